This is an optimization exercise on Yosys and OpenROAD, whose aim is small area, not a production implementation. At most, simulation tests tie the RTL to the original design; equivalence was not proved. The runs stand in the order in which they began. Some may have run side by side, so a run need not build on the results above it, and the first need not be the original design. The series may have gaps, and a smaller design here may also do less where the tests do not look. No functional check of the RTL was part of runs 4, 9, 11 to 14 and 16 to 23. Power is estimated from default activity; no workload was simulated.

### flow/design.v
module alu (
    input wire clk,
    input wire reset,
    input wire [3:0] opcode,
    input wire [15:0] operand_a,
    input wire [15:0] operand_b,
    output reg [15:0] result,
    output wire overflow_flag
);
    wire [15:0] add_result, sub_result, and_result, or_result, xor_result;
    wire [15:0] shift_left, shift_right;
    wire [15:0] mult_result;
    wire carry_out, borrow;
    wire overflow_add, overflow_sub, overflow_mult;
    assign add_result = operand_a + operand_b;
    assign sub_result = operand_a - operand_b;
    assign and_result = operand_a & operand_b;
    assign or_result = operand_a | operand_b;
    assign xor_result = operand_a ^ operand_b;
    assign shift_left = operand_a << operand_b[3:0];
    assign shift_right = operand_a >> operand_b[3:0];
    assign mult_result = operand_a * operand_b;
    assign carry_out = (operand_a + operand_b) > 16'hFFFF;
    assign borrow = operand_a < operand_b;
    assign overflow_add = (operand_a[15] == operand_b[15]) && (add_result[15] != operand_a[15]);
    assign overflow_sub = (operand_a[15] != operand_b[15]) && (sub_result[15] != operand_a[15]);
    assign overflow_mult = (mult_result[15:0] != mult_result);
    assign overflow_flag = (opcode == 4'b0000) ? overflow_add :
                          (opcode == 4'b0001) ? overflow_sub :
                          (opcode == 4'b0010) ? overflow_mult :
                          (opcode == 4'b0011) ? carry_out :
                          (opcode == 4'b0100) ? borrow : 1'b0;
    always @(posedge clk or posedge reset) begin
        if (reset) begin
            result <= 16'h0000;
        end else begin
            case (opcode)
                4'b0000: result <= add_result;
                4'b0001: result <= sub_result;
                4'b0010: result <= mult_result[15:0];
                4'b0011: result <= and_result;
                4'b0100: result <= or_result;
                4'b0101: result <= xor_result;
                4'b0110: result <= shift_left;
                4'b0111: result <= shift_right;
                default: result <= 16'h0000;
            endcase
        end
    end
endmodule 
### flow/run.sh
#!/bin/bash
# synth_recipe.tcl (not shown) runs the flow's synth.tcl, then flattens the netlist and writes it again
# the make line also repeats each setting of config.mk as NAME=value (left out here)
make -C /OpenROAD-flow-scripts/flow DESIGN_CONFIG=/design/flow/config.mk WORK_HOME=/design/flow/orfs CLKGATE_MAP_FILE= SYNTH_SCRIPT=/design/flow/synth_recipe.tcl finish
### flow/config.mk
export PLATFORM = sky130hd
export DESIGN_NAME = alu
export DESIGN_NICKNAME = alu
export VERILOG_FILES = /design/flow/design.v
export SDC_FILE = /design/flow/constraint.sdc
export NUM_CORES = 4
export LEC_CHECK = 0
export CAP_MARGIN = 20
export CORE_MARGIN = 2
export CORE_UTILIZATION = 40
export SLEW_MARGIN = 20
### flow/constraint.sdc
create_clock -name core_clock -period 6.5 [get_ports {clk}]
set_input_delay 1.3000 -clock core_clock [delete_from_list [all_inputs] [get_ports {clk}]]
set_output_delay 1.3000 -clock core_clock [all_outputs]
set_load 0.01 [all_outputs]
==> results.sh, run 1 <==
export IMPL_holdWs_ps=1460
export IMPL_die_x_um=142
export IMPL_dr_pass1_iters=5
export IMPL_worst_slew_pin_transition_ps=999
export IMPL_antenna_found_initial=0
export IMPL_final_layout_size_suffix_gt1_share_pct=18.3
export IMPL_placed_area_sq_um=9240
export IMPL_dp_cells=1383
export IMPL_final_cells=1403
export IMPL_grt_pass1_vias=7749
export IMPL_grt_pass1_wl_mm=44.7
export IMPL_leakage_nw=4.74
export IMPL_syn_to_final_growth_pct=25.4
export IMPL_syn_avg_cell_area_sq_um=7.53
export IMPL_largest_reg_flops=16
export IMPL_syn_nets=1235
export IMPL_reg_top3="result (16)"
export IMPL_start_util_pct=40.9
export IMPL_fp_dieH_um=142
export IMPL_path_class="input port to flip-flop"
export IMPL_wl_per_cell_um=21.3
export IMPL_max_freq_mhz=157
export IMPL_drc=0
export IMPL_antenna_cells=0
export IMPL_met1_length_mm=13.0
export IMPL_path_clk_slew_ps=50
export IMPL_critical_path_required_ps=6610
export IMPL_io_buffers=54
export IMPL_setup_viol=0
export IMPL_final_hold_viol_count=0
export IMPL_drt_antenna_violating_nets=0
export IMPL_period_share_pct=98.1
export IMPL_endpoint_kind="flip-flop"
export IMPL_hold_buffers=0
export IMPL_slew_limit_headroom_pct=33.4
export IMPL_cts_buffers=3
export IMPL_ys_warn_count=1
export IMPL_status="finished clean"
export IMPL_synth_area_sq_um=7650
export IMPL_finalCriticalPeriod_ps=6380
export IMPL_cts_tree="built"
export IMPL_root_buffer="clkbuf_16"
export IMPL_crit_path_start="operand_a[0]"
export IMPL_overflow=0
export IMPL_synth_edff_count=0
export IMPL_rows=50
export IMPL_dp_hpwl_mm=24.9
export IMPL_grt_start_max_net_pins=47
export IMPL_dr_wl_met3_mm=2.40
export IMPL_cap_viol_max_count=0
export IMPL_layout_setup_ws_ps=121
export IMPL_async_reset_ff_share_pct=100
export IMPL_syn_inst=1016
export IMPL_cp_start_kind="input port"
export IMPL_synth_seq_area_share_pct=5.24
export IMPL_yosys_area_top_type="fa_1"
export IMPL_hold_class="input port to asynchronous set/reset pin"
export IMPL_drtIter0Drc=921
export IMPL_h_tree_depth=1
export IMPL_die_area_sq_um=20200
export IMPL_vias_per_cell=5.69
export IMPL_arrival_ps=6490
export IMPL_place_gp_congestion=1.00
export IMPL_pre_cts_slack_ps=-507
export IMPL_final_cell_area_sq_um=9590
export IMPL_regMostFlops="result"
export IMPL_routed_wirelength_mm=29.9
export IMPL_synth_top_area_share_pct=21.2
export IMPL_synth_area_leaders="fa_1 (21%), ha_1 (16%), inv_1 (7.6%)"
export IMPL_final_max_slew_violation_count=0
export IMPL_cts_buffer_depth=2
export IMPL_io_pins=55
export IMPL_rsz0062_at_grt="true"
export IMPL_synth_seq_cells=16
export IMPL_synth_ff_type="dfrtp_1"
export IMPL_vias=7984
export IMPL_synth_cell_types=71
export IMPL_top_layer="met4"
export IMPL_clock_sinks=16
export IMPL_fin_nets=1390
export IMPL_grt_use_total_pct=29.4
export IMPL_wl_met2_mm=13.3
export IMPL_total_power_mw=3.10
export IMPL_crit_fanout=4
export IMPL_worst_ir_drop_vdd_v=0.000375
export IMPL_power_density_nw_per_um2=323
export IMPL_core_sq_um=18700
==> placed cells by master, fill, tap and decap left out, types with 8 or more instances in the layout <==
| master | n |
|---|---|
| nor2_1 | 124 |
| clkdlybuf4s50_1 | 32 |
| a221oi_1 | 11 |
| inv_1 | 146 |
| xor2_1 | 12 |
| nand2_1 | 106 |
| dlygate4sd2_1 | 10 |
| a21o_1 | 10 |
| a211oi_1 | 13 |
| dlymetal6s2s_1 | 8 |
| xnor2_1 | 39 |
| dfrtp_1 | 16 |
| o21ai_0 | 60 |
| a22oi_1 | 8 |
| o22ai_1 | 9 |
| mux2i_1 | 12 |
| nand2b_1 | 10 |
| nor3_1 | 15 |
| inv_2 | 9 |
| a21oi_1 | 45 |
| buf_4 | 142 |
| o31ai_1 | 8 |
| ha_1 | 97 |
| fa_1 | 80 |
| mux2_2 | 8 |
==> area by class of cell <==
type                    instances  area, sq um
fillers                      1895         9120
multi-input cells             785         6520
repair buffers                203         1690
inverters                     162          614
flip-flops and latches         16          400
well taps                     234          293
clock buffers                   3         75.1
==> power by group <==
group          internal (mW)  switching (mW)  leakage (nW)
Clock                 0.0807          0.0375        0.0370
Sequential             0.123         0.00707         0.209
Combinational           1.37            1.49          4.50
Total                   1.57            1.53          4.74
==> through the flow <==
| stage | util (%) | TNS [ps] |
|---|---|---|
| 2_1_floorplan | - | 0 |
| 3_3_place_gp | 49.4 | -1820 |
| 3_5_place_dp | 49.4 | -1960 |
| 4_1_cts | 50.5 | 0 |
| 5_1_grt | 51.3 | -87.7 |
| 6_report | 51.3 | 0 |
==> cells in the mapped netlist (all sizes together), types with 8 or more instances <==
library cell and n:
dfrtp 16, buf 21, o21ai 63, clkbuf 32, mux2 8, nor2 130, xor2 12, a211oi 15
nor3 15, o31ai 9, a21oi 48, a21o 10, ha 100, mux2i 12, nand2b 10, nand2 107
inv 155, a22oi 8, a221oi 12, fa 81, xnor2 39, a31oi 9, o22ai 9
==> per-layer routing <==
layer / global-route usage (%) / vias up
met1: 41.0 / 3826
met3: 4.17 / 72
met5: 0 / -
met2: 46.2 / 415
li1: - / 3671
met4: 11.0 / 0
==> worst max-delay path, cell delays in order <==
cell             delay, ps
clkdlybuf4s50_1        460
buf_4                  170
inv_1                  140
buf_4                  170
buf_4                  130
nor2_1                 110
ha_1                   250
ha_1                   300
fa_1                   510
fa_1                   550
inv_1                   50
fa_1                   450
fa_1                   490
inv_1                   40
ha_1                   200
or4_4                  540
o21ai_2                 80
a31oi_2                 60
xnor2_1                170
a211oi_2               220
o211ai_1               110
==> what timing repair did <==
item	CTS	global route
pin swaps	6	21
cloned	0	0
gates resized for setup	36	31
hold endpoints to repair	0	0
endpoints found under the setup margin	3	6
buffers inserted	11	6
==> worst paths after layout <==
path,end,depth (start not counted)
min in group core_clock,result[0],5
worst min-delay path,result[11],2
worst max-delay path,result[15],21
max in group asynchronous,result[5],2
==> logic make-up (layout without fill, tap and decap cells) <==
family          count (synthesis)  in the layout  synth area share [%]
xor+xnor                       52             52                  6.14
buf+inv                       215            368                  10.9
simple gates                  303            303                  17.0
fa+ha+maj                     181            181                  37.6
mux                            22             22                  3.34
flops                          16             16                  5.24
compound gates                227            227                  19.8
==> inputs of run 2 (changes only) <==
==> flow/design.v (replaced) <==
module alu (
    input wire clk,
    input wire reset,
    input wire [3:0] opcode,
    input wire [15:0] operand_a,
    input wire [15:0] operand_b,
    output reg [15:0] result,
    output wire overflow_flag
);
  wire        sub = opcode[0] | opcode[2];
  wire [15:0] bx = operand_b ^ {16{sub}};
  wire [16:0] sum = {1'b0, operand_a} + {1'b0, bx} + {16'd0, sub};
  wire        ovf = (operand_a[15] == bx[15]) & (sum[15] != operand_a[15]);
  wire        lt = ~sum[16];
  assign overflow_flag = (opcode[3:1] == 3'b000) ? ovf :
                         (opcode == 4'b0100) ? lt : 1'b0;
  wire [15:0] mul;
  wire        is_sh = opcode[2] & opcode[1];
  wire        is_shr = is_sh & opcode[0];
  wire [15:0] onehot = 16'd1 << operand_b[3:0];
  wire [15:0] arev;
  genvar gi;
  generate for (gi = 0; gi < 16; gi = gi + 1) begin : g_rev
    assign arev[gi] = operand_a[15 - gi];
  end endgenerate
  wire [15:0] ma = is_shr ? arev : operand_a;
  wire [15:0] mb = is_sh ? onehot : operand_b;
  wire [15:0] mrev;
  generate for (gi = 0; gi < 16; gi = gi + 1) begin : g_mrev
    assign mrev[gi] = mul[15 - gi];
  end endgenerate
  wire pp0_0 = ma[0] & mb[0];
  wire pp0_1 = ma[0] & mb[1];
  wire pp0_2 = ma[0] & mb[2];
  wire pp0_3 = ma[0] & mb[3];
  wire pp0_4 = ma[0] & mb[4];
  wire pp0_5 = ma[0] & mb[5];
  wire pp0_6 = ma[0] & mb[6];
  wire pp0_7 = ma[0] & mb[7];
  wire pp0_8 = ma[0] & mb[8];
  wire pp0_9 = ma[0] & mb[9];
  wire pp0_10 = ma[0] & mb[10];
  wire pp0_11 = ma[0] & mb[11];
  wire pp0_12 = ma[0] & mb[12];
  wire pp0_13 = ma[0] & mb[13];
  wire pp0_14 = ma[0] & mb[14];
  wire pp0_15 = ma[0] & mb[15];
  wire pp1_0 = ma[1] & mb[0];
  wire pp1_1 = ma[1] & mb[1];
  wire pp1_2 = ma[1] & mb[2];
  wire pp1_3 = ma[1] & mb[3];
  wire pp1_4 = ma[1] & mb[4];
  wire pp1_5 = ma[1] & mb[5];
  wire pp1_6 = ma[1] & mb[6];
  wire pp1_7 = ma[1] & mb[7];
  wire pp1_8 = ma[1] & mb[8];
  wire pp1_9 = ma[1] & mb[9];
  wire pp1_10 = ma[1] & mb[10];
  wire pp1_11 = ma[1] & mb[11];
  wire pp1_12 = ma[1] & mb[12];
  wire pp1_13 = ma[1] & mb[13];
  wire pp1_14 = ma[1] & mb[14];
  wire pp2_0 = ma[2] & mb[0];
  wire pp2_1 = ma[2] & mb[1];
  wire pp2_2 = ma[2] & mb[2];
  wire pp2_3 = ma[2] & mb[3];
  wire pp2_4 = ma[2] & mb[4];
  wire pp2_5 = ma[2] & mb[5];
  wire pp2_6 = ma[2] & mb[6];
  wire pp2_7 = ma[2] & mb[7];
  wire pp2_8 = ma[2] & mb[8];
  wire pp2_9 = ma[2] & mb[9];
  wire pp2_10 = ma[2] & mb[10];
  wire pp2_11 = ma[2] & mb[11];
  wire pp2_12 = ma[2] & mb[12];
  wire pp2_13 = ma[2] & mb[13];
  wire pp3_0 = ma[3] & mb[0];
  wire pp3_1 = ma[3] & mb[1];
  wire pp3_2 = ma[3] & mb[2];
  wire pp3_3 = ma[3] & mb[3];
  wire pp3_4 = ma[3] & mb[4];
  wire pp3_5 = ma[3] & mb[5];
  wire pp3_6 = ma[3] & mb[6];
  wire pp3_7 = ma[3] & mb[7];
  wire pp3_8 = ma[3] & mb[8];
  wire pp3_9 = ma[3] & mb[9];
  wire pp3_10 = ma[3] & mb[10];
  wire pp3_11 = ma[3] & mb[11];
  wire pp3_12 = ma[3] & mb[12];
  wire pp4_0 = ma[4] & mb[0];
  wire pp4_1 = ma[4] & mb[1];
  wire pp4_2 = ma[4] & mb[2];
  wire pp4_3 = ma[4] & mb[3];
  wire pp4_4 = ma[4] & mb[4];
  wire pp4_5 = ma[4] & mb[5];
  wire pp4_6 = ma[4] & mb[6];
  wire pp4_7 = ma[4] & mb[7];
  wire pp4_8 = ma[4] & mb[8];
  wire pp4_9 = ma[4] & mb[9];
  wire pp4_10 = ma[4] & mb[10];
  wire pp4_11 = ma[4] & mb[11];
  wire pp5_0 = ma[5] & mb[0];
  wire pp5_1 = ma[5] & mb[1];
  wire pp5_2 = ma[5] & mb[2];
  wire pp5_3 = ma[5] & mb[3];
  wire pp5_4 = ma[5] & mb[4];
  wire pp5_5 = ma[5] & mb[5];
  wire pp5_6 = ma[5] & mb[6];
  wire pp5_7 = ma[5] & mb[7];
  wire pp5_8 = ma[5] & mb[8];
  wire pp5_9 = ma[5] & mb[9];
  wire pp5_10 = ma[5] & mb[10];
  wire pp6_0 = ma[6] & mb[0];
  wire pp6_1 = ma[6] & mb[1];
  wire pp6_2 = ma[6] & mb[2];
  wire pp6_3 = ma[6] & mb[3];
  wire pp6_4 = ma[6] & mb[4];
  wire pp6_5 = ma[6] & mb[5];
  wire pp6_6 = ma[6] & mb[6];
  wire pp6_7 = ma[6] & mb[7];
  wire pp6_8 = ma[6] & mb[8];
  wire pp6_9 = ma[6] & mb[9];
  wire pp7_0 = ma[7] & mb[0];
  wire pp7_1 = ma[7] & mb[1];
  wire pp7_2 = ma[7] & mb[2];
  wire pp7_3 = ma[7] & mb[3];
  wire pp7_4 = ma[7] & mb[4];
  wire pp7_5 = ma[7] & mb[5];
  wire pp7_6 = ma[7] & mb[6];
  wire pp7_7 = ma[7] & mb[7];
  wire pp7_8 = ma[7] & mb[8];
  wire pp8_0 = ma[8] & mb[0];
  wire pp8_1 = ma[8] & mb[1];
  wire pp8_2 = ma[8] & mb[2];
  wire pp8_3 = ma[8] & mb[3];
  wire pp8_4 = ma[8] & mb[4];
  wire pp8_5 = ma[8] & mb[5];
  wire pp8_6 = ma[8] & mb[6];
  wire pp8_7 = ma[8] & mb[7];
  wire pp9_0 = ma[9] & mb[0];
  wire pp9_1 = ma[9] & mb[1];
  wire pp9_2 = ma[9] & mb[2];
  wire pp9_3 = ma[9] & mb[3];
  wire pp9_4 = ma[9] & mb[4];
  wire pp9_5 = ma[9] & mb[5];
  wire pp9_6 = ma[9] & mb[6];
  wire pp10_0 = ma[10] & mb[0];
  wire pp10_1 = ma[10] & mb[1];
  wire pp10_2 = ma[10] & mb[2];
  wire pp10_3 = ma[10] & mb[3];
  wire pp10_4 = ma[10] & mb[4];
  wire pp10_5 = ma[10] & mb[5];
  wire pp11_0 = ma[11] & mb[0];
  wire pp11_1 = ma[11] & mb[1];
  wire pp11_2 = ma[11] & mb[2];
  wire pp11_3 = ma[11] & mb[3];
  wire pp11_4 = ma[11] & mb[4];
  wire pp12_0 = ma[12] & mb[0];
  wire pp12_1 = ma[12] & mb[1];
  wire pp12_2 = ma[12] & mb[2];
  wire pp12_3 = ma[12] & mb[3];
  wire pp13_0 = ma[13] & mb[0];
  wire pp13_1 = ma[13] & mb[1];
  wire pp13_2 = ma[13] & mb[2];
  wire pp14_0 = ma[14] & mb[0];
  wire pp14_1 = ma[14] & mb[1];
  wire pp15_0 = ma[15] & mb[0];
  wire s1, c2;
  assign {c2, s1} = pp0_13 + pp10_3;
  wire s3, c4;
  assign {c4, s3} = pp0_14 + pp10_4 + pp11_3;
  wire s5, c6;
  assign {c6, s5} = pp12_2 + pp13_1;
  wire s7 = pp0_15 ^ pp10_5 ^ pp11_4;
  wire s8 = pp12_3 ^ pp13_2 ^ pp14_1;
  wire s9 = pp15_0 ^ pp1_14;
  wire s10, c11;
  assign {c11, s10} = pp0_9 + pp1_8;
  wire s12, c13;
  assign {c13, s12} = pp0_10 + pp10_0 + pp1_9;
  wire s14, c15;
  assign {c15, s14} = pp2_8 + pp3_7;
  wire s16, c17;
  assign {c17, s16} = pp0_11 + pp10_1 + pp11_0;
  wire s18, c19;
  assign {c19, s18} = pp1_10 + pp2_9 + pp3_8;
  wire s20, c21;
  assign {c21, s20} = pp4_7 + pp5_6;
  wire s22, c23;
  assign {c23, s22} = pp0_12 + pp10_2 + pp11_1;
  wire s24, c25;
  assign {c25, s24} = pp12_0 + pp1_11 + pp2_10;
  wire s26, c27;
  assign {c27, s26} = pp3_9 + pp4_8 + pp5_7;
  wire s28, c29;
  assign {c29, s28} = pp6_6 + pp7_5;
  wire s30, c31;
  assign {c31, s30} = pp11_2 + pp12_1 + pp13_0;
  wire s32, c33;
  assign {c33, s32} = pp1_12 + pp2_11 + pp3_10;
  wire s34, c35;
  assign {c35, s34} = pp4_9 + pp5_8 + pp6_7;
  wire s36, c37;
  assign {c37, s36} = pp7_6 + pp8_5 + pp9_4;
  wire s38, c39;
  assign {c39, s38} = pp14_0 + pp1_13 + pp2_12;
  wire s40, c41;
  assign {c41, s40} = pp3_11 + pp4_10 + pp5_9;
  wire s42, c43;
  assign {c43, s42} = pp6_8 + pp7_7 + pp8_6;
  wire s44, c45;
  assign {c45, s44} = pp9_5 + c2 + s5;
  wire s46 = pp2_13 ^ pp3_12 ^ pp4_11;
  wire s47 = pp5_10 ^ pp6_9 ^ pp7_8;
  wire s48 = pp8_7 ^ pp9_6 ^ c6;
  wire s49 = s9 ^ c4 ^ s7;
  wire s50, c51;
  assign {c51, s50} = pp0_6 + pp1_5;
  wire s52, c53;
  assign {c53, s52} = pp0_7 + pp1_6 + pp2_5;
  wire s54, c55;
  assign {c55, s54} = pp3_4 + pp4_3;
  wire s56, c57;
  assign {c57, s56} = pp0_8 + pp1_7 + pp2_6;
  wire s58, c59;
  assign {c59, s58} = pp3_5 + pp4_4 + pp5_3;
  wire s60, c61;
  assign {c61, s60} = pp6_2 + pp7_1;
  wire s62, c63;
  assign {c63, s62} = pp2_7 + pp3_6 + pp4_5;
  wire s64, c65;
  assign {c65, s64} = pp5_4 + pp6_3 + pp7_2;
  wire s66, c67;
  assign {c67, s66} = pp8_1 + pp9_0 + s10;
  wire s68, c69;
  assign {c69, s68} = pp4_6 + pp5_5 + pp6_4;
  wire s70, c71;
  assign {c71, s70} = pp7_3 + pp8_2 + pp9_1;
  wire s72, c73;
  assign {c73, s72} = c11 + s14 + s12;
  wire s74, c75;
  assign {c75, s74} = pp6_5 + pp7_4 + pp8_3;
  wire s76, c77;
  assign {c77, s76} = pp9_2 + c15 + s20;
  wire s78, c79;
  assign {c79, s78} = c13 + s16 + s18;
  wire s80, c81;
  assign {c81, s80} = pp8_4 + pp9_3 + c21;
  wire s82, c83;
  assign {c83, s82} = s28 + c17 + c19;
  wire s84, c85;
  assign {c85, s84} = s22 + s24 + s26;
  wire s86, c87;
  assign {c87, s86} = c29 + s1 + c23;
  wire s88, c89;
  assign {c89, s88} = c25 + c27 + s30;
  wire s90, c91;
  assign {c91, s90} = s32 + s34 + s36;
  wire s92, c93;
  assign {c93, s92} = c31 + c33 + c35;
  wire s94, c95;
  assign {c95, s94} = c37 + s3 + s38;
  wire s96, c97;
  assign {c97, s96} = s40 + s42 + s44;
  wire s98 = c39 ^ c41 ^ c43;
  wire s99 = s46 ^ s47 ^ s8;
  wire s100 = c45 ^ s48 ^ s49;
  wire s101, c102;
  assign {c102, s101} = pp0_4 + pp1_3;
  wire s103, c104;
  assign {c104, s103} = pp0_5 + pp1_4 + pp2_3;
  wire s105, c106;
  assign {c106, s105} = pp3_2 + pp4_1;
  wire s107, c108;
  assign {c108, s107} = pp2_4 + pp3_3 + pp4_2;
  wire s109, c110;
  assign {c110, s109} = pp5_1 + pp6_0 + s50;
  wire s111, c112;
  assign {c112, s111} = pp5_2 + pp6_1 + pp7_0;
  wire s113, c114;
  assign {c114, s113} = c51 + s54 + s52;
  wire s115, c116;
  assign {c116, s115} = pp8_0 + c55 + s60;
  wire s117, c118;
  assign {c118, s117} = c53 + s56 + s58;
  wire s119, c120;
  assign {c120, s119} = c61 + c57 + c59;
  wire s121, c122;
  assign {c122, s121} = s62 + s64 + s66;
  wire s123, c124;
  assign {c124, s123} = c63 + c65 + s68;
  wire s125, c126;
  assign {c126, s125} = s70 + c67 + s72;
  wire s127, c128;
  assign {c128, s127} = c69 + c71 + s74;
  wire s129, c130;
  assign {c130, s129} = s76 + c73 + s78;
  wire s131, c132;
  assign {c132, s131} = c75 + c77 + s80;
  wire s133, c134;
  assign {c134, s133} = c79 + s82 + s84;
  wire s135, c136;
  assign {c136, s135} = c81 + c83 + c85;
  wire s137, c138;
  assign {c138, s137} = s86 + s88 + s90;
  wire s139, c140;
  assign {c140, s139} = c87 + c89 + c91;
  wire s141, c142;
  assign {c142, s141} = s92 + s94 + s96;
  wire s143 = c93 ^ c95 ^ s98;
  wire s144 = s99 ^ c97 ^ s100;
  wire s145, c146;
  assign {c146, s145} = pp0_3 + pp1_2;
  wire s147, c148;
  assign {c148, s147} = pp2_2 + pp3_1 + pp4_0;
  wire s149, c150;
  assign {c150, s149} = pp5_0 + c102 + s105;
  wire s151, c152;
  assign {c152, s151} = c106 + c104 + s107;
  wire s153, c154;
  assign {c154, s153} = c108 + s111 + c110;
  wire s155, c156;
  assign {c156, s155} = c112 + s115 + c114;
  wire s157, c158;
  assign {c158, s157} = c116 + c118 + s119;
  wire s159, c160;
  assign {c160, s159} = c120 + s123 + c122;
  wire s161, c162;
  assign {c162, s161} = c124 + s127 + c126;
  wire s163, c164;
  assign {c164, s163} = c128 + s131 + c130;
  wire s165, c166;
  assign {c166, s165} = c132 + c134 + s135;
  wire s167, c168;
  assign {c168, s167} = c136 + c138 + s139;
  wire s169 = c140 ^ s143 ^ c142;
  wire s170, c171;
  assign {c171, s170} = pp0_2 + pp1_1;
  wire s172, c173;
  assign {c173, s172} = pp2_1 + pp3_0 + s145;
  wire s174, c175;
  assign {c175, s174} = c146 + s101 + s147;
  wire s176, c177;
  assign {c177, s176} = c148 + s103 + s149;
  wire s178, c179;
  assign {c179, s178} = c150 + s109 + s151;
  wire s180, c181;
  assign {c181, s180} = c152 + s113 + s153;
  wire s182, c183;
  assign {c183, s182} = s117 + c154 + s155;
  wire s184, c185;
  assign {c185, s184} = s121 + c156 + s157;
  wire s186, c187;
  assign {c187, s186} = c158 + s125 + s159;
  wire s188, c189;
  assign {c189, s188} = s129 + c160 + s161;
  wire s190, c191;
  assign {c191, s190} = s133 + c162 + s163;
  wire s192, c193;
  assign {c193, s192} = s137 + c164 + s165;
  wire s194, c195;
  assign {c195, s194} = s141 + c166 + s167;
  wire s196 = c168 ^ s144 ^ s169;
  assign mul = {c195, c193, c191, c189, c187, c185, c183, c181, c179, c177, c175, c173, c171, s170, pp0_1, pp0_0} + {s196, s194, s192, s190, s188, s186, s184, s182, s180, s178, s176, s174, s172, pp2_0, pp1_0, 1'b0};
  always @(posedge clk or posedge reset) begin
    if (reset) begin
      result <= 16'h0000;
    end else begin
      case (opcode)
        4'b0000: result <= sum[15:0];
        4'b0001: result <= sum[15:0];
        4'b0010: result <= mul;
        4'b0011: result <= operand_a & operand_b;
        4'b0100: result <= operand_a | operand_b;
        4'b0101: result <= operand_a ^ operand_b;
        4'b0110: result <= mul;
        4'b0111: result <= mrev;
        default: result <= 16'h0000;
      endcase
    end
  end
endmodule
==> results.sh, run 2 <==
export IMPL_status="finished clean"
export IMPL_max_freq_mhz=160
export IMPL_synth_area_sq_um=6430
export IMPL_synth_top_family_by_area="adder cells"
export IMPL_die_x_um=131
export IMPL_dp_hpwl_mm=17.5
export IMPL_hold_buffers=0
export IMPL_synth_most_common_cell="nor2_1"
export IMPL_arrival_ps=6370
export IMPL_routed_wirelength_mm=20.8
export IMPL_final_layout_size_suffix_gt1_share_pct=29.3
export IMPL_synthMuxAreaShare_pct=2.96
export IMPL_crit_fanout=4
export IMPL_path_class="input port to flip-flop"
export IMPL_cp_start_kind="input port"
export IMPL_synthXorXnorAreaFrac_pct=9.60
export IMPL_final_common_cell="buf_4"
export IMPL_io_pins=55
export IMPL_synth_compound_area_share_pct=16.4
export IMPL_worst_slew_pin_transition_ps=970
export IMPL_clock_sinks=16
export IMPL_antenna_found_initial=0
export IMPL_rsz0062_at_grt="false"
export IMPL_core_sq_um=15800
export IMPL_synth_ff_type="dfrtp_1"
export IMPL_wl_per_cell_um=17.5
export IMPL_regMostFlops="result"
export IMPL_drt_antenna_violating_nets=0
export IMPL_period_share_pct=96.1
export IMPL_synth_seq_cells=16
export IMPL_drc=0
export IMPL_leakage_nw=4.16
export IMPL_syn_inst=755
export IMPL_finalCriticalPeriod_ps=6240
export IMPL_largest_reg_flops=16
export IMPL_post_synth_most_frequent_cells="nor2_1 (110), inv_1 (106), fa_1 (80)"
export IMPL_cts_buffers=3
export IMPL_setup_viol=0
export IMPL_synth_area_leaders="fa_1 (25%), ha_1 (14%), xnor2_1 (6.8%)"
export IMPL_io_buffers=54
export IMPL_async_reset_ff_share_pct=100
export IMPL_cts_tree="built"
export IMPL_vias_per_cell=5.11
export IMPL_slew_limit_headroom_pct=35.1
export IMPL_synth_cell_types=67
export IMPL_h_tree_depth=1
export IMPL_syn_to_final_growth_pct=38.4
export IMPL_grt_pass1_wl_mm=32.7
export IMPL_rows=46
export IMPL_antenna_cells=0
export IMPL_root_buffer="clkbuf_16"
export IMPL_dr_pass1_iters=4
export IMPL_path_clk_slew_ps=50
export IMPL_ys_warn_count=1
export IMPL_grt_use_total_pct=25.1
export IMPL_cts_buffer_depth=2
export IMPL_grt_start_max_net_pins=18
export IMPL_synth_adder_area_share_pct=39.3
export IMPL_synth_simple_gate_area_share_pct=16.4
export IMPL_syn_nets=947
export IMPL_holdWs_ps=1440
export IMPL_fp_dieH_um=131
export IMPL_cap_viol_max_count=0
export IMPL_synth_edff_count=0
export IMPL_worst_ir_drop_vdd_v=0.000336
export IMPL_synth_top_area_share_pct=24.9
export IMPL_final_max_slew_violation_count=0
export IMPL_reg_top3="result (16)"
export IMPL_fin_nets=1166
export IMPL_final_hold_viol_count=0
export IMPL_post_route_util_pct=56.4
export IMPL_critical_path_required_ps=6620
export IMPL_grt_pass1_vias=6219
export IMPL_most_common_layout_cells="buf_4 (181), nor2_1 (107), inv_1 (106)"
export IMPL_overflow=0
export IMPL_hold_class="input port to asynchronous set/reset pin"
export IMPL_drtIter0Drc=302
export IMPL_endpoint_kind="flip-flop"
export IMPL_power_density_nw_per_um2=320
export IMPL_vias=6079
export IMPL_yosys_area_top_type="fa_1"
export IMPL_start_util_pct=40.8
export IMPL_syn_avg_cell_area_sq_um=8.51
export IMPL_synth_seq_area_share_pct=6.23
export IMPL_place_gp_congestion=0.918
export IMPL_die_area_sq_um=17100
==> run 2: cell count changes after synthesis, sizes merged, moves of 14 or more <==
cell,delta
a21oi,-23
clkbuf,-14
nor2,-19
inv,-49
or2,+26
nand2,-61
ha,-26
o21ai,-31
==> run 2: stage by stage <==
step	setup WS, ps	setup TNS (ps)	std cells	cell area (sq um)	power, mW
global route	70.2	0	1189	8900	3.08
global placement	-533	-3240	1175	8430	2.55
finish	257	0	1189	8900	2.84
floorplan	3.63	0	755	6440	1.46
detailed placement	-609	-3540	1175	8430	2.56
CTS	-9.79	-9.79	1184	8750	2.81
==> run 2: worst max-delay path by stage <==
stage / start / endpoint / slack, ps
floorplan: opcode[0] / result[15] / 4
global placement: opcode[2] / result[15] / -530
detailed placement: opcode[2] / result[15] / -610
CTS: opcode[1] / result[15] / -10
global route: operand_b[3] / result[13] / 70
finish: operand_b[3] / result[3] / 260
==> run 2: where the power goes <==
part	total, mW	switching (mW)	internal [mW]
Sequential	0.147	0.00967	0.138
Clock	0.136	0.0423	0.0937
Combinational	2.56	1.28	1.28
Total	2.84	1.33	1.52
==> run 2: logic make-up after synthesis <==
kind of cell / Yosys count
flops: 16
compound gates: 141
simple gates: 224
buf+inv: 138
fa+ha+maj: 154
mux: 14
xor+xnor: 68
==> run 2: per-layer routing <==
| layer | GRT usage (%) | wire length [um] |
|---|---|---|
| met1 | 33.6 | 9140 |
| met2 | 42.9 | 10000 |
| met3 | 4.15 | 1180 |
| met4 | 5.07 | 423 |
| met5 | 0 | 0 |
==> run 2: area by class of cell <==
type / count / area (sq um)
Sequential cell: 16 / 400
Inverter: 106 / 398
Tap cell: 216 / 270
Fill cell: 1460 / 6870
Timing Repair Buffer: 246 / 2110
Multi-Input combinational cell: 601 / 5630
Clock buffer: 4 / 88.8
==> run 2: worst max-delay path, stage by stage <==
cell           delay [ps]
dlygate4sd2_1         340
and4bb_2              310
buf_4                 160
a22oi_2               240
nor2_2                 80
fa_1                  480
inv_1                  50
fa_1                  490
fa_2                  380
fa_1                  470
fa_1                  500
inv_1                  50
ha_2                  180
or3_4                 330
a211oi_2              200
buf_4                 150
nor2_1                 60
xor2_2                180
a221o_1               400
==> run 2: timing repair <==
action | 4_1_cts | 5_1_grt
cloned | 3 | 0
gates resized for setup | 44 | 25
pin swaps | 28 | 23
setup buffers | 3 | 5
endpoints found under the setup margin | 9 | 11
==> inputs of run 3 (changes only) <==
--- a/flow/config.mk
+++ b/flow/config.mk
@@ -10,2 +10,3 @@
 export CORE_UTILIZATION = 40
+export GPL_TIMING_DRIVEN = 0
 export SLEW_MARGIN = 20
==> results.sh, run 3 <==
export IMPL_drtIter0Drc=434
export IMPL_syn_nets=947
export IMPL_yosys_area_top_type="fa_1"
export IMPL_most_common_layout_cells="nor2_1 (106), inv_1 (106), ha_1 (74)"
export IMPL_setup_viol=0
export IMPL_grt_pass1_wl_mm=31.1
export IMPL_reg_top3="result (16)"
export IMPL_drt_antenna_violating_nets=0
export IMPL_root_buffer="clkbuf_16"
export IMPL_leakage_nw=3.45
export IMPL_grt_start_max_net_pins=17
export IMPL_worst_slew_pin_transition_ps=970
export IMPL_sw_frac_of_total_pct=53.2
export IMPL_io_buffers=50
export IMPL_h_tree_depth=1
export IMPL_worst_ir_drop_vdd_v=0.000375
export IMPL_clockPowerShare_pct=5.1
export IMPL_vias=5625
export IMPL_path_clk_slew_ps=50
export IMPL_overflow=0
export IMPL_critPathTopFamily="adder cells"
export IMPL_post_synth_most_frequent_cells="nor2_1 (110), inv_1 (106), fa_1 (80)"
export IMPL_hold_class="input port to asynchronous set/reset pin"
export IMPL_final_max_slew_violation_count=0
export IMPL_holdWs_ps=1430
export IMPL_antenna_cells=0
export IMPL_routed_wirelength_mm=19.6
export IMPL_cp_cell_sequence="clkdlybuf4s50_1 > mux2i_4 > or2_2 > fa_1 > fa_2 > fa_2 > fa_1 > fa_2 > xnor2_2 > xnor2_2 > xnor2_2 > xnor2_2 > xnor2_2 > xnor2_1 > xnor3_1 > xor2_2 > o221ai_2"
export IMPL_drc=0
export IMPL_cap_viol_max_count=0
export IMPL_dp_hpwl_mm=15.9
export IMPL_path_buf_inv=1
export IMPL_grt_use_total_pct=24.1
export IMPL_rsz0062_at_grt="true"
export IMPL_synth_area_sq_um=6430
export IMPL_die_x_um=131
export IMPL_wl_per_cell_um=18.8
export IMPL_core_sq_um=15800
export IMPL_syn_avg_cell_area_sq_um=8.51
export IMPL_synth_ff_type="dfrtp_1"
export IMPL_combPwrFrac_pct=88.7
export IMPL_fillers=1587
export IMPL_crit_fanout=7
export IMPL_path_class="input port to flip-flop"
export IMPL_critPathSlowestCell="clkdlybuf4s50_1"
export IMPL_critical_path_required_ps=6610
export IMPL_synth_cell_types=67
export IMPL_endpoint_kind="flip-flop"
export IMPL_fp_dieH_um=131
export IMPL_pre_cts_slack_ps=-1460
export IMPL_status="finished clean"
export IMPL_final_layout_size_suffix_gt1_share_pct=16.7
export IMPL_pwr_share_seq_pct=6.2
export IMPL_cts_buffer_depth=2
export IMPL_period_share_pct=97.7
export IMPL_seqCellArea_sq_um=400
export IMPL_tns_ps=0
export IMPL_die_area_sq_um=17100
export IMPL_rows=46
export IMPL_grt_pass1_vias=5642
export IMPL_cts_tree="built"
export IMPL_cp_common_cell="xnor2_2"
export IMPL_start_util_pct=40.8
export IMPL_syn_to_final_growth_pct=20.0
export IMPL_p_int_mw=1.11
export IMPL_multi_input_area_sq_um=5650
export IMPL_arrival_ps=6460
export IMPL_vias_per_cell=5.41
export IMPL_antenna_found_initial=0
export IMPL_place_gp_congestion=0.888
export IMPL_largest_reg_flops=16
export IMPL_io_pins=55
export IMPL_cp_start_kind="input port"
export IMPL_p_sw_mw=1.26
export IMPL_synth_most_common_cell="nor2_1"
export IMPL_slew_limit_headroom_pct=34.9
export IMPL_synth_area_leaders="fa_1 (25%), ha_1 (14%), xnor2_1 (6.8%)"
export IMPL_syn_inst=755
export IMPL_clock_sinks=16
export IMPL_finalCriticalPeriod_ps=6350
export IMPL_synth_top_area_share_pct=24.9
export IMPL_crit_path_max_incr_delay_ps=720
export IMPL_dr_pass1_iters=5
export IMPL_regMostFlops="result"
export IMPL_power_density_nw_per_um2=307
export IMPL_synth_seq_area_share_pct=6.23
export IMPL_cts_buffers=3
export IMPL_layout_setup_ws_ps=149
export IMPL_synth_edff_count=0
export IMPL_max_freq_mhz=157
export IMPL_fin_nets=1018
export IMPL_ys_warn_count=1
export IMPL_async_reset_ff_share_pct=100
export IMPL_final_hold_viol_count=0
export IMPL_synth_seq_cells=16
run 3: cell types whose count changed in the layout (fill, tap and decap cells not counted), moves of 4 or more:
| cell | before | now |
|---|---|---|
| buf_4 | 181 | 19 |
| fa_2 | 15 | 9 |
| clkdlybuf4s50_1 | 46 | 32 |
| xnor2_1 | 49 | 45 |
| or2_4 | 4 | 0 |
| clkbuf_1 | 0 | 7 |
| o21ai_2 | 1 | 5 |
| dlygate4sd2_1 | 2 | 6 |
| clkbuf_8 | 1 | 5 |
| xnor2_2 | 2 | 6 |
| or2_2 | 22 | 26 |
| buf_6 | 5 | 11 |
| fa_1 | 65 | 71 |
run 3: cell families after synthesis:
family,count (synthesis),synth area share (%)
AND/OR/NAND/NOR,224,16.4
adder cells (fa/ha/maj),154,39.3
AO/OA/AOI/OAI,141,16.4
buffers and inverters,138,9.11
XOR/XNOR,68,9.60
flip-flops,16,6.23
multiplexers,14,2.96
run 3: final cells by class:
| type | count | area share (%) |
|---|---|---|
| multi-input cells | 601 | 73.2 |
| plain buffers | 32 | 3.81 |
| well taps | 216 | 3.50 |
| clock buffers | 3 | 0.973 |
| flip-flops and latches | 16 | 5.19 |
| inverters | 106 | 5.16 |
| repair buffers | 66 | 8.18 |
run 3: through the flow:
| stage | power (mW) | instance area [sq um] | instances | util (%) |
|---|---|---|---|---|
| 3_3_place_gp | 2.04 | 7210 | 1021 | 45.7 |
| 2_1_floorplan | 1.46 | 6440 | 755 | - |
| 4_1_cts | 2.34 | 7640 | 1039 | 48.4 |
| 5_1_grt | 2.56 | 7710 | 1040 | 48.9 |
| 3_5_place_dp | 2.05 | 7210 | 1021 | 45.7 |
| 6_report | 2.36 | 7710 | 1040 | 48.9 |
run 3: worst paths after layout:
path | cells past startpoint | endpoint | slack [ps] | from
max | 17 | result[15] | 150 | operand_a[9]
max in group asynchronous | 2 | result[4] | 4680 | reset
min in group core_clock | 4 | result[2] | 1520 | operand_b[2]
min | 2 | result[7] | 1430 | reset
run 3: repair_timing:
item | in CTS | in global routing
pin swaps | 22 | 10
resized for setup | 76 | 37
hold buffers | 0 | 0
setup buffers | 15 | 1
endpoints found under the setup margin | 13 | 9
hold endpoints to repair | 0 | 0
run 3: layer usage:
metal	vias up	routed length [um]	GRT usage, %
met5	-	0	0
met4	0	255	2.44
met3	23	1550	5.25
met2	216	9030	40.1
met1	2753	8730	33.6
li1	2633	-	-
run 3: power groups by stage:
stage	Combinational, mW	Clock, mW	Sequential (mW)
4_1_cts	2.07	0.121	0.147
5_1_grt	2.28	0.127	0.150
2_1_floorplan	1.29	0	0.170
3_3_place_gp	1.89	0	0.148
6_report	2.10	0.120	0.146
3_5_place_dp	1.90	0	0.149
==> inputs of run 4 (changes only) <==
==> flow/design.v (replaced) <==
module alu (
    input wire clk,
    input wire reset,
    input wire [3:0] opcode,
    input wire [15:0] operand_a,
    input wire [15:0] operand_b,
    output reg [15:0] result,
    output wire overflow_flag
);
  wire        sub = ~opcode[1] & (opcode[0] ^ opcode[2]);
  wire [15:0] bx = operand_b ^ {16{sub}};
  wire ap0 = operand_a[0] ^ bx[0];
  wire ac1;
  wire as0 = ap0 ^ sub;
  carry_p uac0 (.x(operand_a[0]), .y(bx[0]), .p(ap0), .ci(sub), .con(ac1));
  wire ap1 = operand_a[1] ^ bx[1];
  wire ac2;
  wire as1 = ~(ap1 ^ ac1);
  carry_n uac1 (.x(operand_a[1]), .y(bx[1]), .cin(ac1), .co(ac2));
  wire ap2 = operand_a[2] ^ bx[2];
  wire ac3;
  wire as2 = ap2 ^ ac2;
  carry_p uac2 (.x(operand_a[2]), .y(bx[2]), .p(ap2), .ci(ac2), .con(ac3));
  wire ap3 = operand_a[3] ^ bx[3];
  wire ac4;
  wire as3 = ~(ap3 ^ ac3);
  carry_n uac3 (.x(operand_a[3]), .y(bx[3]), .cin(ac3), .co(ac4));
  wire ap4 = operand_a[4] ^ bx[4];
  wire ac5;
  wire as4 = ap4 ^ ac4;
  carry_p uac4 (.x(operand_a[4]), .y(bx[4]), .p(ap4), .ci(ac4), .con(ac5));
  wire ap5 = operand_a[5] ^ bx[5];
  wire ac6;
  wire as5 = ~(ap5 ^ ac5);
  carry_n uac5 (.x(operand_a[5]), .y(bx[5]), .cin(ac5), .co(ac6));
  wire ap6 = operand_a[6] ^ bx[6];
  wire ac7;
  wire as6 = ap6 ^ ac6;
  carry_p uac6 (.x(operand_a[6]), .y(bx[6]), .p(ap6), .ci(ac6), .con(ac7));
  wire ap7 = operand_a[7] ^ bx[7];
  wire ac8;
  wire as7 = ~(ap7 ^ ac7);
  carry_n uac7 (.x(operand_a[7]), .y(bx[7]), .cin(ac7), .co(ac8));
  wire ap8 = operand_a[8] ^ bx[8];
  wire ac9;
  wire as8 = ap8 ^ ac8;
  carry_p uac8 (.x(operand_a[8]), .y(bx[8]), .p(ap8), .ci(ac8), .con(ac9));
  wire ap9 = operand_a[9] ^ bx[9];
  wire ac10;
  wire as9 = ~(ap9 ^ ac9);
  carry_n uac9 (.x(operand_a[9]), .y(bx[9]), .cin(ac9), .co(ac10));
  wire ap10 = operand_a[10] ^ bx[10];
  wire ac11;
  wire as10 = ap10 ^ ac10;
  carry_p uac10 (.x(operand_a[10]), .y(bx[10]), .p(ap10), .ci(ac10), .con(ac11));
  wire ap11 = operand_a[11] ^ bx[11];
  wire ac12;
  wire as11 = ~(ap11 ^ ac11);
  carry_n uac11 (.x(operand_a[11]), .y(bx[11]), .cin(ac11), .co(ac12));
  wire ap12 = operand_a[12] ^ bx[12];
  wire ac13;
  wire as12 = ap12 ^ ac12;
  carry_p uac12 (.x(operand_a[12]), .y(bx[12]), .p(ap12), .ci(ac12), .con(ac13));
  wire ap13 = operand_a[13] ^ bx[13];
  wire ac14;
  wire as13 = ~(ap13 ^ ac13);
  carry_n uac13 (.x(operand_a[13]), .y(bx[13]), .cin(ac13), .co(ac14));
  wire ap14 = operand_a[14] ^ bx[14];
  wire ac15;
  wire as14 = ap14 ^ ac14;
  carry_p uac14 (.x(operand_a[14]), .y(bx[14]), .p(ap14), .ci(ac14), .con(ac15));
  wire ap15 = operand_a[15] ^ bx[15];
  wire ac16;
  wire as15 = ~(ap15 ^ ac15);
  carry_n uac15 (.x(operand_a[15]), .y(bx[15]), .cin(ac15), .co(ac16));
  wire [16:0] sum = {ac16, as15, as14, as13, as12, as11, as10, as9, as8, as7, as6, as5, as4, as3, as2, as1, as0};
  wire        ovf = (operand_a[15] == bx[15]) & (sum[15] != operand_a[15]);
  wire        lt = ~sum[16];
  assign overflow_flag = (opcode[3:1] == 3'b000) ? ovf :
                         (opcode == 4'b0100) ? lt : 1'b0;
  wire [15:0] mul;
  wire        is_sh = opcode[2] & opcode[1];
  wire        is_shr = is_sh & opcode[0];
  wire [15:0] onehot = 16'd1 << operand_b[3:0];
  wire [15:0] arev, mrev;
  genvar gi;
  generate for (gi = 0; gi < 16; gi = gi + 1) begin : g_rev
    assign arev[gi] = operand_a[15 - gi];
    assign mrev[gi] = mul[15 - gi];
  end endgenerate
  wire [15:0] ma = is_shr ? arev : operand_a;
  wire [15:0] mb = is_sh ? onehot : operand_b;
  wire one0 = mb[0] ^ 1'b0;
  wire two0 = (mb[1] & ~mb[0] & ~1'b0) | (~mb[1] & mb[0] & 1'b0);
  wire neg0 = mb[1];
  wire pp0_0 = ((one0 & ma[0]) | (two0 & 1'b0)) ^ neg0;
  wire pp0_1 = ((one0 & ma[1]) | (two0 & ma[0])) ^ neg0;
  wire pp0_2 = ((one0 & ma[2]) | (two0 & ma[1])) ^ neg0;
  wire pp0_3 = ((one0 & ma[3]) | (two0 & ma[2])) ^ neg0;
  wire pp0_4 = ((one0 & ma[4]) | (two0 & ma[3])) ^ neg0;
  wire pp0_5 = ((one0 & ma[5]) | (two0 & ma[4])) ^ neg0;
  wire pp0_6 = ((one0 & ma[6]) | (two0 & ma[5])) ^ neg0;
  wire pp0_7 = ((one0 & ma[7]) | (two0 & ma[6])) ^ neg0;
  wire pp0_8 = ((one0 & ma[8]) | (two0 & ma[7])) ^ neg0;
  wire pp0_9 = ((one0 & ma[9]) | (two0 & ma[8])) ^ neg0;
  wire pp0_10 = ((one0 & ma[10]) | (two0 & ma[9])) ^ neg0;
  wire pp0_11 = ((one0 & ma[11]) | (two0 & ma[10])) ^ neg0;
  wire pp0_12 = ((one0 & ma[12]) | (two0 & ma[11])) ^ neg0;
  wire pp0_13 = ((one0 & ma[13]) | (two0 & ma[12])) ^ neg0;
  wire pp0_14 = ((one0 & ma[14]) | (two0 & ma[13])) ^ neg0;
  wire pp0_15 = ((one0 & ma[15]) | (two0 & ma[14])) ^ neg0;
  wire one1 = mb[2] ^ mb[1];
  wire two1 = (mb[3] & ~mb[2] & ~mb[1]) | (~mb[3] & mb[2] & mb[1]);
  wire neg1 = mb[3];
  wire pp1_0 = ((one1 & ma[0]) | (two1 & 1'b0)) ^ neg1;
  wire pp1_1 = ((one1 & ma[1]) | (two1 & ma[0])) ^ neg1;
  wire pp1_2 = ((one1 & ma[2]) | (two1 & ma[1])) ^ neg1;
  wire pp1_3 = ((one1 & ma[3]) | (two1 & ma[2])) ^ neg1;
  wire pp1_4 = ((one1 & ma[4]) | (two1 & ma[3])) ^ neg1;
  wire pp1_5 = ((one1 & ma[5]) | (two1 & ma[4])) ^ neg1;
  wire pp1_6 = ((one1 & ma[6]) | (two1 & ma[5])) ^ neg1;
  wire pp1_7 = ((one1 & ma[7]) | (two1 & ma[6])) ^ neg1;
  wire pp1_8 = ((one1 & ma[8]) | (two1 & ma[7])) ^ neg1;
  wire pp1_9 = ((one1 & ma[9]) | (two1 & ma[8])) ^ neg1;
  wire pp1_10 = ((one1 & ma[10]) | (two1 & ma[9])) ^ neg1;
  wire pp1_11 = ((one1 & ma[11]) | (two1 & ma[10])) ^ neg1;
  wire pp1_12 = ((one1 & ma[12]) | (two1 & ma[11])) ^ neg1;
  wire pp1_13 = ((one1 & ma[13]) | (two1 & ma[12])) ^ neg1;
  wire one2 = mb[4] ^ mb[3];
  wire two2 = (mb[5] & ~mb[4] & ~mb[3]) | (~mb[5] & mb[4] & mb[3]);
  wire neg2 = mb[5];
  wire pp2_0 = ((one2 & ma[0]) | (two2 & 1'b0)) ^ neg2;
  wire pp2_1 = ((one2 & ma[1]) | (two2 & ma[0])) ^ neg2;
  wire pp2_2 = ((one2 & ma[2]) | (two2 & ma[1])) ^ neg2;
  wire pp2_3 = ((one2 & ma[3]) | (two2 & ma[2])) ^ neg2;
  wire pp2_4 = ((one2 & ma[4]) | (two2 & ma[3])) ^ neg2;
  wire pp2_5 = ((one2 & ma[5]) | (two2 & ma[4])) ^ neg2;
  wire pp2_6 = ((one2 & ma[6]) | (two2 & ma[5])) ^ neg2;
  wire pp2_7 = ((one2 & ma[7]) | (two2 & ma[6])) ^ neg2;
  wire pp2_8 = ((one2 & ma[8]) | (two2 & ma[7])) ^ neg2;
  wire pp2_9 = ((one2 & ma[9]) | (two2 & ma[8])) ^ neg2;
  wire pp2_10 = ((one2 & ma[10]) | (two2 & ma[9])) ^ neg2;
  wire pp2_11 = ((one2 & ma[11]) | (two2 & ma[10])) ^ neg2;
  wire one3 = mb[6] ^ mb[5];
  wire two3 = (mb[7] & ~mb[6] & ~mb[5]) | (~mb[7] & mb[6] & mb[5]);
  wire neg3 = mb[7];
  wire pp3_0 = ((one3 & ma[0]) | (two3 & 1'b0)) ^ neg3;
  wire pp3_1 = ((one3 & ma[1]) | (two3 & ma[0])) ^ neg3;
  wire pp3_2 = ((one3 & ma[2]) | (two3 & ma[1])) ^ neg3;
  wire pp3_3 = ((one3 & ma[3]) | (two3 & ma[2])) ^ neg3;
  wire pp3_4 = ((one3 & ma[4]) | (two3 & ma[3])) ^ neg3;
  wire pp3_5 = ((one3 & ma[5]) | (two3 & ma[4])) ^ neg3;
  wire pp3_6 = ((one3 & ma[6]) | (two3 & ma[5])) ^ neg3;
  wire pp3_7 = ((one3 & ma[7]) | (two3 & ma[6])) ^ neg3;
  wire pp3_8 = ((one3 & ma[8]) | (two3 & ma[7])) ^ neg3;
  wire pp3_9 = ((one3 & ma[9]) | (two3 & ma[8])) ^ neg3;
  wire one4 = mb[8] ^ mb[7];
  wire two4 = (mb[9] & ~mb[8] & ~mb[7]) | (~mb[9] & mb[8] & mb[7]);
  wire neg4 = mb[9];
  wire pp4_0 = ((one4 & ma[0]) | (two4 & 1'b0)) ^ neg4;
  wire pp4_1 = ((one4 & ma[1]) | (two4 & ma[0])) ^ neg4;
  wire pp4_2 = ((one4 & ma[2]) | (two4 & ma[1])) ^ neg4;
  wire pp4_3 = ((one4 & ma[3]) | (two4 & ma[2])) ^ neg4;
  wire pp4_4 = ((one4 & ma[4]) | (two4 & ma[3])) ^ neg4;
  wire pp4_5 = ((one4 & ma[5]) | (two4 & ma[4])) ^ neg4;
  wire pp4_6 = ((one4 & ma[6]) | (two4 & ma[5])) ^ neg4;
  wire pp4_7 = ((one4 & ma[7]) | (two4 & ma[6])) ^ neg4;
  wire one5 = mb[10] ^ mb[9];
  wire two5 = (mb[11] & ~mb[10] & ~mb[9]) | (~mb[11] & mb[10] & mb[9]);
  wire neg5 = mb[11];
  wire pp5_0 = ((one5 & ma[0]) | (two5 & 1'b0)) ^ neg5;
  wire pp5_1 = ((one5 & ma[1]) | (two5 & ma[0])) ^ neg5;
  wire pp5_2 = ((one5 & ma[2]) | (two5 & ma[1])) ^ neg5;
  wire pp5_3 = ((one5 & ma[3]) | (two5 & ma[2])) ^ neg5;
  wire pp5_4 = ((one5 & ma[4]) | (two5 & ma[3])) ^ neg5;
  wire pp5_5 = ((one5 & ma[5]) | (two5 & ma[4])) ^ neg5;
  wire one6 = mb[12] ^ mb[11];
  wire two6 = (mb[13] & ~mb[12] & ~mb[11]) | (~mb[13] & mb[12] & mb[11]);
  wire neg6 = mb[13];
  wire pp6_0 = ((one6 & ma[0]) | (two6 & 1'b0)) ^ neg6;
  wire pp6_1 = ((one6 & ma[1]) | (two6 & ma[0])) ^ neg6;
  wire pp6_2 = ((one6 & ma[2]) | (two6 & ma[1])) ^ neg6;
  wire pp6_3 = ((one6 & ma[3]) | (two6 & ma[2])) ^ neg6;
  wire one7 = mb[14] ^ mb[13];
  wire two7 = (mb[15] & ~mb[14] & ~mb[13]) | (~mb[15] & mb[14] & mb[13]);
  wire neg7 = mb[15];
  wire pp7_0 = ((one7 & ma[0]) | (two7 & 1'b0)) ^ neg7;
  wire pp7_1 = ((one7 & ma[1]) | (two7 & ma[0])) ^ neg7;
  wire s1, c2;
  ha_cell us1 (.a(neg5), .b(pp0_10), .s(s1), .co(c2));
  wire s3, c4;
  ha_cell us3 (.a(pp0_11), .b(pp1_9), .s(s3), .co(c4));
  wire s5, c6;
  fa_cell us5 (.a(neg6), .b(pp0_12), .c(pp1_10), .s(s5), .co(c6));
  wire s7, c8;
  ha_cell us7 (.a(pp2_8), .b(pp3_6), .s(s7), .co(c8));
  wire s9, c10;
  fa_cell us9 (.a(pp0_13), .b(pp1_11), .c(pp2_9), .s(s9), .co(c10));
  wire s11, c12;
  ha_cell us11 (.a(pp3_7), .b(pp4_5), .s(s11), .co(c12));
  wire s13, c14;
  fa_cell us13 (.a(neg7), .b(pp0_14), .c(pp1_12), .s(s13), .co(c14));
  wire s15, c16;
  fa_cell us15 (.a(pp2_10), .b(pp3_8), .c(pp4_6), .s(s15), .co(c16));
  wire s17, c18;
  ha_cell us17 (.a(pp5_4), .b(pp6_2), .s(s17), .co(c18));
  wire s19, c20;
  ha_cell us19 (.a(neg3), .b(pp0_6), .s(s19), .co(c20));
  wire s21, c22;
  ha_cell us21 (.a(pp0_7), .b(pp1_5), .s(s21), .co(c22));
  wire s23, c24;
  fa_cell us23 (.a(neg4), .b(pp0_8), .c(pp1_6), .s(s23), .co(c24));
  wire s25, c26;
  ha_cell us25 (.a(pp2_4), .b(pp3_2), .s(s25), .co(c26));
  wire s27, c28;
  fa_cell us27 (.a(pp0_9), .b(pp1_7), .c(pp2_5), .s(s27), .co(c28));
  wire s29, c30;
  ha_cell us29 (.a(pp3_3), .b(pp4_1), .s(s29), .co(c30));
  wire s31, c32;
  fa_cell us31 (.a(pp1_8), .b(pp2_6), .c(pp3_4), .s(s31), .co(c32));
  wire s33, c34;
  fa_cell us33 (.a(pp4_2), .b(pp5_0), .c(s1), .s(s33), .co(c34));
  wire s35, c36;
  fa_cell us35 (.a(pp2_7), .b(pp3_5), .c(pp4_3), .s(s35), .co(c36));
  wire s37, c38;
  fa_cell us37 (.a(pp5_1), .b(c2), .c(s3), .s(s37), .co(c38));
  wire s39, c40;
  fa_cell us39 (.a(pp4_4), .b(pp5_2), .c(pp6_0), .s(s39), .co(c40));
  wire s41, c42;
  fa_cell us41 (.a(c4), .b(s7), .c(s5), .s(s41), .co(c42));
  wire s43, c44;
  fa_cell us43 (.a(pp5_3), .b(pp6_1), .c(c8), .s(s43), .co(c44));
  wire s45, c46;
  fa_cell us45 (.a(s11), .b(c6), .c(s9), .s(s45), .co(c46));
  wire s47, c48;
  fa_cell us47 (.a(pp7_0), .b(c12), .c(s17), .s(s47), .co(c48));
  wire s49, c50;
  fa_cell us49 (.a(c10), .b(s13), .c(s15), .s(s49), .co(c50));
  wire s51, c52;
  ha_cell us51 (.a(neg2), .b(pp0_4), .s(s51), .co(c52));
  wire s53, c54;
  ha_cell us53 (.a(pp0_5), .b(pp1_3), .s(s53), .co(c54));
  wire s55, c56;
  fa_cell us55 (.a(pp1_4), .b(pp2_2), .c(pp3_0), .s(s55), .co(c56));
  wire s57, c58;
  fa_cell us57 (.a(pp2_3), .b(pp3_1), .c(c20), .s(s57), .co(c58));
  wire s59, c60;
  fa_cell us59 (.a(pp4_0), .b(c22), .c(s25), .s(s59), .co(c60));
  wire s61, c62;
  fa_cell us61 (.a(c26), .b(s29), .c(c24), .s(s61), .co(c62));
  wire s63, c64;
  fa_cell us63 (.a(c30), .b(c28), .c(s31), .s(s63), .co(c64));
  wire s65, c66;
  fa_cell us65 (.a(c32), .b(s35), .c(c34), .s(s65), .co(c66));
  wire s67, c68;
  fa_cell us67 (.a(c36), .b(s39), .c(c38), .s(s67), .co(c68));
  wire s69, c70;
  fa_cell us69 (.a(c40), .b(s43), .c(c42), .s(s69), .co(c70));
  wire s71, c72;
  fa_cell us71 (.a(c44), .b(s47), .c(c46), .s(s71), .co(c72));
  wire s73, c74;
  ha_cell us73 (.a(neg1), .b(pp0_2), .s(s73), .co(c74));
  wire s75, c76;
  ha_cell us75 (.a(pp0_3), .b(pp1_1), .s(s75), .co(c76));
  wire s77, c78;
  fa_cell us77 (.a(pp1_2), .b(pp2_0), .c(s51), .s(s77), .co(c78));
  wire s79, c80;
  fa_cell us79 (.a(pp2_1), .b(c52), .c(s53), .s(s79), .co(c80));
  wire s81, c82;
  fa_cell us81 (.a(c54), .b(s19), .c(s55), .s(s81), .co(c82));
  wire s83, c84;
  fa_cell us83 (.a(s21), .b(c56), .c(s57), .s(s83), .co(c84));
  wire s85, c86;
  fa_cell us85 (.a(s23), .b(c58), .c(s59), .s(s85), .co(c86));
  wire s87, c88;
  fa_cell us87 (.a(s27), .b(c60), .c(s61), .s(s87), .co(c88));
  wire s89, c90;
  fa_cell us89 (.a(s33), .b(c62), .c(s63), .s(s89), .co(c90));
  wire s91, c92;
  fa_cell us91 (.a(s37), .b(c64), .c(s65), .s(s91), .co(c92));
  wire s93, c94;
  fa_cell us93 (.a(s41), .b(c66), .c(s67), .s(s93), .co(c94));
  wire s95, c96;
  fa_cell us95 (.a(s45), .b(c68), .c(s69), .s(s95), .co(c96));
  wire s97, c98;
  fa_cell us97 (.a(s49), .b(c70), .c(s71), .s(s97), .co(c98));
  wire x99 = pp0_15 ^ pp1_13;
  wire x100 = pp2_11 ^ pp3_9;
  wire x101 = pp4_7 ^ pp5_5;
  wire x102 = pp6_3 ^ pp7_1;
  wire x103 = x100 ^ x101;
  wire x104 = x102 ^ x99;
  wire x105 = c18 ^ x103;
  wire x106 = x104 ^ c14;
  wire x107 = c16 ^ x105;
  wire x108 = x106 ^ c48;
  wire x109 = x107 ^ x108;
  wire x110 = c50 ^ x109;
  wire x111 = x110 ^ c72;
  wire s112, c113;
  ha_cell us112 (.a(neg0), .b(pp0_0), .s(s112), .co(c113));
  wire fp0 = pp0_1 ^ 1'b0;
  wire fc1;
  wire fs0 = fp0 ^ c113;
  carry_p ufc0 (.x(pp0_1), .y(1'b0), .p(fp0), .ci(c113), .con(fc1));
  wire fp1 = pp1_0 ^ s73;
  wire fc2;
  wire fs1 = ~(fp1 ^ fc1);
  carry_n ufc1 (.x(pp1_0), .y(s73), .cin(fc1), .co(fc2));
  wire fp2 = c74 ^ s75;
  wire fc3;
  wire fs2 = fp2 ^ fc2;
  carry_p ufc2 (.x(c74), .y(s75), .p(fp2), .ci(fc2), .con(fc3));
  wire fp3 = c76 ^ s77;
  wire fc4;
  wire fs3 = ~(fp3 ^ fc3);
  carry_n ufc3 (.x(c76), .y(s77), .cin(fc3), .co(fc4));
  wire fp4 = c78 ^ s79;
  wire fc5;
  wire fs4 = fp4 ^ fc4;
  carry_p ufc4 (.x(c78), .y(s79), .p(fp4), .ci(fc4), .con(fc5));
  wire fp5 = c80 ^ s81;
  wire fc6;
  wire fs5 = ~(fp5 ^ fc5);
  carry_n ufc5 (.x(c80), .y(s81), .cin(fc5), .co(fc6));
  wire fp6 = c82 ^ s83;
  wire fc7;
  wire fs6 = fp6 ^ fc6;
  carry_p ufc6 (.x(c82), .y(s83), .p(fp6), .ci(fc6), .con(fc7));
  wire fp7 = c84 ^ s85;
  wire fc8;
  wire fs7 = ~(fp7 ^ fc7);
  carry_n ufc7 (.x(c84), .y(s85), .cin(fc7), .co(fc8));
  wire fp8 = c86 ^ s87;
  wire fc9;
  wire fs8 = fp8 ^ fc8;
  carry_p ufc8 (.x(c86), .y(s87), .p(fp8), .ci(fc8), .con(fc9));
  wire fp9 = c88 ^ s89;
  wire fc10;
  wire fs9 = ~(fp9 ^ fc9);
  carry_n ufc9 (.x(c88), .y(s89), .cin(fc9), .co(fc10));
  wire fp10 = c90 ^ s91;
  wire fc11;
  wire fs10 = fp10 ^ fc10;
  carry_p ufc10 (.x(c90), .y(s91), .p(fp10), .ci(fc10), .con(fc11));
  wire fp11 = c92 ^ s93;
  wire fc12;
  wire fs11 = ~(fp11 ^ fc11);
  carry_n ufc11 (.x(c92), .y(s93), .cin(fc11), .co(fc12));
  wire fp12 = c94 ^ s95;
  wire fc13;
  wire fs12 = fp12 ^ fc12;
  carry_p ufc12 (.x(c94), .y(s95), .p(fp12), .ci(fc12), .con(fc13));
  wire fp13 = c96 ^ s97;
  wire fc14;
  wire fs13 = ~(fp13 ^ fc13);
  carry_n ufc13 (.x(c96), .y(s97), .cin(fc13), .co(fc14));
  wire s114 = c98 ^ x111 ^ fc14;
  assign mul = {s114, fs13, fs12, fs11, fs10, fs9, fs8, fs7, fs6, fs5, fs4, fs3, fs2, fs1, fs0, s112};
  always @(posedge clk or posedge reset) begin
    if (reset) begin
      result <= 16'h0000;
    end else begin
      case (opcode)
        4'b0000: result <= sum[15:0];
        4'b0001: result <= sum[15:0];
        4'b0010: result <= mul;
        4'b0011: result <= operand_a & operand_b;
        4'b0100: result <= operand_a | operand_b;
        4'b0101: result <= operand_a ^ operand_b;
        4'b0110: result <= mul;
        4'b0111: result <= mrev;
        default: result <= 16'h0000;
      endcase
    end
  end
endmodule
module fa_cell (input wire a, input wire b, input wire c, output wire s, output wire co);
  assign s = a ^ b ^ c;
  assign co = (a & b) | (a & c) | (b & c);
endmodule
module ha_cell (input wire a, input wire b, output wire s, output wire co);
  assign s = a ^ b;
  assign co = a & b;
endmodule
module carry_p (input wire x, input wire y, input wire p, input wire ci, output wire con);
  assign con = ~((x & y) | (p & ci));
endmodule
module carry_n (input wire x, input wire y, input wire cin, output wire co);
  assign co = ~(~(x & y) & (~(x | y) | cin));
endmodule
==> flow/flow/run.sh (new file) <==
#!/bin/bash
# Layout flow: the standard flow (standard.sh), with two changes:
#  - synthesis is the standard synthesis script, except that the final ABC
#    mapping uses an area-oriented script (flow/abc_area.script) instead of
#    ORFS's delay-oriented one; timing is then repaired by OpenROAD as usual.
#  - port buffers are sky130_fd_sc_hd__buf_1 instead of the default choice.
# Each tool's output goes to a log file in this folder.
set -euo pipefail
W=$(pwd)
ABC=$W/flow/abc_area.script
# synthesis script: ORFS synth.tcl with the abc script swapped
sed "s#^  log_cmd abc {\*}\$abc_args#  lset abc_args 1 $ABC\n  log_cmd abc {*}\$abc_args#" \
  "$FLOW_HOME/scripts/synth.tcl" > "$W/synth_area.tcl"
grep -q "lset abc_args 1" "$W/synth_area.tcl"
sed "s#^source .*synth.tcl\$#source $W/synth_area.tcl#" "$W/synth_recipe.tcl" > "$W/synth_recipe_area.tcl"
grep -q "synth_area.tcl" "$W/synth_recipe_area.tcl"
bash standard.sh SYNTH_SCRIPT="$W/synth_recipe_area.tcl" \
  BUFFER_PORTS_ARGS="-buffer_cell sky130_fd_sc_hd__buf_1" finish > "$W/standard.log" 2>&1
==> flow/flow/abc_area.script (new file) <==
&get -n
&st
&dch
&nf -R 1000
&put
topo
stime -c
==> flow/standard.sh (new file) <==
#!/bin/bash
# synth_recipe.tcl (not shown) runs the flow's synth.tcl, then flattens the netlist and writes it again
# the make line also repeats each setting of config.mk as NAME=value (left out here)
make -C /OpenROAD-flow-scripts/flow DESIGN_CONFIG=/design/flow/config.mk WORK_HOME=/design/flow/orfs CLKGATE_MAP_FILE= SYNTH_SCRIPT=/design/flow/synth_recipe.tcl "${@:-finish}"
--- a/flow/config.mk
+++ b/flow/config.mk
@@ -12 +12,3 @@
 export SLEW_MARGIN = 20
+export SYNTH_HIERARCHICAL = 1
+export SYNTH_MINIMUM_KEEP_SIZE = 0
removed: flow/run.sh
==> results.sh, run 4 <==
export IMPL_place_gp_congestion=0.901
export IMPL_path_buf_inv=2
export IMPL_regMostFlops="result"
export IMPL_status="finished clean"
export IMPL_slew_limit_headroom_pct=32.1
export IMPL_synth_top_area_share_pct=23.6
export IMPL_yosys_area_top_type="xnor2_1"
export IMPL_cp_cell_sequence="buf_16 > xnor2_4 > nor2_4 > xnor2_2 > xnor2_1 > a22oi_2 > o21ai_2 > a22oi_2 > o21ai_2 > a22oi_2 > o21ai_2 > a22oi_2 > o21ai_2 > a22oi_2 > o21ai_2 > a22oi_2 > o21ai_2 > a22oi_2 > o21ai_2 > a22oi_2 > xor2_1 > or3_1 > o21ai_2 > buf_2"
export IMPL_critPathTopFamily="compound AO/OA/AOI/OAI gates"
export IMPL_path_class="input port to primary output"
export IMPL_io_pins=55
export IMPL_max_freq_mhz=157
export IMPL_worst_ir_drop_vdd_v=0.000976
export IMPL_clock_sinks=16
export IMPL_cap_viol_max_count=0
export IMPL_synth_seq_area_share_pct=8.00
export IMPL_grt_pass1_wl_mm=25.8
export IMPL_power_density_nw_per_um2=504
export IMPL_multi_input_area_sq_um=5130
export IMPL_synth_cell_types=32
export IMPL_wl_per_cell_um=18.1
export IMPL_arrival_ps=5080
export IMPL_synth_area_leaders="xnor2_1 (24%), fa_1 (14%), ha_1 (12%)"
export IMPL_dp_hpwl_mm=11.8
export IMPL_grt_pass1_vias=5048
export IMPL_critical_path_required_ps=5200
export IMPL_crit_fanout=5
export IMPL_syn_nets=732
export IMPL_grt_start_max_net_pins=20
export IMPL_syn_to_final_growth_pct=35.7
export IMPL_final_hold_viol_count=0
export IMPL_reg_top3="result (16)"
export IMPL_grt_use_total_pct=24.2
export IMPL_die_area_sq_um=13400
export IMPL_setup_viol=0
export IMPL_endpoint_kind="primary output"
export IMPL_final_common_cell="xnor2_1"
export IMPL_core_sq_um=12100
export IMPL_post_route_util_pct=56.0
export IMPL_worst_slew_pin_transition_ps=1010
export IMPL_holdWs_ps=1010
export IMPL_path_clk_slew_ps=50
export IMPL_total_power_mw=3.42
export IMPL_antenna_cells=0
export IMPL_tns_ps=0
export IMPL_final_max_slew_violation_count=0
export IMPL_synth_most_common_cell="xnor2_1"
export IMPL_vias_per_cell=5.79
export IMPL_syn_inst=612
export IMPL_final_layout_size_suffix_gt1_share_pct=24.1
export IMPL_most_common_layout_cells="xnor2_1 (121), o22ai_1 (62), buf_4 (56)"
export IMPL_cts_tree="built"
export IMPL_crit_path_max_incr_delay_ps=370
export IMPL_antenna_found_initial=0
export IMPL_h_tree_depth=1
export IMPL_root_buffer="clkbuf_16"
export IMPL_io_buffers=54
export IMPL_period_share_pct=98.2
export IMPL_drtIter0Drc=485
export IMPL_synth_ff_type="dfrtp_1"
export IMPL_critPathSlowestCell="or3_1"
export IMPL_vias=5231
export IMPL_fp_dieH_um=116
export IMPL_hold_class="input port to asynchronous set/reset pin"
export IMPL_rsz0062_at_grt="true"
export IMPL_cts_buffer_depth=2
export IMPL_finalCriticalPeriod_ps=6380
export IMPL_dr_pass1_iters=8
export IMPL_drt_antenna_violating_nets=0
export IMPL_synth_edff_count=0
export IMPL_fin_nets=857
export IMPL_async_reset_ff_share_pct=100
export IMPL_hold_buffers=0
export IMPL_die_x_um=116
export IMPL_overflow=0
export IMPL_post_synth_most_frequent_cells="xnor2_1 (135), o22ai_1 (65), nor2_1 (51)"
export IMPL_leakage_nw=2.54
export IMPL_fillers=1111
export IMPL_cts_buffers=3
export IMPL_cp_start_kind="input port"
export IMPL_synth_seq_cells=16
export IMPL_syn_avg_cell_area_sq_um=8.17
export IMPL_seqCellArea_sq_um=400
export IMPL_drc=0
export IMPL_rows=40
export IMPL_ys_warn_count=7
export IMPL_synth_area_sq_um=5000
export IMPL_routed_wirelength_mm=16.4
export IMPL_start_util_pct=41.3
export IMPL_largest_reg_flops=16
## run 4: per-module statistics from Yosys, one instance, submodules excluded
| module | flip-flops and latches | copies in the design | cell area [sq um] |
|---|---|---|---|
| alu | 16 | 1 | 3810 |
| carry_n | 0 | 15 | 12.5 |
| carry_p | 0 | 15 | 7.51 |
| ha_cell | 0 | 14 | 12.5 |
| fa_cell | 0 | 36 | 20.0 |
## run 4: cell type report
cell class              count  area share [%]
flip-flops and latches     16            5.90
inverters                  41            2.43
well taps                 168            3.10
clock buffers               3            1.11
multi-input cells         557            75.6
repair buffers            118            11.9
## run 4: metrics by stage
| step | std cells | area [sq um] | setup WS (ps) |
|---|---|---|---|
| 2_1_floorplan | 612 | 5150 | -180 |
| 3_3_place_gp | 834 | 5560 | -1850 |
| 3_5_place_dp | 840 | 5670 | -1850 |
| 4_1_cts | 870 | 6270 | -1.39 |
| 5_1_grt | 903 | 6790 | -125 |
| 6_report | 903 | 6790 | 119 |
## run 4: report_power, final
| group | internal, mW | leakage, nW | switching [mW] |
|---|---|---|---|
| sequential | 0.140 | 0.208 | 0.00731 |
| clock | 0.0804 | 0.0370 | 0.0340 |
| combinational | 1.35 | 2.29 | 1.81 |
## run 4: routing by layer
layer,global-route usage (%),wire length (um),vias up
met1,33.6,7370,2551
met5,0,0,-
met4,5.87,293,0
met2,41.3,7950,187
met3,1.52,768,25
li1,-,-,2468
## run 4: kinds of logic (layout without fill, tap and decap cells)
| kind of cell | count (synthesis) | count (layout) | share of synthesized area, % |
|---|---|---|---|
| adders and majority gates | 82 | 82 | 25.9 |
| buffers and inverters | 41 | 162 | 3.08 |
| xor gates and xnor gates | 162 | 162 | 28.4 |
| and+or+nand+nor | 118 | 120 | 10.0 |
| AOI/OAI and AO/OA | 191 | 191 | 24.4 |
| DFF | 16 | 16 | 8.00 |
| muxes | 1 | 1 | 0.200 |
| other | 1 | 1 | 0.0750 |
## run 4: worst paths after layout
path,end,depth (start not counted),start
max in group asynchronous,result[8],2,reset
min in group core_clock,result[11],4,opcode[2]
max,overflow_flag,24,opcode[2]
min,result[15],2,reset
## run 4: what timing repair did
action,CTS,global route
setup endpoints to repair,13,4
pin swaps,19,45
resized for setup,67,51
gates cloned,1,2
buffers inserted,26,31
==> inputs of run 5 (changes only) <==
==> flow/design.v (replaced) <==
module alu (
    input wire clk,
    input wire reset,
    input wire [3:0] opcode,
    input wire [15:0] operand_a,
    input wire [15:0] operand_b,
    output reg [15:0] result,
    output wire overflow_flag
);
  wire        sub = opcode[0] | opcode[2];
  wire [15:0] bx = operand_b ^ {16{sub}};
  wire [16:0] sum = {1'b0, operand_a} + {1'b0, bx} + {16'd0, sub};
  wire        ovf = (operand_a[15] == bx[15]) & (sum[15] != operand_a[15]);
  wire        lt = ~sum[16];
  assign overflow_flag = (opcode[3:1] == 3'b000) ? ovf :
                         (opcode == 4'b0100) ? lt : 1'b0;
  wire [15:0] mul;
  wire        is_sh = opcode[2] & opcode[1];
  wire        is_shr = is_sh & opcode[0];
  wire [15:0] onehot = 16'd1 << operand_b[3:0];
  wire [15:0] arev;
  genvar gi;
  generate for (gi = 0; gi < 16; gi = gi + 1) begin : g_rev
    assign arev[gi] = operand_a[15 - gi];
  end endgenerate
  wire [15:0] ma = is_shr ? arev : operand_a;
  wire [15:0] mb = is_sh ? onehot : operand_b;
  wire [15:0] mrev;
  generate for (gi = 0; gi < 16; gi = gi + 1) begin : g_mrev
    assign mrev[gi] = mul[15 - gi];
  end endgenerate
  wire pp0_0 = ma[0] & mb[0];
  wire pp0_1 = ma[0] & mb[1];
  wire pp0_2 = ma[0] & mb[2];
  wire pp0_3 = ma[0] & mb[3];
  wire pp0_4 = ma[0] & mb[4];
  wire pp0_5 = ma[0] & mb[5];
  wire pp0_6 = ma[0] & mb[6];
  wire pp0_7 = ma[0] & mb[7];
  wire pp0_8 = ma[0] & mb[8];
  wire pp0_9 = ma[0] & mb[9];
  wire pp0_10 = ma[0] & mb[10];
  wire pp0_11 = ma[0] & mb[11];
  wire pp0_12 = ma[0] & mb[12];
  wire pp0_13 = ma[0] & mb[13];
  wire pp0_14 = ma[0] & mb[14];
  wire pp0_15 = ma[0] & mb[15];
  wire pp1_0 = ma[1] & mb[0];
  wire pp1_1 = ma[1] & mb[1];
  wire pp1_2 = ma[1] & mb[2];
  wire pp1_3 = ma[1] & mb[3];
  wire pp1_4 = ma[1] & mb[4];
  wire pp1_5 = ma[1] & mb[5];
  wire pp1_6 = ma[1] & mb[6];
  wire pp1_7 = ma[1] & mb[7];
  wire pp1_8 = ma[1] & mb[8];
  wire pp1_9 = ma[1] & mb[9];
  wire pp1_10 = ma[1] & mb[10];
  wire pp1_11 = ma[1] & mb[11];
  wire pp1_12 = ma[1] & mb[12];
  wire pp1_13 = ma[1] & mb[13];
  wire pp1_14 = ma[1] & mb[14];
  wire pp2_0 = ma[2] & mb[0];
  wire pp2_1 = ma[2] & mb[1];
  wire pp2_2 = ma[2] & mb[2];
  wire pp2_3 = ma[2] & mb[3];
  wire pp2_4 = ma[2] & mb[4];
  wire pp2_5 = ma[2] & mb[5];
  wire pp2_6 = ma[2] & mb[6];
  wire pp2_7 = ma[2] & mb[7];
  wire pp2_8 = ma[2] & mb[8];
  wire pp2_9 = ma[2] & mb[9];
  wire pp2_10 = ma[2] & mb[10];
  wire pp2_11 = ma[2] & mb[11];
  wire pp2_12 = ma[2] & mb[12];
  wire pp2_13 = ma[2] & mb[13];
  wire pp3_0 = ma[3] & mb[0];
  wire pp3_1 = ma[3] & mb[1];
  wire pp3_2 = ma[3] & mb[2];
  wire pp3_3 = ma[3] & mb[3];
  wire pp3_4 = ma[3] & mb[4];
  wire pp3_5 = ma[3] & mb[5];
  wire pp3_6 = ma[3] & mb[6];
  wire pp3_7 = ma[3] & mb[7];
  wire pp3_8 = ma[3] & mb[8];
  wire pp3_9 = ma[3] & mb[9];
  wire pp3_10 = ma[3] & mb[10];
  wire pp3_11 = ma[3] & mb[11];
  wire pp3_12 = ma[3] & mb[12];
  wire pp4_0 = ma[4] & mb[0];
  wire pp4_1 = ma[4] & mb[1];
  wire pp4_2 = ma[4] & mb[2];
  wire pp4_3 = ma[4] & mb[3];
  wire pp4_4 = ma[4] & mb[4];
  wire pp4_5 = ma[4] & mb[5];
  wire pp4_6 = ma[4] & mb[6];
  wire pp4_7 = ma[4] & mb[7];
  wire pp4_8 = ma[4] & mb[8];
  wire pp4_9 = ma[4] & mb[9];
  wire pp4_10 = ma[4] & mb[10];
  wire pp4_11 = ma[4] & mb[11];
  wire pp5_0 = ma[5] & mb[0];
  wire pp5_1 = ma[5] & mb[1];
  wire pp5_2 = ma[5] & mb[2];
  wire pp5_3 = ma[5] & mb[3];
  wire pp5_4 = ma[5] & mb[4];
  wire pp5_5 = ma[5] & mb[5];
  wire pp5_6 = ma[5] & mb[6];
  wire pp5_7 = ma[5] & mb[7];
  wire pp5_8 = ma[5] & mb[8];
  wire pp5_9 = ma[5] & mb[9];
  wire pp5_10 = ma[5] & mb[10];
  wire pp6_0 = ma[6] & mb[0];
  wire pp6_1 = ma[6] & mb[1];
  wire pp6_2 = ma[6] & mb[2];
  wire pp6_3 = ma[6] & mb[3];
  wire pp6_4 = ma[6] & mb[4];
  wire pp6_5 = ma[6] & mb[5];
  wire pp6_6 = ma[6] & mb[6];
  wire pp6_7 = ma[6] & mb[7];
  wire pp6_8 = ma[6] & mb[8];
  wire pp6_9 = ma[6] & mb[9];
  wire pp7_0 = ma[7] & mb[0];
  wire pp7_1 = ma[7] & mb[1];
  wire pp7_2 = ma[7] & mb[2];
  wire pp7_3 = ma[7] & mb[3];
  wire pp7_4 = ma[7] & mb[4];
  wire pp7_5 = ma[7] & mb[5];
  wire pp7_6 = ma[7] & mb[6];
  wire pp7_7 = ma[7] & mb[7];
  wire pp7_8 = ma[7] & mb[8];
  wire pp8_0 = ma[8] & mb[0];
  wire pp8_1 = ma[8] & mb[1];
  wire pp8_2 = ma[8] & mb[2];
  wire pp8_3 = ma[8] & mb[3];
  wire pp8_4 = ma[8] & mb[4];
  wire pp8_5 = ma[8] & mb[5];
  wire pp8_6 = ma[8] & mb[6];
  wire pp8_7 = ma[8] & mb[7];
  wire pp9_0 = ma[9] & mb[0];
  wire pp9_1 = ma[9] & mb[1];
  wire pp9_2 = ma[9] & mb[2];
  wire pp9_3 = ma[9] & mb[3];
  wire pp9_4 = ma[9] & mb[4];
  wire pp9_5 = ma[9] & mb[5];
  wire pp9_6 = ma[9] & mb[6];
  wire pp10_0 = ma[10] & mb[0];
  wire pp10_1 = ma[10] & mb[1];
  wire pp10_2 = ma[10] & mb[2];
  wire pp10_3 = ma[10] & mb[3];
  wire pp10_4 = ma[10] & mb[4];
  wire pp10_5 = ma[10] & mb[5];
  wire pp11_0 = ma[11] & mb[0];
  wire pp11_1 = ma[11] & mb[1];
  wire pp11_2 = ma[11] & mb[2];
  wire pp11_3 = ma[11] & mb[3];
  wire pp11_4 = ma[11] & mb[4];
  wire pp12_0 = ma[12] & mb[0];
  wire pp12_1 = ma[12] & mb[1];
  wire pp12_2 = ma[12] & mb[2];
  wire pp12_3 = ma[12] & mb[3];
  wire pp13_0 = ma[13] & mb[0];
  wire pp13_1 = ma[13] & mb[1];
  wire pp13_2 = ma[13] & mb[2];
  wire pp14_0 = ma[14] & mb[0];
  wire pp14_1 = ma[14] & mb[1];
  wire pp15_0 = ma[15] & mb[0];
  wire s1, c2;
  ha_cell us1 (.a(pp0_13), .b(pp10_3), .s(s1), .co(c2));
  wire s3, c4;
  fa_cell us3 (.a(pp0_14), .b(pp10_4), .c(pp11_3), .s(s3), .co(c4));
  wire s5, c6;
  ha_cell us5 (.a(pp12_2), .b(pp13_1), .s(s5), .co(c6));
  wire s7 = pp0_15 ^ pp10_5 ^ pp11_4;
  wire s8 = pp12_3 ^ pp13_2 ^ pp14_1;
  wire s9 = pp15_0 ^ pp1_14;
  wire s10, c11;
  ha_cell us10 (.a(pp0_9), .b(pp1_8), .s(s10), .co(c11));
  wire s12, c13;
  fa_cell us12 (.a(pp0_10), .b(pp10_0), .c(pp1_9), .s(s12), .co(c13));
  wire s14, c15;
  ha_cell us14 (.a(pp2_8), .b(pp3_7), .s(s14), .co(c15));
  wire s16, c17;
  fa_cell us16 (.a(pp0_11), .b(pp10_1), .c(pp11_0), .s(s16), .co(c17));
  wire s18, c19;
  fa_cell us18 (.a(pp1_10), .b(pp2_9), .c(pp3_8), .s(s18), .co(c19));
  wire s20, c21;
  ha_cell us20 (.a(pp4_7), .b(pp5_6), .s(s20), .co(c21));
  wire s22, c23;
  fa_cell us22 (.a(pp0_12), .b(pp10_2), .c(pp11_1), .s(s22), .co(c23));
  wire s24, c25;
  fa_cell us24 (.a(pp12_0), .b(pp1_11), .c(pp2_10), .s(s24), .co(c25));
  wire s26, c27;
  fa_cell us26 (.a(pp3_9), .b(pp4_8), .c(pp5_7), .s(s26), .co(c27));
  wire s28, c29;
  ha_cell us28 (.a(pp6_6), .b(pp7_5), .s(s28), .co(c29));
  wire s30, c31;
  fa_cell us30 (.a(pp11_2), .b(pp12_1), .c(pp13_0), .s(s30), .co(c31));
  wire s32, c33;
  fa_cell us32 (.a(pp1_12), .b(pp2_11), .c(pp3_10), .s(s32), .co(c33));
  wire s34, c35;
  fa_cell us34 (.a(pp4_9), .b(pp5_8), .c(pp6_7), .s(s34), .co(c35));
  wire s36, c37;
  fa_cell us36 (.a(pp7_6), .b(pp8_5), .c(pp9_4), .s(s36), .co(c37));
  wire s38, c39;
  fa_cell us38 (.a(pp14_0), .b(pp1_13), .c(pp2_12), .s(s38), .co(c39));
  wire s40, c41;
  fa_cell us40 (.a(pp3_11), .b(pp4_10), .c(pp5_9), .s(s40), .co(c41));
  wire s42, c43;
  fa_cell us42 (.a(pp6_8), .b(pp7_7), .c(pp8_6), .s(s42), .co(c43));
  wire s44, c45;
  fa_cell us44 (.a(pp9_5), .b(c2), .c(s5), .s(s44), .co(c45));
  wire s46 = pp2_13 ^ pp3_12 ^ pp4_11;
  wire s47 = pp5_10 ^ pp6_9 ^ pp7_8;
  wire s48 = pp8_7 ^ pp9_6 ^ c6;
  wire s49 = s9 ^ c4 ^ s7;
  wire s50, c51;
  ha_cell us50 (.a(pp0_6), .b(pp1_5), .s(s50), .co(c51));
  wire s52, c53;
  fa_cell us52 (.a(pp0_7), .b(pp1_6), .c(pp2_5), .s(s52), .co(c53));
  wire s54, c55;
  ha_cell us54 (.a(pp3_4), .b(pp4_3), .s(s54), .co(c55));
  wire s56, c57;
  fa_cell us56 (.a(pp0_8), .b(pp1_7), .c(pp2_6), .s(s56), .co(c57));
  wire s58, c59;
  fa_cell us58 (.a(pp3_5), .b(pp4_4), .c(pp5_3), .s(s58), .co(c59));
  wire s60, c61;
  ha_cell us60 (.a(pp6_2), .b(pp7_1), .s(s60), .co(c61));
  wire s62, c63;
  fa_cell us62 (.a(pp2_7), .b(pp3_6), .c(pp4_5), .s(s62), .co(c63));
  wire s64, c65;
  fa_cell us64 (.a(pp5_4), .b(pp6_3), .c(pp7_2), .s(s64), .co(c65));
  wire s66, c67;
  fa_cell us66 (.a(pp8_1), .b(pp9_0), .c(s10), .s(s66), .co(c67));
  wire s68, c69;
  fa_cell us68 (.a(pp4_6), .b(pp5_5), .c(pp6_4), .s(s68), .co(c69));
  wire s70, c71;
  fa_cell us70 (.a(pp7_3), .b(pp8_2), .c(pp9_1), .s(s70), .co(c71));
  wire s72, c73;
  fa_cell us72 (.a(c11), .b(s14), .c(s12), .s(s72), .co(c73));
  wire s74, c75;
  fa_cell us74 (.a(pp6_5), .b(pp7_4), .c(pp8_3), .s(s74), .co(c75));
  wire s76, c77;
  fa_cell us76 (.a(pp9_2), .b(c15), .c(s20), .s(s76), .co(c77));
  wire s78, c79;
  fa_cell us78 (.a(c13), .b(s16), .c(s18), .s(s78), .co(c79));
  wire s80, c81;
  fa_cell us80 (.a(pp8_4), .b(pp9_3), .c(c21), .s(s80), .co(c81));
  wire s82, c83;
  fa_cell us82 (.a(s28), .b(c17), .c(c19), .s(s82), .co(c83));
  wire s84, c85;
  fa_cell us84 (.a(s22), .b(s24), .c(s26), .s(s84), .co(c85));
  wire s86, c87;
  fa_cell us86 (.a(c29), .b(s1), .c(c23), .s(s86), .co(c87));
  wire s88, c89;
  fa_cell us88 (.a(c25), .b(c27), .c(s30), .s(s88), .co(c89));
  wire s90, c91;
  fa_cell us90 (.a(s32), .b(s34), .c(s36), .s(s90), .co(c91));
  wire s92, c93;
  fa_cell us92 (.a(c31), .b(c33), .c(c35), .s(s92), .co(c93));
  wire s94, c95;
  fa_cell us94 (.a(c37), .b(s3), .c(s38), .s(s94), .co(c95));
  wire s96, c97;
  fa_cell us96 (.a(s40), .b(s42), .c(s44), .s(s96), .co(c97));
  wire s98 = c39 ^ c41 ^ c43;
  wire s99 = s46 ^ s47 ^ s8;
  wire s100 = c45 ^ s48 ^ s49;
  wire s101, c102;
  ha_cell us101 (.a(pp0_4), .b(pp1_3), .s(s101), .co(c102));
  wire s103, c104;
  fa_cell us103 (.a(pp0_5), .b(pp1_4), .c(pp2_3), .s(s103), .co(c104));
  wire s105, c106;
  ha_cell us105 (.a(pp3_2), .b(pp4_1), .s(s105), .co(c106));
  wire s107, c108;
  fa_cell us107 (.a(pp2_4), .b(pp3_3), .c(pp4_2), .s(s107), .co(c108));
  wire s109, c110;
  fa_cell us109 (.a(pp5_1), .b(pp6_0), .c(s50), .s(s109), .co(c110));
  wire s111, c112;
  fa_cell us111 (.a(pp5_2), .b(pp6_1), .c(pp7_0), .s(s111), .co(c112));
  wire s113, c114;
  fa_cell us113 (.a(c51), .b(s54), .c(s52), .s(s113), .co(c114));
  wire s115, c116;
  fa_cell us115 (.a(pp8_0), .b(c55), .c(s60), .s(s115), .co(c116));
  wire s117, c118;
  fa_cell us117 (.a(c53), .b(s56), .c(s58), .s(s117), .co(c118));
  wire s119, c120;
  fa_cell us119 (.a(c61), .b(c57), .c(c59), .s(s119), .co(c120));
  wire s121, c122;
  fa_cell us121 (.a(s62), .b(s64), .c(s66), .s(s121), .co(c122));
  wire s123, c124;
  fa_cell us123 (.a(c63), .b(c65), .c(s68), .s(s123), .co(c124));
  wire s125, c126;
  fa_cell us125 (.a(s70), .b(c67), .c(s72), .s(s125), .co(c126));
  wire s127, c128;
  fa_cell us127 (.a(c69), .b(c71), .c(s74), .s(s127), .co(c128));
  wire s129, c130;
  fa_cell us129 (.a(s76), .b(c73), .c(s78), .s(s129), .co(c130));
  wire s131, c132;
  fa_cell us131 (.a(c75), .b(c77), .c(s80), .s(s131), .co(c132));
  wire s133, c134;
  fa_cell us133 (.a(c79), .b(s82), .c(s84), .s(s133), .co(c134));
  wire s135, c136;
  fa_cell us135 (.a(c81), .b(c83), .c(c85), .s(s135), .co(c136));
  wire s137, c138;
  fa_cell us137 (.a(s86), .b(s88), .c(s90), .s(s137), .co(c138));
  wire s139, c140;
  fa_cell us139 (.a(c87), .b(c89), .c(c91), .s(s139), .co(c140));
  wire s141, c142;
  fa_cell us141 (.a(s92), .b(s94), .c(s96), .s(s141), .co(c142));
  wire s143 = c93 ^ c95 ^ s98;
  wire s144 = s99 ^ c97 ^ s100;
  wire s145, c146;
  ha_cell us145 (.a(pp0_3), .b(pp1_2), .s(s145), .co(c146));
  wire s147, c148;
  fa_cell us147 (.a(pp2_2), .b(pp3_1), .c(pp4_0), .s(s147), .co(c148));
  wire s149, c150;
  fa_cell us149 (.a(pp5_0), .b(c102), .c(s105), .s(s149), .co(c150));
  wire s151, c152;
  fa_cell us151 (.a(c106), .b(c104), .c(s107), .s(s151), .co(c152));
  wire s153, c154;
  fa_cell us153 (.a(c108), .b(s111), .c(c110), .s(s153), .co(c154));
  wire s155, c156;
  fa_cell us155 (.a(c112), .b(s115), .c(c114), .s(s155), .co(c156));
  wire s157, c158;
  fa_cell us157 (.a(c116), .b(c118), .c(s119), .s(s157), .co(c158));
  wire s159, c160;
  fa_cell us159 (.a(c120), .b(s123), .c(c122), .s(s159), .co(c160));
  wire s161, c162;
  fa_cell us161 (.a(c124), .b(s127), .c(c126), .s(s161), .co(c162));
  wire s163, c164;
  fa_cell us163 (.a(c128), .b(s131), .c(c130), .s(s163), .co(c164));
  wire s165, c166;
  fa_cell us165 (.a(c132), .b(c134), .c(s135), .s(s165), .co(c166));
  wire s167, c168;
  fa_cell us167 (.a(c136), .b(c138), .c(s139), .s(s167), .co(c168));
  wire s169 = c140 ^ s143 ^ c142;
  wire s170, c171;
  ha_cell us170 (.a(pp0_2), .b(pp1_1), .s(s170), .co(c171));
  wire s172, c173;
  fa_cell us172 (.a(pp2_1), .b(pp3_0), .c(s145), .s(s172), .co(c173));
  wire s174, c175;
  fa_cell us174 (.a(c146), .b(s101), .c(s147), .s(s174), .co(c175));
  wire s176, c177;
  fa_cell us176 (.a(c148), .b(s103), .c(s149), .s(s176), .co(c177));
  wire s178, c179;
  fa_cell us178 (.a(c150), .b(s109), .c(s151), .s(s178), .co(c179));
  wire s180, c181;
  fa_cell us180 (.a(c152), .b(s113), .c(s153), .s(s180), .co(c181));
  wire s182, c183;
  fa_cell us182 (.a(s117), .b(c154), .c(s155), .s(s182), .co(c183));
  wire s184, c185;
  fa_cell us184 (.a(s121), .b(c156), .c(s157), .s(s184), .co(c185));
  wire s186, c187;
  fa_cell us186 (.a(c158), .b(s125), .c(s159), .s(s186), .co(c187));
  wire s188, c189;
  fa_cell us188 (.a(s129), .b(c160), .c(s161), .s(s188), .co(c189));
  wire s190, c191;
  fa_cell us190 (.a(s133), .b(c162), .c(s163), .s(s190), .co(c191));
  wire s192, c193;
  fa_cell us192 (.a(s137), .b(c164), .c(s165), .s(s192), .co(c193));
  wire s194, c195;
  fa_cell us194 (.a(s141), .b(c166), .c(s167), .s(s194), .co(c195));
  wire s196 = c168 ^ s144 ^ s169;
  assign mul = {c195, c193, c191, c189, c187, c185, c183, c181, c179, c177, c175, c173, c171, s170, pp0_1, pp0_0} + {s196, s194, s192, s190, s188, s186, s184, s182, s180, s178, s176, s174, s172, pp2_0, pp1_0, 1'b0};
  always @(posedge clk or posedge reset) begin
    if (reset) begin
      result <= 16'h0000;
    end else begin
      case (opcode)
        4'b0000: result <= sum[15:0];
        4'b0001: result <= sum[15:0];
        4'b0010: result <= mul;
        4'b0011: result <= operand_a & operand_b;
        4'b0100: result <= operand_a | operand_b;
        4'b0101: result <= operand_a ^ operand_b;
        4'b0110: result <= mul;
        4'b0111: result <= mrev;
        default: result <= 16'h0000;
      endcase
    end
  end
endmodule
module fa_cell (input wire a, input wire b, input wire c, output wire s, output wire co);
  assign s = a ^ b ^ c;
  assign co = (a & b) | (a & c) | (b & c);
endmodule
module ha_cell (input wire a, input wire b, output wire s, output wire co);
  assign s = a ^ b;
  assign co = a & b;
endmodule
==> results.sh, run 5 <==
export IMPL_dp_cells=884
export IMPL_drtIter0Drc=381
export IMPL_syn_nets=838
export IMPL_fin_nets=929
export IMPL_slew_limit_headroom_pct=27.3
export IMPL_setup_viol=0
export IMPL_cts_buffers=3
export IMPL_final_hold_viol_count=0
export IMPL_grt_use_total_pct=24.4
export IMPL_period_share_pct=95.9
export IMPL_hold_class="input port to asynchronous set/reset pin"
export IMPL_synth_edff_count=0
export IMPL_antenna_found_initial=0
export IMPL_synth_ff_type="dfrtp_1"
export IMPL_post_synth_most_frequent_cells="nor2_1 (165), fa_1 (80), ha_1 (74)"
export IMPL_wl_per_cell_um=19.2
export IMPL_fp_dieH_um=121
export IMPL_grt_pass1_wl_mm=27.7
export IMPL_syn_inst=646
export IMPL_largest_reg_flops=16
export IMPL_drt_antenna_violating_nets=0
export IMPL_pre_cts_slack_ps=-888
export IMPL_vias=5168
export IMPL_endpoint_kind="flip-flop"
export IMPL_tns_ps=0
export IMPL_rows=42
export IMPL_grt_start_max_net_pins=20
export IMPL_worst_slew_pin_transition_ps=1090
export IMPL_final_max_slew_violation_count=0
export IMPL_yosys_area_top_type="fa_1"
export IMPL_syn_to_final_growth_pct=20.5
export IMPL_synth_cell_types=35
export IMPL_async_reset_ff_share_pct=100
export IMPL_start_util_pct=41.1
export IMPL_ys_warn_count=7
export IMPL_arrival_ps=6400
export IMPL_status="finished clean"
export IMPL_combPwrFrac_pct=85.0
export IMPL_antenna_cells=0
export IMPL_overflow=0
export IMPL_final_common_cell="nor2_1"
export IMPL_synth_seq_cells=16
export IMPL_synth_most_common_cell="nor2_1"
export IMPL_cts_tree="built"
export IMPL_layout_setup_ws_ps=265
export IMPL_leakage_nw=2.93
export IMPL_power_density_nw_per_um2=281
export IMPL_synth_area_sq_um=5460
export IMPL_die_area_sq_um=14600
export IMPL_clock_sinks=16
export IMPL_drc=0
export IMPL_final_layout_size_suffix_gt1_share_pct=11.0
export IMPL_grt_pass1_vias=5247
export IMPL_syn_avg_cell_area_sq_um=8.45
export IMPL_reg_top3="result (16)"
export IMPL_core_sq_um=13300
export IMPL_regMostFlops="result"
export IMPL_final_cells=912
export IMPL_synth_top_area_share_pct=29.3
export IMPL_die_x_um=121
export IMPL_path_clk_slew_ps=50
export IMPL_multi_input_area_sq_um=5200
export IMPL_crit_fanout=17
export IMPL_place_gp_congestion=0.903
export IMPL_most_common_layout_cells="nor2_1 (162), fa_1 (80), ha_1 (74)"
export IMPL_io_buffers=54
export IMPL_synth_seq_area_share_pct=7.33
export IMPL_pwr_share_seq_pct=7.9
export IMPL_root_buffer="clkbuf_16"
export IMPL_cp_start_kind="input port"
export IMPL_seqCellArea_sq_um=400
export IMPL_path_class="input port to flip-flop"
export IMPL_cts_buffer_depth=2
export IMPL_routed_wirelength_mm=17.5
export IMPL_cap_viol_max_count=0
export IMPL_finalCriticalPeriod_ps=6240
export IMPL_clockPowerShare_pct=7.1
export IMPL_sw_frac_of_total_pct=52.8
export IMPL_p_sw_mw=0.976
export IMPL_vias_per_cell=5.67
export IMPL_h_tree_depth=1
export IMPL_io_pins=55
export IMPL_max_freq_mhz=160
export IMPL_fillers=1286
export IMPL_dr_pass1_iters=5
export IMPL_p_int_mw=0.874
export IMPL_worst_ir_drop_vdd_v=0.000192
export IMPL_dp_hpwl_mm=13.3
export IMPL_critical_path_required_ps=6670
export IMPL_synth_area_leaders="fa_1 (29%), ha_1 (17%), nor2_1 (11%)"
run 5: cell count changes after synthesis, moves of 13 or more:
cell,before,now
nor2_1,51,165
xnor2_1,135,55
o22ai_1,65,3
fa_1,36,80
ha_1,46,74
a21oi_1,30,50
a22oi_1,37,20
xor2_1,27,14
run 5: repair_timing:
action,4_1_cts,5_1_grt
cloned,1,0
buffers inserted,17,6
hold buffers,0,0
resized for setup,29,19
hold endpoints to repair,0,0
setup endpoints to repair,13,8
pin swaps,8,5
run 5: layout make-up:
cell class              count  area share [%]
multi-input cells         591            79.1
repair buffers             85            7.74
flip-flops and latches     16            6.09
clock buffers               4            1.35
inverters                  40            2.34
well taps                 176            3.35
run 5: power groups by stage:
stage | sequential, mW | combinational [mW] | clock (mW)
after floorplan | 0.169 | 1.06 | 0
after global placement | 0.147 | 1.45 | 0
after detailed placement | 0.148 | 1.49 | 0
after CTS | 0.147 | 1.53 | 0.135
after global routing | 0.149 | 1.71 | 0.139
final | 0.146 | 1.57 | 0.132
run 5: modules after synthesis (local to each module, per instance):
module | flip-flops and latches | cells | area, sq um | times used
alu | 16 | 555 | 3740 | 1
ha_cell | 0 | 1 | 12.5 | 13
fa_cell | 0 | 1 | 20.0 | 78
run 5: layer usage:
metal / global-route usage, % / vias up / routed length, um
li1: - / 2381 / -
met1: 32.8 / 2526 / 7380
met2: 39.9 / 224 / 8230
met3: 4.39 / 37 / 1290
met4: 7.49 / 0 / 612
met5: 0 / - / 0
run 5: kinds of logic after synthesis:
group / share of synthesized area [%]
compound gates: 15.0
buf+inv: 2.75
flops: 7.33
fa+ha+maj: 46.3
xor+xnor: 11.1
simple gates: 17.6
run 5: final timing paths:
path	cells after the start	slack (ps)	end	from
min	2	1030	result[4]	reset
min in group core_clock	5	1550	result[12]	operand_b[12]
max in group asynchronous	2	5170	result[3]	reset
max	18	260	result[15]	opcode[0]
run 5: per-stage QoR:
stage	utilization (%)	hold slack, ps	cell area, sq um	power [mW]
4_1_cts	48.5	1030	6450	1.81
3_3_place_gp	44.3	1260	5880	1.59
2_1_floorplan	-	1150	5460	1.23
5_1_grt	49.5	1060	6580	1.99
6_report	49.5	1030	6580	1.85
3_5_place_dp	45.5	1280	6050	1.64
run 5: critical path, cell delays in order:
cell and delay (ps):
buf_2 230, nand3_4 350, a21oi_4 440, nor2_1 130
fa_1 600, fa_1 450, fa_1 400, fa_1 520
fa_1 420, ha_1 340, clkinv_1 70, o21bai_1 180
a21oi_2 100, o21bai_1 170, a21oi_1 120, xnor2_1 340
nand2_1 90, nand3_1 120
==> inputs of run 6 (changes only) <==
--- a/flow/config.mk
+++ b/flow/config.mk
@@ -9,3 +9,4 @@
 export CORE_MARGIN = 2
-export CORE_UTILIZATION = 40
+export CORE_UTILIZATION = 65
+export CTS_BUF_LIST = sky130_fd_sc_hd__clkbuf_4
 export GPL_TIMING_DRIVEN = 0
==> results.sh, run 6 <==
export IMPL_cts_buffer_depth=2
export IMPL_grt_start_max_net_pins=20
export IMPL_critical_path_required_ps=6740
export IMPL_leakage_nw=2.87
export IMPL_fillers=609
export IMPL_crit_path_start="operand_b[1]"
export IMPL_seqCellArea_sq_um=400
export IMPL_endpoint_kind="flip-flop"
export IMPL_path_class="input port to flip-flop"
export IMPL_drtIter0Drc=463
export IMPL_regMostFlops="result"
export IMPL_final_layout_size_suffix_gt1_share_pct=9.43
export IMPL_sw_frac_of_total_pct=54.5
export IMPL_worst_ir_drop_vdd_v=0.000267
export IMPL_fp_dieH_um=95.7
export IMPL_final_max_slew_violation_count=0
export IMPL_slew_limit_headroom_pct=32.2
export IMPL_endpoint="result[15]"
export IMPL_pwr_share_seq_pct=8.2
export IMPL_wl_per_cell_um=20.2
export IMPL_antenna_found_initial=0
export IMPL_h_tree_depth=1
export IMPL_arrival_ps=6510
export IMPL_post_synth_most_frequent_cells="nor2_1 (165), fa_1 (80), ha_1 (74)"
export IMPL_vias_per_cell=6.37
export IMPL_drt_antenna_violating_nets=0
export IMPL_async_reset_ff_share_pct=100
export IMPL_overflow=0
export IMPL_io_pins=55
export IMPL_post_route_util_pct=77.4
export IMPL_yosys_area_top_type="fa_1"
export IMPL_vias=5328
export IMPL_rows=33
export IMPL_fin_nets=926
export IMPL_power_density_nw_per_um2=276
export IMPL_synth_seq_area_share_pct=7.33
export IMPL_clock_sinks=16
export IMPL_crit_fanout=9
export IMPL_p_int_mw=0.794
export IMPL_synth_area_leaders="fa_1 (29%), ha_1 (17%), nor2_1 (11%)"
export IMPL_grt_pass1_vias=5239
export IMPL_syn_nets=838
export IMPL_max_freq_mhz=160
export IMPL_multi_input_area_sq_um=5150
export IMPL_synth_top_area_share_pct=29.3
export IMPL_dp_hpwl_mm=12.6
export IMPL_synth_ff_type="dfrtp_1"
export IMPL_final_hold_viol_count=0
export IMPL_place_gp_congestion=0.937
export IMPL_grt_pass1_wl_mm=25.8
export IMPL_p_sw_mw=0.951
export IMPL_synth_most_common_cell="nor2_1"
export IMPL_period_share_pct=96.4
export IMPL_setup_viol=0
export IMPL_syn_avg_cell_area_sq_um=8.45
export IMPL_clockPowerShare_pct=3.1
export IMPL_synth_edff_count=0
export IMPL_syn_to_final_growth_pct=15.9
export IMPL_synth_seq_cells=16
export IMPL_most_common_layout_cells="nor2_1 (161), fa_1 (80), ha_1 (74)"
export IMPL_cts_tree="built"
export IMPL_finalCriticalPeriod_ps=6260
export IMPL_largest_reg_flops=16
export IMPL_die_area_sq_um=9150
export IMPL_start_util_pct=66.8
export IMPL_antenna_cells=0
export IMPL_dr_pass1_iters=7
export IMPL_reg_top3="result (16)"
export IMPL_die_x_um=95.7
export IMPL_root_buffer="clkbuf_4"
export IMPL_hold_class="input port to asynchronous set/reset pin"
export IMPL_status="finished clean"
export IMPL_grt_use_total_pct=37.0
export IMPL_tns_ps=0
export IMPL_cts_buffers=3
export IMPL_holdWs_ps=937
export IMPL_path_clk_slew_ps=100
export IMPL_ys_warn_count=7
export IMPL_cap_viol_max_count=0
export IMPL_synth_cell_types=35
export IMPL_routed_wirelength_mm=16.9
export IMPL_io_buffers=54
export IMPL_combPwrFrac_pct=88.6
export IMPL_core_sq_um=8180
export IMPL_final_common_cell="nor2_1"
export IMPL_worst_slew_pin_transition_ps=1010
export IMPL_cp_start_kind="input port"
export IMPL_synth_area_sq_um=5460
export IMPL_syn_inst=646
export IMPL_drc=0
-- run 6: cell types whose count changed in the layout (fill, tap and decap cells not counted), moves of 2 or more --
cell,delta
a22oi_2,-3
clkbuf_4,+4
a21oi_4,-2
nor2_2,+2
a21oi_1,+3
clkbuf_16,-3
buf_4,-4
a22oi_1,+3
-- run 6: routing by layer --
layer	part of all wire, %	track usage [%]
met4	3.7	15.0
met2	47	60.3
met3	9.1	4.98
met1	40	49.7
met5	0	0
-- run 6: through the flow --
step	cell area [sq um]	instances	worst slack, ps	power (mW)
finish	6330	837	235	1.74
global route	6330	837	-18.4	1.89
global placement	5790	805	-1490	1.56
detailed placement	5970	815	-876	1.61
CTS	6110	819	127	1.69
floorplan	5460	646	18.0	1.23
-- run 6: cell type report --
class | instances | share of cell area (%)
repair buffers | 81 | 7.49
flip-flops and latches | 16 | 6.33
clock buffers | 3 | 0.356
inverters | 40 | 2.37
multi-input cells | 592 | 81.4
well taps | 105 | 2.08
-- run 6: Yosys stat by module, one instance, submodules excluded --
module / cells / area, sq um / flops+latches / copies in the design
fa_cell: 1 / 20.0 / 0 / 78
alu: 555 / 3740 / 16 / 1
ha_cell: 1 / 12.5 / 0 / 13
-- run 6: timing repair --
action                     CTS  global route
pin swaps                    1             7
hold buffers                 0             0
buffers inserted             0            17
cloned                       1             1
setup endpoints to repair   11             7
resized for setup           24            11
-- run 6: critical path, cell delays in order --
cell and delay [ps]:
clkbuf_2 220, clkinv_1 160, nor3_1 320, a22oi_2 180, buf_4 200, buf_4 160
nor2_1 140, fa_1 430, fa_1 480, ha_1 360, a21oi_1 180, o21ai_0 190
a21o_1 230, a21o_1 200, a21oi_1 140, nor2b_1 70, o21ai_0 170, nand2b_1 120
a21oi_2 200, o21bai_1 80, a21oi_1 240, o21bai_1 100, a21oi_1 190, xnor2_1 230
nand2_1 110, nand3_1 110
-- run 6: cell families after synthesis --
family / share of synthesized area, %
AO/OA/AOI/OAI: 15.0
XOR/XNOR: 11.1
adder cells (fa/ha/maj): 46.3
buffers and inverters: 2.75
flip-flops: 7.33
AND/OR/NAND/NOR: 17.6
-- run 6: how the worst min path moves through the flow --
stage / start / end / slack, ps / cells after the start
6_report: reset / result[12] / 940 / 2
5_1_grt: reset / result[12] / 980 / 2
4_1_cts: reset / result[3] / 960 / 2
3_5_place_dp: reset / result[8] / 1280 / 2
3_3_place_gp: reset / result[8] / 1260 / 2
2_1_floorplan: reset / result[0] / 1150 / 1
-- run 6: power groups by stage --
stage / combinational, mW / sequential [mW] / clock [mW]
2_1_floorplan: 1.06 / 0.169 / 0
4_1_cts: 1.49 / 0.144 / 0.0544
3_3_place_gp: 1.42 / 0.146 / 0
5_1_grt: 1.68 / 0.148 / 0.0595
3_5_place_dp: 1.46 / 0.146 / 0
6_report: 1.55 / 0.144 / 0.0549
==> inputs of run 7 (changes only) <==
--- a/flow/config.mk
+++ b/flow/config.mk
@@ -7,8 +7,8 @@
 export LEC_CHECK = 0
-export CAP_MARGIN = 20
+export CAP_MARGIN = 0
 export CORE_MARGIN = 2
-export CORE_UTILIZATION = 65
+export CORE_UTILIZATION = 80
 export CTS_BUF_LIST = sky130_fd_sc_hd__clkbuf_4
 export GPL_TIMING_DRIVEN = 0
-export SLEW_MARGIN = 20
+export SLEW_MARGIN = 0
 export SYNTH_HIERARCHICAL = 1
==> results.sh, run 7 <==
export IMPL_synth_simple_gate_area_share_pct=17.6
export IMPL_yosys_area_top_type="fa_1"
export IMPL_clock_sinks=16
export IMPL_syn_inst=646
export IMPL_io_buffers=54
export IMPL_synth_top_family_by_area="adder cells"
export IMPL_ys_warn_count=7
export IMPL_synth_cell_types=35
export IMPL_overflow=644
export IMPL_place_gp_congestion=0.915
export IMPL_io_pins=55
export IMPL_firstError="[ERROR GRT-0232] Routing congestion too high. Check the congestion heatmap in the GUI."
export IMPL_h_tree_depth=1
export IMPL_synthMuxAreaShare_pct=0
export IMPL_synth_area_leaders="fa_1 (29%), ha_1 (17%), nor2_1 (11%)"
export IMPL_grt_use_total_pct=101
export IMPL_root_buffer="clkbuf_4"
export IMPL_synth_most_common_cell="nor2_1"
export IMPL_grt_start_max_net_pins=20
export IMPL_cts_buffers=3
export IMPL_start_util_pct=81.7
export IMPL_lastStage="5_1_grt"
export IMPL_status="aborted with a tool error"
export IMPL_synth_ff_type="dfrtp_1"
export IMPL_synth_seq_cells=16
export IMPL_synth_edff_count=0
export IMPL_post_synth_most_frequent_cells="nor2_1 (165), fa_1 (80), ha_1 (74)"
export IMPL_fp_dieH_um=86.6
export IMPL_syn_nets=838
export IMPL_die_x_um=86.6
export IMPL_synth_seq_area_share_pct=7.33
export IMPL_syn_avg_cell_area_sq_um=8.45
export IMPL_async_reset_ff_share_pct=100
export IMPL_synthXorXnorAreaFrac_pct=11.1
export IMPL_cts_buffer_depth=2
export IMPL_placed_area_sq_um=5820
export IMPL_rows=30
export IMPL_synth_area_sq_um=5460
export IMPL_dp_hpwl_mm=13.2
export IMPL_synth_top_area_share_pct=29.3
export IMPL_pre_cts_slack_ps=-1780
export IMPL_synth_compound_area_share_pct=15.0
export IMPL_synth_adder_area_share_pct=46.3
export IMPL_dp_cells=782
==> run 7: cell counts after synthesis <==
No cell type changed its count.
==> run 7: worst min path at each step <==
| stage | from | end | slack, ps | cells past startpoint |
|---|---|---|---|---|
| after floorplan | reset | result[0] | 1150 | 1 |
| after detailed placement | reset | result[8] | 1290 | 2 |
| after CTS | reset | result[13] | 970 | 2 |
| after global placement | reset | result[6] | 1260 | 2 |
==> run 7: timing repair <==
| action | in CTS |
|---|---|
| hold endpoints to repair | 0 |
| gates cloned | 1 |
| pin swaps | 13 |
| hold buffers | 0 |
| buffers inserted | 34 |
| resized for setup | 39 |
| setup endpoints to repair | 17 |
==> run 7: modules after synthesis, one instance, submodules excluded <==
module / copies in the design / area [sq um]
ha_cell: 13 / 12.5
alu: 1 / 3740
fa_cell: 78 / 20.0
==> run 7: routing by layer <==
layer | GRT overflow | GRT usage [%]
met1 | 14 | 88.9
met5 | 3 | 44.8
met3 | 14 | 76.8
met4 | 188 | 121
met2 | 425 | 128
==> run 7: power groups by stage <==
| stage | sequential (mW) | clock (mW) | combinational (mW) |
|---|---|---|---|
| 2_1_floorplan | 0.169 | 0 | 1.06 |
| 3_3_place_gp | 0.146 | 0 | 1.38 |
| 3_5_place_dp | 0.149 | 0 | 1.49 |
| 4_1_cts | 0.146 | 0.0579 | 1.54 |
==> run 7: metrics by stage <==
step	setup TNS, ps	hold slack [ps]	power [mW]
2_1_floorplan	0	1150	1.23
3_3_place_gp	-13780	1260	1.53
3_5_place_dp	-19040	1290	1.64
4_1_cts	0	968	1.74
==> run 7: cell families after synthesis <==
logic type | count (synthesis)
buf+inv | 40
xor+xnor | 69
flops | 16
compound gates | 132
simple gates | 235
fa+ha+maj | 154
==> inputs of run 8 (changes only) <==
--- a/flow/config.mk
+++ b/flow/config.mk
@@ -9,3 +9,3 @@
 export CORE_MARGIN = 2
-export CORE_UTILIZATION = 80
+export CORE_UTILIZATION = 65
 export CTS_BUF_LIST = sky130_fd_sc_hd__clkbuf_4
==> results.sh, run 8 <==
export IMPL_routed_wirelength_mm=17.0
export IMPL_root_buffer="clkbuf_4"
export IMPL_vias_per_cell=6.37
export IMPL_final_layout_size_suffix_gt1_share_pct=10.8
export IMPL_grt_pass1_wl_mm=25.8
export IMPL_cp_start_kind="input port"
export IMPL_power_density_nw_per_um2=269
export IMPL_reg_top3="result (16)"
export IMPL_clock_sinks=16
export IMPL_fin_nets=935
export IMPL_final_cell_area_sq_um=6410
export IMPL_most_common_layout_cells="nor2_1 (161), fa_1 (80), ha_1 (74)"
export IMPL_max_freq_mhz=159
export IMPL_final_hold_viol_count=0
export IMPL_critical_path_required_ps=6720
export IMPL_fp_dieH_um=95.7
export IMPL_path_clk_slew_ps=90
export IMPL_path_class="input port to flip-flop"
export IMPL_arrival_ps=6500
export IMPL_core_sq_um=8180
export IMPL_crit_fanout=19
export IMPL_place_gp_congestion=0.937
export IMPL_synth_ff_type="dfrtp_1"
export IMPL_so_violations="max-capacitance violations, max-slew violations"
export IMPL_cp_cell_sequence="clkbuf_2 > nand2_4 > nor2_2 > a22oi_1 > nor2_1 > fa_1 > fa_1 > fa_1 > fa_1 > fa_1 > ha_1 > clkinv_1 > o21bai_1 > a21oi_1 > o21bai_1 > a21oi_1 > xnor2_1 > nand2_1 > nand3_1"
export IMPL_regMostFlops="result"
export IMPL_io_pins=55
export IMPL_grt_pass1_vias=5185
export IMPL_hold_buffers=0
export IMPL_yosys_area_top_type="fa_1"
export IMPL_synth_most_common_cell="nor2_1"
export IMPL_synth_area_leaders="fa_1 (29%), ha_1 (17%), nor2_1 (11%)"
export IMPL_setup_viol=0
export IMPL_drc=0
export IMPL_grt_start_max_net_pins=35
export IMPL_path_buf_inv=2
export IMPL_cts_buffers=3
export IMPL_h_tree_depth=1
export IMPL_fillers=608
export IMPL_dr_pass1_iters=5
export IMPL_grt_use_total_pct=37.0
export IMPL_syn_avg_cell_area_sq_um=8.45
export IMPL_vias=5390
export IMPL_period_share_pct=96.7
export IMPL_synth_cell_types=35
export IMPL_synth_top_area_share_pct=29.3
export IMPL_dp_hpwl_mm=12.2
export IMPL_drt_antenna_violating_nets=0
export IMPL_synth_edff_count=0
export IMPL_status="failed layout checks"
export IMPL_placed_area_sq_um=5860
export IMPL_cts_tree="built"
export IMPL_multi_input_area_sq_um=5160
export IMPL_leakage_nw=2.92
export IMPL_overflow=0
export IMPL_slew_limit_headroom_pct=-4.03
export IMPL_drtIter0Drc=488
export IMPL_async_reset_ff_share_pct=100
export IMPL_worst_slew_pin_transition_ps=1550
export IMPL_synth_area_sq_um=5460
export IMPL_post_synth_most_frequent_cells="nor2_1 (165), fa_1 (80), ha_1 (74)"
export IMPL_critPathSlowestCell="a22oi_1"
export IMPL_syn_to_final_growth_pct=17.4
export IMPL_io_buffers=54
export IMPL_final_max_slew_violation_count=10
export IMPL_final_common_cell="nor2_1"
export IMPL_antenna_cells=0
export IMPL_hold_class="input port to asynchronous set/reset pin"
export IMPL_crit_path_max_incr_delay_ps=590
export IMPL_seqCellArea_sq_um=400
export IMPL_worst_ir_drop_vdd_v=0.000229
export IMPL_synth_seq_area_share_pct=7.33
export IMPL_start_util_pct=66.8
export IMPL_cts_buffer_depth=2
export IMPL_die_area_sq_um=9150
export IMPL_rows=33
export IMPL_cap_viol_max_count=1
export IMPL_total_power_mw=1.72
export IMPL_synth_seq_cells=16
export IMPL_largest_reg_flops=16
export IMPL_die_x_um=95.7
export IMPL_finalCriticalPeriod_ps=6280
export IMPL_syn_inst=646
export IMPL_antenna_found_initial=0
export IMPL_wl_per_cell_um=20.1
export IMPL_endpoint_kind="flip-flop"
export IMPL_ys_warn_count=7
export IMPL_critPathTopFamily="adder cells"
export IMPL_cp_common_cell="fa_1"
export IMPL_syn_nets=838
## run 8: cell counts after synthesis
No cell type changed its count.
## run 8: report_power, final
part | internal (mW) | switching (mW) | total, mW | leakage (nW)
registers | 0.136 | 0.00790 | 0.144 | 0.208
clock network | 0.0215 | 0.0294 | 0.0509 | 0.0138
logic | 0.635 | 0.893 | 1.53 | 2.70
## run 8: area by class of cell
type / count / share of cell area, %
Multi-Input combinational cell: 592 / 80.5
Timing Repair Buffer: 90 / 8.47
Sequential cell: 16 / 6.25
Inverter: 40 / 2.34
Tap cell: 105 / 2.05
Clock buffer: 3 / 0.351
## run 8: final timing paths
| check | startpoint | end | cells past startpoint |
|---|---|---|---|
| setup / recovery | opcode[1] | result[15] | 19 |
| hold / removal | reset | result[12] | 2 |
| max in group asynchronous | reset | result[11] | 2 |
| min in group core_clock | operand_b[15] | result[15] | 5 |
## run 8: logic make-up (layout without fill, tap and decap cells)
logic type                 Yosys count  in the layout  share of synthesized area (%)
AOI/OAI and AO/OA                  132            133                           15.0
xor gates and xnor gates            69             69                           11.1
buffers and inverters               40            133                           2.75
and+or+nand+nor                    235            236                           17.6
adders and majority gates          154            154                           46.3
DFF                                 16             16                           7.33
## run 8: modules after synthesis (local to each module, per instance)
module / flops+latches / area (sq um) / copies in the design
alu: 16 / 3740 / 1
fa_cell: 0 / 20.0 / 78
ha_cell: 0 / 12.5 / 13
## run 8: what timing repair did
item | 4_1_cts | 5_1_grt
buffers inserted | 14 | 18
endpoints found under the setup margin | 17 | 10
gates resized for setup | 36 | 13
pin swaps | 7 | 8
cloned | 0 | 2
## run 8: metrics by stage
stage	TNS [ps]	std cells	hold WS [ps]	setup WS, ps	utilization (%)
after global routing	-40.9	846	987	-21.6	78.4
final	0	846	957	216	78.4
after CTS	-18.9	826	970	-18.9	75.6
after floorplan	0	646	1150	18.0	-
after detailed placement	-19170	809	1280	-1690	71.7
after global placement	-16180	805	1260	-1490	70.9
## run 8: per-layer routing
metal | up-vias | share of wire, % | routed length (um) | track usage [%]
met5 | - | 0 | 0 | 0
met4 | 0 | 4.0 | 683 | 12.7
met3 | 63 | 11 | 1800 | 6.80
met2 | 359 | 47 | 7930 | 59.8
met1 | 2580 | 39 | 6610 | 50.1
li1 | 2388 | - | - | -
==> inputs of run 9 (changes only) <==
==> flow/design.v (replaced) <==
module alu (
    input wire clk,
    input wire reset,
    input wire [3:0] opcode,
    input wire [15:0] operand_a,
    input wire [15:0] operand_b,
    output reg [15:0] result,
    output wire overflow_flag
);
  wire        sub = ~opcode[1] & (opcode[0] ^ opcode[2]);
  wire [15:0] bx = operand_b ^ {16{sub}};
  wire ap0 = operand_a[0] ^ bx[0];
  wire ag0 = operand_a[0] & bx[0];
  wire ap1 = operand_a[1] ^ bx[1];
  wire ag1 = operand_a[1] & bx[1];
  wire ap2 = operand_a[2] ^ bx[2];
  wire ag2 = operand_a[2] & bx[2];
  wire ap3 = operand_a[3] ^ bx[3];
  wire ag3 = operand_a[3] & bx[3];
  wire ap4 = operand_a[4] ^ bx[4];
  wire ag4 = operand_a[4] & bx[4];
  wire ap5 = operand_a[5] ^ bx[5];
  wire ag5 = operand_a[5] & bx[5];
  wire ap6 = operand_a[6] ^ bx[6];
  wire ag6 = operand_a[6] & bx[6];
  wire ap7 = operand_a[7] ^ bx[7];
  wire ag7 = operand_a[7] & bx[7];
  wire ap8 = operand_a[8] ^ bx[8];
  wire ag8 = operand_a[8] & bx[8];
  wire ap9 = operand_a[9] ^ bx[9];
  wire ag9 = operand_a[9] & bx[9];
  wire ap10 = operand_a[10] ^ bx[10];
  wire ag10 = operand_a[10] & bx[10];
  wire ap11 = operand_a[11] ^ bx[11];
  wire ag11 = operand_a[11] & bx[11];
  wire ap12 = operand_a[12] ^ bx[12];
  wire ag12 = operand_a[12] & bx[12];
  wire ap13 = operand_a[13] ^ bx[13];
  wire ag13 = operand_a[13] & bx[13];
  wire ap14 = operand_a[14] ^ bx[14];
  wire ag14 = operand_a[14] & bx[14];
  wire ap15 = operand_a[15] ^ bx[15];
  wire ag15 = operand_a[15] & bx[15];
  wire agc0 = ag0 | (ap0 & sub);
  wire aG1_1 = ag1 | (ap1 & agc0);
  wire aG1_2 = ag2 | (ap2 & ag1);
  wire aP1_2 = ap2 & ap1;
  wire aG1_3 = ag3 | (ap3 & ag2);
  wire aP1_3 = ap3 & ap2;
  wire aG1_4 = ag4 | (ap4 & ag3);
  wire aP1_4 = ap4 & ap3;
  wire aG1_5 = ag5 | (ap5 & ag4);
  wire aP1_5 = ap5 & ap4;
  wire aG1_6 = ag6 | (ap6 & ag5);
  wire aP1_6 = ap6 & ap5;
  wire aG1_7 = ag7 | (ap7 & ag6);
  wire aP1_7 = ap7 & ap6;
  wire aG1_8 = ag8 | (ap8 & ag7);
  wire aP1_8 = ap8 & ap7;
  wire aG1_9 = ag9 | (ap9 & ag8);
  wire aP1_9 = ap9 & ap8;
  wire aG1_10 = ag10 | (ap10 & ag9);
  wire aP1_10 = ap10 & ap9;
  wire aG1_11 = ag11 | (ap11 & ag10);
  wire aP1_11 = ap11 & ap10;
  wire aG1_12 = ag12 | (ap12 & ag11);
  wire aP1_12 = ap12 & ap11;
  wire aG1_13 = ag13 | (ap13 & ag12);
  wire aP1_13 = ap13 & ap12;
  wire aG1_14 = ag14 | (ap14 & ag13);
  wire aP1_14 = ap14 & ap13;
  wire aG1_15 = ag15 | (ap15 & ag14);
  wire aP1_15 = ap15 & ap14;
  wire aG2_2 = aG1_2 | (aP1_2 & agc0);
  wire aG2_3 = aG1_3 | (aP1_3 & aG1_1);
  wire aG2_4 = aG1_4 | (aP1_4 & aG1_2);
  wire aP2_4 = aP1_4 & aP1_2;
  wire aG2_5 = aG1_5 | (aP1_5 & aG1_3);
  wire aP2_5 = aP1_5 & aP1_3;
  wire aG2_6 = aG1_6 | (aP1_6 & aG1_4);
  wire aP2_6 = aP1_6 & aP1_4;
  wire aG2_7 = aG1_7 | (aP1_7 & aG1_5);
  wire aP2_7 = aP1_7 & aP1_5;
  wire aG2_8 = aG1_8 | (aP1_8 & aG1_6);
  wire aP2_8 = aP1_8 & aP1_6;
  wire aG2_9 = aG1_9 | (aP1_9 & aG1_7);
  wire aP2_9 = aP1_9 & aP1_7;
  wire aG2_10 = aG1_10 | (aP1_10 & aG1_8);
  wire aP2_10 = aP1_10 & aP1_8;
  wire aG2_11 = aG1_11 | (aP1_11 & aG1_9);
  wire aP2_11 = aP1_11 & aP1_9;
  wire aG2_12 = aG1_12 | (aP1_12 & aG1_10);
  wire aP2_12 = aP1_12 & aP1_10;
  wire aG2_13 = aG1_13 | (aP1_13 & aG1_11);
  wire aP2_13 = aP1_13 & aP1_11;
  wire aG2_14 = aG1_14 | (aP1_14 & aG1_12);
  wire aP2_14 = aP1_14 & aP1_12;
  wire aG2_15 = aG1_15 | (aP1_15 & aG1_13);
  wire aP2_15 = aP1_15 & aP1_13;
  wire aG3_4 = aG2_4 | (aP2_4 & agc0);
  wire aG3_5 = aG2_5 | (aP2_5 & aG1_1);
  wire aG3_6 = aG2_6 | (aP2_6 & aG2_2);
  wire aG3_7 = aG2_7 | (aP2_7 & aG2_3);
  wire aG3_8 = aG2_8 | (aP2_8 & aG2_4);
  wire aP3_8 = aP2_8 & aP2_4;
  wire aG3_9 = aG2_9 | (aP2_9 & aG2_5);
  wire aP3_9 = aP2_9 & aP2_5;
  wire aG3_10 = aG2_10 | (aP2_10 & aG2_6);
  wire aP3_10 = aP2_10 & aP2_6;
  wire aG3_11 = aG2_11 | (aP2_11 & aG2_7);
  wire aP3_11 = aP2_11 & aP2_7;
  wire aG3_12 = aG2_12 | (aP2_12 & aG2_8);
  wire aP3_12 = aP2_12 & aP2_8;
  wire aG3_13 = aG2_13 | (aP2_13 & aG2_9);
  wire aP3_13 = aP2_13 & aP2_9;
  wire aG3_14 = aG2_14 | (aP2_14 & aG2_10);
  wire aP3_14 = aP2_14 & aP2_10;
  wire aG3_15 = aG2_15 | (aP2_15 & aG2_11);
  wire aP3_15 = aP2_15 & aP2_11;
  wire aG4_8 = aG3_8 | (aP3_8 & agc0);
  wire aG4_9 = aG3_9 | (aP3_9 & aG1_1);
  wire aG4_10 = aG3_10 | (aP3_10 & aG2_2);
  wire aG4_11 = aG3_11 | (aP3_11 & aG2_3);
  wire aG4_12 = aG3_12 | (aP3_12 & aG3_4);
  wire aG4_13 = aG3_13 | (aP3_13 & aG3_5);
  wire aG4_14 = aG3_14 | (aP3_14 & aG3_6);
  wire aG4_15 = aG3_15 | (aP3_15 & aG3_7);
  wire as0 = ap0 ^ sub;
  wire as1 = ap1 ^ agc0;
  wire as2 = ap2 ^ aG1_1;
  wire as3 = ap3 ^ aG2_2;
  wire as4 = ap4 ^ aG2_3;
  wire as5 = ap5 ^ aG3_4;
  wire as6 = ap6 ^ aG3_5;
  wire as7 = ap7 ^ aG3_6;
  wire as8 = ap8 ^ aG3_7;
  wire as9 = ap9 ^ aG4_8;
  wire as10 = ap10 ^ aG4_9;
  wire as11 = ap11 ^ aG4_10;
  wire as12 = ap12 ^ aG4_11;
  wire as13 = ap13 ^ aG4_12;
  wire as14 = ap14 ^ aG4_13;
  wire as15 = ap15 ^ aG4_14;
  wire [16:0] sum = {aG4_15, as15, as14, as13, as12, as11, as10, as9, as8, as7, as6, as5, as4, as3, as2, as1, as0};
  wire [15:0] ap = {ap15, ap14, ap13, ap12, ap11, ap10, ap9, ap8, ap7, ap6, ap5, ap4, ap3, ap2, ap1, ap0};
  wire [15:0] ag = {ag15, ag14, ag13, ag12, ag11, ag10, ag9, ag8, ag7, ag6, ag5, ag4, ag3, ag2, ag1, ag0};
  wire        ovf = (operand_a[15] == bx[15]) & (sum[15] != operand_a[15]);
  wire        lt = ~sum[16];
  assign overflow_flag = (opcode[3:1] == 3'b000) ? ovf :
                         (opcode == 4'b0100) ? lt : 1'b0;
  wire [15:0] mul;
  wire        is_sh = opcode[2] & opcode[1];
  wire        is_shr = is_sh & opcode[0];
  wire [15:0] onehot = 16'd1 << operand_b[3:0];
  wire [15:0] arev, mrev;
  genvar gi;
  generate for (gi = 0; gi < 16; gi = gi + 1) begin : g_rev
    assign arev[gi] = operand_a[15 - gi];
    assign mrev[gi] = mul[15 - gi];
  end endgenerate
  wire [15:0] ma = is_shr ? arev : operand_a;
  wire [15:0] mb = is_sh ? onehot : operand_b;
  wire pp0_0 = ma[0] & mb[0];
  wire pp0_1 = ma[0] & mb[1];
  wire pp0_2 = ma[0] & mb[2];
  wire pp0_3 = ma[0] & mb[3];
  wire pp0_4 = ma[0] & mb[4];
  wire pp0_5 = ma[0] & mb[5];
  wire pp0_6 = ma[0] & mb[6];
  wire pp0_7 = ma[0] & mb[7];
  wire pp0_8 = ma[0] & mb[8];
  wire pp0_9 = ma[0] & mb[9];
  wire pp0_10 = ma[0] & mb[10];
  wire pp0_11 = ma[0] & mb[11];
  wire pp0_12 = ma[0] & mb[12];
  wire pp0_13 = ma[0] & mb[13];
  wire pp0_14 = ma[0] & mb[14];
  wire pp0_15 = ma[0] & mb[15];
  wire pp1_0 = ma[1] & mb[0];
  wire pp1_1 = ma[1] & mb[1];
  wire pp1_2 = ma[1] & mb[2];
  wire pp1_3 = ma[1] & mb[3];
  wire pp1_4 = ma[1] & mb[4];
  wire pp1_5 = ma[1] & mb[5];
  wire pp1_6 = ma[1] & mb[6];
  wire pp1_7 = ma[1] & mb[7];
  wire pp1_8 = ma[1] & mb[8];
  wire pp1_9 = ma[1] & mb[9];
  wire pp1_10 = ma[1] & mb[10];
  wire pp1_11 = ma[1] & mb[11];
  wire pp1_12 = ma[1] & mb[12];
  wire pp1_13 = ma[1] & mb[13];
  wire pp1_14 = ma[1] & mb[14];
  wire pp2_0 = ma[2] & mb[0];
  wire pp2_1 = ma[2] & mb[1];
  wire pp2_2 = ma[2] & mb[2];
  wire pp2_3 = ma[2] & mb[3];
  wire pp2_4 = ma[2] & mb[4];
  wire pp2_5 = ma[2] & mb[5];
  wire pp2_6 = ma[2] & mb[6];
  wire pp2_7 = ma[2] & mb[7];
  wire pp2_8 = ma[2] & mb[8];
  wire pp2_9 = ma[2] & mb[9];
  wire pp2_10 = ma[2] & mb[10];
  wire pp2_11 = ma[2] & mb[11];
  wire pp2_12 = ma[2] & mb[12];
  wire pp2_13 = ma[2] & mb[13];
  wire pp3_0 = ma[3] & mb[0];
  wire pp3_1 = ma[3] & mb[1];
  wire pp3_2 = ma[3] & mb[2];
  wire pp3_3 = ma[3] & mb[3];
  wire pp3_4 = ma[3] & mb[4];
  wire pp3_5 = ma[3] & mb[5];
  wire pp3_6 = ma[3] & mb[6];
  wire pp3_7 = ma[3] & mb[7];
  wire pp3_8 = ma[3] & mb[8];
  wire pp3_9 = ma[3] & mb[9];
  wire pp3_10 = ma[3] & mb[10];
  wire pp3_11 = ma[3] & mb[11];
  wire pp3_12 = ma[3] & mb[12];
  wire pp4_0 = ma[4] & mb[0];
  wire pp4_1 = ma[4] & mb[1];
  wire pp4_2 = ma[4] & mb[2];
  wire pp4_3 = ma[4] & mb[3];
  wire pp4_4 = ma[4] & mb[4];
  wire pp4_5 = ma[4] & mb[5];
  wire pp4_6 = ma[4] & mb[6];
  wire pp4_7 = ma[4] & mb[7];
  wire pp4_8 = ma[4] & mb[8];
  wire pp4_9 = ma[4] & mb[9];
  wire pp4_10 = ma[4] & mb[10];
  wire pp4_11 = ma[4] & mb[11];
  wire pp5_0 = ma[5] & mb[0];
  wire pp5_1 = ma[5] & mb[1];
  wire pp5_2 = ma[5] & mb[2];
  wire pp5_3 = ma[5] & mb[3];
  wire pp5_4 = ma[5] & mb[4];
  wire pp5_5 = ma[5] & mb[5];
  wire pp5_6 = ma[5] & mb[6];
  wire pp5_7 = ma[5] & mb[7];
  wire pp5_8 = ma[5] & mb[8];
  wire pp5_9 = ma[5] & mb[9];
  wire pp5_10 = ma[5] & mb[10];
  wire pp6_0 = ma[6] & mb[0];
  wire pp6_1 = ma[6] & mb[1];
  wire pp6_2 = ma[6] & mb[2];
  wire pp6_3 = ma[6] & mb[3];
  wire pp6_4 = ma[6] & mb[4];
  wire pp6_5 = ma[6] & mb[5];
  wire pp6_6 = ma[6] & mb[6];
  wire pp6_7 = ma[6] & mb[7];
  wire pp6_8 = ma[6] & mb[8];
  wire pp6_9 = ma[6] & mb[9];
  wire pp7_0 = ma[7] & mb[0];
  wire pp7_1 = ma[7] & mb[1];
  wire pp7_2 = ma[7] & mb[2];
  wire pp7_3 = ma[7] & mb[3];
  wire pp7_4 = ma[7] & mb[4];
  wire pp7_5 = ma[7] & mb[5];
  wire pp7_6 = ma[7] & mb[6];
  wire pp7_7 = ma[7] & mb[7];
  wire pp7_8 = ma[7] & mb[8];
  wire pp8_0 = ma[8] & mb[0];
  wire pp8_1 = ma[8] & mb[1];
  wire pp8_2 = ma[8] & mb[2];
  wire pp8_3 = ma[8] & mb[3];
  wire pp8_4 = ma[8] & mb[4];
  wire pp8_5 = ma[8] & mb[5];
  wire pp8_6 = ma[8] & mb[6];
  wire pp8_7 = ma[8] & mb[7];
  wire pp9_0 = ma[9] & mb[0];
  wire pp9_1 = ma[9] & mb[1];
  wire pp9_2 = ma[9] & mb[2];
  wire pp9_3 = ma[9] & mb[3];
  wire pp9_4 = ma[9] & mb[4];
  wire pp9_5 = ma[9] & mb[5];
  wire pp9_6 = ma[9] & mb[6];
  wire pp10_0 = ma[10] & mb[0];
  wire pp10_1 = ma[10] & mb[1];
  wire pp10_2 = ma[10] & mb[2];
  wire pp10_3 = ma[10] & mb[3];
  wire pp10_4 = ma[10] & mb[4];
  wire pp10_5 = ma[10] & mb[5];
  wire pp11_0 = ma[11] & mb[0];
  wire pp11_1 = ma[11] & mb[1];
  wire pp11_2 = ma[11] & mb[2];
  wire pp11_3 = ma[11] & mb[3];
  wire pp11_4 = ma[11] & mb[4];
  wire pp12_0 = ma[12] & mb[0];
  wire pp12_1 = ma[12] & mb[1];
  wire pp12_2 = ma[12] & mb[2];
  wire pp12_3 = ma[12] & mb[3];
  wire pp13_0 = ma[13] & mb[0];
  wire pp13_1 = ma[13] & mb[1];
  wire pp13_2 = ma[13] & mb[2];
  wire pp14_0 = ma[14] & mb[0];
  wire pp14_1 = ma[14] & mb[1];
  wire pp15_0 = ma[15] & mb[0];
  wire s1, c2;
  ha_cell us1 (.a(pp0_13), .b(pp10_3), .s(s1), .co(c2));
  wire s3, c4;
  fa_cell us3 (.a(pp0_14), .b(pp10_4), .c(pp11_3), .s(s3), .co(c4));
  wire s5, c6;
  ha_cell us5 (.a(pp12_2), .b(pp13_1), .s(s5), .co(c6));
  wire s7, c8;
  ha_cell us7 (.a(pp0_9), .b(pp1_8), .s(s7), .co(c8));
  wire s9, c10;
  fa_cell us9 (.a(pp0_10), .b(pp10_0), .c(pp1_9), .s(s9), .co(c10));
  wire s11, c12;
  ha_cell us11 (.a(pp2_8), .b(pp3_7), .s(s11), .co(c12));
  wire s13, c14;
  fa_cell us13 (.a(pp0_11), .b(pp10_1), .c(pp11_0), .s(s13), .co(c14));
  wire s15, c16;
  fa_cell us15 (.a(pp1_10), .b(pp2_9), .c(pp3_8), .s(s15), .co(c16));
  wire s17, c18;
  ha_cell us17 (.a(pp4_7), .b(pp5_6), .s(s17), .co(c18));
  wire s19, c20;
  fa_cell us19 (.a(pp0_12), .b(pp10_2), .c(pp11_1), .s(s19), .co(c20));
  wire s21, c22;
  fa_cell us21 (.a(pp12_0), .b(pp1_11), .c(pp2_10), .s(s21), .co(c22));
  wire s23, c24;
  fa_cell us23 (.a(pp3_9), .b(pp4_8), .c(pp5_7), .s(s23), .co(c24));
  wire s25, c26;
  ha_cell us25 (.a(pp6_6), .b(pp7_5), .s(s25), .co(c26));
  wire s27, c28;
  fa_cell us27 (.a(pp11_2), .b(pp12_1), .c(pp13_0), .s(s27), .co(c28));
  wire s29, c30;
  fa_cell us29 (.a(pp1_12), .b(pp2_11), .c(pp3_10), .s(s29), .co(c30));
  wire s31, c32;
  fa_cell us31 (.a(pp4_9), .b(pp5_8), .c(pp6_7), .s(s31), .co(c32));
  wire s33, c34;
  fa_cell us33 (.a(pp7_6), .b(pp8_5), .c(pp9_4), .s(s33), .co(c34));
  wire s35, c36;
  fa_cell us35 (.a(pp14_0), .b(pp1_13), .c(pp2_12), .s(s35), .co(c36));
  wire s37, c38;
  fa_cell us37 (.a(pp3_11), .b(pp4_10), .c(pp5_9), .s(s37), .co(c38));
  wire s39, c40;
  fa_cell us39 (.a(pp6_8), .b(pp7_7), .c(pp8_6), .s(s39), .co(c40));
  wire s41, c42;
  fa_cell us41 (.a(pp9_5), .b(c2), .c(s5), .s(s41), .co(c42));
  wire s43, c44;
  ha_cell us43 (.a(pp0_6), .b(pp1_5), .s(s43), .co(c44));
  wire s45, c46;
  fa_cell us45 (.a(pp0_7), .b(pp1_6), .c(pp2_5), .s(s45), .co(c46));
  wire s47, c48;
  ha_cell us47 (.a(pp3_4), .b(pp4_3), .s(s47), .co(c48));
  wire s49, c50;
  fa_cell us49 (.a(pp0_8), .b(pp1_7), .c(pp2_6), .s(s49), .co(c50));
  wire s51, c52;
  fa_cell us51 (.a(pp3_5), .b(pp4_4), .c(pp5_3), .s(s51), .co(c52));
  wire s53, c54;
  ha_cell us53 (.a(pp6_2), .b(pp7_1), .s(s53), .co(c54));
  wire s55, c56;
  fa_cell us55 (.a(pp2_7), .b(pp3_6), .c(pp4_5), .s(s55), .co(c56));
  wire s57, c58;
  fa_cell us57 (.a(pp5_4), .b(pp6_3), .c(pp7_2), .s(s57), .co(c58));
  wire s59, c60;
  fa_cell us59 (.a(pp8_1), .b(pp9_0), .c(s7), .s(s59), .co(c60));
  wire s61, c62;
  fa_cell us61 (.a(pp4_6), .b(pp5_5), .c(pp6_4), .s(s61), .co(c62));
  wire s63, c64;
  fa_cell us63 (.a(pp7_3), .b(pp8_2), .c(pp9_1), .s(s63), .co(c64));
  wire s65, c66;
  fa_cell us65 (.a(c8), .b(s11), .c(s9), .s(s65), .co(c66));
  wire s67, c68;
  fa_cell us67 (.a(pp6_5), .b(pp7_4), .c(pp8_3), .s(s67), .co(c68));
  wire s69, c70;
  fa_cell us69 (.a(pp9_2), .b(c12), .c(s17), .s(s69), .co(c70));
  wire s71, c72;
  fa_cell us71 (.a(c10), .b(s13), .c(s15), .s(s71), .co(c72));
  wire s73, c74;
  fa_cell us73 (.a(pp8_4), .b(pp9_3), .c(c18), .s(s73), .co(c74));
  wire s75, c76;
  fa_cell us75 (.a(s25), .b(c14), .c(c16), .s(s75), .co(c76));
  wire s77, c78;
  fa_cell us77 (.a(s19), .b(s21), .c(s23), .s(s77), .co(c78));
  wire s79, c80;
  fa_cell us79 (.a(c26), .b(s1), .c(c20), .s(s79), .co(c80));
  wire s81, c82;
  fa_cell us81 (.a(c22), .b(c24), .c(s27), .s(s81), .co(c82));
  wire s83, c84;
  fa_cell us83 (.a(s29), .b(s31), .c(s33), .s(s83), .co(c84));
  wire s85, c86;
  fa_cell us85 (.a(c28), .b(c30), .c(c32), .s(s85), .co(c86));
  wire s87, c88;
  fa_cell us87 (.a(c34), .b(s3), .c(s35), .s(s87), .co(c88));
  wire s89, c90;
  fa_cell us89 (.a(s37), .b(s39), .c(s41), .s(s89), .co(c90));
  wire s91, c92;
  ha_cell us91 (.a(pp0_4), .b(pp1_3), .s(s91), .co(c92));
  wire s93, c94;
  fa_cell us93 (.a(pp0_5), .b(pp1_4), .c(pp2_3), .s(s93), .co(c94));
  wire s95, c96;
  ha_cell us95 (.a(pp3_2), .b(pp4_1), .s(s95), .co(c96));
  wire s97, c98;
  fa_cell us97 (.a(pp2_4), .b(pp3_3), .c(pp4_2), .s(s97), .co(c98));
  wire s99, c100;
  fa_cell us99 (.a(pp5_1), .b(pp6_0), .c(s43), .s(s99), .co(c100));
  wire s101, c102;
  fa_cell us101 (.a(pp5_2), .b(pp6_1), .c(pp7_0), .s(s101), .co(c102));
  wire s103, c104;
  fa_cell us103 (.a(c44), .b(s47), .c(s45), .s(s103), .co(c104));
  wire s105, c106;
  fa_cell us105 (.a(pp8_0), .b(c48), .c(s53), .s(s105), .co(c106));
  wire s107, c108;
  fa_cell us107 (.a(c46), .b(s49), .c(s51), .s(s107), .co(c108));
  wire s109, c110;
  fa_cell us109 (.a(c54), .b(c50), .c(c52), .s(s109), .co(c110));
  wire s111, c112;
  fa_cell us111 (.a(s55), .b(s57), .c(s59), .s(s111), .co(c112));
  wire s113, c114;
  fa_cell us113 (.a(c56), .b(c58), .c(s61), .s(s113), .co(c114));
  wire s115, c116;
  fa_cell us115 (.a(s63), .b(c60), .c(s65), .s(s115), .co(c116));
  wire s117, c118;
  fa_cell us117 (.a(c62), .b(c64), .c(s67), .s(s117), .co(c118));
  wire s119, c120;
  fa_cell us119 (.a(s69), .b(c66), .c(s71), .s(s119), .co(c120));
  wire s121, c122;
  fa_cell us121 (.a(c68), .b(c70), .c(s73), .s(s121), .co(c122));
  wire s123, c124;
  fa_cell us123 (.a(c72), .b(s75), .c(s77), .s(s123), .co(c124));
  wire s125, c126;
  fa_cell us125 (.a(c74), .b(c76), .c(c78), .s(s125), .co(c126));
  wire s127, c128;
  fa_cell us127 (.a(s79), .b(s81), .c(s83), .s(s127), .co(c128));
  wire s129, c130;
  fa_cell us129 (.a(c80), .b(c82), .c(c84), .s(s129), .co(c130));
  wire s131, c132;
  fa_cell us131 (.a(s85), .b(s87), .c(s89), .s(s131), .co(c132));
  wire s133, c134;
  ha_cell us133 (.a(pp0_3), .b(pp1_2), .s(s133), .co(c134));
  wire s135, c136;
  fa_cell us135 (.a(pp2_2), .b(pp3_1), .c(pp4_0), .s(s135), .co(c136));
  wire s137, c138;
  fa_cell us137 (.a(pp5_0), .b(c92), .c(s95), .s(s137), .co(c138));
  wire s139, c140;
  fa_cell us139 (.a(c96), .b(c94), .c(s97), .s(s139), .co(c140));
  wire s141, c142;
  fa_cell us141 (.a(c98), .b(s101), .c(c100), .s(s141), .co(c142));
  wire s143, c144;
  fa_cell us143 (.a(c102), .b(s105), .c(c104), .s(s143), .co(c144));
  wire s145, c146;
  fa_cell us145 (.a(c106), .b(c108), .c(s109), .s(s145), .co(c146));
  wire s147, c148;
  fa_cell us147 (.a(c110), .b(s113), .c(c112), .s(s147), .co(c148));
  wire s149, c150;
  fa_cell us149 (.a(c114), .b(s117), .c(c116), .s(s149), .co(c150));
  wire s151, c152;
  fa_cell us151 (.a(c118), .b(s121), .c(c120), .s(s151), .co(c152));
  wire s153, c154;
  fa_cell us153 (.a(c122), .b(c124), .c(s125), .s(s153), .co(c154));
  wire s155, c156;
  fa_cell us155 (.a(c126), .b(c128), .c(s129), .s(s155), .co(c156));
  wire s157, c158;
  ha_cell us157 (.a(pp0_2), .b(pp1_1), .s(s157), .co(c158));
  wire s159, c160;
  fa_cell us159 (.a(pp2_1), .b(pp3_0), .c(s133), .s(s159), .co(c160));
  wire s161, c162;
  fa_cell us161 (.a(c134), .b(s91), .c(s135), .s(s161), .co(c162));
  wire s163, c164;
  fa_cell us163 (.a(c136), .b(s93), .c(s137), .s(s163), .co(c164));
  wire s165, c166;
  fa_cell us165 (.a(c138), .b(s99), .c(s139), .s(s165), .co(c166));
  wire s167, c168;
  fa_cell us167 (.a(c140), .b(s103), .c(s141), .s(s167), .co(c168));
  wire s169, c170;
  fa_cell us169 (.a(s107), .b(c142), .c(s143), .s(s169), .co(c170));
  wire s171, c172;
  fa_cell us171 (.a(s111), .b(c144), .c(s145), .s(s171), .co(c172));
  wire s173, c174;
  fa_cell us173 (.a(c146), .b(s115), .c(s147), .s(s173), .co(c174));
  wire s175, c176;
  fa_cell us175 (.a(s119), .b(c148), .c(s149), .s(s175), .co(c176));
  wire s177, c178;
  fa_cell us177 (.a(s123), .b(c150), .c(s151), .s(s177), .co(c178));
  wire s179, c180;
  fa_cell us179 (.a(s127), .b(c152), .c(s153), .s(s179), .co(c180));
  wire s181, c182;
  fa_cell us181 (.a(s131), .b(c154), .c(s155), .s(s181), .co(c182));
  wire x183 = pp0_15 ^ pp10_5;
  wire x184 = pp11_4 ^ pp12_3;
  wire x185 = pp13_2 ^ pp14_1;
  wire x186 = pp15_0 ^ pp1_14;
  wire x187 = pp2_13 ^ pp3_12;
  wire x188 = pp4_11 ^ pp5_10;
  wire x189 = pp6_9 ^ pp7_8;
  wire x190 = pp8_7 ^ pp9_6;
  wire x191 = x183 ^ x184;
  wire x192 = x185 ^ x186;
  wire x193 = x187 ^ x188;
  wire x194 = x189 ^ x190;
  wire x195 = c6 ^ x191;
  wire x196 = x192 ^ x193;
  wire x197 = x194 ^ c36;
  wire x198 = c38 ^ c4;
  wire x199 = c40 ^ x195;
  wire x200 = x196 ^ x197;
  wire x201 = x198 ^ c42;
  wire x202 = x199 ^ x200;
  wire x203 = c86 ^ x201;
  wire x204 = c88 ^ x202;
  wire x205 = x203 ^ x204;
  wire x206 = c90 ^ x205;
  wire x207 = c130 ^ x206;
  wire x208 = x207 ^ c132;
  wire x209 = c156 ^ x208;
  wire [14:0] fsum = {c182, c180, c178, c176, c174, c172, c170, c168, c166, c164, c162, c160, c158, pp2_0, pp0_1} + {x209, s181, s179, s177, s175, s173, s171, s169, s167, s165, s163, s161, s159, s157, pp1_0};
  assign mul = {fsum[14], fsum[13], fsum[12], fsum[11], fsum[10], fsum[9], fsum[8], fsum[7], fsum[6], fsum[5], fsum[4], fsum[3], fsum[2], fsum[1], fsum[0], pp0_0};
  always @(posedge clk or posedge reset) begin
    if (reset) begin
      result <= 16'h0000;
    end else begin
      case (opcode)
        4'b0000: result <= sum[15:0];
        4'b0001: result <= sum[15:0];
        4'b0010: result <= mul;
        4'b0011: result <= ag;
        4'b0100: result <= ~ap | operand_a;
        4'b0101: result <= ap;
        4'b0110: result <= mul;
        4'b0111: result <= mrev;
        default: result <= 16'h0000;
      endcase
    end
  end
endmodule
module fa_cell (input wire a, input wire b, input wire c, output wire s, output wire co);
  assign s = a ^ b ^ c;
  assign co = (a & b) | (a & c) | (b & c);
endmodule
module ha_cell (input wire a, input wire b, output wire s, output wire co);
  assign s = a ^ b;
  assign co = a & b;
endmodule
module carry_p (input wire x, input wire y, input wire p, input wire ci, output wire con);
  assign con = ~((x & y) | (p & ci));
endmodule
module carry_n (input wire x, input wire y, input wire cin, output wire co);
  assign co = ~(~(x & y) & (~(x | y) | cin));
endmodule
--- a/flow/config.mk
+++ b/flow/config.mk
@@ -7,3 +7,3 @@
 export LEC_CHECK = 0
-export CAP_MARGIN = 0
+export CAP_MARGIN = 20
 export CORE_MARGIN = 2
@@ -12,3 +12,3 @@
 export GPL_TIMING_DRIVEN = 0
-export SLEW_MARGIN = 0
+export SLEW_MARGIN = 20
 export SYNTH_HIERARCHICAL = 1
==> results.sh, run 9 <==
export IMPL_status="failed layout checks"
export IMPL_so_violations="negative setup slack"
export IMPL_critPathSlowestCell="fa_1"
export IMPL_setup_viol=1
export IMPL_io_buffers=54
export IMPL_critical_path_required_ps=6650
export IMPL_rsz0062_at_grt="true"
export IMPL_final_hold_viol_count=0
export IMPL_final_common_cell="nor2_1"
export IMPL_hold_buffers=0
export IMPL_synth_seq_cells=16
export IMPL_leakage_nw=2.99
export IMPL_path_buf_inv=2
export IMPL_path_clk_slew_ps=100
export IMPL_layout_setup_ws_ps=-11.1
export IMPL_regMostFlops="result"
export IMPL_io_pins=55
export IMPL_antenna_found_initial=0
export IMPL_fp_dieH_um=94.3
export IMPL_final_layout_size_suffix_gt1_share_pct=16.6
export IMPL_power_density_nw_per_um2=364
export IMPL_drtIter0Drc=565
export IMPL_root_buffer="clkbuf_4"
export IMPL_synth_area_sq_um=5300
export IMPL_arrival_ps=6660
export IMPL_overflow=0
export IMPL_synth_most_common_cell="nor2_1"
export IMPL_tns_ps=-11.1
export IMPL_place_gp_congestion=0.949
export IMPL_syn_nets=802
export IMPL_grt_pass1_wl_mm=26.8
export IMPL_final_cell_area_sq_um=6630
export IMPL_hold_class="input port to asynchronous set/reset pin"
export IMPL_routed_wirelength_mm=18.2
export IMPL_wl_per_cell_um=21.5
export IMPL_rows=32
export IMPL_grt_pass1_vias=5361
export IMPL_vias_per_cell=6.55
export IMPL_dr_pass1_iters=6
export IMPL_syn_inst=625
export IMPL_finalCriticalPeriod_ps=6510
export IMPL_synth_top_area_share_pct=30.2
export IMPL_syn_avg_cell_area_sq_um=8.48
export IMPL_crit_fanout=8
export IMPL_cts_buffers=3
export IMPL_cap_viol_max_count=0
export IMPL_async_reset_ff_share_pct=100
export IMPL_clock_sinks=16
export IMPL_cts_buffer_depth=2
export IMPL_crit_path_start="operand_b[1]"
export IMPL_fin_nets=923
export IMPL_period_share_pct=100
export IMPL_placed_area_sq_um=5750
export IMPL_largest_reg_flops=16
export IMPL_slew_limit_headroom_pct=14.5
export IMPL_fillers=447
export IMPL_syn_to_final_growth_pct=25.2
export IMPL_max_freq_mhz=154
export IMPL_synth_area_leaders="fa_1 (30%), ha_1 (14%), nor2_1 (14%)"
export IMPL_most_common_layout_cells="nor2_1 (186), fa_1 (79), ha_1 (59)"
export IMPL_drt_antenna_violating_nets=0
export IMPL_drc=0
export IMPL_cp_cell_sequence="clkbuf_2 > nand2b_1 > or2_0 > o21ai_0 > o21ai_2 > buf_4 > nor2_1 > ha_1 > fa_1 > fa_1 > fa_1 > ha_1 > o21ai_0 > nand2b_1 > a21o_1 > a21oi_2 > o31ai_2 > a21o_1 > a21o_1 > xnor2_2 > o221ai_1 > a21oi_1 > o21ai_0"
export IMPL_synth_cell_types=36
export IMPL_path_class="input port to flip-flop"
export IMPL_dp_hpwl_mm=12.0
export IMPL_start_util_pct=67.9
export IMPL_grt_use_total_pct=39.4
export IMPL_final_max_slew_violation_count=0
export IMPL_synth_edff_count=0
export IMPL_yosys_area_top_type="fa_1"
export IMPL_synth_seq_area_share_pct=7.56
export IMPL_core_sq_um=7810
export IMPL_synth_ff_type="dfrtp_1"
export IMPL_die_area_sq_um=8890
export IMPL_die_x_um=94.3
export IMPL_critPathTopFamily="compound AO/OA/AOI/OAI gates"
export IMPL_worst_ir_drop_vdd_v=0.000343
export IMPL_crit_path_max_incr_delay_ps=520
export IMPL_h_tree_depth=1
export IMPL_ys_warn_count=7
export IMPL_cts_tree="built"
export IMPL_reg_top3="result (16)"
export IMPL_post_synth_most_frequent_cells="nor2_1 (191), fa_1 (80), ha_1 (59)"
export IMPL_antenna_cells=0
export IMPL_endpoint_kind="flip-flop"
export IMPL_cp_start_kind="input port"
export IMPL_vias=5545
export IMPL_grt_start_max_net_pins=20
export IMPL_worst_slew_pin_transition_ps=1280
-- run 9: timing repair --
| item | in CTS | in global routing |
|---|---|---|
| gates resized for setup | 32 | 46 |
| pin swaps | 4 | 16 |
| setup endpoints to repair | 15 | 9 |
| cloned | 1 | 4 |
| buffers inserted | 31 | 21 |
-- run 9: worst max path at each step --
stage / endpoint / slack, ps / cells past startpoint
after floorplan: result[14] / -10 / 18
after global placement: result[15] / -1420 / 20
after detailed placement: result[15] / -1560 / 20
after CTS: result[14] / 2 / 23
after global routing: overflow_flag / -90 / 28
final: result[14] / -10 / 23
-- run 9: layer usage --
metal	wire [um]	global-route usage [%]	vias to the layer above
met5	0	0	-
met4	772	10.3	0
met3	2170	8.75	102
met2	8590	65.8	413
met1	6690	52.0	2665
li1	-	-	2365
-- run 9: cells by family (layout without fill, tap and decap cells) --
kind of cell	after synthesis	count (layout)	synth area share [%]
AO/OA/AOI/OAI	107	107	13.1
XOR/XNOR	68	68	11.2
adder cells (fa/ha/maj)	139	139	44.2
buffers and inverters	28	143	1.98
flip-flops	16	16	7.56
multiplexers	15	16	2.83
AND/OR/NAND/NOR	252	256	19.1
-- run 9: per-module statistics from Yosys, one instance, submodules excluded --
module / times used / cells / flops+latches
ha_cell: 13 / 1 / 0
fa_cell: 78 / 1 / 0
alu: 1 / 534 / 16
-- run 9: final cells by class --
cell class | count | area (sq um) | share of cell area (%)
Clock inverter | 1 | 3.75 | 0.0566
Multi-Input combinational cell | 586 | 5250 | 79.2
Clock buffer | 3 | 22.5 | 0.340
Sequential cell | 16 | 400 | 6.04
Inverter | 28 | 105 | 1.59
Timing Repair Buffer | 111 | 718 | 10.8
Tap cell | 102 | 128 | 1.92
-- run 9: stage by stage --
step	setup WS, ps	hold WS [ps]	utilization, %	power [mW]	cells
floorplan	-14.6	1150	-	1.52	625
global placement	-1420	1260	72.9	1.93	781
detailed placement	-1560	1290	73.6	1.98	786
CTS	1.80	965	79.6	2.09	822
global route	-86.4	984	84.9	2.57	847
finish	-11.1	948	84.9	2.42	847
-- run 9: power by group --
part	leakage [nW]	internal (mW)	switching, mW	total (mW)
Sequential	0.208	0.139	0.00900	0.148
Clock	0.0154	0.0224	0.0340	0.0564
Combinational	2.76	0.949	1.26	2.21
Total	2.99	1.11	1.31	2.42
==> inputs of run 10 (changes only) <==
--- a/flow/design.v
+++ b/flow/design.v
@@ -151,4 +151,2 @@
   wire [15:0] mul;
-  wire        is_sh = opcode[2] & opcode[1];
-  wire        is_shr = is_sh & opcode[0];
   wire [15:0] onehot = 16'd1 << operand_b[3:0];
@@ -160,140 +158,278 @@
   end endgenerate
-  wire [15:0] ma = is_shr ? arev : operand_a;
-  wire [15:0] mb = is_sh ? onehot : operand_b;
-  wire pp0_0 = ma[0] & mb[0];
-  wire pp0_1 = ma[0] & mb[1];
-  wire pp0_2 = ma[0] & mb[2];
-  wire pp0_3 = ma[0] & mb[3];
-  wire pp0_4 = ma[0] & mb[4];
-  wire pp0_5 = ma[0] & mb[5];
-  wire pp0_6 = ma[0] & mb[6];
-  wire pp0_7 = ma[0] & mb[7];
-  wire pp0_8 = ma[0] & mb[8];
-  wire pp0_9 = ma[0] & mb[9];
-  wire pp0_10 = ma[0] & mb[10];
-  wire pp0_11 = ma[0] & mb[11];
-  wire pp0_12 = ma[0] & mb[12];
-  wire pp0_13 = ma[0] & mb[13];
-  wire pp0_14 = ma[0] & mb[14];
-  wire pp0_15 = ma[0] & mb[15];
-  wire pp1_0 = ma[1] & mb[0];
-  wire pp1_1 = ma[1] & mb[1];
-  wire pp1_2 = ma[1] & mb[2];
-  wire pp1_3 = ma[1] & mb[3];
-  wire pp1_4 = ma[1] & mb[4];
-  wire pp1_5 = ma[1] & mb[5];
-  wire pp1_6 = ma[1] & mb[6];
-  wire pp1_7 = ma[1] & mb[7];
-  wire pp1_8 = ma[1] & mb[8];
-  wire pp1_9 = ma[1] & mb[9];
-  wire pp1_10 = ma[1] & mb[10];
-  wire pp1_11 = ma[1] & mb[11];
-  wire pp1_12 = ma[1] & mb[12];
-  wire pp1_13 = ma[1] & mb[13];
-  wire pp1_14 = ma[1] & mb[14];
-  wire pp2_0 = ma[2] & mb[0];
-  wire pp2_1 = ma[2] & mb[1];
-  wire pp2_2 = ma[2] & mb[2];
-  wire pp2_3 = ma[2] & mb[3];
-  wire pp2_4 = ma[2] & mb[4];
-  wire pp2_5 = ma[2] & mb[5];
-  wire pp2_6 = ma[2] & mb[6];
-  wire pp2_7 = ma[2] & mb[7];
-  wire pp2_8 = ma[2] & mb[8];
-  wire pp2_9 = ma[2] & mb[9];
-  wire pp2_10 = ma[2] & mb[10];
-  wire pp2_11 = ma[2] & mb[11];
-  wire pp2_12 = ma[2] & mb[12];
-  wire pp2_13 = ma[2] & mb[13];
-  wire pp3_0 = ma[3] & mb[0];
-  wire pp3_1 = ma[3] & mb[1];
-  wire pp3_2 = ma[3] & mb[2];
-  wire pp3_3 = ma[3] & mb[3];
-  wire pp3_4 = ma[3] & mb[4];
-  wire pp3_5 = ma[3] & mb[5];
-  wire pp3_6 = ma[3] & mb[6];
-  wire pp3_7 = ma[3] & mb[7];
-  wire pp3_8 = ma[3] & mb[8];
-  wire pp3_9 = ma[3] & mb[9];
-  wire pp3_10 = ma[3] & mb[10];
-  wire pp3_11 = ma[3] & mb[11];
-  wire pp3_12 = ma[3] & mb[12];
-  wire pp4_0 = ma[4] & mb[0];
-  wire pp4_1 = ma[4] & mb[1];
-  wire pp4_2 = ma[4] & mb[2];
-  wire pp4_3 = ma[4] & mb[3];
-  wire pp4_4 = ma[4] & mb[4];
-  wire pp4_5 = ma[4] & mb[5];
-  wire pp4_6 = ma[4] & mb[6];
-  wire pp4_7 = ma[4] & mb[7];
-  wire pp4_8 = ma[4] & mb[8];
-  wire pp4_9 = ma[4] & mb[9];
-  wire pp4_10 = ma[4] & mb[10];
-  wire pp4_11 = ma[4] & mb[11];
-  wire pp5_0 = ma[5] & mb[0];
-  wire pp5_1 = ma[5] & mb[1];
-  wire pp5_2 = ma[5] & mb[2];
-  wire pp5_3 = ma[5] & mb[3];
-  wire pp5_4 = ma[5] & mb[4];
-  wire pp5_5 = ma[5] & mb[5];
-  wire pp5_6 = ma[5] & mb[6];
-  wire pp5_7 = ma[5] & mb[7];
-  wire pp5_8 = ma[5] & mb[8];
-  wire pp5_9 = ma[5] & mb[9];
-  wire pp5_10 = ma[5] & mb[10];
-  wire pp6_0 = ma[6] & mb[0];
-  wire pp6_1 = ma[6] & mb[1];
-  wire pp6_2 = ma[6] & mb[2];
-  wire pp6_3 = ma[6] & mb[3];
-  wire pp6_4 = ma[6] & mb[4];
-  wire pp6_5 = ma[6] & mb[5];
-  wire pp6_6 = ma[6] & mb[6];
-  wire pp6_7 = ma[6] & mb[7];
-  wire pp6_8 = ma[6] & mb[8];
-  wire pp6_9 = ma[6] & mb[9];
-  wire pp7_0 = ma[7] & mb[0];
-  wire pp7_1 = ma[7] & mb[1];
-  wire pp7_2 = ma[7] & mb[2];
-  wire pp7_3 = ma[7] & mb[3];
-  wire pp7_4 = ma[7] & mb[4];
-  wire pp7_5 = ma[7] & mb[5];
-  wire pp7_6 = ma[7] & mb[6];
-  wire pp7_7 = ma[7] & mb[7];
-  wire pp7_8 = ma[7] & mb[8];
-  wire pp8_0 = ma[8] & mb[0];
-  wire pp8_1 = ma[8] & mb[1];
-  wire pp8_2 = ma[8] & mb[2];
-  wire pp8_3 = ma[8] & mb[3];
-  wire pp8_4 = ma[8] & mb[4];
-  wire pp8_5 = ma[8] & mb[5];
-  wire pp8_6 = ma[8] & mb[6];
-  wire pp8_7 = ma[8] & mb[7];
-  wire pp9_0 = ma[9] & mb[0];
-  wire pp9_1 = ma[9] & mb[1];
-  wire pp9_2 = ma[9] & mb[2];
-  wire pp9_3 = ma[9] & mb[3];
-  wire pp9_4 = ma[9] & mb[4];
-  wire pp9_5 = ma[9] & mb[5];
-  wire pp9_6 = ma[9] & mb[6];
-  wire pp10_0 = ma[10] & mb[0];
-  wire pp10_1 = ma[10] & mb[1];
-  wire pp10_2 = ma[10] & mb[2];
-  wire pp10_3 = ma[10] & mb[3];
-  wire pp10_4 = ma[10] & mb[4];
-  wire pp10_5 = ma[10] & mb[5];
-  wire pp11_0 = ma[11] & mb[0];
-  wire pp11_1 = ma[11] & mb[1];
-  wire pp11_2 = ma[11] & mb[2];
-  wire pp11_3 = ma[11] & mb[3];
-  wire pp11_4 = ma[11] & mb[4];
-  wire pp12_0 = ma[12] & mb[0];
-  wire pp12_1 = ma[12] & mb[1];
-  wire pp12_2 = ma[12] & mb[2];
-  wire pp12_3 = ma[12] & mb[3];
-  wire pp13_0 = ma[13] & mb[0];
-  wire pp13_1 = ma[13] & mb[1];
-  wire pp13_2 = ma[13] & mb[2];
-  wire pp14_0 = ma[14] & mb[0];
-  wire pp14_1 = ma[14] & mb[1];
-  wire pp15_0 = ma[15] & mb[0];
+  wire [15:0] ma = opcode[0] ? arev : operand_a;
+  wire [15:0] mb = opcode[2] ? onehot : operand_b;
+  wire [15:0] man = ~ma;
+  wire [15:0] mbn = ~mb;
+  wire pp0_0;
+  pp_nor upp0_0 (.an(man[0]), .bn(mbn[0]), .y(pp0_0));
+  wire pp0_1;
+  pp_nor upp0_1 (.an(man[0]), .bn(mbn[1]), .y(pp0_1));
+  wire pp0_2;
+  pp_nor upp0_2 (.an(man[0]), .bn(mbn[2]), .y(pp0_2));
+  wire pp0_3;
+  pp_nor upp0_3 (.an(man[0]), .bn(mbn[3]), .y(pp0_3));
+  wire pp0_4;
+  pp_nor upp0_4 (.an(man[0]), .bn(mbn[4]), .y(pp0_4));
+  wire pp0_5;
+  pp_nor upp0_5 (.an(man[0]), .bn(mbn[5]), .y(pp0_5));
+  wire pp0_6;
+  pp_nor upp0_6 (.an(man[0]), .bn(mbn[6]), .y(pp0_6));
+  wire pp0_7;
+  pp_nor upp0_7 (.an(man[0]), .bn(mbn[7]), .y(pp0_7));
+  wire pp0_8;
+  pp_nor upp0_8 (.an(man[0]), .bn(mbn[8]), .y(pp0_8));
+  wire pp0_9;
+  pp_nor upp0_9 (.an(man[0]), .bn(mbn[9]), .y(pp0_9));
+  wire pp0_10;
+  pp_nor upp0_10 (.an(man[0]), .bn(mbn[10]), .y(pp0_10));
+  wire pp0_11;
+  pp_nor upp0_11 (.an(man[0]), .bn(mbn[11]), .y(pp0_11));
+  wire pp0_12;
+  pp_nor upp0_12 (.an(man[0]), .bn(mbn[12]), .y(pp0_12));
+  wire pp0_13;
+  pp_nor upp0_13 (.an(man[0]), .bn(mbn[13]), .y(pp0_13));
+  wire pp0_14;
+  pp_nor upp0_14 (.an(man[0]), .bn(mbn[14]), .y(pp0_14));
+  wire pp0_15;
+  pp_nor upp0_15 (.an(man[0]), .bn(mbn[15]), .y(pp0_15));
+  wire pp1_0;
+  pp_nor upp1_0 (.an(man[1]), .bn(mbn[0]), .y(pp1_0));
+  wire pp1_1;
+  pp_nor upp1_1 (.an(man[1]), .bn(mbn[1]), .y(pp1_1));
+  wire pp1_2;
+  pp_nor upp1_2 (.an(man[1]), .bn(mbn[2]), .y(pp1_2));
+  wire pp1_3;
+  pp_nor upp1_3 (.an(man[1]), .bn(mbn[3]), .y(pp1_3));
+  wire pp1_4;
+  pp_nor upp1_4 (.an(man[1]), .bn(mbn[4]), .y(pp1_4));
+  wire pp1_5;
+  pp_nor upp1_5 (.an(man[1]), .bn(mbn[5]), .y(pp1_5));
+  wire pp1_6;
+  pp_nor upp1_6 (.an(man[1]), .bn(mbn[6]), .y(pp1_6));
+  wire pp1_7;
+  pp_nor upp1_7 (.an(man[1]), .bn(mbn[7]), .y(pp1_7));
+  wire pp1_8;
+  pp_nor upp1_8 (.an(man[1]), .bn(mbn[8]), .y(pp1_8));
+  wire pp1_9;
+  pp_nor upp1_9 (.an(man[1]), .bn(mbn[9]), .y(pp1_9));
+  wire pp1_10;
+  pp_nor upp1_10 (.an(man[1]), .bn(mbn[10]), .y(pp1_10));
+  wire pp1_11;
+  pp_nor upp1_11 (.an(man[1]), .bn(mbn[11]), .y(pp1_11));
+  wire pp1_12;
+  pp_nor upp1_12 (.an(man[1]), .bn(mbn[12]), .y(pp1_12));
+  wire pp1_13;
+  pp_nor upp1_13 (.an(man[1]), .bn(mbn[13]), .y(pp1_13));
+  wire pp1_14;
+  pp_nor upp1_14 (.an(man[1]), .bn(mbn[14]), .y(pp1_14));
+  wire pp2_0;
+  pp_nor upp2_0 (.an(man[2]), .bn(mbn[0]), .y(pp2_0));
+  wire pp2_1;
+  pp_nor upp2_1 (.an(man[2]), .bn(mbn[1]), .y(pp2_1));
+  wire pp2_2;
+  pp_nor upp2_2 (.an(man[2]), .bn(mbn[2]), .y(pp2_2));
+  wire pp2_3;
+  pp_nor upp2_3 (.an(man[2]), .bn(mbn[3]), .y(pp2_3));
+  wire pp2_4;
+  pp_nor upp2_4 (.an(man[2]), .bn(mbn[4]), .y(pp2_4));
+  wire pp2_5;
+  pp_nor upp2_5 (.an(man[2]), .bn(mbn[5]), .y(pp2_5));
+  wire pp2_6;
+  pp_nor upp2_6 (.an(man[2]), .bn(mbn[6]), .y(pp2_6));
+  wire pp2_7;
+  pp_nor upp2_7 (.an(man[2]), .bn(mbn[7]), .y(pp2_7));
+  wire pp2_8;
+  pp_nor upp2_8 (.an(man[2]), .bn(mbn[8]), .y(pp2_8));
+  wire pp2_9;
+  pp_nor upp2_9 (.an(man[2]), .bn(mbn[9]), .y(pp2_9));
+  wire pp2_10;
+  pp_nor upp2_10 (.an(man[2]), .bn(mbn[10]), .y(pp2_10));
+  wire pp2_11;
+  pp_nor upp2_11 (.an(man[2]), .bn(mbn[11]), .y(pp2_11));
+  wire pp2_12;
+  pp_nor upp2_12 (.an(man[2]), .bn(mbn[12]), .y(pp2_12));
+  wire pp2_13;
+  pp_nor upp2_13 (.an(man[2]), .bn(mbn[13]), .y(pp2_13));
+  wire pp3_0;
+  pp_nor upp3_0 (.an(man[3]), .bn(mbn[0]), .y(pp3_0));
+  wire pp3_1;
+  pp_nor upp3_1 (.an(man[3]), .bn(mbn[1]), .y(pp3_1));
+  wire pp3_2;
+  pp_nor upp3_2 (.an(man[3]), .bn(mbn[2]), .y(pp3_2));
+  wire pp3_3;
+  pp_nor upp3_3 (.an(man[3]), .bn(mbn[3]), .y(pp3_3));
+  wire pp3_4;
+  pp_nor upp3_4 (.an(man[3]), .bn(mbn[4]), .y(pp3_4));
+  wire pp3_5;
+  pp_nor upp3_5 (.an(man[3]), .bn(mbn[5]), .y(pp3_5));
+  wire pp3_6;
+  pp_nor upp3_6 (.an(man[3]), .bn(mbn[6]), .y(pp3_6));
+  wire pp3_7;
+  pp_nor upp3_7 (.an(man[3]), .bn(mbn[7]), .y(pp3_7));
+  wire pp3_8;
+  pp_nor upp3_8 (.an(man[3]), .bn(mbn[8]), .y(pp3_8));
+  wire pp3_9;
+  pp_nor upp3_9 (.an(man[3]), .bn(mbn[9]), .y(pp3_9));
+  wire pp3_10;
+  pp_nor upp3_10 (.an(man[3]), .bn(mbn[10]), .y(pp3_10));
+  wire pp3_11;
+  pp_nor upp3_11 (.an(man[3]), .bn(mbn[11]), .y(pp3_11));
+  wire pp3_12;
+  pp_nor upp3_12 (.an(man[3]), .bn(mbn[12]), .y(pp3_12));
+  wire pp4_0;
+  pp_nor upp4_0 (.an(man[4]), .bn(mbn[0]), .y(pp4_0));
+  wire pp4_1;
+  pp_nor upp4_1 (.an(man[4]), .bn(mbn[1]), .y(pp4_1));
+  wire pp4_2;
+  pp_nor upp4_2 (.an(man[4]), .bn(mbn[2]), .y(pp4_2));
+  wire pp4_3;
+  pp_nor upp4_3 (.an(man[4]), .bn(mbn[3]), .y(pp4_3));
+  wire pp4_4;
+  pp_nor upp4_4 (.an(man[4]), .bn(mbn[4]), .y(pp4_4));
+  wire pp4_5;
+  pp_nor upp4_5 (.an(man[4]), .bn(mbn[5]), .y(pp4_5));
+  wire pp4_6;
+  pp_nor upp4_6 (.an(man[4]), .bn(mbn[6]), .y(pp4_6));
+  wire pp4_7;
+  pp_nor upp4_7 (.an(man[4]), .bn(mbn[7]), .y(pp4_7));
+  wire pp4_8;
+  pp_nor upp4_8 (.an(man[4]), .bn(mbn[8]), .y(pp4_8));
+  wire pp4_9;
+  pp_nor upp4_9 (.an(man[4]), .bn(mbn[9]), .y(pp4_9));
+  wire pp4_10;
+  pp_nor upp4_10 (.an(man[4]), .bn(mbn[10]), .y(pp4_10));
+  wire pp4_11;
+  pp_nor upp4_11 (.an(man[4]), .bn(mbn[11]), .y(pp4_11));
+  wire pp5_0;
+  pp_nor upp5_0 (.an(man[5]), .bn(mbn[0]), .y(pp5_0));
+  wire pp5_1;
+  pp_nor upp5_1 (.an(man[5]), .bn(mbn[1]), .y(pp5_1));
+  wire pp5_2;
+  pp_nor upp5_2 (.an(man[5]), .bn(mbn[2]), .y(pp5_2));
+  wire pp5_3;
+  pp_nor upp5_3 (.an(man[5]), .bn(mbn[3]), .y(pp5_3));
+  wire pp5_4;
+  pp_nor upp5_4 (.an(man[5]), .bn(mbn[4]), .y(pp5_4));
+  wire pp5_5;
+  pp_nor upp5_5 (.an(man[5]), .bn(mbn[5]), .y(pp5_5));
+  wire pp5_6;
+  pp_nor upp5_6 (.an(man[5]), .bn(mbn[6]), .y(pp5_6));
+  wire pp5_7;
+  pp_nor upp5_7 (.an(man[5]), .bn(mbn[7]), .y(pp5_7));
+  wire pp5_8;
+  pp_nor upp5_8 (.an(man[5]), .bn(mbn[8]), .y(pp5_8));
+  wire pp5_9;
+  pp_nor upp5_9 (.an(man[5]), .bn(mbn[9]), .y(pp5_9));
+  wire pp5_10;
+  pp_nor upp5_10 (.an(man[5]), .bn(mbn[10]), .y(pp5_10));
+  wire pp6_0;
+  pp_nor upp6_0 (.an(man[6]), .bn(mbn[0]), .y(pp6_0));
+  wire pp6_1;
+  pp_nor upp6_1 (.an(man[6]), .bn(mbn[1]), .y(pp6_1));
+  wire pp6_2;
+  pp_nor upp6_2 (.an(man[6]), .bn(mbn[2]), .y(pp6_2));
+  wire pp6_3;
+  pp_nor upp6_3 (.an(man[6]), .bn(mbn[3]), .y(pp6_3));
+  wire pp6_4;
+  pp_nor upp6_4 (.an(man[6]), .bn(mbn[4]), .y(pp6_4));
+  wire pp6_5;
+  pp_nor upp6_5 (.an(man[6]), .bn(mbn[5]), .y(pp6_5));
+  wire pp6_6;
+  pp_nor upp6_6 (.an(man[6]), .bn(mbn[6]), .y(pp6_6));
+  wire pp6_7;
+  pp_nor upp6_7 (.an(man[6]), .bn(mbn[7]), .y(pp6_7));
+  wire pp6_8;
+  pp_nor upp6_8 (.an(man[6]), .bn(mbn[8]), .y(pp6_8));
+  wire pp6_9;
+  pp_nor upp6_9 (.an(man[6]), .bn(mbn[9]), .y(pp6_9));
+  wire pp7_0;
+  pp_nor upp7_0 (.an(man[7]), .bn(mbn[0]), .y(pp7_0));
+  wire pp7_1;
+  pp_nor upp7_1 (.an(man[7]), .bn(mbn[1]), .y(pp7_1));
+  wire pp7_2;
+  pp_nor upp7_2 (.an(man[7]), .bn(mbn[2]), .y(pp7_2));
+  wire pp7_3;
+  pp_nor upp7_3 (.an(man[7]), .bn(mbn[3]), .y(pp7_3));
+  wire pp7_4;
+  pp_nor upp7_4 (.an(man[7]), .bn(mbn[4]), .y(pp7_4));
+  wire pp7_5;
+  pp_nor upp7_5 (.an(man[7]), .bn(mbn[5]), .y(pp7_5));
+  wire pp7_6;
+  pp_nor upp7_6 (.an(man[7]), .bn(mbn[6]), .y(pp7_6));
+  wire pp7_7;
+  pp_nor upp7_7 (.an(man[7]), .bn(mbn[7]), .y(pp7_7));
+  wire pp7_8;
+  pp_nor upp7_8 (.an(man[7]), .bn(mbn[8]), .y(pp7_8));
+  wire pp8_0;
+  pp_nor upp8_0 (.an(man[8]), .bn(mbn[0]), .y(pp8_0));
+  wire pp8_1;
+  pp_nor upp8_1 (.an(man[8]), .bn(mbn[1]), .y(pp8_1));
+  wire pp8_2;
+  pp_nor upp8_2 (.an(man[8]), .bn(mbn[2]), .y(pp8_2));
+  wire pp8_3;
+  pp_nor upp8_3 (.an(man[8]), .bn(mbn[3]), .y(pp8_3));
+  wire pp8_4;
+  pp_nor upp8_4 (.an(man[8]), .bn(mbn[4]), .y(pp8_4));
+  wire pp8_5;
+  pp_nor upp8_5 (.an(man[8]), .bn(mbn[5]), .y(pp8_5));
+  wire pp8_6;
+  pp_nor upp8_6 (.an(man[8]), .bn(mbn[6]), .y(pp8_6));
+  wire pp8_7;
+  pp_nor upp8_7 (.an(man[8]), .bn(mbn[7]), .y(pp8_7));
+  wire pp9_0;
+  pp_nor upp9_0 (.an(man[9]), .bn(mbn[0]), .y(pp9_0));
+  wire pp9_1;
+  pp_nor upp9_1 (.an(man[9]), .bn(mbn[1]), .y(pp9_1));
+  wire pp9_2;
+  pp_nor upp9_2 (.an(man[9]), .bn(mbn[2]), .y(pp9_2));
+  wire pp9_3;
+  pp_nor upp9_3 (.an(man[9]), .bn(mbn[3]), .y(pp9_3));
+  wire pp9_4;
+  pp_nor upp9_4 (.an(man[9]), .bn(mbn[4]), .y(pp9_4));
+  wire pp9_5;
+  pp_nor upp9_5 (.an(man[9]), .bn(mbn[5]), .y(pp9_5));
+  wire pp9_6;
+  pp_nor upp9_6 (.an(man[9]), .bn(mbn[6]), .y(pp9_6));
+  wire pp10_0;
+  pp_nor upp10_0 (.an(man[10]), .bn(mbn[0]), .y(pp10_0));
+  wire pp10_1;
+  pp_nor upp10_1 (.an(man[10]), .bn(mbn[1]), .y(pp10_1));
+  wire pp10_2;
+  pp_nor upp10_2 (.an(man[10]), .bn(mbn[2]), .y(pp10_2));
+  wire pp10_3;
+  pp_nor upp10_3 (.an(man[10]), .bn(mbn[3]), .y(pp10_3));
+  wire pp10_4;
+  pp_nor upp10_4 (.an(man[10]), .bn(mbn[4]), .y(pp10_4));
+  wire pp10_5;
+  pp_nor upp10_5 (.an(man[10]), .bn(mbn[5]), .y(pp10_5));
+  wire pp11_0;
+  pp_nor upp11_0 (.an(man[11]), .bn(mbn[0]), .y(pp11_0));
+  wire pp11_1;
+  pp_nor upp11_1 (.an(man[11]), .bn(mbn[1]), .y(pp11_1));
+  wire pp11_2;
+  pp_nor upp11_2 (.an(man[11]), .bn(mbn[2]), .y(pp11_2));
+  wire pp11_3;
+  pp_nor upp11_3 (.an(man[11]), .bn(mbn[3]), .y(pp11_3));
+  wire pp11_4;
+  pp_nor upp11_4 (.an(man[11]), .bn(mbn[4]), .y(pp11_4));
+  wire pp12_0;
+  pp_nor upp12_0 (.an(man[12]), .bn(mbn[0]), .y(pp12_0));
+  wire pp12_1;
+  pp_nor upp12_1 (.an(man[12]), .bn(mbn[1]), .y(pp12_1));
+  wire pp12_2;
+  pp_nor upp12_2 (.an(man[12]), .bn(mbn[2]), .y(pp12_2));
+  wire pp12_3;
+  pp_nor upp12_3 (.an(man[12]), .bn(mbn[3]), .y(pp12_3));
+  wire pp13_0;
+  pp_nor upp13_0 (.an(man[13]), .bn(mbn[0]), .y(pp13_0));
+  wire pp13_1;
+  pp_nor upp13_1 (.an(man[13]), .bn(mbn[1]), .y(pp13_1));
+  wire pp13_2;
+  pp_nor upp13_2 (.an(man[13]), .bn(mbn[2]), .y(pp13_2));
+  wire pp14_0;
+  pp_nor upp14_0 (.an(man[14]), .bn(mbn[0]), .y(pp14_0));
+  wire pp14_1;
+  pp_nor upp14_1 (.an(man[14]), .bn(mbn[1]), .y(pp14_1));
+  wire pp15_0;
+  pp_nor upp15_0 (.an(man[15]), .bn(mbn[0]), .y(pp15_0));
   wire s1, c2;
@@ -541 +677,4 @@
 endmodule
+module pp_nor (input wire an, input wire bn, output wire y);
+  assign y = ~(an | bn);
+endmodule
==> flow/flow/abc_area.script (replaced) <==
&get -n
&st
&dc2
&dch -f
&nf -R 1000
&put
topo
stime -c
==> results.sh, run 10 <==
export IMPL_endpoint_kind="flip-flop"
export IMPL_tns_ps=0
export IMPL_reg_top3="result (16)"
export IMPL_ys_warn_count=7
export IMPL_path_class="input port to flip-flop"
export IMPL_final_common_cell="nor2_1"
export IMPL_slew_limit_headroom_pct=27.9
export IMPL_arrival_ps=6560
export IMPL_grt_pass1_vias=4990
export IMPL_rsz0062_at_grt="true"
export IMPL_max_freq_mhz=157
export IMPL_worst_ir_drop_vdd_v=0.000326
export IMPL_cp_common_cell="fa_1"
export IMPL_root_buffer="clkbuf_4"
export IMPL_overflow=0
export IMPL_cp_cell_sequence="buf_2 > nor2b_1 > nor2b_1 > a22oi_1 > nor2_1 > ha_1 > fa_1 > fa_1 > fa_1 > fa_1 > ha_1 > a21oi_1 > o21bai_1 > a21oi_1 > o21bai_1 > a21oi_2 > xnor2_1 > a221o_1"
export IMPL_post_synth_most_frequent_cells="nor2_1 (187), fa_1 (80), ha_1 (59)"
export IMPL_final_hold_viol_count=0
export IMPL_final_max_slew_violation_count=0
export IMPL_finalCriticalPeriod_ps=6370
export IMPL_antenna_found_initial=0
export IMPL_clock_sinks=16
export IMPL_routed_wirelength_mm=15.4
export IMPL_syn_inst=618
export IMPL_cts_buffers=3
export IMPL_largest_reg_flops=16
export IMPL_antenna_cells=0
export IMPL_synth_seq_cells=16
export IMPL_die_x_um=94.0
export IMPL_grt_use_total_pct=35.9
export IMPL_regMostFlops="result"
export IMPL_final_layout_size_suffix_gt1_share_pct=8.79
export IMPL_endpoint="result[0]"
export IMPL_place_gp_congestion=0.953
export IMPL_synth_ff_type="dfrtp_1"
export IMPL_synth_edff_count=0
export IMPL_synth_seq_area_share_pct=7.60
export IMPL_critPathSlowestCell="a22oi_1"
export IMPL_syn_to_final_growth_pct=13.9
export IMPL_crit_path_start="operand_b[0]"
export IMPL_total_power_mw=1.44
export IMPL_critPathTopFamily="adder cells"
export IMPL_rows=32
export IMPL_h_tree_depth=1
export IMPL_synth_area_leaders="fa_1 (30%), ha_1 (14%), nor2_1 (13%)"
export IMPL_cp_start_kind="input port"
export IMPL_drt_antenna_violating_nets=0
export IMPL_crit_fanout=11
export IMPL_io_pins=55
export IMPL_synth_area_sq_um=5270
export IMPL_dr_pass1_iters=5
export IMPL_grt_start_max_net_pins=24
export IMPL_setup_viol=0
export IMPL_drc=0
export IMPL_vias_per_cell=6.31
export IMPL_die_area_sq_um=8840
export IMPL_path_buf_inv=1
export IMPL_hold_buffers=0
export IMPL_cts_buffer_depth=2
export IMPL_synth_top_area_share_pct=30.4
export IMPL_fin_nets=872
export IMPL_fp_dieH_um=94.0
export IMPL_synth_most_common_cell="nor2_1"
export IMPL_syn_nets=795
export IMPL_critical_path_required_ps=6680
export IMPL_syn_avg_cell_area_sq_um=8.53
export IMPL_async_reset_ff_share_pct=100
export IMPL_vias=5020
export IMPL_dp_hpwl_mm=12.0
export IMPL_most_common_layout_cells="nor2_1 (183), fa_1 (79), ha_1 (59)"
export IMPL_leakage_nw=2.74
export IMPL_wl_per_cell_um=19.3
export IMPL_crit_path_max_incr_delay_ps=650
export IMPL_path_clk_slew_ps=100
export IMPL_cts_tree="built"
export IMPL_drtIter0Drc=309
export IMPL_fillers=599
export IMPL_status="finished clean"
export IMPL_grt_pass1_wl_mm=24.5
export IMPL_worst_slew_pin_transition_ps=1050
export IMPL_io_buffers=54
export IMPL_cap_viol_max_count=0
export IMPL_hold_class="input port to asynchronous set/reset pin"
export IMPL_cp_depth=18
export IMPL_power_density_nw_per_um2=240
export IMPL_synth_cell_types=34
export IMPL_period_share_pct=98.1
export IMPL_start_util_pct=67.5
export IMPL_core_sq_um=7810
export IMPL_yosys_area_top_type="fa_1"
[run 10: cell types whose count changed after synthesis, moves of 5 or more]
cell | before | now
a21oi_1 | 27 | 34
o21bai_1 | 2 | 9
a32oi_1 | 0 | 6
nand3_1 | 3 | 9
nor3_1 | 9 | 3
o211ai_1 | 7 | 1
o21ai_0 | 22 | 16
o221ai_1 | 11 | 5
a21o_1 | 7 | 2
a221o_1 | 0 | 5
nand2_1 | 30 | 25
o22ai_1 | 8 | 13
[run 10: final cells by class]
type | instances | area (sq um) | area share, %
timing repair buffer | 72 | 374 | 6.23
tap | 102 | 128 | 2.13
sequential | 16 | 400 | 6.67
clock buffer | 3 | 22.5 | 0.375
clock inverter | 1 | 3.75 | 0.0625
multi-input combinational | 570 | 4950 | 82.5
inverter | 32 | 123 | 2.04
[run 10: logic make-up (layout without fill, tap and decap cells)]
family	after synthesis	after routing	synth area share, %
AO/OA/AOI/OAI	106	106	13.0
XOR/XNOR	68	68	11.3
AND/OR/NAND/NOR	241	241	18.3
buffers and inverters	32	108	2.28
flip-flops	16	16	7.60
adder cells (fa/ha/maj)	139	139	44.4
multiplexers	16	16	3.04
[run 10: modules after synthesis (local to each module, per instance)]
module,cells,cell area (sq um),flip-flops and latches
alu,391,3030,16
fa_cell,1,20.0,0
ha_cell,1,12.5,0
pp_nor,1,3.75,0
[run 10: how the worst min path moves through the flow]
stage                 to  slack [ps]
6_report       result[3]         950
5_1_grt        result[6]        1000
4_1_cts        result[6]         960
3_5_place_dp   result[6]        1280
3_3_place_gp   result[9]        1260
2_1_floorplan  result[0]        1150
[run 10: timing repair]
item,4_1_cts,5_1_grt
endpoints found under the setup margin,10,3
setup buffers,3,5
pin swaps,1,9
gates resized for setup,13,31
[run 10: stage by stage]
step / area [sq um] / util [%] / setup WS, ps / instances / hold WS (ps)
after floorplan: 5270 / - / 316 / 618 / 1150
final: 6000 / 76.9 / 127 / 796 / 954
after global routing: 6000 / 76.9 / -105 / 796 / 999
after detailed placement: 5730 / 73.4 / -1100 / 784 / 1280
after CTS: 5830 / 74.7 / 17.7 / 791 / 963
after global placement: 5600 / 71.7 / -1430 / 774 / 1260
[run 10: layer usage]
metal,up-vias,global-route usage [%],share of wire (%)
met3,45,5.30,9.7
met4,0,9.30,2.8
met2,315,58.6,48
met5,-,0,0
li1,2232,-,-
met1,2428,50.3,40
[run 10: power by group]
| part | internal, mW | switching (mW) |
|---|---|---|
| registers | 0.133 | 0.00778 |
| logic | 0.511 | 0.736 |
| clock network | 0.0223 | 0.0333 |
==> inputs of run 11 (changes only) <==
--- a/flow/design.v
+++ b/flow/design.v
@@ -127,17 +127,33 @@
   wire aG4_15 = aG3_15 | (aP3_15 & aG3_7);
+  wire ac0 = sub;
   wire as0 = ap0 ^ sub;
+  wire ac1 = agc0;
   wire as1 = ap1 ^ agc0;
+  wire ac2 = aG1_1;
   wire as2 = ap2 ^ aG1_1;
+  wire ac3 = aG2_2;
   wire as3 = ap3 ^ aG2_2;
+  wire ac4 = aG2_3;
   wire as4 = ap4 ^ aG2_3;
+  wire ac5 = aG3_4;
   wire as5 = ap5 ^ aG3_4;
+  wire ac6 = aG3_5;
   wire as6 = ap6 ^ aG3_5;
+  wire ac7 = aG3_6;
   wire as7 = ap7 ^ aG3_6;
+  wire ac8 = aG3_7;
   wire as8 = ap8 ^ aG3_7;
+  wire ac9 = aG4_8;
   wire as9 = ap9 ^ aG4_8;
+  wire ac10 = aG4_9;
   wire as10 = ap10 ^ aG4_9;
+  wire ac11 = aG4_10;
   wire as11 = ap11 ^ aG4_10;
+  wire ac12 = aG4_11;
   wire as12 = ap12 ^ aG4_11;
+  wire ac13 = aG4_12;
   wire as13 = ap13 ^ aG4_12;
+  wire ac14 = aG4_13;
   wire as14 = ap14 ^ aG4_13;
+  wire ac15 = aG4_14;
   wire as15 = ap15 ^ aG4_14;
@@ -146,2 +162,3 @@
   wire [15:0] ag = {ag15, ag14, ag13, ag12, ag11, ag10, ag9, ag8, ag7, ag6, ag5, ag4, ag3, ag2, ag1, ag0};
+  wire [15:0] ac = {ac15, ac14, ac13, ac12, ac11, ac10, ac9, ac8, ac7, ac6, ac5, ac4, ac3, ac2, ac1, ac0};
   wire        ovf = (operand_a[15] == bx[15]) & (sum[15] != operand_a[15]);
@@ -645,2 +662,11 @@
   assign mul = {fsum[14], fsum[13], fsum[12], fsum[11], fsum[10], fsum[9], fsum[8], fsum[7], fsum[6], fsum[5], fsum[4], fsum[3], fsum[2], fsum[1], fsum[0], pp0_0};
+  wire        op_arith = ~opcode[3] & ~opcode[2] & ~opcode[1];
+  wire        sel_x = op_arith | (opcode == 4'b0101);
+  wire        sel_mul = ~opcode[3] & opcode[1] & ~opcode[0];
+  wire        sel_rev = (opcode == 4'b0111);
+  wire        sel_and = (opcode == 4'b0011);
+  wire        sel_or = (opcode == 4'b0100);
+  wire [15:0] xs = ap ^ (ac & {16{op_arith}});
+  wire [15:0] next = ({16{sel_x}} & xs) | ({16{sel_mul}} & mul) | ({16{sel_rev}} & mrev) |
+                     ({16{sel_and}} & ag) | ({16{sel_or}} & (operand_a | ~ap));
   always @(posedge clk or posedge reset) begin
@@ -649,13 +675,3 @@
     end else begin
-      case (opcode)
-        4'b0000: result <= sum[15:0];
-        4'b0001: result <= sum[15:0];
-        4'b0010: result <= mul;
-        4'b0011: result <= ag;
-        4'b0100: result <= ~ap | operand_a;
-        4'b0101: result <= ap;
-        4'b0110: result <= mul;
-        4'b0111: result <= mrev;
-        default: result <= 16'h0000;
-      endcase
+      result <= next;
     end
--- a/flow/config.mk
+++ b/flow/config.mk
@@ -9,3 +9,3 @@
 export CORE_MARGIN = 2
-export CORE_UTILIZATION = 65
+export CORE_UTILIZATION = 72
 export CTS_BUF_LIST = sky130_fd_sc_hd__clkbuf_4
==> results.sh, run 11 <==
export IMPL_final_max_slew_violation_count=0
export IMPL_vias=5162
export IMPL_critPathTopFamily="compound AO/OA/AOI/OAI gates"
export IMPL_post_synth_most_frequent_cells="nor2_1 (164), fa_1 (79), ha_1 (61)"
export IMPL_vias_per_cell=6.61
export IMPL_most_common_layout_cells="nor2_1 (163), fa_1 (79), ha_1 (61)"
export IMPL_crit_path_max_incr_delay_ps=540
export IMPL_final_cells=781
export IMPL_leakage_nw=2.68
export IMPL_routed_wirelength_mm=15.8
export IMPL_clockPowerShare_pct=3.8
export IMPL_path_clk_slew_ps=100
export IMPL_cap_viol_max_count=0
export IMPL_async_reset_ff_share_pct=100
export IMPL_die_area_sq_um=8010
export IMPL_drtIter0Drc=406
export IMPL_max_freq_mhz=159
export IMPL_arrival_ps=6450
export IMPL_endpoint_kind="flip-flop"
export IMPL_reg_top3="result (16)"
export IMPL_syn_nets=786
export IMPL_p_sw_mw=0.788
export IMPL_rows=31
export IMPL_slew_limit_headroom_pct=24.8
export IMPL_ys_warn_count=7
export IMPL_grt_use_total_pct=40.9
export IMPL_synth_area_leaders="fa_1 (30%), ha_1 (15%), nor2_1 (12%)"
export IMPL_crit_fanout=17
export IMPL_largest_reg_flops=16
export IMPL_path_class="input port to flip-flop"
export IMPL_period_share_pct=96.9
export IMPL_synth_seq_area_share_pct=7.61
export IMPL_place_gp_congestion=0.942
export IMPL_rsz0062_at_grt="true"
export IMPL_hold_class="input port to asynchronous set/reset pin"
export IMPL_synth_area_sq_um=5260
export IMPL_dp_cells=769
export IMPL_grt_start_max_net_pins=22
export IMPL_synth_ff_type="dfrtp_1"
export IMPL_dr_pass1_iters=5
export IMPL_core_sq_um=7180
export IMPL_cts_buffers=3
export IMPL_final_hold_viol_count=0
export IMPL_grt_pass1_wl_mm=24.9
export IMPL_worst_ir_drop_vdd_v=0.000590
export IMPL_synth_edff_count=0
export IMPL_die_x_um=89.5
export IMPL_root_buffer="clkbuf_4"
export IMPL_final_layout_size_suffix_gt1_share_pct=7.62
export IMPL_sw_frac_of_total_pct=53.5
export IMPL_synth_top_area_share_pct=30.1
export IMPL_antenna_found_initial=0
export IMPL_placed_area_sq_um=5710
export IMPL_power_density_nw_per_um2=248
export IMPL_fin_nets=861
export IMPL_regMostFlops="result"
export IMPL_syn_inst=608
export IMPL_antenna_cells=0
export IMPL_worst_slew_pin_transition_ps=1130
export IMPL_cts_buffer_depth=2
export IMPL_combPwrFrac_pct=86.6
export IMPL_wl_per_cell_um=20.2
export IMPL_yosys_area_top_type="fa_1"
export IMPL_cp_common_cell="a21oi_1"
export IMPL_dp_hpwl_mm=12.3
export IMPL_total_power_mw=1.47
export IMPL_cp_cell_sequence="buf_2 > clkinv_4 > nor2_4 > a21oi_1 > buf_4 > nor2_1 > fa_1 > fa_1 > fa_1 > ha_1 > a21oi_1 > o21bai_1 > a21oi_1 > o21bai_1 > a21oi_1 > o21bai_1 > a21oi_1 > o21ai_0 > xnor2_1 > buf_4 > a21oi_1 > o21ai_0"
export IMPL_clock_sinks=16
export IMPL_critical_path_required_ps=6650
export IMPL_critPathSlowestCell="a21oi_1"
export IMPL_status="finished clean"
export IMPL_drt_antenna_violating_nets=0
export IMPL_hold_buffers=0
export IMPL_drc=0
export IMPL_cp_start_kind="input port"
export IMPL_setup_viol=0
export IMPL_h_tree_depth=1
export IMPL_pwr_share_seq_pct=9.5
export IMPL_fp_dieH_um=89.5
export IMPL_path_buf_inv=4
export IMPL_post_route_util_pct=82.7
export IMPL_syn_avg_cell_area_sq_um=8.66
export IMPL_start_util_pct=73.3
export IMPL_io_pins=55
export IMPL_finalCriticalPeriod_ps=6300
export IMPL_overflow=0
export IMPL_cts_tree="built"
export IMPL_synth_seq_cells=16
export IMPL_syn_to_final_growth_pct=12.8
export IMPL_p_int_mw=0.685
export IMPL_synth_most_common_cell="nor2_1"
export IMPL_final_cell_area_sq_um=5940
export IMPL_final_common_cell="nor2_1"
export IMPL_grt_pass1_vias=5075
export IMPL_io_buffers=54
export IMPL_synth_cell_types=39
==> run 11: power groups by stage <==
stage / combinational, mW / clock (mW) / sequential [mW]
global placement: 1.12 / 0 / 0.140
CTS: 1.19 / 0.0579 / 0.141
global route: 1.40 / 0.0619 / 0.144
detailed placement: 1.18 / 0 / 0.143
finish: 1.28 / 0.0560 / 0.141
floorplan: 0.833 / 0 / 0.161
==> run 11: path summary, 6_finish.rpt <==
path,start,endpoint,cells after the start
max in group asynchronous,reset,result[0],2
worst max-delay path,opcode[2],result[0],22
min in group core_clock,opcode[1],result[6],4
worst min-delay path,reset,result[9],2
==> run 11: modules after synthesis (local to each module, per instance) <==
module	copies in the design	cells	flip-flops and latches	cell area, sq um
alu	1	381	16	3030
ha_cell	13	1	0	12.5
pp_nor	136	1	0	3.75
fa_cell	78	1	0	20.0
==> run 11: through the flow <==
stage          hold WS (ps)  setup slack [ps]  TNS, ps
4_1_cts                 975               119        0
5_1_grt                1010             -36.3    -64.3
6_report                967               200        0
3_3_place_gp           1260             -1730   -11560
2_1_floorplan          1150               146        0
3_5_place_dp           1300              -871    -6440
==> run 11: kinds of logic (layout without fill, tap and decap cells) <==
group / count (synthesis) / count (layout) / synth area share [%]
AOI/OAI and AO/OA: 114 / 114 / 14.8
xor gates and xnor gates: 60 / 60 / 9.99
adders and majority gates: 140 / 140 / 44.6
buffers and inverters: 36 / 110 / 2.57
DFF: 16 / 16 / 7.61
muxes: 17 / 17 / 3.26
and+or+nand+nor: 225 / 225 / 17.3
==> run 11: routing by layer <==
metal / share of wire (%) / wire length (um) / vias to the layer above / GRT usage (%)
li1: - / - / 2239 / -
met1: 38 / 5930 / 2472 / 53.8
met2: 48 / 7640 / 372 / 67.1
met3: 11 / 1670 / 79 / 9.42
met4: 3.6 / 568 / 0 / 13.6
met5: 0 / 0 / - / 0
==> run 11: repair_timing <==
item | in CTS | in global routing
resized for setup | 10 | 20
pin swaps | 0 | 3
endpoints found under the setup margin | 11 | 3
cloned | 0 | 0
setup buffers | 0 | 8
==> run 11: cell type report <==
cell class / instances / area [sq um]
tap: 99 / 124
inverter: 36 / 140
fill: 470 / 1240
clock inverter: 1 / 3.75
timing repair buffer: 70 / 355
clock buffer: 3 / 22.5
multi-input combinational: 556 / 4890
sequential: 16 / 400
==> inputs of run 12 (changes only) <==
--- a/flow/config.mk
+++ b/flow/config.mk
@@ -9,3 +9,3 @@
 export CORE_MARGIN = 2
-export CORE_UTILIZATION = 72
+export CORE_UTILIZATION = 65
 export CTS_BUF_LIST = sky130_fd_sc_hd__clkbuf_4
==> results.sh, run 12 <==
export IMPL_dp_hpwl_mm=11.9
export IMPL_critPathSlowestCell="fa_1"
export IMPL_arrival_ps=6530
export IMPL_fp_dieH_um=94.0
export IMPL_cts_buffers=3
export IMPL_synth_most_common_cell="nor2_1"
export IMPL_dr_pass1_iters=5
export IMPL_ys_warn_count=7
export IMPL_p_int_mw=0.652
export IMPL_grt_pass1_wl_mm=24.1
export IMPL_syn_nets=786
export IMPL_tns_ps=0
export IMPL_placed_area_sq_um=5710
export IMPL_path_clk_slew_ps=90
export IMPL_grt_pass1_vias=5055
export IMPL_crit_path_max_incr_delay_ps=540
export IMPL_antenna_found_initial=0
export IMPL_drtIter0Drc=327
export IMPL_h_tree_depth=1
export IMPL_drt_antenna_violating_nets=0
export IMPL_post_synth_most_frequent_cells="nor2_1 (164), fa_1 (79), ha_1 (61)"
export IMPL_finalCriticalPeriod_ps=6340
export IMPL_wl_per_cell_um=19.5
export IMPL_io_pins=55
export IMPL_clockPowerShare_pct=3.7
export IMPL_setup_viol=0
export IMPL_regMostFlops="result"
export IMPL_leakage_nw=2.68
export IMPL_final_cell_area_sq_um=6020
export IMPL_io_buffers=54
export IMPL_cp_common_cell="a21oi_1"
export IMPL_die_area_sq_um=8830
export IMPL_period_share_pct=97.6
export IMPL_synth_seq_area_share_pct=7.61
export IMPL_pwr_share_seq_pct=9.7
export IMPL_antenna_cells=0
export IMPL_dp_cells=771
export IMPL_synth_top_family_by_area="adder cells"
export IMPL_place_gp_congestion=0.951
export IMPL_syn_inst=608
export IMPL_cp_cell_sequence="clkbuf_2 > nor2b_1 > nor2b_1 > a22oi_2 > buf_4 > buf_4 > nor2_1 > fa_1 > fa_1 > fa_1 > ha_1 > clkinv_1 > o21bai_1 > a21oi_1 > o21bai_1 > a21oi_1 > o21bai_1 > a21oi_1 > o21ai_0 > xnor2_1 > a21oi_1 > o21ai_0"
export IMPL_synth_simple_gate_area_share_pct=17.3
export IMPL_slew_limit_headroom_pct=30.1
export IMPL_syn_to_final_growth_pct=14.3
export IMPL_status="finished clean"
export IMPL_synthMuxAreaShare_pct=3.26
export IMPL_cts_tree="built"
export IMPL_vias_per_cell=6.38
export IMPL_crit_fanout=8
export IMPL_synth_adder_area_share_pct=44.6
export IMPL_cap_viol_max_count=0
export IMPL_grt_start_max_net_pins=22
export IMPL_critical_path_required_ps=6690
export IMPL_final_layout_size_suffix_gt1_share_pct=7.77
export IMPL_combPwrFrac_pct=86.6
export IMPL_endpoint_kind="flip-flop"
export IMPL_overflow=0
export IMPL_die_x_um=94.0
export IMPL_root_buffer="clkbuf_4"
export IMPL_synth_area_leaders="fa_1 (30%), ha_1 (15%), nor2_1 (12%)"
export IMPL_final_hold_viol_count=0
export IMPL_synth_edff_count=0
export IMPL_synth_cell_types=39
export IMPL_rows=32
export IMPL_worst_slew_pin_transition_ps=1020
export IMPL_reg_top3="result (16)"
export IMPL_core_sq_um=7770
export IMPL_yosys_area_top_type="fa_1"
export IMPL_max_freq_mhz=158
export IMPL_async_reset_ff_share_pct=100
export IMPL_synth_area_sq_um=5260
export IMPL_p_sw_mw=0.788
export IMPL_cts_buffer_depth=2
export IMPL_final_max_slew_violation_count=0
export IMPL_most_common_layout_cells="nor2_1 (163), fa_1 (79), ha_1 (61)"
export IMPL_sw_frac_of_total_pct=54.7
export IMPL_start_util_pct=67.8
export IMPL_path_class="input port to flip-flop"
export IMPL_power_density_nw_per_um2=239
export IMPL_clock_sinks=16
export IMPL_worst_ir_drop_vdd_v=0.000367
export IMPL_final_cells=784
export IMPL_drc=0
export IMPL_synth_seq_cells=16
export IMPL_routed_wirelength_mm=15.3
export IMPL_grt_use_total_pct=35.2
export IMPL_synth_compound_area_share_pct=14.8
export IMPL_fin_nets=861
export IMPL_synthXorXnorAreaFrac_pct=9.99
export IMPL_hold_buffers=0
export IMPL_synth_top_area_share_pct=30.1
export IMPL_largest_reg_flops=16
export IMPL_hold_class="input port to asynchronous set/reset pin"
export IMPL_final_common_cell="nor2_1"
export IMPL_cp_start_kind="input port"
export IMPL_vias=5005
export IMPL_synth_ff_type="dfrtp_1"
export IMPL_syn_avg_cell_area_sq_um=8.66
run 12: power by group through the flow:
stage / clock [mW] / combinational [mW] / sequential [mW]
after floorplan: 0 / 0.833 / 0.161
after global placement: 0 / 1.14 / 0.140
after detailed placement: 0 / 1.17 / 0.141
after CTS: 0.0548 / 1.18 / 0.139
after global routing: 0.0603 / 1.37 / 0.143
final: 0.0534 / 1.25 / 0.139
run 12: timing repair:
action                     CTS  global route
pin swaps                    0             3
gates cloned                 0             0
setup buffers                0             9
resized for setup            6            30
setup endpoints to repair   14             6
run 12: metal layers:
metal	routed length [um]	vias up	part of all wire, %	track usage, %
li1	-	2242	-	-
met1	5930	2418	39	47.0
met2	7380	291	48	57.4
met3	1460	54	9.6	7.62
met4	515	0	3.4	11.1
met5	0	-	0	0
run 12: worst max-delay path, delay by kind of cell:
kind,cells,cell delay (ps)
xor gates and xnor gates,1,340
buffers and inverters,4,630
AOI/OAI and AO/OA,10,1650
adders and majority gates,4,1770
and+or+nand+nor,3,830
run 12: logic make-up after synthesis:
| logic type | after synthesis |
|---|---|
| simple gates | 225 |
| fa+ha+maj | 140 |
| compound gates | 114 |
| xor+xnor | 60 |
| buf+inv | 36 |
| mux | 17 |
| flops | 16 |
run 12: Yosys stat by module, one instance, submodules excluded:
module	flops+latches	area, sq um	times used
alu	16	3030	1
ha_cell	0	12.5	13
fa_cell	0	20.0	78
pp_nor	0	3.75	136
run 12: worst max path at each step:
stage                             from  cells past startpoint  slack, ps       endpoint
final                     operand_b[1]                     22        160      result[0]
after global routing      operand_b[1]                     22       -130      result[0]
after CTS                    opcode[2]                     18         10     result[15]
after detailed placement     opcode[2]                     20      -1100     result[15]
after global placement       opcode[0]                     21      -1600  overflow_flag
after floorplan              opcode[1]                     19        150  overflow_flag
run 12: cell type report:
type | instances | area (sq um)
flip-flops and latches | 16 | 400
well taps | 102 | 128
clock inverters | 1 | 3.75
repair buffers | 70 | 360
clock buffers | 3 | 22.5
multi-input cells | 556 | 4960
fillers | 582 | 1750
inverters | 36 | 140
run 12: through the flow:
stage	hold WS, ps	total power [mW]	utilization, %	setup slack (ps)
global placement	1260	1.28	72.0	-1600
global route	979	1.57	77.4	-130
CTS	973	1.38	74.1	13.1
detailed placement	1290	1.31	73.5	-1100
finish	961	1.44	77.4	159
floorplan	1150	0.994	-	146
==> inputs of run 13 (changes only) <==
--- a/flow/design.v
+++ b/flow/design.v
@@ -45,84 +45,65 @@
   wire aG1_1 = ag1 | (ap1 & agc0);
-  wire aG1_2 = ag2 | (ap2 & ag1);
-  wire aP1_2 = ap2 & ap1;
+  wire aP1_1 = ap1 & ap0;
   wire aG1_3 = ag3 | (ap3 & ag2);
   wire aP1_3 = ap3 & ap2;
-  wire aG1_4 = ag4 | (ap4 & ag3);
-  wire aP1_4 = ap4 & ap3;
   wire aG1_5 = ag5 | (ap5 & ag4);
   wire aP1_5 = ap5 & ap4;
-  wire aG1_6 = ag6 | (ap6 & ag5);
-  wire aP1_6 = ap6 & ap5;
   wire aG1_7 = ag7 | (ap7 & ag6);
   wire aP1_7 = ap7 & ap6;
-  wire aG1_8 = ag8 | (ap8 & ag7);
-  wire aP1_8 = ap8 & ap7;
   wire aG1_9 = ag9 | (ap9 & ag8);
   wire aP1_9 = ap9 & ap8;
-  wire aG1_10 = ag10 | (ap10 & ag9);
-  wire aP1_10 = ap10 & ap9;
   wire aG1_11 = ag11 | (ap11 & ag10);
   wire aP1_11 = ap11 & ap10;
-  wire aG1_12 = ag12 | (ap12 & ag11);
-  wire aP1_12 = ap12 & ap11;
   wire aG1_13 = ag13 | (ap13 & ag12);
   wire aP1_13 = ap13 & ap12;
-  wire aG1_14 = ag14 | (ap14 & ag13);
-  wire aP1_14 = ap14 & ap13;
   wire aG1_15 = ag15 | (ap15 & ag14);
   wire aP1_15 = ap15 & ap14;
-  wire aG2_2 = aG1_2 | (aP1_2 & agc0);
+  wire aG2_2 = ag2 | (ap2 & aG1_1);
+  wire aP2_2 = ap2 & aP1_1;
   wire aG2_3 = aG1_3 | (aP1_3 & aG1_1);
-  wire aG2_4 = aG1_4 | (aP1_4 & aG1_2);
-  wire aP2_4 = aP1_4 & aP1_2;
-  wire aG2_5 = aG1_5 | (aP1_5 & aG1_3);
-  wire aP2_5 = aP1_5 & aP1_3;
-  wire aG2_6 = aG1_6 | (aP1_6 & aG1_4);
-  wire aP2_6 = aP1_6 & aP1_4;
+  wire aP2_3 = aP1_3 & aP1_1;
+  wire aG2_6 = ag6 | (ap6 & aG1_5);
+  wire aP2_6 = ap6 & aP1_5;
   wire aG2_7 = aG1_7 | (aP1_7 & aG1_5);
   wire aP2_7 = aP1_7 & aP1_5;
-  wire aG2_8 = aG1_8 | (aP1_8 & aG1_6);
-  wire aP2_8 = aP1_8 & aP1_6;
-  wire aG2_9 = aG1_9 | (aP1_9 & aG1_7);
-  wire aP2_9 = aP1_9 & aP1_7;
-  wire aG2_10 = aG1_10 | (aP1_10 & aG1_8);
-  wire aP2_10 = aP1_10 & aP1_8;
+  wire aG2_10 = ag10 | (ap10 & aG1_9);
+  wire aP2_10 = ap10 & aP1_9;
   wire aG2_11 = aG1_11 | (aP1_11 & aG1_9);
   wire aP2_11 = aP1_11 & aP1_9;
-  wire aG2_12 = aG1_12 | (aP1_12 & aG1_10);
-  wire aP2_12 = aP1_12 & aP1_10;
-  wire aG2_13 = aG1_13 | (aP1_13 & aG1_11);
-  wire aP2_13 = aP1_13 & aP1_11;
-  wire aG2_14 = aG1_14 | (aP1_14 & aG1_12);
-  wire aP2_14 = aP1_14 & aP1_12;
+  wire aG2_14 = ag14 | (ap14 & aG1_13);
+  wire aP2_14 = ap14 & aP1_13;
   wire aG2_15 = aG1_15 | (aP1_15 & aG1_13);
   wire aP2_15 = aP1_15 & aP1_13;
-  wire aG3_4 = aG2_4 | (aP2_4 & agc0);
-  wire aG3_5 = aG2_5 | (aP2_5 & aG1_1);
-  wire aG3_6 = aG2_6 | (aP2_6 & aG2_2);
+  wire aG3_4 = ag4 | (ap4 & aG2_3);
+  wire aP3_4 = ap4 & aP2_3;
+  wire aG3_5 = aG1_5 | (aP1_5 & aG2_3);
+  wire aP3_5 = aP1_5 & aP2_3;
+  wire aG3_6 = aG2_6 | (aP2_6 & aG2_3);
+  wire aP3_6 = aP2_6 & aP2_3;
   wire aG3_7 = aG2_7 | (aP2_7 & aG2_3);
-  wire aG3_8 = aG2_8 | (aP2_8 & aG2_4);
-  wire aP3_8 = aP2_8 & aP2_4;
-  wire aG3_9 = aG2_9 | (aP2_9 & aG2_5);
-  wire aP3_9 = aP2_9 & aP2_5;
-  wire aG3_10 = aG2_10 | (aP2_10 & aG2_6);
-  wire aP3_10 = aP2_10 & aP2_6;
-  wire aG3_11 = aG2_11 | (aP2_11 & aG2_7);
-  wire aP3_11 = aP2_11 & aP2_7;
-  wire aG3_12 = aG2_12 | (aP2_12 & aG2_8);
-  wire aP3_12 = aP2_12 & aP2_8;
-  wire aG3_13 = aG2_13 | (aP2_13 & aG2_9);
-  wire aP3_13 = aP2_13 & aP2_9;
-  wire aG3_14 = aG2_14 | (aP2_14 & aG2_10);
-  wire aP3_14 = aP2_14 & aP2_10;
+  wire aP3_7 = aP2_7 & aP2_3;
+  wire aG3_12 = ag12 | (ap12 & aG2_11);
+  wire aP3_12 = ap12 & aP2_11;
+  wire aG3_13 = aG1_13 | (aP1_13 & aG2_11);
+  wire aP3_13 = aP1_13 & aP2_11;
+  wire aG3_14 = aG2_14 | (aP2_14 & aG2_11);
+  wire aP3_14 = aP2_14 & aP2_11;
   wire aG3_15 = aG2_15 | (aP2_15 & aG2_11);
   wire aP3_15 = aP2_15 & aP2_11;
-  wire aG4_8 = aG3_8 | (aP3_8 & agc0);
-  wire aG4_9 = aG3_9 | (aP3_9 & aG1_1);
-  wire aG4_10 = aG3_10 | (aP3_10 & aG2_2);
-  wire aG4_11 = aG3_11 | (aP3_11 & aG2_3);
-  wire aG4_12 = aG3_12 | (aP3_12 & aG3_4);
-  wire aG4_13 = aG3_13 | (aP3_13 & aG3_5);
-  wire aG4_14 = aG3_14 | (aP3_14 & aG3_6);
+  wire aG4_8 = ag8 | (ap8 & aG3_7);
+  wire aP4_8 = ap8 & aP3_7;
+  wire aG4_9 = aG1_9 | (aP1_9 & aG3_7);
+  wire aP4_9 = aP1_9 & aP3_7;
+  wire aG4_10 = aG2_10 | (aP2_10 & aG3_7);
+  wire aP4_10 = aP2_10 & aP3_7;
+  wire aG4_11 = aG2_11 | (aP2_11 & aG3_7);
+  wire aP4_11 = aP2_11 & aP3_7;
+  wire aG4_12 = aG3_12 | (aP3_12 & aG3_7);
+  wire aP4_12 = aP3_12 & aP3_7;
+  wire aG4_13 = aG3_13 | (aP3_13 & aG3_7);
+  wire aP4_13 = aP3_13 & aP3_7;
+  wire aG4_14 = aG3_14 | (aP3_14 & aG3_7);
+  wire aP4_14 = aP3_14 & aP3_7;
   wire aG4_15 = aG3_15 | (aP3_15 & aG3_7);
+  wire aP4_15 = aP3_15 & aP3_7;
   wire ac0 = sub;
@@ -660,4 +641,109 @@
   wire x209 = c156 ^ x208;
-  wire [14:0] fsum = {c182, c180, c178, c176, c174, c172, c170, c168, c166, c164, c162, c160, c158, pp2_0, pp0_1} + {x209, s181, s179, s177, s175, s173, s171, s169, s167, s165, s163, s161, s159, s157, pp1_0};
-  assign mul = {fsum[14], fsum[13], fsum[12], fsum[11], fsum[10], fsum[9], fsum[8], fsum[7], fsum[6], fsum[5], fsum[4], fsum[3], fsum[2], fsum[1], fsum[0], pp0_0};
+  wire fp0 = pp0_1 ^ pp1_0;
+  wire fg0 = pp0_1 & pp1_0;
+  wire fp1 = pp2_0 ^ s157;
+  wire fg1 = pp2_0 & s157;
+  wire fp2 = c158 ^ s159;
+  wire fg2 = c158 & s159;
+  wire fp3 = c160 ^ s161;
+  wire fg3 = c160 & s161;
+  wire fp4 = c162 ^ s163;
+  wire fg4 = c162 & s163;
+  wire fp5 = c164 ^ s165;
+  wire fg5 = c164 & s165;
+  wire fp6 = c166 ^ s167;
+  wire fg6 = c166 & s167;
+  wire fp7 = c168 ^ s169;
+  wire fg7 = c168 & s169;
+  wire fp8 = c170 ^ s171;
+  wire fg8 = c170 & s171;
+  wire fp9 = c172 ^ s173;
+  wire fg9 = c172 & s173;
+  wire fp10 = c174 ^ s175;
+  wire fg10 = c174 & s175;
+  wire fp11 = c176 ^ s177;
+  wire fg11 = c176 & s177;
+  wire fp12 = c178 ^ s179;
+  wire fg12 = c178 & s179;
+  wire fp13 = c180 ^ s181;
+  wire fg13 = c180 & s181;
+  wire fG1_1 = fg1 | (fp1 & fg0);
+  wire fP1_1 = fp1 & fp0;
+  wire fG1_3 = fg3 | (fp3 & fg2);
+  wire fP1_3 = fp3 & fp2;
+  wire fG1_5 = fg5 | (fp5 & fg4);
+  wire fP1_5 = fp5 & fp4;
+  wire fG1_7 = fg7 | (fp7 & fg6);
+  wire fP1_7 = fp7 & fp6;
+  wire fG1_9 = fg9 | (fp9 & fg8);
+  wire fP1_9 = fp9 & fp8;
+  wire fG1_11 = fg11 | (fp11 & fg10);
+  wire fP1_11 = fp11 & fp10;
+  wire fG1_13 = fg13 | (fp13 & fg12);
+  wire fP1_13 = fp13 & fp12;
+  wire fG2_2 = fg2 | (fp2 & fG1_1);
+  wire fP2_2 = fp2 & fP1_1;
+  wire fG2_3 = fG1_3 | (fP1_3 & fG1_1);
+  wire fP2_3 = fP1_3 & fP1_1;
+  wire fG2_6 = fg6 | (fp6 & fG1_5);
+  wire fP2_6 = fp6 & fP1_5;
+  wire fG2_7 = fG1_7 | (fP1_7 & fG1_5);
+  wire fP2_7 = fP1_7 & fP1_5;
+  wire fG2_10 = fg10 | (fp10 & fG1_9);
+  wire fP2_10 = fp10 & fP1_9;
+  wire fG2_11 = fG1_11 | (fP1_11 & fG1_9);
+  wire fP2_11 = fP1_11 & fP1_9;
+  wire fG3_4 = fg4 | (fp4 & fG2_3);
+  wire fP3_4 = fp4 & fP2_3;
+  wire fG3_5 = fG1_5 | (fP1_5 & fG2_3);
+  wire fP3_5 = fP1_5 & fP2_3;
+  wire fG3_6 = fG2_6 | (fP2_6 & fG2_3);
+  wire fP3_6 = fP2_6 & fP2_3;
+  wire fG3_7 = fG2_7 | (fP2_7 & fG2_3);
+  wire fP3_7 = fP2_7 & fP2_3;
+  wire fG3_12 = fg12 | (fp12 & fG2_11);
+  wire fP3_12 = fp12 & fP2_11;
+  wire fG3_13 = fG1_13 | (fP1_13 & fG2_11);
+  wire fP3_13 = fP1_13 & fP2_11;
+  wire fG4_8 = fg8 | (fp8 & fG3_7);
+  wire fP4_8 = fp8 & fP3_7;
+  wire fG4_9 = fG1_9 | (fP1_9 & fG3_7);
+  wire fP4_9 = fP1_9 & fP3_7;
+  wire fG4_10 = fG2_10 | (fP2_10 & fG3_7);
+  wire fP4_10 = fP2_10 & fP3_7;
+  wire fG4_11 = fG2_11 | (fP2_11 & fG3_7);
+  wire fP4_11 = fP2_11 & fP3_7;
+  wire fG4_12 = fG3_12 | (fP3_12 & fG3_7);
+  wire fP4_12 = fP3_12 & fP3_7;
+  wire fG4_13 = fG3_13 | (fP3_13 & fG3_7);
+  wire fP4_13 = fP3_13 & fP3_7;
+  wire fs0 = fp0;
+  wire fc1 = fg0;
+  wire fs1 = fp1 ^ fg0;
+  wire fc2 = fG1_1;
+  wire fs2 = fp2 ^ fG1_1;
+  wire fc3 = fG2_2;
+  wire fs3 = fp3 ^ fG2_2;
+  wire fc4 = fG2_3;
+  wire fs4 = fp4 ^ fG2_3;
+  wire fc5 = fG3_4;
+  wire fs5 = fp5 ^ fG3_4;
+  wire fc6 = fG3_5;
+  wire fs6 = fp6 ^ fG3_5;
+  wire fc7 = fG3_6;
+  wire fs7 = fp7 ^ fG3_6;
+  wire fc8 = fG3_7;
+  wire fs8 = fp8 ^ fG3_7;
+  wire fc9 = fG4_8;
+  wire fs9 = fp9 ^ fG4_8;
+  wire fc10 = fG4_9;
+  wire fs10 = fp10 ^ fG4_9;
+  wire fc11 = fG4_10;
+  wire fs11 = fp11 ^ fG4_10;
+  wire fc12 = fG4_11;
+  wire fs12 = fp12 ^ fG4_11;
+  wire fc13 = fG4_12;
+  wire fs13 = fp13 ^ fG4_12;
+  wire s210 = c182 ^ x209 ^ fG4_13;
+  assign mul = {s210, fs13, fs12, fs11, fs10, fs9, fs8, fs7, fs6, fs5, fs4, fs3, fs2, fs1, fs0, pp0_0};
   wire        op_arith = ~opcode[3] & ~opcode[2] & ~opcode[1];
--- a/flow/config.mk
+++ b/flow/config.mk
@@ -9,3 +9,3 @@
 export CORE_MARGIN = 2
-export CORE_UTILIZATION = 65
+export CORE_UTILIZATION = 72
 export CTS_BUF_LIST = sky130_fd_sc_hd__clkbuf_4
==> results.sh, run 13 <==
export IMPL_syn_nets=757
export IMPL_final_layout_size_suffix_gt1_share_pct=12.9
export IMPL_clockPowerShare_pct=3.5
export IMPL_rows=30
export IMPL_path_clk_slew_ps=100
export IMPL_die_x_um=88.3
export IMPL_endpoint="overflow_flag"
export IMPL_met1_length_mm=6.02
export IMPL_largest_reg_flops=16
export IMPL_io_pins=55
export IMPL_dr_wl_met3_mm=2.89
export IMPL_p_sw_mw=0.899
export IMPL_holdWs_ps=952
export IMPL_syn_to_final_growth_pct=19.4
export IMPL_vias=5583
export IMPL_vias_per_cell=7.34
export IMPL_worst_slew_pin_transition_ps=1050
export IMPL_antenna_found_initial=0
export IMPL_grt_pass1_vias=5610
export IMPL_crit_path_start="opcode[2]"
export IMPL_grt_use_total_pct=47.2
export IMPL_final_common_cell="nor2_1"
export IMPL_cts_tree="built"
export IMPL_final_max_slew_violation_count=0
export IMPL_so_violations="negative setup slack"
export IMPL_cts_buffer_depth=2
export IMPL_arrival_ps=5330
export IMPL_cts_buffers=3
export IMPL_critical_path_required_ps=5200
export IMPL_drc=0
export IMPL_synth_most_common_cell="nor2_1"
export IMPL_period_share_pct=102
export IMPL_wl_per_cell_um=26.0
export IMPL_reg_top3="result (16)"
export IMPL_cap_viol_max_count=0
export IMPL_async_reset_ff_share_pct=100
export IMPL_hold_class="input port to asynchronous set/reset pin"
export IMPL_clock_sinks=16
export IMPL_most_common_layout_cells="nor2_1 (158), fa_1 (82), ha_1 (57)"
export IMPL_synth_top_area_share_pct=32.1
export IMPL_crit_fanout=10
export IMPL_synth_area_sq_um=5120
export IMPL_place_gp_congestion=0.905
export IMPL_core_sq_um=6830
export IMPL_slew_limit_headroom_pct=29.9
export IMPL_fp_dieH_um=88.3
export IMPL_power_density_nw_per_um2=259
export IMPL_grt_start_max_net_pins=24
export IMPL_syn_inst=579
export IMPL_p_int_mw=0.687
export IMPL_setup_viol=2
export IMPL_pwr_share_seq_pct=8.8
export IMPL_ys_warn_count=7
export IMPL_sw_frac_of_total_pct=56.7
export IMPL_tns_ps=-150
export IMPL_h_tree_depth=1
export IMPL_start_util_pct=74.9
export IMPL_dp_hpwl_mm=12.1
export IMPL_total_power_mw=1.59
export IMPL_yosys_area_top_type="fa_1"
export IMPL_cp_start_kind="input port"
export IMPL_synth_ff_type="dfrtp_1"
export IMPL_placed_area_sq_um=5530
export IMPL_synth_seq_area_share_pct=7.82
export IMPL_hold_buffers=0
export IMPL_wl_met2_mm=8.58
export IMPL_synth_cell_types=36
export IMPL_finalCriticalPeriod_ps=6630
export IMPL_combPwrFrac_pct=87.7
export IMPL_dr_pass1_iters=7
export IMPL_leakage_nw=2.75
export IMPL_pre_cts_slack_ps=-1440
export IMPL_post_synth_most_frequent_cells="nor2_1 (165), fa_1 (82), ha_1 (58)"
export IMPL_path_class="input port to primary output"
export IMPL_layout_setup_ws_ps=-134
export IMPL_synth_edff_count=0
export IMPL_synth_seq_cells=16
export IMPL_routed_wirelength_mm=19.8
export IMPL_regMostFlops="result"
export IMPL_drt_antenna_violating_nets=0
export IMPL_die_area_sq_um=7800
export IMPL_overflow=0
export IMPL_antenna_cells=0
export IMPL_final_hold_viol_count=0
export IMPL_top_layer="met4"
export IMPL_worst_ir_drop_vdd_v=0.000361
export IMPL_endpoint_kind="primary output"
export IMPL_grt_pass1_wl_mm=27.5
export IMPL_fillers=302
export IMPL_status="failed layout checks"
export IMPL_io_buffers=54
export IMPL_synth_area_leaders="fa_1 (32%), ha_1 (14%), nor2_1 (12%)"
export IMPL_max_freq_mhz=151
export IMPL_root_buffer="clkbuf_4"
export IMPL_fin_nets=844
export IMPL_final_cell_area_sq_um=6110
export IMPL_drtIter0Drc=719
export IMPL_syn_avg_cell_area_sq_um=8.84
[run 13: changes by cell type in the layout (fill, tap and decap cells not counted), moves of 4 or more]
cell,before,now
nor2b_4,0,5
o21a_1,0,4
ha_1,61,57
xnor2_1,36,32
buf_4,10,24
a21oi_1,22,17
nor2_1,163,158
buf_6,5,1
nand2_1,28,17
o21bai_1,8,1
clkinv_1,36,30
[run 13: per-module statistics from Yosys, one instance, submodules excluded]
module,copies in the design,flops+latches,cells inside
ha_cell,13,0,1
alu,1,16,352
fa_cell,78,0,1
pp_nor,136,0,1
[run 13: timing repair]
item                                    4_1_cts  5_1_grt
gates resized for setup                      45       35
buffers inserted                             10       10
endpoints found under the setup margin       15        7
pin swaps                                     6        9
[run 13: layout make-up]
class / instances / area [sq um] / share of cell area, %
clock buffers: 3 / 22.5 / 0.368
clock inverters: 1 / 3.75 / 0.0614
inverters: 30 / 125 / 2.05
multi-input cells: 533 / 4960 / 81.2
flip-flops and latches: 16 / 400 / 6.55
well taps: 96 / 120 / 1.97
repair buffers: 82 / 479 / 7.84
[run 13: worst min path at each step]
stage	startpoint	to	cells after the start
final	reset	result[8]	2
after global routing	reset	result[9]	2
after CTS	reset	result[7]	2
after detailed placement	reset	result[7]	2
after global placement	reset	result[9]	2
after floorplan	reset	result[0]	1
[run 13: cell families after synthesis]
logic type               count (synthesis)  share of synthesized area, %
buffers and inverters                   30                          2.20
XOR/XNOR                                58                          9.92
adder cells (fa/ha/maj)                140                          46.2
multiplexers                            18                          3.54
AND/OR/NAND/NOR                        220                          17.6
flip-flops                              16                          7.82
AO/OA/AOI/OAI                           97                          12.6
[run 13: critical path: stages]
cell and delay [ps]:
buf_4 200, clkinv_8 110, nor2_4 160, nor2_4 50
nor2_4 180, xor2_4 230, ha_4 250, nor2_1 200
nor2_1 110, nor2_1 120, nor2_2 60, nor2_1 120
nor2_2 70, o31ai_2 260, a221oi_2 130, o31ai_2 320
a221oi_2 160, nor3_1 230, nor3_2 120, buf_4 150
buf_4 140, o31ai_1 320, o21ai_0 140, buf_2 180
[run 13: power groups by stage]
stage	clock network, mW	logic, mW	registers, mW
floorplan	0	0.737	0.159
global placement	0	1.02	0.139
detailed placement	0	1.09	0.142
CTS	0.0554	1.14	0.140
global route	0.0606	1.47	0.143
finish	0.0555	1.39	0.140
[run 13: stage by stage]
| step | utilization, % | std cells |
|---|---|---|
| floorplan | - | 579 |
| global placement | 79.8 | 729 |
| detailed placement | 81.0 | 737 |
| CTS | 86.2 | 751 |
| global route | 89.5 | 761 |
| finish | 89.5 | 761 |
[run 13: metal layers]
metal | vias up | global-route usage, %
li1 | 2141 | -
met1 | 2545 | 53.6
met2 | 623 | 74.6
met3 | 274 | 16.3
met4 | 0 | 33.2
met5 | - | 0
==> inputs of run 14 (changes only) <==
--- a/flow/design.v
+++ b/flow/design.v
@@ -641,109 +641,4 @@
   wire x209 = c156 ^ x208;
-  wire fp0 = pp0_1 ^ pp1_0;
-  wire fg0 = pp0_1 & pp1_0;
-  wire fp1 = pp2_0 ^ s157;
-  wire fg1 = pp2_0 & s157;
-  wire fp2 = c158 ^ s159;
-  wire fg2 = c158 & s159;
-  wire fp3 = c160 ^ s161;
-  wire fg3 = c160 & s161;
-  wire fp4 = c162 ^ s163;
-  wire fg4 = c162 & s163;
-  wire fp5 = c164 ^ s165;
-  wire fg5 = c164 & s165;
-  wire fp6 = c166 ^ s167;
-  wire fg6 = c166 & s167;
-  wire fp7 = c168 ^ s169;
-  wire fg7 = c168 & s169;
-  wire fp8 = c170 ^ s171;
-  wire fg8 = c170 & s171;
-  wire fp9 = c172 ^ s173;
-  wire fg9 = c172 & s173;
-  wire fp10 = c174 ^ s175;
-  wire fg10 = c174 & s175;
-  wire fp11 = c176 ^ s177;
-  wire fg11 = c176 & s177;
-  wire fp12 = c178 ^ s179;
-  wire fg12 = c178 & s179;
-  wire fp13 = c180 ^ s181;
-  wire fg13 = c180 & s181;
-  wire fG1_1 = fg1 | (fp1 & fg0);
-  wire fP1_1 = fp1 & fp0;
-  wire fG1_3 = fg3 | (fp3 & fg2);
-  wire fP1_3 = fp3 & fp2;
-  wire fG1_5 = fg5 | (fp5 & fg4);
-  wire fP1_5 = fp5 & fp4;
-  wire fG1_7 = fg7 | (fp7 & fg6);
-  wire fP1_7 = fp7 & fp6;
-  wire fG1_9 = fg9 | (fp9 & fg8);
-  wire fP1_9 = fp9 & fp8;
-  wire fG1_11 = fg11 | (fp11 & fg10);
-  wire fP1_11 = fp11 & fp10;
-  wire fG1_13 = fg13 | (fp13 & fg12);
-  wire fP1_13 = fp13 & fp12;
-  wire fG2_2 = fg2 | (fp2 & fG1_1);
-  wire fP2_2 = fp2 & fP1_1;
-  wire fG2_3 = fG1_3 | (fP1_3 & fG1_1);
-  wire fP2_3 = fP1_3 & fP1_1;
-  wire fG2_6 = fg6 | (fp6 & fG1_5);
-  wire fP2_6 = fp6 & fP1_5;
-  wire fG2_7 = fG1_7 | (fP1_7 & fG1_5);
-  wire fP2_7 = fP1_7 & fP1_5;
-  wire fG2_10 = fg10 | (fp10 & fG1_9);
-  wire fP2_10 = fp10 & fP1_9;
-  wire fG2_11 = fG1_11 | (fP1_11 & fG1_9);
-  wire fP2_11 = fP1_11 & fP1_9;
-  wire fG3_4 = fg4 | (fp4 & fG2_3);
-  wire fP3_4 = fp4 & fP2_3;
-  wire fG3_5 = fG1_5 | (fP1_5 & fG2_3);
-  wire fP3_5 = fP1_5 & fP2_3;
-  wire fG3_6 = fG2_6 | (fP2_6 & fG2_3);
-  wire fP3_6 = fP2_6 & fP2_3;
-  wire fG3_7 = fG2_7 | (fP2_7 & fG2_3);
-  wire fP3_7 = fP2_7 & fP2_3;
-  wire fG3_12 = fg12 | (fp12 & fG2_11);
-  wire fP3_12 = fp12 & fP2_11;
-  wire fG3_13 = fG1_13 | (fP1_13 & fG2_11);
-  wire fP3_13 = fP1_13 & fP2_11;
-  wire fG4_8 = fg8 | (fp8 & fG3_7);
-  wire fP4_8 = fp8 & fP3_7;
-  wire fG4_9 = fG1_9 | (fP1_9 & fG3_7);
-  wire fP4_9 = fP1_9 & fP3_7;
-  wire fG4_10 = fG2_10 | (fP2_10 & fG3_7);
-  wire fP4_10 = fP2_10 & fP3_7;
-  wire fG4_11 = fG2_11 | (fP2_11 & fG3_7);
-  wire fP4_11 = fP2_11 & fP3_7;
-  wire fG4_12 = fG3_12 | (fP3_12 & fG3_7);
-  wire fP4_12 = fP3_12 & fP3_7;
-  wire fG4_13 = fG3_13 | (fP3_13 & fG3_7);
-  wire fP4_13 = fP3_13 & fP3_7;
-  wire fs0 = fp0;
-  wire fc1 = fg0;
-  wire fs1 = fp1 ^ fg0;
-  wire fc2 = fG1_1;
-  wire fs2 = fp2 ^ fG1_1;
-  wire fc3 = fG2_2;
-  wire fs3 = fp3 ^ fG2_2;
-  wire fc4 = fG2_3;
-  wire fs4 = fp4 ^ fG2_3;
-  wire fc5 = fG3_4;
-  wire fs5 = fp5 ^ fG3_4;
-  wire fc6 = fG3_5;
-  wire fs6 = fp6 ^ fG3_5;
-  wire fc7 = fG3_6;
-  wire fs7 = fp7 ^ fG3_6;
-  wire fc8 = fG3_7;
-  wire fs8 = fp8 ^ fG3_7;
-  wire fc9 = fG4_8;
-  wire fs9 = fp9 ^ fG4_8;
-  wire fc10 = fG4_9;
-  wire fs10 = fp10 ^ fG4_9;
-  wire fc11 = fG4_10;
-  wire fs11 = fp11 ^ fG4_10;
-  wire fc12 = fG4_11;
-  wire fs12 = fp12 ^ fG4_11;
-  wire fc13 = fG4_12;
-  wire fs13 = fp13 ^ fG4_12;
-  wire s210 = c182 ^ x209 ^ fG4_13;
-  assign mul = {s210, fs13, fs12, fs11, fs10, fs9, fs8, fs7, fs6, fs5, fs4, fs3, fs2, fs1, fs0, pp0_0};
+  wire [14:0] fsum = {c182, c180, c178, c176, c174, c172, c170, c168, c166, c164, c162, c160, c158, pp2_0, pp0_1} + {x209, s181, s179, s177, s175, s173, s171, s169, s167, s165, s163, s161, s159, s157, pp1_0};
+  assign mul = {fsum[14], fsum[13], fsum[12], fsum[11], fsum[10], fsum[9], fsum[8], fsum[7], fsum[6], fsum[5], fsum[4], fsum[3], fsum[2], fsum[1], fsum[0], pp0_0};
   wire        op_arith = ~opcode[3] & ~opcode[2] & ~opcode[1];
==> results.sh, run 14 <==
export IMPL_status="finished clean"
export IMPL_dr_pass1_iters=5
export IMPL_synth_seq_cells=16
export IMPL_vias=4965
export IMPL_critPathTopFamily="adder cells"
export IMPL_syn_nets=767
export IMPL_drtIter0Drc=366
export IMPL_critical_path_required_ps=6710
export IMPL_path_buf_inv=1
export IMPL_antenna_found_initial=0
export IMPL_hold_buffers=0
export IMPL_core_sq_um=6870
export IMPL_die_x_um=88.6
export IMPL_syn_to_final_growth_pct=11.4
export IMPL_root_buffer="clkbuf_4"
export IMPL_drt_antenna_violating_nets=0
export IMPL_fin_nets=835
export IMPL_synth_top_area_share_pct=30.7
export IMPL_worst_ir_drop_vdd_v=0.000299
export IMPL_crit_path_max_incr_delay_ps=520
export IMPL_grt_use_total_pct=39.9
export IMPL_cts_buffer_depth=2
export IMPL_rsz0062_at_grt="true"
export IMPL_post_synth_most_frequent_cells="nor2_1 (177), fa_1 (79), ha_1 (59)"
export IMPL_clock_sinks=16
export IMPL_dp_hpwl_mm=11.8
export IMPL_setup_viol=0
export IMPL_synth_edff_count=0
export IMPL_leakage_nw=2.60
export IMPL_reg_top3="result (16)"
export IMPL_cts_buffers=3
export IMPL_final_layout_size_suffix_gt1_share_pct=6.53
export IMPL_synth_seq_area_share_pct=7.77
export IMPL_hold_class="input port to asynchronous set/reset pin"
export IMPL_fp_dieH_um=88.6
export IMPL_multi_input_area_sq_um=4780
export IMPL_most_common_layout_cells="nor2_1 (175), fa_1 (79), ha_1 (59)"
export IMPL_largest_reg_flops=16
export IMPL_start_util_pct=75.0
export IMPL_io_pins=55
export IMPL_routed_wirelength_mm=15.2
export IMPL_vias_per_cell=6.58
export IMPL_grt_pass1_vias=5043
export IMPL_layout_setup_ws_ps=141
export IMPL_synth_area_leaders="fa_1 (31%), ha_1 (14%), nor2_1 (13%)"
export IMPL_rows=30
export IMPL_path_class="input port to flip-flop"
export IMPL_antenna_cells=0
export IMPL_ys_warn_count=7
export IMPL_cp_common_cell="fa_1"
export IMPL_regMostFlops="result"
export IMPL_grt_pass1_wl_mm=23.8
export IMPL_final_max_slew_violation_count=0
export IMPL_drc=0
export IMPL_cp_start_kind="input port"
export IMPL_h_tree_depth=1
export IMPL_overflow=0
export IMPL_synth_most_common_cell="nor2_1"
export IMPL_cp_cell_sequence="buf_1 > and2_0 > nor2_1 > nand2_1 > nor2_1 > fa_1 > fa_1 > fa_1 > fa_1 > ha_1 > a21oi_1 > o21bai_1 > a21oi_1 > o21bai_1 > a21oi_1 > o21ai_0 > xnor2_1 > nand2_1 > o211ai_1"
export IMPL_seqCellArea_sq_um=400
export IMPL_slew_limit_headroom_pct=29.7
export IMPL_path_clk_slew_ps=100
export IMPL_endpoint_kind="flip-flop"
export IMPL_io_buffers=54
export IMPL_final_common_cell="nor2_1"
export IMPL_syn_inst=591
export IMPL_fillers=412
export IMPL_async_reset_ff_share_pct=100
export IMPL_dp_cells=749
export IMPL_final_cells=754
export IMPL_crit_fanout=9
export IMPL_synth_area_sq_um=5150
export IMPL_synth_cell_types=39
export IMPL_power_density_nw_per_um2=245
export IMPL_period_share_pct=97.8
export IMPL_post_route_util_pct=83.6
export IMPL_die_area_sq_um=7850
export IMPL_holdWs_ps=964
export IMPL_syn_avg_cell_area_sq_um=8.72
export IMPL_pre_cts_slack_ps=-1000
export IMPL_worst_slew_pin_transition_ps=1020
export IMPL_yosys_area_top_type="fa_1"
export IMPL_wl_per_cell_um=20.2
export IMPL_finalCriticalPeriod_ps=6360
export IMPL_cap_viol_max_count=0
export IMPL_final_hold_viol_count=0
export IMPL_cts_tree="built"
export IMPL_max_freq_mhz=157
export IMPL_place_gp_congestion=0.885
export IMPL_critPathSlowestCell="and2_0"
export IMPL_synth_ff_type="dfrtp_1"
export IMPL_arrival_ps=6570
export IMPL_grt_start_max_net_pins=24
-- run 14: logic make-up (layout without fill, tap and decap cells) --
| logic type | Yosys count | after routing | synth area share (%) |
|---|---|---|---|
| AO/OA/AOI/OAI | 105 | 105 | 13.7 |
| XOR/XNOR | 63 | 63 | 10.7 |
| adder cells (fa/ha/maj) | 138 | 138 | 45.0 |
| buffers and inverters | 30 | 97 | 2.18 |
| flip-flops | 16 | 16 | 7.77 |
| multiplexers | 17 | 17 | 3.30 |
| AND/OR/NAND/NOR | 222 | 222 | 17.3 |
-- run 14: per-layer routing --
layer	vias up	part of all wire [%]	GRT usage, %	routed length (um)
li1	2146	-	-	-
met1	2346	37	49.8	5660
met2	373	47	65.6	7200
met3	100	10	9.05	1540
met4	0	5.4	20.0	822
met5	-	0	0	0
-- run 14: final cells by class --
class                      instances  share of cell area (%)
multi-input combinational        545                    83.2
sequential                        16                    6.97
timing repair buffer              63                    5.19
tap                               96                    2.09
inverter                          30                    2.05
clock buffer                       3                   0.392
clock inverter                     1                  0.0654
-- run 14: metrics by stage --
stage	power (mW)	cell area [sq um]	TNS, ps
2_1_floorplan	0.980	5150	0
3_3_place_gp	1.25	5480	-11890
3_5_place_dp	1.30	5600	-8940
4_1_cts	1.37	5670	0
5_1_grt	1.51	5740	-28.0
6_report	1.41	5740	0
-- run 14: report_power, final --
group | internal, mW | switching [mW] | total [mW]
logic | 0.484 | 0.730 | 1.21
registers | 0.132 | 0.00809 | 0.140
clock network | 0.0223 | 0.0333 | 0.0556
-- run 14: worst paths after layout --
check,startpoint,endpoint,cells after the start
setup / recovery,operand_b[3],result[0],19
hold / removal,reset,result[12],2
min in group core_clock,operand_a[9],result[9],5
max in group asynchronous,reset,result[3],2
-- run 14: modules after synthesis, one instance, submodules excluded --
module,times used,flip-flops and latches,area (sq um),cells
alu,1,16,2920,364
ha_cell,13,0,12.5,1
fa_cell,78,0,20.0,1
pp_nor,136,0,3.75,1
-- run 14: what timing repair did --
action,in CTS,in global routing
pin swaps,0,1
setup buffers,0,1
endpoints found under the setup margin,13,7
resized for setup,10,13
==> inputs of run 15 (changes only) <==
--- a/flow/design.v
+++ b/flow/design.v
@@ -647,3 +647,3 @@
   wire        sel_rev = (opcode == 4'b0111);
-  wire        sel_and = (opcode == 4'b0011);
+  wire        sel_ag = (opcode == 4'b0011) | (opcode == 4'b0100);
   wire        sel_or = (opcode == 4'b0100);
@@ -651,3 +651,3 @@
   wire [15:0] next = ({16{sel_x}} & xs) | ({16{sel_mul}} & mul) | ({16{sel_rev}} & mrev) |
-                     ({16{sel_and}} & ag) | ({16{sel_or}} & (operand_a | ~ap));
+                     ({16{sel_ag}} & ag) | ({16{sel_or}} & operand_b);
   always @(posedge clk or posedge reset) begin
==> results.sh, run 15 <==
export IMPL_cp_cell_sequence="buf_1 > and2_0 > a22oi_1 > nor2_1 > ha_1 > fa_1 > fa_1 > fa_1 > fa_1 > ha_1 > o21ai_0 > o21bai_1 > a21oi_1 > xnor2_1 > a221o_1"
export IMPL_h_tree_depth=1
export IMPL_path_class="input port to flip-flop"
export IMPL_combPwrFrac_pct=86.4
export IMPL_crit_fanout=9
export IMPL_io_buffers=54
export IMPL_wl_per_cell_um=20.7
export IMPL_clockPowerShare_pct=3.5
export IMPL_syn_avg_cell_area_sq_um=8.83
export IMPL_arrival_ps=6510
export IMPL_sw_frac_of_total_pct=53.8
export IMPL_fillers=444
export IMPL_cts_tree="built"
export IMPL_die_x_um=86.6
export IMPL_antenna_cells=0
export IMPL_grt_pass1_vias=4663
export IMPL_tns_ps=0
export IMPL_final_hold_viol_count=0
export IMPL_critical_path_required_ps=6650
export IMPL_core_sq_um=6680
export IMPL_met1_length_mm=5.49
export IMPL_finalCriticalPeriod_ps=6360
export IMPL_syn_nets=717
export IMPL_critPathSlowestCell="a22oi_1"
export IMPL_io_pins=55
export IMPL_synth_edff_count=0
export IMPL_pre_cts_slack_ps=-1400
export IMPL_period_share_pct=97.8
export IMPL_wl_met2_mm=6.61
export IMPL_power_density_nw_per_um2=252
export IMPL_cts_buffer_depth=2
export IMPL_final_max_slew_violation_count=0
export IMPL_status="finished clean"
export IMPL_worst_ir_drop_vdd_v=0.000201
export IMPL_most_common_layout_cells="nor2_1 (156), fa_1 (79), xnor2_1 (50)"
export IMPL_p_int_mw=0.637
export IMPL_leakage_nw=2.50
export IMPL_synth_ff_type="dfrtp_1"
export IMPL_rows=30
export IMPL_dr_wl_met3_mm=1.84
export IMPL_path_buf_inv=1
export IMPL_critPathTopFamily="adder cells"
export IMPL_vias_per_cell=6.85
export IMPL_overflow=0
export IMPL_cp_start_kind="input port"
export IMPL_die_area_sq_um=7500
export IMPL_path_clk_slew_ps=80
export IMPL_grt_use_total_pct=40.1
export IMPL_synth_cell_types=37
export IMPL_synth_area_sq_um=4920
export IMPL_synth_seq_cells=16
export IMPL_synth_area_leaders="fa_1 (32%), nor2_1 (12%), ha_1 (11%)"
export IMPL_yosys_area_top_type="fa_1"
export IMPL_slew_limit_headroom_pct=26.7
export IMPL_synth_most_common_cell="nor2_1"
export IMPL_pwr_share_seq_pct=10.1
export IMPL_place_gp_congestion=0.988
export IMPL_clock_sinks=16
export IMPL_final_layout_size_suffix_gt1_share_pct=7.17
export IMPL_dr_pass1_iters=5
export IMPL_synth_seq_area_share_pct=8.14
export IMPL_vias=4852
export IMPL_worst_slew_pin_transition_ps=1080
export IMPL_post_synth_most_frequent_cells="nor2_1 (158), fa_1 (79), xnor2_1 (51)"
export IMPL_layout_setup_ws_ps=144
export IMPL_max_freq_mhz=157
export IMPL_syn_to_final_growth_pct=11.4
export IMPL_syn_inst=557
export IMPL_antenna_found_initial=0
export IMPL_hold_class="input port to asynchronous set/reset pin"
export IMPL_final_common_cell="nor2_1"
export IMPL_drt_antenna_violating_nets=0
export IMPL_largest_reg_flops=16
export IMPL_grt_start_max_net_pins=23
export IMPL_dp_hpwl_mm=11.3
export IMPL_p_sw_mw=0.743
export IMPL_fin_nets=790
export IMPL_regMostFlops="result"
export IMPL_drtIter0Drc=634
export IMPL_crit_path_max_incr_delay_ps=790
export IMPL_reg_top3="result (16)"
export IMPL_drc=0
export IMPL_async_reset_ff_share_pct=100
export IMPL_synth_top_area_share_pct=32.2
export IMPL_routed_wirelength_mm=14.7
export IMPL_fp_dieH_um=86.6
export IMPL_cap_viol_max_count=0
export IMPL_root_buffer="clkbuf_4"
export IMPL_cp_depth=15
export IMPL_grt_pass1_wl_mm=23.2
export IMPL_setup_viol=0
export IMPL_cts_buffers=3
export IMPL_top_layer="met4"
export IMPL_start_util_pct=73.6
export IMPL_ys_warn_count=7
export IMPL_endpoint_kind="flip-flop"
export IMPL_cp_common_cell="fa_1"
==> run 15: changes by cell type after synthesis, moves of 9 or more <==
cell,delta
clkinv_1,-17
nor2_1,-19
xor2_1,-13
xnor2_1,+12
a21o_1,+9
ha_1,-16
==> run 15: layout make-up <==
class / count / area (sq um) / area share, %
well taps: 80 / 100 / 1.83
multi-input cells: 528 / 4560 / 83.4
clock buffers: 3 / 22.5 / 0.411
flip-flops and latches: 16 / 400 / 7.31
repair buffers: 68 / 332 / 6.06
inverters: 13 / 56.3 / 1.03
==> run 15: cell families after synthesis <==
family,synth area share [%]
xor+xnor,11.0
simple gates,17.2
mux,3.46
buf+inv,0.993
fa+ha+maj,43.1
flops,8.14
compound gates,16.0
==> run 15: per-module statistics from Yosys (local to each module, per instance) <==
| module | cell area (sq um) | flip-flops and latches |
|---|---|---|
| alu | 2680 | 16 |
| fa_cell | 20.0 | 0 |
| ha_cell | 12.5 | 0 |
| pp_nor | 3.75 | 0 |
==> run 15: per-stage QoR <==
stage                     hold slack (ps)  util (%)  total power, mW  instance area, sq um  instances
after floorplan                      1150         -            0.972                  4920        557
after global placement               1260      78.1             1.23                  5220        691
after detailed placement             1270      79.5             1.27                  5310        698
after CTS                             966      80.8             1.34                  5400        704
after global routing                  994      81.9             1.48                  5480        708
final                                 955      81.9             1.38                  5480        708
==> run 15: layer usage <==
layer  global-route usage, %  vias up
li1                        -     2091
met4                    17.0        0
met3                    6.57       77
met1                    54.7     2304
met2                    63.6      380
met5                       0        -
==> run 15: what timing repair did <==
| item | in CTS | in global routing |
|---|---|---|
| gates resized for setup | 12 | 12 |
| gates cloned | 0 | 0 |
| setup endpoints to repair | 10 | 9 |
| pin swaps | 0 | 3 |
| hold buffers | 0 | 0 |
| buffers inserted | 3 | 3 |
==> run 15: worst paths after layout <==
path	start	to	slack (ps)
min in group core_clock	operand_b[12]	result[12]	1470
max in group asynchronous	reset	result[15]	5270
setup / recovery	operand_b[3]	result[1]	140
hold / removal	reset	result[8]	950
==> run 15: power by group through the flow <==
stage,clock network (mW),logic (mW),registers [mW]
floorplan,0,0.812,0.161
global placement,0,1.09,0.142
detailed placement,0,1.13,0.142
CTS,0.0492,1.15,0.140
global route,0.0513,1.29,0.143
finish,0.0483,1.19,0.140
==> inputs of run 16 (changes only) <==
==> flow/design.v (replaced) <==
module alu (
    input wire clk,
    input wire reset,
    input wire [3:0] opcode,
    input wire [15:0] operand_a,
    input wire [15:0] operand_b,
    output reg [15:0] result,
    output wire overflow_flag
);
  wire        sub = ~opcode[1] & (opcode[0] ^ opcode[2]);
  wire [15:0] bx = operand_b ^ {16{sub}};
  wire ap0 = operand_a[0] ^ bx[0];
  wire ag0 = operand_a[0] & bx[0];
  wire ap1 = operand_a[1] ^ bx[1];
  wire ag1 = operand_a[1] & bx[1];
  wire ap2 = operand_a[2] ^ bx[2];
  wire ag2 = operand_a[2] & bx[2];
  wire ap3 = operand_a[3] ^ bx[3];
  wire ag3 = operand_a[3] & bx[3];
  wire ap4 = operand_a[4] ^ bx[4];
  wire ag4 = operand_a[4] & bx[4];
  wire ap5 = operand_a[5] ^ bx[5];
  wire ag5 = operand_a[5] & bx[5];
  wire ap6 = operand_a[6] ^ bx[6];
  wire ag6 = operand_a[6] & bx[6];
  wire ap7 = operand_a[7] ^ bx[7];
  wire ag7 = operand_a[7] & bx[7];
  wire ap8 = operand_a[8] ^ bx[8];
  wire ag8 = operand_a[8] & bx[8];
  wire ap9 = operand_a[9] ^ bx[9];
  wire ag9 = operand_a[9] & bx[9];
  wire ap10 = operand_a[10] ^ bx[10];
  wire ag10 = operand_a[10] & bx[10];
  wire ap11 = operand_a[11] ^ bx[11];
  wire ag11 = operand_a[11] & bx[11];
  wire ap12 = operand_a[12] ^ bx[12];
  wire ag12 = operand_a[12] & bx[12];
  wire ap13 = operand_a[13] ^ bx[13];
  wire ag13 = operand_a[13] & bx[13];
  wire ap14 = operand_a[14] ^ bx[14];
  wire ag14 = operand_a[14] & bx[14];
  wire ap15 = operand_a[15] ^ bx[15];
  wire ag15 = operand_a[15] & bx[15];
  wire agc0 = ag0 | (ap0 & sub);
  wire aG1_1 = ag1 | (ap1 & agc0);
  wire aP1_1 = ap1 & ap0;
  wire aG1_3 = ag3 | (ap3 & ag2);
  wire aP1_3 = ap3 & ap2;
  wire aG1_5 = ag5 | (ap5 & ag4);
  wire aP1_5 = ap5 & ap4;
  wire aG1_7 = ag7 | (ap7 & ag6);
  wire aP1_7 = ap7 & ap6;
  wire aG1_9 = ag9 | (ap9 & ag8);
  wire aP1_9 = ap9 & ap8;
  wire aG1_11 = ag11 | (ap11 & ag10);
  wire aP1_11 = ap11 & ap10;
  wire aG1_13 = ag13 | (ap13 & ag12);
  wire aP1_13 = ap13 & ap12;
  wire aG1_15 = ag15 | (ap15 & ag14);
  wire aP1_15 = ap15 & ap14;
  wire aG2_2 = ag2 | (ap2 & aG1_1);
  wire aP2_2 = ap2 & aP1_1;
  wire aG2_3 = aG1_3 | (aP1_3 & aG1_1);
  wire aP2_3 = aP1_3 & aP1_1;
  wire aG2_6 = ag6 | (ap6 & aG1_5);
  wire aP2_6 = ap6 & aP1_5;
  wire aG2_7 = aG1_7 | (aP1_7 & aG1_5);
  wire aP2_7 = aP1_7 & aP1_5;
  wire aG2_10 = ag10 | (ap10 & aG1_9);
  wire aP2_10 = ap10 & aP1_9;
  wire aG2_11 = aG1_11 | (aP1_11 & aG1_9);
  wire aP2_11 = aP1_11 & aP1_9;
  wire aG2_14 = ag14 | (ap14 & aG1_13);
  wire aP2_14 = ap14 & aP1_13;
  wire aG2_15 = aG1_15 | (aP1_15 & aG1_13);
  wire aP2_15 = aP1_15 & aP1_13;
  wire aG3_4 = ag4 | (ap4 & aG2_3);
  wire aP3_4 = ap4 & aP2_3;
  wire aG3_5 = aG1_5 | (aP1_5 & aG2_3);
  wire aP3_5 = aP1_5 & aP2_3;
  wire aG3_6 = aG2_6 | (aP2_6 & aG2_3);
  wire aP3_6 = aP2_6 & aP2_3;
  wire aG3_7 = aG2_7 | (aP2_7 & aG2_3);
  wire aP3_7 = aP2_7 & aP2_3;
  wire aG3_12 = ag12 | (ap12 & aG2_11);
  wire aP3_12 = ap12 & aP2_11;
  wire aG3_13 = aG1_13 | (aP1_13 & aG2_11);
  wire aP3_13 = aP1_13 & aP2_11;
  wire aG3_14 = aG2_14 | (aP2_14 & aG2_11);
  wire aP3_14 = aP2_14 & aP2_11;
  wire aG3_15 = aG2_15 | (aP2_15 & aG2_11);
  wire aP3_15 = aP2_15 & aP2_11;
  wire aG4_8 = ag8 | (ap8 & aG3_7);
  wire aP4_8 = ap8 & aP3_7;
  wire aG4_9 = aG1_9 | (aP1_9 & aG3_7);
  wire aP4_9 = aP1_9 & aP3_7;
  wire aG4_10 = aG2_10 | (aP2_10 & aG3_7);
  wire aP4_10 = aP2_10 & aP3_7;
  wire aG4_11 = aG2_11 | (aP2_11 & aG3_7);
  wire aP4_11 = aP2_11 & aP3_7;
  wire aG4_12 = aG3_12 | (aP3_12 & aG3_7);
  wire aP4_12 = aP3_12 & aP3_7;
  wire aG4_13 = aG3_13 | (aP3_13 & aG3_7);
  wire aP4_13 = aP3_13 & aP3_7;
  wire aG4_14 = aG3_14 | (aP3_14 & aG3_7);
  wire aP4_14 = aP3_14 & aP3_7;
  wire aG4_15 = aG3_15 | (aP3_15 & aG3_7);
  wire aP4_15 = aP3_15 & aP3_7;
  wire ac0 = sub;
  wire as0 = ap0 ^ sub;
  wire ac1 = agc0;
  wire as1 = ap1 ^ agc0;
  wire ac2 = aG1_1;
  wire as2 = ap2 ^ aG1_1;
  wire ac3 = aG2_2;
  wire as3 = ap3 ^ aG2_2;
  wire ac4 = aG2_3;
  wire as4 = ap4 ^ aG2_3;
  wire ac5 = aG3_4;
  wire as5 = ap5 ^ aG3_4;
  wire ac6 = aG3_5;
  wire as6 = ap6 ^ aG3_5;
  wire ac7 = aG3_6;
  wire as7 = ap7 ^ aG3_6;
  wire ac8 = aG3_7;
  wire as8 = ap8 ^ aG3_7;
  wire ac9 = aG4_8;
  wire as9 = ap9 ^ aG4_8;
  wire ac10 = aG4_9;
  wire as10 = ap10 ^ aG4_9;
  wire ac11 = aG4_10;
  wire as11 = ap11 ^ aG4_10;
  wire ac12 = aG4_11;
  wire as12 = ap12 ^ aG4_11;
  wire ac13 = aG4_12;
  wire as13 = ap13 ^ aG4_12;
  wire ac14 = aG4_13;
  wire as14 = ap14 ^ aG4_13;
  wire ac15 = aG4_14;
  wire as15 = ap15 ^ aG4_14;
  wire [16:0] sum = {aG4_15, as15, as14, as13, as12, as11, as10, as9, as8, as7, as6, as5, as4, as3, as2, as1, as0};
  wire [15:0] ap = {ap15, ap14, ap13, ap12, ap11, ap10, ap9, ap8, ap7, ap6, ap5, ap4, ap3, ap2, ap1, ap0};
  wire [15:0] ag = {ag15, ag14, ag13, ag12, ag11, ag10, ag9, ag8, ag7, ag6, ag5, ag4, ag3, ag2, ag1, ag0};
  wire [15:0] ac = {ac15, ac14, ac13, ac12, ac11, ac10, ac9, ac8, ac7, ac6, ac5, ac4, ac3, ac2, ac1, ac0};
  wire        ovf = (operand_a[15] == bx[15]) & (sum[15] != operand_a[15]);
  wire        lt = ~sum[16];
  assign overflow_flag = (opcode[3:1] == 3'b000) ? ovf :
                         (opcode == 4'b0100) ? lt : 1'b0;
  wire [15:0] mul;
  wire [15:0] onehot = 16'd1 << operand_b[3:0];
  wire [15:0] arev, mrev;
  genvar gi;
  generate for (gi = 0; gi < 16; gi = gi + 1) begin : g_rev
    assign arev[gi] = operand_a[15 - gi];
    assign mrev[gi] = mul[15 - gi];
  end endgenerate
  wire [15:0] ma = opcode[0] ? arev : operand_a;
  wire [15:0] mb = opcode[2] ? onehot : operand_b;
  wire one0 = mb[0] ^ 1'b0;
  wire two0 = (mb[1] & ~mb[0] & ~1'b0) | (~mb[1] & mb[0] & 1'b0);
  wire neg0 = mb[1];
  wire pp0_0 = ((one0 & ma[0]) | (two0 & 1'b0)) ^ neg0;
  wire pp0_1 = ((one0 & ma[1]) | (two0 & ma[0])) ^ neg0;
  wire pp0_2 = ((one0 & ma[2]) | (two0 & ma[1])) ^ neg0;
  wire pp0_3 = ((one0 & ma[3]) | (two0 & ma[2])) ^ neg0;
  wire pp0_4 = ((one0 & ma[4]) | (two0 & ma[3])) ^ neg0;
  wire pp0_5 = ((one0 & ma[5]) | (two0 & ma[4])) ^ neg0;
  wire pp0_6 = ((one0 & ma[6]) | (two0 & ma[5])) ^ neg0;
  wire pp0_7 = ((one0 & ma[7]) | (two0 & ma[6])) ^ neg0;
  wire pp0_8 = ((one0 & ma[8]) | (two0 & ma[7])) ^ neg0;
  wire pp0_9 = ((one0 & ma[9]) | (two0 & ma[8])) ^ neg0;
  wire pp0_10 = ((one0 & ma[10]) | (two0 & ma[9])) ^ neg0;
  wire pp0_11 = ((one0 & ma[11]) | (two0 & ma[10])) ^ neg0;
  wire pp0_12 = ((one0 & ma[12]) | (two0 & ma[11])) ^ neg0;
  wire pp0_13 = ((one0 & ma[13]) | (two0 & ma[12])) ^ neg0;
  wire pp0_14 = ((one0 & ma[14]) | (two0 & ma[13])) ^ neg0;
  wire pp0_15 = ((one0 & ma[15]) | (two0 & ma[14])) ^ neg0;
  wire one1 = mb[2] ^ mb[1];
  wire two1 = (mb[3] & ~mb[2] & ~mb[1]) | (~mb[3] & mb[2] & mb[1]);
  wire neg1 = mb[3];
  wire pp1_0 = ((one1 & ma[0]) | (two1 & 1'b0)) ^ neg1;
  wire pp1_1 = ((one1 & ma[1]) | (two1 & ma[0])) ^ neg1;
  wire pp1_2 = ((one1 & ma[2]) | (two1 & ma[1])) ^ neg1;
  wire pp1_3 = ((one1 & ma[3]) | (two1 & ma[2])) ^ neg1;
  wire pp1_4 = ((one1 & ma[4]) | (two1 & ma[3])) ^ neg1;
  wire pp1_5 = ((one1 & ma[5]) | (two1 & ma[4])) ^ neg1;
  wire pp1_6 = ((one1 & ma[6]) | (two1 & ma[5])) ^ neg1;
  wire pp1_7 = ((one1 & ma[7]) | (two1 & ma[6])) ^ neg1;
  wire pp1_8 = ((one1 & ma[8]) | (two1 & ma[7])) ^ neg1;
  wire pp1_9 = ((one1 & ma[9]) | (two1 & ma[8])) ^ neg1;
  wire pp1_10 = ((one1 & ma[10]) | (two1 & ma[9])) ^ neg1;
  wire pp1_11 = ((one1 & ma[11]) | (two1 & ma[10])) ^ neg1;
  wire pp1_12 = ((one1 & ma[12]) | (two1 & ma[11])) ^ neg1;
  wire pp1_13 = ((one1 & ma[13]) | (two1 & ma[12])) ^ neg1;
  wire one2 = mb[4] ^ mb[3];
  wire two2 = (mb[5] & ~mb[4] & ~mb[3]) | (~mb[5] & mb[4] & mb[3]);
  wire neg2 = mb[5];
  wire pp2_0 = ((one2 & ma[0]) | (two2 & 1'b0)) ^ neg2;
  wire pp2_1 = ((one2 & ma[1]) | (two2 & ma[0])) ^ neg2;
  wire pp2_2 = ((one2 & ma[2]) | (two2 & ma[1])) ^ neg2;
  wire pp2_3 = ((one2 & ma[3]) | (two2 & ma[2])) ^ neg2;
  wire pp2_4 = ((one2 & ma[4]) | (two2 & ma[3])) ^ neg2;
  wire pp2_5 = ((one2 & ma[5]) | (two2 & ma[4])) ^ neg2;
  wire pp2_6 = ((one2 & ma[6]) | (two2 & ma[5])) ^ neg2;
  wire pp2_7 = ((one2 & ma[7]) | (two2 & ma[6])) ^ neg2;
  wire pp2_8 = ((one2 & ma[8]) | (two2 & ma[7])) ^ neg2;
  wire pp2_9 = ((one2 & ma[9]) | (two2 & ma[8])) ^ neg2;
  wire pp2_10 = ((one2 & ma[10]) | (two2 & ma[9])) ^ neg2;
  wire pp2_11 = ((one2 & ma[11]) | (two2 & ma[10])) ^ neg2;
  wire one3 = mb[6] ^ mb[5];
  wire two3 = (mb[7] & ~mb[6] & ~mb[5]) | (~mb[7] & mb[6] & mb[5]);
  wire neg3 = mb[7];
  wire pp3_0 = ((one3 & ma[0]) | (two3 & 1'b0)) ^ neg3;
  wire pp3_1 = ((one3 & ma[1]) | (two3 & ma[0])) ^ neg3;
  wire pp3_2 = ((one3 & ma[2]) | (two3 & ma[1])) ^ neg3;
  wire pp3_3 = ((one3 & ma[3]) | (two3 & ma[2])) ^ neg3;
  wire pp3_4 = ((one3 & ma[4]) | (two3 & ma[3])) ^ neg3;
  wire pp3_5 = ((one3 & ma[5]) | (two3 & ma[4])) ^ neg3;
  wire pp3_6 = ((one3 & ma[6]) | (two3 & ma[5])) ^ neg3;
  wire pp3_7 = ((one3 & ma[7]) | (two3 & ma[6])) ^ neg3;
  wire pp3_8 = ((one3 & ma[8]) | (two3 & ma[7])) ^ neg3;
  wire pp3_9 = ((one3 & ma[9]) | (two3 & ma[8])) ^ neg3;
  wire one4 = mb[8] ^ mb[7];
  wire two4 = (mb[9] & ~mb[8] & ~mb[7]) | (~mb[9] & mb[8] & mb[7]);
  wire neg4 = mb[9];
  wire pp4_0 = ((one4 & ma[0]) | (two4 & 1'b0)) ^ neg4;
  wire pp4_1 = ((one4 & ma[1]) | (two4 & ma[0])) ^ neg4;
  wire pp4_2 = ((one4 & ma[2]) | (two4 & ma[1])) ^ neg4;
  wire pp4_3 = ((one4 & ma[3]) | (two4 & ma[2])) ^ neg4;
  wire pp4_4 = ((one4 & ma[4]) | (two4 & ma[3])) ^ neg4;
  wire pp4_5 = ((one4 & ma[5]) | (two4 & ma[4])) ^ neg4;
  wire pp4_6 = ((one4 & ma[6]) | (two4 & ma[5])) ^ neg4;
  wire pp4_7 = ((one4 & ma[7]) | (two4 & ma[6])) ^ neg4;
  wire one5 = mb[10] ^ mb[9];
  wire two5 = (mb[11] & ~mb[10] & ~mb[9]) | (~mb[11] & mb[10] & mb[9]);
  wire neg5 = mb[11];
  wire pp5_0 = ((one5 & ma[0]) | (two5 & 1'b0)) ^ neg5;
  wire pp5_1 = ((one5 & ma[1]) | (two5 & ma[0])) ^ neg5;
  wire pp5_2 = ((one5 & ma[2]) | (two5 & ma[1])) ^ neg5;
  wire pp5_3 = ((one5 & ma[3]) | (two5 & ma[2])) ^ neg5;
  wire pp5_4 = ((one5 & ma[4]) | (two5 & ma[3])) ^ neg5;
  wire pp5_5 = ((one5 & ma[5]) | (two5 & ma[4])) ^ neg5;
  wire one6 = mb[12] ^ mb[11];
  wire two6 = (mb[13] & ~mb[12] & ~mb[11]) | (~mb[13] & mb[12] & mb[11]);
  wire neg6 = mb[13];
  wire pp6_0 = ((one6 & ma[0]) | (two6 & 1'b0)) ^ neg6;
  wire pp6_1 = ((one6 & ma[1]) | (two6 & ma[0])) ^ neg6;
  wire pp6_2 = ((one6 & ma[2]) | (two6 & ma[1])) ^ neg6;
  wire pp6_3 = ((one6 & ma[3]) | (two6 & ma[2])) ^ neg6;
  wire one7 = mb[14] ^ mb[13];
  wire two7 = (mb[15] & ~mb[14] & ~mb[13]) | (~mb[15] & mb[14] & mb[13]);
  wire neg7 = mb[15];
  wire pp7_0 = ((one7 & ma[0]) | (two7 & 1'b0)) ^ neg7;
  wire pp7_1 = ((one7 & ma[1]) | (two7 & ma[0])) ^ neg7;
  wire s1, c2;
  ha_cell us1 (.a(neg5), .b(pp0_10), .s(s1), .co(c2));
  wire s3, c4;
  ha_cell us3 (.a(pp0_11), .b(pp1_9), .s(s3), .co(c4));
  wire s5, c6;
  fa_cell us5 (.a(neg6), .b(pp0_12), .c(pp1_10), .s(s5), .co(c6));
  wire s7, c8;
  ha_cell us7 (.a(pp2_8), .b(pp3_6), .s(s7), .co(c8));
  wire s9, c10;
  fa_cell us9 (.a(pp0_13), .b(pp1_11), .c(pp2_9), .s(s9), .co(c10));
  wire s11, c12;
  ha_cell us11 (.a(pp3_7), .b(pp4_5), .s(s11), .co(c12));
  wire s13, c14;
  fa_cell us13 (.a(neg7), .b(pp0_14), .c(pp1_12), .s(s13), .co(c14));
  wire s15, c16;
  fa_cell us15 (.a(pp2_10), .b(pp3_8), .c(pp4_6), .s(s15), .co(c16));
  wire s17, c18;
  ha_cell us17 (.a(pp5_4), .b(pp6_2), .s(s17), .co(c18));
  wire s19, c20;
  ha_cell us19 (.a(neg3), .b(pp0_6), .s(s19), .co(c20));
  wire s21, c22;
  ha_cell us21 (.a(pp0_7), .b(pp1_5), .s(s21), .co(c22));
  wire s23, c24;
  fa_cell us23 (.a(neg4), .b(pp0_8), .c(pp1_6), .s(s23), .co(c24));
  wire s25, c26;
  ha_cell us25 (.a(pp2_4), .b(pp3_2), .s(s25), .co(c26));
  wire s27, c28;
  fa_cell us27 (.a(pp0_9), .b(pp1_7), .c(pp2_5), .s(s27), .co(c28));
  wire s29, c30;
  ha_cell us29 (.a(pp3_3), .b(pp4_1), .s(s29), .co(c30));
  wire s31, c32;
  fa_cell us31 (.a(pp1_8), .b(pp2_6), .c(pp3_4), .s(s31), .co(c32));
  wire s33, c34;
  fa_cell us33 (.a(pp4_2), .b(pp5_0), .c(s1), .s(s33), .co(c34));
  wire s35, c36;
  fa_cell us35 (.a(pp2_7), .b(pp3_5), .c(pp4_3), .s(s35), .co(c36));
  wire s37, c38;
  fa_cell us37 (.a(pp5_1), .b(c2), .c(s3), .s(s37), .co(c38));
  wire s39, c40;
  fa_cell us39 (.a(pp4_4), .b(pp5_2), .c(pp6_0), .s(s39), .co(c40));
  wire s41, c42;
  fa_cell us41 (.a(c4), .b(s7), .c(s5), .s(s41), .co(c42));
  wire s43, c44;
  fa_cell us43 (.a(pp5_3), .b(pp6_1), .c(c8), .s(s43), .co(c44));
  wire s45, c46;
  fa_cell us45 (.a(s11), .b(c6), .c(s9), .s(s45), .co(c46));
  wire s47, c48;
  fa_cell us47 (.a(pp7_0), .b(c12), .c(s17), .s(s47), .co(c48));
  wire s49, c50;
  fa_cell us49 (.a(c10), .b(s13), .c(s15), .s(s49), .co(c50));
  wire s51, c52;
  ha_cell us51 (.a(neg2), .b(pp0_4), .s(s51), .co(c52));
  wire s53, c54;
  ha_cell us53 (.a(pp0_5), .b(pp1_3), .s(s53), .co(c54));
  wire s55, c56;
  fa_cell us55 (.a(pp1_4), .b(pp2_2), .c(pp3_0), .s(s55), .co(c56));
  wire s57, c58;
  fa_cell us57 (.a(pp2_3), .b(pp3_1), .c(c20), .s(s57), .co(c58));
  wire s59, c60;
  fa_cell us59 (.a(pp4_0), .b(c22), .c(s25), .s(s59), .co(c60));
  wire s61, c62;
  fa_cell us61 (.a(c26), .b(s29), .c(c24), .s(s61), .co(c62));
  wire s63, c64;
  fa_cell us63 (.a(c30), .b(c28), .c(s31), .s(s63), .co(c64));
  wire s65, c66;
  fa_cell us65 (.a(c32), .b(s35), .c(c34), .s(s65), .co(c66));
  wire s67, c68;
  fa_cell us67 (.a(c36), .b(s39), .c(c38), .s(s67), .co(c68));
  wire s69, c70;
  fa_cell us69 (.a(c40), .b(s43), .c(c42), .s(s69), .co(c70));
  wire s71, c72;
  fa_cell us71 (.a(c44), .b(s47), .c(c46), .s(s71), .co(c72));
  wire s73, c74;
  ha_cell us73 (.a(neg1), .b(pp0_2), .s(s73), .co(c74));
  wire s75, c76;
  ha_cell us75 (.a(pp0_3), .b(pp1_1), .s(s75), .co(c76));
  wire s77, c78;
  fa_cell us77 (.a(pp1_2), .b(pp2_0), .c(s51), .s(s77), .co(c78));
  wire s79, c80;
  fa_cell us79 (.a(pp2_1), .b(c52), .c(s53), .s(s79), .co(c80));
  wire s81, c82;
  fa_cell us81 (.a(c54), .b(s19), .c(s55), .s(s81), .co(c82));
  wire s83, c84;
  fa_cell us83 (.a(s21), .b(c56), .c(s57), .s(s83), .co(c84));
  wire s85, c86;
  fa_cell us85 (.a(s23), .b(c58), .c(s59), .s(s85), .co(c86));
  wire s87, c88;
  fa_cell us87 (.a(s27), .b(c60), .c(s61), .s(s87), .co(c88));
  wire s89, c90;
  fa_cell us89 (.a(s33), .b(c62), .c(s63), .s(s89), .co(c90));
  wire s91, c92;
  fa_cell us91 (.a(s37), .b(c64), .c(s65), .s(s91), .co(c92));
  wire s93, c94;
  fa_cell us93 (.a(s41), .b(c66), .c(s67), .s(s93), .co(c94));
  wire s95, c96;
  fa_cell us95 (.a(s45), .b(c68), .c(s69), .s(s95), .co(c96));
  wire s97, c98;
  fa_cell us97 (.a(s49), .b(c70), .c(s71), .s(s97), .co(c98));
  wire x99 = pp0_15 ^ pp1_13;
  wire x100 = pp2_11 ^ pp3_9;
  wire x101 = pp4_7 ^ pp5_5;
  wire x102 = pp6_3 ^ pp7_1;
  wire x103 = x100 ^ x101;
  wire x104 = x102 ^ x99;
  wire x105 = c18 ^ x103;
  wire x106 = x104 ^ c14;
  wire x107 = c16 ^ x105;
  wire x108 = x106 ^ c48;
  wire x109 = x107 ^ x108;
  wire x110 = c50 ^ x109;
  wire x111 = x110 ^ c72;
  wire [15:0] fsum = {c98, c96, c94, c92, c90, c88, c86, c84, c82, c80, c78, c76, c74, pp1_0, pp0_1, neg0} + {x111, s97, s95, s93, s91, s89, s87, s85, s83, s81, s79, s77, s75, s73, 1'b0, pp0_0};
  assign mul = {fsum[15], fsum[14], fsum[13], fsum[12], fsum[11], fsum[10], fsum[9], fsum[8], fsum[7], fsum[6], fsum[5], fsum[4], fsum[3], fsum[2], fsum[1], fsum[0]};
  wire        op_arith = ~opcode[3] & ~opcode[2] & ~opcode[1];
  wire        sel_x = op_arith | (opcode == 4'b0101);
  wire        sel_mul = ~opcode[3] & opcode[1] & ~opcode[0];
  wire        sel_rev = (opcode == 4'b0111);
  wire        sel_ag = (opcode == 4'b0011) | (opcode == 4'b0100);
  wire        sel_or = (opcode == 4'b0100);
  wire [15:0] xs = ap ^ (ac & {16{op_arith}});
  wire [15:0] next = ({16{sel_x}} & xs) | ({16{sel_mul}} & mul) | ({16{sel_rev}} & mrev) |
                     ({16{sel_ag}} & ag) | ({16{sel_or}} & operand_b);
  always @(posedge clk or posedge reset) begin
    if (reset) begin
      result <= 16'h0000;
    end else begin
      result <= next;
    end
  end
endmodule
module fa_cell (input wire a, input wire b, input wire c, output wire s, output wire co);
  assign s = a ^ b ^ c;
  assign co = (a & b) | (a & c) | (b & c);
endmodule
module ha_cell (input wire a, input wire b, output wire s, output wire co);
  assign s = a ^ b;
  assign co = a & b;
endmodule
module carry_p (input wire x, input wire y, input wire p, input wire ci, output wire con);
  assign con = ~((x & y) | (p & ci));
endmodule
module carry_n (input wire x, input wire y, input wire cin, output wire co);
  assign co = ~(~(x & y) & (~(x | y) | cin));
endmodule
==> results.sh, run 16 <==
export IMPL_root_buffer="clkbuf_4"
export IMPL_fin_nets=762
export IMPL_synth_area_sq_um=4730
export IMPL_async_reset_ff_share_pct=100
export IMPL_syn_nets=674
export IMPL_grt_pass1_wl_mm=24.2
export IMPL_place_gp_congestion=0.942
export IMPL_h_tree_depth=1
export IMPL_endpoint_kind="flip-flop"
export IMPL_cts_buffers=3
export IMPL_period_share_pct=97.0
export IMPL_antenna_cells=0
export IMPL_cap_viol_max_count=0
export IMPL_synth_top_area_share_pct=15.2
export IMPL_worst_ir_drop_vdd_v=0.00112
export IMPL_critical_path_required_ps=6730
export IMPL_cts_tree="built"
export IMPL_grt_start_max_net_pins=23
export IMPL_reg_top3="result (16)"
export IMPL_grt_use_total_pct=41.7
export IMPL_routed_wirelength_mm=15.6
export IMPL_synth_seq_cells=16
export IMPL_synth_most_common_cell="o22ai_1"
export IMPL_power_density_nw_per_um2=445
export IMPL_post_synth_most_frequent_cells="o22ai_1 (67), xnor2_1 (61), a21oi_1 (55)"
export IMPL_dp_cells=693
export IMPL_layout_setup_ws_ps=194
export IMPL_syn_to_final_growth_pct=15.7
export IMPL_yosys_area_top_type="fa_1"
export IMPL_crit_path_max_incr_delay_ps=510
export IMPL_final_hold_viol_count=0
export IMPL_synth_ff_type="dfrtp_1"
export IMPL_hold_class="input port to asynchronous set/reset pin"
export IMPL_final_common_cell="o22ai_1"
export IMPL_seqCellArea_sq_um=400
export IMPL_grt_pass1_vias=4960
export IMPL_die_x_um=85.0
export IMPL_drtIter0Drc=935
export IMPL_vias_per_cell=7.28
export IMPL_arrival_ps=6530
export IMPL_status="finished clean"
export IMPL_synth_cell_types=39
export IMPL_finalCriticalPeriod_ps=6310
export IMPL_antenna_found_initial=0
export IMPL_pre_cts_slack_ps=-1710
export IMPL_worst_slew_pin_transition_ps=1140
export IMPL_hold_buffers=0
export IMPL_regMostFlops="result"
export IMPL_rows=29
export IMPL_final_cell_area_sq_um=5470
export IMPL_slew_limit_headroom_pct=21.8
export IMPL_largest_reg_flops=16
export IMPL_most_common_layout_cells="o22ai_1 (66), xnor2_1 (59), a21oi_1 (54)"
export IMPL_crit_path_start="opcode[2]"
export IMPL_synth_area_leaders="fa_1 (15%), ha_1 (12%), xnor2_1 (11%)"
export IMPL_cp_cell_sequence="buf_12 > clkinv_8 > buf_4 > nor2_1 > a22oi_2 > clkinv_2 > a221o_1 > mux2_2 > o22ai_1 > xor2_1 > fa_1 > fa_1 > fa_1 > ha_1 > clkinv_1 > o21bai_1 > a21oi_2 > o21bai_1 > a21oi_1 > xnor2_1 > nand2_1 > nand3_1"
export IMPL_start_util_pct=74.5
export IMPL_syn_inst=556
export IMPL_clock_sinks=16
export IMPL_placed_area_sq_um=5130
export IMPL_io_buffers=54
export IMPL_fp_dieH_um=85.0
export IMPL_dp_hpwl_mm=11.2
export IMPL_leakage_nw=2.30
export IMPL_fillers=380
export IMPL_synth_seq_area_share_pct=8.47
export IMPL_critPathSlowestCell="fa_1"
export IMPL_die_area_sq_um=7230
export IMPL_drt_antenna_violating_nets=0
export IMPL_max_freq_mhz=159
export IMPL_cp_start_kind="input port"
export IMPL_ys_warn_count=7
export IMPL_holdWs_ps=954
export IMPL_path_clk_slew_ps=90
export IMPL_path_class="input port to flip-flop"
export IMPL_final_max_slew_violation_count=0
export IMPL_cp_common_cell="fa_1"
export IMPL_dr_pass1_iters=9
export IMPL_crit_fanout=15
export IMPL_multi_input_area_sq_um=4420
export IMPL_syn_avg_cell_area_sq_um=8.50
export IMPL_core_sq_um=6350
export IMPL_overflow=0
export IMPL_total_power_mw=2.43
export IMPL_setup_viol=0
export IMPL_wl_per_cell_um=21.6
export IMPL_io_pins=55
export IMPL_final_cells=720
export IMPL_cts_buffer_depth=2
export IMPL_synth_edff_count=0
export IMPL_vias=5241
export IMPL_final_layout_size_suffix_gt1_share_pct=11.0
export IMPL_drc=0
-- run 16: power by group --
group | switching [mW] | internal, mW | total, mW
clock | 0.0323 | 0.0224 | 0.0547
sequential | 0.00925 | 0.141 | 0.151
combinational | 1.35 | 0.876 | 2.23
-- run 16: per-stage QoR --
stage	util (%)	setup TNS (ps)
floorplan	-	0
finish	86.2	0
global route	86.2	-20.6
global placement	79.3	-17970
CTS	83.3	0
detailed placement	80.7	-23080
-- run 16: logic make-up after synthesis --
group	Yosys count	share of synthesized area, %
xor+xnor	113	20.9
mux	18	3.89
fa+ha+maj	80	26.9
flops	16	8.47
compound gates	200	27.1
buf+inv	16	1.27
simple gates	113	11.5
-- run 16: worst max path at each step --
stage | endpoint | slack (ps) | cells after the start
floorplan | result[0] | 30 | 15
global placement | result[0] | -1370 | 16
detailed placement | result[0] | -1710 | 18
CTS | result[0] | 8 | 19
global route | result[1] | -10 | 23
finish | result[14] | 190 | 22
-- run 16: modules after synthesis, one instance, submodules excluded --
module,flops+latches,cells,times used
alu,16,507,1
fa_cell,0,1,36
ha_cell,0,1,13
-- run 16: area by class of cell --
cell class / count / area share (%)
Timing Repair Buffer: 82 / 8.32
Inverter: 16 / 1.35
Clock buffer: 3 / 0.412
Clock inverter: 1 / 0.0686
Multi-Input combinational cell: 525 / 80.8
Tap cell: 77 / 1.76
Sequential cell: 16 / 7.32
-- run 16: routing by layer --
layer / GRT usage, % / wire (um) / vias up
met2: 67.4 / 7140 / 451
li1: - / - / 2284
met4: 19.9 / 914 / 0
met1: 52.5 / 5550 / 2389
met3: 9.73 / 1950 / 117
met5: 0 / 0 / -
-- run 16: critical path: cells and delay by family --
kind / cells / cell delay, ps
compound gates: 7 / 1460
mux: 1 / 410
simple gates: 3 / 370
fa+ha+maj: 4 / 1740
buf+inv: 5 / 650
xor+xnor: 2 / 600
-- run 16: what timing repair did --
item,in CTS,in global routing
setup buffers,8,13
endpoints found under the setup margin,17,11
gates resized for setup,17,23
cloned,1,0
pin swaps,2,8
==> inputs of run 17 (changes only) <==
==> flow/design.v (replaced) <==
module alu (
    input wire clk,
    input wire reset,
    input wire [3:0] opcode,
    input wire [15:0] operand_a,
    input wire [15:0] operand_b,
    output reg [15:0] result,
    output wire overflow_flag
);
  wire        sub = ~opcode[1] & (opcode[0] ^ opcode[2]);
  wire [15:0] bx = operand_b ^ {16{sub}};
  wire ap0 = operand_a[0] ^ bx[0];
  wire ag0 = operand_a[0] & bx[0];
  wire ap1 = operand_a[1] ^ bx[1];
  wire ag1 = operand_a[1] & bx[1];
  wire ap2 = operand_a[2] ^ bx[2];
  wire ag2 = operand_a[2] & bx[2];
  wire ap3 = operand_a[3] ^ bx[3];
  wire ag3 = operand_a[3] & bx[3];
  wire ap4 = operand_a[4] ^ bx[4];
  wire ag4 = operand_a[4] & bx[4];
  wire ap5 = operand_a[5] ^ bx[5];
  wire ag5 = operand_a[5] & bx[5];
  wire ap6 = operand_a[6] ^ bx[6];
  wire ag6 = operand_a[6] & bx[6];
  wire ap7 = operand_a[7] ^ bx[7];
  wire ag7 = operand_a[7] & bx[7];
  wire ap8 = operand_a[8] ^ bx[8];
  wire ag8 = operand_a[8] & bx[8];
  wire ap9 = operand_a[9] ^ bx[9];
  wire ag9 = operand_a[9] & bx[9];
  wire ap10 = operand_a[10] ^ bx[10];
  wire ag10 = operand_a[10] & bx[10];
  wire ap11 = operand_a[11] ^ bx[11];
  wire ag11 = operand_a[11] & bx[11];
  wire ap12 = operand_a[12] ^ bx[12];
  wire ag12 = operand_a[12] & bx[12];
  wire ap13 = operand_a[13] ^ bx[13];
  wire ag13 = operand_a[13] & bx[13];
  wire ap14 = operand_a[14] ^ bx[14];
  wire ag14 = operand_a[14] & bx[14];
  wire ap15 = operand_a[15] ^ bx[15];
  wire ag15 = operand_a[15] & bx[15];
  wire agc0 = ag0 | (ap0 & sub);
  wire aG1_1 = ag1 | (ap1 & agc0);
  wire aP1_1 = ap1 & ap0;
  wire aG1_3 = ag3 | (ap3 & ag2);
  wire aP1_3 = ap3 & ap2;
  wire aG1_5 = ag5 | (ap5 & ag4);
  wire aP1_5 = ap5 & ap4;
  wire aG1_7 = ag7 | (ap7 & ag6);
  wire aP1_7 = ap7 & ap6;
  wire aG1_9 = ag9 | (ap9 & ag8);
  wire aP1_9 = ap9 & ap8;
  wire aG1_11 = ag11 | (ap11 & ag10);
  wire aP1_11 = ap11 & ap10;
  wire aG1_13 = ag13 | (ap13 & ag12);
  wire aP1_13 = ap13 & ap12;
  wire aG1_15 = ag15 | (ap15 & ag14);
  wire aP1_15 = ap15 & ap14;
  wire aG2_2 = ag2 | (ap2 & aG1_1);
  wire aP2_2 = ap2 & aP1_1;
  wire aG2_3 = aG1_3 | (aP1_3 & aG1_1);
  wire aP2_3 = aP1_3 & aP1_1;
  wire aG2_6 = ag6 | (ap6 & aG1_5);
  wire aP2_6 = ap6 & aP1_5;
  wire aG2_7 = aG1_7 | (aP1_7 & aG1_5);
  wire aP2_7 = aP1_7 & aP1_5;
  wire aG2_10 = ag10 | (ap10 & aG1_9);
  wire aP2_10 = ap10 & aP1_9;
  wire aG2_11 = aG1_11 | (aP1_11 & aG1_9);
  wire aP2_11 = aP1_11 & aP1_9;
  wire aG2_14 = ag14 | (ap14 & aG1_13);
  wire aP2_14 = ap14 & aP1_13;
  wire aG2_15 = aG1_15 | (aP1_15 & aG1_13);
  wire aP2_15 = aP1_15 & aP1_13;
  wire aG3_4 = ag4 | (ap4 & aG2_3);
  wire aP3_4 = ap4 & aP2_3;
  wire aG3_5 = aG1_5 | (aP1_5 & aG2_3);
  wire aP3_5 = aP1_5 & aP2_3;
  wire aG3_6 = aG2_6 | (aP2_6 & aG2_3);
  wire aP3_6 = aP2_6 & aP2_3;
  wire aG3_7 = aG2_7 | (aP2_7 & aG2_3);
  wire aP3_7 = aP2_7 & aP2_3;
  wire aG3_12 = ag12 | (ap12 & aG2_11);
  wire aP3_12 = ap12 & aP2_11;
  wire aG3_13 = aG1_13 | (aP1_13 & aG2_11);
  wire aP3_13 = aP1_13 & aP2_11;
  wire aG3_14 = aG2_14 | (aP2_14 & aG2_11);
  wire aP3_14 = aP2_14 & aP2_11;
  wire aG3_15 = aG2_15 | (aP2_15 & aG2_11);
  wire aP3_15 = aP2_15 & aP2_11;
  wire aG4_8 = ag8 | (ap8 & aG3_7);
  wire aP4_8 = ap8 & aP3_7;
  wire aG4_9 = aG1_9 | (aP1_9 & aG3_7);
  wire aP4_9 = aP1_9 & aP3_7;
  wire aG4_10 = aG2_10 | (aP2_10 & aG3_7);
  wire aP4_10 = aP2_10 & aP3_7;
  wire aG4_11 = aG2_11 | (aP2_11 & aG3_7);
  wire aP4_11 = aP2_11 & aP3_7;
  wire aG4_12 = aG3_12 | (aP3_12 & aG3_7);
  wire aP4_12 = aP3_12 & aP3_7;
  wire aG4_13 = aG3_13 | (aP3_13 & aG3_7);
  wire aP4_13 = aP3_13 & aP3_7;
  wire aG4_14 = aG3_14 | (aP3_14 & aG3_7);
  wire aP4_14 = aP3_14 & aP3_7;
  wire aG4_15 = aG3_15 | (aP3_15 & aG3_7);
  wire aP4_15 = aP3_15 & aP3_7;
  wire ac0 = sub;
  wire as0 = ap0 ^ sub;
  wire ac1 = agc0;
  wire as1 = ap1 ^ agc0;
  wire ac2 = aG1_1;
  wire as2 = ap2 ^ aG1_1;
  wire ac3 = aG2_2;
  wire as3 = ap3 ^ aG2_2;
  wire ac4 = aG2_3;
  wire as4 = ap4 ^ aG2_3;
  wire ac5 = aG3_4;
  wire as5 = ap5 ^ aG3_4;
  wire ac6 = aG3_5;
  wire as6 = ap6 ^ aG3_5;
  wire ac7 = aG3_6;
  wire as7 = ap7 ^ aG3_6;
  wire ac8 = aG3_7;
  wire as8 = ap8 ^ aG3_7;
  wire ac9 = aG4_8;
  wire as9 = ap9 ^ aG4_8;
  wire ac10 = aG4_9;
  wire as10 = ap10 ^ aG4_9;
  wire ac11 = aG4_10;
  wire as11 = ap11 ^ aG4_10;
  wire ac12 = aG4_11;
  wire as12 = ap12 ^ aG4_11;
  wire ac13 = aG4_12;
  wire as13 = ap13 ^ aG4_12;
  wire ac14 = aG4_13;
  wire as14 = ap14 ^ aG4_13;
  wire ac15 = aG4_14;
  wire as15 = ap15 ^ aG4_14;
  wire [16:0] sum = {aG4_15, as15, as14, as13, as12, as11, as10, as9, as8, as7, as6, as5, as4, as3, as2, as1, as0};
  wire [15:0] ap = {ap15, ap14, ap13, ap12, ap11, ap10, ap9, ap8, ap7, ap6, ap5, ap4, ap3, ap2, ap1, ap0};
  wire [15:0] ag = {ag15, ag14, ag13, ag12, ag11, ag10, ag9, ag8, ag7, ag6, ag5, ag4, ag3, ag2, ag1, ag0};
  wire [15:0] ac = {ac15, ac14, ac13, ac12, ac11, ac10, ac9, ac8, ac7, ac6, ac5, ac4, ac3, ac2, ac1, ac0};
  wire        lt = ~sum[16];
  wire        ovf = (operand_a[15] == bx[15]) & (xs[15] != operand_a[15]);
  assign overflow_flag = (opcode[3:1] == 3'b000) ? ovf :
                         (opcode == 4'b0100) ? lt : 1'b0;
  wire [15:0] mul;
  wire [15:0] onehot = 16'd1 << operand_b[3:0];
  wire [15:0] arev, mrev;
  genvar gi;
  generate for (gi = 0; gi < 16; gi = gi + 1) begin : g_rev
    assign arev[gi] = operand_a[15 - gi];
    assign mrev[gi] = mul[15 - gi];
  end endgenerate
  wire [15:0] ma = opcode[0] ? arev : operand_a;
  wire [15:0] mb = opcode[2] ? onehot : operand_b;
  wire [15:0] man = ~ma;
  wire [15:0] mbn = ~mb;
  wire pp0_0;
  pp_nor upp0_0 (.an(man[0]), .bn(mbn[0]), .y(pp0_0));
  wire pp0_1;
  pp_nor upp0_1 (.an(man[0]), .bn(mbn[1]), .y(pp0_1));
  wire pp0_2;
  pp_nor upp0_2 (.an(man[0]), .bn(mbn[2]), .y(pp0_2));
  wire pp0_3;
  pp_nor upp0_3 (.an(man[0]), .bn(mbn[3]), .y(pp0_3));
  wire pp0_4;
  pp_nor upp0_4 (.an(man[0]), .bn(mbn[4]), .y(pp0_4));
  wire pp0_5;
  pp_nor upp0_5 (.an(man[0]), .bn(mbn[5]), .y(pp0_5));
  wire pp0_6;
  pp_nor upp0_6 (.an(man[0]), .bn(mbn[6]), .y(pp0_6));
  wire pp0_7;
  pp_nor upp0_7 (.an(man[0]), .bn(mbn[7]), .y(pp0_7));
  wire pp0_8;
  pp_nor upp0_8 (.an(man[0]), .bn(mbn[8]), .y(pp0_8));
  wire pp0_9;
  pp_nor upp0_9 (.an(man[0]), .bn(mbn[9]), .y(pp0_9));
  wire pp0_10;
  pp_nor upp0_10 (.an(man[0]), .bn(mbn[10]), .y(pp0_10));
  wire pp0_11;
  pp_nor upp0_11 (.an(man[0]), .bn(mbn[11]), .y(pp0_11));
  wire pp0_12;
  pp_nor upp0_12 (.an(man[0]), .bn(mbn[12]), .y(pp0_12));
  wire pp0_13;
  pp_nor upp0_13 (.an(man[0]), .bn(mbn[13]), .y(pp0_13));
  wire pp0_14;
  pp_nor upp0_14 (.an(man[0]), .bn(mbn[14]), .y(pp0_14));
  wire pp0_15;
  pp_nor upp0_15 (.an(man[0]), .bn(mbn[15]), .y(pp0_15));
  wire pp1_0;
  pp_nor upp1_0 (.an(man[1]), .bn(mbn[0]), .y(pp1_0));
  wire pp1_1;
  pp_nor upp1_1 (.an(man[1]), .bn(mbn[1]), .y(pp1_1));
  wire pp1_2;
  pp_nor upp1_2 (.an(man[1]), .bn(mbn[2]), .y(pp1_2));
  wire pp1_3;
  pp_nor upp1_3 (.an(man[1]), .bn(mbn[3]), .y(pp1_3));
  wire pp1_4;
  pp_nor upp1_4 (.an(man[1]), .bn(mbn[4]), .y(pp1_4));
  wire pp1_5;
  pp_nor upp1_5 (.an(man[1]), .bn(mbn[5]), .y(pp1_5));
  wire pp1_6;
  pp_nor upp1_6 (.an(man[1]), .bn(mbn[6]), .y(pp1_6));
  wire pp1_7;
  pp_nor upp1_7 (.an(man[1]), .bn(mbn[7]), .y(pp1_7));
  wire pp1_8;
  pp_nor upp1_8 (.an(man[1]), .bn(mbn[8]), .y(pp1_8));
  wire pp1_9;
  pp_nor upp1_9 (.an(man[1]), .bn(mbn[9]), .y(pp1_9));
  wire pp1_10;
  pp_nor upp1_10 (.an(man[1]), .bn(mbn[10]), .y(pp1_10));
  wire pp1_11;
  pp_nor upp1_11 (.an(man[1]), .bn(mbn[11]), .y(pp1_11));
  wire pp1_12;
  pp_nor upp1_12 (.an(man[1]), .bn(mbn[12]), .y(pp1_12));
  wire pp1_13;
  pp_nor upp1_13 (.an(man[1]), .bn(mbn[13]), .y(pp1_13));
  wire pp1_14;
  pp_nor upp1_14 (.an(man[1]), .bn(mbn[14]), .y(pp1_14));
  wire pp2_0;
  pp_nor upp2_0 (.an(man[2]), .bn(mbn[0]), .y(pp2_0));
  wire pp2_1;
  pp_nor upp2_1 (.an(man[2]), .bn(mbn[1]), .y(pp2_1));
  wire pp2_2;
  pp_nor upp2_2 (.an(man[2]), .bn(mbn[2]), .y(pp2_2));
  wire pp2_3;
  pp_nor upp2_3 (.an(man[2]), .bn(mbn[3]), .y(pp2_3));
  wire pp2_4;
  pp_nor upp2_4 (.an(man[2]), .bn(mbn[4]), .y(pp2_4));
  wire pp2_5;
  pp_nor upp2_5 (.an(man[2]), .bn(mbn[5]), .y(pp2_5));
  wire pp2_6;
  pp_nor upp2_6 (.an(man[2]), .bn(mbn[6]), .y(pp2_6));
  wire pp2_7;
  pp_nor upp2_7 (.an(man[2]), .bn(mbn[7]), .y(pp2_7));
  wire pp2_8;
  pp_nor upp2_8 (.an(man[2]), .bn(mbn[8]), .y(pp2_8));
  wire pp2_9;
  pp_nor upp2_9 (.an(man[2]), .bn(mbn[9]), .y(pp2_9));
  wire pp2_10;
  pp_nor upp2_10 (.an(man[2]), .bn(mbn[10]), .y(pp2_10));
  wire pp2_11;
  pp_nor upp2_11 (.an(man[2]), .bn(mbn[11]), .y(pp2_11));
  wire pp2_12;
  pp_nor upp2_12 (.an(man[2]), .bn(mbn[12]), .y(pp2_12));
  wire pp2_13;
  pp_nor upp2_13 (.an(man[2]), .bn(mbn[13]), .y(pp2_13));
  wire pp3_0;
  pp_nor upp3_0 (.an(man[3]), .bn(mbn[0]), .y(pp3_0));
  wire pp3_1;
  pp_nor upp3_1 (.an(man[3]), .bn(mbn[1]), .y(pp3_1));
  wire pp3_2;
  pp_nor upp3_2 (.an(man[3]), .bn(mbn[2]), .y(pp3_2));
  wire pp3_3;
  pp_nor upp3_3 (.an(man[3]), .bn(mbn[3]), .y(pp3_3));
  wire pp3_4;
  pp_nor upp3_4 (.an(man[3]), .bn(mbn[4]), .y(pp3_4));
  wire pp3_5;
  pp_nor upp3_5 (.an(man[3]), .bn(mbn[5]), .y(pp3_5));
  wire pp3_6;
  pp_nor upp3_6 (.an(man[3]), .bn(mbn[6]), .y(pp3_6));
  wire pp3_7;
  pp_nor upp3_7 (.an(man[3]), .bn(mbn[7]), .y(pp3_7));
  wire pp3_8;
  pp_nor upp3_8 (.an(man[3]), .bn(mbn[8]), .y(pp3_8));
  wire pp3_9;
  pp_nor upp3_9 (.an(man[3]), .bn(mbn[9]), .y(pp3_9));
  wire pp3_10;
  pp_nor upp3_10 (.an(man[3]), .bn(mbn[10]), .y(pp3_10));
  wire pp3_11;
  pp_nor upp3_11 (.an(man[3]), .bn(mbn[11]), .y(pp3_11));
  wire pp3_12;
  pp_nor upp3_12 (.an(man[3]), .bn(mbn[12]), .y(pp3_12));
  wire pp4_0;
  pp_nor upp4_0 (.an(man[4]), .bn(mbn[0]), .y(pp4_0));
  wire pp4_1;
  pp_nor upp4_1 (.an(man[4]), .bn(mbn[1]), .y(pp4_1));
  wire pp4_2;
  pp_nor upp4_2 (.an(man[4]), .bn(mbn[2]), .y(pp4_2));
  wire pp4_3;
  pp_nor upp4_3 (.an(man[4]), .bn(mbn[3]), .y(pp4_3));
  wire pp4_4;
  pp_nor upp4_4 (.an(man[4]), .bn(mbn[4]), .y(pp4_4));
  wire pp4_5;
  pp_nor upp4_5 (.an(man[4]), .bn(mbn[5]), .y(pp4_5));
  wire pp4_6;
  pp_nor upp4_6 (.an(man[4]), .bn(mbn[6]), .y(pp4_6));
  wire pp4_7;
  pp_nor upp4_7 (.an(man[4]), .bn(mbn[7]), .y(pp4_7));
  wire pp4_8;
  pp_nor upp4_8 (.an(man[4]), .bn(mbn[8]), .y(pp4_8));
  wire pp4_9;
  pp_nor upp4_9 (.an(man[4]), .bn(mbn[9]), .y(pp4_9));
  wire pp4_10;
  pp_nor upp4_10 (.an(man[4]), .bn(mbn[10]), .y(pp4_10));
  wire pp4_11;
  pp_nor upp4_11 (.an(man[4]), .bn(mbn[11]), .y(pp4_11));
  wire pp5_0;
  pp_nor upp5_0 (.an(man[5]), .bn(mbn[0]), .y(pp5_0));
  wire pp5_1;
  pp_nor upp5_1 (.an(man[5]), .bn(mbn[1]), .y(pp5_1));
  wire pp5_2;
  pp_nor upp5_2 (.an(man[5]), .bn(mbn[2]), .y(pp5_2));
  wire pp5_3;
  pp_nor upp5_3 (.an(man[5]), .bn(mbn[3]), .y(pp5_3));
  wire pp5_4;
  pp_nor upp5_4 (.an(man[5]), .bn(mbn[4]), .y(pp5_4));
  wire pp5_5;
  pp_nor upp5_5 (.an(man[5]), .bn(mbn[5]), .y(pp5_5));
  wire pp5_6;
  pp_nor upp5_6 (.an(man[5]), .bn(mbn[6]), .y(pp5_6));
  wire pp5_7;
  pp_nor upp5_7 (.an(man[5]), .bn(mbn[7]), .y(pp5_7));
  wire pp5_8;
  pp_nor upp5_8 (.an(man[5]), .bn(mbn[8]), .y(pp5_8));
  wire pp5_9;
  pp_nor upp5_9 (.an(man[5]), .bn(mbn[9]), .y(pp5_9));
  wire pp5_10;
  pp_nor upp5_10 (.an(man[5]), .bn(mbn[10]), .y(pp5_10));
  wire pp6_0;
  pp_nor upp6_0 (.an(man[6]), .bn(mbn[0]), .y(pp6_0));
  wire pp6_1;
  pp_nor upp6_1 (.an(man[6]), .bn(mbn[1]), .y(pp6_1));
  wire pp6_2;
  pp_nor upp6_2 (.an(man[6]), .bn(mbn[2]), .y(pp6_2));
  wire pp6_3;
  pp_nor upp6_3 (.an(man[6]), .bn(mbn[3]), .y(pp6_3));
  wire pp6_4;
  pp_nor upp6_4 (.an(man[6]), .bn(mbn[4]), .y(pp6_4));
  wire pp6_5;
  pp_nor upp6_5 (.an(man[6]), .bn(mbn[5]), .y(pp6_5));
  wire pp6_6;
  pp_nor upp6_6 (.an(man[6]), .bn(mbn[6]), .y(pp6_6));
  wire pp6_7;
  pp_nor upp6_7 (.an(man[6]), .bn(mbn[7]), .y(pp6_7));
  wire pp6_8;
  pp_nor upp6_8 (.an(man[6]), .bn(mbn[8]), .y(pp6_8));
  wire pp6_9;
  pp_nor upp6_9 (.an(man[6]), .bn(mbn[9]), .y(pp6_9));
  wire pp7_0;
  pp_nor upp7_0 (.an(man[7]), .bn(mbn[0]), .y(pp7_0));
  wire pp7_1;
  pp_nor upp7_1 (.an(man[7]), .bn(mbn[1]), .y(pp7_1));
  wire pp7_2;
  pp_nor upp7_2 (.an(man[7]), .bn(mbn[2]), .y(pp7_2));
  wire pp7_3;
  pp_nor upp7_3 (.an(man[7]), .bn(mbn[3]), .y(pp7_3));
  wire pp7_4;
  pp_nor upp7_4 (.an(man[7]), .bn(mbn[4]), .y(pp7_4));
  wire pp7_5;
  pp_nor upp7_5 (.an(man[7]), .bn(mbn[5]), .y(pp7_5));
  wire pp7_6;
  pp_nor upp7_6 (.an(man[7]), .bn(mbn[6]), .y(pp7_6));
  wire pp7_7;
  pp_nor upp7_7 (.an(man[7]), .bn(mbn[7]), .y(pp7_7));
  wire pp7_8;
  pp_nor upp7_8 (.an(man[7]), .bn(mbn[8]), .y(pp7_8));
  wire pp8_0;
  pp_nor upp8_0 (.an(man[8]), .bn(mbn[0]), .y(pp8_0));
  wire pp8_1;
  pp_nor upp8_1 (.an(man[8]), .bn(mbn[1]), .y(pp8_1));
  wire pp8_2;
  pp_nor upp8_2 (.an(man[8]), .bn(mbn[2]), .y(pp8_2));
  wire pp8_3;
  pp_nor upp8_3 (.an(man[8]), .bn(mbn[3]), .y(pp8_3));
  wire pp8_4;
  pp_nor upp8_4 (.an(man[8]), .bn(mbn[4]), .y(pp8_4));
  wire pp8_5;
  pp_nor upp8_5 (.an(man[8]), .bn(mbn[5]), .y(pp8_5));
  wire pp8_6;
  pp_nor upp8_6 (.an(man[8]), .bn(mbn[6]), .y(pp8_6));
  wire pp8_7;
  pp_nor upp8_7 (.an(man[8]), .bn(mbn[7]), .y(pp8_7));
  wire pp9_0;
  pp_nor upp9_0 (.an(man[9]), .bn(mbn[0]), .y(pp9_0));
  wire pp9_1;
  pp_nor upp9_1 (.an(man[9]), .bn(mbn[1]), .y(pp9_1));
  wire pp9_2;
  pp_nor upp9_2 (.an(man[9]), .bn(mbn[2]), .y(pp9_2));
  wire pp9_3;
  pp_nor upp9_3 (.an(man[9]), .bn(mbn[3]), .y(pp9_3));
  wire pp9_4;
  pp_nor upp9_4 (.an(man[9]), .bn(mbn[4]), .y(pp9_4));
  wire pp9_5;
  pp_nor upp9_5 (.an(man[9]), .bn(mbn[5]), .y(pp9_5));
  wire pp9_6;
  pp_nor upp9_6 (.an(man[9]), .bn(mbn[6]), .y(pp9_6));
  wire pp10_0;
  pp_nor upp10_0 (.an(man[10]), .bn(mbn[0]), .y(pp10_0));
  wire pp10_1;
  pp_nor upp10_1 (.an(man[10]), .bn(mbn[1]), .y(pp10_1));
  wire pp10_2;
  pp_nor upp10_2 (.an(man[10]), .bn(mbn[2]), .y(pp10_2));
  wire pp10_3;
  pp_nor upp10_3 (.an(man[10]), .bn(mbn[3]), .y(pp10_3));
  wire pp10_4;
  pp_nor upp10_4 (.an(man[10]), .bn(mbn[4]), .y(pp10_4));
  wire pp10_5;
  pp_nor upp10_5 (.an(man[10]), .bn(mbn[5]), .y(pp10_5));
  wire pp11_0;
  pp_nor upp11_0 (.an(man[11]), .bn(mbn[0]), .y(pp11_0));
  wire pp11_1;
  pp_nor upp11_1 (.an(man[11]), .bn(mbn[1]), .y(pp11_1));
  wire pp11_2;
  pp_nor upp11_2 (.an(man[11]), .bn(mbn[2]), .y(pp11_2));
  wire pp11_3;
  pp_nor upp11_3 (.an(man[11]), .bn(mbn[3]), .y(pp11_3));
  wire pp11_4;
  pp_nor upp11_4 (.an(man[11]), .bn(mbn[4]), .y(pp11_4));
  wire pp12_0;
  pp_nor upp12_0 (.an(man[12]), .bn(mbn[0]), .y(pp12_0));
  wire pp12_1;
  pp_nor upp12_1 (.an(man[12]), .bn(mbn[1]), .y(pp12_1));
  wire pp12_2;
  pp_nor upp12_2 (.an(man[12]), .bn(mbn[2]), .y(pp12_2));
  wire pp12_3;
  pp_nor upp12_3 (.an(man[12]), .bn(mbn[3]), .y(pp12_3));
  wire pp13_0;
  pp_nor upp13_0 (.an(man[13]), .bn(mbn[0]), .y(pp13_0));
  wire pp13_1;
  pp_nor upp13_1 (.an(man[13]), .bn(mbn[1]), .y(pp13_1));
  wire pp13_2;
  pp_nor upp13_2 (.an(man[13]), .bn(mbn[2]), .y(pp13_2));
  wire pp14_0;
  pp_nor upp14_0 (.an(man[14]), .bn(mbn[0]), .y(pp14_0));
  wire pp14_1;
  pp_nor upp14_1 (.an(man[14]), .bn(mbn[1]), .y(pp14_1));
  wire pp15_0;
  pp_nor upp15_0 (.an(man[15]), .bn(mbn[0]), .y(pp15_0));
  wire s1, c2;
  ha_cell us1 (.a(pp0_13), .b(pp10_3), .s(s1), .co(c2));
  wire s3, c4;
  fa_cell us3 (.a(pp0_14), .b(pp10_4), .c(pp11_3), .s(s3), .co(c4));
  wire s5, c6;
  ha_cell us5 (.a(pp12_2), .b(pp13_1), .s(s5), .co(c6));
  wire s7, c8;
  ha_cell us7 (.a(pp0_9), .b(pp1_8), .s(s7), .co(c8));
  wire s9, c10;
  fa_cell us9 (.a(pp0_10), .b(pp10_0), .c(pp1_9), .s(s9), .co(c10));
  wire s11, c12;
  ha_cell us11 (.a(pp2_8), .b(pp3_7), .s(s11), .co(c12));
  wire s13, c14;
  fa_cell us13 (.a(pp0_11), .b(pp10_1), .c(pp11_0), .s(s13), .co(c14));
  wire s15, c16;
  fa_cell us15 (.a(pp1_10), .b(pp2_9), .c(pp3_8), .s(s15), .co(c16));
  wire s17, c18;
  ha_cell us17 (.a(pp4_7), .b(pp5_6), .s(s17), .co(c18));
  wire s19, c20;
  fa_cell us19 (.a(pp0_12), .b(pp10_2), .c(pp11_1), .s(s19), .co(c20));
  wire s21, c22;
  fa_cell us21 (.a(pp12_0), .b(pp1_11), .c(pp2_10), .s(s21), .co(c22));
  wire s23, c24;
  fa_cell us23 (.a(pp3_9), .b(pp4_8), .c(pp5_7), .s(s23), .co(c24));
  wire s25, c26;
  ha_cell us25 (.a(pp6_6), .b(pp7_5), .s(s25), .co(c26));
  wire s27, c28;
  fa_cell us27 (.a(pp11_2), .b(pp12_1), .c(pp13_0), .s(s27), .co(c28));
  wire s29, c30;
  fa_cell us29 (.a(pp1_12), .b(pp2_11), .c(pp3_10), .s(s29), .co(c30));
  wire s31, c32;
  fa_cell us31 (.a(pp4_9), .b(pp5_8), .c(pp6_7), .s(s31), .co(c32));
  wire s33, c34;
  fa_cell us33 (.a(pp7_6), .b(pp8_5), .c(pp9_4), .s(s33), .co(c34));
  wire s35, c36;
  fa_cell us35 (.a(pp14_0), .b(pp1_13), .c(pp2_12), .s(s35), .co(c36));
  wire s37, c38;
  fa_cell us37 (.a(pp3_11), .b(pp4_10), .c(pp5_9), .s(s37), .co(c38));
  wire s39, c40;
  fa_cell us39 (.a(pp6_8), .b(pp7_7), .c(pp8_6), .s(s39), .co(c40));
  wire s41, c42;
  fa_cell us41 (.a(pp9_5), .b(c2), .c(s5), .s(s41), .co(c42));
  wire s43, c44;
  ha_cell us43 (.a(pp0_6), .b(pp1_5), .s(s43), .co(c44));
  wire s45, c46;
  fa_cell us45 (.a(pp0_7), .b(pp1_6), .c(pp2_5), .s(s45), .co(c46));
  wire s47, c48;
  ha_cell us47 (.a(pp3_4), .b(pp4_3), .s(s47), .co(c48));
  wire s49, c50;
  fa_cell us49 (.a(pp0_8), .b(pp1_7), .c(pp2_6), .s(s49), .co(c50));
  wire s51, c52;
  fa_cell us51 (.a(pp3_5), .b(pp4_4), .c(pp5_3), .s(s51), .co(c52));
  wire s53, c54;
  ha_cell us53 (.a(pp6_2), .b(pp7_1), .s(s53), .co(c54));
  wire s55, c56;
  fa_cell us55 (.a(pp2_7), .b(pp3_6), .c(pp4_5), .s(s55), .co(c56));
  wire s57, c58;
  fa_cell us57 (.a(pp5_4), .b(pp6_3), .c(pp7_2), .s(s57), .co(c58));
  wire s59, c60;
  fa_cell us59 (.a(pp8_1), .b(pp9_0), .c(s7), .s(s59), .co(c60));
  wire s61, c62;
  fa_cell us61 (.a(pp4_6), .b(pp5_5), .c(pp6_4), .s(s61), .co(c62));
  wire s63, c64;
  fa_cell us63 (.a(pp7_3), .b(pp8_2), .c(pp9_1), .s(s63), .co(c64));
  wire s65, c66;
  fa_cell us65 (.a(c8), .b(s11), .c(s9), .s(s65), .co(c66));
  wire s67, c68;
  fa_cell us67 (.a(pp6_5), .b(pp7_4), .c(pp8_3), .s(s67), .co(c68));
  wire s69, c70;
  fa_cell us69 (.a(pp9_2), .b(c12), .c(s17), .s(s69), .co(c70));
  wire s71, c72;
  fa_cell us71 (.a(c10), .b(s13), .c(s15), .s(s71), .co(c72));
  wire s73, c74;
  fa_cell us73 (.a(pp8_4), .b(pp9_3), .c(c18), .s(s73), .co(c74));
  wire s75, c76;
  fa_cell us75 (.a(s25), .b(c14), .c(c16), .s(s75), .co(c76));
  wire s77, c78;
  fa_cell us77 (.a(s19), .b(s21), .c(s23), .s(s77), .co(c78));
  wire s79, c80;
  fa_cell us79 (.a(c26), .b(s1), .c(c20), .s(s79), .co(c80));
  wire s81, c82;
  fa_cell us81 (.a(c22), .b(c24), .c(s27), .s(s81), .co(c82));
  wire s83, c84;
  fa_cell us83 (.a(s29), .b(s31), .c(s33), .s(s83), .co(c84));
  wire s85, c86;
  fa_cell us85 (.a(c28), .b(c30), .c(c32), .s(s85), .co(c86));
  wire s87, c88;
  fa_cell us87 (.a(c34), .b(s3), .c(s35), .s(s87), .co(c88));
  wire s89, c90;
  fa_cell us89 (.a(s37), .b(s39), .c(s41), .s(s89), .co(c90));
  wire s91, c92;
  ha_cell us91 (.a(pp0_4), .b(pp1_3), .s(s91), .co(c92));
  wire s93, c94;
  fa_cell us93 (.a(pp0_5), .b(pp1_4), .c(pp2_3), .s(s93), .co(c94));
  wire s95, c96;
  ha_cell us95 (.a(pp3_2), .b(pp4_1), .s(s95), .co(c96));
  wire s97, c98;
  fa_cell us97 (.a(pp2_4), .b(pp3_3), .c(pp4_2), .s(s97), .co(c98));
  wire s99, c100;
  fa_cell us99 (.a(pp5_1), .b(pp6_0), .c(s43), .s(s99), .co(c100));
  wire s101, c102;
  fa_cell us101 (.a(pp5_2), .b(pp6_1), .c(pp7_0), .s(s101), .co(c102));
  wire s103, c104;
  fa_cell us103 (.a(c44), .b(s47), .c(s45), .s(s103), .co(c104));
  wire s105, c106;
  fa_cell us105 (.a(pp8_0), .b(c48), .c(s53), .s(s105), .co(c106));
  wire s107, c108;
  fa_cell us107 (.a(c46), .b(s49), .c(s51), .s(s107), .co(c108));
  wire s109, c110;
  fa_cell us109 (.a(c54), .b(c50), .c(c52), .s(s109), .co(c110));
  wire s111, c112;
  fa_cell us111 (.a(s55), .b(s57), .c(s59), .s(s111), .co(c112));
  wire s113, c114;
  fa_cell us113 (.a(c56), .b(c58), .c(s61), .s(s113), .co(c114));
  wire s115, c116;
  fa_cell us115 (.a(s63), .b(c60), .c(s65), .s(s115), .co(c116));
  wire s117, c118;
  fa_cell us117 (.a(c62), .b(c64), .c(s67), .s(s117), .co(c118));
  wire s119, c120;
  fa_cell us119 (.a(s69), .b(c66), .c(s71), .s(s119), .co(c120));
  wire s121, c122;
  fa_cell us121 (.a(c68), .b(c70), .c(s73), .s(s121), .co(c122));
  wire s123, c124;
  fa_cell us123 (.a(c72), .b(s75), .c(s77), .s(s123), .co(c124));
  wire s125, c126;
  fa_cell us125 (.a(c74), .b(c76), .c(c78), .s(s125), .co(c126));
  wire s127, c128;
  fa_cell us127 (.a(s79), .b(s81), .c(s83), .s(s127), .co(c128));
  wire s129, c130;
  fa_cell us129 (.a(c80), .b(c82), .c(c84), .s(s129), .co(c130));
  wire s131, c132;
  fa_cell us131 (.a(s85), .b(s87), .c(s89), .s(s131), .co(c132));
  wire s133, c134;
  ha_cell us133 (.a(pp0_3), .b(pp1_2), .s(s133), .co(c134));
  wire s135, c136;
  fa_cell us135 (.a(pp2_2), .b(pp3_1), .c(pp4_0), .s(s135), .co(c136));
  wire s137, c138;
  fa_cell us137 (.a(pp5_0), .b(c92), .c(s95), .s(s137), .co(c138));
  wire s139, c140;
  fa_cell us139 (.a(c96), .b(c94), .c(s97), .s(s139), .co(c140));
  wire s141, c142;
  fa_cell us141 (.a(c98), .b(s101), .c(c100), .s(s141), .co(c142));
  wire s143, c144;
  fa_cell us143 (.a(c102), .b(s105), .c(c104), .s(s143), .co(c144));
  wire s145, c146;
  fa_cell us145 (.a(c106), .b(c108), .c(s109), .s(s145), .co(c146));
  wire s147, c148;
  fa_cell us147 (.a(c110), .b(s113), .c(c112), .s(s147), .co(c148));
  wire s149, c150;
  fa_cell us149 (.a(c114), .b(s117), .c(c116), .s(s149), .co(c150));
  wire s151, c152;
  fa_cell us151 (.a(c118), .b(s121), .c(c120), .s(s151), .co(c152));
  wire s153, c154;
  fa_cell us153 (.a(c122), .b(c124), .c(s125), .s(s153), .co(c154));
  wire s155, c156;
  fa_cell us155 (.a(c126), .b(c128), .c(s129), .s(s155), .co(c156));
  wire s157, c158;
  ha_cell us157 (.a(pp0_2), .b(pp1_1), .s(s157), .co(c158));
  wire s159, c160;
  fa_cell us159 (.a(pp2_1), .b(pp3_0), .c(s133), .s(s159), .co(c160));
  wire s161, c162;
  fa_cell us161 (.a(c134), .b(s91), .c(s135), .s(s161), .co(c162));
  wire s163, c164;
  fa_cell us163 (.a(c136), .b(s93), .c(s137), .s(s163), .co(c164));
  wire s165, c166;
  fa_cell us165 (.a(c138), .b(s99), .c(s139), .s(s165), .co(c166));
  wire s167, c168;
  fa_cell us167 (.a(c140), .b(s103), .c(s141), .s(s167), .co(c168));
  wire s169, c170;
  fa_cell us169 (.a(s107), .b(c142), .c(s143), .s(s169), .co(c170));
  wire s171, c172;
  fa_cell us171 (.a(s111), .b(c144), .c(s145), .s(s171), .co(c172));
  wire s173, c174;
  fa_cell us173 (.a(c146), .b(s115), .c(s147), .s(s173), .co(c174));
  wire s175, c176;
  fa_cell us175 (.a(s119), .b(c148), .c(s149), .s(s175), .co(c176));
  wire s177, c178;
  fa_cell us177 (.a(s123), .b(c150), .c(s151), .s(s177), .co(c178));
  wire s179, c180;
  fa_cell us179 (.a(s127), .b(c152), .c(s153), .s(s179), .co(c180));
  wire s181, c182;
  fa_cell us181 (.a(s131), .b(c154), .c(s155), .s(s181), .co(c182));
  wire x183 = pp0_15 ^ pp10_5;
  wire x184 = pp11_4 ^ pp12_3;
  wire x185 = pp13_2 ^ pp14_1;
  wire x186 = pp15_0 ^ pp1_14;
  wire x187 = pp2_13 ^ pp3_12;
  wire x188 = pp4_11 ^ pp5_10;
  wire x189 = pp6_9 ^ pp7_8;
  wire x190 = pp8_7 ^ pp9_6;
  wire x191 = x183 ^ x184;
  wire x192 = x185 ^ x186;
  wire x193 = x187 ^ x188;
  wire x194 = x189 ^ x190;
  wire x195 = c6 ^ x191;
  wire x196 = x192 ^ x193;
  wire x197 = x194 ^ c36;
  wire x198 = c38 ^ c4;
  wire x199 = c40 ^ x195;
  wire x200 = x196 ^ x197;
  wire x201 = x198 ^ c42;
  wire x202 = x199 ^ x200;
  wire x203 = c86 ^ x201;
  wire x204 = c88 ^ x202;
  wire x205 = x203 ^ x204;
  wire x206 = c90 ^ x205;
  wire x207 = c130 ^ x206;
  wire x208 = x207 ^ c132;
  wire x209 = c156 ^ x208;
  wire [14:0] fsum = {c182, c180, c178, c176, c174, c172, c170, c168, c166, c164, c162, c160, c158, pp2_0, pp0_1} + {x209, s181, s179, s177, s175, s173, s171, s169, s167, s165, s163, s161, s159, s157, pp1_0};
  assign mul = {fsum[14], fsum[13], fsum[12], fsum[11], fsum[10], fsum[9], fsum[8], fsum[7], fsum[6], fsum[5], fsum[4], fsum[3], fsum[2], fsum[1], fsum[0], pp0_0};
  wire        op_arith = ~opcode[3] & ~opcode[2] & ~opcode[1];
  wire        sel_x = op_arith | (opcode == 4'b0101);
  wire        sel_mul = ~opcode[3] & opcode[1] & ~opcode[0];
  wire        sel_rev = (opcode == 4'b0111);
  wire        sel_ag = (opcode == 4'b0011) | (opcode == 4'b0100);
  wire        sel_or = (opcode == 4'b0100);
  wire [15:0] xs = ap ^ (ac & {16{op_arith}});
  wire [15:0] next = ({16{sel_x}} & xs) | ({16{sel_mul}} & mul) | ({16{sel_rev}} & mrev) |
                     ({16{sel_ag}} & ag) | ({16{sel_or}} & operand_b);
  always @(posedge clk or posedge reset) begin
    if (reset) begin
      result <= 16'h0000;
    end else begin
      result <= next;
    end
  end
endmodule
module fa_cell (input wire a, input wire b, input wire c, output wire s, output wire co);
  assign s = a ^ b ^ c;
  assign co = (a & b) | (a & c) | (b & c);
endmodule
module ha_cell (input wire a, input wire b, output wire s, output wire co);
  assign s = a ^ b;
  assign co = a & b;
endmodule
module carry_p (input wire x, input wire y, input wire p, input wire ci, output wire con);
  assign con = ~((x & y) | (p & ci));
endmodule
module carry_n (input wire x, input wire y, input wire cin, output wire co);
  assign co = ~(~(x & y) & (~(x | y) | cin));
endmodule
module pp_nor (input wire an, input wire bn, output wire y);
  assign y = ~(an | bn);
endmodule
==> results.sh, run 17 <==
export IMPL_max_freq_mhz=157
export IMPL_clock_sinks=16
export IMPL_cap_viol_max_count=0
export IMPL_cts_buffers=3
export IMPL_final_common_cell="nor2_1"
export IMPL_crit_fanout=25
export IMPL_synth_edff_count=0
export IMPL_fp_dieH_um=86.5
export IMPL_final_cell_area_sq_um=5490
export IMPL_final_hold_viol_count=0
export IMPL_antenna_cells=0
export IMPL_combPwrFrac_pct=86.4
export IMPL_grt_pass1_vias=5054
export IMPL_synth_seq_cells=16
export IMPL_p_int_mw=0.621
export IMPL_path_class="input port to flip-flop"
export IMPL_hold_class="input port to asynchronous set/reset pin"
export IMPL_yosys_area_top_type="fa_1"
export IMPL_reg_top3="result (16)"
export IMPL_synth_top_area_share_pct=32.3
export IMPL_grt_pass1_wl_mm=24.4
export IMPL_die_x_um=86.5
export IMPL_root_buffer="clkbuf_4"
export IMPL_overflow=0
export IMPL_pre_cts_slack_ps=-952
export IMPL_cts_buffer_depth=2
export IMPL_io_buffers=54
export IMPL_post_route_util_pct=82.2
export IMPL_post_synth_most_frequent_cells="nor2_1 (159), fa_1 (79), ha_1 (43)"
export IMPL_synth_cell_types=37
export IMPL_grt_start_max_net_pins=26
export IMPL_vias=4785
export IMPL_tns_ps=0
export IMPL_cp_start_kind="input port"
export IMPL_ys_warn_count=7
export IMPL_place_gp_congestion=0.977
export IMPL_worst_ir_drop_vdd_v=0.000217
export IMPL_synth_area_sq_um=4900
export IMPL_clockPowerShare_pct=3.4
export IMPL_synth_ff_type="dfrtp_1"
export IMPL_worst_slew_pin_transition_ps=1060
export IMPL_synth_most_common_cell="nor2_1"
export IMPL_endpoint_kind="flip-flop"
export IMPL_rows=30
export IMPL_hold_buffers=0
export IMPL_grt_use_total_pct=41.9
export IMPL_power_density_nw_per_um2=249
export IMPL_vias_per_cell=6.71
export IMPL_status="finished clean"
export IMPL_final_max_slew_violation_count=0
export IMPL_slew_limit_headroom_pct=27.3
export IMPL_rsz0062_at_grt="true"
export IMPL_io_pins=55
export IMPL_leakage_nw=2.57
export IMPL_setup_viol=0
export IMPL_antenna_found_initial=0
export IMPL_drt_antenna_violating_nets=0
export IMPL_cts_tree="built"
export IMPL_core_sq_um=6680
export IMPL_synth_area_leaders="fa_1 (32%), nor2_1 (12%), ha_1 (11%)"
export IMPL_sw_frac_of_total_pct=54.6
export IMPL_path_clk_slew_ps=70
export IMPL_pwr_share_seq_pct=10.2
export IMPL_syn_inst=558
export IMPL_finalCriticalPeriod_ps=6350
export IMPL_syn_nets=718
export IMPL_dp_hpwl_mm=11.8
export IMPL_dr_pass1_iters=6
export IMPL_layout_setup_ws_ps=147
export IMPL_arrival_ps=6500
export IMPL_most_common_layout_cells="nor2_1 (157), fa_1 (79), buf_1 (49)"
export IMPL_placed_area_sq_um=5350
export IMPL_h_tree_depth=1
export IMPL_final_layout_size_suffix_gt1_share_pct=7.58
export IMPL_async_reset_ff_share_pct=100
export IMPL_p_sw_mw=0.747
export IMPL_total_power_mw=1.37
export IMPL_syn_avg_cell_area_sq_um=8.78
export IMPL_drc=0
export IMPL_drtIter0Drc=510
export IMPL_routed_wirelength_mm=14.9
export IMPL_regMostFlops="result"
export IMPL_largest_reg_flops=16
export IMPL_fin_nets=795
export IMPL_die_area_sq_um=7480
export IMPL_critical_path_required_ps=6650
export IMPL_period_share_pct=97.7
export IMPL_syn_to_final_growth_pct=12.1
export IMPL_start_util_pct=73.4
export IMPL_synth_seq_area_share_pct=8.17
export IMPL_wl_per_cell_um=20.9
## run 17: metrics by stage
step,hold WS (ps),cells
6_report,963,713
5_1_grt,997,713
4_1_cts,977,710
3_5_place_dp,1260,703
3_3_place_gp,1250,692
2_1_floorplan,1150,558
## run 17: cell type report
cell class / count / area [sq um]
fill: 415 / 1190
multi-input combinational: 531 / 4570
sequential: 16 / 400
inverter: 11 / 46.3
tap: 80 / 100
clock buffer: 3 / 22.5
timing repair buffer: 72 / 358
## run 17: modules after synthesis (local to each module, per instance)
| module | area, sq um | copies in the design | flip-flops and latches |
|---|---|---|---|
| alu | 2670 | 1 | 16 |
| fa_cell | 20.0 | 78 | 0 |
| ha_cell | 12.5 | 13 | 0 |
| pp_nor | 3.75 | 136 | 0 |
## run 17: power groups by stage
stage	clock [mW]	sequential [mW]	combinational [mW]
finish	0.0462	0.140	1.18
global route	0.0499	0.144	1.29
CTS	0.0463	0.140	1.15
detailed placement	0	0.142	1.14
global placement	0	0.141	1.08
floorplan	0	0.161	0.791
## run 17: final timing paths
kind                          startpoint  depth (start not counted)  slack, ps         end
hold / removal                     reset                          2        960  result[14]
min in group core_clock    operand_b[15]                          3       1490  result[15]
setup / recovery               opcode[0]                         16        150   result[2]
max in group asynchronous          reset                          2       5270   result[6]
## run 17: logic make-up (layout without fill, tap and decap cells)
kind of cell / count (synthesis) / after routing / share of synthesized area (%)
compound gates: 114 / 114 / 15.2
buf+inv: 11 / 86 / 0.842
flops: 16 / 16 / 8.17
simple gates: 214 / 214 / 17.6
xor+xnor: 64 / 64 / 11.4
fa+ha+maj: 122 / 122 / 43.2
mux: 17 / 17 / 3.50
## run 17: metal layers
layer | share of wire, % | vias to the layer above | global-route usage (%)
met5 | 0 | - | 0
met4 | 5.2 | 0 | 22.4
met3 | 9.9 | 86 | 7.62
met2 | 47 | 325 | 67.7
met1 | 38 | 2284 | 53.6
li1 | - | 2090 | -
## run 17: worst max-delay path: stages
cell,delay [ps]
buf_6,260
mux2i_2,910
nor2_1,140
fa_1,510
fa_1,400
fa_1,510
fa_1,410
ha_1,330
a21oi_1,230
o21bai_1,100
a21oi_1,230
o21bai_1,90
a21oi_1,220
xor2_1,370
nor2_1,70
or3_1,390
## run 17: timing repair
item | in CTS | in global routing
gates cloned | 0 | 0
buffers inserted | 4 | 3
gates resized for setup | 9 | 11
endpoints found under the setup margin | 12 | 7
pin swaps | 1 | 1
==> inputs of run 18 (changes only) <==
--- a/flow/config.mk
+++ b/flow/config.mk
@@ -9,4 +9,6 @@
 export CORE_MARGIN = 2
-export CORE_UTILIZATION = 72
+export CORE_UTILIZATION = 76
 export CTS_BUF_LIST = sky130_fd_sc_hd__clkbuf_4
+export CTS_CLUSTER_DIAMETER = 100
+export CTS_CLUSTER_SIZE = 30
 export GPL_TIMING_DRIVEN = 0
==> results.sh, run 18 <==
export IMPL_h_tree_depth=1
export IMPL_path_buf_inv=3
export IMPL_syn_nets=718
export IMPL_wl_met2_mm=7.53
export IMPL_largest_reg_flops=16
export IMPL_cts_buffers=3
export IMPL_io_buffers=54
export IMPL_syn_inst=558
export IMPL_cap_viol_max_count=0
export IMPL_cts_buffer_depth=2
export IMPL_met1_length_mm=5.51
export IMPL_slew_limit_headroom_pct=18.2
export IMPL_fp_dieH_um=84.3
export IMPL_setup_viol=3
export IMPL_synth_area_leaders="fa_1 (32%), nor2_1 (12%), ha_1 (11%)"
export IMPL_worst_ir_drop_vdd_v=0.000431
export IMPL_synth_seq_cells=16
export IMPL_async_reset_ff_share_pct=100
export IMPL_wl_per_cell_um=22.8
export IMPL_dp_cells=698
export IMPL_grt_pass1_vias=5096
export IMPL_ys_warn_count=7
export IMPL_io_pins=55
export IMPL_grt_use_total_pct=43.8
export IMPL_root_buffer="clkbuf_4"
export IMPL_max_freq_mhz=152
export IMPL_status="failed layout checks"
export IMPL_drc=0
export IMPL_drtIter0Drc=762
export IMPL_synth_ff_type="dfrtp_1"
export IMPL_final_max_slew_violation_count=0
export IMPL_clock_sinks=16
export IMPL_grt_pass1_wl_mm=24.6
export IMPL_synth_cell_types=37
export IMPL_final_common_cell="nor2_1"
export IMPL_antenna_cells=0
export IMPL_power_density_nw_per_um2=260
export IMPL_finalCriticalPeriod_ps=6580
export IMPL_path_class="input port to flip-flop"
export IMPL_drt_antenna_violating_nets=0
export IMPL_hold_class="input port to asynchronous set/reset pin"
export IMPL_routed_wirelength_mm=16.1
export IMPL_synth_top_area_share_pct=32.3
export IMPL_dr_pass1_iters=8
export IMPL_yosys_area_top_type="fa_1"
export IMPL_syn_avg_cell_area_sq_um=8.78
export IMPL_final_cells=705
export IMPL_syn_to_final_growth_pct=12.4
export IMPL_synth_edff_count=0
export IMPL_post_route_util_pct=87.7
export IMPL_period_share_pct=101
export IMPL_synth_seq_area_share_pct=8.17
export IMPL_final_layout_size_suffix_gt1_share_pct=6.69
export IMPL_post_synth_most_frequent_cells="nor2_1 (159), fa_1 (79), ha_1 (43)"
export IMPL_critical_path_required_ps=6650
export IMPL_vias_per_cell=7.20
export IMPL_layout_setup_ws_ps=-79.6
export IMPL_core_sq_um=6280
export IMPL_so_violations="negative setup slack"
export IMPL_grt_start_max_net_pins=26
export IMPL_most_common_layout_cells="nor2_1 (157), fa_1 (79), buf_1 (49)"
export IMPL_die_x_um=84.3
export IMPL_synth_most_common_cell="nor2_1"
export IMPL_cts_tree="built"
export IMPL_critPathSlowestCell="a22oi_1"
export IMPL_path_clk_slew_ps=100
export IMPL_top_layer="met4"
export IMPL_leakage_nw=2.55
export IMPL_holdWs_ps=956
export IMPL_overflow=0
export IMPL_die_area_sq_um=7110
export IMPL_crit_path_max_incr_delay_ps=820
export IMPL_synth_area_sq_um=4900
export IMPL_antenna_found_initial=0
export IMPL_reg_top3="result (16)"
export IMPL_tns_ps=-149
export IMPL_final_hold_viol_count=0
export IMPL_fin_nets=789
export IMPL_fillers=337
export IMPL_cp_common_cell="fa_1"
export IMPL_vias=5074
export IMPL_worst_slew_pin_transition_ps=1220
export IMPL_arrival_ps=6730
export IMPL_cp_start_kind="input port"
export IMPL_dr_wl_met3_mm=2.01
export IMPL_place_gp_congestion=0.921
export IMPL_endpoint_kind="flip-flop"
export IMPL_rows=29
export IMPL_regMostFlops="result"
export IMPL_cp_cell_sequence="buf_2 > clkinv_4 > a22oi_1 > nor2_1 > ha_1 > fa_1 > fa_1 > fa_1 > fa_1 > ha_1 > clkinv_1 > o21ai_0 > o21ai_0 > o21bai_1 > a21oi_1 > xor2_1 > o221ai_1"
export IMPL_dp_hpwl_mm=11.8
export IMPL_start_util_pct=78.1
export IMPL_crit_fanout=18
export IMPL_critPathTopFamily="adder cells"
==> run 18: cell counts after synthesis <==
No cell type changed its count.
==> run 18: where the power goes <==
part | total [mW] | switching [mW] | internal [mW] | leakage [nW]
combinational | 1.24 | 0.759 | 0.479 | 2.33
clock | 0.0554 | 0.0331 | 0.0223 | 0.0154
sequential | 0.140 | 0.00851 | 0.132 | 0.209
==> run 18: worst max-delay path by stage <==
| stage | start | to | slack (ps) | depth (start not counted) |
|---|---|---|---|---|
| after global routing | opcode[2] | result[0] | -140 | 18 |
| after CTS | operand_b[0] | result[0] | 30 | 20 |
| after detailed placement | opcode[2] | result[0] | -940 | 18 |
| after floorplan | opcode[0] | overflow_flag | 370 | 16 |
| after global placement | opcode[0] | overflow_flag | -1420 | 18 |
| final | opcode[2] | result[1] | -80 | 17 |
==> run 18: layout make-up <==
class / instances / area (sq um) / share of cell area (%)
tap: 77 / 96.3 / 1.75
timing repair buffer: 66 / 334 / 6.07
inverter: 11 / 46.3 / 0.841
sequential: 16 / 400 / 7.27
multi-input combinational: 531 / 4600 / 83.6
clock buffer: 3 / 22.5 / 0.409
clock inverter: 1 / 3.75 / 0.0682
==> run 18: logic make-up after synthesis <==
family,after synthesis,share of synthesized area (%)
fa+ha+maj,122,43.2
simple gates,214,17.6
xor+xnor,64,11.4
flops,16,8.17
mux,17,3.50
compound gates,114,15.2
buf+inv,11,0.842
==> run 18: timing repair <==
item,in CTS,in global routing
gates cloned,0,0
pin swaps,0,3
hold buffers,0,0
gates resized for setup,13,12
buffers inserted,0,3
endpoints found under the hold margin,0,0
endpoints found under the setup margin,11,7
==> run 18: Yosys stat by module, one instance, submodules excluded <==
module / times used / area, sq um
alu: 1 / 2670
ha_cell: 13 / 12.5
pp_nor: 136 / 3.75
fa_cell: 78 / 20.0
==> run 18: routing by layer <==
metal	up-vias	GRT usage (%)
met2	485	71.7
met5	-	0
met3	127	6.69
met1	2382	57.8
li1	2080	-
met4	0	20.2
==> run 18: stage by stage <==
stage	setup slack (ps)	cell area (sq um)	power, mW
after floorplan	375	4900	0.951
after global placement	-1420	5200	1.21
after detailed placement	-938	5320	1.28
after CTS	31.4	5410	1.34
after global routing	-140	5510	1.51
final	-79.6	5510	1.43
==> inputs of run 19 (changes only) <==
--- a/flow/design.v
+++ b/flow/design.v
@@ -641,4 +641,10 @@
   wire x209 = c156 ^ x208;
-  wire [14:0] fsum = {c182, c180, c178, c176, c174, c172, c170, c168, c166, c164, c162, c160, c158, pp2_0, pp0_1} + {x209, s181, s179, s177, s175, s173, s171, s169, s167, s165, s163, s161, s159, s157, pp1_0};
-  assign mul = {fsum[14], fsum[13], fsum[12], fsum[11], fsum[10], fsum[9], fsum[8], fsum[7], fsum[6], fsum[5], fsum[4], fsum[3], fsum[2], fsum[1], fsum[0], pp0_0};
+  wire s210, c211;
+  ha_cell us210 (.a(pp0_1), .b(pp1_0), .s(s210), .co(c211));
+  wire s212, c213;
+  fa_cell us212 (.a(pp2_0), .b(s157), .c(c211), .s(s212), .co(c213));
+  wire s214, c215;
+  fa_cell us214 (.a(c158), .b(s159), .c(c213), .s(s214), .co(c215));
+  wire [11:0] fsum = {c182, c180, c178, c176, c174, c172, c170, c168, c166, c164, c162, c160} + {x209, s181, s179, s177, s175, s173, s171, s169, s167, s165, s163, s161} + c215;
+  assign mul = {fsum[11], fsum[10], fsum[9], fsum[8], fsum[7], fsum[6], fsum[5], fsum[4], fsum[3], fsum[2], fsum[1], fsum[0], s214, s212, s210, pp0_0};
   wire        op_arith = ~opcode[3] & ~opcode[2] & ~opcode[1];
--- a/flow/config.mk
+++ b/flow/config.mk
@@ -9,7 +9,6 @@
 export CORE_MARGIN = 2
-export CORE_UTILIZATION = 76
+export CORE_UTILIZATION = 72
 export CTS_BUF_LIST = sky130_fd_sc_hd__clkbuf_4
-export CTS_CLUSTER_DIAMETER = 100
-export CTS_CLUSTER_SIZE = 30
 export GPL_TIMING_DRIVEN = 0
+export SETUP_SLACK_MARGIN = 0.1
 export SLEW_MARGIN = 20
==> results.sh, run 19 <==
export IMPL_wl_per_cell_um=22.6
export IMPL_clockPowerShare_pct=4.3
export IMPL_final_max_slew_violation_count=0
export IMPL_p_sw_mw=0.724
export IMPL_critical_path_required_ps=6710
export IMPL_rows=29
export IMPL_synth_cell_types=34
export IMPL_status="finished clean"
export IMPL_syn_to_final_growth_pct=13.5
export IMPL_ys_warn_count=7
export IMPL_syn_inst=540
export IMPL_grt_start_max_net_pins=24
export IMPL_final_common_cell="nor2_1"
export IMPL_largest_reg_flops=16
export IMPL_layout_setup_ws_ps=164
export IMPL_h_tree_depth=1
export IMPL_finalCriticalPeriod_ps=6340
export IMPL_holdWs_ps=958
export IMPL_routed_wirelength_mm=15.5
export IMPL_syn_avg_cell_area_sq_um=8.99
export IMPL_path_clk_slew_ps=110
export IMPL_grt_pass1_vias=4933
export IMPL_synth_seq_area_share_pct=8.25
export IMPL_worst_slew_pin_transition_ps=1050
export IMPL_synth_area_leaders="fa_1 (34%), nor2_1 (12%), ha_1 (10%)"
export IMPL_drtIter0Drc=732
export IMPL_die_area_sq_um=7420
export IMPL_p_int_mw=0.614
export IMPL_fin_nets=770
export IMPL_leakage_nw=2.49
export IMPL_synth_area_sq_um=4850
export IMPL_start_util_pct=75.6
export IMPL_final_layout_size_suffix_gt1_share_pct=8.37
export IMPL_post_synth_most_frequent_cells="nor2_1 (152), fa_1 (82), ha_1 (40)"
export IMPL_dr_pass1_iters=8
export IMPL_multi_input_area_sq_um=4630
export IMPL_reg_top3="result (16)"
export IMPL_overflow=0
export IMPL_clock_sinks=16
export IMPL_regMostFlops="result"
export IMPL_arrival_ps=6540
export IMPL_yosys_area_top_type="fa_1"
export IMPL_die_x_um=86.1
export IMPL_path_class="input port to flip-flop"
export IMPL_syn_nets=700
export IMPL_vias=4980
export IMPL_cts_tree="built"
export IMPL_pwr_share_seq_pct=10.5
export IMPL_io_pins=55
export IMPL_drt_antenna_violating_nets=0
export IMPL_endpoint_kind="flip-flop"
export IMPL_synth_most_common_cell="nor2_1"
export IMPL_crit_fanout=9
export IMPL_fp_dieH_um=86.1
export IMPL_seqCellArea_sq_um=400
export IMPL_antenna_cells=0
export IMPL_pre_cts_slack_ps=-1140
export IMPL_drc=0
export IMPL_fillers=361
export IMPL_setup_viol=0
export IMPL_antenna_found_initial=0
export IMPL_synth_top_area_share_pct=33.8
export IMPL_worst_ir_drop_vdd_v=0.000256
export IMPL_synth_edff_count=0
export IMPL_period_share_pct=97.5
export IMPL_cts_buffers=3
export IMPL_place_gp_congestion=0.915
export IMPL_total_power_mw=1.34
export IMPL_sw_frac_of_total_pct=54.1
export IMPL_rsz0062_at_grt="true"
export IMPL_hold_class="input port to asynchronous set/reset pin"
export IMPL_cts_buffer_depth=2
export IMPL_power_density_nw_per_um2=243
export IMPL_grt_pass1_wl_mm=24.1
export IMPL_cp_start_kind="input port"
export IMPL_max_freq_mhz=158
export IMPL_combPwrFrac_pct=85.2
export IMPL_dp_hpwl_mm=11.2
export IMPL_hold_buffers=0
export IMPL_slew_limit_headroom_pct=28.2
export IMPL_tns_ps=0
export IMPL_most_common_layout_cells="nor2_1 (148), fa_1 (82), buf_1 (48)"
export IMPL_grt_use_total_pct=42.0
export IMPL_io_buffers=54
export IMPL_vias_per_cell=7.26
export IMPL_synth_ff_type="dfrtp_1"
export IMPL_root_buffer="clkbuf_4"
export IMPL_cap_viol_max_count=0
export IMPL_synth_seq_cells=16
export IMPL_async_reset_ff_share_pct=100
export IMPL_final_hold_viol_count=0
export IMPL_core_sq_um=6420
[run 19: modules after synthesis, one instance, submodules excluded]
| module | cell area [sq um] | times used |
|---|---|---|
| fa_cell | 20.0 | 80 |
| pp_nor | 3.75 | 136 |
| ha_cell | 12.5 | 14 |
| alu | 2570 | 1 |
[run 19: per-layer routing]
metal  part of all wire (%)  routed length [um]  track usage [%]
met4                    5.6                 866             16.6
met5                      0                   0                0
met2                     46                7200             67.2
met3                     13                2020             9.05
met1                     35                5410             56.0
[run 19: through the flow]
stage                     util, %  instances  instance area (sq um)
after global placement       80.3        671                   5160
after CTS                    83.8        684                   5380
after floorplan                 -        540                   4860
final                        85.8        686                   5510
after global routing         85.8        686                   5510
after detailed placement     81.9        677                   5260
[run 19: layout make-up]
type,instances,share of cell area [%]
clock buffers,3,0.409
well taps,77,1.75
repair buffers,65,5.70
flip-flops and latches,16,7.26
clock inverters,1,0.0681
inverters,11,0.885
multi-input cells,513,83.9
[run 19: timing repair]
action	4_1_cts	5_1_grt
hold endpoints to repair	0	0
pin swaps	1	1
buffers inserted	3	2
gates resized for setup	17	25
setup endpoints to repair	13	7
[run 19: final timing paths]
kind                          startpoint    endpoint  slack, ps  cells after the start
max in group asynchronous          reset  result[11]       5220                      2
min                                reset   result[3]        960                      2
min in group core_clock    operand_b[11]  result[11]       1430                      3
max                         operand_b[1]  result[15]        160                     23
[run 19: cell families after synthesis]
family,share of synthesized area (%)
xor gates and xnor gates,11.0
DFF,8.25
AOI/OAI and AO/OA,14.9
muxes,3.53
adders and majority gates,44.1
and+or+nand+nor,17.3
buffers and inverters,0.851
[run 19: worst max-delay path: stages]
cell	delay [ps]
buf_2	240
nor2b_4	300
nor2b_1	330
a22oi_2	120
buf_4	200
nor2_1	120
ha_1	270
fa_1	480
fa_1	450
fa_1	440
a21o_1	190
a21oi_1	240
o21bai_1	120
a21oi_1	240
o21bai_1	110
a21oi_1	250
o21bai_1	90
a21oi_1	230
o21bai_1	110
a21oi_1	210
xnor2_1	180
o21ai_0	140
a21o_1	180
[run 19: power by group through the flow]
stage	clock (mW)	sequential (mW)	combinational, mW
final	0.0574	0.141	1.14
after global routing	0.0615	0.143	1.23
after CTS	0.0563	0.141	1.09
after detailed placement	0	0.143	1.08
after global placement	0	0.140	1.04
after floorplan	0	0.160	0.768
==> inputs of run 20 (changes only) <==
--- a/flow/design.v
+++ b/flow/design.v
@@ -641,10 +641,4 @@
   wire x209 = c156 ^ x208;
-  wire s210, c211;
-  ha_cell us210 (.a(pp0_1), .b(pp1_0), .s(s210), .co(c211));
-  wire s212, c213;
-  fa_cell us212 (.a(pp2_0), .b(s157), .c(c211), .s(s212), .co(c213));
-  wire s214, c215;
-  fa_cell us214 (.a(c158), .b(s159), .c(c213), .s(s214), .co(c215));
-  wire [11:0] fsum = {c182, c180, c178, c176, c174, c172, c170, c168, c166, c164, c162, c160} + {x209, s181, s179, s177, s175, s173, s171, s169, s167, s165, s163, s161} + c215;
-  assign mul = {fsum[11], fsum[10], fsum[9], fsum[8], fsum[7], fsum[6], fsum[5], fsum[4], fsum[3], fsum[2], fsum[1], fsum[0], s214, s212, s210, pp0_0};
+  wire [14:0] fsum = {c182, c180, c178, c176, c174, c172, c170, c168, c166, c164, c162, c160, c158, pp2_0, pp0_1} + {x209, s181, s179, s177, s175, s173, s171, s169, s167, s165, s163, s161, s159, s157, pp1_0};
+  assign mul = {fsum[14], fsum[13], fsum[12], fsum[11], fsum[10], fsum[9], fsum[8], fsum[7], fsum[6], fsum[5], fsum[4], fsum[3], fsum[2], fsum[1], fsum[0], pp0_0};
   wire        op_arith = ~opcode[3] & ~opcode[2] & ~opcode[1];
--- a/flow/flow/run.sh
+++ b/flow/flow/run.sh
@@ -6,2 +6,4 @@
 #  - port buffers are sky130_fd_sc_hd__buf_1 instead of the default choice.
+#  - after timing repair at global route, non-critical cells are downsized
+#    again (ORFS's RECOVER_POWER step), which keeps setup slack.
 # Each tool's output goes to a log file in this folder.
@@ -17,2 +19,2 @@
 bash standard.sh SYNTH_SCRIPT="$W/synth_recipe_area.tcl" \
-  BUFFER_PORTS_ARGS="-buffer_cell sky130_fd_sc_hd__buf_1" finish > "$W/standard.log" 2>&1
+  BUFFER_PORTS_ARGS="-buffer_cell sky130_fd_sc_hd__buf_1" RECOVER_POWER=100 finish > "$W/standard.log" 2>&1
==> results.sh, run 20 <==
export IMPL_syn_avg_cell_area_sq_um=8.78
export IMPL_syn_to_final_growth_pct=13.4
export IMPL_synth_seq_area_share_pct=8.17
export IMPL_reg_top3="result (16)"
export IMPL_syn_nets=718
export IMPL_synth_top_area_share_pct=32.3
export IMPL_die_area_sq_um=7480
export IMPL_core_sq_um=6680
export IMPL_io_buffers=54
export IMPL_drtIter0Drc=552
export IMPL_cap_viol_max_count=0
export IMPL_synth_area_sq_um=4900
export IMPL_grt_use_total_pct=41.9
export IMPL_path_class="input port to flip-flop"
export IMPL_root_buffer="clkbuf_4"
export IMPL_p_int_mw=0.625
export IMPL_synth_edff_count=0
export IMPL_regMostFlops="result"
export IMPL_sw_frac_of_total_pct=54.9
export IMPL_vias_per_cell=6.89
export IMPL_drc=0
export IMPL_wl_per_cell_um=21.3
export IMPL_fp_dieH_um=86.5
export IMPL_fillers=408
export IMPL_synth_seq_cells=16
export IMPL_die_x_um=86.5
export IMPL_cts_tree="built"
export IMPL_drt_antenna_violating_nets=0
export IMPL_clock_sinks=16
export IMPL_crit_fanout=10
export IMPL_critical_path_required_ps=6640
export IMPL_synth_most_common_cell="nor2_1"
export IMPL_cp_start_kind="input port"
export IMPL_vias=4936
export IMPL_hold_class="input port to asynchronous set/reset pin"
export IMPL_synth_area_leaders="fa_1 (32%), nor2_1 (12%), ha_1 (11%)"
export IMPL_p_sw_mw=0.761
export IMPL_post_synth_most_frequent_cells="nor2_1 (159), fa_1 (79), ha_1 (43)"
export IMPL_overflow=0
export IMPL_setup_viol=0
export IMPL_combPwrFrac_pct=86.6
export IMPL_antenna_found_initial=0
export IMPL_layout_setup_ws_ps=135
export IMPL_worst_ir_drop_vdd_v=0.000192
export IMPL_endpoint_kind="flip-flop"
export IMPL_rsz0062_at_grt="false"
export IMPL_final_common_cell="nor2_1"
export IMPL_status="finished clean"
export IMPL_place_gp_congestion=0.977
export IMPL_grt_pass1_wl_mm=24.4
export IMPL_cts_buffer_depth=2
export IMPL_io_pins=55
export IMPL_hold_buffers=0
export IMPL_period_share_pct=97.9
export IMPL_grt_pass1_vias=5054
export IMPL_start_util_pct=73.4
export IMPL_dp_cells=703
export IMPL_pre_cts_slack_ps=-952
export IMPL_async_reset_ff_share_pct=100
export IMPL_max_freq_mhz=157
export IMPL_path_clk_slew_ps=80
export IMPL_final_cells=716
export IMPL_yosys_area_top_type="fa_1"
export IMPL_cts_buffers=3
export IMPL_dp_hpwl_mm=11.8
export IMPL_leakage_nw=2.59
export IMPL_h_tree_depth=1
export IMPL_most_common_layout_cells="nor2_1 (157), fa_1 (79), buf_1 (48)"
export IMPL_arrival_ps=6510
export IMPL_antenna_cells=0
export IMPL_worst_slew_pin_transition_ps=1050
export IMPL_dr_pass1_iters=8
export IMPL_rows=30
export IMPL_fin_nets=798
export IMPL_synth_ff_type="dfrtp_1"
export IMPL_ys_warn_count=7
export IMPL_grt_start_max_net_pins=26
export IMPL_pwr_share_seq_pct=10.1
export IMPL_routed_wirelength_mm=15.3
export IMPL_largest_reg_flops=16
export IMPL_finalCriticalPeriod_ps=6360
export IMPL_final_layout_size_suffix_gt1_share_pct=8.49
export IMPL_power_density_nw_per_um2=249
export IMPL_synth_cell_types=37
export IMPL_total_power_mw=1.39
export IMPL_final_hold_viol_count=0
export IMPL_syn_inst=558
export IMPL_slew_limit_headroom_pct=28.9
export IMPL_clockPowerShare_pct=3.3
export IMPL_final_max_slew_violation_count=0
-- run 20: power by group through the flow --
stage	Clock, mW	Combinational (mW)	Sequential (mW)
global route	0.0499	1.30	0.144
floorplan	0	0.791	0.161
CTS	0.0463	1.15	0.140
detailed placement	0	1.14	0.142
finish	0.0461	1.20	0.140
global placement	0	1.08	0.141
-- run 20: cell families after synthesis --
group,after synthesis,synth area share (%)
simple gates,214,17.6
fa+ha+maj,122,43.2
compound gates,114,15.2
xor+xnor,64,11.4
mux,17,3.50
flops,16,8.17
buf+inv,11,0.842
-- run 20: layout make-up --
type	count	area, sq um	share of cell area [%]
repair buffers	75	380	6.84
flip-flops and latches	16	400	7.20
inverters	11	48.8	0.878
well taps	80	100	1.80
multi-input cells	531	4610	82.9
clock buffers	3	22.5	0.405
-- run 20: timing repair --
item | in CTS | in global routing
buffers inserted | 4 | 6
endpoints found under the setup margin | 13 | 7
endpoints found under the hold margin | 0 | 0
pin swaps | 1 | 3
gates resized for setup | 9 | 19
-- run 20: worst max-delay path by stage --
stage | from | endpoint | slack, ps
detailed placement | opcode[2] | result[2] | -950
CTS | operand_b[1] | result[2] | 120
floorplan | opcode[0] | overflow_flag | 370
global placement | opcode[0] | overflow_flag | -1400
global route | operand_b[0] | result[2] | 60
finish | operand_b[0] | result[2] | 140
-- run 20: modules after synthesis, one instance, submodules excluded --
module   area [sq um]  cells  flops+latches  times used
alu              2670    331             16           1
fa_cell          20.0      1              0          78
ha_cell          12.5      1              0          13
pp_nor           3.75      1              0         136
-- run 20: layer usage --
metal | wire length [um] | GRT usage [%]
met5 | 0 | 0
met2 | 7180 | 67.7
met3 | 1680 | 7.62
met1 | 5480 | 53.6
met4 | 920 | 22.4
-- run 20: critical path, stage by stage --
cell and delay [ps]:
clkbuf_2 180, nor2b_2 230, nor2b_1 190, a22oi_2 350, buf_2 290, nor2_1 90
ha_1 350, fa_1 480, fa_1 540, fa_1 410, ha_1 330, a21oi_1 240
o21bai_1 110, a21oi_1 230, o21bai_1 90, a21oi_1 230, xor2_1 410, nor2_1 60
or3_1 390
-- run 20: through the flow --
stage                     hold slack [ps]  setup TNS (ps)  cell area, sq um  utilization [%]
after global placement               1250          -15230              5200             77.9
after detailed placement             1260           -7510              5350             80.0
after CTS                             977               0              5440             81.3
after floorplan                      1150               0              4900                -
final                                 967               0              5560             83.2
after global routing                  997               0              5560             83.2
==> inputs of run 21 (changes only) <==
--- a/flow/flow/run.sh
+++ b/flow/flow/run.sh
@@ -6,4 +6,2 @@
 #  - port buffers are sky130_fd_sc_hd__buf_1 instead of the default choice.
-#  - after timing repair at global route, non-critical cells are downsized
-#    again (ORFS's RECOVER_POWER step), which keeps setup slack.
 # Each tool's output goes to a log file in this folder.
@@ -19,2 +17,2 @@
 bash standard.sh SYNTH_SCRIPT="$W/synth_recipe_area.tcl" \
-  BUFFER_PORTS_ARGS="-buffer_cell sky130_fd_sc_hd__buf_1" RECOVER_POWER=100 finish > "$W/standard.log" 2>&1
+  BUFFER_PORTS_ARGS="-buffer_cell sky130_fd_sc_hd__buf_1" finish > "$W/standard.log" 2>&1
--- a/flow/config.mk
+++ b/flow/config.mk
@@ -11,4 +11,3 @@
 export CTS_BUF_LIST = sky130_fd_sc_hd__clkbuf_4
-export GPL_TIMING_DRIVEN = 0
-export SETUP_SLACK_MARGIN = 0.1
+export GPL_TIMING_DRIVEN = 1
 export SLEW_MARGIN = 20
==> results.sh, run 21 <==
export IMPL_fp_dieH_um=86.5
export IMPL_root_buffer="clkbuf_4"
export IMPL_synth_cell_types=37
export IMPL_syn_to_final_growth_pct=12.6
export IMPL_cp_common_cell="fa_1"
export IMPL_antenna_cells=0
export IMPL_syn_nets=718
export IMPL_synth_seq_area_share_pct=8.17
export IMPL_post_route_util_pct=82.6
export IMPL_dp_hpwl_mm=12.1
export IMPL_place_gp_congestion=1.06
export IMPL_dp_cells=726
export IMPL_fin_nets=811
export IMPL_dr_pass1_iters=6
export IMPL_cts_buffer_depth=2
export IMPL_io_buffers=54
export IMPL_die_area_sq_um=7480
export IMPL_path_clk_slew_ps=80
export IMPL_largest_reg_flops=16
export IMPL_period_share_pct=97.0
export IMPL_crit_path_max_incr_delay_ps=610
export IMPL_crit_fanout=9
export IMPL_final_cells=730
export IMPL_cap_viol_max_count=0
export IMPL_hold_buffers=0
export IMPL_antenna_found_initial=0
export IMPL_grt_use_total_pct=40.8
export IMPL_endpoint_kind="flip-flop"
export IMPL_vias=4885
export IMPL_ys_warn_count=7
export IMPL_finalCriticalPeriod_ps=6310
export IMPL_use_met1_pct=53.5
export IMPL_vias_per_cell=6.69
export IMPL_drt_antenna_violating_nets=0
export IMPL_power_density_nw_per_um2=244
export IMPL_grt_pass1_wl_mm=23.5
export IMPL_synth_seq_cells=16
export IMPL_critPathTopFamily="adder cells"
export IMPL_synth_top_area_share_pct=32.3
export IMPL_path_class="input port to flip-flop"
export IMPL_critPathSlowestCell="fa_1"
export IMPL_regMostFlops="result"
export IMPL_core_sq_um=6680
export IMPL_slew_limit_headroom_pct=29.0
export IMPL_grt_pass1_vias=4778
export IMPL_synth_edff_count=0
export IMPL_top_usage_layer="met2"
export IMPL_final_hold_viol_count=0
export IMPL_arrival_ps=6450
export IMPL_yosys_area_top_type="fa_1"
export IMPL_placed_area_sq_um=5490
export IMPL_async_reset_ff_share_pct=100
export IMPL_cp_cell_sequence="buf_1 > nor2b_1 > nor2b_1 > a22oi_1 > nor2_1 > fa_1 > fa_1 > fa_1 > fa_1 > fa_1 > ha_1 > o21ai_0 > o21bai_1 > a21oi_1 > xor2_1 > o221ai_1"
export IMPL_hold_class="input port to asynchronous set/reset pin"
export IMPL_holdWs_ps=947
export IMPL_grt_util_met2_pct=68.0
export IMPL_final_max_slew_violation_count=0
export IMPL_h_tree_depth=1
export IMPL_syn_avg_cell_area_sq_um=8.78
export IMPL_synth_ff_type="dfrtp_1"
export IMPL_final_cell_area_sq_um=5520
export IMPL_final_common_cell="nor2_1"
export IMPL_synth_area_leaders="fa_1 (32%), nor2_1 (12%), ha_1 (11%)"
export IMPL_start_util_pct=73.4
export IMPL_overflow=0
export IMPL_wl_per_cell_um=20.4
export IMPL_fillers=451
export IMPL_synth_most_common_cell="nor2_1"
export IMPL_drc=0
export IMPL_total_power_mw=1.35
export IMPL_cp_start_kind="input port"
export IMPL_post_synth_most_frequent_cells="nor2_1 (159), fa_1 (79), ha_1 (43)"
export IMPL_cts_resized=0
export IMPL_cts_tree="built"
export IMPL_drtIter0Drc=517
export IMPL_most_common_layout_cells="nor2_1 (158), fa_1 (79), buf_1 (54)"
export IMPL_grt_start_max_net_pins=25
export IMPL_leakage_nw=2.63
export IMPL_clock_sinks=16
export IMPL_status="finished clean"
export IMPL_worst_slew_pin_transition_ps=1060
export IMPL_syn_inst=558
export IMPL_die_x_um=86.5
export IMPL_reg_top3="result (16)"
export IMPL_worst_ir_drop_vdd_v=0.000223
export IMPL_io_pins=55
export IMPL_synth_area_sq_um=4900
export IMPL_routed_wirelength_mm=14.9
export IMPL_setup_viol=0
export IMPL_cts_setup_buffers=0
export IMPL_cts_buffers=3
export IMPL_critical_path_required_ps=6640
export IMPL_rows=30
export IMPL_path_buf_inv=1
export IMPL_rsz0062_at_grt="false"
export IMPL_max_freq_mhz=159
export IMPL_final_layout_size_suffix_gt1_share_pct=6.00
export IMPL_grtUsageMet3_pct=7.43
[run 21: per-module statistics from Yosys, one instance, submodules excluded]
module / flops+latches / cells / copies in the design / area, sq um
pp_nor: 0 / 1 / 136 / 3.75
ha_cell: 0 / 1 / 13 / 12.5
fa_cell: 0 / 1 / 78 / 20.0
alu: 16 / 331 / 1 / 2670
[run 21: cells by family after synthesis]
kind of cell             after synthesis  share of synthesized area (%)
multiplexers                          17                           3.50
flip-flops                            16                           8.17
XOR/XNOR                              64                           11.4
AO/OA/AOI/OAI                        114                           15.2
adder cells (fa/ha/maj)              122                           43.2
AND/OR/NAND/NOR                      214                           17.6
buffers and inverters                 11                          0.842
[run 21: metrics by stage]
step	worst slack [ps]	setup TNS [ps]
floorplan	375	0
global placement	54.4	0
detailed placement	-13.8	-13.8
CTS	263	0
global route	20.0	0
finish	194	0
[run 21: routing by layer]
layer  part of all wire (%)  wire length, um
met5                      0                0
met4                    3.8              568
met3                     10             1540
met2                     48             7190
met1                     38             5630
[run 21: area by class of cell]
| class | count | area [sq um] | area share, % |
|---|---|---|---|
| multi-input cells | 531 | 4470 | 81.0 |
| repair buffers | 88 | 483 | 8.75 |
| flip-flops and latches | 16 | 400 | 7.25 |
| well taps | 80 | 100 | 1.81 |
| inverters | 11 | 41.3 | 0.748 |
| clock buffers | 3 | 22.5 | 0.408 |
| clock inverters | 1 | 3.75 | 0.0680 |
[run 21: final timing paths]
| kind | startpoint | slack (ps) | cells after the start | endpoint |
|---|---|---|---|---|
| max in group asynchronous | reset | 5280 | 2 | result[12] |
| worst max-delay path | operand_b[1] | 190 | 16 | result[1] |
| worst min-delay path | reset | 950 | 2 | result[4] |
| min in group core_clock | operand_b[15] | 1450 | 3 | result[15] |
[run 21: where the power goes]
| group | leakage, nW | switching, mW | internal (mW) | total (mW) |
|---|---|---|---|---|
| sequential | 0.209 | 0.00878 | 0.132 | 0.141 |
| clock | 0.0154 | 0.0288 | 0.0223 | 0.0511 |
| combinational | 2.41 | 0.682 | 0.472 | 1.15 |
| total | 2.63 | 0.720 | 0.626 | 1.35 |
==> inputs of run 22 (changes only) <==
--- a/flow/config.mk
+++ b/flow/config.mk
@@ -7,3 +7,3 @@
 export LEC_CHECK = 0
-export CAP_MARGIN = 20
+export CAP_MARGIN = 10
 export CORE_MARGIN = 2
@@ -11,4 +11,4 @@
 export CTS_BUF_LIST = sky130_fd_sc_hd__clkbuf_4
-export GPL_TIMING_DRIVEN = 1
-export SLEW_MARGIN = 20
+export GPL_TIMING_DRIVEN = 0
+export SLEW_MARGIN = 10
 export SYNTH_HIERARCHICAL = 1
==> results.sh, run 22 <==
export IMPL_final_cells=706
export IMPL_grt_use_total_pct=42.1
export IMPL_cts_buffer_depth=2
export IMPL_max_freq_mhz=156
export IMPL_worst_slew_pin_transition_ps=1060
export IMPL_start_util_pct=73.4
export IMPL_power_density_nw_per_um2=253
export IMPL_status="finished clean"
export IMPL_io_pins=55
export IMPL_final_common_cell="nor2_1"
export IMPL_grt_pass1_vias=5076
export IMPL_finalCriticalPeriod_ps=6390
export IMPL_dr_pass1_iters=5
export IMPL_cts_tree="built"
export IMPL_dp_hpwl_mm=12.1
export IMPL_io_buffers=54
export IMPL_wl_met2_mm=7.30
export IMPL_cp_start_kind="input port"
export IMPL_syn_nets=718
export IMPL_grt_pass1_wl_mm=24.3
export IMPL_grt_start_max_net_pins=26
export IMPL_period_share_pct=98.3
export IMPL_synth_ff_type="dfrtp_1"
export IMPL_largest_reg_flops=16
export IMPL_met1_length_mm=5.57
export IMPL_synth_seq_area_share_pct=8.17
export IMPL_antenna_found_initial=0
export IMPL_dr_wl_met3_mm=1.60
export IMPL_layout_setup_ws_ps=109
export IMPL_pre_cts_slack_ps=-941
export IMPL_critPathTopFamily="adder cells"
export IMPL_dp_cells=701
export IMPL_synth_top_area_share_pct=32.3
export IMPL_vias_per_cell=6.83
export IMPL_synth_area_sq_um=4900
export IMPL_core_sq_um=6680
export IMPL_vias=4825
export IMPL_cap_viol_max_count=0
export IMPL_cts_buffers=3
export IMPL_top_layer="met4"
export IMPL_die_x_um=86.5
export IMPL_synth_cell_types=37
export IMPL_syn_to_final_growth_pct=12.3
export IMPL_wl_per_cell_um=21.7
export IMPL_final_max_slew_violation_count=0
export IMPL_synth_area_leaders="fa_1 (32%), nor2_1 (12%), ha_1 (11%)"
export IMPL_holdWs_ps=949
export IMPL_yosys_area_top_type="fa_1"
export IMPL_arrival_ps=6550
export IMPL_rsz0062_at_grt="true"
export IMPL_synth_edff_count=0
export IMPL_final_cell_area_sq_um=5500
export IMPL_post_synth_most_frequent_cells="nor2_1 (159), fa_1 (79), ha_1 (43)"
export IMPL_total_power_mw=1.39
export IMPL_leakage_nw=2.54
export IMPL_hold_class="input port to asynchronous set/reset pin"
export IMPL_path_clk_slew_ps=80
export IMPL_ys_warn_count=7
export IMPL_slew_limit_headroom_pct=27.1
export IMPL_path_class="input port to flip-flop"
export IMPL_final_layout_size_suffix_gt1_share_pct=6.55
export IMPL_routed_wirelength_mm=15.3
export IMPL_place_gp_congestion=0.977
export IMPL_reg_top3="result (16)"
export IMPL_placed_area_sq_um=5340
export IMPL_fin_nets=787
export IMPL_critical_path_required_ps=6660
export IMPL_async_reset_ff_share_pct=100
export IMPL_most_common_layout_cells="nor2_1 (157), fa_1 (79), buf_1 (49)"
export IMPL_drtIter0Drc=510
export IMPL_synth_seq_cells=16
export IMPL_die_area_sq_um=7480
export IMPL_syn_inst=558
export IMPL_cp_common_cell="fa_1"
export IMPL_syn_avg_cell_area_sq_um=8.78
export IMPL_final_hold_viol_count=0
export IMPL_rows=30
export IMPL_regMostFlops="result"
export IMPL_tns_ps=0
export IMPL_drt_antenna_violating_nets=0
export IMPL_crit_fanout=9
export IMPL_endpoint_kind="flip-flop"
export IMPL_fp_dieH_um=86.5
export IMPL_overflow=0
export IMPL_setup_viol=0
export IMPL_drc=0
export IMPL_clock_sinks=16
export IMPL_synth_most_common_cell="nor2_1"
export IMPL_path_buf_inv=1
export IMPL_root_buffer="clkbuf_4"
export IMPL_h_tree_depth=1
export IMPL_post_route_util_pct=82.3
export IMPL_critPathSlowestCell="fa_1"
export IMPL_cp_cell_sequence="buf_1 > and2_1 > nor2_1 > nand2_1 > nor2_1 > fa_1 > fa_1 > fa_1 > fa_1 > ha_1 > a21oi_1 > o21bai_1 > a21oi_1 > o21bai_1 > a21oi_1 > xor2_1 > nor2_1 > or3_1"
export IMPL_crit_path_max_incr_delay_ps=510
export IMPL_worst_ir_drop_vdd_v=0.000212
export IMPL_antenna_cells=0
[run 22: cells by family (layout without fill, tap and decap cells)]
family / Yosys count / after routing / synth area share, %
xor gates and xnor gates: 64 / 64 / 11.4
and+or+nand+nor: 214 / 214 / 17.6
buffers and inverters: 11 / 79 / 0.842
muxes: 17 / 17 / 3.50
adders and majority gates: 122 / 122 / 43.2
AOI/OAI and AO/OA: 114 / 114 / 15.2
DFF: 16 / 16 / 8.17
[run 22: layout make-up]
| cell class | count | area, sq um |
|---|---|---|
| Clock buffer | 3 | 22.5 |
| Clock inverter | 1 | 3.75 |
| Fill cell | 430 | 1180 |
| Inverter | 11 | 46.3 |
| Multi-Input combinational cell | 531 | 4620 |
| Sequential cell | 16 | 400 |
| Tap cell | 80 | 100 |
| Timing Repair Buffer | 64 | 310 |
[run 22: modules after synthesis (local to each module, per instance)]
module	flip-flops and latches	copies in the design
alu	16	1
fa_cell	0	78
ha_cell	0	13
pp_nor	0	136
[run 22: timing repair]
action,4_1_cts,5_1_grt
gates cloned,0,0
setup buffers,0,1
resized for setup,15,13
hold buffers,0,0
pin swaps,0,1
endpoints found under the setup margin,12,7
[run 22: how the worst max path moves through the flow]
stage                      start             to  slack [ps]  depth (start not counted)
floorplan              opcode[0]  overflow_flag         370                         16
global placement       opcode[0]  overflow_flag       -1400                         18
detailed placement     opcode[2]      result[0]        -940                         17
CTS                 operand_b[2]      result[0]           3                         16
global route        operand_b[3]      result[2]         -70                         18
finish              operand_b[3]      result[2]         110                         18
[run 22: layer usage]
metal / vias up / GRT usage, %
met5: - / 0
met4: 0 / 23.4
met3: 84 / 6.00
met2: 358 / 69.4
met1: 2313 / 53.5
li1: 2070 / -
[run 22: where the power goes]
group / internal, mW / switching [mW] / total, mW / leakage, nW
sequential: 0.132 / 0.00771 / 0.139 / 0.209
combinational: 0.470 / 0.732 / 1.20 / 2.32
clock: 0.0223 / 0.0281 / 0.0504 / 0.0154
total: 0.624 / 0.767 / 1.39 / 2.54
==> inputs of run 23 (changes only) <==
--- a/flow/design.v
+++ b/flow/design.v
@@ -641,4 +641,10 @@
   wire x209 = c156 ^ x208;
-  wire [14:0] fsum = {c182, c180, c178, c176, c174, c172, c170, c168, c166, c164, c162, c160, c158, pp2_0, pp0_1} + {x209, s181, s179, s177, s175, s173, s171, s169, s167, s165, s163, s161, s159, s157, pp1_0};
-  assign mul = {fsum[14], fsum[13], fsum[12], fsum[11], fsum[10], fsum[9], fsum[8], fsum[7], fsum[6], fsum[5], fsum[4], fsum[3], fsum[2], fsum[1], fsum[0], pp0_0};
+  wire s210, c211;
+  ha_cell us210 (.a(pp0_1), .b(pp1_0), .s(s210), .co(c211));
+  wire s212, c213;
+  fa_cell us212 (.a(pp2_0), .b(s157), .c(c211), .s(s212), .co(c213));
+  wire s214, c215;
+  fa_cell us214 (.a(c158), .b(s159), .c(c213), .s(s214), .co(c215));
+  wire [11:0] fsum = {c182, c180, c178, c176, c174, c172, c170, c168, c166, c164, c162, c160} + {x209, s181, s179, s177, s175, s173, s171, s169, s167, s165, s163, s161} + c215;
+  assign mul = {fsum[11], fsum[10], fsum[9], fsum[8], fsum[7], fsum[6], fsum[5], fsum[4], fsum[3], fsum[2], fsum[1], fsum[0], s214, s212, s210, pp0_0};
   wire        op_arith = ~opcode[3] & ~opcode[2] & ~opcode[1];
--- a/flow/config.mk
+++ b/flow/config.mk
@@ -7,3 +7,3 @@
 export LEC_CHECK = 0
-export CAP_MARGIN = 10
+export CAP_MARGIN = 20
 export CORE_MARGIN = 2
@@ -12,3 +12,4 @@
 export GPL_TIMING_DRIVEN = 0
-export SLEW_MARGIN = 10
+export SETUP_SLACK_MARGIN = 0.03
+export SLEW_MARGIN = 20
 export SYNTH_HIERARCHICAL = 1
==> results.sh, run 23 <==
export IMPL_layout_setup_ws_ps=173
export IMPL_post_synth_most_frequent_cells="nor2_1 (152), fa_1 (82), ha_1 (40)"
export IMPL_synth_top_area_share_pct=33.8
export IMPL_dp_hpwl_mm=11.2
export IMPL_final_cells=687
export IMPL_largest_reg_flops=16
export IMPL_crit_path_start="opcode[2]"
export IMPL_reg_top3="result (16)"
export IMPL_critPathSlowestCell="fa_1"
export IMPL_most_common_layout_cells="nor2_1 (149), fa_1 (82), buf_1 (48)"
export IMPL_final_hold_viol_count=0
export IMPL_path_class="input port to flip-flop"
export IMPL_leakage_nw=2.49
export IMPL_cp_cell_sequence="clkbuf_4 > inv_8 > nor2_4 > a32oi_2 > buf_4 > nor2_1 > fa_1 > fa_1 > fa_1 > ha_1 > a21oi_1 > o21bai_1 > a21oi_1 > o21bai_1 > a21oi_1 > o21bai_1 > a21oi_1 > o21bai_1 > a21oi_1 > xnor2_1 > o21ai_0 > a21o_1"
export IMPL_drc=0
export IMPL_dp_cells=677
export IMPL_arrival_ps=6540
export IMPL_rows=29
export IMPL_cap_viol_max_count=0
export IMPL_vias=4931
export IMPL_h_tree_depth=1
export IMPL_yosys_area_top_type="fa_1"
export IMPL_fin_nets=771
export IMPL_cts_buffers=3
export IMPL_period_share_pct=97.3
export IMPL_final_common_cell="nor2_1"
export IMPL_drtIter0Drc=703
export IMPL_rsz0062_at_grt="false"
export IMPL_critical_path_required_ps=6710
export IMPL_fp_dieH_um=86.1
export IMPL_ys_warn_count=7
export IMPL_setup_viol=0
export IMPL_io_pins=55
export IMPL_crit_fanout=16
export IMPL_grt_pass1_vias=4895
export IMPL_crit_path_max_incr_delay_ps=580
export IMPL_syn_nets=700
export IMPL_power_density_nw_per_um2=243
export IMPL_antenna_found_initial=0
export IMPL_worst_slew_pin_transition_ps=1010
export IMPL_worst_ir_drop_vdd_v=0.000268
export IMPL_synth_most_common_cell="nor2_1"
export IMPL_dr_pass1_iters=6
export IMPL_place_gp_congestion=0.915
export IMPL_path_clk_slew_ps=110
export IMPL_vias_per_cell=7.18
export IMPL_die_area_sq_um=7420
export IMPL_syn_avg_cell_area_sq_um=8.99
export IMPL_antenna_cells=0
export IMPL_grt_start_max_net_pins=24
export IMPL_async_reset_ff_share_pct=100
export IMPL_overflow=0
export IMPL_core_sq_um=6420
export IMPL_tns_ps=0
export IMPL_grt_pass1_wl_mm=24.1
export IMPL_cts_buffer_depth=2
export IMPL_hold_class="input port to asynchronous set/reset pin"
export IMPL_synth_seq_area_share_pct=8.25
export IMPL_start_util_pct=75.6
export IMPL_cp_start_kind="input port"
export IMPL_synth_area_sq_um=4850
export IMPL_pre_cts_slack_ps=-1140
export IMPL_holdWs_ps=950
export IMPL_grt_use_total_pct=42.0
export IMPL_die_x_um=86.1
export IMPL_finalCriticalPeriod_ps=6330
export IMPL_io_buffers=54
export IMPL_endpoint_kind="flip-flop"
export IMPL_max_freq_mhz=158
export IMPL_cts_tree="built"
export IMPL_slew_limit_headroom_pct=30.9
export IMPL_syn_inst=540
export IMPL_regMostFlops="result"
export IMPL_syn_to_final_growth_pct=13.2
export IMPL_synth_area_leaders="fa_1 (34%), nor2_1 (12%), ha_1 (10%)"
export IMPL_wl_per_cell_um=22.2
export IMPL_fillers=361
export IMPL_synth_ff_type="dfrtp_1"
export IMPL_routed_wirelength_mm=15.3
export IMPL_synth_edff_count=0
export IMPL_final_max_slew_violation_count=0
export IMPL_root_buffer="clkbuf_4"
export IMPL_final_layout_size_suffix_gt1_share_pct=8.36
export IMPL_cp_common_cell="a21oi_1"
export IMPL_synth_seq_cells=16
export IMPL_drt_antenna_violating_nets=0
export IMPL_clock_sinks=16
export IMPL_synth_cell_types=34
export IMPL_status="finished clean"
-- run 23: final timing paths --
check                              to  slack, ps  depth (start not counted)
max                        result[15]        170                         22
min                        result[14]        950                          2
max in group asynchronous  result[12]       5230                          2
min in group core_clock    result[11]       1420                          3
-- run 23: metrics by stage --
step	util (%)	total power, mW	area (sq um)
finish	85.6	1.34	5500
global route	85.6	1.43	5500
CTS	83.4	1.29	5360
detailed placement	81.9	1.22	5260
global placement	80.3	1.18	5160
floorplan	-	0.928	4860
-- run 23: cell type report --
| class | instances | area (sq um) | share of cell area [%] |
|---|---|---|---|
| repair buffers | 66 | 322 | 5.85 |
| flip-flops and latches | 16 | 400 | 7.29 |
| multi-input cells | 513 | 4600 | 83.7 |
| inverters | 11 | 48.8 | 0.888 |
| clock buffers | 3 | 22.5 | 0.410 |
| clock inverters | 1 | 3.75 | 0.0683 |
| well taps | 77 | 96.3 | 1.75 |
-- run 23: per-layer routing --
metal / global-route usage (%) / share of wire (%)
met5: 0 / 0
met3: 8.95 / 12
met1: 56.7 / 36
met2: 67.0 / 47
met4: 15.9 / 5.4
-- run 23: where the power goes --
group          total (mW)  switching (mW)  internal [mW]  leakage, nW
combinational        1.14           0.677          0.459         2.27
clock              0.0586          0.0361         0.0224       0.0154
sequential          0.142         0.00989          0.132        0.208
-- run 23: timing repair --
| item | 4_1_cts | 5_1_grt |
|---|---|---|
| hold buffers | 0 | 0 |
| setup buffers | 3 | 3 |
| gates resized for setup | 11 | 27 |
| endpoints found under the setup margin | 11 | 6 |
| pin swaps | 1 | 2 |
-- run 23: logic make-up after synthesis --
kind of cell             share of synthesized area, %
AO/OA/AOI/OAI                                    14.9
XOR/XNOR                                         11.0
adder cells (fa/ha/maj)                          44.1
buffers and inverters                           0.851
flip-flops                                       8.25
multiplexers                                     3.53
AND/OR/NAND/NOR                                  17.3
-- run 23: per-module statistics from Yosys, one instance, submodules excluded --
module,area [sq um],times used,cells inside,flip-flops and latches
alu,2570,1,310,16
ha_cell,12.5,14,1,0
pp_nor,3.75,136,1,0
fa_cell,20.0,80,1,0
-- run 23: worst max-delay path, delay by kind of cell --
family	cells	cell delay (ps)
adders and majority gates	4	1840
xor gates and xnor gates	1	180
buffers and inverters	3	630
and+or+nand+nor	2	190
AOI/OAI and AO/OA	12	2390

==> re-timing with driven ports <==
The flow's constraints put no driver on any port. The routed layouts listed below were extracted and timed again, unchanged, in two steps.
Step 1 (the two cells are an assumption about what drives the block):
set clk [get_ports {clk}]
set_driving_cell -lib_cell sky130_fd_sc_hd__clkbuf_16 $clk
set_driving_cell -lib_cell sky130_fd_sc_hd__buf_2 [delete_from_list [all_inputs] $clk]
Step 2 also shifts input and output timing later by t, the mid clock arrival at the registers, as if the neighbouring blocks saw the same clock.
a / b / c = ideal ports / drivers / drivers and shift; a / b = the first two.
run | t (ns) | slack for setup (ns) | worst setup path at the end | clock arrival spread, ns
run 1 | 0.273 | 0.121 / 0.120 / -0.153 | input to register | 0.003 / 0.004
run 2 | 0.283 | 0.257 / 0.268 / -0.015 | input to register | 0.004 / 0.004
run 3 | 0.280 | 0.149 / 0.153 / -0.127 | input to register | 0.003 / 0.003
run 4 | 0.270 | 0.119 / 0.028 / -0.162 | input to register | 0.003 / 0.003
run 5 | 0.272 | 0.265 / 0.245 / -0.027 | input to register | 0.003 / 0.002
run 6 | 0.319 | 0.235 / 0.230 / -0.088 | input to register | 0.012 / 0.013
run 8 | 0.304 | 0.216 / 0.211 / -0.093 | input to register | 0.002 / 0.002
run 9 | 0.318 | -0.011 / -0.009 / -0.327 | input to register | 0.007 / 0.007
run 10 | 0.310 | 0.127 / 0.130 / -0.180 | input to register | 0.004 / 0.005
run 11 | 0.310 | 0.200 / 0.171 / -0.110 | input to register | 0.002 / 0.002
run 12 | 0.309 | 0.159 / 0.159 / -0.150 | input to register | 0.003 / 0.002
run 13 | 0.315 | -0.134 / -0.162 / -0.344 | input to register | 0.013 / 0.013
run 14 | 0.305 | 0.141 / 0.134 / -0.171 | input to register | 0.005 / 0.005
run 15 | 0.302 | 0.144 / 0.105 / -0.160 | input to register | 0.008 / 0.008
run 16 | 0.310 | 0.194 / 0.134 / -0.144 | input to register | 0.003 / 0.003
run 17 | 0.288 | 0.147 / 0.117 / -0.171 | input to register | 0.001 / 0.001
run 18 | 0.312 | -0.080 / -0.093 / -0.405 | input to register | 0.006 / 0.006
run 19 | 0.321 | 0.164 / 0.168 / -0.153 | input to register | 0.013 / 0.012
run 20 | 0.285 | 0.135 / 0.125 / -0.161 | input to register | 0.002 / 0.001
run 21 | 0.305 | 0.194 / 0.195 / -0.110 | input to register | 0.003 / 0.004
run 22 | 0.295 | 0.109 / 0.090 / -0.206 | input to register | 0.001 / 0.001
run 23 | 0.328 | 0.173 / 0.170 / -0.158 | input to register | 0.013 / 0.013
The setup slack of run 16, which loses most, moves by -0.060 ns with the drivers and by -0.338 ns with both steps.
